What follows belongs to an exercise in optimizing a design on an open flow for small area and a short achievable clock period; a production flow would make more cautious choices. Where RTL was checked, it was by simulation tests only, not by an equivalence proof against the original. Order is by start time. A run may have started before the one above it ended, and the first run may already hold edits. The series may have gaps, and a smaller design here may also do less where the tests do not look. The RTL of runs 2 to 14, 17, 21, 28 to 32, 35 and 36 was laid out without a check of its function. The flow treats the clock pin as an ideal source, which a real chip does not have.

==> flow/design.v <==
module multi_node #(
    parameter IDX   = 0,
    parameter WIDTH = 32
) (
    input clk,
    input reset,
    input [WIDTH - 1: 0] md_val,
    input [WIDTH - 1: 0] pd_val,
    input [WIDTH - 1: 0] mr_val,
    input mx_val,
    output reg [WIDTH - 1: 0] md_next,
    output reg [WIDTH - 1: 0] pd_next,
    output reg [WIDTH - 1: 0] mr_next,
    output reg mx_next
);
	wire [WIDTH: 0] pd_ext = { pd_val[WIDTH - 1], pd_val };
	wire [WIDTH: 0] md_ext = { md_val[WIDTH - 1], md_val };
	wire [WIDTH: 0] pd_res =
		mr_val[0] == 1 && mx_val == 0 ?
			pd_ext - md_ext:
		mr_val[0] == 0 && mx_val == 1 ?
			pd_ext + md_ext:
			pd_ext;
	always @(posedge clk) begin
		if (reset) begin
			md_next <= 0;
			pd_next <= 0;
			mr_next <= 0;
			mx_next <= 0;
		end else begin
			md_next <= md_val;
			pd_next[WIDTH - 1: 0] <= pd_res[WIDTH: 1];
			mr_next[WIDTH - 1] <= pd_res[0];
			mr_next[WIDTH - 2: 0] <= mr_val >> 1;
			mx_next <= mr_val[0];
		end
	end
endmodule
module pipelined_boothe_multiplier #(
    parameter WIDTH = 32
) (
    input clk,
    input reset,
    input en,
    input [WIDTH - 1: 0] md,
    input [WIDTH - 1: 0] mr,
    output [(2 * WIDTH) - 1: 0] s_result
);
	wire [WIDTH - 1: 0] _md[WIDTH: 0];
	wire [WIDTH - 1: 0] _pd[WIDTH: 0];
	wire [WIDTH - 1: 0] _mr[WIDTH: 0];
	wire _mx[WIDTH: 0];
	genvar i;
	assign _md[0] = md;
	assign _pd[0] = 0;
	assign _mr[0] = mr;
	assign _mx[0] = 0;
	assign s_result[(2 * WIDTH) - 1: 0] = { _pd[WIDTH], _mr[WIDTH] };
	for (i = 0; i < WIDTH; i = i + 1) begin
		multi_node #(
			.IDX        (i),
			.WIDTH      (WIDTH)
		) u_multi_node (
			.clk        (clk),
			.reset      (reset),
			.md_val     (_md[i]),
			.pd_val     (_pd[i]),
			.mr_val     (_mr[i]),
			.mx_val     (_mx[i]),
			.md_next    (_md[i + 1]),
			.pd_next    (_pd[i + 1]),
			.mr_next    (_mr[i + 1]),
			.mx_next    (_mx[i + 1])
		);
	end
endmodule
==> flow/run.sh <==
#!/bin/bash
# synth_recipe.tcl (not shown) runs the flow's synth.tcl, then flattens the netlist and writes it again
# the make line also repeats each setting of config.mk as NAME=value (left out here)
make -C /OpenROAD-flow-scripts/flow DESIGN_CONFIG=/design/flow/config.mk WORK_HOME=/design/flow/orfs CLKGATE_MAP_FILE= SYNTH_SCRIPT=/design/flow/synth_recipe.tcl finish
==> flow/config.mk <==
export PLATFORM = sky130hd
export DESIGN_NAME = pipelined_boothe_multiplier
export DESIGN_NICKNAME = pipelined_boothe_multiplier
export VERILOG_FILES = /design/flow/design.v
export SDC_FILE = /design/flow/constraint.sdc
export NUM_CORES = 4
export LEC_CHECK = 0
export CAP_MARGIN = 20
export CORE_MARGIN = 2
export CORE_UTILIZATION = 30
export PLACE_DENSITY = 0.4
export SLEW_MARGIN = 20
==> flow/constraint.sdc <==
create_clock -name core_clock -period 5.0 [get_ports {clk}]
set_input_delay 1.0000 -clock core_clock [delete_from_list [all_inputs] [get_ports {clk}]]
set_output_delay 1.0000 -clock core_clock [all_outputs]
set_load 0.01 [all_outputs]
==> results of run 1 <==
-- worst max-delay path, cell delays in order (launching register included) --
cell       delay [ns]
dfxtp_1          0.33
inv_1            0.06
ha_1             0.39
nor2_1           0.16
o21ai_0          0.20
a2111oi_0        0.81
o21ai_1          0.24
a2111oi_0        0.64
buf_4            0.22
o31a_1           0.25
a221o_1          0.39
a31oi_1          0.16
a2111oi_0        0.61
a32oi_1          0.10
nor2_1           0.12
-- registers in the layout (all words and copies together) (netlist names) --
register	count
genblk1.u_multi_node.mr_next	1024
genblk1.u_multi_node.pd_next	1024
genblk1.u_multi_node.mx_next	31
genblk1.u_multi_node.md_next	992
-- cells by family (layout without fill, tap and decap cells) --
group,after synthesis,after routing,synth area share (%)
other,0,25,0
DFF,3071,3071,32.0
and+or+nand+nor,7701,7701,18.9
buffers and inverters,3393,3152,6.63
muxes,86,86,0.462
xor gates and xnor gates,317,317,1.44
AOI/OAI and AO/OA,7519,7519,27.0
adders and majority gates,2048,2048,13.6
-- worst paths after layout --
check                                               to  cells after the start  slack, ns
hold reg to reg   genblk1[31].u_multi_node.mr_next[26]                      1       0.38
setup / recovery  genblk1[27].u_multi_node.pd_next[25]                     14       0.28
hold / removal    genblk1[31].u_multi_node.mr_next[26]                      1       0.38
setup reg to reg  genblk1[27].u_multi_node.pd_next[25]                     14       0.28
-- per-stage QoR --
stage	cells	setup slack (ns)	util (%)	area (µm²)	hold slack [ns]
global route	32300	0.0394	33.7	215000	0.373
floorplan	24100	1.37	-	192000	0.414
CTS	32300	0.489	33.7	215000	0.353
finish	32300	0.277	33.7	215000	0.382
global placement	31600	0.399	31.7	202000	0.415
detailed placement	31600	0.502	31.7	202000	0.420
-- cells in the final DEF, fill, tap and decap left out, drive strengths merged, types with 92 or more instances in the layout --
master,instances
nor3,542
clkbuf,546
a221o,406
and3,99
clkinv,98
a22oi,96
a21oi,2069
nand3,279
nor2,3616
xnor2,263
clkdlybuf4s50,128
a21o,380
a2111oi,163
ha,1985
o221ai,436
dfxtp,3071
o21a,142
or3,136
nand2b,324
o21bai,553
o211ai,136
a211oi,692
o21ai,910
nor4,136
o31ai,177
inv,1986
nand2,820
buf,342
o22ai,198
a31oi,220
a221oi,153
nor2b,1339
nand4,92
-- per-layer routing --
layer | part of all wire [%] | global-route usage (%) | routed length [µm]
met1 | 51 | 28.5 | 323000
met2 | 41 | 27.6 | 261000
met3 | 5.5 | 2.33 | 34800
met4 | 1.8 | 3.44 | 11400
met5 | 0.0021 | 0 | 13
-- layout make-up --
class | count | area [µm²] | area share (%)
flip-flops and latches | 3071 | 61500 | 28.6
multi-input cells | 17700 | 118000 | 55.0
clock inverters | 154 | 1960 | 0.912
diodes | 25 | 62.6 | 0.0291
repair buffers | 470 | 4150 | 1.93
clock buffers | 546 | 11200 | 5.23
inverters | 1982 | 7450 | 3.46
well taps | 8407 | 10500 | 4.89
==> impl_metrics.json, run 1 <==
{
  "status": "finished clean",
  "drt_first_iter_violations": 13300,
  "wl_um": 631000,
  "core_um2": 638000,
  "grt_max_degree": 158,
  "finClkSkew_ns": 0.0694,
  "yosysWarnings": 33,
  "worstSetupStartpoint": "genblk1[26].u_multi_node.md_next[4]",
  "via_per_inst": 5.29,
  "floorplan.rows": 293,
  "synth-main-ff-cell": "dfxtp_1",
  "wire_per_inst_um": 19.5,
  "ctsResizeCount": 0,
  "route.detailed.drc": 0,
  "vias": 171000,
  "critPathKind": "flip-flop to flip-flop",
  "htree_levels": 5,
  "initial_core_util_pct": 30.1,
  "tightest_slew_ns": 1.14,
  "r2r-start": "genblk1[26].u_multi_node.md_next[4]",
  "clockBufferDepth": 4,
  "yosysSeqAreaShare_pct": 32.0,
  "syn_area_um2": 192000,
  "cts_buffers": 386,
  "synth_edf_count": 0,
  "dr.pass1.iters": 6,
  "synth.area.top_cells": "dfxtp_1, ha_1, nor2_1",
  "tritoncts": "built",
  "ant_nets": 0,
  "ioPinCount": 131,
  "period_needed_ns": 4.72,
  "cts_hold_buf": 0,
  "dpl.hpwl_um": 476000,
  "holdCritStartpoint": "genblk1[30].u_multi_node.mr_next[27]",
  "hold_violations": 0,
  "worstSetupStartpointType": "flip-flop",
  "dieArea_um2": 647000,
  "slew_violations": 0,
  "grt.overflow.total": 0,
  "synth_area_per_cell_um2": 7.96,
  "drv_cap": 0,
  "postCtsSetupBuffers": 0,
  "drive_above_1_share_pct": 5.29,
  "die_y_um": 804,
  "cp.required_ns": 5.94,
  "yosysTopAreaCellShare_pct": 32.0,
  "worst_ep_arrival_time_ns": 5.66,
  "fillers": 67500,
  "syn_inst": 24100,
  "die_x_um": 804,
  "cp_max_fo": 8,
  "cts_root_buffer": "clkbuf_16",
  "clkLatencyLatePin_ns": 1.04,
  "grt_usage_pct": 18.6,
  "critPathCaptureType": "flip-flop",
  "period_share_pct": 94.5,
  "port_buffers": 129,
  "areaGrowthSynthToFinish_pct": 11.9,
  "clkTransAtPathRegs_ns": 0.06,
  "yosys.area.top_type": "dfxtp_1",
  "tns_ns": 0,
  "synth.distinct_cells": 95,
  "clock-sinks": 3071,
  "hp-class": "flip-flop to flip-flop",
  "ys_async_sr_fraction_pct": 0,
  "setup_viol": 0,
  "synth.most_common_cell": "nor2_1",
  "grt_pass1_wl_um": 981000,
  "gp_congestion": 0.856,
  "synthTopCellsByCount": "nor2_1, dfxtp_1, a21oi_1",
  "synth_seq_cells": 3071,
  "fin_nets": 25700,
  "antenna_found_initial": 28,
  "fmax_mhz": 212,
  "relSlewSlack_pct": 23.7,
  "grt_pass1_vias": 165000,
  "rsz0062_at_grt": "false"
}
Power of run 1 is not shown: the default activity estimate is doubtful for this run.
==> run 2: too many edits to list; what changed since run 1 <==
flow/design.v: 76 -> 1792 lines; modules unchanged: 0
  pipelined_boothe_multiplier: edited, 38 -> 1792 lines, shown in part
  removed: multi_node
==> module pipelined_boothe_multiplier, changes in run 2, first 70 of 1811 lines <==
@@ -10,29 +10,1783 @@
 );
-	wire [WIDTH - 1: 0] _md[WIDTH: 0];
-	wire [WIDTH - 1: 0] _pd[WIDTH: 0];
-	wire [WIDTH - 1: 0] _mr[WIDTH: 0];
-	wire _mx[WIDTH: 0];
-	genvar i;
-	assign _md[0] = md;
-	assign _pd[0] = 0;
-	assign _mr[0] = mr;
-	assign _mx[0] = 0;
-	assign s_result[(2 * WIDTH) - 1: 0] = { _pd[WIDTH], _mr[WIDTH] };
-	for (i = 0; i < WIDTH; i = i + 1) begin
-		multi_node #(
-			.IDX        (i),
-			.WIDTH      (WIDTH)
-		) u_multi_node (
-			.clk        (clk),
-			.reset      (reset),
-			.md_val     (_md[i]),
-			.pd_val     (_pd[i]),
-			.mr_val     (_mr[i]),
-			.mx_val     (_mx[i]),
-			.md_next    (_md[i + 1]),
-			.pd_next    (_pd[i + 1]),
-			.mr_next    (_mr[i + 1]),
-			.mx_next    (_mx[i + 1])
-		);
-	end
+  reg [63:0] s1;
+  reg [133:0] s2;
+  reg [135:0] s3;
+  reg [135:0] s4;
+  reg [103:0] s5;
+  reg [63:0] s6;
+  reg [63:0] s7;
+  reg [63:0] s8;
+  reg [63:0] s9;
+  reg [63:0] s10;
+  reg [63:0] s11;
+  reg [63:0] s12;
+  reg [63:0] s13;
+  reg [63:0] s14;
+  reg [63:0] s15;
+  reg [63:0] s16;
+  reg [63:0] s17;
+  reg [63:0] s18;
+  reg [63:0] s19;
+  reg [63:0] s20;
+  reg [63:0] s21;
+  reg [63:0] s22;
+  reg [63:0] s23;
+  reg [63:0] s24;
+  reg [63:0] s25;
+  reg [63:0] s26;
+  reg [63:0] s27;
+  reg [63:0] s28;
+  reg [63:0] s29;
+  reg [63:0] s30;
+  reg [63:0] s31;
+  reg [63:0] s32;
+  reg [4:0] rcnt;
+  wire bone1 = s1[32];
+  wire btwo2 = s1[33] & ~s1[32];
+  wire pp3 = (bone1 & s1[0]) ^ s1[33];
+  wire pp4 = ((bone1 & s1[1]) | (btwo2 & s1[0])) ^ s1[33];
+  wire pp5 = ((bone1 & s1[2]) | (btwo2 & s1[1])) ^ s1[33];
+  wire pp6 = ((bone1 & s1[3]) | (btwo2 & s1[2])) ^ s1[33];
+  wire pp7 = ((bone1 & s1[4]) | (btwo2 & s1[3])) ^ s1[33];
+  wire pp8 = ((bone1 & s1[5]) | (btwo2 & s1[4])) ^ s1[33];
==> run 2 against run 1 <==
Net effect: critical path depth fell by 4; global-route usage fell by 5.7 points; routed wire length decreased by 71%; critical endpoint is now s3[44]; die area is 57% lower; via count is 70% lower; setup slack improved by 0.89 ns; maximum frequency grew 23%; cell area decreased by 56%.
==> impl_metrics.json, run 2 <==
{
  "tns_ns": 0,
  "htree_levels": 5,
  "synth.most_common_cell": "dfxtp_1",
  "wl_um": 180000,
  "cts_hold_buf": 0,
  "clockBufferDepth": 4,
  "dpl.hpwl_um": 118000,
  "floorplan.rows": 191,
  "dieArea_um2": 277000,
  "grt_pass1_vias": 51200,
  "drv_cap": 0,
  "worstSetupStartpointType": "flip-flop",
  "postCtsSetupBuffers": 0,
  "clock-sinks": 2306,
  "cp.required_ns": 5.72,
  "period_needed_ns": 3.84,
  "port_buffers": 129,
  "crit_cells": 10,
  "worst_ep_arrival_time_ns": 4.56,
  "status": "finished clean",
  "seq_area_um2": 46200,
  "slowest_delay_ns": 0.80,
  "drive_above_1_share_pct": 7.38,
  "r2r_cells": 10,
  "mostFrequentLayoutCells": "dfxtp_1, nand2_1, a21oi_1",
  "syn_inst": 7730,
  "relSlewSlack_pct": 21.1,
  "route.detailed.drc": 0,
  "rsz0062_at_grt": "false",
  "period_share_pct": 76.7,
  "critical_path_buf_inv_count": 3,
  "hold_depth": 0,
  "finClkSkew_ns": 0.0614,
  "synth_area_per_cell_um2": 10.6,
  "gp_congestion": 0.794,
  "grt_usage_pct": 12.8,
  "synth-main-ff-cell": "dfxtp_1",
  "clkTransAtPathRegs_ns": 0.06,
  "multi_input_area_um2": 31200,
  "slowest_stage": "dfxtp_4",
  "cts_buffers": 264,
  "areaGrowthSynthToFinish_pct": 15.9,
  "dr.pass1.iters": 7,
  "antenna_found_initial": 10,
  "yosysWarnings": 1,
  "syn_area_um2": 81900,
  "path_cells": "and2_1 > buf_4 > a21oi_1 > o22ai_1 > a21oi_1 > fa_1 > inv_1 > fa_1 > inv_1 > fa_1",
  "crit_path_frequent_cell": "fa_1",
  "wire_per_inst_um": 15.9,
  "setup_viol": 0,
  "synth_edf_count": 0,
  "die_x_um": 527,
  "final_common_cell": "dfxtp_1",
  "fillers": 26800,
  "slew_violations": 0,
  "via_per_inst": 4.57,
  "synthTopCellsByCount": "dfxtp_1, nand2_1, a21oi_1",
  "core_um2": 271000,
  "hp-class": "flip-flop to flip-flop",
  "yosysTopAreaCellShare_pct": 56.4,
  "tightest_slew_ns": 1.18,
  "fmax_mhz": 261,
  "critPathCaptureType": "flip-flop",
  "cp_max_fo": 60,
  "synth.area.top_cells": "dfxtp_1, fa_1, a21oi_1",
  "initial_core_util_pct": 30.2,
  "fin_nets": 8212,
  "vias": 51700,
  "synth_seq_cells": 2306,
  "grt_max_degree": 127,
  "ant_nets": 0,
  "grt.overflow.total": 0,
  "cts_root_buffer": "clkbuf_16",
  "yosysSeqAreaShare_pct": 56.4,
  "tritoncts": "built",
  "ioPinCount": 131,
  "yosys.area.top_type": "dfxtp_1",
  "ys_async_sr_fraction_pct": 0,
  "clkLatencyLatePin_ns": 0.87,
  "die_y_um": 527,
  "critPathKind": "flip-flop to flip-flop",
  "critical-path-top-delay-family": "adder cells",
  "drt_first_iter_violations": 3146,
  "grt_pass1_wl_um": 288000,
  "reg_top3": "s3: 136 flops, s4: 136 flops, s2: 134 flops",
  "synth.distinct_cells": 67,
  "hold_violations": 0,
  "ctsResizeCount": 0
}
## run 2: cell types whose count changed in the layout (fill, tap and decap cells not counted), sizes merged, moves of 375 or more
cell    previous run  this run
o21bai           553        10
o21ai            910       381
a221o            406         0
inv             1986       564
nor3             542         5
nor2            3616       475
dfxtp           3071      2306
o221ai           436         3
fa                62       437
ha              1985       192
a211oi           692        17
nor2b           1339       123
a21oi           2069       615
## run 2: layout make-up
class	count	area share (%)
Clock buffer	361	7.89
Timing Repair Buffer	211	2.16
Multi-Input combinational cell	4185	32.8
Tap cell	3570	4.71
Clock inverter	111	1.52
Sequential cell	2306	48.7
Antenna cell	8	0.0211
Inverter	548	2.17
## run 2: logic make-up (layout without fill, tap and decap cells)
| kind of cell | Yosys count | after routing | share of synthesized area [%] |
|---|---|---|---|
| AO/OA/AOI/OAI | 1724 | 1724 | 12.7 |
| XOR/XNOR | 86 | 86 | 0.920 |
| adder cells (fa/ha/maj) | 824 | 824 | 16.0 |
| buffers and inverters | 1239 | 1231 | 5.69 |
| flip-flops | 2306 | 2306 | 56.4 |
| multiplexers | 10 | 10 | 0.125 |
| other | 0 | 8 | 0 |
| AND/OR/NAND/NOR | 1541 | 1541 | 8.22 |
## run 2: metal layers
metal / up-vias / wire length (µm) / global-route usage, %
li1: 25100 / - / -
met1: 25000 / 81700 / 16.8
met2: 1273 / 82600 / 20.7
met3: 365 / 8600 / 2.20
met4: 0 / 6930 / 5.60
met5: - / 0 / 0
## run 2: through the flow
step / cells / hold slack (ns) / instance area (µm²) / utilization, % / setup WS [ns]
floorplan: 7730 / 0.310 / 81900 / - / 1.87
global placement: 10800 / 0.310 / 85900 / 31.7 / 1.14
detailed placement: 10800 / 0.312 / 85900 / 31.7 / 1.14
CTS: 11300 / 0.267 / 94900 / 35.0 / 1.14
global route: 11300 / 0.276 / 94900 / 35.0 / 0.924
finish: 11300 / 0.277 / 94900 / 35.0 / 1.16
## run 2: worst paths after layout
path              startpoint  endpoint  slack, ns
setup / recovery     s2[113]    s3[44]       1.16
hold / removal       s12[54]   s13[54]       0.28
setup reg to reg     s2[113]    s3[44]       1.16
hold reg to reg      s12[54]   s13[54]       0.28
Power of run 2 is not shown: the default activity estimate is doubtful for this run.
==> inputs of run 3 (changes only) <==
--- a/flow/config.mk
+++ b/flow/config.mk
@@ -9,4 +9,4 @@
 export CORE_MARGIN = 2
-export CORE_UTILIZATION = 30
-export PLACE_DENSITY = 0.4
+export CORE_UTILIZATION = 60
+export PLACE_DENSITY = 0.7
 export SLEW_MARGIN = 20
==> run 3 against run 2 <==
Net effect: worst hold slack got worse by 0.012 ns; synthesized cell count is the same; critical path depth is 2 lower; sequential share of layout area up 1.9 points; highest routed layer unchanged; critical endpoint is now s4[72]; cell area down 3.7%; global-route usage increased by 9.3 points; clock skew increased by 0.0092 ns; cell count fell by 17%; core utilization grew 32 points; critical path type unchanged; area after synthesis did not move.
==> impl_metrics.json, run 3 <==
{
  "status": "finished clean",
  "cp.required_ns": 5.67,
  "fmax_mhz": 272,
  "worstSetupStartpointType": "flip-flop",
  "floorplan.rows": 135,
  "vias": 51600,
  "cts_hold_buf": 0,
  "finalNonFillerCells": 9430,
  "grt_pass1_vias": 49500,
  "wl_um": 156000,
  "gp_congestion": 0.845,
  "relSlewSlack_pct": 27.3,
  "holdCritStartpoint": "s27[9]",
  "period_needed_ns": 3.68,
  "syn_area_um2": 81900,
  "period_share_pct": 73.6,
  "tritoncts": "built",
  "dr_wl_met3_um": 9400,
  "drive_above_1_share_pct": 6.68,
  "crit_path_frequent_cell": "fa_1",
  "hp-class": "flip-flop to flip-flop",
  "fillers": 10000,
  "via_per_inst": 5.47,
  "min_to": "s28[9]",
  "cts_root_buffer": "clkbuf_16",
  "ioPinCount": 131,
  "syn_inst": 7730,
  "clock-sinks": 2306,
  "yosys.area.top_type": "dfxtp_1",
  "setup_viol": 0,
  "wl_met1_um": 68300,
  "slew_violations": 0,
  "reg_top3": "s3: 136 flops, s4: 136 flops, s2: 134 flops",
  "yosysSeqAreaShare_pct": 56.4,
  "hold_violations": 0,
  "grt_max_degree": 112,
  "postCtsSetupBuffers": 0,
  "ant_nets": 0,
  "die_y_um": 373,
  "wl_met2_um": 72800,
  "slowest_delay_ns": 0.85,
  "path_cells": "xor2_1 > and2_1 > a221oi_1 > fa_1 > inv_1 > fa_1 > inv_1 > fa_1",
  "antenna_found_initial": 4,
  "grt.overflow.total": 0,
  "dieArea_um2": 139000,
  "tightest_slew_ns": 1.09,
  "dr.pass1.iters": 7,
  "clkLatencyLatePin_ns": 0.84,
  "r2r_setup_slack_ns": 1.32,
  "synthTopCellsByCount": "dfxtp_1, nand2_1, a21oi_1",
  "dpl.hpwl_um": 102000,
  "clkTransAtPathRegs_ns": 0.06,
  "slowest_stage": "and2_1",
  "cts_buffers": 206,
  "rsz0062_at_grt": "false",
  "critPathCaptureType": "flip-flop",
  "htree_levels": 4,
  "synth.area.top_cells": "dfxtp_1, fa_1, a21oi_1",
  "grt_pass1_wl_um": 255000,
  "synth.distinct_cells": 67,
  "placed_cells": 9040,
  "synth_area_per_cell_um2": 10.6,
  "synth_edf_count": 0,
  "timing.rr.end": "s4[72]",
  "critPathKind": "flip-flop to flip-flop",
  "finClkSkew_ns": 0.0706,
  "drv_cap": 0,
  "worst_ep_arrival_time_ns": 4.35,
  "clockBufferDepth": 3,
  "synth-main-ff-cell": "dfxtp_1",
  "grt_usage_pct": 22.2,
  "port_buffers": 129,
  "core_um2": 135000,
  "final_common_cell": "dfxtp_1",
  "route.detailed.drc": 0,
  "initial_core_util_pct": 60.5,
  "hold_depth": 0,
  "drt_first_iter_violations": 4153,
  "wire_per_inst_um": 16.5,
  "yosysWarnings": 1,
  "ys_async_sr_fraction_pct": 0,
  "dp_slack_ns": 1.34,
  "r2r-start": "s3[120]",
  "mostFrequentLayoutCells": "dfxtp_1, nand2_1, a21oi_1",
  "fin_area_um2": 91400,
  "ctsResizeCount": 0,
  "layout_setup_ws_ns": 1.32,
  "synth.most_common_cell": "dfxtp_1",
  "cp_max_fo": 26,
  "synth_seq_cells": 2306,
  "r2r_cells": 8,
  "fin_nets": 8164,
  "yosysTopAreaCellShare_pct": 56.4,
  "tns_ns": 0,
  "die_x_um": 373,
  "areaGrowthSynthToFinish_pct": 11.6,
  "highest_layer": "met4",
  "placed_cell_area_um2": 83800
}
==> run 3: cell counts after synthesis <==
No cell type changed its count.
==> run 3: through the flow <==
step,util (%),hold slack (ns)
6_report,67.5,0.265
5_1_grt,67.5,0.253
4_1_cts,67.4,0.254
3_5_place_dp,61.8,0.312
3_3_place_gp,61.8,0.310
2_1_floorplan,-,0.310
==> run 3: worst max-delay path by stage <==
stage | start | end | slack [ns] | depth (start not counted)
after floorplan | s2[110] | s3[26] | 1.87 | 11
after detailed placement | s3[120] | s4[72] | 1.34 | 8
after global placement | s3[123] | s4[58] | 1.37 | 10
final | s3[120] | s4[72] | 1.32 | 8
after global routing | s3[120] | s4[54] | 1.11 | 8
after CTS | s3[120] | s4[72] | 1.36 | 8
==> run 3: cell families (layout without fill, tap and decap cells) <==
group                    count (synthesis)  in the layout  synth area share (%)
flip-flops                            2306           2306                  56.4
AO/OA/AOI/OAI                         1724           1724                  12.7
AND/OR/NAND/NOR                       1541           1541                  8.22
buffers and inverters                 1239           1156                  5.69
adder cells (fa/ha/maj)                824            824                  16.0
XOR/XNOR                                86             86                 0.920
multiplexers                            10             10                 0.125
other                                    0              2                     0
==> run 3: area by class of cell <==
cell class	instances	area, µm²	area share [%]
multi-input cells	4185	31200	34.1
diodes	2	5.00	0.00548
well taps	1781	2230	2.44
clock buffers	285	6050	6.62
repair buffers	221	2130	2.33
clock inverters	102	1540	1.69
flip-flops and latches	2306	46200	50.6
inverters	548	2060	2.25
==> run 3: metal layers <==
metal	vias up	GRT usage, %
met4	0	8.78
met1	24500	29.7
met2	1812	36.0
li1	24900	-
met5	-	0
met3	352	3.67
==> run 3: worst max-delay path: cells and delay by family (launching register included) <==
kind,cells,cell delay (ns)
buf+inv,2,0.13
simple gates,1,0.85
xor+xnor,1,0.20
fa+ha+maj,3,1.63
compound gates,1,0.27
flops,1,0.47
Power of run 3 is not shown: the default activity estimate is doubtful for this run.
## Run 4: large edit since run 3, in outline
flow/design.v: 1792 -> 1808 lines; modules unchanged: 0
  pipelined_boothe_multiplier: edited, 1792 -> 1808 lines, shown in part
==> module pipelined_boothe_multiplier, changes in run 4, first 39 of 3373 lines <==
@@ -10,6 +10,6 @@
 );
-  reg [63:0] s1;
-  reg [133:0] s2;
-  reg [135:0] s3;
-  reg [135:0] s4;
+  reg [68:0] s1;
+  reg [137:0] s2;
+  reg [139:0] s3;
+  reg [139:0] s4;
   reg [103:0] s5;
@@ -43,276 +43,276 @@
   reg [4:0] rcnt;
-  wire bone1 = s1[32];
-  wire btwo2 = s1[33] & ~s1[32];
-  wire pp3 = (bone1 & s1[0]) ^ s1[33];
-  wire pp4 = ((bone1 & s1[1]) | (btwo2 & s1[0])) ^ s1[33];
-  wire pp5 = ((bone1 & s1[2]) | (btwo2 & s1[1])) ^ s1[33];
-  wire pp6 = ((bone1 & s1[3]) | (btwo2 & s1[2])) ^ s1[33];
-  wire pp7 = ((bone1 & s1[4]) | (btwo2 & s1[3])) ^ s1[33];
-  wire pp8 = ((bone1 & s1[5]) | (btwo2 & s1[4])) ^ s1[33];
-  wire pp9 = ((bone1 & s1[6]) | (btwo2 & s1[5])) ^ s1[33];
-  wire pp10 = ((bone1 & s1[7]) | (btwo2 & s1[6])) ^ s1[33];
-  wire pp11 = ((bone1 & s1[8]) | (btwo2 & s1[7])) ^ s1[33];
-  wire pp12 = ((bone1 & s1[9]) | (btwo2 & s1[8])) ^ s1[33];
-  wire pp13 = ((bone1 & s1[10]) | (btwo2 & s1[9])) ^ s1[33];
-  wire pp14 = ((bone1 & s1[11]) | (btwo2 & s1[10])) ^ s1[33];
-  wire pp15 = ((bone1 & s1[12]) | (btwo2 & s1[11])) ^ s1[33];
-  wire pp16 = ((bone1 & s1[13]) | (btwo2 & s1[12])) ^ s1[33];
-  wire pp17 = ((bone1 & s1[14]) | (btwo2 & s1[13])) ^ s1[33];
-  wire pp18 = ((bone1 & s1[15]) | (btwo2 & s1[14])) ^ s1[33];
-  wire pp19 = ((bone1 & s1[16]) | (btwo2 & s1[15])) ^ s1[33];
-  wire pp20 = ((bone1 & s1[17]) | (btwo2 & s1[16])) ^ s1[33];
-  wire pp21 = ((bone1 & s1[18]) | (btwo2 & s1[17])) ^ s1[33];
-  wire pp22 = ((bone1 & s1[19]) | (btwo2 & s1[18])) ^ s1[33];
-  wire pp23 = ((bone1 & s1[20]) | (btwo2 & s1[19])) ^ s1[33];
-  wire pp24 = ((bone1 & s1[21]) | (btwo2 & s1[20])) ^ s1[33];
-  wire pp25 = ((bone1 & s1[22]) | (btwo2 & s1[21])) ^ s1[33];
-  wire pp26 = ((bone1 & s1[23]) | (btwo2 & s1[22])) ^ s1[33];
--- a/flow/config.mk
+++ b/flow/config.mk
@@ -11,2 +11,3 @@
 export PLACE_DENSITY = 0.7
+export SETUP_SLACK_MARGIN = 2.7
 export SLEW_MARGIN = 20
==> run 4 against run 3 <==
Net effect: still clean; critical endpoint is now s6[62]; setup slack improved by 0.93 ns; cell count shrank 22%; critical path type unchanged; maximum frequency increased by 34%.
==> impl_metrics.json, run 4 <==
{
  "cp_max_fo": 3,
  "grt_max_degree": 65,
  "yosysTopAreaCellShare_pct": 64.2,
  "ant_nets": 0,
  "synth_area_per_cell_um2": 13.6,
  "setup_viol": 0,
  "dieArea_um2": 123000,
  "multi_input_area_um2": 24600,
  "hold_violations": 0,
  "synth_edf_count": 0,
  "clkTransAtPathRegs_ns": 0.06,
  "final_common_cell": "dfxtp_1",
  "clockBufferDepth": 3,
  "slowest_stage": "fa_2",
  "critical-path-top-delay-family": "compound AO/OA/AOI/OAI gates",
  "grt_pass1_wl_um": 209000,
  "port_buffers": 129,
  "slowest_delay_ns": 0.40,
  "die_x_um": 351,
  "route.detailed.drc": 0,
  "htree_levels": 4,
  "tns_ns": 0,
  "r2r-start": "s5[24]",
  "worstSetupStartpoint": "s5[24]",
  "ioPinCount": 131,
  "cts_root_buffer": "clkbuf_16",
  "status": "finished clean",
  "grt.overflow.total": 0,
  "dr.pass1.iters": 5,
  "relSlewSlack_pct": 53.6,
  "drive_above_1_share_pct": 25.1,
  "reg_top3": "s3: 139 flops, s4: 139 flops, s2: 137 flops",
  "slew_violations": 0,
  "syn_inst": 5313,
  "yosys.area.top_type": "dfxtp_1",
  "seq_area_um2": 46700,
  "clkLatencyLatePin_ns": 0.83,
  "placed_cell_area_um2": 75400,
  "grt_pass1_vias": 39300,
  "holdCritStartpoint": "s4[0]",
  "fmax_mhz": 364,
  "drt_first_iter_violations": 2284,
  "initial_core_util_pct": 60.4,
  "rsz0062_at_grt": "true",
  "ys_async_sr_fraction_pct": 0,
  "synth.area.top_cells": "dfxtp_1, fa_1, a22oi_1",
  "gp_congestion": 0.810,
  "yosysWarnings": 1,
  "synth.most_common_cell": "dfxtp_1",
  "floorplan.rows": 127,
  "period_needed_ns": 2.75,
  "tritoncts": "built",
  "yosysSeqAreaShare_pct": 64.2,
  "fin_nets": 6280,
  "drv_cap": 0,
  "synth-main-ff-cell": "dfxtp_1",
  "areaGrowthSynthToFinish_pct": 20.9,
  "worstSetupStartpointType": "flip-flop",
  "worst_ep_arrival_time_ns": 3.47,
  "critPathCaptureType": "flip-flop",
  "die_y_um": 351,
  "syn_area_um2": 72300,
  "wl_um": 133000,
  "via_per_inst": 5.04,
  "fin_area_um2": 87400,
  "clock-sinks": 2319,
  "antenna_found_initial": 0,
  "crit_path_frequent_cell": "fa_2",
  "synth.distinct_cells": 54,
  "fillers": 7581,
  "critical_path_buf_inv_count": 1,
  "finClkSkew_ns": 0.0791,
  "r2r_setup_slack_ns": 2.25,
  "grt_usage_pct": 21.7,
  "cts_buffers": 203,
  "path_cells": "fa_2 > fa_2 > a211oi_2 > o21bai_2 > o211ai_1 > buf_4 > a211oi_4 > o41ai_4 > o21bai_1 > a21oi_2 > xnor2_1",
  "vias": 37100,
  "cp.required_ns": 5.72,
  "hp-class": "flip-flop to flip-flop",
  "tightest_slew_ns": 0.678,
  "num_antenna_cells": 0,
  "synthTopCellsByCount": "dfxtp_1, inv_1, a22oi_1",
  "period_share_pct": 55.0,
  "core_um2": 120000,
  "critPathKind": "flip-flop to flip-flop",
  "wire_per_inst_um": 18.1,
  "dpl.hpwl_um": 70600,
  "synth_seq_cells": 2319,
  "mostFrequentLayoutCells": "dfxtp_1, inv_1, xor2_1"
}
## run 4: changes by cell type after synthesis, sizes merged, moves of 196 or more
cell,before,now
xor2,40,355
nor2,475,25
a22oi,74,497
o21ai,381,57
clkbuf,589,271
o22ai,330,0
xnor2,46,242
a21oi,615,49
nand2,672,46
## run 4: through the flow
stage	util, %	cells	worst slack, ns	hold WS (ns)
after floorplan	-	5313	2.54	0.310
after global placement	63.0	6773	1.64	0.310
after detailed placement	63.0	6773	1.63	0.312
after CTS	71.8	7307	2.24	0.246
after global routing	73.1	7364	2.07	0.266
final	73.1	7364	2.25	0.264
## run 4: timing repair
| action | in CTS | in global routing |
|---|---|---|
| setup buffers | 140 | 50 |
| gates cloned | 21 | 6 |
| gates resized for setup | 680 | 308 |
| hold buffers | 0 | 0 |
| pin swaps | 164 | 242 |
| endpoints found under the setup margin | 365 | 314 |
## run 4: layout make-up
cell class | instances | area share, %
clock inverters | 90 | 1.55
multi-input cells | 2120 | 28.1
flip-flops and latches | 2319 | 53.4
repair buffers | 381 | 5.51
well taps | 1612 | 2.31
clock buffers | 283 | 6.64
inverters | 559 | 2.40
## run 4: kinds of logic after synthesis
| kind of cell | Yosys count | synth area share, % |
|---|---|---|
| DFF | 2319 | 64.2 |
| xor gates and xnor gates | 597 | 7.23 |
| adders and majority gates | 629 | 15.4 |
| AOI/OAI and AO/OA | 669 | 6.71 |
| and+or+nand+nor | 222 | 1.68 |
| muxes | 3 | 0.0415 |
| buffers and inverters | 874 | 4.69 |
## run 4: final timing paths
path / to / cells after the start
hold / removal: s5[0] / 0
hold reg to reg: s5[0] / 0
setup / recovery: s6[62] / 11
setup reg to reg: s6[62] / 11
## run 4: routing by layer
| layer | global-route usage [%] | routed length (µm) | vias to the layer above | part of all wire (%) |
|---|---|---|---|---|
| li1 | - | - | 17300 | - |
| met1 | 26.3 | 53500 | 18300 | 40 |
| met2 | 37.6 | 66500 | 1111 | 50 |
| met3 | 4.61 | 8510 | 345 | 6.4 |
| met4 | 8.98 | 4790 | 0 | 3.6 |
| met5 | 0 | 0 | - | 0 |
Power of run 4 is not shown: the default activity estimate is doubtful for this run.
--- run 5: outline of the changes from run 4 ---
flow/design.v: 1808 -> 1856 lines; modules unchanged: 0
  pipelined_boothe_multiplier: edited, 1808 -> 1856 lines, shown in part
==> module pipelined_boothe_multiplier, changes in run 5, first 40 of 3447 lines <==
@@ -10,6 +10,6 @@
 );
-  reg [68:0] s1;
-  reg [137:0] s2;
-  reg [139:0] s3;
-  reg [139:0] s4;
+  reg [80:0] s1;
+  reg [149:0] s2;
+  reg [151:0] s3;
+  reg [151:0] s4;
   reg [103:0] s5;
@@ -46,285 +46,285 @@
   wire bneg3 = mr[1];
-  wire bone4 = mr[2] ^ mr[1];
-  wire btwo5 = (mr[3] & ~mr[2] & ~mr[1]) | (~mr[3] & mr[2] & mr[1]);
-  wire bneg6 = mr[3];
-  wire bone7 = mr[4] ^ mr[3];
-  wire btwo8 = (mr[5] & ~mr[4] & ~mr[3]) | (~mr[5] & mr[4] & mr[3]);
-  wire bneg9 = mr[5];
-  wire bone10 = mr[6] ^ mr[5];
-  wire btwo11 = (mr[7] & ~mr[6] & ~mr[5]) | (~mr[7] & mr[6] & mr[5]);
-  wire bneg12 = mr[7];
-  wire pp13 = (s1[32] & s1[0]) ^ s1[34];
-  wire pp14 = ((s1[32] & s1[1]) | (s1[33] & s1[0])) ^ s1[34];
-  wire pp15 = ((s1[32] & s1[2]) | (s1[33] & s1[1])) ^ s1[34];
-  wire pp16 = ((s1[32] & s1[3]) | (s1[33] & s1[2])) ^ s1[34];
-  wire pp17 = ((s1[32] & s1[4]) | (s1[33] & s1[3])) ^ s1[34];
-  wire pp18 = ((s1[32] & s1[5]) | (s1[33] & s1[4])) ^ s1[34];
-  wire pp19 = ((s1[32] & s1[6]) | (s1[33] & s1[5])) ^ s1[34];
-  wire pp20 = ((s1[32] & s1[7]) | (s1[33] & s1[6])) ^ s1[34];
-  wire pp21 = ((s1[32] & s1[8]) | (s1[33] & s1[7])) ^ s1[34];
-  wire pp22 = ((s1[32] & s1[9]) | (s1[33] & s1[8])) ^ s1[34];
-  wire pp23 = ((s1[32] & s1[10]) | (s1[33] & s1[9])) ^ s1[34];
-  wire pp24 = ((s1[32] & s1[11]) | (s1[33] & s1[10])) ^ s1[34];
-  wire pp25 = ((s1[32] & s1[12]) | (s1[33] & s1[11])) ^ s1[34];
-  wire pp26 = ((s1[32] & s1[13]) | (s1[33] & s1[12])) ^ s1[34];
-  wire pp27 = ((s1[32] & s1[14]) | (s1[33] & s1[13])) ^ s1[34];
-  wire pp28 = ((s1[32] & s1[15]) | (s1[33] & s1[14])) ^ s1[34];
-  wire pp29 = ((s1[32] & s1[16]) | (s1[33] & s1[15])) ^ s1[34];
-  wire pp30 = ((s1[32] & s1[17]) | (s1[33] & s1[16])) ^ s1[34];
--- a/flow/config.mk
+++ b/flow/config.mk
@@ -11,3 +11,3 @@
 export PLACE_DENSITY = 0.7
-export SETUP_SLACK_MARGIN = 2.7
+export SETUP_SLACK_MARGIN = 2.9
 export SLEW_MARGIN = 20
==> run 5 against run 4 <==
Net effect: cell area increased by 1.2%; die area increased by 1.5%; core utilization decreased by 0.32 points; cell count increased by 2.2%; critical endpoint is now s4[56]; largest cell class unchanged; highest routed layer unchanged.
==> impl_metrics.json, run 5 <==
{
  "hold_slack_ns": 0.277,
  "core_um2": 122000,
  "dieArea_um2": 125000,
  "tightest_slew_ns": 0.715,
  "drive_above_1_share_pct": 26.3,
  "final_common_cell": "dfxtp_1",
  "clkLatencyLatePin_ns": 0.82,
  "via_per_inst": 4.86,
  "slowest_stage": "fa_1",
  "cp_max_fo": 7,
  "synth.most_common_cell": "dfxtp_1",
  "period_needed_ns": 2.53,
  "placed_cells": 6947,
  "cts_root_buffer": "clkbuf_16",
  "status": "finished clean",
  "hold_depth": 0,
  "wl_um": 122000,
  "tritoncts": "built",
  "dr.pass1.iters": 5,
  "period_share_pct": 50.5,
  "die_x_um": 354,
  "path_cells": "buf_12 > o22ai_4 > xnor2_2 > fa_1 > inv_2 > fa_1 > inv_2 > fa_2",
  "gp_congestion": 0.838,
  "areaGrowthSynthToFinish_pct": 20.5,
  "clock-sinks": 2367,
  "mostFrequentLayoutCells": "dfxtp_1, inv_1, xnor2_1",
  "dpl.hpwl_um": 74800,
  "relSlewSlack_pct": 52.2,
  "vias": 36600,
  "rsz0062_at_grt": "true",
  "reg_top3": "s3: 151 flops, s4: 151 flops, s2: 149 flops",
  "antenna_found_initial": 0,
  "yosysWarnings": 1,
  "hold_violations": 0,
  "cts_hold_buf": 0,
  "setup_viol": 0,
  "finalNonFillerCells": 7528,
  "hp-class": "flip-flop to flip-flop",
  "dp_slack_ns": 1.85,
  "ant_nets": 0,
  "route.detailed.drc": 0,
  "yosysSeqAreaShare_pct": 64.6,
  "floorplan.rows": 128,
  "critPathKind": "flip-flop to flip-flop",
  "fin_nets": 6418,
  "synth_area_per_cell_um2": 13.4,
  "port_buffers": 129,
  "ioPinCount": 131,
  "syn_area_um2": 73400,
  "grt.overflow.total": 0,
  "die_y_um": 354,
  "critPathCaptureType": "flip-flop",
  "grt_usage_pct": 19.5,
  "synth.area.top_cells": "dfxtp_1, fa_1, xnor2_1",
  "clockBufferDepth": 3,
  "finClkSkew_ns": 0.0548,
  "cts_buffers": 206,
  "cp.required_ns": 5.71,
  "grt_pass1_vias": 39000,
  "worst_ep_arrival_time_ns": 3.24,
  "grt_pass1_wl_um": 198000,
  "synth_seq_cells": 2367,
  "wire_per_inst_um": 16.2,
  "drv_cap": 0,
  "yosys.area.top_type": "dfxtp_1",
  "initial_core_util_pct": 60.4,
  "layout_setup_ws_ns": 2.47,
  "fillers": 7819,
  "drt_first_iter_violations": 1624,
  "synth-main-ff-cell": "dfxtp_1",
  "synth.distinct_cells": 62,
  "tns_ns": 0,
  "synth_edf_count": 0,
  "yosysTopAreaCellShare_pct": 64.6,
  "fmax_mhz": 396,
  "r2r_cells": 8,
  "htree_levels": 4,
  "slowest_delay_ns": 0.53,
  "num_antenna_cells": 0,
  "clkTransAtPathRegs_ns": 0.06,
  "grt_max_degree": 33,
  "worstSetupStartpointType": "flip-flop",
  "synthTopCellsByCount": "dfxtp_1, inv_1, xnor2_1",
  "slew_violations": 0,
  "syn_inst": 5472,
  "ys_async_sr_fraction_pct": 0
}
==> run 5: cell types whose count changed in the layout (fill, tap and decap cells not counted), sizes merged, moves of 16 or more <==
cell / previous run / this run
a22oi: 497 / 259
buf: 308 / 248
dfxtp: 2319 / 2367
inv: 563 / 660
nand2: 46 / 94
nand2b: 22 / 6
nand3b: 16 / 0
o21a: 2 / 20
o21ai: 57 / 31
o22ai: 0 / 240
xnor2: 242 / 493
xor2: 355 / 111
==> run 5: final timing paths <==
| path | startpoint | to | slack, ns |
|---|---|---|---|
| max | s3[122] | s4[56] | 2.47 |
| min | s6[12] | s7[12] | 0.28 |
| max reg2reg | s3[122] | s4[56] | 2.47 |
| min reg2reg | s6[12] | s7[12] | 0.28 |
==> run 5: worst max-delay path, delay by kind of cell (launching register included) <==
| kind | cells | cell delay (ns) |
|---|---|---|
| adders and majority gates | 3 | 1.56 |
| AOI/OAI and AO/OA | 1 | 0.18 |
| buffers and inverters | 3 | 0.26 |
| DFF | 1 | 0.38 |
| xor gates and xnor gates | 1 | 0.08 |
==> run 5: cells by family after synthesis <==
group / after synthesis / synth area share, %
AO/OA/AOI/OAI: 674 / 6.25
multiplexers: 2 / 0.0273
adder cells (fa/ha/maj): 629 / 15.2
flip-flops: 2367 / 64.6
AND/OR/NAND/NOR: 263 / 1.82
buffers and inverters: 933 / 4.96
XOR/XNOR: 604 / 7.21
==> run 5: layout make-up <==
type                    count  area (µm²)  area share [%]
clock buffers             294        5970            6.75
well taps                1625        2030            2.30
clock inverters            95        1320            1.49
flip-flops and latches   2367       48000            54.2
repair buffers            318        3210            3.63
multi-input cells        2175       25400            28.7
inverters                 654        2570            2.91
==> run 5: stage by stage <==
stage               util, %  instance area [µm²]
floorplan                 -                76000
global placement       63.1                76600
detailed placement     63.1                76600
CTS                    71.4                86800
global route           72.7                88400
finish                 72.7                88400
==> run 5: repair_timing <==
action                     in CTS  in global routing
gates resized for setup       935                306
gates cloned                    4                  3
setup buffers                 138                 47
setup endpoints to repair     416                366
pin swaps                     236                171
==> run 5: routing by layer <==
metal  vias up  share of wire (%)  track usage, %
met3       298                4.2            3.65
met1     17700                 42            23.5
met5         -                  0               0
met2       842                 51            34.4
met4         0                3.3            7.93
li1      17800                  -               -
Power of run 5 is not shown: the default activity estimate is doubtful for this run.
==> inputs of run 6 (changes only) <==
--- a/flow/config.mk
+++ b/flow/config.mk
@@ -10,2 +10,4 @@
 export CORE_UTILIZATION = 60
+export CTS_BUF_LIST = sky130_fd_sc_hd__clkbuf_8
+export CTS_CLUSTER_SIZE = 24
 export PLACE_DENSITY = 0.7
==> run 6 against run 5 <==
Net effect: non-clock buffer count rose by 52; synthesized cell count did not move; core utilization rose by 0.086 points; cell count rose by 3.4%; clock skew fell by 0.0030 ns; die area did not move; global-route usage fell by 0.27 points; worst hold slack improved by 0.0068 ns; routed wire length fell by 1.2%; sequential cell count did not move; maximum frequency fell by 2.0%; critical endpoint is now s5[80].
==> impl_metrics.json, run 6 <==
{
  "cp_max_fo": 9,
  "met3_usage_pct": 4.76,
  "drv_cap": 0,
  "setup_viol": 0,
  "yosysSeqAreaShare_pct": 64.6,
  "postLayoutCoreUtil_pct": 72.8,
  "cts_hold_buf": 0,
  "yosysWarnings": 1,
  "clkTransAtPathRegs_ns": 0.07,
  "syn_area_um2": 73400,
  "vias": 37700,
  "hold_violations": 0,
  "critPathKind": "flip-flop to flip-flop",
  "tritoncts": "built",
  "synth_area_per_cell_um2": 13.4,
  "wl_um": 121000,
  "clockBufferDepth": 4,
  "yosysTopAreaCellShare_pct": 64.6,
  "cp.required_ns": 5.89,
  "rsz0062_at_grt": "true",
  "synth-main-ff-cell": "dfxtp_1",
  "worstSetupStartpointType": "flip-flop",
  "dr.pass1.iters": 7,
  "tightest_slew_ns": 0.763,
  "grt_pass1_wl_um": 196000,
  "period_share_pct": 51.6,
  "ioPinCount": 131,
  "synth_seq_cells": 2367,
  "core_um2": 122000,
  "worst_ep_arrival_time_ns": 3.47,
  "gp_congestion": 0.838,
  "relSlewSlack_pct": 49.0,
  "dieArea_um2": 125000,
  "slew_violations": 0,
  "grt_max_degree": 33,
  "floorplan.rows": 128,
  "reg_top3": "s3: 151 flops, s4: 151 flops, s2: 149 flops",
  "synth_edf_count": 0,
  "fmax_mhz": 388,
  "dpl.hpwl_um": 74800,
  "via_per_inst": 4.84,
  "finalNonFillerCells": 7781,
  "synth.most_common_cell": "dfxtp_1",
  "period_needed_ns": 2.58,
  "cts_root_buffer": "clkbuf_8",
  "die_y_um": 354,
  "grt.overflow.total": 0,
  "route.detailed.drc": 0,
  "hold_slack_ns": 0.284,
  "wire_per_inst_um": 15.5,
  "fin_nets": 6612,
  "clkLatencyLatePin_ns": 0.98,
  "ant_nets": 0,
  "met2_usage_pct": 32.9,
  "die_x_um": 354,
  "clock-sinks": 2367,
  "grt_usage_pct": 19.2,
  "tns_ns": 0,
  "syn_inst": 5472,
  "port_buffers": 129,
  "synthTopCellsByCount": "dfxtp_1, inv_1, xnor2_1",
  "antenna_found_initial": 1,
  "final_common_cell": "dfxtp_1",
  "synth.area.top_cells": "dfxtp_1, fa_1, xnor2_1",
  "grt_use_met1_pct": 22.7,
  "htree_levels": 5,
  "drive_above_1_share_pct": 28.5,
  "status": "finished clean",
  "initial_core_util_pct": 60.4,
  "placed_cells": 6947,
  "hp-class": "flip-flop to flip-flop",
  "mostFrequentLayoutCells": "dfxtp_1, inv_1, xnor2_1",
  "drt_first_iter_violations": 1624,
  "ys_async_sr_fraction_pct": 0,
  "top_usage_layer": "met2",
  "finClkSkew_ns": 0.0518,
  "grt_pass1_vias": 40000,
  "synth.distinct_cells": 62,
  "cts_buffers": 348,
  "critPathCaptureType": "flip-flop",
  "areaGrowthSynthToFinish_pct": 20.6,
  "yosys.area.top_type": "dfxtp_1"
}
run 6: kinds of logic after synthesis:
group,Yosys count,share of synthesized area (%)
AND/OR/NAND/NOR,263,1.82
multiplexers,2,0.0273
buffers and inverters,933,4.96
XOR/XNOR,604,7.21
flip-flops,2367,64.6
AO/OA/AOI/OAI,674,6.25
adder cells (fa/ha/maj),629,15.2
run 6: metrics by stage:
step | cell area (µm²) | worst slack (ns)
4_1_cts | 86900 | 2.45
5_1_grt | 88500 | 2.33
6_report | 88500 | 2.42
3_3_place_gp | 76600 | 1.88
2_1_floorplan | 76000 | 2.55
3_5_place_dp | 76600 | 1.85
run 6: metal layers:
layer,up-vias,share of wire [%]
met5,-,0
met4,0,3.7
met3,339,5.3
met2,1032,50
met1,18100,41
li1,18200,-
run 6: path summary, 6_finish.rpt:
path	startpoint	endpoint	slack (ns)	cells past startpoint
worst max-delay path	s4[131]	s5[80]	2.42	8
worst min-delay path	s8[24]	s9[24]	0.28	0
worst max register to register	s4[131]	s5[80]	2.42	8
worst min register to register	s8[24]	s9[24]	0.28	0
run 6: timing repair:
action | CTS | global route
gates resized for setup | 991 | 293
gates cloned | 5 | 4
buffers inserted | 179 | 56
pin swaps | 256 | 142
endpoints found under the setup margin | 416 | 395
run 6: area by class of cell:
cell class                      instances  area (µm²)
Clock buffer                          428        5890
Sequential cell                      2367       47900
Antenna cell                            2        5.00
Inverter                              654        2560
Multi-Input combinational cell       2175       25500
Fill cell                            7947       33000
Tap cell                             1625        2030
Clock inverter                        160         855
Timing Repair Buffer                  370        3710
run 6: worst max-delay path, cell delays in order (launching register included):
cell     delay [ns]
dfxtp_4        0.39
buf_4          0.15
o22ai_4        0.20
xnor2_2        0.11
fa_1           0.51
inv_2          0.04
fa_1           0.49
inv_2          0.04
fa_2           0.57
Power of run 6 is not shown: the default activity estimate is doubtful for this run.
--- run 7: outline of the changes from run 6 ---
flow/design.v: 1856 -> 3302 lines; modules unchanged: 0
  bxor: new, 3 lines
  pipelined_boothe_multiplier: edited, 1856 -> 3299 lines, shown in part
==> module bxor as of run 7 <==
module bxor (input a, input b, output y);
  assign y = a ^ b;
endmodule
==> module pipelined_boothe_multiplier, changes in run 7, first 60 of 4667 lines <==
@@ -199,1626 +199,3069 @@
   wire pp156 = ~(((~s1[53] & s1[31]) | (~s1[54] & s1[31])) ^ ~s1[55]);
-  wire hs157 = s1[52] ^ pp31;
+  wire x157;
+  bxor ux157 (.a(s1[52]), .b(pp31), .y(x157));
   wire hc158 = s1[52] & pp31;
-  wire hs159 = pp32 ^ pp63;
+  wire x159;
+  bxor ux159 (.a(pp32), .b(pp63), .y(x159));
   wire hc160 = pp32 & pp63;
-  wire hs161 = pp33 ^ pp64;
+  wire x161;
+  bxor ux161 (.a(pp33), .b(pp64), .y(x161));
   wire hc162 = pp33 & pp64;
-  wire hs163 = pp34 ^ pp65;
+  wire x163;
+  bxor ux163 (.a(pp34), .b(pp65), .y(x163));
   wire hc164 = pp34 & pp65;
-  wire hs165 = pp35 ^ pp66;
+  wire x165;
+  bxor ux165 (.a(pp35), .b(pp66), .y(x165));
   wire hc166 = pp35 & pp66;
-  wire hs167 = pp36 ^ pp67;
+  wire x167;
+  bxor ux167 (.a(pp36), .b(pp67), .y(x167));
   wire hc168 = pp36 & pp67;
-  wire hs169 = pp37 ^ pp68;
+  wire x169;
+  bxor ux169 (.a(pp37), .b(pp68), .y(x169));
   wire hc170 = pp37 & pp68;
-  wire hs171 = pp38 ^ pp69;
+  wire x171;
+  bxor ux171 (.a(pp38), .b(pp69), .y(x171));
   wire hc172 = pp38 & pp69;
-  wire hs173 = pp39 ^ pp70;
+  wire x173;
+  bxor ux173 (.a(pp39), .b(pp70), .y(x173));
   wire hc174 = pp39 & pp70;
-  wire hs175 = pp40 ^ pp71;
+  wire x175;
+  bxor ux175 (.a(pp40), .b(pp71), .y(x175));
   wire hc176 = pp40 & pp71;
-  wire hs177 = pp41 ^ pp72;
+  wire x177;
+  bxor ux177 (.a(pp41), .b(pp72), .y(x177));
   wire hc178 = pp41 & pp72;
-  wire hs179 = pp42 ^ pp73;
+  wire x179;
+  bxor ux179 (.a(pp42), .b(pp73), .y(x179));
   wire hc180 = pp42 & pp73;
-  wire hs181 = pp43 ^ pp74;
+  wire x181;
+  bxor ux181 (.a(pp43), .b(pp74), .y(x181));
   wire hc182 = pp43 & pp74;
-  wire hs183 = pp44 ^ pp75;
+  wire x183;
+  bxor ux183 (.a(pp44), .b(pp75), .y(x183));
   wire hc184 = pp44 & pp75;
-  wire hs185 = pp45 ^ pp76;
+  wire x185;
--- a/flow/config.mk
+++ b/flow/config.mk
@@ -10,4 +10,2 @@
 export CORE_UTILIZATION = 60
-export CTS_BUF_LIST = sky130_fd_sc_hd__clkbuf_8
-export CTS_CLUSTER_SIZE = 24
 export PLACE_DENSITY = 0.7
@@ -15 +13,3 @@
 export SLEW_MARGIN = 20
+export SYNTH_HIERARCHICAL = 1
+export SYNTH_MINIMUM_KEEP_SIZE = 0
==> run 7 against run 6 <==
Net effect: still clean; synthesized cell count grew 9.4%; largest cell class unchanged; cell area down 0.90%; sequential cell count unchanged; register-to-register slack improved by 0.08 ns; clock-buffer cell count is 130 lower; critical path type unchanged; global-route usage is 1.3 points lower; highest routed layer unchanged; area after synthesis grew 4.6%.
==> impl_metrics.json, run 7 <==
{
  "r2r_cells": 9,
  "status": "finished clean",
  "final_common_cell": "dfxtp_1",
  "fin_nets": 6277,
  "cts_root_buffer": "clkbuf_16",
  "tritoncts": "built",
  "critPathKind": "flip-flop to flip-flop",
  "slowest_stage": "fa_2",
  "hp-class": "flip-flop to flip-flop",
  "worstSetupStartpoint": "s5[25]",
  "clkLatencyLatePin_ns": 0.83,
  "crit_end": "s6[61]",
  "drive_above_1_share_pct": 20.1,
  "crit_cells": 9,
  "cp_max_fo": 3,
  "floorplan.rows": 131,
  "grt_max_degree": 33,
  "synth_edf_count": 0,
  "tightest_slew_ns": 0.711,
  "antenna_found_initial": 1,
  "critical_path_buf_inv_count": 0,
  "synth.area.top_cells": "dfxtp_1, xor2_1, xnor2_1",
  "grt_usage_pct": 17.9,
  "setup_viol": 0,
  "route.detailed.drc": 0,
  "rsz0062_at_grt": "true",
  "worst_ep_arrival_time_ns": 3.20,
  "slowest_delay_ns": 0.42,
  "ioPinCount": 131,
  "dr.pass1.iters": 7,
  "wire_per_inst_um": 15.0,
  "r2r-start": "s5[25]",
  "grt_pass1_wl_um": 194000,
  "gp_congestion": 0.863,
  "slew_violations": 0,
  "cp.required_ns": 5.70,
  "drt_first_iter_violations": 1654,
  "finClkSkew_ns": 0.0738,
  "synth.most_common_cell": "dfxtp_1",
  "relSlewSlack_pct": 52.5,
  "wl_um": 120000,
  "path_cells": "fa_2 > a211oi_2 > o21bai_2 > o21ai_4 > o31ai_4 > a22o_4 > a311oi_4 > o21ai_2 > xor2_1",
  "tns_ns": 0,
  "yosysSeqAreaShare_pct": 61.7,
  "ant_nets": 0,
  "dieArea_um2": 131000,
  "dpl.hpwl_um": 78000,
  "syn_area_um2": 76800,
  "worstSetupStartpointType": "flip-flop",
  "reg_top3": "s3: 151 flops, s4: 151 flops, s2: 149 flops",
  "critical-path-top-delay-family": "compound AO/OA/AOI/OAI gates",
  "grt_pass1_vias": 39300,
  "cts_hold_buf": 0,
  "initial_core_util_pct": 60.3,
  "yosys.area.top_type": "dfxtp_1",
  "die_y_um": 362,
  "synth_area_per_cell_um2": 12.8,
  "ys_async_sr_fraction_pct": 0,
  "fillers": 8974,
  "synth_seq_cells": 2367,
  "timing.rr.end": "s6[61]",
  "die_x_um": 362,
  "syn_inst": 5984,
  "yosysTopAreaCellShare_pct": 61.7,
  "areaGrowthSynthToFinish_pct": 14.3,
  "core_um2": 127000,
  "mostFrequentLayoutCells": "dfxtp_1, xor2_1, xnor2_1",
  "clock-sinks": 2367,
  "htree_levels": 4,
  "grt.overflow.total": 0,
  "period_share_pct": 49.9,
  "synthTopCellsByCount": "dfxtp_1, xor2_1, xnor2_1",
  "port_buffers": 129,
  "r2r_setup_slack_ns": 2.50,
  "via_per_inst": 4.93,
  "critPathCaptureType": "flip-flop",
  "clkTransAtPathRegs_ns": 0.06,
  "clockBufferDepth": 3,
  "yosysWarnings": 7,
  "period_needed_ns": 2.50,
  "drv_cap": 0,
  "cts_buffers": 206,
  "fmax_mhz": 401,
  "synth-main-ff-cell": "dfxtp_1",
  "vias": 39300,
  "synth.distinct_cells": 71,
  "hold_violations": 0
}
[run 7: changes by cell type after synthesis, sizes merged, moves of 178 or more]
cell	previous run	this run
xor2	111	1040
clkbuf	262	84
maj3	0	430
buf	10	199
inv	653	136
fa	434	3
[run 7: worst min-delay path by stage]
| stage | startpoint | end | slack (ns) | cells past startpoint |
|---|---|---|---|---|
| 3_5_place_dp | s9[13] | s10[13] | 0.31 | 0 |
| 2_1_floorplan | s9[0] | s10[0] | 0.31 | 0 |
| 6_report | s7[11] | s8[11] | 0.26 | 0 |
| 4_1_cts | s7[11] | s8[11] | 0.25 | 0 |
| 3_3_place_gp | s6[27] | s7[27] | 0.31 | 0 |
| 5_1_grt | s7[11] | s8[11] | 0.25 | 0 |
[run 7: repair_timing]
item                       CTS  global route
pin swaps                   34            88
setup endpoints to repair  404           313
resized for setup          504           290
buffers inserted            17            68
cloned                       1             1
[run 7: logic make-up (layout without fill, tap and decap cells)]
family                     after synthesis  count (layout)  synth area share [%]
muxes                                    5               5                0.0652
DFF                                   2367            2367                  61.7
AOI/OAI and AO/OA                      695             695                  6.81
other                                    1              17               0.00488
adders and majority gates              498             498                  7.22
and+or+nand+nor                        393             395                  2.83
buffers and inverters                  419             725                  3.04
xor gates and xnor gates              1606            1606                  18.3
[run 7: layout make-up]
cell class	instances	area [µm²]	share of cell area, %
clock buffer	298	5960	6.79
multi-input combinational	3215	28300	32.3
tap	1662	2080	2.37
sequential	2367	47800	54.5
clock inverter	75	1150	1.31
inverter	136	513	0.585
antenna	1	2.50	0.00285
timing repair buffer	216	1870	2.13
[run 7: per-module statistics from Yosys (local to each module, per instance)]
module | cells inside | cell area, µm² | flip-flops and latches | times used
bxor | 1 | 8.76 | 0 | 1008
pipelined_boothe_multiplier | 4976 | 68000 | 2367 | 1
[run 7: metal layers]
| metal | routed length [µm] | GRT usage [%] | vias up |
|---|---|---|---|
| met4 | 3400 | 7.57 | 0 |
| li1 | - | - | 19900 |
| met5 | 0 | 0 | - |
| met2 | 59100 | 30.5 | 752 |
| met1 | 52700 | 22.3 | 18400 |
| met3 | 4370 | 3.28 | 270 |
[run 7: per-stage QoR]
step	std cells	worst slack (ns)	util [%]	cell area, µm²	hold WS (ns)
after floorplan	5999	2.79	-	76900	0.310
after global placement	7509	2.28	61.6	78500	0.310
after detailed placement	7509	2.23	61.6	78500	0.312
after CTS	7900	2.48	67.6	86100	0.254
after global routing	7969	2.45	68.9	87700	0.254
final	7970	2.50	68.9	87700	0.265
Power of run 7 is not shown: the default activity estimate is doubtful for this run.
==> run 8: too many edits to list; what changed since run 7 <==
flow/design.v: 3302 -> 3208 lines; modules unchanged: 1
  pipelined_boothe_multiplier: edited, 3299 -> 3205 lines, shown in part
==> module pipelined_boothe_multiplier, changes in run 8, first 38 of 5898 lines <==
@@ -10,7 +10,7 @@
 );
-  reg [80:0] s1;
-  reg [149:0] s2;
-  reg [151:0] s3;
-  reg [151:0] s4;
-  reg [103:0] s5;
+  reg [88:0] s1;
+  reg [157:0] s2;
+  reg [157:0] s3;
+  reg [105:0] s4;
+  reg [63:0] s5;
   reg [63:0] s6;
@@ -67,3201 +67,3107 @@
   wire bnegn24 = ~bneg21;
-  wire pp25 = (s1[32] & s1[0]) ^ s1[34];
-  wire pp26 = ((s1[32] & s1[1]) | (s1[33] & s1[0])) ^ s1[34];
-  wire pp27 = ((s1[32] & s1[2]) | (s1[33] & s1[1])) ^ s1[34];
-  wire pp28 = ((s1[32] & s1[3]) | (s1[33] & s1[2])) ^ s1[34];
-  wire pp29 = ((s1[32] & s1[4]) | (s1[33] & s1[3])) ^ s1[34];
-  wire pp30 = ((s1[32] & s1[5]) | (s1[33] & s1[4])) ^ s1[34];
-  wire pp31 = ((s1[32] & s1[6]) | (s1[33] & s1[5])) ^ s1[34];
-  wire pp32 = ((s1[32] & s1[7]) | (s1[33] & s1[6])) ^ s1[34];
-  wire pp33 = ((s1[32] & s1[8]) | (s1[33] & s1[7])) ^ s1[34];
-  wire pp34 = ((s1[32] & s1[9]) | (s1[33] & s1[8])) ^ s1[34];
-  wire pp35 = ((s1[32] & s1[10]) | (s1[33] & s1[9])) ^ s1[34];
-  wire pp36 = ((s1[32] & s1[11]) | (s1[33] & s1[10])) ^ s1[34];
-  wire pp37 = ((s1[32] & s1[12]) | (s1[33] & s1[11])) ^ s1[34];
-  wire pp38 = ((s1[32] & s1[13]) | (s1[33] & s1[12])) ^ s1[34];
-  wire pp39 = ((s1[32] & s1[14]) | (s1[33] & s1[13])) ^ s1[34];
-  wire pp40 = ((s1[32] & s1[15]) | (s1[33] & s1[14])) ^ s1[34];
-  wire pp41 = ((s1[32] & s1[16]) | (s1[33] & s1[15])) ^ s1[34];
-  wire pp42 = ((~s1[35] & s1[17]) | (~s1[36] & s1[16])) ^ ~s1[37];
-  wire pp43 = ((~s1[35] & s1[18]) | (~s1[36] & s1[17])) ^ ~s1[37];
-  wire pp44 = ((~s1[35] & s1[19]) | (~s1[36] & s1[18])) ^ ~s1[37];
-  wire pp45 = ((~s1[35] & s1[20]) | (~s1[36] & s1[19])) ^ ~s1[37];
-  wire pp46 = ((~s1[35] & s1[21]) | (~s1[36] & s1[20])) ^ ~s1[37];
-  wire pp47 = ((~s1[35] & s1[22]) | (~s1[36] & s1[21])) ^ ~s1[37];
==> run 8 against run 7 <==
Net effect: still clean on timing, DRC and antenna; setup slack lost 0.045 ns; routed wire length rose by 23%; critical path depth rose by 6; worst hold slack improved by 0.013 ns.
==> impl_metrics.json, run 8 <==
{
  "status": "finished clean",
  "grt.overflow.total": 0,
  "r2r-start": "s4[28]",
  "tns_ns": 0,
  "finClkSkew_ns": 0.0741,
  "synth_seq_cells": 2304,
  "synth.area.top_cells": "dfxtp_1, xor2_1, xnor2_1",
  "grt_pass1_vias": 42800,
  "path_cells": "ha_4 > buf_4 > buf_6 > buf_6 > buf_6 > a21oi_4 > o22ai_4 > o21ai_4 > buf_6 > o21ai_4 > a21oi_4 > buf_6 > o22ai_4 > a31oi_2 > xnor2_1",
  "ys_async_sr_fraction_pct": 0,
  "critical-path-top-delay-family": "compound AO/OA/AOI/OAI gates",
  "cts_buffers": 200,
  "floorplan.rows": 128,
  "hp-class": "flip-flop to flip-flop",
  "dpl.hpwl_um": 82800,
  "slew_violations": 0,
  "worstSetupStartpoint": "s4[28]",
  "yosysSeqAreaShare_pct": 62.3,
  "slowest_delay_ns": 0.33,
  "dr.pass1.iters": 5,
  "htree_levels": 4,
  "cp.required_ns": 5.73,
  "antenna_found_initial": 0,
  "yosysWarnings": 7,
  "crit_path_frequent_cell": "buf_6",
  "fillers": 7355,
  "synthTopCellsByCount": "dfxtp_1, xor2_1, xnor2_1",
  "timing.rr.end": "s5[56]",
  "grt_pass1_wl_um": 230000,
  "synth-main-ff-cell": "dfxtp_1",
  "dp_slack_ns": 1.92,
  "syn_inst": 5854,
  "setup_viol": 0,
  "areaGrowthSynthToFinish_pct": 24.8,
  "grt_usage_pct": 22.9,
  "fin_nets": 6495,
  "drv_cap": 0,
  "synthAdderAreaFrac_pct": 7.29,
  "synthXorXnorAreaFrac_pct": 18.7,
  "mostFrequentLayoutCells": "dfxtp_1, xor2_1, xnor2_1",
  "drive_above_1_share_pct": 30.3,
  "synth_area_per_cell_um2": 12.6,
  "r2r_cells": 15,
  "gp_congestion": 0.812,
  "met2_usage_pct": 41.9,
  "cts_root_buffer": "clkbuf_16",
  "syn_area_um2": 74000,
  "rsz0062_at_grt": "true",
  "crit_cells": 15,
  "layout_setup_ws_ns": 2.46,
  "critPathKind": "flip-flop to flip-flop",
  "crit_end": "s5[56]",
  "period_share_pct": 50.8,
  "final_common_cell": "dfxtp_1",
  "route.detailed.drc": 0,
  "met3_usage_pct": 3.36,
  "wl_um": 147000,
  "clkLatencyLatePin_ns": 0.82,
  "grt_max_degree": 22,
  "synth_top_family_by_area": "XOR/XNOR gates",
  "relSlewSlack_pct": 46.1,
  "grt_use_met1_pct": 27.1,
  "synth_edf_count": 0,
  "ioPinCount": 131,
  "worstSetupStartpointType": "flip-flop",
  "dieArea_um2": 126000,
  "clkTransAtPathRegs_ns": 0.07,
  "synth.most_common_cell": "dfxtp_1",
  "reg_top3": "s2: 157 flops, s3: 157 flops, s4: 105 flops",
  "core_um2": 122000,
  "slowest_stage": "dfxtp_2",
  "synth_compound_area_share_pct": 6.36,
  "top_usage_layer": "met2",
  "synth.mux.area_fraction_pct": 0.0406,
  "wire_per_inst_um": 18.1,
  "critPathCaptureType": "flip-flop",
  "drt_first_iter_violations": 2097,
  "yosysTopAreaCellShare_pct": 62.3,
  "synth.distinct_cells": 63,
  "hold_violations": 0,
  "worst_ep_arrival_time_ns": 3.28,
  "holdCritStartpoint": "s9[35]",
  "tightest_slew_ns": 0.805,
  "die_x_um": 355,
  "initial_core_util_pct": 60.6,
  "critical_path_buf_inv_count": 6,
  "vias": 41200,
  "tritoncts": "built",
  "fmax_mhz": 393,
  "port_buffers": 129,
  "cp_max_fo": 3,
  "ant_nets": 0,
  "synth-simple-area-share_pct": 2.82,
  "clockBufferDepth": 3,
  "clock-sinks": 2304,
  "yosys.area.top_type": "dfxtp_1",
  "die_y_um": 355,
  "period_needed_ns": 2.54,
  "via_per_inst": 5.06,
  "cts_hold_buf": 0,
  "r2r_setup_slack_ns": 2.46
}
## run 8: cell count changes in the layout (fill, tap and decap cells not counted), sizes merged, moves of 8 or more
cell,previous run,this run
o21bai,13,4
xor2,1040,1022
nand2,81,92
clkinvlp,9,29
clkinv,38,60
clkbuf,299,282
dfxtp,2367,2304
xnor2,566,558
inv,147,107
nor2,29,61
a21o,35,13
and2,194,163
buf,150,489
o21a,17,25
## run 8: how the worst min path moves through the flow
stage / end / depth (start not counted)
6_report: s10[35] / 0
5_1_grt: s10[35] / 0
4_1_cts: s9[38] / 0
3_5_place_dp: s10[14] / 0
3_3_place_gp: s28[22] / 0
2_1_floorplan: s10[0] / 0
## run 8: worst reg2reg max path, delay by kind of cell (launching register included)
kind	cells	cell delay [ns]
compound gates	7	1.02
flops	1	0.33
buf+inv	6	0.73
fa+ha+maj	1	0.24
xor+xnor	1	0.15
## run 8: through the flow
step | hold WS [ns] | utilization [%] | instances | cell area, µm²
after floorplan | 0.310 | - | 5869 | 75300
after global placement | 0.309 | 63.0 | 7360 | 76900
after detailed placement | 0.312 | 63.0 | 7360 | 76900
after CTS | 0.287 | 73.2 | 8035 | 89400
after global routing | 0.287 | 75.6 | 8147 | 92300
final | 0.278 | 75.6 | 8148 | 92300
## run 8: metal layers
metal,part of all wire [%],wire (µm)
met1,41,59900
met2,52,77200
met3,3.9,5670
met4,2.9,4310
met5,0,0
## run 8: cells by family (layout without fill, tap and decap cells)
family,count (synthesis),count (layout)
AO/OA/AOI/OAI,678,678
flip-flops,2304,2304
XOR/XNOR,1580,1580
adder cells (fa/ha/maj),495,495
multiplexers,3,3
other,1,17
buffers and inverters,396,1046
AND/OR/NAND/NOR,397,400
## run 8: area by class of cell
type / count / area, µm² / area share (%)
Antenna cell: 1 / 2.50 / 0.00271
Clock buffer: 282 / 5740 / 6.21
Clock inverter: 81 / 1130 / 1.22
Inverter: 125 / 669 / 0.725
Multi-Input combinational cell: 3172 / 30500 / 33.1
Sequential cell: 2304 / 46800 / 50.7
Tap cell: 1625 / 2030 / 2.20
Timing Repair Buffer: 554 / 5390 / 5.84
Timing Repair inverter: 4 / 21.3 / 0.0230
## run 8: what timing repair did
action	4_1_cts	5_1_grt
setup buffers	306	108
gates resized for setup	1101	368
pin swaps	489	467
setup endpoints to repair	367	319
cloned	6	4
## run 8: per-module statistics from Yosys (local to each module, per instance)
module                       cells  area (µm²)  flops+latches  times used
pipelined_boothe_multiplier   4877       65400           2304           1
bxor                             1        8.76              0         977
Power of run 8 is not shown: the default activity estimate is doubtful for this run.
==> run 9: too many edits to list; what changed since run 8 <==
flow/design.v: 3208 -> 3832 lines; modules unchanged: 1
  bao: new, 3 lines
  band: new, 3 lines
  pipelined_boothe_multiplier: edited, 3205 -> 3823 lines, shown in part
==> module bao as of run 9 <==
module bao (input a, input b, input c, output y);
  assign y = a | (b & c);
endmodule
==> module band as of run 9 <==
module band (input a, input b, output y);
  assign y = a & b;
endmodule
==> module pipelined_boothe_multiplier, changes in run 9, first 44 of 6422 lines <==
@@ -10,7 +10,7 @@
 );
-  reg [88:0] s1;
-  reg [157:0] s2;
-  reg [157:0] s3;
-  reg [105:0] s4;
-  reg [63:0] s5;
+  reg [80:0] s1;
+  reg [149:0] s2;
+  reg [151:0] s3;
+  reg [151:0] s4;
+  reg [103:0] s5;
   reg [63:0] s6;
@@ -67,3107 +67,3725 @@
   wire bnegn24 = ~bneg21;
-  wire bone25 = mr[8] ^ mr[7];
-  wire btwo26 = (mr[9] & ~mr[8] & ~mr[7]) | (~mr[9] & mr[8] & mr[7]);
-  wire bneg27 = mr[9];
-  wire bonen28 = ~bone25;
-  wire btwon29 = ~btwo26;
-  wire bnegn30 = ~bneg27;
-  wire bone31 = mr[10] ^ mr[9];
-  wire btwo32 = (mr[11] & ~mr[10] & ~mr[9]) | (~mr[11] & mr[10] & mr[9]);
-  wire bneg33 = mr[11];
-  wire bonen34 = ~bone31;
-  wire btwon35 = ~btwo32;
-  wire bnegn36 = ~bneg33;
-  wire pp37 = (s1[32] & s1[0]) ^ s1[34];
-  wire pp38 = ((s1[32] & s1[1]) | (s1[33] & s1[0])) ^ s1[34];
-  wire pp39 = ((s1[32] & s1[2]) | (s1[33] & s1[1])) ^ s1[34];
-  wire pp40 = ((s1[32] & s1[3]) | (s1[33] & s1[2])) ^ s1[34];
-  wire pp41 = ((s1[32] & s1[4]) | (s1[33] & s1[3])) ^ s1[34];
-  wire pp42 = ((s1[32] & s1[5]) | (s1[33] & s1[4])) ^ s1[34];
-  wire pp43 = ((s1[32] & s1[6]) | (s1[33] & s1[5])) ^ s1[34];
-  wire pp44 = ((s1[32] & s1[7]) | (s1[33] & s1[6])) ^ s1[34];
-  wire pp45 = ((s1[32] & s1[8]) | (s1[33] & s1[7])) ^ s1[34];
-  wire pp46 = ((s1[32] & s1[9]) | (s1[33] & s1[8])) ^ s1[34];
-  wire pp47 = ((s1[32] & s1[10]) | (s1[33] & s1[9])) ^ s1[34];
-  wire pp48 = ((s1[32] & s1[11]) | (s1[33] & s1[10])) ^ s1[34];
-  wire pp49 = ((s1[32] & s1[12]) | (s1[33] & s1[11])) ^ s1[34];
-  wire pp50 = ((s1[32] & s1[13]) | (s1[33] & s1[12])) ^ s1[34];
-  wire pp51 = ((s1[32] & s1[14]) | (s1[33] & s1[13])) ^ s1[34];
-  wire pp52 = ((s1[32] & s1[15]) | (s1[33] & s1[14])) ^ s1[34];
-  wire pp53 = ((s1[32] & s1[16]) | (s1[33] & s1[15])) ^ s1[34];
==> run 9 against run 8 <==
Net effect: cell count grew 14%; maximum frequency grew 0.35%; clock-buffer cell count shrank 2; setup slack gained 0.0088 ns; critical path depth shrank 3; first-iteration DRC count grew 1.4%; core utilization shrank 0.83 points; global-route usage shrank 2.7 points; critical endpoint is now s4[79].
==> impl_metrics.json, run 9 <==
{
  "synth_seq_cells": 2367,
  "fin_nets": 7440,
  "r2r_cells": 12,
  "critical-path-top-delay-family": "compound AO/OA/AOI/OAI gates",
  "grt.overflow.total": 0,
  "antenna_found_initial": 1,
  "syn_area_um2": 79900,
  "via_per_inst": 5.17,
  "synth.area.top_cells": "dfxtp_1, xor2_1, xnor2_1",
  "placed_cell_area_um2": 82400,
  "drt_first_iter_violations": 2127,
  "synth_edf_count": 0,
  "floorplan.rows": 133,
  "yosysWarnings": 7,
  "yosys.area.top_type": "dfxtp_1",
  "finClkSkew_ns": 0.0432,
  "timing.rr.end": "s4[79]",
  "htree_levels": 4,
  "ant_nets": 0,
  "wire_per_inst_um": 16.3,
  "dieArea_um2": 136000,
  "core_um2": 132000,
  "rsz0062_at_grt": "true",
  "vias": 47900,
  "clkLatencyLatePin_ns": 0.82,
  "tritoncts": "built",
  "wl_um": 151000,
  "ys_async_sr_fraction_pct": 0,
  "relSlewSlack_pct": 51.7,
  "tightest_slew_ns": 0.722,
  "holdCritStartpoint": "s13[36]",
  "clockBufferDepth": 3,
  "min_to": "s14[36]",
  "gp_congestion": 0.802,
  "synth_compound_area_share_pct": 8.88,
  "synth-main-ff-cell": "dfxtp_1",
  "slew_violations": 0,
  "ioPinCount": 131,
  "die_y_um": 369,
  "cts_root_buffer": "clkbuf_16",
  "synth.mux.area_fraction_pct": 0.0501,
  "worst_ep_arrival_time_ns": 3.23,
  "critPathKind": "flip-flop to flip-flop",
  "yosysSeqAreaShare_pct": 59.3,
  "critPathCaptureType": "flip-flop",
  "grt_max_degree": 33,
  "die_x_um": 369,
  "synthXorXnorAreaFrac_pct": 16.5,
  "slowest_stage": "dfxtp_4",
  "r2r_setup_slack_ns": 2.47,
  "fmax_mhz": 395,
  "synth.distinct_cells": 55,
  "final_common_cell": "dfxtp_1",
  "setup_viol": 0,
  "initial_core_util_pct": 60.6,
  "yosysTopAreaCellShare_pct": 59.3,
  "critical_path_buf_inv_count": 4,
  "dpl.hpwl_um": 85600,
  "cts_buffers": 206,
  "clock-sinks": 2367,
  "status": "finished clean",
  "reg_top3": "s3: 151 flops, s4: 151 flops, s2: 149 flops",
  "hold_violations": 0,
  "hp-class": "flip-flop to flip-flop",
  "slowest_delay_ns": 0.39,
  "synth_top_family_by_area": "XOR/XNOR gates",
  "crit_cells": 12,
  "fin_area_um2": 98600,
  "dr.pass1.iters": 8,
  "synth-simple-area-share_pct": 8.14,
  "synthAdderAreaFrac_pct": 4.47,
  "cp_max_fo": 4,
  "syn_inst": 6753,
  "drive_above_1_share_pct": 27.9,
  "period_needed_ns": 2.53,
  "period_share_pct": 50.7,
  "port_buffers": 129,
  "grt_usage_pct": 20.2,
  "route.detailed.drc": 0,
  "synth.most_common_cell": "dfxtp_1",
  "synthTopCellsByCount": "dfxtp_1, xor2_1, xnor2_1",
  "grt_pass1_wl_um": 227000,
  "cp.required_ns": 5.70,
  "clkTransAtPathRegs_ns": 0.07,
  "grt_pass1_vias": 46700,
  "worstSetupStartpointType": "flip-flop",
  "areaGrowthSynthToFinish_pct": 23.5,
  "synth_area_per_cell_um2": 11.8,
  "drv_cap": 0,
  "r2r-start": "s3[134]",
  "tns_ns": 0,
  "path_cells": "buf_12 > buf_12 > nor2b_4 > or3_4 > a22oi_2 > a21oi_2 > inv_2 > xor2_1 > xor2_1 > buf_4 > o21ai_0 > o211ai_1",
  "hold_depth": 0,
  "mostFrequentLayoutCells": "dfxtp_1, xor2_1, buf_4"
}
[run 9: cell types whose count changed in the layout (fill, tap and decap cells not counted), sizes merged, moves of 123 or more]
| cell | previous run | this run |
|---|---|---|
| xor2 | 1022 | 1145 |
| nor2b | 10 | 276 |
| o21ai | 30 | 166 |
| and2 | 163 | 300 |
| xnor2 | 558 | 363 |
| nand2 | 92 | 224 |
| or3 | 4 | 133 |
| maj3 | 428 | 301 |
| o22ai | 243 | 105 |
[run 9: Yosys stat by module (local to each module, per instance)]
module	cells	area, µm²	copies in the design
bao	1	7.51	100
pipelined_boothe_multiplier	5505	69200	1
bxor	1	8.76	1087
band	1	6.26	61
[run 9: per-layer routing]
metal  vias to the layer above  wire [µm]  track usage, %
met5                         -          0               0
met4                         0       7520            8.81
met3                       555       6450            3.54
met2                      1256      75200            35.6
met1                     22700      61900            24.2
li1                      23400          -               -
[run 9: how the worst max path moves through the flow]
stage,start,to,slack (ns)
after floorplan,s3[138],s4[63],2.79
after global placement,s3[142],s4[71],2.20
after detailed placement,s3[142],s4[71],2.12
after CTS,s32[48],s_result[48],2.66
after global routing,s3[134],s4[73],2.43
final,s3[134],s4[79],2.47
[run 9: kinds of logic after synthesis]
group | count (synthesis)
DFF | 2367
xor gates and xnor gates | 1508
and+or+nand+nor | 1170
AOI/OAI and AO/OA | 959
buffers and inverters | 415
adders and majority gates | 329
muxes | 4
other | 1
[run 9: final cells by class]
cell class / count / area [µm²]
Timing Repair Buffer: 610 / 5570
Clock inverter: 103 / 1360
Clock buffer: 280 / 5810
Antenna cell: 1 / 2.50
Fill cell: 8519 / 33200
Tap cell: 1755 / 2200
Multi-Input combinational cell: 3991 / 35100
Inverter: 169 / 641
Sequential cell: 2367 / 47900
[run 9: repair_timing]
item	4_1_cts	5_1_grt
buffers inserted	313	159
endpoints found under the hold margin	0	0
pin swaps	238	273
hold buffers	0	0
gates resized for setup	1177	455
gates cloned	4	2
endpoints found under the setup margin	398	333
[run 9: metrics by stage]
stage	utilization (%)	worst slack, ns	std cells	hold slack [ns]
global placement	62.5	2.20	8414	0.310
global route	74.8	2.43	9275	0.298
floorplan	-	2.79	6769	0.310
finish	74.8	2.47	9276	0.292
detailed placement	62.5	2.12	8414	0.312
CTS	72.3	2.66	9114	0.293
Power of run 9 is not shown: the default activity estimate is doubtful for this run.
==> inputs of run 10 (changes only) <==
--- a/flow/design.v
+++ b/flow/design.v
@@ -3464,331 +3464,215 @@
   wire q2326;
-  bao uq2326 (.a(g2211), .b(x2212), .c(q2287), .y(q2326));
+  bao uq2326 (.a(q2288), .b(q2289), .c(q2287), .y(q2326));
   wire q2327;
-  bao uq2327 (.a(q2288), .b(q2289), .c(q2287), .y(q2327));
+  bao uq2327 (.a(q2292), .b(q2293), .c(q2290), .y(q2327));
   wire q2328;
-  bao uq2328 (.a(g2219), .b(x2220), .c(q2290), .y(q2328));
+  band uq2328 (.a(q2293), .b(q2291), .y(q2328));
   wire q2329;
-  band uq2329 (.a(x2220), .b(q2291), .y(q2329));
+  bao uq2329 (.a(q2296), .b(q2297), .c(q2294), .y(q2329));
   wire q2330;
-  bao uq2330 (.a(q2292), .b(q2293), .c(q2290), .y(q2330));
+  band uq2330 (.a(q2297), .b(q2295), .y(q2330));
   wire q2331;
-  band uq2331 (.a(q2293), .b(q2291), .y(q2331));
+  bao uq2331 (.a(q2300), .b(q2301), .c(q2298), .y(q2331));
   wire q2332;
-  bao uq2332 (.a(g2227), .b(x2228), .c(q2294), .y(q2332));
+  band uq2332 (.a(q2301), .b(q2299), .y(q2332));
   wire q2333;
-  band uq2333 (.a(x2228), .b(q2295), .y(q2333));
+  bao uq2333 (.a(q2304), .b(q2305), .c(q2302), .y(q2333));
   wire q2334;
-  bao uq2334 (.a(q2296), .b(q2297), .c(q2294), .y(q2334));
+  band uq2334 (.a(q2305), .b(q2303), .y(q2334));
   wire q2335;
-  band uq2335 (.a(q2297), .b(q2295), .y(q2335));
+  bao uq2335 (.a(q2308), .b(q2309), .c(q2306), .y(q2335));
   wire q2336;
-  bao uq2336 (.a(g2235), .b(x2236), .c(q2298), .y(q2336));
+  band uq2336 (.a(q2309), .b(q2307), .y(q2336));
   wire q2337;
-  band uq2337 (.a(x2236), .b(q2299), .y(q2337));
+  bao uq2337 (.a(q2312), .b(q2313), .c(q2310), .y(q2337));
   wire q2338;
-  bao uq2338 (.a(q2300), .b(q2301), .c(q2298), .y(q2338));
+  band uq2338 (.a(q2313), .b(q2311), .y(q2338));
   wire q2339;
-  band uq2339 (.a(q2301), .b(q2299), .y(q2339));
+  bao uq2339 (.a(q2316), .b(q2317), .c(q2314), .y(q2339));
   wire q2340;
-  bao uq2340 (.a(g2243), .b(x2244), .c(q2302), .y(q2340));
+  band uq2340 (.a(q2317), .b(q2315), .y(q2340));
   wire q2341;
-  band uq2341 (.a(x2244), .b(q2303), .y(q2341));
+  bao uq2341 (.a(q2320), .b(q2321), .c(q2318), .y(q2341));
   wire q2342;
-  bao uq2342 (.a(q2304), .b(q2305), .c(q2302), .y(q2342));
+  band uq2342 (.a(q2321), .b(q2319), .y(q2342));
   wire q2343;
-  band uq2343 (.a(q2305), .b(q2303), .y(q2343));
+  bao uq2343 (.a(q2324), .b(q2325), .c(q2322), .y(q2343));
   wire q2344;
-  bao uq2344 (.a(g2251), .b(x2252), .c(q2306), .y(q2344));
+  band uq2344 (.a(q2325), .b(q2323), .y(q2344));
   wire q2345;
-  band uq2345 (.a(x2252), .b(q2307), .y(q2345));
+  bao uq2345 (.a(q2327), .b(q2328), .c(q2326), .y(q2345));
   wire q2346;
-  bao uq2346 (.a(q2308), .b(q2309), .c(q2306), .y(q2346));
+  bao uq2346 (.a(q2331), .b(q2332), .c(q2329), .y(q2346));
   wire q2347;
-  band uq2347 (.a(q2309), .b(q2307), .y(q2347));
+  band uq2347 (.a(q2332), .b(q2330), .y(q2347));
   wire q2348;
-  bao uq2348 (.a(g2259), .b(x2260), .c(q2310), .y(q2348));
+  bao uq2348 (.a(q2335), .b(q2336), .c(q2333), .y(q2348));
   wire q2349;
-  band uq2349 (.a(x2260), .b(q2311), .y(q2349));
+  band uq2349 (.a(q2336), .b(q2334), .y(q2349));
   wire q2350;
-  bao uq2350 (.a(q2312), .b(q2313), .c(q2310), .y(q2350));
+  bao uq2350 (.a(q2339), .b(q2340), .c(q2337), .y(q2350));
   wire q2351;
-  band uq2351 (.a(q2313), .b(q2311), .y(q2351));
+  band uq2351 (.a(q2340), .b(q2338), .y(q2351));
   wire q2352;
-  bao uq2352 (.a(g2267), .b(x2268), .c(q2314), .y(q2352));
+  bao uq2352 (.a(q2343), .b(q2344), .c(q2341), .y(q2352));
   wire q2353;
-  band uq2353 (.a(x2268), .b(q2315), .y(q2353));
+  band uq2353 (.a(q2344), .b(q2342), .y(q2353));
   wire q2354;
-  bao uq2354 (.a(q2316), .b(q2317), .c(q2314), .y(q2354));
+  bao uq2354 (.a(q2346), .b(q2347), .c(q2345), .y(q2354));
   wire q2355;
-  band uq2355 (.a(q2317), .b(q2315), .y(q2355));
+  bao uq2355 (.a(q2350), .b(q2351), .c(q2348), .y(q2355));
   wire q2356;
-  bao uq2356 (.a(g2275), .b(x2276), .c(q2318), .y(q2356));
+  band uq2356 (.a(q2351), .b(q2349), .y(q2356));
   wire q2357;
-  band uq2357 (.a(x2276), .b(q2319), .y(q2357));
+  bao uq2357 (.a(q2355), .b(q2356), .c(q2354), .y(q2357));
   wire q2358;
-  bao uq2358 (.a(q2320), .b(q2321), .c(q2318), .y(q2358));
+  bao uq2358 (.a(q2348), .b(q2349), .c(q2354), .y(q2358));
   wire q2359;
-  band uq2359 (.a(q2321), .b(q2319), .y(q2359));
+  bao uq2359 (.a(q2352), .b(q2353), .c(q2357), .y(q2359));
   wire q2360;
-  bao uq2360 (.a(g2283), .b(x2284), .c(q2322), .y(q2360));
+  bao uq2360 (.a(q2329), .b(q2330), .c(q2345), .y(q2360));
   wire q2361;
-  band uq2361 (.a(x2284), .b(q2323), .y(q2361));
+  bao uq2361 (.a(q2333), .b(q2334), .c(q2354), .y(q2361));
   wire q2362;
-  bao uq2362 (.a(q2324), .b(q2325), .c(q2322), .y(q2362));
+  bao uq2362 (.a(q2337), .b(q2338), .c(q2358), .y(q2362));
   wire q2363;
-  band uq2363 (.a(q2325), .b(q2323), .y(q2363));
+  bao uq2363 (.a(q2341), .b(q2342), .c(q2357), .y(q2363));
   wire q2364;
-  bao uq2364 (.a(g2215), .b(x2216), .c(q2327), .y(q2364));
+  bao uq2364 (.a(q2290), .b(q2291), .c(q2326), .y(q2364));
   wire q2365;
-  bao uq2365 (.a(q2290), .b(q2291), .c(q2327), .y(q2365));
+  bao uq2365 (.a(q2294), .b(q2295), .c(q2345), .y(q2365));
   wire q2366;
-  bao uq2366 (.a(q2328), .b(q2329), .c(q2327), .y(q2366));
+  bao uq2366 (.a(q2298), .b(q2299), .c(q2360), .y(q2366));
   wire q2367;
-  bao uq2367 (.a(q2330), .b(q2331), .c(q2327), .y(q2367));
+  bao uq2367 (.a(q2302), .b(q2303), .c(q2354), .y(q2367));
   wire q2368;
-  bao uq2368 (.a(g2231), .b(x2232), .c(q2334), .y(q2368));
+  bao uq2368 (.a(q2306), .b(q2307), .c(q2361), .y(q2368));
   wire q2369;
-  band uq2369 (.a(x2232), .b(q2335), .y(q2369));
+  bao uq2369 (.a(q2310), .b(q2311), .c(q2358), .y(q2369));
   wire q2370;
-  bao uq2370 (.a(q2298), .b(q2299), .c(q2334), .y(q2370));
+  bao uq2370 (.a(q2314), .b(q2315), .c(q2362), .y(q2370));
   wire q2371;
-  band uq2371 (.a(q2299), .b(q2335), .y(q2371));
+  bao uq2371 (.a(q2318), .b(q2319), .c(q2357), .y(q2371));
   wire q2372;
-  bao uq2372 (.a(q2336), .b(q2337), .c(q2334), .y(q2372));
+  bao uq2372 (.a(q2322), .b(q2323), .c(q2363), .y(q2372));
   wire q2373;
-  band uq2373 (.a(q2337), .b(q2335), .y(q2373));
+  bao uq2373 (.a(g2211), .b(x2212), .c(q2287), .y(q2373));
   wire q2374;
-  bao uq2374 (.a(q2338), .b(q2339), .c(q2334), .y(q2374));
+  bao uq2374 (.a(g2215), .b(x2216), .c(q2326), .y(q2374));
   wire q2375;
-  band uq2375 (.a(q2339), .b(q2335), .y(q2375));
+  bao uq2375 (.a(g2219), .b(x2220), .c(q2364), .y(q2375));
   wire q2376;
-  bao uq2376 (.a(g2247), .b(x2248), .c(q2342), .y(q2376));
+  bao uq2376 (.a(g2223), .b(x2224), .c(q2345), .y(q2376));
   wire q2377;
-  band uq2377 (.a(x2248), .b(q2343), .y(q2377));
+  bao uq2377 (.a(g2227), .b(x2228), .c(q2365), .y(q2377));
   wire q2378;
-  bao uq2378 (.a(q2306), .b(q2307), .c(q2342), .y(q2378));
+  bao uq2378 (.a(g2231), .b(x2232), .c(q2360), .y(q2378));
   wire q2379;
-  band uq2379 (.a(q2307), .b(q2343), .y(q2379));
+  bao uq2379 (.a(g2235), .b(x2236), .c(q2366), .y(q2379));
   wire q2380;
-  bao uq2380 (.a(q2344), .b(q2345), .c(q2342), .y(q2380));
+  bao uq2380 (.a(g2239), .b(x2240), .c(q2354), .y(q2380));
   wire q2381;
-  band uq2381 (.a(q2345), .b(q2343), .y(q2381));
+  bao uq2381 (.a(g2243), .b(x2244), .c(q2367), .y(q2381));
   wire q2382;
-  bao uq2382 (.a(q2346), .b(q2347), .c(q2342), .y(q2382));
+  bao uq2382 (.a(g2247), .b(x2248), .c(q2361), .y(q2382));
   wire q2383;
-  band uq2383 (.a(q2347), .b(q2343), .y(q2383));
+  bao uq2383 (.a(g2251), .b(x2252), .c(q2368), .y(q2383));
   wire q2384;
-  bao uq2384 (.a(g2263), .b(x2264), .c(q2350), .y(q2384));
+  bao uq2384 (.a(g2255), .b(x2256), .c(q2358), .y(q2384));
   wire q2385;
-  band uq2385 (.a(x2264), .b(q2351), .y(q2385));
+  bao uq2385 (.a(g2259), .b(x2260), .c(q2369), .y(q2385));
   wire q2386;
-  bao uq2386 (.a(q2314), .b(q2315), .c(q2350), .y(q2386));
+  bao uq2386 (.a(g2263), .b(x2264), .c(q2362), .y(q2386));
   wire q2387;
-  band uq2387 (.a(q2315), .b(q2351), .y(q2387));
+  bao uq2387 (.a(g2267), .b(x2268), .c(q2370), .y(q2387));
   wire q2388;
-  bao uq2388 (.a(q2352), .b(q2353), .c(q2350), .y(q2388));
+  bao uq2388 (.a(g2271), .b(x2272), .c(q2357), .y(q2388));
   wire q2389;
-  band uq2389 (.a(q2353), .b(q2351), .y(q2389));
+  bao uq2389 (.a(g2275), .b(x2276), .c(q2371), .y(q2389));
   wire q2390;
-  bao uq2390 (.a(q2354), .b(q2355), .c(q2350), .y(q2390));
+  bao uq2390 (.a(g2279), .b(x2280), .c(q2363), .y(q2390));
   wire q2391;
-  band uq2391 (.a(q2355), .b(q2351), .y(q2391));
+  bao uq2391 (.a(g2283), .b(x2284), .c(q2372), .y(q2391));
   wire q2392;
-  bao uq2392 (.a(g2279), .b(x2280), .c(q2358), .y(q2392));
-  wire q2393;
-  band uq2393 (.a(x2280), .b(q2359), .y(q2393));
-  wire q2394;
-  bao uq2394 (.a(q2322), .b(q2323), .c(q2358), .y(q2394));
-  wire q2395;
-  band uq2395 (.a(q2323), .b(q2359), .y(q2395));
-  wire q2396;
-  bao uq2396 (.a(q2360), .b(q2361), .c(q2358), .y(q2396));
-  wire q2397;
-  band uq2397 (.a(q2361), .b(q2359), .y(q2397));
-  wire q2398;
-  bao uq2398 (.a(q2362), .b(q2363), .c(q2358), .y(q2398));
-  wire q2399;
-  band uq2399 (.a(q2363), .b(q2359), .y(q2399));
-  wire q2400;
-  bao uq2400 (.a(g2223), .b(x2224), .c(q2367), .y(q2400));
-  wire q2401;
-  bao uq2401 (.a(q2294), .b(q2295), .c(q2367), .y(q2401));
-  wire q2402;
-  bao uq2402 (.a(q2332), .b(q2333), .c(q2367), .y(q2402));
-  wire q2403;
-  bao uq2403 (.a(q2334), .b(q2335), .c(q2367), .y(q2403));
-  wire q2404;
-  bao uq2404 (.a(q2368), .b(q2369), .c(q2367), .y(q2404));
-  wire q2405;
-  bao uq2405 (.a(q2370), .b(q2371), .c(q2367), .y(q2405));
-  wire q2406;
-  bao uq2406 (.a(q2372), .b(q2373), .c(q2367), .y(q2406));
-  wire q2407;
-  bao uq2407 (.a(q2374), .b(q2375), .c(q2367), .y(q2407));
-  wire q2408;
-  bao uq2408 (.a(g2255), .b(x2256), .c(q2382), .y(q2408));
-  wire q2409;
-  band uq2409 (.a(x2256), .b(q2383), .y(q2409));
-  wire q2410;
-  bao uq2410 (.a(q2310), .b(q2311), .c(q2382), .y(q2410));
-  wire q2411;
-  band uq2411 (.a(q2311), .b(q2383), .y(q2411));
-  wire q2412;
-  bao uq2412 (.a(q2348), .b(q2349), .c(q2382), .y(q2412));
-  wire q2413;
-  band uq2413 (.a(q2349), .b(q2383), .y(q2413));
-  wire q2414;
-  bao uq2414 (.a(q2350), .b(q2351), .c(q2382), .y(q2414));
-  wire q2415;
-  band uq2415 (.a(q2351), .b(q2383), .y(q2415));
-  wire q2416;
-  bao uq2416 (.a(q2384), .b(q2385), .c(q2382), .y(q2416));
-  wire q2417;
-  band uq2417 (.a(q2385), .b(q2383), .y(q2417));
-  wire q2418;
-  bao uq2418 (.a(q2386), .b(q2387), .c(q2382), .y(q2418));
-  wire q2419;
-  band uq2419 (.a(q2387), .b(q2383), .y(q2419));
-  wire q2420;
-  bao uq2420 (.a(q2388), .b(q2389), .c(q2382), .y(q2420));
-  wire q2421;
-  band uq2421 (.a(q2389), .b(q2383), .y(q2421));
-  wire q2422;
-  bao uq2422 (.a(q2390), .b(q2391), .c(q2382), .y(q2422));
-  wire q2423;
-  band uq2423 (.a(q2391), .b(q2383), .y(q2423));
-  wire q2424;
-  band uq2424 (.a(s5[103]), .b(q2398), .y(q2424));
-  wire q2425;
-  band uq2425 (.a(s5[103]), .b(q2399), .y(q2425));
-  wire q2426;
-  bao uq2426 (.a(g2239), .b(x2240), .c(q2407), .y(q2426));
-  wire q2427;
-  bao uq2427 (.a(q2302), .b(q2303), .c(q2407), .y(q2427));
-  wire q2428;
-  bao uq2428 (.a(q2340), .b(q2341), .c(q2407), .y(q2428));
-  wire q2429;
-  bao uq2429 (.a(q2342), .b(q2343), .c(q2407), .y(q2429));
-  wire q2430;
-  bao uq2430 (.a(q2376), .b(q2377), .c(q2407), .y(q2430));
-  wire q2431;
-  bao uq2431 (.a(q2378), .b(q2379), .c(q2407), .y(q2431));
-  wire q2432;
-  bao uq2432 (.a(q2380), .b(q2381), .c(q2407), .y(q2432));
-  wire q2433;
-  bao uq2433 (.a(q2382), .b(q2383), .c(q2407), .y(q2433));
-  wire q2434;
-  bao uq2434 (.a(q2408), .b(q2409), .c(q2407), .y(q2434));
-  wire q2435;
-  bao uq2435 (.a(q2410), .b(q2411), .c(q2407), .y(q2435));
-  wire q2436;
-  bao uq2436 (.a(q2412), .b(q2413), .c(q2407), .y(q2436));
-  wire q2437;
-  bao uq2437 (.a(q2414), .b(q2415), .c(q2407), .y(q2437));
-  wire q2438;
-  bao uq2438 (.a(q2416), .b(q2417), .c(q2407), .y(q2438));
-  wire q2439;
-  bao uq2439 (.a(q2418), .b(q2419), .c(q2407), .y(q2439));
-  wire q2440;
-  bao uq2440 (.a(q2420), .b(q2421), .c(q2407), .y(q2440));
-  wire q2441;
-  bao uq2441 (.a(q2422), .b(q2423), .c(q2407), .y(q2441));
-  wire q2442;
-  bao uq2442 (.a(g2271), .b(x2272), .c(q2441), .y(q2442));
-  wire q2443;
-  bao uq2443 (.a(q2318), .b(q2319), .c(q2441), .y(q2443));
-  wire q2444;
-  bao uq2444 (.a(q2356), .b(q2357), .c(q2441), .y(q2444));
-  wire q2445;
-  bao uq2445 (.a(q2358), .b(q2359), .c(q2441), .y(q2445));
-  wire q2446;
-  bao uq2446 (.a(q2392), .b(q2393), .c(q2441), .y(q2446));
-  wire q2447;
-  bao uq2447 (.a(q2394), .b(q2395), .c(q2441), .y(q2447));
-  wire q2448;
-  bao uq2448 (.a(q2396), .b(q2397), .c(q2441), .y(q2448));
-  wire q2449;
-  bao uq2449 (.a(q2398), .b(q2399), .c(q2441), .y(q2449));
-  wire q2450;
-  bao uq2450 (.a(q2424), .b(q2425), .c(q2441), .y(q2450));
-  wire x2451;
-  bxor ux2451 (.a(x2210), .b(s5[24]), .y(x2451));
-  wire x2452;
-  bxor ux2452 (.a(x2212), .b(q2287), .y(x2452));
-  wire x2453;
-  bxor ux2453 (.a(x2214), .b(q2326), .y(x2453));
-  wire x2454;
-  bxor ux2454 (.a(x2216), .b(q2327), .y(x2454));
-  wire x2455;
-  bxor ux2455 (.a(x2218), .b(q2364), .y(x2455));
-  wire x2456;
-  bxor ux2456 (.a(x2220), .b(q2365), .y(x2456));
-  wire x2457;
-  bxor ux2457 (.a(x2222), .b(q2366), .y(x2457));
-  wire x2458;
-  bxor ux2458 (.a(x2224), .b(q2367), .y(x2458));
-  wire x2459;
-  bxor ux2459 (.a(x2226), .b(q2400), .y(x2459));
-  wire x2460;
-  bxor ux2460 (.a(x2228), .b(q2401), .y(x2460));
-  wire x2461;
-  bxor ux2461 (.a(x2230), .b(q2402), .y(x2461));
-  wire x2462;
-  bxor ux2462 (.a(x2232), .b(q2403), .y(x2462));
-  wire x2463;
-  bxor ux2463 (.a(x2234), .b(q2404), .y(x2463));
-  wire x2464;
-  bxor ux2464 (.a(x2236), .b(q2405), .y(x2464));
-  wire x2465;
-  bxor ux2465 (.a(x2238), .b(q2406), .y(x2465));
-  wire x2466;
-  bxor ux2466 (.a(x2240), .b(q2407), .y(x2466));
-  wire x2467;
-  bxor ux2467 (.a(x2242), .b(q2426), .y(x2467));
-  wire x2468;
-  bxor ux2468 (.a(x2244), .b(q2427), .y(x2468));
-  wire x2469;
-  bxor ux2469 (.a(x2246), .b(q2428), .y(x2469));
-  wire x2470;
-  bxor ux2470 (.a(x2248), .b(q2429), .y(x2470));
-  wire x2471;
-  bxor ux2471 (.a(x2250), .b(q2430), .y(x2471));
-  wire x2472;
-  bxor ux2472 (.a(x2252), .b(q2431), .y(x2472));
-  wire x2473;
-  bxor ux2473 (.a(x2254), .b(q2432), .y(x2473));
-  wire x2474;
-  bxor ux2474 (.a(x2256), .b(q2433), .y(x2474));
-  wire x2475;
-  bxor ux2475 (.a(x2258), .b(q2434), .y(x2475));
-  wire x2476;
-  bxor ux2476 (.a(x2260), .b(q2435), .y(x2476));
-  wire x2477;
-  bxor ux2477 (.a(x2262), .b(q2436), .y(x2477));
-  wire x2478;
-  bxor ux2478 (.a(x2264), .b(q2437), .y(x2478));
-  wire x2479;
-  bxor ux2479 (.a(x2266), .b(q2438), .y(x2479));
-  wire x2480;
-  bxor ux2480 (.a(x2268), .b(q2439), .y(x2480));
-  wire x2481;
-  bxor ux2481 (.a(x2270), .b(q2440), .y(x2481));
-  wire x2482;
-  bxor ux2482 (.a(x2272), .b(q2441), .y(x2482));
-  wire x2483;
-  bxor ux2483 (.a(x2274), .b(q2442), .y(x2483));
-  wire x2484;
-  bxor ux2484 (.a(x2276), .b(q2443), .y(x2484));
-  wire x2485;
-  bxor ux2485 (.a(x2278), .b(q2444), .y(x2485));
-  wire x2486;
-  bxor ux2486 (.a(x2280), .b(q2445), .y(x2486));
-  wire x2487;
-  bxor ux2487 (.a(x2282), .b(q2446), .y(x2487));
-  wire x2488;
-  bxor ux2488 (.a(x2284), .b(q2447), .y(x2488));
-  wire x2489;
-  bxor ux2489 (.a(x2286), .b(q2448), .y(x2489));
-  wire x2490;
-  bxor ux2490 (.a(s5[103]), .b(q2449), .y(x2490));
+  band uq2392 (.a(s5[103]), .b(q2359), .y(q2392));
+  wire x2393;
+  bxor ux2393 (.a(x2210), .b(s5[24]), .y(x2393));
+  wire x2394;
+  bxor ux2394 (.a(x2212), .b(q2287), .y(x2394));
+  wire x2395;
+  bxor ux2395 (.a(x2214), .b(q2373), .y(x2395));
+  wire x2396;
+  bxor ux2396 (.a(x2216), .b(q2326), .y(x2396));
+  wire x2397;
+  bxor ux2397 (.a(x2218), .b(q2374), .y(x2397));
+  wire x2398;
+  bxor ux2398 (.a(x2220), .b(q2364), .y(x2398));
+  wire x2399;
+  bxor ux2399 (.a(x2222), .b(q2375), .y(x2399));
+  wire x2400;
+  bxor ux2400 (.a(x2224), .b(q2345), .y(x2400));
+  wire x2401;
+  bxor ux2401 (.a(x2226), .b(q2376), .y(x2401));
+  wire x2402;
+  bxor ux2402 (.a(x2228), .b(q2365), .y(x2402));
+  wire x2403;
+  bxor ux2403 (.a(x2230), .b(q2377), .y(x2403));
+  wire x2404;
+  bxor ux2404 (.a(x2232), .b(q2360), .y(x2404));
+  wire x2405;
+  bxor ux2405 (.a(x2234), .b(q2378), .y(x2405));
+  wire x2406;
+  bxor ux2406 (.a(x2236), .b(q2366), .y(x2406));
+  wire x2407;
+  bxor ux2407 (.a(x2238), .b(q2379), .y(x2407));
+  wire x2408;
+  bxor ux2408 (.a(x2240), .b(q2354), .y(x2408));
+  wire x2409;
+  bxor ux2409 (.a(x2242), .b(q2380), .y(x2409));
+  wire x2410;
+  bxor ux2410 (.a(x2244), .b(q2367), .y(x2410));
+  wire x2411;
+  bxor ux2411 (.a(x2246), .b(q2381), .y(x2411));
+  wire x2412;
+  bxor ux2412 (.a(x2248), .b(q2361), .y(x2412));
+  wire x2413;
+  bxor ux2413 (.a(x2250), .b(q2382), .y(x2413));
+  wire x2414;
+  bxor ux2414 (.a(x2252), .b(q2368), .y(x2414));
+  wire x2415;
+  bxor ux2415 (.a(x2254), .b(q2383), .y(x2415));
+  wire x2416;
+  bxor ux2416 (.a(x2256), .b(q2358), .y(x2416));
+  wire x2417;
+  bxor ux2417 (.a(x2258), .b(q2384), .y(x2417));
+  wire x2418;
+  bxor ux2418 (.a(x2260), .b(q2369), .y(x2418));
+  wire x2419;
+  bxor ux2419 (.a(x2262), .b(q2385), .y(x2419));
+  wire x2420;
+  bxor ux2420 (.a(x2264), .b(q2362), .y(x2420));
+  wire x2421;
+  bxor ux2421 (.a(x2266), .b(q2386), .y(x2421));
+  wire x2422;
+  bxor ux2422 (.a(x2268), .b(q2370), .y(x2422));
+  wire x2423;
+  bxor ux2423 (.a(x2270), .b(q2387), .y(x2423));
+  wire x2424;
+  bxor ux2424 (.a(x2272), .b(q2357), .y(x2424));
+  wire x2425;
+  bxor ux2425 (.a(x2274), .b(q2388), .y(x2425));
+  wire x2426;
+  bxor ux2426 (.a(x2276), .b(q2371), .y(x2426));
+  wire x2427;
+  bxor ux2427 (.a(x2278), .b(q2389), .y(x2427));
+  wire x2428;
+  bxor ux2428 (.a(x2280), .b(q2363), .y(x2428));
+  wire x2429;
+  bxor ux2429 (.a(x2282), .b(q2390), .y(x2429));
+  wire x2430;
+  bxor ux2430 (.a(x2284), .b(q2372), .y(x2430));
+  wire x2431;
+  bxor ux2431 (.a(x2286), .b(q2391), .y(x2431));
+  wire x2432;
+  bxor ux2432 (.a(s5[103]), .b(q2359), .y(x2432));
   always @(posedge clk) s1 <= {mr[31], mr[30], mr[29], mr[28], mr[27], mr[26], mr[25], mr[24], mr[23], mr[22], mr[21], mr[20], mr[19], mr[18], mr[17], mr[16], mr[15], mr[14], mr[13], mr[12], mr[11], mr[10], mr[9], mr[8], mr[7], bnegn24, btwon23, bonen22, bneg21, btwo20, bone19, bnegn18, btwon17, bonen16, bneg15, btwo14, bone13, bnegn12, btwon11, bonen10, bneg9, btwo8, bone7, bnegn6, btwon5, bonen4, bneg3, btwo2, bone1, md[31], md[30], md[29], md[28], md[27], md[26], md[25], md[24], md[23], md[22], md[21], md[20], md[19], md[18], md[17], md[16], md[15], md[14], md[13], md[12], md[11], md[10], md[9], md[8], md[7], md[6], md[5], md[4], md[3], md[2], md[1], md[0]};
@@ -3798,3 +3682,3 @@
   always @(posedge clk) s5 <= {1'b1, hc2208, pp1765, fc2206, x2207, fc2203, x2205, fc2200, x2202, x2199, fc2197, x2196, fc2194, x2193, fc2191, x2190, fc2188, x2187, fc2185, x2184, fc2182, x2181, fc2179, x2178, fc2176, x2175, fc2173, x2172, fc2170, x2169, fc2167, x2166, fc2164, x2163, fc2161, x2160, fc2158, x2157, fc2155, x2154, fc2152, x2151, fc2149, x2148, fc2146, x2145, fc2143, x2142, fc2140, x2139, fc2137, x2136, fc2134, x2133, fc2131, x2130, fc2128, x2127, fc2125, x2124, fc2122, x2121, fc2119, x2118, fc2116, x2115, fc2113, x2112, fc2110, x2109, fc2107, x2106, fc2104, x2103, fc2101, x2100, hc2098, x2097, pp1634, ra1766[9], ra1766[8], ra1766[7], ra1766[6], ra1766[5], ra1766[4], ra1766[3], ra1766[2], ra1766[1], s4[15], s4[14], s4[13], s4[12], s4[11], s4[10], s4[9], s4[8], s4[7], s4[6], s4[5], s4[4], s4[3], s4[2], s4[1], s4[0]};
-  always @(posedge clk) s6 <= {x2490, x2489, x2488, x2487, x2486, x2485, x2484, x2483, x2482, x2481, x2480, x2479, x2478, x2477, x2476, x2475, x2474, x2473, x2472, x2471, x2470, x2469, x2468, x2467, x2466, x2465, x2464, x2463, x2462, x2461, x2460, x2459, x2458, x2457, x2456, x2455, x2454, x2453, x2452, x2451, s5[23], s5[22], s5[21], s5[20], s5[19], s5[18], s5[17], s5[16], s5[15], s5[14], s5[13], s5[12], s5[11], s5[10], s5[9], s5[8], s5[7], s5[6], s5[5], s5[4], s5[3], s5[2], s5[1], s5[0]};
+  always @(posedge clk) s6 <= {x2432, x2431, x2430, x2429, x2428, x2427, x2426, x2425, x2424, x2423, x2422, x2421, x2420, x2419, x2418, x2417, x2416, x2415, x2414, x2413, x2412, x2411, x2410, x2409, x2408, x2407, x2406, x2405, x2404, x2403, x2402, x2401, x2400, x2399, x2398, x2397, x2396, x2395, x2394, x2393, s5[23], s5[22], s5[21], s5[20], s5[19], s5[18], s5[17], s5[16], s5[15], s5[14], s5[13], s5[12], s5[11], s5[10], s5[9], s5[8], s5[7], s5[6], s5[5], s5[4], s5[3], s5[2], s5[1], s5[0]};
   always @(posedge clk) s7 <= {s6[63], s6[62], s6[61], s6[60], s6[59], s6[58], s6[57], s6[56], s6[55], s6[54], s6[53], s6[52], s6[51], s6[50], s6[49], s6[48], s6[47], s6[46], s6[45], s6[44], s6[43], s6[42], s6[41], s6[40], s6[39], s6[38], s6[37], s6[36], s6[35], s6[34], s6[33], s6[32], s6[31], s6[30], s6[29], s6[28], s6[27], s6[26], s6[25], s6[24], s6[23], s6[22], s6[21], s6[20], s6[19], s6[18], s6[17], s6[16], s6[15], s6[14], s6[13], s6[12], s6[11], s6[10], s6[9], s6[8], s6[7], s6[6], s6[5], s6[4], s6[3], s6[2], s6[1], s6[0]};
==> run 10 against run 9 <==
Net effect: clock skew up 0.031 ns; sequential share of layout area up 0.29 points; global-route usage is essentially flat; critical endpoint is now s4[71].
==> impl_metrics.json, run 10 <==
{
  "status": "finished clean",
  "cp_max_fo": 5,
  "synth.area.top_cells": "dfxtp_1, xor2_1, xnor2_1",
  "finClkSkew_ns": 0.0740,
  "synth-main-ff-cell": "dfxtp_1",
  "reg_top3": "s3: 151 flops, s4: 151 flops, s2: 149 flops",
  "fin_nets": 7350,
  "fillers": 8356,
  "route.detailed.drc": 0,
  "grt_usage_pct": 20.2,
  "initial_core_util_pct": 60.4,
  "fin_area_um2": 98000,
  "grt_max_degree": 33,
  "critPathCaptureType": "flip-flop",
  "clkTransAtPathRegs_ns": 0.06,
  "areaGrowthSynthToFinish_pct": 23.3,
  "ant_nets": 0,
  "via_per_inst": 5.11,
  "synthTopCellsByCount": "dfxtp_1, xor2_1, xnor2_1",
  "drv_cap": 0,
  "seq_area_um2": 47900,
  "port_buffers": 129,
  "tightest_slew_ns": 0.733,
  "synth.most_common_cell": "dfxtp_1",
  "synth_area_per_cell_um2": 11.9,
  "worstSetupStartpointType": "flip-flop",
  "drt_first_iter_violations": 2318,
  "yosysWarnings": 7,
  "period_needed_ns": 2.46,
  "relSlewSlack_pct": 51.0,
  "htree_levels": 4,
  "worst_ep_arrival_time_ns": 3.08,
  "grt.overflow.total": 0,
  "ys_async_sr_fraction_pct": 0,
  "yosysSeqAreaShare_pct": 59.6,
  "wire_per_inst_um": 15.9,
  "hold_violations": 0,
  "slew_violations": 0,
  "clkLatencyLatePin_ns": 0.83,
  "cts_buffers": 209,
  "postLayoutCoreUtil_pct": 74.6,
  "vias": 46900,
  "dr.pass1.iters": 6,
  "synth_edf_count": 0,
  "tritoncts": "built",
  "gp_congestion": 0.804,
  "clock-sinks": 2367,
  "die_y_um": 368,
  "synth.distinct_cells": 55,
  "syn_inst": 6697,
  "synth_seq_cells": 2367,
  "final_common_cell": "dfxtp_1",
  "die_x_um": 368,
  "hp-class": "flip-flop to flip-flop",
  "grt_pass1_vias": 46300,
  "floorplan.rows": 133,
  "drive_above_1_share_pct": 27.5,
  "tns_ns": 0,
  "period_share_pct": 49.2,
  "dieArea_um2": 135000,
  "setup_viol": 0,
  "clockBufferDepth": 3,
  "fmax_mhz": 407,
  "cp.required_ns": 5.62,
  "critPathKind": "flip-flop to flip-flop",
  "yosysTopAreaCellShare_pct": 59.6,
  "wl_um": 146000,
  "antenna_found_initial": 1,
  "core_um2": 131000,
  "rsz0062_at_grt": "true",
  "syn_area_um2": 79500,
  "mostFrequentLayoutCells": "dfxtp_1, xor2_1, xnor2_1",
  "dpl.hpwl_um": 85700,
  "yosys.area.top_type": "dfxtp_1",
  "grt_pass1_wl_um": 226000,
  "multi_input_area_um2": 34500,
  "cts_root_buffer": "clkbuf_16",
  "placed_cell_area_um2": 82100,
  "num_antenna_cells": 0,
  "ioPinCount": 131
}
-- run 10: cell types whose count changed in the layout (fill, tap and decap cells not counted), moves of 7 or more --
cell / change
clkbuf_8: +7
clkinv_2: -9
buf_8: -7
buf_4: -36
nor2b_1: +10
clkinv_16: +8
and2_1: -28
dfxtp_2: +10
clkinv_4: -8
nor2b_2: +8
nor2b_4: -18
a21o_1: -26
-- run 10: timing repair --
item,CTS,global route
gates cloned,4,3
resized for setup,1030,551
hold buffers,0,0
pin swaps,190,307
endpoints found under the setup margin,402,301
buffers inserted,288,145
-- run 10: path summary, 6_finish.rpt --
check                             start     end  slack, ns  cells after the start
worst max-delay path            s3[108]  s4[71]       2.54                     11
worst min-delay path             s27[7]  s28[7]       0.27                      0
worst max register to register  s3[108]  s4[71]       2.54                     11
worst min register to register   s27[7]  s28[7]       0.27                      0
-- run 10: layout make-up --
type                       count  share of cell area (%)
clock buffer                 293                    6.13
clock inverter                92                    1.43
inverter                     169                   0.657
multi-input combinational   3934                    35.2
sequential                  2367                    48.9
tap                         1755                    2.24
timing repair buffer         574                    5.44
-- run 10: metrics by stage --
step                      hold WS (ns)  std cells  setup WS [ns]
final                            0.266       9184           2.54
after CTS                        0.251       9036           2.61
after global routing             0.256       9184           2.44
after global placement           0.310       8359           2.18
after floorplan                  0.310       6713           2.71
after detailed placement         0.312       8359           2.10
-- run 10: per-module statistics from Yosys (local to each module, per instance) --
module	times used	area [µm²]
band	33	6.26
bxor	1087	8.76
pipelined_boothe_multiplier	1	69200
bao	72	7.51
-- run 10: routing by layer --
layer	vias up	part of all wire, %	track usage, %
met5	-	0	0
met4	0	3.7	8.25
met3	395	4.3	3.37
met2	1118	50	35.9
met1	22300	42	24.3
li1	23100	-	-
-- run 10: cells by family after synthesis --
family | share of synthesized area (%)
and+or+nand+nor | 7.96
muxes | 0.0504
AOI/OAI and AO/OA | 8.66
xor gates and xnor gates | 16.6
other | 0.00472
DFF | 59.6
adders and majority gates | 4.49
buffers and inverters | 2.58
-- run 10: critical path, cell delays in order (launching register included) --
cell and delay, ns:
dfxtp_4 0.38, buf_6 0.12, nor2b_4 0.12, or3_4 0.36
a22oi_2 0.28, a21oi_2 0.07, inv_2 0.10, xor2_2 0.19
xor2_2 0.12, o21a_1 0.23, a22oi_2 0.14, o211ai_1 0.15
Power of run 10 is not shown: the default activity estimate is doubtful for this run.
## Run 11: large edit since run 10, in outline
flow/design.v: 3716 -> 4672 lines; modules unchanged: 3
  bmaj: new, 3 lines
  bpp: new, 3 lines
  bppn: new, 3 lines
  pipelined_boothe_multiplier: edited, 3707 -> 4654 lines, shown in part
==> module bmaj as of run 11 <==
module bmaj (input a, input b, input c, output y);
  assign y = (a & b) | (c & (a | b));
endmodule
==> module bpp as of run 11 <==
module bpp (input o, input t, input n, input x, input z, output y);
  assign y = ((o & x) | (t & z)) ^ n;
endmodule
==> module bppn as of run 11 <==
module bppn (input o, input t, input n, input x, input z, output y);
  assign y = ~((o | x) & (t | z)) ^ ~n;
endmodule
==> module pipelined_boothe_multiplier, changes in run 11, first 49 of 7459 lines <==
@@ -10,6 +10,6 @@
 );
-  reg [80:0] s1;
-  reg [149:0] s2;
-  reg [151:0] s3;
-  reg [151:0] s4;
+  reg [81:0] s1;
+  reg [150:0] s2;
+  reg [152:0] s3;
+  reg [152:0] s4;
   reg [103:0] s5;
@@ -43,1475 +43,1908 @@
   reg [4:0] rcnt;
-  wire bone1 = mr[0];
-  wire btwo2 = mr[1] & ~mr[0];
-  wire bneg3 = mr[1];
-  wire bonen4 = ~bone1;
-  wire btwon5 = ~btwo2;
-  wire bnegn6 = ~bneg3;
-  wire bone7 = mr[2] ^ mr[1];
-  wire btwo8 = (mr[3] & ~mr[2] & ~mr[1]) | (~mr[3] & mr[2] & mr[1]);
-  wire bneg9 = mr[3];
-  wire bonen10 = ~bone7;
-  wire btwon11 = ~btwo8;
-  wire bnegn12 = ~bneg9;
-  wire bone13 = mr[4] ^ mr[3];
-  wire btwo14 = (mr[5] & ~mr[4] & ~mr[3]) | (~mr[5] & mr[4] & mr[3]);
-  wire bneg15 = mr[5];
-  wire bonen16 = ~bone13;
-  wire btwon17 = ~btwo14;
-  wire bnegn18 = ~bneg15;
-  wire bone19 = mr[6] ^ mr[5];
-  wire btwo20 = (mr[7] & ~mr[6] & ~mr[5]) | (~mr[7] & mr[6] & mr[5]);
-  wire bneg21 = mr[7];
-  wire bonen22 = ~bone19;
-  wire btwon23 = ~btwo20;
-  wire bnegn24 = ~bneg21;
-  wire pp25 = (s1[32] & s1[0]) ^ s1[34];
-  wire pp26 = ((s1[32] & s1[1]) | (s1[33] & s1[0])) ^ s1[34];
-  wire pp27 = ((s1[32] & s1[2]) | (s1[33] & s1[1])) ^ s1[34];
-  wire pp28 = ((s1[32] & s1[3]) | (s1[33] & s1[2])) ^ s1[34];
-  wire pp29 = ((s1[32] & s1[4]) | (s1[33] & s1[3])) ^ s1[34];
-  wire pp30 = ((s1[32] & s1[5]) | (s1[33] & s1[4])) ^ s1[34];
-  wire pp31 = ((s1[32] & s1[6]) | (s1[33] & s1[5])) ^ s1[34];
-  wire pp32 = ((s1[32] & s1[7]) | (s1[33] & s1[6])) ^ s1[34];
-  wire pp33 = ((s1[32] & s1[8]) | (s1[33] & s1[7])) ^ s1[34];
-  wire pp34 = ((s1[32] & s1[9]) | (s1[33] & s1[8])) ^ s1[34];
-  wire pp35 = ((s1[32] & s1[10]) | (s1[33] & s1[9])) ^ s1[34];
-  wire pp36 = ((s1[32] & s1[11]) | (s1[33] & s1[10])) ^ s1[34];
==> run 11 against run 10 <==
Net effect: critical path depth shrank 1; largest cell class unchanged; routed wire length shrank 17%; clock-buffer cell count is the same; highest routed layer unchanged.
==> impl_metrics.json, run 11 <==
{
  "synth.most_common_cell": "dfxtp_1",
  "cp_max_fo": 3,
  "tightest_slew_ns": 0.743,
  "reg_top3": "s3: 152 flops, s4: 152 flops, s2: 150 flops",
  "areaGrowthSynthToFinish_pct": 16.7,
  "die_y_um": 362,
  "floorplan.rows": 131,
  "placed_cells": 7345,
  "rsz0062_at_grt": "true",
  "period_share_pct": 47.3,
  "grt_max_degree": 33,
  "num_antenna_cells": 0,
  "hold_violations": 0,
  "crit_end": "s6[62]",
  "synth_seq_cells": 2371,
  "layout_setup_ws_ns": 2.63,
  "mostFrequentLayoutCells": "dfxtp_1, xor2_1, xnor2_1",
  "r2r-start": "s5[29]",
  "cp.required_ns": 5.66,
  "drv_cap": 0,
  "setup_viol": 0,
  "period_needed_ns": 2.37,
  "synth-main-ff-cell": "dfxtp_1",
  "status": "finished clean",
  "antenna_found_initial": 0,
  "worst_ep_arrival_time_ns": 3.02,
  "slew_violations": 0,
  "initial_core_util_pct": 60.3,
  "grt_usage_pct": 18.6,
  "tritoncts": "built",
  "htree_levels": 4,
  "vias": 38400,
  "dr.pass1.iters": 5,
  "wl_um": 122000,
  "port_buffers": 129,
  "worstSetupStartpointType": "flip-flop",
  "synth_edf_count": 0,
  "critPathCaptureType": "flip-flop",
  "ant_nets": 0,
  "synth.distinct_cells": 43,
  "dpl.hpwl_um": 76600,
  "fin_nets": 6115,
  "ioPinCount": 131,
  "yosys.area.top_type": "dfxtp_1",
  "worstSetupStartpoint": "s5[29]",
  "clkTransAtPathRegs_ns": 0.06,
  "synth_area_per_cell_um2": 13.8,
  "drive_above_1_share_pct": 29.0,
  "dp_slack_ns": 2.20,
  "via_per_inst": 4.89,
  "yosysTopAreaCellShare_pct": 61.8,
  "yosysSeqAreaShare_pct": 61.8,
  "grt_pass1_vias": 39100,
  "drt_first_iter_violations": 1270,
  "die_x_um": 362,
  "cts_root_buffer": "clkbuf_16",
  "ys_async_sr_fraction_pct": 0,
  "syn_area_um2": 76900,
  "final_common_cell": "dfxtp_1",
  "yosysWarnings": 7,
  "grt.overflow.total": 0,
  "route.detailed.drc": 0,
  "relSlewSlack_pct": 50.3,
  "clock-sinks": 2371,
  "postLayoutCoreUtil_pct": 70.4,
  "r2r_setup_slack_ns": 2.63,
  "synthTopCellsByCount": "dfxtp_1, xor2_1, xnor2_1",
  "synth.area.top_cells": "dfxtp_1, xor2_1, maj3_2",
  "tns_ns": 0,
  "clkLatencyLatePin_ns": 0.81,
  "clockBufferDepth": 3,
  "finalNonFillerCells": 7851,
  "syn_inst": 5561,
  "cts_buffers": 211,
  "hp-class": "flip-flop to flip-flop",
  "fmax_mhz": 423,
  "timing.rr.end": "s6[62]",
  "gp_congestion": 0.802,
  "cts_hold_buf": 0,
  "core_um2": 127000,
  "critPathKind": "flip-flop to flip-flop",
  "dieArea_um2": 131000,
  "wire_per_inst_um": 15.5,
  "r2r_cells": 10,
  "finClkSkew_ns": 0.0479,
  "grt_pass1_wl_um": 200000
}
[run 11: changes by cell type in the layout (fill, tap and decap cells not counted), moves of 85 or more]
cell	previous run	this run
maj3_2	178	431
buf_4	315	92
nor2b_1	181	1
maj3_1	123	0
xnor2_1	345	494
a22oi_1	159	0
a22oi_2	162	256
o22ai_2	29	256
xor2_2	129	31
nand2_1	204	28
or3_4	85	0
[run 11: Yosys stat by module, one instance, submodules excluded]
module / cell area [µm²] / cells inside / times used
bpp: 21.3 / 2 / 256
bao: 7.51 / 1 / 72
pipelined_boothe_multiplier: 51000 / 2930 / 1
bmaj: 11.3 / 1 / 431
bxor: 8.76 / 1 / 1071
band: 6.26 / 1 / 33
bppn: 21.3 / 2 / 256
[run 11: how the worst min path moves through the flow]
stage	from	end	slack, ns	depth (start not counted)
finish	s1[80]	s2[149]	0.29	0
global route	s1[80]	s2[149]	0.29	0
CTS	s1[80]	s2[149]	0.29	0
detailed placement	s13[58]	s14[58]	0.31	0
global placement	s6[25]	s7[25]	0.31	0
floorplan	s9[0]	s10[0]	0.31	0
[run 11: per-stage QoR]
stage | hold slack [ns] | area, µm²
floorplan | 0.310 | 76900
global placement | 0.310 | 80300
detailed placement | 0.312 | 80300
CTS | 0.292 | 87900
global route | 0.295 | 89700
finish | 0.294 | 89700
[run 11: final cells by class]
class	instances	area, µm²
clock buffer	293	6030
clock inverter	89	1350
fill	8677	37700
inverter	102	383
multi-input combinational	3083	29600
sequential	2371	48000
tap	1662	2080
timing repair buffer	251	2210
[run 11: cells by family (layout without fill, tap and decap cells)]
logic type | after synthesis | in the layout | synth area share [%]
XOR/XNOR | 1636 | 1636 | 18.6
AND/OR/NAND/NOR | 345 | 348 | 2.65
flip-flops | 2371 | 2371 | 61.8
buffers and inverters | 110 | 735 | 0.554
multiplexers | 2 | 2 | 0.0260
adder cells (fa/ha/maj) | 459 | 459 | 6.79
AO/OA/AOI/OAI | 637 | 637 | 9.57
other | 1 | 1 | 0.00488
[run 11: critical path, cell delays in order, from the launching register on]
cell	delay, ns
dfxtp_2	0.33
xor2_2	0.19
and2_1	0.17
a21o_1	0.21
a21o_4	0.23
a21o_4	0.22
a21o_4	0.22
a21o_1	0.17
a21o_1	0.18
a21o_1	0.17
xor2_1	0.16
[run 11: what timing repair did]
item | 4_1_cts | 5_1_grt
setup endpoints to repair | 380 | 309
buffers inserted | 18 | 103
pin swaps | 16 | 40
endpoints found under the hold margin | 0 | 0
cloned | 2 | 1
gates resized for setup | 462 | 175
[run 11: routing by layer]
metal	vias to the layer above	global-route usage [%]	routed length, µm
met2	482	33.0	62000
met1	18200	23.0	53600
li1	19500	-	-
met4	0	5.69	2560
met5	-	0	0
met3	207	3.23	3740
Power of run 11 is not shown: the default activity estimate is doubtful for this run.
==> inputs of run 12 (changes only) <==
--- a/flow/design.v
+++ b/flow/design.v
@@ -4420,215 +4420,331 @@
   wire q2346;
-  bao uq2346 (.a(q2308), .b(q2309), .c(q2307), .y(q2346));
+  bao uq2346 (.a(g2231), .b(x2232), .c(q2307), .y(q2346));
   wire q2347;
-  bao uq2347 (.a(q2312), .b(q2313), .c(q2310), .y(q2347));
+  bao uq2347 (.a(q2308), .b(q2309), .c(q2307), .y(q2347));
   wire q2348;
-  band uq2348 (.a(q2313), .b(q2311), .y(q2348));
+  bao uq2348 (.a(g2239), .b(x2240), .c(q2310), .y(q2348));
   wire q2349;
-  bao uq2349 (.a(q2316), .b(q2317), .c(q2314), .y(q2349));
+  band uq2349 (.a(x2240), .b(q2311), .y(q2349));
   wire q2350;
-  band uq2350 (.a(q2317), .b(q2315), .y(q2350));
+  bao uq2350 (.a(q2312), .b(q2313), .c(q2310), .y(q2350));
   wire q2351;
-  bao uq2351 (.a(q2320), .b(q2321), .c(q2318), .y(q2351));
+  band uq2351 (.a(q2313), .b(q2311), .y(q2351));
   wire q2352;
-  band uq2352 (.a(q2321), .b(q2319), .y(q2352));
+  bao uq2352 (.a(g2247), .b(x2248), .c(q2314), .y(q2352));
   wire q2353;
-  bao uq2353 (.a(q2324), .b(q2325), .c(q2322), .y(q2353));
+  band uq2353 (.a(x2248), .b(q2315), .y(q2353));
   wire q2354;
-  band uq2354 (.a(q2325), .b(q2323), .y(q2354));
+  bao uq2354 (.a(q2316), .b(q2317), .c(q2314), .y(q2354));
   wire q2355;
-  bao uq2355 (.a(q2328), .b(q2329), .c(q2326), .y(q2355));
+  band uq2355 (.a(q2317), .b(q2315), .y(q2355));
   wire q2356;
-  band uq2356 (.a(q2329), .b(q2327), .y(q2356));
+  bao uq2356 (.a(g2255), .b(x2256), .c(q2318), .y(q2356));
   wire q2357;
-  bao uq2357 (.a(q2332), .b(q2333), .c(q2330), .y(q2357));
+  band uq2357 (.a(x2256), .b(q2319), .y(q2357));
   wire q2358;
-  band uq2358 (.a(q2333), .b(q2331), .y(q2358));
+  bao uq2358 (.a(q2320), .b(q2321), .c(q2318), .y(q2358));
   wire q2359;
-  bao uq2359 (.a(q2336), .b(q2337), .c(q2334), .y(q2359));
+  band uq2359 (.a(q2321), .b(q2319), .y(q2359));
   wire q2360;
-  band uq2360 (.a(q2337), .b(q2335), .y(q2360));
+  bao uq2360 (.a(g2263), .b(x2264), .c(q2322), .y(q2360));
   wire q2361;
-  bao uq2361 (.a(q2340), .b(q2341), .c(q2338), .y(q2361));
+  band uq2361 (.a(x2264), .b(q2323), .y(q2361));
   wire q2362;
-  band uq2362 (.a(q2341), .b(q2339), .y(q2362));
+  bao uq2362 (.a(q2324), .b(q2325), .c(q2322), .y(q2362));
   wire q2363;
-  bao uq2363 (.a(q2344), .b(q2345), .c(q2342), .y(q2363));
+  band uq2363 (.a(q2325), .b(q2323), .y(q2363));
   wire q2364;
-  band uq2364 (.a(q2345), .b(q2343), .y(q2364));
+  bao uq2364 (.a(g2271), .b(x2272), .c(q2326), .y(q2364));
   wire q2365;
-  bao uq2365 (.a(q2347), .b(q2348), .c(q2346), .y(q2365));
+  band uq2365 (.a(x2272), .b(q2327), .y(q2365));
   wire q2366;
-  bao uq2366 (.a(q2351), .b(q2352), .c(q2349), .y(q2366));
+  bao uq2366 (.a(q2328), .b(q2329), .c(q2326), .y(q2366));
   wire q2367;
-  band uq2367 (.a(q2352), .b(q2350), .y(q2367));
+  band uq2367 (.a(q2329), .b(q2327), .y(q2367));
   wire q2368;
-  bao uq2368 (.a(q2355), .b(q2356), .c(q2353), .y(q2368));
+  bao uq2368 (.a(g2279), .b(x2280), .c(q2330), .y(q2368));
   wire q2369;
-  band uq2369 (.a(q2356), .b(q2354), .y(q2369));
+  band uq2369 (.a(x2280), .b(q2331), .y(q2369));
   wire q2370;
-  bao uq2370 (.a(q2359), .b(q2360), .c(q2357), .y(q2370));
+  bao uq2370 (.a(q2332), .b(q2333), .c(q2330), .y(q2370));
   wire q2371;
-  band uq2371 (.a(q2360), .b(q2358), .y(q2371));
+  band uq2371 (.a(q2333), .b(q2331), .y(q2371));
   wire q2372;
-  bao uq2372 (.a(q2363), .b(q2364), .c(q2361), .y(q2372));
+  bao uq2372 (.a(g2287), .b(x2288), .c(q2334), .y(q2372));
   wire q2373;
-  band uq2373 (.a(q2364), .b(q2362), .y(q2373));
+  band uq2373 (.a(x2288), .b(q2335), .y(q2373));
   wire q2374;
-  bao uq2374 (.a(q2366), .b(q2367), .c(q2365), .y(q2374));
+  bao uq2374 (.a(q2336), .b(q2337), .c(q2334), .y(q2374));
   wire q2375;
-  bao uq2375 (.a(q2370), .b(q2371), .c(q2368), .y(q2375));
+  band uq2375 (.a(q2337), .b(q2335), .y(q2375));
   wire q2376;
-  band uq2376 (.a(q2371), .b(q2369), .y(q2376));
+  bao uq2376 (.a(g2295), .b(x2296), .c(q2338), .y(q2376));
   wire q2377;
-  bao uq2377 (.a(q2375), .b(q2376), .c(q2374), .y(q2377));
+  band uq2377 (.a(x2296), .b(q2339), .y(q2377));
   wire q2378;
-  bao uq2378 (.a(q2368), .b(q2369), .c(q2374), .y(q2378));
+  bao uq2378 (.a(q2340), .b(q2341), .c(q2338), .y(q2378));
   wire q2379;
-  bao uq2379 (.a(q2372), .b(q2373), .c(q2377), .y(q2379));
+  band uq2379 (.a(q2341), .b(q2339), .y(q2379));
   wire q2380;
-  bao uq2380 (.a(q2349), .b(q2350), .c(q2365), .y(q2380));
+  bao uq2380 (.a(g2303), .b(x2304), .c(q2342), .y(q2380));
   wire q2381;
-  bao uq2381 (.a(q2353), .b(q2354), .c(q2374), .y(q2381));
+  band uq2381 (.a(x2304), .b(q2343), .y(q2381));
   wire q2382;
-  bao uq2382 (.a(q2357), .b(q2358), .c(q2378), .y(q2382));
+  bao uq2382 (.a(q2344), .b(q2345), .c(q2342), .y(q2382));
   wire q2383;
-  bao uq2383 (.a(q2361), .b(q2362), .c(q2377), .y(q2383));
+  band uq2383 (.a(q2345), .b(q2343), .y(q2383));
   wire q2384;
-  bao uq2384 (.a(q2310), .b(q2311), .c(q2346), .y(q2384));
+  bao uq2384 (.a(g2235), .b(x2236), .c(q2347), .y(q2384));
   wire q2385;
-  bao uq2385 (.a(q2314), .b(q2315), .c(q2365), .y(q2385));
+  bao uq2385 (.a(q2310), .b(q2311), .c(q2347), .y(q2385));
   wire q2386;
-  bao uq2386 (.a(q2318), .b(q2319), .c(q2380), .y(q2386));
+  bao uq2386 (.a(q2348), .b(q2349), .c(q2347), .y(q2386));
   wire q2387;
-  bao uq2387 (.a(q2322), .b(q2323), .c(q2374), .y(q2387));
+  bao uq2387 (.a(q2350), .b(q2351), .c(q2347), .y(q2387));
   wire q2388;
-  bao uq2388 (.a(q2326), .b(q2327), .c(q2381), .y(q2388));
+  bao uq2388 (.a(g2251), .b(x2252), .c(q2354), .y(q2388));
   wire q2389;
-  bao uq2389 (.a(q2330), .b(q2331), .c(q2378), .y(q2389));
+  band uq2389 (.a(x2252), .b(q2355), .y(q2389));
   wire q2390;
-  bao uq2390 (.a(q2334), .b(q2335), .c(q2382), .y(q2390));
+  bao uq2390 (.a(q2318), .b(q2319), .c(q2354), .y(q2390));
   wire q2391;
-  bao uq2391 (.a(q2338), .b(q2339), .c(q2377), .y(q2391));
+  band uq2391 (.a(q2319), .b(q2355), .y(q2391));
   wire q2392;
-  bao uq2392 (.a(q2342), .b(q2343), .c(q2383), .y(q2392));
+  bao uq2392 (.a(q2356), .b(q2357), .c(q2354), .y(q2392));
   wire q2393;
-  bao uq2393 (.a(g2231), .b(x2232), .c(q2307), .y(q2393));
+  band uq2393 (.a(q2357), .b(q2355), .y(q2393));
   wire q2394;
-  bao uq2394 (.a(g2235), .b(x2236), .c(q2346), .y(q2394));
+  bao uq2394 (.a(q2358), .b(q2359), .c(q2354), .y(q2394));
   wire q2395;
-  bao uq2395 (.a(g2239), .b(x2240), .c(q2384), .y(q2395));
+  band uq2395 (.a(q2359), .b(q2355), .y(q2395));
   wire q2396;
-  bao uq2396 (.a(g2243), .b(x2244), .c(q2365), .y(q2396));
+  bao uq2396 (.a(g2267), .b(x2268), .c(q2362), .y(q2396));
   wire q2397;
-  bao uq2397 (.a(g2247), .b(x2248), .c(q2385), .y(q2397));
+  band uq2397 (.a(x2268), .b(q2363), .y(q2397));
   wire q2398;
-  bao uq2398 (.a(g2251), .b(x2252), .c(q2380), .y(q2398));
+  bao uq2398 (.a(q2326), .b(q2327), .c(q2362), .y(q2398));
   wire q2399;
-  bao uq2399 (.a(g2255), .b(x2256), .c(q2386), .y(q2399));
+  band uq2399 (.a(q2327), .b(q2363), .y(q2399));
   wire q2400;
-  bao uq2400 (.a(g2259), .b(x2260), .c(q2374), .y(q2400));
+  bao uq2400 (.a(q2364), .b(q2365), .c(q2362), .y(q2400));
   wire q2401;
-  bao uq2401 (.a(g2263), .b(x2264), .c(q2387), .y(q2401));
+  band uq2401 (.a(q2365), .b(q2363), .y(q2401));
   wire q2402;
-  bao uq2402 (.a(g2267), .b(x2268), .c(q2381), .y(q2402));
+  bao uq2402 (.a(q2366), .b(q2367), .c(q2362), .y(q2402));
   wire q2403;
-  bao uq2403 (.a(g2271), .b(x2272), .c(q2388), .y(q2403));
+  band uq2403 (.a(q2367), .b(q2363), .y(q2403));
   wire q2404;
-  bao uq2404 (.a(g2275), .b(x2276), .c(q2378), .y(q2404));
+  bao uq2404 (.a(g2283), .b(x2284), .c(q2370), .y(q2404));
   wire q2405;
-  bao uq2405 (.a(g2279), .b(x2280), .c(q2389), .y(q2405));
+  band uq2405 (.a(x2284), .b(q2371), .y(q2405));
   wire q2406;
-  bao uq2406 (.a(g2283), .b(x2284), .c(q2382), .y(q2406));
+  bao uq2406 (.a(q2334), .b(q2335), .c(q2370), .y(q2406));
   wire q2407;
-  bao uq2407 (.a(g2287), .b(x2288), .c(q2390), .y(q2407));
+  band uq2407 (.a(q2335), .b(q2371), .y(q2407));
   wire q2408;
-  bao uq2408 (.a(g2291), .b(x2292), .c(q2377), .y(q2408));
+  bao uq2408 (.a(q2372), .b(q2373), .c(q2370), .y(q2408));
   wire q2409;
-  bao uq2409 (.a(g2295), .b(x2296), .c(q2391), .y(q2409));
+  band uq2409 (.a(q2373), .b(q2371), .y(q2409));
   wire q2410;
-  bao uq2410 (.a(g2299), .b(x2300), .c(q2383), .y(q2410));
+  bao uq2410 (.a(q2374), .b(q2375), .c(q2370), .y(q2410));
   wire q2411;
-  bao uq2411 (.a(g2303), .b(x2304), .c(q2392), .y(q2411));
+  band uq2411 (.a(q2375), .b(q2371), .y(q2411));
   wire q2412;
-  band uq2412 (.a(s5[103]), .b(q2379), .y(q2412));
-  wire x2413;
-  bxor ux2413 (.a(x2230), .b(s5[24]), .y(x2413));
-  wire x2414;
-  bxor ux2414 (.a(x2232), .b(q2307), .y(x2414));
-  wire x2415;
-  bxor ux2415 (.a(x2234), .b(q2393), .y(x2415));
-  wire x2416;
-  bxor ux2416 (.a(x2236), .b(q2346), .y(x2416));
-  wire x2417;
-  bxor ux2417 (.a(x2238), .b(q2394), .y(x2417));
-  wire x2418;
-  bxor ux2418 (.a(x2240), .b(q2384), .y(x2418));
-  wire x2419;
-  bxor ux2419 (.a(x2242), .b(q2395), .y(x2419));
-  wire x2420;
-  bxor ux2420 (.a(x2244), .b(q2365), .y(x2420));
-  wire x2421;
-  bxor ux2421 (.a(x2246), .b(q2396), .y(x2421));
-  wire x2422;
-  bxor ux2422 (.a(x2248), .b(q2385), .y(x2422));
-  wire x2423;
-  bxor ux2423 (.a(x2250), .b(q2397), .y(x2423));
-  wire x2424;
-  bxor ux2424 (.a(x2252), .b(q2380), .y(x2424));
-  wire x2425;
-  bxor ux2425 (.a(x2254), .b(q2398), .y(x2425));
-  wire x2426;
-  bxor ux2426 (.a(x2256), .b(q2386), .y(x2426));
-  wire x2427;
-  bxor ux2427 (.a(x2258), .b(q2399), .y(x2427));
-  wire x2428;
-  bxor ux2428 (.a(x2260), .b(q2374), .y(x2428));
-  wire x2429;
-  bxor ux2429 (.a(x2262), .b(q2400), .y(x2429));
-  wire x2430;
-  bxor ux2430 (.a(x2264), .b(q2387), .y(x2430));
-  wire x2431;
-  bxor ux2431 (.a(x2266), .b(q2401), .y(x2431));
-  wire x2432;
-  bxor ux2432 (.a(x2268), .b(q2381), .y(x2432));
-  wire x2433;
-  bxor ux2433 (.a(x2270), .b(q2402), .y(x2433));
-  wire x2434;
-  bxor ux2434 (.a(x2272), .b(q2388), .y(x2434));
-  wire x2435;
-  bxor ux2435 (.a(x2274), .b(q2403), .y(x2435));
-  wire x2436;
-  bxor ux2436 (.a(x2276), .b(q2378), .y(x2436));
-  wire x2437;
-  bxor ux2437 (.a(x2278), .b(q2404), .y(x2437));
-  wire x2438;
-  bxor ux2438 (.a(x2280), .b(q2389), .y(x2438));
-  wire x2439;
-  bxor ux2439 (.a(x2282), .b(q2405), .y(x2439));
-  wire x2440;
-  bxor ux2440 (.a(x2284), .b(q2382), .y(x2440));
-  wire x2441;
-  bxor ux2441 (.a(x2286), .b(q2406), .y(x2441));
-  wire x2442;
-  bxor ux2442 (.a(x2288), .b(q2390), .y(x2442));
-  wire x2443;
-  bxor ux2443 (.a(x2290), .b(q2407), .y(x2443));
-  wire x2444;
-  bxor ux2444 (.a(x2292), .b(q2377), .y(x2444));
-  wire x2445;
-  bxor ux2445 (.a(x2294), .b(q2408), .y(x2445));
-  wire x2446;
-  bxor ux2446 (.a(x2296), .b(q2391), .y(x2446));
-  wire x2447;
-  bxor ux2447 (.a(x2298), .b(q2409), .y(x2447));
-  wire x2448;
-  bxor ux2448 (.a(x2300), .b(q2383), .y(x2448));
-  wire x2449;
-  bxor ux2449 (.a(x2302), .b(q2410), .y(x2449));
-  wire x2450;
-  bxor ux2450 (.a(x2304), .b(q2392), .y(x2450));
-  wire x2451;
-  bxor ux2451 (.a(x2306), .b(q2411), .y(x2451));
-  wire x2452;
-  bxor ux2452 (.a(s5[103]), .b(q2379), .y(x2452));
+  bao uq2412 (.a(g2299), .b(x2300), .c(q2378), .y(q2412));
+  wire q2413;
+  band uq2413 (.a(x2300), .b(q2379), .y(q2413));
+  wire q2414;
+  bao uq2414 (.a(q2342), .b(q2343), .c(q2378), .y(q2414));
+  wire q2415;
+  band uq2415 (.a(q2343), .b(q2379), .y(q2415));
+  wire q2416;
+  bao uq2416 (.a(q2380), .b(q2381), .c(q2378), .y(q2416));
+  wire q2417;
+  band uq2417 (.a(q2381), .b(q2379), .y(q2417));
+  wire q2418;
+  bao uq2418 (.a(q2382), .b(q2383), .c(q2378), .y(q2418));
+  wire q2419;
+  band uq2419 (.a(q2383), .b(q2379), .y(q2419));
+  wire q2420;
+  bao uq2420 (.a(g2243), .b(x2244), .c(q2387), .y(q2420));
+  wire q2421;
+  bao uq2421 (.a(q2314), .b(q2315), .c(q2387), .y(q2421));
+  wire q2422;
+  bao uq2422 (.a(q2352), .b(q2353), .c(q2387), .y(q2422));
+  wire q2423;
+  bao uq2423 (.a(q2354), .b(q2355), .c(q2387), .y(q2423));
+  wire q2424;
+  bao uq2424 (.a(q2388), .b(q2389), .c(q2387), .y(q2424));
+  wire q2425;
+  bao uq2425 (.a(q2390), .b(q2391), .c(q2387), .y(q2425));
+  wire q2426;
+  bao uq2426 (.a(q2392), .b(q2393), .c(q2387), .y(q2426));
+  wire q2427;
+  bao uq2427 (.a(q2394), .b(q2395), .c(q2387), .y(q2427));
+  wire q2428;
+  bao uq2428 (.a(g2275), .b(x2276), .c(q2402), .y(q2428));
+  wire q2429;
+  band uq2429 (.a(x2276), .b(q2403), .y(q2429));
+  wire q2430;
+  bao uq2430 (.a(q2330), .b(q2331), .c(q2402), .y(q2430));
+  wire q2431;
+  band uq2431 (.a(q2331), .b(q2403), .y(q2431));
+  wire q2432;
+  bao uq2432 (.a(q2368), .b(q2369), .c(q2402), .y(q2432));
+  wire q2433;
+  band uq2433 (.a(q2369), .b(q2403), .y(q2433));
+  wire q2434;
+  bao uq2434 (.a(q2370), .b(q2371), .c(q2402), .y(q2434));
+  wire q2435;
+  band uq2435 (.a(q2371), .b(q2403), .y(q2435));
+  wire q2436;
+  bao uq2436 (.a(q2404), .b(q2405), .c(q2402), .y(q2436));
+  wire q2437;
+  band uq2437 (.a(q2405), .b(q2403), .y(q2437));
+  wire q2438;
+  bao uq2438 (.a(q2406), .b(q2407), .c(q2402), .y(q2438));
+  wire q2439;
+  band uq2439 (.a(q2407), .b(q2403), .y(q2439));
+  wire q2440;
+  bao uq2440 (.a(q2408), .b(q2409), .c(q2402), .y(q2440));
+  wire q2441;
+  band uq2441 (.a(q2409), .b(q2403), .y(q2441));
+  wire q2442;
+  bao uq2442 (.a(q2410), .b(q2411), .c(q2402), .y(q2442));
+  wire q2443;
+  band uq2443 (.a(q2411), .b(q2403), .y(q2443));
+  wire q2444;
+  band uq2444 (.a(s5[103]), .b(q2418), .y(q2444));
+  wire q2445;
+  band uq2445 (.a(s5[103]), .b(q2419), .y(q2445));
+  wire q2446;
+  bao uq2446 (.a(g2259), .b(x2260), .c(q2427), .y(q2446));
+  wire q2447;
+  bao uq2447 (.a(q2322), .b(q2323), .c(q2427), .y(q2447));
+  wire q2448;
+  bao uq2448 (.a(q2360), .b(q2361), .c(q2427), .y(q2448));
+  wire q2449;
+  bao uq2449 (.a(q2362), .b(q2363), .c(q2427), .y(q2449));
+  wire q2450;
+  bao uq2450 (.a(q2396), .b(q2397), .c(q2427), .y(q2450));
+  wire q2451;
+  bao uq2451 (.a(q2398), .b(q2399), .c(q2427), .y(q2451));
+  wire q2452;
+  bao uq2452 (.a(q2400), .b(q2401), .c(q2427), .y(q2452));
+  wire q2453;
+  bao uq2453 (.a(q2402), .b(q2403), .c(q2427), .y(q2453));
+  wire q2454;
+  bao uq2454 (.a(q2428), .b(q2429), .c(q2427), .y(q2454));
+  wire q2455;
+  bao uq2455 (.a(q2430), .b(q2431), .c(q2427), .y(q2455));
+  wire q2456;
+  bao uq2456 (.a(q2432), .b(q2433), .c(q2427), .y(q2456));
+  wire q2457;
+  bao uq2457 (.a(q2434), .b(q2435), .c(q2427), .y(q2457));
+  wire q2458;
+  bao uq2458 (.a(q2436), .b(q2437), .c(q2427), .y(q2458));
+  wire q2459;
+  bao uq2459 (.a(q2438), .b(q2439), .c(q2427), .y(q2459));
+  wire q2460;
+  bao uq2460 (.a(q2440), .b(q2441), .c(q2427), .y(q2460));
+  wire q2461;
+  bao uq2461 (.a(q2442), .b(q2443), .c(q2427), .y(q2461));
+  wire q2462;
+  bao uq2462 (.a(g2291), .b(x2292), .c(q2461), .y(q2462));
+  wire q2463;
+  bao uq2463 (.a(q2338), .b(q2339), .c(q2461), .y(q2463));
+  wire q2464;
+  bao uq2464 (.a(q2376), .b(q2377), .c(q2461), .y(q2464));
+  wire q2465;
+  bao uq2465 (.a(q2378), .b(q2379), .c(q2461), .y(q2465));
+  wire q2466;
+  bao uq2466 (.a(q2412), .b(q2413), .c(q2461), .y(q2466));
+  wire q2467;
+  bao uq2467 (.a(q2414), .b(q2415), .c(q2461), .y(q2467));
+  wire q2468;
+  bao uq2468 (.a(q2416), .b(q2417), .c(q2461), .y(q2468));
+  wire q2469;
+  bao uq2469 (.a(q2418), .b(q2419), .c(q2461), .y(q2469));
+  wire q2470;
+  bao uq2470 (.a(q2444), .b(q2445), .c(q2461), .y(q2470));
+  wire x2471;
+  bxor ux2471 (.a(x2230), .b(s5[24]), .y(x2471));
+  wire x2472;
+  bxor ux2472 (.a(x2232), .b(q2307), .y(x2472));
+  wire x2473;
+  bxor ux2473 (.a(x2234), .b(q2346), .y(x2473));
+  wire x2474;
+  bxor ux2474 (.a(x2236), .b(q2347), .y(x2474));
+  wire x2475;
+  bxor ux2475 (.a(x2238), .b(q2384), .y(x2475));
+  wire x2476;
+  bxor ux2476 (.a(x2240), .b(q2385), .y(x2476));
+  wire x2477;
+  bxor ux2477 (.a(x2242), .b(q2386), .y(x2477));
+  wire x2478;
+  bxor ux2478 (.a(x2244), .b(q2387), .y(x2478));
+  wire x2479;
+  bxor ux2479 (.a(x2246), .b(q2420), .y(x2479));
+  wire x2480;
+  bxor ux2480 (.a(x2248), .b(q2421), .y(x2480));
+  wire x2481;
+  bxor ux2481 (.a(x2250), .b(q2422), .y(x2481));
+  wire x2482;
+  bxor ux2482 (.a(x2252), .b(q2423), .y(x2482));
+  wire x2483;
+  bxor ux2483 (.a(x2254), .b(q2424), .y(x2483));
+  wire x2484;
+  bxor ux2484 (.a(x2256), .b(q2425), .y(x2484));
+  wire x2485;
+  bxor ux2485 (.a(x2258), .b(q2426), .y(x2485));
+  wire x2486;
+  bxor ux2486 (.a(x2260), .b(q2427), .y(x2486));
+  wire x2487;
+  bxor ux2487 (.a(x2262), .b(q2446), .y(x2487));
+  wire x2488;
+  bxor ux2488 (.a(x2264), .b(q2447), .y(x2488));
+  wire x2489;
+  bxor ux2489 (.a(x2266), .b(q2448), .y(x2489));
+  wire x2490;
+  bxor ux2490 (.a(x2268), .b(q2449), .y(x2490));
+  wire x2491;
+  bxor ux2491 (.a(x2270), .b(q2450), .y(x2491));
+  wire x2492;
+  bxor ux2492 (.a(x2272), .b(q2451), .y(x2492));
+  wire x2493;
+  bxor ux2493 (.a(x2274), .b(q2452), .y(x2493));
+  wire x2494;
+  bxor ux2494 (.a(x2276), .b(q2453), .y(x2494));
+  wire x2495;
+  bxor ux2495 (.a(x2278), .b(q2454), .y(x2495));
+  wire x2496;
+  bxor ux2496 (.a(x2280), .b(q2455), .y(x2496));
+  wire x2497;
+  bxor ux2497 (.a(x2282), .b(q2456), .y(x2497));
+  wire x2498;
+  bxor ux2498 (.a(x2284), .b(q2457), .y(x2498));
+  wire x2499;
+  bxor ux2499 (.a(x2286), .b(q2458), .y(x2499));
+  wire x2500;
+  bxor ux2500 (.a(x2288), .b(q2459), .y(x2500));
+  wire x2501;
+  bxor ux2501 (.a(x2290), .b(q2460), .y(x2501));
+  wire x2502;
+  bxor ux2502 (.a(x2292), .b(q2461), .y(x2502));
+  wire x2503;
+  bxor ux2503 (.a(x2294), .b(q2462), .y(x2503));
+  wire x2504;
+  bxor ux2504 (.a(x2296), .b(q2463), .y(x2504));
+  wire x2505;
+  bxor ux2505 (.a(x2298), .b(q2464), .y(x2505));
+  wire x2506;
+  bxor ux2506 (.a(x2300), .b(q2465), .y(x2506));
+  wire x2507;
+  bxor ux2507 (.a(x2302), .b(q2466), .y(x2507));
+  wire x2508;
+  bxor ux2508 (.a(x2304), .b(q2467), .y(x2508));
+  wire x2509;
+  bxor ux2509 (.a(x2306), .b(q2468), .y(x2509));
+  wire x2510;
+  bxor ux2510 (.a(s5[103]), .b(q2469), .y(x2510));
   always @(posedge clk) s1 <= {mr[31], mr[30], mr[29], mr[28], mr[27], mr[26], mr[25], mr[24], mr[23], mr[22], mr[21], mr[20], mr[19], mr[18], mr[17], mr[16], mr[15], mr[14], mr[13], mr[12], mr[11], mr[10], mr[9], mr[8], mr[7], bnegn40, btwon39, bonen38, bneg37, btwo36, bone35, bnegn34, btwon33, bonen32, bneg31, btwo30, bone29, bnegn28, btwon27, bonen26, bneg25, btwo24, bone23, bnegn22, btwon21, bonen20, bneg19, btwo18, bone17, md[16], md[15], md[14], md[13], md[12], md[11], md[10], md[9], md[8], md[7], md[6], md[5], md[4], md[3], md[2], md[1], md[0], mdn16, mdn15, mdn14, mdn13, mdn12, mdn11, mdn10, mdn9, mdn8, mdn7, mdn6, mdn5, mdn4, mdn3, mdn2, mdn1};
@@ -4638,3 +4754,3 @@
   always @(posedge clk) s5 <= {1'b1, pi1788, q1786, q2227, hn2228, x2226, q2224, q2221, x2223, x2220, q2218, x2217, q2215, x2214, q2212, x2211, q2209, x2208, q2206, x2205, q2203, x2202, q2200, x2199, q2197, x2196, q2194, x2193, q2191, x2190, q2188, x2187, q2185, x2184, q2182, x2181, q2179, x2178, q2176, x2175, q2173, x2172, q2170, x2169, q2167, x2166, q2164, x2163, q2161, x2160, q2158, x2157, q2155, x2154, q2152, x2151, q2149, x2148, q2146, x2145, q2143, x2142, q2140, x2139, q2137, x2136, q2134, x2133, q2131, x2130, q2128, x2127, q2125, x2124, q2122, x2121, hc2119, x2118, pp1653, ra1789[9], ra1789[8], ra1789[7], ra1789[6], ra1789[5], ra1789[4], ra1789[3], ra1789[2], ra1789[1], s4[15], s4[14], s4[13], s4[12], s4[11], s4[10], s4[9], s4[8], s4[7], s4[6], s4[5], s4[4], s4[3], s4[2], s4[1], s4[0]};
-  always @(posedge clk) s6 <= {x2452, x2451, x2450, x2449, x2448, x2447, x2446, x2445, x2444, x2443, x2442, x2441, x2440, x2439, x2438, x2437, x2436, x2435, x2434, x2433, x2432, x2431, x2430, x2429, x2428, x2427, x2426, x2425, x2424, x2423, x2422, x2421, x2420, x2419, x2418, x2417, x2416, x2415, x2414, x2413, s5[23], s5[22], s5[21], s5[20], s5[19], s5[18], s5[17], s5[16], s5[15], s5[14], s5[13], s5[12], s5[11], s5[10], s5[9], s5[8], s5[7], s5[6], s5[5], s5[4], s5[3], s5[2], s5[1], s5[0]};
+  always @(posedge clk) s6 <= {x2510, x2509, x2508, x2507, x2506, x2505, x2504, x2503, x2502, x2501, x2500, x2499, x2498, x2497, x2496, x2495, x2494, x2493, x2492, x2491, x2490, x2489, x2488, x2487, x2486, x2485, x2484, x2483, x2482, x2481, x2480, x2479, x2478, x2477, x2476, x2475, x2474, x2473, x2472, x2471, s5[23], s5[22], s5[21], s5[20], s5[19], s5[18], s5[17], s5[16], s5[15], s5[14], s5[13], s5[12], s5[11], s5[10], s5[9], s5[8], s5[7], s5[6], s5[5], s5[4], s5[3], s5[2], s5[1], s5[0]};
   always @(posedge clk) s7 <= {s6[63], s6[62], s6[61], s6[60], s6[59], s6[58], s6[57], s6[56], s6[55], s6[54], s6[53], s6[52], s6[51], s6[50], s6[49], s6[48], s6[47], s6[46], s6[45], s6[44], s6[43], s6[42], s6[41], s6[40], s6[39], s6[38], s6[37], s6[36], s6[35], s6[34], s6[33], s6[32], s6[31], s6[30], s6[29], s6[28], s6[27], s6[26], s6[25], s6[24], s6[23], s6[22], s6[21], s6[20], s6[19], s6[18], s6[17], s6[16], s6[15], s6[14], s6[13], s6[12], s6[11], s6[10], s6[9], s6[8], s6[7], s6[6], s6[5], s6[4], s6[3], s6[2], s6[1], s6[0]};
==> run 12 against run 11 <==
Net effect: sequential cell count unchanged; via count up 1.8%; cell area up 0.79%; first-iteration DRC count up 4.4%; clock-buffer cell count up 4; maximum frequency up 2.9%; setup slack better by 0.066 ns; cell count up 1.1%; register-to-register slack better by 0.21 ns; worst hold slack worse by 0.010 ns; critical path depth down 9; core utilization up 0.38 points; critical path type is now flip-flop to output pin; largest cell class unchanged.
==> impl_metrics.json, run 12 <==
{
  "status": "finished clean",
  "drive_above_1_share_pct": 29.0,
  "layout_setup_ws_ns": 2.70,
  "grt_pass1_vias": 39800,
  "rsz0062_at_grt": "true",
  "tritoncts": "built",
  "hp-class": "flip-flop to flip-flop",
  "clkLatencyLatePin_ns": 0.82,
  "dpl.hpwl_um": 81700,
  "placed_cell_area_um2": 80700,
  "hold_slack_ns": 0.283,
  "r2r-start": "s5[26]",
  "synthTopCellsByCount": "dfxtp_1, xor2_1, xnor2_1",
  "cp.required_ns": 4.00,
  "slew_violations": 0,
  "mostFrequentLayoutCells": "dfxtp_1, xor2_1, xnor2_1",
  "core_um2": 128000,
  "wl_um": 131000,
  "fin_area_um2": 90400,
  "gp_congestion": 0.779,
  "vias": 39100,
  "syn_area_um2": 77200,
  "period_needed_ns": 2.30,
  "num_antenna_cells": 0,
  "synth_seq_cells": 2371,
  "clockBufferDepth": 3,
  "ioPinCount": 131,
  "final_common_cell": "dfxtp_1",
  "fillers": 8653,
  "via_per_inst": 4.92,
  "drv_cap": 0,
  "yosys.area.top_type": "dfxtp_1",
  "relSlewSlack_pct": 57.6,
  "crit_cells": 1,
  "seq_area_um2": 48000,
  "port_buffers": 129,
  "critPathKind": "flip-flop to output pin",
  "yosysSeqAreaShare_pct": 61.5,
  "holdCritStartpoint": "s12[57]",
  "setup_viol": 0,
  "die_y_um": 363,
  "dr.pass1.iters": 5,
  "path_cells": "buf_6",
  "hold_depth": 0,
  "tns_ns": 0,
  "worst_ep_arrival_time_ns": 1.30,
  "synth.distinct_cells": 43,
  "critical-path-top-delay-family": "flip-flops",
  "grt_usage_pct": 19.7,
  "dieArea_um2": 132000,
  "multi_input_area_um2": 29800,
  "die_x_um": 363,
  "yosysWarnings": 7,
  "yosysTopAreaCellShare_pct": 61.5,
  "cp_max_fo": 1,
  "htree_levels": 4,
  "r2r_cells": 8,
  "period_share_pct": 46.0,
  "reg_top3": "s3: 152 flops, s4: 152 flops, s2: 150 flops",
  "grt.overflow.total": 0,
  "clkTransAtPathRegs_ns": 0.07,
  "r2r_setup_slack_ns": 2.84,
  "crit_end": "s_result[36]",
  "cts_buffers": 206,
  "grt_pass1_wl_um": 210000,
  "synth.most_common_cell": "dfxtp_1",
  "worstSetupStartpoint": "s32[36]",
  "ant_nets": 0,
  "hold_violations": 0,
  "wl_met2_um": 66800,
  "wire_per_inst_um": 16.4,
  "route.detailed.drc": 0,
  "synth-main-ff-cell": "dfxtp_1",
  "timing.rr.end": "s6[62]",
  "cts_root_buffer": "clkbuf_16",
  "antenna_found_initial": 3,
  "slowest_delay_ns": 0.36,
  "slowest_stage": "dfxtp_4",
  "grt_max_degree": 42,
  "clock-sinks": 2371,
  "synth_area_per_cell_um2": 13.8,
  "dp_slack_ns": 2.40,
  "highest_layer": "met4",
  "areaGrowthSynthToFinish_pct": 17.0,
  "synth.area.top_cells": "dfxtp_1, xor2_1, maj3_2",
  "syn_inst": 5617,
  "critPathCaptureType": "output pin",
  "tightest_slew_ns": 0.637,
  "floorplan.rows": 131,
  "fin_nets": 6205,
  "cts_hold_buf": 0,
  "initial_core_util_pct": 60.5,
  "drt_first_iter_violations": 1326,
  "worstSetupStartpointType": "flip-flop",
  "critical_path_buf_inv_count": 1,
  "ys_async_sr_fraction_pct": 0,
  "dr_wl_met3_um": 3440,
  "finClkSkew_ns": 0.0689,
  "synth_edf_count": 0,
  "wl_met1_um": 57400,
  "fmax_mhz": 435
}
run 12: changes by cell type after synthesis, sizes merged:
cell	previous run	this run
and2	262	290
a21o	76	104
run 12: per-layer routing:
layer	track usage [%]	vias up
li1	-	19800
met1	24.3	18600
met2	35.0	474
met3	2.98	197
met4	6.26	0
met5	0	-
run 12: layout make-up:
class	instances	area share [%]
clock buffer	297	6.64
clock inverter	80	1.41
inverter	102	0.424
multi-input combinational	3138	33.0
sequential	2371	53.2
tap	1662	2.30
timing repair buffer	291	3.09
run 12: metrics by stage:
stage | std cells | util, %
after CTS | 7790 | 69.1
after floorplan | 5617 | -
after global routing | 7941 | 70.8
final | 7941 | 70.8
after detailed placement | 7403 | 63.2
after global placement | 7402 | 63.2
run 12: Yosys stat by module (local to each module, per instance):
module / copies in the design / flip-flops and latches / cell area [µm²]
band: 61 / 0 / 6.26
bao: 100 / 0 / 7.51
bmaj: 431 / 0 / 11.3
bpp: 256 / 0 / 21.3
bppn: 256 / 0 / 21.3
bxor: 1071 / 0 / 8.76
pipelined_boothe_multiplier: 1 / 2371 / 51000
run 12: logic make-up after synthesis:
| logic type | count (synthesis) | share of synthesized area, % |
|---|---|---|
| flops | 2371 | 61.5 |
| xor+xnor | 1636 | 18.6 |
| compound gates | 665 | 9.79 |
| fa+ha+maj | 459 | 6.76 |
| simple gates | 373 | 2.86 |
| buf+inv | 110 | 0.551 |
| mux | 2 | 0.0259 |
| other cells | 1 | 0.00486 |
run 12: worst min-delay path by stage:
stage / endpoint / slack, ns
after floorplan: s10[0] / 0.31
after global placement: s13[49] / 0.31
after detailed placement: s10[13] / 0.31
after CTS: s13[57] / 0.28
after global routing: s13[57] / 0.28
final: s13[57] / 0.28
run 12: timing repair:
action	CTS	global route
endpoints found under the hold margin	0	0
setup endpoints to repair	313	323
gates resized for setup	486	153
setup buffers	9	150
cloned	1	1
pin swaps	8	26
Power of run 12 is not shown: the default activity estimate is doubtful for this run.
==> inputs of run 13 (changes only) <==
--- a/flow/config.mk
+++ b/flow/config.mk
@@ -10,4 +10,6 @@
 export CORE_UTILIZATION = 60
+export CTS_CLUSTER_DIAMETER = 100
+export CTS_CLUSTER_SIZE = 30
 export PLACE_DENSITY = 0.7
-export SETUP_SLACK_MARGIN = 2.9
+export SETUP_SLACK_MARGIN = 2.8
 export SLEW_MARGIN = 20
==> run 13 against run 12 <==
Net effect: still clean; register-to-register slack got worse by 0.17 ns; sequential share of layout area rose by 4.1 points; clock skew fell by 0.021 ns; setup slack got worse by 0.034 ns; global-route usage fell by 1.9 points; routed wire length fell by 11%; die area did not move; cell count fell by 5.2%; critical path depth rose by 8; sequential cell count did not move; synthesized cell count did not move; via count fell by 4.8%; critical endpoint is now s6[60].
==> impl_metrics.json, run 13 <==
{
  "status": "finished clean",
  "vias": 37200,
  "syn_area_um2": 77200,
  "grt_use_met1_pct": 23.1,
  "hold_violations": 0,
  "cp_max_fo": 7,
  "cts_root_buffer": "clkbuf_16",
  "clockBufferDepth": 3,
  "setup_viol": 0,
  "initial_core_util_pct": 60.5,
  "synth_edf_count": 0,
  "yosysTopAreaCellShare_pct": 61.5,
  "synthXorXnorAreaFrac_pct": 18.6,
  "synthAdderAreaFrac_pct": 6.76,
  "period_share_pct": 46.7,
  "critical_path_buf_inv_count": 1,
  "drv_cap": 0,
  "worstSetupStartpointType": "flip-flop",
  "rsz0062_at_grt": "true",
  "synth-main-ff-cell": "dfxtp_1",
  "finClkSkew_ns": 0.0475,
  "gp_congestion": 0.794,
  "grt_pass1_vias": 36900,
  "synth_area_per_cell_um2": 13.8,
  "die_x_um": 363,
  "path_cells": "xor2_2 > a21o_1 > a21o_4 > a21o_4 > a21o_1 > buf_12 > a21o_4 > a21o_1 > xor2_2",
  "floorplan.rows": 131,
  "grt_usage_pct": 17.7,
  "synth.most_common_cell": "dfxtp_1",
  "synth_top_family_by_area": "XOR/XNOR gates",
  "fin_nets": 5942,
  "synth.mux.area_fraction_pct": 0.0259,
  "synth.distinct_cells": 43,
  "num_antenna_cells": 0,
  "clkLatencyLatePin_ns": 0.74,
  "worst_ep_arrival_time_ns": 2.94,
  "synth-simple-area-share_pct": 2.86,
  "synth_compound_area_share_pct": 9.79,
  "dr.pass1.iters": 4,
  "core_um2": 128000,
  "synthTopCellsByCount": "dfxtp_1, xor2_1, xnor2_1",
  "cts_buffers": 91,
  "critical-path-top-delay-family": "compound AO/OA/AOI/OAI gates",
  "synth.area.top_cells": "dfxtp_1, xor2_1, maj3_2",
  "top_usage_layer": "met2",
  "relSlewSlack_pct": 31.2,
  "mostFrequentLayoutCells": "dfxtp_1, xor2_1, xnor2_1",
  "cp.required_ns": 5.61,
  "clock-sinks": 2371,
  "route.detailed.drc": 0,
  "met2_usage_pct": 31.2,
  "yosysSeqAreaShare_pct": 61.5,
  "via_per_inst": 4.94,
  "ys_async_sr_fraction_pct": 0,
  "final_common_cell": "dfxtp_1",
  "syn_inst": 5617,
  "fmax_mhz": 428,
  "port_buffers": 129,
  "wl_um": 116000,
  "tns_ns": 0,
  "critPathKind": "flip-flop to flip-flop",
  "dpl.hpwl_um": 81400,
  "drive_above_1_share_pct": 23.4,
  "slew_violations": 0,
  "period_needed_ns": 2.33,
  "hp-class": "flip-flop to flip-flop",
  "tritoncts": "built",
  "met3_usage_pct": 2.39,
  "grt.overflow.total": 0,
  "grt_max_degree": 47,
  "slowest_delay_ns": 0.35,
  "ant_nets": 0,
  "tightest_slew_ns": 1.03,
  "dieArea_um2": 132000,
  "yosysWarnings": 7,
  "drt_first_iter_violations": 1566,
  "antenna_found_initial": 0,
  "synth_seq_cells": 2371,
  "critPathCaptureType": "flip-flop",
  "wire_per_inst_um": 15.5,
  "ioPinCount": 131,
  "areaGrowthSynthToFinish_pct": 8.38,
  "die_y_um": 363,
  "yosys.area.top_type": "dfxtp_1",
  "grt_pass1_wl_um": 191000,
  "slowest_stage": "dfxtp_2",
  "reg_top3": "s3: 152 flops, s4: 152 flops, s2: 150 flops",
  "htree_levels": 3,
  "clkTransAtPathRegs_ns": 0.10,
  "r2r_setup_slack_ns": 2.67,
  "fillers": 9475
}
run 13: per-module statistics from Yosys (local to each module, per instance):
module,flops+latches,times used,area (µm²)
bmaj,0,431,11.3
bxor,0,1071,8.76
bpp,0,256,21.3
band,0,61,6.26
pipelined_boothe_multiplier,2371,1,51000
bao,0,100,7.51
bppn,0,256,21.3
run 13: layout make-up:
| type | instances | area [µm²] | share of cell area, % |
|---|---|---|---|
| sequential | 2371 | 47900 | 57.2 |
| multi-input combinational | 3136 | 29500 | 35.2 |
| clock buffer | 91 | 2280 | 2.72 |
| tap | 1662 | 2080 | 2.48 |
| timing repair buffer | 145 | 1320 | 1.58 |
| inverter | 102 | 383 | 0.457 |
| clock inverter | 19 | 289 | 0.345 |
run 13: per-layer routing:
metal | wire length (µm) | vias to the layer above
li1 | - | 19100
met1 | 54900 | 17700
met2 | 56700 | 325
met3 | 2650 | 130
met4 | 2240 | 0
met5 | 0 | -
run 13: final timing paths:
path / cells past startpoint / start / endpoint
max: 9 / s5[26] / s6[60]
min: 0 / s10[31] / s11[31]
max reg2reg: 9 / s5[26] / s6[60]
min reg2reg: 0 / s10[31] / s11[31]
run 13: stage by stage:
step           cell area (µm²)  hold slack (ns)  setup slack (ns)  util, %  cells
2_1_floorplan            77300            0.310              2.82        -   5617
3_3_place_gp             80600            0.309              2.20     63.1   7403
3_5_place_dp             80600            0.312              2.15     63.1   7403
4_1_cts                  83400            0.311              2.61     65.3   7519
5_1_grt                  83700            0.310              2.58     65.6   7526
6_report                 83700            0.309              2.67     65.6   7526
run 13: what timing repair did:
item	4_1_cts	5_1_grt
setup buffers	6	7
setup endpoints to repair	316	358
gates resized for setup	456	119
gates cloned	0	0
hold buffers	0	0
pin swaps	6	4
run 13: cells by family (layout without fill, tap and decap cells):
kind of cell	after synthesis	after routing
buffers and inverters	110	357
AO/OA/AOI/OAI	665	665
XOR/XNOR	1636	1636
flip-flops	2371	2371
AND/OR/NAND/NOR	373	373
adder cells (fa/ha/maj)	459	459
multiplexers	2	2
other	1	1
Power of run 13 is not shown: the default activity estimate is doubtful for this run.
==> inputs of run 14 (changes only) <==
--- a/flow/config.mk
+++ b/flow/config.mk
@@ -10,4 +10,4 @@
 export CORE_UTILIZATION = 60
-export CTS_CLUSTER_DIAMETER = 100
-export CTS_CLUSTER_SIZE = 30
+export CTS_CLUSTER_DIAMETER = 50
+export CTS_CLUSTER_SIZE = 40
 export PLACE_DENSITY = 0.7
==> run 14 against run 13 <==
Net effect: global-route usage grew 0.65 points; clock skew up 0.0079 ns; via count rose by 1.4%; maximum frequency rose by 0.99%; worst hold slack worse by 0.038 ns; cell count rose by 2.0%; first-iteration DRC count stayed put; sequential cell count stayed put; setup slack gained 0.023 ns; critical endpoint is now s_result[36].
==> impl_metrics.json, run 14 <==
{
  "tightest_slew_ns": 1.07,
  "htree_levels": 4,
  "tritoncts": "built",
  "crit_end": "s_result[36]",
  "slew_violations": 0,
  "grt_pass1_vias": 37500,
  "drt_first_iter_violations": 1566,
  "setup_viol": 0,
  "port_buffers": 129,
  "synth.area.top_cells": "dfxtp_1, xor2_1, maj3_2",
  "critPathCaptureType": "output pin",
  "mostFrequentLayoutCells": "dfxtp_1, xor2_1, xnor2_1",
  "grt.overflow.total": 0,
  "grt_usage_pct": 18.4,
  "period_share_pct": 46.2,
  "wire_per_inst_um": 15.6,
  "die_x_um": 363,
  "critPathKind": "flip-flop to output pin",
  "synth_area_per_cell_um2": 13.8,
  "yosys.area.top_type": "dfxtp_1",
  "fmax_mhz": 433,
  "synth.distinct_cells": 43,
  "cts_root_buffer": "clkbuf_16",
  "hp-class": "flip-flop to flip-flop",
  "cp.required_ns": 4.00,
  "wl_um": 120000,
  "worstSetupStartpointType": "flip-flop",
  "yosysWarnings": 7,
  "clock-sinks": 2371,
  "syn_inst": 5617,
  "multi_input_area_um2": 29500,
  "synth_seq_cells": 2371,
  "worstSetupStartpoint": "s32[36]",
  "die_y_um": 363,
  "ioPinCount": 131,
  "drv_cap": 0,
  "hold_violations": 0,
  "grt_max_degree": 47,
  "ys_async_sr_fraction_pct": 0,
  "fillers": 9134,
  "clkTransAtPathRegs_ns": 0.12,
  "r2r_cells": 10,
  "postLayoutCoreUtil_pct": 67.8,
  "via_per_inst": 4.91,
  "cts_buffers": 142,
  "slowest_delay_ns": 0.38,
  "reg_top3": "s3: 152 flops, s4: 152 flops, s2: 150 flops",
  "clockBufferDepth": 3,
  "final_common_cell": "dfxtp_1",
  "period_needed_ns": 2.31,
  "dr.pass1.iters": 4,
  "synth.most_common_cell": "dfxtp_1",
  "status": "finished clean",
  "finClkSkew_ns": 0.0554,
  "gp_congestion": 0.794,
  "cp_max_fo": 1,
  "cts_hold_buf": 0,
  "areaGrowthSynthToFinish_pct": 12.1,
  "seq_area_um2": 47900,
  "path_cells": "buf_6",
  "r2r_setup_slack_ns": 2.73,
  "ant_nets": 0,
  "slowest_stage": "dfxtp_4",
  "synth-main-ff-cell": "dfxtp_1",
  "yosysSeqAreaShare_pct": 61.5,
  "dieArea_um2": 132000,
  "timing.rr.end": "s6[57]",
  "route.detailed.drc": 0,
  "relSlewSlack_pct": 28.8,
  "core_um2": 128000,
  "dpl.hpwl_um": 81400,
  "crit_cells": 1,
  "num_antenna_cells": 0,
  "worst_ep_arrival_time_ns": 1.31,
  "clkLatencyLatePin_ns": 0.79,
  "rsz0062_at_grt": "true",
  "holdCritStartpoint": "s7[51]",
  "yosysTopAreaCellShare_pct": 61.5,
  "critical-path-top-delay-family": "flip-flops",
  "synth_edf_count": 0,
  "tns_ns": 0,
  "syn_area_um2": 77200,
  "antenna_found_initial": 0,
  "synthTopCellsByCount": "dfxtp_1, xor2_1, xnor2_1",
  "fin_nets": 5990,
  "grt_pass1_wl_um": 196000,
  "critical_path_buf_inv_count": 1,
  "vias": 37700,
  "floorplan.rows": 131,
  "initial_core_util_pct": 60.5,
  "drive_above_1_share_pct": 25.4,
  "r2r-start": "s5[25]"
}
[run 14: cell counts after synthesis]
Identical to the previous run, type by type.
[run 14: layout make-up]
type                       count  share of cell area (%)
sequential                  2371                    55.3
inverter                     102                   0.442
clock buffer                 156                    4.30
tap                         1662                    2.40
clock inverter               109                    1.96
timing repair buffer         141                    1.47
multi-input combinational   3137                    34.1
[run 14: timing repair]
action                                  4_1_cts  5_1_grt
setup buffers                                 8        1
endpoints found under the setup margin      326      353
resized for setup                           452      131
cloned                                        1        0
pin swaps                                     9       10
[run 14: worst min path at each step]
| stage | end | slack (ns) | depth (start not counted) |
|---|---|---|---|
| floorplan | s10[0] | 0.31 | 0 |
| global placement | s8[21] | 0.31 | 0 |
| detailed placement | s10[26] | 0.31 | 0 |
| CTS | s8[51] | 0.27 | 0 |
| global route | s24[35] | 0.28 | 0 |
| finish | s8[51] | 0.27 | 0 |
[run 14: Yosys stat by module, one instance, submodules excluded]
module                       cell area [µm²]  flip-flops and latches
pipelined_boothe_multiplier            51000                    2371
bpp                                     21.3                       0
bppn                                    21.3                       0
bmaj                                    11.3                       0
bxor                                    8.76                       0
bao                                     7.51                       0
band                                    6.26                       0
[run 14: cell families after synthesis]
family                   count (synthesis)  share of synthesized area [%]
flip-flops                            2371                           61.5
AO/OA/AOI/OAI                          665                           9.79
buffers and inverters                  110                          0.551
other                                    1                        0.00486
AND/OR/NAND/NOR                        373                           2.86
XOR/XNOR                              1636                           18.6
multiplexers                             2                         0.0259
adder cells (fa/ha/maj)                459                           6.76
[run 14: metrics by stage]
step | std cells | hold slack, ns | setup slack, ns | area [µm²]
floorplan | 5617 | 0.310 | 2.82 | 77300
global placement | 7403 | 0.309 | 2.20 | 80600
detailed placement | 7403 | 0.312 | 2.15 | 80600
CTS | 7677 | 0.270 | 2.62 | 86200
global route | 7678 | 0.282 | 2.63 | 86600
finish | 7678 | 0.271 | 2.69 | 86600
[run 14: per-layer routing]
layer	track usage, %	vias to the layer above	share of wire (%)
met5	0	-	0
met4	5.38	0	2.1
met3	2.84	177	2.7
met2	32.2	398	49
met1	23.4	17800	46
li1	-	19300	-
Power of run 14 is not shown: the default activity estimate is doubtful for this run.
## Run 15: large edit since run 14, in outline
flow/design.v: 4788 -> 5135 lines; modules unchanged: 4
  baoi: new, 3 lines
  boai: new, 3 lines
  bnand: new, 3 lines
  bnor: new, 3 lines
  bxnor: new, 3 lines
  pipelined_boothe_multiplier: edited, 4770 -> 5108 lines, shown in part
  removed: bao, band
==> module baoi as of run 15 <==
module baoi (input a, input b, input c, output y);
  assign y = ~(a | (b & c));
endmodule
==> module boai as of run 15 <==
module boai (input a, input b, input c, output y);
  assign y = ~(a & (b | c));
endmodule
==> module bnand as of run 15 <==
module bnand (input a, input b, output y);
  assign y = ~(a & b);
endmodule
==> module bnor as of run 15 <==
module bnor (input a, input b, output y);
  assign y = ~(a | b);
endmodule
==> module bxnor as of run 15 <==
module bxnor (input a, input b, output y);
  assign y = ~(a ^ b);
endmodule
==> module pipelined_boothe_multiplier, changes in run 15, first 42 of 999 lines <==
@@ -4324,409 +4324,747 @@
   wire q2307;
-  bao uq2307 (.a(g2229), .b(x2230), .c(s5[24]), .y(q2307));
+  baoi uq2307 (.a(g2229), .b(x2230), .c(s5[24]), .y(q2307));
   wire q2308;
-  bao uq2308 (.a(g2233), .b(x2234), .c(g2231), .y(q2308));
+  baoi uq2308 (.a(g2231), .b(x2232), .c(g2229), .y(q2308));
   wire q2309;
-  band uq2309 (.a(x2234), .b(x2232), .y(q2309));
+  bnand uq2309 (.a(x2232), .b(x2230), .y(q2309));
   wire q2310;
-  bao uq2310 (.a(g2237), .b(x2238), .c(g2235), .y(q2310));
+  baoi uq2310 (.a(g2233), .b(x2234), .c(g2231), .y(q2310));
   wire q2311;
-  band uq2311 (.a(x2238), .b(x2236), .y(q2311));
+  bnand uq2311 (.a(x2234), .b(x2232), .y(q2311));
   wire q2312;
-  bao uq2312 (.a(g2241), .b(x2242), .c(g2239), .y(q2312));
+  baoi uq2312 (.a(g2235), .b(x2236), .c(g2233), .y(q2312));
   wire q2313;
-  band uq2313 (.a(x2242), .b(x2240), .y(q2313));
+  bnand uq2313 (.a(x2236), .b(x2234), .y(q2313));
   wire q2314;
-  bao uq2314 (.a(g2245), .b(x2246), .c(g2243), .y(q2314));
+  baoi uq2314 (.a(g2237), .b(x2238), .c(g2235), .y(q2314));
   wire q2315;
-  band uq2315 (.a(x2246), .b(x2244), .y(q2315));
+  bnand uq2315 (.a(x2238), .b(x2236), .y(q2315));
   wire q2316;
-  bao uq2316 (.a(g2249), .b(x2250), .c(g2247), .y(q2316));
+  baoi uq2316 (.a(g2239), .b(x2240), .c(g2237), .y(q2316));
   wire q2317;
-  band uq2317 (.a(x2250), .b(x2248), .y(q2317));
+  bnand uq2317 (.a(x2240), .b(x2238), .y(q2317));
   wire q2318;
-  bao uq2318 (.a(g2253), .b(x2254), .c(g2251), .y(q2318));
+  baoi uq2318 (.a(g2241), .b(x2242), .c(g2239), .y(q2318));
   wire q2319;
-  band uq2319 (.a(x2254), .b(x2252), .y(q2319));
+  bnand uq2319 (.a(x2242), .b(x2240), .y(q2319));
   wire q2320;
-  bao uq2320 (.a(g2257), .b(x2258), .c(g2255), .y(q2320));
--- a/flow/config.mk
+++ b/flow/config.mk
@@ -10,4 +10,4 @@
 export CORE_UTILIZATION = 60
-export CTS_CLUSTER_DIAMETER = 50
-export CTS_CLUSTER_SIZE = 40
+export CTS_CLUSTER_DIAMETER = 100
+export CTS_CLUSTER_SIZE = 30
 export PLACE_DENSITY = 0.7
==> run 15 against run 14 <==
Net effect: first-iteration DRC count shrank 0.57%; maximum frequency grew 6.6%; still clean; largest cell class unchanged; die area grew 0.86%; sequential cell count is the same; register-to-register slack gained 0.13 ns.
==> impl_metrics.json, run 15 <==
{
  "mostFrequentLayoutCells": "dfxtp_1, xor2_1, xnor2_1",
  "port_buffers": 129,
  "fmax_mhz": 461,
  "areaGrowthSynthToFinish_pct": 9.04,
  "wl_um": 122000,
  "tightest_slew_ns": 0.701,
  "fillers": 9603,
  "finClkSkew_ns": 0.0558,
  "cp_max_fo": 1,
  "dpl.hpwl_um": 86700,
  "syn_inst": 5784,
  "relSlewSlack_pct": 53.1,
  "r2r_cells": 8,
  "drive_above_1_share_pct": 25.0,
  "dieArea_um2": 133000,
  "hold_depth": 0,
  "rsz0062_at_grt": "true",
  "setup_viol": 0,
  "yosysSeqAreaShare_pct": 60.9,
  "drv_cap": 0,
  "cp.required_ns": 4.00,
  "tns_ns": 0,
  "slew_violations": 0,
  "clock-sinks": 2371,
  "r2r-start": "s5[82]",
  "clkLatencyLatePin_ns": 0.73,
  "num_antenna_cells": 0,
  "placed_cells": 7649,
  "clockBufferDepth": 3,
  "reg_top3": "s3: 152 flops, s4: 152 flops, s2: 150 flops",
  "worstSetupStartpoint": "s32[36]",
  "grt_usage_pct": 18.5,
  "seq_area_um2": 47900,
  "synthTopCellsByCount": "dfxtp_1, xor2_1, xnor2_1",
  "worst_ep_arrival_time_ns": 1.17,
  "grt_pass1_wl_um": 201000,
  "yosysWarnings": 7,
  "grt_pass1_vias": 38800,
  "synth.area.top_cells": "dfxtp_1, xor2_1, xnor2_1",
  "synth.distinct_cells": 39,
  "synth_area_per_cell_um2": 13.5,
  "wire_per_inst_um": 15.7,
  "grt_max_degree": 33,
  "path_cells": "buf_2",
  "slowest_delay_ns": 0.32,
  "synth-main-ff-cell": "dfxtp_1",
  "yosys.area.top_type": "dfxtp_1",
  "period_needed_ns": 2.17,
  "die_x_um": 364,
  "r2r_setup_slack_ns": 2.86,
  "die_y_um": 364,
  "critPathCaptureType": "output pin",
  "hold_violations": 0,
  "final_common_cell": "dfxtp_1",
  "clkTransAtPathRegs_ns": 0.11,
  "yosysTopAreaCellShare_pct": 60.9,
  "drt_first_iter_violations": 1557,
  "syn_area_um2": 77900,
  "fin_nets": 6108,
  "ant_nets": 0,
  "cts_root_buffer": "clkbuf_16",
  "core_um2": 129000,
  "tritoncts": "built",
  "synth_edf_count": 0,
  "ioPinCount": 131,
  "floorplan.rows": 132,
  "vias": 38600,
  "holdCritStartpoint": "s10[14]",
  "route.detailed.drc": 0,
  "critical-path-top-delay-family": "flip-flops",
  "cts_hold_buf": 0,
  "cts_buffers": 93,
  "synth.most_common_cell": "dfxtp_1",
  "period_share_pct": 43.4,
  "synth_seq_cells": 2371,
  "via_per_inst": 4.96,
  "gp_congestion": 0.828,
  "htree_levels": 3,
  "grt.overflow.total": 0,
  "slowest_stage": "dfxtp_1",
  "status": "finished clean",
  "ys_async_sr_fraction_pct": 0,
  "initial_core_util_pct": 60.3,
  "worstSetupStartpointType": "flip-flop",
  "crit_cells": 1,
  "dr.pass1.iters": 5,
  "critical_path_buf_inv_count": 1,
  "antenna_found_initial": 1,
  "finalNonFillerCells": 7775,
  "hp-class": "flip-flop to flip-flop",
  "critPathKind": "flip-flop to output pin",
  "multi_input_area_um2": 30600
}
==> run 15: final cells by class <==
cell class | instances | area share [%]
inverters | 105 | 0.464
flip-flops and latches | 2371 | 56.4
clock inverters | 18 | 0.393
well taps | 1742 | 2.57
multi-input cells | 3302 | 36.0
repair buffers | 140 | 1.40
clock buffers | 97 | 2.81
==> run 15: layer usage <==
layer	share of wire, %	up-vias	global-route usage, %
li1	-	19700	-
met1	45	18400	23.3
met2	50	386	33.4
met3	2.4	173	2.33
met4	2.2	0	5.06
met5	0	-	0
==> run 15: cells by family after synthesis <==
kind of cell               Yosys count  synth area share [%]
DFF                               2371                  60.9
xor gates and xnor gates          1635                  18.4
AOI/OAI and AO/OA                  751                  10.4
adders and majority gates          459                  6.70
and+or+nand+nor                    452                  3.04
buffers and inverters              113                 0.548
muxes                                2                0.0257
other                                1               0.00481
==> run 15: what timing repair did <==
action                                  4_1_cts  5_1_grt
hold endpoints to repair                      0        0
pin swaps                                     0        2
resized for setup                           481      132
setup buffers                                 0        9
endpoints found under the setup margin      388      258
gates cloned                                  1        1
==> run 15: stage by stage <==
stage	hold WS [ns]	utilization, %	instance area, µm²	setup WS (ns)
final	0.308	65.8	85000	2.83
after global routing	0.312	65.8	85000	2.71
after CTS	0.318	65.4	84400	2.63
after detailed placement	0.312	63.0	81400	2.17
after global placement	0.309	63.0	81400	2.22
after floorplan	0.310	-	77900	2.82
==> run 15: worst paths after layout <==
path | to
worst max-delay path | s_result[36]
worst min register to register | s11[14]
worst max register to register | s6[60]
worst min-delay path | s11[14]
==> run 15: worst register-to-register path, stage by stage (launching register included) <==
cell     delay (ns)
dfxtp_1        0.43
xor2_4         0.28
nand2_1        0.16
nor2_2         0.25
nand2_1        0.17
nor2_1         0.19
nand2_1        0.09
o21ai_2        0.26
xor2_2         0.22
==> run 15: Yosys stat by module (local to each module, per instance) <==
module | flops+latches | cells | copies in the design | area (µm²)
baoi | 0 | 1 | 99 | 8.76
bppn | 0 | 2 | 256 | 21.3
pipelined_boothe_multiplier | 2371 | 2943 | 1 | 51000
bnand | 0 | 1 | 78 | 3.75
boai | 0 | 1 | 78 | 5.00
bmaj | 0 | 1 | 431 | 11.3
bpp | 0 | 2 | 256 | 21.3
bnor | 0 | 1 | 60 | 3.75
bxor | 0 | 1 | 1050 | 8.76
bxnor | 0 | 1 | 21 | 8.76
Power of run 15 is not shown: the default activity estimate is doubtful for this run.
==> inputs of run 16 (changes only) <==
--- a/flow/config.mk
+++ b/flow/config.mk
@@ -10,6 +10,6 @@
 export CORE_UTILIZATION = 60
-export CTS_CLUSTER_DIAMETER = 100
-export CTS_CLUSTER_SIZE = 30
+export CTS_CLUSTER_DIAMETER = 160
+export CTS_CLUSTER_SIZE = 32
 export PLACE_DENSITY = 0.7
-export SETUP_SLACK_MARGIN = 2.8
+export SETUP_SLACK_MARGIN = 2.85
 export SLEW_MARGIN = 20
==> run 16 against run 15 <==
Net effect: largest cell class unchanged; non-clock buffer count is 65 higher; sequential cell count stayed put; highest routed layer unchanged; worst hold slack better by 0.0053 ns; via count is 0.18% higher.
==> impl_metrics.json, run 16 <==
{
  "synth-main-ff-cell": "dfxtp_1",
  "hold_slack_ns": 0.314,
  "slowest_delay_ns": 0.33,
  "route.detailed.drc": 0,
  "cp_max_fo": 1,
  "tns_ns": 0,
  "grt_usage_pct": 18.4,
  "critical_path_buf_inv_count": 1,
  "setup_viol": 0,
  "clkTransAtPathRegs_ns": 0.11,
  "gp_congestion": 0.827,
  "yosysSeqAreaShare_pct": 60.9,
  "synth_seq_cells": 2371,
  "r2r_setup_slack_ns": 2.90,
  "clockBufferDepth": 3,
  "critPathCaptureType": "output pin",
  "path_cells": "buf_6",
  "period_needed_ns": 2.16,
  "synth.most_common_cell": "dfxtp_1",
  "synth_area_per_cell_um2": 13.5,
  "wl_um": 122000,
  "cts_hold_buf": 0,
  "drv_cap": 0,
  "yosysTopAreaCellShare_pct": 60.9,
  "drive_above_1_share_pct": 26.3,
  "num_antenna_cells": 0,
  "syn_inst": 5784,
  "final_common_cell": "dfxtp_1",
  "postLayoutCoreUtil_pct": 66.1,
  "synth_edf_count": 0,
  "synth.distinct_cells": 39,
  "worstSetupStartpointType": "flip-flop",
  "die_y_um": 364,
  "vias": 38700,
  "ant_nets": 0,
  "relSlewSlack_pct": 53.5,
  "antenna_found_initial": 0,
  "grt.overflow.total": 0,
  "initial_core_util_pct": 60.3,
  "finClkSkew_ns": 0.0542,
  "yosys.area.top_type": "dfxtp_1",
  "yosysWarnings": 7,
  "reg_top3": "s3: 152 flops, s4: 152 flops, s2: 150 flops",
  "ioPinCount": 131,
  "wire_per_inst_um": 15.6,
  "synthTopCellsByCount": "dfxtp_1, xor2_1, xnor2_1",
  "areaGrowthSynthToFinish_pct": 9.61,
  "fin_nets": 6163,
  "slew_violations": 0,
  "core_um2": 129000,
  "worst_ep_arrival_time_ns": 1.16,
  "grt_max_degree": 33,
  "critical-path-top-delay-family": "flip-flops",
  "critPathKind": "flip-flop to output pin",
  "grt_pass1_wl_um": 200000,
  "fmax_mhz": 463,
  "clock-sinks": 2371,
  "status": "finished clean",
  "tightest_slew_ns": 0.696,
  "slowest_stage": "dfxtp_2",
  "htree_levels": 3,
  "cts_root_buffer": "clkbuf_16",
  "ys_async_sr_fraction_pct": 0,
  "cp.required_ns": 4.00,
  "rsz0062_at_grt": "true",
  "tritoncts": "built",
  "dpl.hpwl_um": 85900,
  "hold_violations": 0,
  "drt_first_iter_violations": 1355,
  "port_buffers": 129,
  "die_x_um": 364,
  "dr.pass1.iters": 4,
  "cts_buffers": 84,
  "period_share_pct": 43.2,
  "floorplan.rows": 132,
  "clkLatencyLatePin_ns": 0.75,
  "synth.area.top_cells": "dfxtp_1, xor2_1, xnor2_1",
  "mostFrequentLayoutCells": "dfxtp_1, xor2_1, xnor2_1",
  "hp-class": "flip-flop to flip-flop",
  "dieArea_um2": 133000,
  "via_per_inst": 4.95,
  "syn_area_um2": 77900,
  "grt_pass1_vias": 38600
}
==> run 16: stage by stage <==
stage	std cells	setup slack (ns)	cell area, µm²
finish	7816	2.84	85400
global route	7816	2.76	85400
CTS	7743	2.74	84200
detailed placement	7648	2.15	81400
global placement	7648	2.22	81400
floorplan	5784	2.85	78000
==> run 16: logic make-up after synthesis <==
| group | synth area share, % |
|---|---|
| xor gates and xnor gates | 18.4 |
| other | 0.00481 |
| buffers and inverters | 0.548 |
| AOI/OAI and AO/OA | 10.4 |
| adders and majority gates | 6.70 |
| muxes | 0.0257 |
| and+or+nand+nor | 3.04 |
| DFF | 60.9 |
==> run 16: final cells by class <==
type | instances | area, µm²
Timing Repair Buffer | 205 | 1720
Inverter | 105 | 394
Sequential cell | 2371 | 48000
Clock buffer | 84 | 2100
Multi-Input combinational cell | 3301 | 30800
Clock inverter | 8 | 191
Fill cell | 9632 | 43800
Tap cell | 1742 | 2180
==> run 16: metal layers <==
metal / part of all wire, % / vias to the layer above / GRT usage (%)
li1: - / 19800 / -
met1: 45 / 18300 / 23.2
met2: 50 / 402 / 33.0
met3: 2.5 / 174 / 2.19
met4: 2.1 / 0 / 5.32
met5: 0 / - / 0
==> run 16: path summary, 6_finish.rpt <==
kind / cells past startpoint / to / startpoint
setup / recovery: 1 / s_result[14] / s32[14]
hold / removal: 0 / s6[22] / s5[22]
setup reg to reg: 7 / s6[50] / s5[25]
hold reg to reg: 0 / s6[22] / s5[22]
==> run 16: per-module statistics from Yosys, one instance, submodules excluded, excerpt <==
| module | cells inside | times used |
|---|---|---|
| pipelined_boothe_multiplier | 2943 | 1 |
| bpp | 2 | 256 |
| bmaj | 1 | 431 |
| bxor | 1 | 1050 |
| baoi | 1 | 99 |
| boai | 1 | 78 |
| bnand | 1 | 78 |
| bnor | 1 | 60 |
==> run 16: timing repair <==
action / CTS / global route
resized for setup: 527 / 150
cloned: 1 / 0
setup endpoints to repair: 397 / 275
setup buffers: 2 / 73
pin swaps: 1 / 17
endpoints found under the hold margin: 0 / 0
Power of run 16 is not shown: the default activity estimate is doubtful for this run.
==> run 17: too many edits to list; what changed since run 16 <==
flow/design.v: 5135 -> 6165 lines; modules unchanged: 9
  bsel: new, 3 lines
  bseln: new, 3 lines
  pipelined_boothe_multiplier: edited, 5108 -> 6132 lines, shown in part
==> module bsel as of run 17 <==
module bsel (input o, input t, input x, input z, output y);
  assign y = (o & x) | (t & z);
endmodule
==> module bseln as of run 17 <==
module bseln (input o, input t, input x, input z, output y);
  assign y = ~((o | x) & (t | z));
endmodule
==> module pipelined_boothe_multiplier, changes in run 17, first 35 of 10142 lines <==
@@ -85,4992 +85,6016 @@
   wire q42;
-  bpp uq42 (.o(s1[33]), .t(s1[34]), .n(s1[35]), .x(s1[17]), .z(s1[16]), .y(q42));
+  bsel uq42 (.o(s1[33]), .t(s1[34]), .x(s1[17]), .z(s1[16]), .y(q42));
   wire q43;
-  bpp uq43 (.o(s1[33]), .t(s1[34]), .n(s1[35]), .x(s1[18]), .z(s1[17]), .y(q43));
+  bxor uq43 (.a(q42), .b(s1[35]), .y(q43));
   wire q44;
-  bpp uq44 (.o(s1[33]), .t(s1[34]), .n(s1[35]), .x(s1[19]), .z(s1[18]), .y(q44));
+  bsel uq44 (.o(s1[33]), .t(s1[34]), .x(s1[18]), .z(s1[17]), .y(q44));
   wire q45;
-  bpp uq45 (.o(s1[33]), .t(s1[34]), .n(s1[35]), .x(s1[20]), .z(s1[19]), .y(q45));
+  bxor uq45 (.a(q44), .b(s1[35]), .y(q45));
   wire q46;
-  bpp uq46 (.o(s1[33]), .t(s1[34]), .n(s1[35]), .x(s1[21]), .z(s1[20]), .y(q46));
+  bsel uq46 (.o(s1[33]), .t(s1[34]), .x(s1[19]), .z(s1[18]), .y(q46));
   wire q47;
-  bpp uq47 (.o(s1[33]), .t(s1[34]), .n(s1[35]), .x(s1[22]), .z(s1[21]), .y(q47));
+  bxor uq47 (.a(q46), .b(s1[35]), .y(q47));
   wire q48;
-  bpp uq48 (.o(s1[33]), .t(s1[34]), .n(s1[35]), .x(s1[23]), .z(s1[22]), .y(q48));
+  bsel uq48 (.o(s1[33]), .t(s1[34]), .x(s1[20]), .z(s1[19]), .y(q48));
   wire q49;
-  bpp uq49 (.o(s1[33]), .t(s1[34]), .n(s1[35]), .x(s1[24]), .z(s1[23]), .y(q49));
+  bxor uq49 (.a(q48), .b(s1[35]), .y(q49));
   wire q50;
-  bpp uq50 (.o(s1[33]), .t(s1[34]), .n(s1[35]), .x(s1[25]), .z(s1[24]), .y(q50));
+  bsel uq50 (.o(s1[33]), .t(s1[34]), .x(s1[21]), .z(s1[20]), .y(q50));
   wire q51;
-  bpp uq51 (.o(s1[33]), .t(s1[34]), .n(s1[35]), .x(s1[26]), .z(s1[25]), .y(q51));
+  bxor uq51 (.a(q50), .b(s1[35]), .y(q51));
   wire q52;
-  bpp uq52 (.o(s1[33]), .t(s1[34]), .n(s1[35]), .x(s1[27]), .z(s1[26]), .y(q52));
+  bsel uq52 (.o(s1[33]), .t(s1[34]), .x(s1[22]), .z(s1[21]), .y(q52));
   wire q53;
--- a/flow/config.mk
+++ b/flow/config.mk
@@ -10,6 +10,6 @@
 export CORE_UTILIZATION = 60
-export CTS_CLUSTER_DIAMETER = 160
-export CTS_CLUSTER_SIZE = 32
+export CTS_CLUSTER_DIAMETER = 100
+export CTS_CLUSTER_SIZE = 30
 export PLACE_DENSITY = 0.7
-export SETUP_SLACK_MARGIN = 2.85
+export SETUP_SLACK_MARGIN = 2.8
 export SLEW_MARGIN = 20
==> run 17 against run 16 <==
Net effect: core utilization down 0.48 points; register-to-register slack worse by 0.04 ns; highest routed layer unchanged; largest cell class unchanged; routed wire length down 3.4%; setup slack worse by 0.0011 ns; maximum frequency about the same; critical path depth unchanged; die area down 3.3%; clock-buffer cell count up 11.
==> impl_metrics.json, run 17 <==
{
  "critical_path_buf_inv_count": 1,
  "timing.rr.end": "s6[56]",
  "cp.required_ns": 4.00,
  "path_cells": "buf_6",
  "grt_pass1_wl_um": 192000,
  "setup_viol": 0,
  "wl_um": 118000,
  "critPathCaptureType": "output pin",
  "synth_area_per_cell_um2": 13.0,
  "relSlewSlack_pct": 47.7,
  "synth.area.top_cells": "dfxtp_1, xor2_1, maj3_2",
  "antenna_found_initial": 0,
  "tritoncts": "built",
  "dr.pass1.iters": 5,
  "wire_per_inst_um": 15.4,
  "finClkSkew_ns": 0.0516,
  "cts_buffers": 91,
  "worstSetupStartpointType": "flip-flop",
  "gp_congestion": 0.838,
  "ioPinCount": 131,
  "grt.overflow.total": 0,
  "synthTopCellsByCount": "dfxtp_1, xor2_1, maj3_2",
  "hp-class": "flip-flop to flip-flop",
  "critPathKind": "flip-flop to output pin",
  "synth_seq_cells": 2371,
  "port_buffers": 129,
  "yosysSeqAreaShare_pct": 63.0,
  "fmax_mhz": 463,
  "synth_edf_count": 0,
  "initial_core_util_pct": 60.2,
  "r2r-start": "s5[64]",
  "clockBufferDepth": 3,
  "mostFrequentLayoutCells": "dfxtp_1, xor2_1, maj3_2",
  "grt_usage_pct": 18.2,
  "holdCritStartpoint": "s11[34]",
  "period_needed_ns": 2.16,
  "dieArea_um2": 128000,
  "tns_ns": 0,
  "critical-path-top-delay-family": "flip-flops",
  "synth.distinct_cells": 38,
  "hold_violations": 0,
  "die_y_um": 358,
  "cp_max_fo": 1,
  "cts_hold_buf": 0,
  "r2r_setup_slack_ns": 2.86,
  "htree_levels": 3,
  "vias": 38200,
  "floorplan.rows": 130,
  "rsz0062_at_grt": "true",
  "grt_max_degree": 33,
  "synth-main-ff-cell": "dfxtp_1",
  "clkLatencyLatePin_ns": 0.73,
  "yosysTopAreaCellShare_pct": 63.0,
  "synth.most_common_cell": "dfxtp_1",
  "slew_violations": 0,
  "status": "finished clean",
  "cts_root_buffer": "clkbuf_16",
  "r2r_cells": 8,
  "worst_ep_arrival_time_ns": 1.16,
  "tightest_slew_ns": 0.783,
  "hold_depth": 0,
  "route.detailed.drc": 0,
  "drt_first_iter_violations": 1491,
  "die_x_um": 358,
  "core_um2": 125000,
  "min_to": "s12[34]",
  "areaGrowthSynthToFinish_pct": 8.97,
  "drive_above_1_share_pct": 16.2,
  "clock-sinks": 2371,
  "syn_inst": 5784,
  "drv_cap": 0,
  "ys_async_sr_fraction_pct": 0,
  "clkTransAtPathRegs_ns": 0.11,
  "fin_nets": 6098,
  "ant_nets": 0,
  "dpl.hpwl_um": 84300,
  "slowest_stage": "dfxtp_2",
  "yosysWarnings": 7,
  "slowest_delay_ns": 0.34,
  "syn_area_um2": 75400,
  "grt_pass1_vias": 37800,
  "final_common_cell": "dfxtp_1",
  "period_share_pct": 43.2,
  "via_per_inst": 4.98,
  "yosys.area.top_type": "dfxtp_1",
  "reg_top3": "s3: 152 flops, s4: 152 flops, s2: 150 flops"
}
[run 17: cell count changes after synthesis]
cell,delta
o22ai_1,+256
a22o_1,+256
xnor2_1,-256
o22ai_2,-256
a22oi_2,-256
xor2_1,+256
[run 17: worst max path at each step]
stage	end	start	cells after the start	slack, ns
after global placement	s32[61]	reset	3	2.22
after CTS	s_result[12]	s32[12]	1	2.75
after global routing	s6[56]	s5[74]	8	2.73
after floorplan	s5[42]	s4[148]	5	2.85
after detailed placement	s32[56]	reset	3	2.19
final	s_result[12]	s32[12]	1	2.84
[run 17: timing repair]
action,CTS,global route
pin swaps,1,5
resized for setup,408,201
buffers inserted,0,4
setup endpoints to repair,354,251
cloned,1,0
[run 17: kinds of logic after synthesis]
family | after synthesis | synth area share [%]
mux | 2 | 0.0266
fa+ha+maj | 459 | 6.93
simple gates | 452 | 3.14
other cells | 1 | 0.00498
flops | 2371 | 63.0
compound gates | 751 | 7.33
xor+xnor | 1635 | 19.0
buf+inv | 113 | 0.566
[run 17: routing by layer]
metal	share of wire [%]	global-route usage (%)	up-vias	wire, µm
met3	3.0	2.34	170	3560
met4	2.3	5.88	0	2690
met5	0	0	-	0
li1	-	-	19700	-
met1	45	22.8	17900	53300
met2	50	32.6	500	58400
[run 17: stage by stage]
stage / hold WS [ns] / setup WS, ns / std cells / util (%) / area [µm²]
floorplan: 0.310 / 2.85 / 5784 / - / 75400
global placement: 0.309 / 2.22 / 7555 / 62.9 / 78700
detailed placement: 0.312 / 2.19 / 7555 / 62.9 / 78700
CTS: 0.320 / 2.75 / 7667 / 65.1 / 81500
global route: 0.324 / 2.73 / 7671 / 65.6 / 82100
finish: 0.319 / 2.84 / 7672 / 65.6 / 82100
[run 17: modules after synthesis (local to each module, per instance), excerpt]
module | cell area [µm²] | flops+latches | times used
bseln | 6.26 | 0 | 256
bxnor | 8.76 | 0 | 277
bnor | 3.75 | 0 | 60
bxor | 8.76 | 0 | 1306
bsel | 8.76 | 0 | 256
bnand | 3.75 | 0 | 78
baoi | 8.76 | 0 | 99
bmaj | 11.3 | 0 | 431
boai | 5.00 | 0 | 78
[run 17: cell type report]
class | count | area (µm²)
multi-input combinational | 3301 | 28100
tap | 1650 | 2060
sequential | 2371 | 47800
clock inverter | 16 | 250
fill | 9420 | 43000
antenna | 1 | 2.50
clock buffer | 95 | 2320
timing repair buffer | 133 | 1210
inverter | 105 | 394
Power of run 17 is not shown: the default activity estimate is doubtful for this run.
==> inputs of run 18 (changes only) <==
--- a/flow/design.v
+++ b/flow/design.v
@@ -48,28 +48,28 @@
   reg [103:0] s5;
-  reg [63:0] s6;
-  reg [63:0] s7;
-  reg [63:0] s8;
-  reg [63:0] s9;
-  reg [63:0] s10;
-  reg [63:0] s11;
-  reg [63:0] s12;
-  reg [63:0] s13;
-  reg [63:0] s14;
-  reg [63:0] s15;
-  reg [63:0] s16;
-  reg [63:0] s17;
-  reg [63:0] s18;
-  reg [63:0] s19;
-  reg [63:0] s20;
-  reg [63:0] s21;
-  reg [63:0] s22;
-  reg [63:0] s23;
-  reg [63:0] s24;
-  reg [63:0] s25;
-  reg [63:0] s26;
-  reg [63:0] s27;
-  reg [63:0] s28;
-  reg [63:0] s29;
-  reg [63:0] s30;
-  reg [63:0] s31;
+  reg [62:0] s6;
+  reg [62:0] s7;
+  reg [62:0] s8;
+  reg [62:0] s9;
+  reg [62:0] s10;
+  reg [62:0] s11;
+  reg [62:0] s12;
+  reg [62:0] s13;
+  reg [62:0] s14;
+  reg [62:0] s15;
+  reg [62:0] s16;
+  reg [62:0] s17;
+  reg [62:0] s18;
+  reg [62:0] s19;
+  reg [62:0] s20;
+  reg [62:0] s21;
+  reg [62:0] s22;
+  reg [62:0] s23;
+  reg [62:0] s24;
+  reg [62:0] s25;
+  reg [62:0] s26;
+  reg [62:0] s27;
+  reg [62:0] s28;
+  reg [62:0] s29;
+  reg [62:0] s30;
+  reg [62:0] s31;
   reg [63:0] s32;
@@ -6131,28 +6131,28 @@
   always @(posedge clk) s5 <= {1'b1, pi2300, q2297, q2739, hn2740, x2738, q2736, q2733, x2735, x2732, q2730, x2729, q2727, x2726, q2724, x2723, q2721, x2720, q2718, x2717, q2715, x2714, q2712, x2711, q2709, x2708, q2706, x2705, q2703, x2702, q2700, x2699, q2697, x2696, q2694, x2693, q2691, x2690, q2688, x2687, q2685, x2684, q2682, x2681, q2679, x2678, q2676, x2675, q2673, x2672, q2670, x2669, q2667, x2666, q2664, x2663, q2661, x2660, q2658, x2657, q2655, x2654, q2652, x2651, q2649, x2648, q2646, x2645, q2643, x2642, q2640, x2639, q2637, x2636, q2634, x2633, hc2631, x2630, pp2037, ra2301[9], ra2301[8], ra2301[7], ra2301[6], ra2301[5], ra2301[4], ra2301[3], ra2301[2], ra2301[1], s4[15], s4[14], s4[13], s4[12], s4[11], s4[10], s4[9], s4[8], s4[7], s4[6], s4[5], s4[4], s4[3], s4[2], s4[1], s4[0]};
-  always @(posedge clk) s6 <= {x3198, x3197, x3196, x3195, x3194, x3193, x3192, x3191, q3190, q3189, q3188, q3187, q3186, q3185, q3184, q3183, q3182, q3181, q3180, q3179, q3178, q3177, q3176, q3175, x3174, x3173, x3172, x3171, x3170, x3169, x3168, x3167, q3166, q3165, q3164, q3163, x3162, x3161, q3160, x3159, s5[23], s5[22], s5[21], s5[20], s5[19], s5[18], s5[17], s5[16], s5[15], s5[14], s5[13], s5[12], s5[11], s5[10], s5[9], s5[8], s5[7], s5[6], s5[5], s5[4], s5[3], s5[2], s5[1], s5[0]};
-  always @(posedge clk) s7 <= {s6[63], s6[62], s6[61], s6[60], s6[59], s6[58], s6[57], s6[56], s6[55], s6[54], s6[53], s6[52], s6[51], s6[50], s6[49], s6[48], s6[47], s6[46], s6[45], s6[44], s6[43], s6[42], s6[41], s6[40], s6[39], s6[38], s6[37], s6[36], s6[35], s6[34], s6[33], s6[32], s6[31], s6[30], s6[29], s6[28], s6[27], s6[26], s6[25], s6[24], s6[23], s6[22], s6[21], s6[20], s6[19], s6[18], s6[17], s6[16], s6[15], s6[14], s6[13], s6[12], s6[11], s6[10], s6[9], s6[8], s6[7], s6[6], s6[5], s6[4], s6[3], s6[2], s6[1], s6[0]};
-  always @(posedge clk) s8 <= {s7[63], s7[62], s7[61], s7[60], s7[59], s7[58], s7[57], s7[56], s7[55], s7[54], s7[53], s7[52], s7[51], s7[50], s7[49], s7[48], s7[47], s7[46], s7[45], s7[44], s7[43], s7[42], s7[41], s7[40], s7[39], s7[38], s7[37], s7[36], s7[35], s7[34], s7[33], s7[32], s7[31], s7[30], s7[29], s7[28], s7[27], s7[26], s7[25], s7[24], s7[23], s7[22], s7[21], s7[20], s7[19], s7[18], s7[17], s7[16], s7[15], s7[14], s7[13], s7[12], s7[11], s7[10], s7[9], s7[8], s7[7], s7[6], s7[5], s7[4], s7[3], s7[2], s7[1], s7[0]};
-  always @(posedge clk) s9 <= {s8[63], s8[62], s8[61], s8[60], s8[59], s8[58], s8[57], s8[56], s8[55], s8[54], s8[53], s8[52], s8[51], s8[50], s8[49], s8[48], s8[47], s8[46], s8[45], s8[44], s8[43], s8[42], s8[41], s8[40], s8[39], s8[38], s8[37], s8[36], s8[35], s8[34], s8[33], s8[32], s8[31], s8[30], s8[29], s8[28], s8[27], s8[26], s8[25], s8[24], s8[23], s8[22], s8[21], s8[20], s8[19], s8[18], s8[17], s8[16], s8[15], s8[14], s8[13], s8[12], s8[11], s8[10], s8[9], s8[8], s8[7], s8[6], s8[5], s8[4], s8[3], s8[2], s8[1], s8[0]};
-  always @(posedge clk) s10 <= {s9[63], s9[62], s9[61], s9[60], s9[59], s9[58], s9[57], s9[56], s9[55], s9[54], s9[53], s9[52], s9[51], s9[50], s9[49], s9[48], s9[47], s9[46], s9[45], s9[44], s9[43], s9[42], s9[41], s9[40], s9[39], s9[38], s9[37], s9[36], s9[35], s9[34], s9[33], s9[32], s9[31], s9[30], s9[29], s9[28], s9[27], s9[26], s9[25], s9[24], s9[23], s9[22], s9[21], s9[20], s9[19], s9[18], s9[17], s9[16], s9[15], s9[14], s9[13], s9[12], s9[11], s9[10], s9[9], s9[8], s9[7], s9[6], s9[5], s9[4], s9[3], s9[2], s9[1], s9[0]};
-  always @(posedge clk) s11 <= {s10[63], s10[62], s10[61], s10[60], s10[59], s10[58], s10[57], s10[56], s10[55], s10[54], s10[53], s10[52], s10[51], s10[50], s10[49], s10[48], s10[47], s10[46], s10[45], s10[44], s10[43], s10[42], s10[41], s10[40], s10[39], s10[38], s10[37], s10[36], s10[35], s10[34], s10[33], s10[32], s10[31], s10[30], s10[29], s10[28], s10[27], s10[26], s10[25], s10[24], s10[23], s10[22], s10[21], s10[20], s10[19], s10[18], s10[17], s10[16], s10[15], s10[14], s10[13], s10[12], s10[11], s10[10], s10[9], s10[8], s10[7], s10[6], s10[5], s10[4], s10[3], s10[2], s10[1], s10[0]};
-  always @(posedge clk) s12 <= {s11[63], s11[62], s11[61], s11[60], s11[59], s11[58], s11[57], s11[56], s11[55], s11[54], s11[53], s11[52], s11[51], s11[50], s11[49], s11[48], s11[47], s11[46], s11[45], s11[44], s11[43], s11[42], s11[41], s11[40], s11[39], s11[38], s11[37], s11[36], s11[35], s11[34], s11[33], s11[32], s11[31], s11[30], s11[29], s11[28], s11[27], s11[26], s11[25], s11[24], s11[23], s11[22], s11[21], s11[20], s11[19], s11[18], s11[17], s11[16], s11[15], s11[14], s11[13], s11[12], s11[11], s11[10], s11[9], s11[8], s11[7], s11[6], s11[5], s11[4], s11[3], s11[2], s11[1], s11[0]};
-  always @(posedge clk) s13 <= {s12[63], s12[62], s12[61], s12[60], s12[59], s12[58], s12[57], s12[56], s12[55], s12[54], s12[53], s12[52], s12[51], s12[50], s12[49], s12[48], s12[47], s12[46], s12[45], s12[44], s12[43], s12[42], s12[41], s12[40], s12[39], s12[38], s12[37], s12[36], s12[35], s12[34], s12[33], s12[32], s12[31], s12[30], s12[29], s12[28], s12[27], s12[26], s12[25], s12[24], s12[23], s12[22], s12[21], s12[20], s12[19], s12[18], s12[17], s12[16], s12[15], s12[14], s12[13], s12[12], s12[11], s12[10], s12[9], s12[8], s12[7], s12[6], s12[5], s12[4], s12[3], s12[2], s12[1], s12[0]};
-  always @(posedge clk) s14 <= {s13[63], s13[62], s13[61], s13[60], s13[59], s13[58], s13[57], s13[56], s13[55], s13[54], s13[53], s13[52], s13[51], s13[50], s13[49], s13[48], s13[47], s13[46], s13[45], s13[44], s13[43], s13[42], s13[41], s13[40], s13[39], s13[38], s13[37], s13[36], s13[35], s13[34], s13[33], s13[32], s13[31], s13[30], s13[29], s13[28], s13[27], s13[26], s13[25], s13[24], s13[23], s13[22], s13[21], s13[20], s13[19], s13[18], s13[17], s13[16], s13[15], s13[14], s13[13], s13[12], s13[11], s13[10], s13[9], s13[8], s13[7], s13[6], s13[5], s13[4], s13[3], s13[2], s13[1], s13[0]};
-  always @(posedge clk) s15 <= {s14[63], s14[62], s14[61], s14[60], s14[59], s14[58], s14[57], s14[56], s14[55], s14[54], s14[53], s14[52], s14[51], s14[50], s14[49], s14[48], s14[47], s14[46], s14[45], s14[44], s14[43], s14[42], s14[41], s14[40], s14[39], s14[38], s14[37], s14[36], s14[35], s14[34], s14[33], s14[32], s14[31], s14[30], s14[29], s14[28], s14[27], s14[26], s14[25], s14[24], s14[23], s14[22], s14[21], s14[20], s14[19], s14[18], s14[17], s14[16], s14[15], s14[14], s14[13], s14[12], s14[11], s14[10], s14[9], s14[8], s14[7], s14[6], s14[5], s14[4], s14[3], s14[2], s14[1], s14[0]};
-  always @(posedge clk) s16 <= {s15[63], s15[62], s15[61], s15[60], s15[59], s15[58], s15[57], s15[56], s15[55], s15[54], s15[53], s15[52], s15[51], s15[50], s15[49], s15[48], s15[47], s15[46], s15[45], s15[44], s15[43], s15[42], s15[41], s15[40], s15[39], s15[38], s15[37], s15[36], s15[35], s15[34], s15[33], s15[32], s15[31], s15[30], s15[29], s15[28], s15[27], s15[26], s15[25], s15[24], s15[23], s15[22], s15[21], s15[20], s15[19], s15[18], s15[17], s15[16], s15[15], s15[14], s15[13], s15[12], s15[11], s15[10], s15[9], s15[8], s15[7], s15[6], s15[5], s15[4], s15[3], s15[2], s15[1], s15[0]};
-  always @(posedge clk) s17 <= {s16[63], s16[62], s16[61], s16[60], s16[59], s16[58], s16[57], s16[56], s16[55], s16[54], s16[53], s16[52], s16[51], s16[50], s16[49], s16[48], s16[47], s16[46], s16[45], s16[44], s16[43], s16[42], s16[41], s16[40], s16[39], s16[38], s16[37], s16[36], s16[35], s16[34], s16[33], s16[32], s16[31], s16[30], s16[29], s16[28], s16[27], s16[26], s16[25], s16[24], s16[23], s16[22], s16[21], s16[20], s16[19], s16[18], s16[17], s16[16], s16[15], s16[14], s16[13], s16[12], s16[11], s16[10], s16[9], s16[8], s16[7], s16[6], s16[5], s16[4], s16[3], s16[2], s16[1], s16[0]};
-  always @(posedge clk) s18 <= {s17[63], s17[62], s17[61], s17[60], s17[59], s17[58], s17[57], s17[56], s17[55], s17[54], s17[53], s17[52], s17[51], s17[50], s17[49], s17[48], s17[47], s17[46], s17[45], s17[44], s17[43], s17[42], s17[41], s17[40], s17[39], s17[38], s17[37], s17[36], s17[35], s17[34], s17[33], s17[32], s17[31], s17[30], s17[29], s17[28], s17[27], s17[26], s17[25], s17[24], s17[23], s17[22], s17[21], s17[20], s17[19], s17[18], s17[17], s17[16], s17[15], s17[14], s17[13], s17[12], s17[11], s17[10], s17[9], s17[8], s17[7], s17[6], s17[5], s17[4], s17[3], s17[2], s17[1], s17[0]};
-  always @(posedge clk) s19 <= {s18[63], s18[62], s18[61], s18[60], s18[59], s18[58], s18[57], s18[56], s18[55], s18[54], s18[53], s18[52], s18[51], s18[50], s18[49], s18[48], s18[47], s18[46], s18[45], s18[44], s18[43], s18[42], s18[41], s18[40], s18[39], s18[38], s18[37], s18[36], s18[35], s18[34], s18[33], s18[32], s18[31], s18[30], s18[29], s18[28], s18[27], s18[26], s18[25], s18[24], s18[23], s18[22], s18[21], s18[20], s18[19], s18[18], s18[17], s18[16], s18[15], s18[14], s18[13], s18[12], s18[11], s18[10], s18[9], s18[8], s18[7], s18[6], s18[5], s18[4], s18[3], s18[2], s18[1], s18[0]};
-  always @(posedge clk) s20 <= {s19[63], s19[62], s19[61], s19[60], s19[59], s19[58], s19[57], s19[56], s19[55], s19[54], s19[53], s19[52], s19[51], s19[50], s19[49], s19[48], s19[47], s19[46], s19[45], s19[44], s19[43], s19[42], s19[41], s19[40], s19[39], s19[38], s19[37], s19[36], s19[35], s19[34], s19[33], s19[32], s19[31], s19[30], s19[29], s19[28], s19[27], s19[26], s19[25], s19[24], s19[23], s19[22], s19[21], s19[20], s19[19], s19[18], s19[17], s19[16], s19[15], s19[14], s19[13], s19[12], s19[11], s19[10], s19[9], s19[8], s19[7], s19[6], s19[5], s19[4], s19[3], s19[2], s19[1], s19[0]};
-  always @(posedge clk) s21 <= {s20[63], s20[62], s20[61], s20[60], s20[59], s20[58], s20[57], s20[56], s20[55], s20[54], s20[53], s20[52], s20[51], s20[50], s20[49], s20[48], s20[47], s20[46], s20[45], s20[44], s20[43], s20[42], s20[41], s20[40], s20[39], s20[38], s20[37], s20[36], s20[35], s20[34], s20[33], s20[32], s20[31], s20[30], s20[29], s20[28], s20[27], s20[26], s20[25], s20[24], s20[23], s20[22], s20[21], s20[20], s20[19], s20[18], s20[17], s20[16], s20[15], s20[14], s20[13], s20[12], s20[11], s20[10], s20[9], s20[8], s20[7], s20[6], s20[5], s20[4], s20[3], s20[2], s20[1], s20[0]};
-  always @(posedge clk) s22 <= {s21[63], s21[62], s21[61], s21[60], s21[59], s21[58], s21[57], s21[56], s21[55], s21[54], s21[53], s21[52], s21[51], s21[50], s21[49], s21[48], s21[47], s21[46], s21[45], s21[44], s21[43], s21[42], s21[41], s21[40], s21[39], s21[38], s21[37], s21[36], s21[35], s21[34], s21[33], s21[32], s21[31], s21[30], s21[29], s21[28], s21[27], s21[26], s21[25], s21[24], s21[23], s21[22], s21[21], s21[20], s21[19], s21[18], s21[17], s21[16], s21[15], s21[14], s21[13], s21[12], s21[11], s21[10], s21[9], s21[8], s21[7], s21[6], s21[5], s21[4], s21[3], s21[2], s21[1], s21[0]};
-  always @(posedge clk) s23 <= {s22[63], s22[62], s22[61], s22[60], s22[59], s22[58], s22[57], s22[56], s22[55], s22[54], s22[53], s22[52], s22[51], s22[50], s22[49], s22[48], s22[47], s22[46], s22[45], s22[44], s22[43], s22[42], s22[41], s22[40], s22[39], s22[38], s22[37], s22[36], s22[35], s22[34], s22[33], s22[32], s22[31], s22[30], s22[29], s22[28], s22[27], s22[26], s22[25], s22[24], s22[23], s22[22], s22[21], s22[20], s22[19], s22[18], s22[17], s22[16], s22[15], s22[14], s22[13], s22[12], s22[11], s22[10], s22[9], s22[8], s22[7], s22[6], s22[5], s22[4], s22[3], s22[2], s22[1], s22[0]};
-  always @(posedge clk) s24 <= {s23[63], s23[62], s23[61], s23[60], s23[59], s23[58], s23[57], s23[56], s23[55], s23[54], s23[53], s23[52], s23[51], s23[50], s23[49], s23[48], s23[47], s23[46], s23[45], s23[44], s23[43], s23[42], s23[41], s23[40], s23[39], s23[38], s23[37], s23[36], s23[35], s23[34], s23[33], s23[32], s23[31], s23[30], s23[29], s23[28], s23[27], s23[26], s23[25], s23[24], s23[23], s23[22], s23[21], s23[20], s23[19], s23[18], s23[17], s23[16], s23[15], s23[14], s23[13], s23[12], s23[11], s23[10], s23[9], s23[8], s23[7], s23[6], s23[5], s23[4], s23[3], s23[2], s23[1], s23[0]};
-  always @(posedge clk) s25 <= {s24[63], s24[62], s24[61], s24[60], s24[59], s24[58], s24[57], s24[56], s24[55], s24[54], s24[53], s24[52], s24[51], s24[50], s24[49], s24[48], s24[47], s24[46], s24[45], s24[44], s24[43], s24[42], s24[41], s24[40], s24[39], s24[38], s24[37], s24[36], s24[35], s24[34], s24[33], s24[32], s24[31], s24[30], s24[29], s24[28], s24[27], s24[26], s24[25], s24[24], s24[23], s24[22], s24[21], s24[20], s24[19], s24[18], s24[17], s24[16], s24[15], s24[14], s24[13], s24[12], s24[11], s24[10], s24[9], s24[8], s24[7], s24[6], s24[5], s24[4], s24[3], s24[2], s24[1], s24[0]};
-  always @(posedge clk) s26 <= {s25[63], s25[62], s25[61], s25[60], s25[59], s25[58], s25[57], s25[56], s25[55], s25[54], s25[53], s25[52], s25[51], s25[50], s25[49], s25[48], s25[47], s25[46], s25[45], s25[44], s25[43], s25[42], s25[41], s25[40], s25[39], s25[38], s25[37], s25[36], s25[35], s25[34], s25[33], s25[32], s25[31], s25[30], s25[29], s25[28], s25[27], s25[26], s25[25], s25[24], s25[23], s25[22], s25[21], s25[20], s25[19], s25[18], s25[17], s25[16], s25[15], s25[14], s25[13], s25[12], s25[11], s25[10], s25[9], s25[8], s25[7], s25[6], s25[5], s25[4], s25[3], s25[2], s25[1], s25[0]};
-  always @(posedge clk) s27 <= {s26[63], s26[62], s26[61], s26[60], s26[59], s26[58], s26[57], s26[56], s26[55], s26[54], s26[53], s26[52], s26[51], s26[50], s26[49], s26[48], s26[47], s26[46], s26[45], s26[44], s26[43], s26[42], s26[41], s26[40], s26[39], s26[38], s26[37], s26[36], s26[35], s26[34], s26[33], s26[32], s26[31], s26[30], s26[29], s26[28], s26[27], s26[26], s26[25], s26[24], s26[23], s26[22], s26[21], s26[20], s26[19], s26[18], s26[17], s26[16], s26[15], s26[14], s26[13], s26[12], s26[11], s26[10], s26[9], s26[8], s26[7], s26[6], s26[5], s26[4], s26[3], s26[2], s26[1], s26[0]};
-  always @(posedge clk) s28 <= {s27[63], s27[62], s27[61], s27[60], s27[59], s27[58], s27[57], s27[56], s27[55], s27[54], s27[53], s27[52], s27[51], s27[50], s27[49], s27[48], s27[47], s27[46], s27[45], s27[44], s27[43], s27[42], s27[41], s27[40], s27[39], s27[38], s27[37], s27[36], s27[35], s27[34], s27[33], s27[32], s27[31], s27[30], s27[29], s27[28], s27[27], s27[26], s27[25], s27[24], s27[23], s27[22], s27[21], s27[20], s27[19], s27[18], s27[17], s27[16], s27[15], s27[14], s27[13], s27[12], s27[11], s27[10], s27[9], s27[8], s27[7], s27[6], s27[5], s27[4], s27[3], s27[2], s27[1], s27[0]};
-  always @(posedge clk) s29 <= {s28[63], s28[62], s28[61], s28[60], s28[59], s28[58], s28[57], s28[56], s28[55], s28[54], s28[53], s28[52], s28[51], s28[50], s28[49], s28[48], s28[47], s28[46], s28[45], s28[44], s28[43], s28[42], s28[41], s28[40], s28[39], s28[38], s28[37], s28[36], s28[35], s28[34], s28[33], s28[32], s28[31], s28[30], s28[29], s28[28], s28[27], s28[26], s28[25], s28[24], s28[23], s28[22], s28[21], s28[20], s28[19], s28[18], s28[17], s28[16], s28[15], s28[14], s28[13], s28[12], s28[11], s28[10], s28[9], s28[8], s28[7], s28[6], s28[5], s28[4], s28[3], s28[2], s28[1], s28[0]};
-  always @(posedge clk) s30 <= {s29[63], s29[62], s29[61], s29[60], s29[59], s29[58], s29[57], s29[56], s29[55], s29[54], s29[53], s29[52], s29[51], s29[50], s29[49], s29[48], s29[47], s29[46], s29[45], s29[44], s29[43], s29[42], s29[41], s29[40], s29[39], s29[38], s29[37], s29[36], s29[35], s29[34], s29[33], s29[32], s29[31], s29[30], s29[29], s29[28], s29[27], s29[26], s29[25], s29[24], s29[23], s29[22], s29[21], s29[20], s29[19], s29[18], s29[17], s29[16], s29[15], s29[14], s29[13], s29[12], s29[11], s29[10], s29[9], s29[8], s29[7], s29[6], s29[5], s29[4], s29[3], s29[2], s29[1], s29[0]};
-  always @(posedge clk) s31 <= {s30[63], s30[62], s30[61], s30[60], s30[59], s30[58], s30[57], s30[56], s30[55], s30[54], s30[53], s30[52], s30[51], s30[50], s30[49], s30[48], s30[47], s30[46], s30[45], s30[44], s30[43], s30[42], s30[41], s30[40], s30[39], s30[38], s30[37], s30[36], s30[35], s30[34], s30[33], s30[32], s30[31], s30[30], s30[29], s30[28], s30[27], s30[26], s30[25], s30[24], s30[23], s30[22], s30[21], s30[20], s30[19], s30[18], s30[17], s30[16], s30[15], s30[14], s30[13], s30[12], s30[11], s30[10], s30[9], s30[8], s30[7], s30[6], s30[5], s30[4], s30[3], s30[2], s30[1], s30[0]};
+  always @(posedge clk) s6 <= {x3197, x3196, x3195, x3194, x3193, x3192, x3191, q3190, q3189, q3188, q3187, q3186, q3185, q3184, q3183, q3182, q3181, q3180, q3179, q3178, q3177, q3176, q3175, x3174, x3173, x3172, x3171, x3170, x3169, x3168, x3167, q3166, q3165, q3164, q3163, x3162, x3161, q3160, x3159, s5[23], s5[22], s5[21], s5[20], s5[19], s5[18], s5[17], s5[16], s5[15], s5[14], s5[13], s5[12], s5[11], s5[10], s5[9], s5[8], s5[7], s5[6], s5[5], s5[4], s5[3], s5[2], s5[1], s5[0]};
+  always @(posedge clk) s7 <= {s6[62], s6[61], s6[60], s6[59], s6[58], s6[57], s6[56], s6[55], s6[54], s6[53], s6[52], s6[51], s6[50], s6[49], s6[48], s6[47], s6[46], s6[45], s6[44], s6[43], s6[42], s6[41], s6[40], s6[39], s6[38], s6[37], s6[36], s6[35], s6[34], s6[33], s6[32], s6[31], s6[30], s6[29], s6[28], s6[27], s6[26], s6[25], s6[24], s6[23], s6[22], s6[21], s6[20], s6[19], s6[18], s6[17], s6[16], s6[15], s6[14], s6[13], s6[12], s6[11], s6[10], s6[9], s6[8], s6[7], s6[6], s6[5], s6[4], s6[3], s6[2], s6[1], s6[0]};
+  always @(posedge clk) s8 <= {s7[62], s7[61], s7[60], s7[59], s7[58], s7[57], s7[56], s7[55], s7[54], s7[53], s7[52], s7[51], s7[50], s7[49], s7[48], s7[47], s7[46], s7[45], s7[44], s7[43], s7[42], s7[41], s7[40], s7[39], s7[38], s7[37], s7[36], s7[35], s7[34], s7[33], s7[32], s7[31], s7[30], s7[29], s7[28], s7[27], s7[26], s7[25], s7[24], s7[23], s7[22], s7[21], s7[20], s7[19], s7[18], s7[17], s7[16], s7[15], s7[14], s7[13], s7[12], s7[11], s7[10], s7[9], s7[8], s7[7], s7[6], s7[5], s7[4], s7[3], s7[2], s7[1], s7[0]};
+  always @(posedge clk) s9 <= {s8[62], s8[61], s8[60], s8[59], s8[58], s8[57], s8[56], s8[55], s8[54], s8[53], s8[52], s8[51], s8[50], s8[49], s8[48], s8[47], s8[46], s8[45], s8[44], s8[43], s8[42], s8[41], s8[40], s8[39], s8[38], s8[37], s8[36], s8[35], s8[34], s8[33], s8[32], s8[31], s8[30], s8[29], s8[28], s8[27], s8[26], s8[25], s8[24], s8[23], s8[22], s8[21], s8[20], s8[19], s8[18], s8[17], s8[16], s8[15], s8[14], s8[13], s8[12], s8[11], s8[10], s8[9], s8[8], s8[7], s8[6], s8[5], s8[4], s8[3], s8[2], s8[1], s8[0]};
+  always @(posedge clk) s10 <= {s9[62], s9[61], s9[60], s9[59], s9[58], s9[57], s9[56], s9[55], s9[54], s9[53], s9[52], s9[51], s9[50], s9[49], s9[48], s9[47], s9[46], s9[45], s9[44], s9[43], s9[42], s9[41], s9[40], s9[39], s9[38], s9[37], s9[36], s9[35], s9[34], s9[33], s9[32], s9[31], s9[30], s9[29], s9[28], s9[27], s9[26], s9[25], s9[24], s9[23], s9[22], s9[21], s9[20], s9[19], s9[18], s9[17], s9[16], s9[15], s9[14], s9[13], s9[12], s9[11], s9[10], s9[9], s9[8], s9[7], s9[6], s9[5], s9[4], s9[3], s9[2], s9[1], s9[0]};
+  always @(posedge clk) s11 <= {s10[62], s10[61], s10[60], s10[59], s10[58], s10[57], s10[56], s10[55], s10[54], s10[53], s10[52], s10[51], s10[50], s10[49], s10[48], s10[47], s10[46], s10[45], s10[44], s10[43], s10[42], s10[41], s10[40], s10[39], s10[38], s10[37], s10[36], s10[35], s10[34], s10[33], s10[32], s10[31], s10[30], s10[29], s10[28], s10[27], s10[26], s10[25], s10[24], s10[23], s10[22], s10[21], s10[20], s10[19], s10[18], s10[17], s10[16], s10[15], s10[14], s10[13], s10[12], s10[11], s10[10], s10[9], s10[8], s10[7], s10[6], s10[5], s10[4], s10[3], s10[2], s10[1], s10[0]};
+  always @(posedge clk) s12 <= {s11[62], s11[61], s11[60], s11[59], s11[58], s11[57], s11[56], s11[55], s11[54], s11[53], s11[52], s11[51], s11[50], s11[49], s11[48], s11[47], s11[46], s11[45], s11[44], s11[43], s11[42], s11[41], s11[40], s11[39], s11[38], s11[37], s11[36], s11[35], s11[34], s11[33], s11[32], s11[31], s11[30], s11[29], s11[28], s11[27], s11[26], s11[25], s11[24], s11[23], s11[22], s11[21], s11[20], s11[19], s11[18], s11[17], s11[16], s11[15], s11[14], s11[13], s11[12], s11[11], s11[10], s11[9], s11[8], s11[7], s11[6], s11[5], s11[4], s11[3], s11[2], s11[1], s11[0]};
+  always @(posedge clk) s13 <= {s12[62], s12[61], s12[60], s12[59], s12[58], s12[57], s12[56], s12[55], s12[54], s12[53], s12[52], s12[51], s12[50], s12[49], s12[48], s12[47], s12[46], s12[45], s12[44], s12[43], s12[42], s12[41], s12[40], s12[39], s12[38], s12[37], s12[36], s12[35], s12[34], s12[33], s12[32], s12[31], s12[30], s12[29], s12[28], s12[27], s12[26], s12[25], s12[24], s12[23], s12[22], s12[21], s12[20], s12[19], s12[18], s12[17], s12[16], s12[15], s12[14], s12[13], s12[12], s12[11], s12[10], s12[9], s12[8], s12[7], s12[6], s12[5], s12[4], s12[3], s12[2], s12[1], s12[0]};
+  always @(posedge clk) s14 <= {s13[62], s13[61], s13[60], s13[59], s13[58], s13[57], s13[56], s13[55], s13[54], s13[53], s13[52], s13[51], s13[50], s13[49], s13[48], s13[47], s13[46], s13[45], s13[44], s13[43], s13[42], s13[41], s13[40], s13[39], s13[38], s13[37], s13[36], s13[35], s13[34], s13[33], s13[32], s13[31], s13[30], s13[29], s13[28], s13[27], s13[26], s13[25], s13[24], s13[23], s13[22], s13[21], s13[20], s13[19], s13[18], s13[17], s13[16], s13[15], s13[14], s13[13], s13[12], s13[11], s13[10], s13[9], s13[8], s13[7], s13[6], s13[5], s13[4], s13[3], s13[2], s13[1], s13[0]};
+  always @(posedge clk) s15 <= {s14[62], s14[61], s14[60], s14[59], s14[58], s14[57], s14[56], s14[55], s14[54], s14[53], s14[52], s14[51], s14[50], s14[49], s14[48], s14[47], s14[46], s14[45], s14[44], s14[43], s14[42], s14[41], s14[40], s14[39], s14[38], s14[37], s14[36], s14[35], s14[34], s14[33], s14[32], s14[31], s14[30], s14[29], s14[28], s14[27], s14[26], s14[25], s14[24], s14[23], s14[22], s14[21], s14[20], s14[19], s14[18], s14[17], s14[16], s14[15], s14[14], s14[13], s14[12], s14[11], s14[10], s14[9], s14[8], s14[7], s14[6], s14[5], s14[4], s14[3], s14[2], s14[1], s14[0]};
+  always @(posedge clk) s16 <= {s15[62], s15[61], s15[60], s15[59], s15[58], s15[57], s15[56], s15[55], s15[54], s15[53], s15[52], s15[51], s15[50], s15[49], s15[48], s15[47], s15[46], s15[45], s15[44], s15[43], s15[42], s15[41], s15[40], s15[39], s15[38], s15[37], s15[36], s15[35], s15[34], s15[33], s15[32], s15[31], s15[30], s15[29], s15[28], s15[27], s15[26], s15[25], s15[24], s15[23], s15[22], s15[21], s15[20], s15[19], s15[18], s15[17], s15[16], s15[15], s15[14], s15[13], s15[12], s15[11], s15[10], s15[9], s15[8], s15[7], s15[6], s15[5], s15[4], s15[3], s15[2], s15[1], s15[0]};
+  always @(posedge clk) s17 <= {s16[62], s16[61], s16[60], s16[59], s16[58], s16[57], s16[56], s16[55], s16[54], s16[53], s16[52], s16[51], s16[50], s16[49], s16[48], s16[47], s16[46], s16[45], s16[44], s16[43], s16[42], s16[41], s16[40], s16[39], s16[38], s16[37], s16[36], s16[35], s16[34], s16[33], s16[32], s16[31], s16[30], s16[29], s16[28], s16[27], s16[26], s16[25], s16[24], s16[23], s16[22], s16[21], s16[20], s16[19], s16[18], s16[17], s16[16], s16[15], s16[14], s16[13], s16[12], s16[11], s16[10], s16[9], s16[8], s16[7], s16[6], s16[5], s16[4], s16[3], s16[2], s16[1], s16[0]};
+  always @(posedge clk) s18 <= {s17[62], s17[61], s17[60], s17[59], s17[58], s17[57], s17[56], s17[55], s17[54], s17[53], s17[52], s17[51], s17[50], s17[49], s17[48], s17[47], s17[46], s17[45], s17[44], s17[43], s17[42], s17[41], s17[40], s17[39], s17[38], s17[37], s17[36], s17[35], s17[34], s17[33], s17[32], s17[31], s17[30], s17[29], s17[28], s17[27], s17[26], s17[25], s17[24], s17[23], s17[22], s17[21], s17[20], s17[19], s17[18], s17[17], s17[16], s17[15], s17[14], s17[13], s17[12], s17[11], s17[10], s17[9], s17[8], s17[7], s17[6], s17[5], s17[4], s17[3], s17[2], s17[1], s17[0]};
+  always @(posedge clk) s19 <= {s18[62], s18[61], s18[60], s18[59], s18[58], s18[57], s18[56], s18[55], s18[54], s18[53], s18[52], s18[51], s18[50], s18[49], s18[48], s18[47], s18[46], s18[45], s18[44], s18[43], s18[42], s18[41], s18[40], s18[39], s18[38], s18[37], s18[36], s18[35], s18[34], s18[33], s18[32], s18[31], s18[30], s18[29], s18[28], s18[27], s18[26], s18[25], s18[24], s18[23], s18[22], s18[21], s18[20], s18[19], s18[18], s18[17], s18[16], s18[15], s18[14], s18[13], s18[12], s18[11], s18[10], s18[9], s18[8], s18[7], s18[6], s18[5], s18[4], s18[3], s18[2], s18[1], s18[0]};
+  always @(posedge clk) s20 <= {s19[62], s19[61], s19[60], s19[59], s19[58], s19[57], s19[56], s19[55], s19[54], s19[53], s19[52], s19[51], s19[50], s19[49], s19[48], s19[47], s19[46], s19[45], s19[44], s19[43], s19[42], s19[41], s19[40], s19[39], s19[38], s19[37], s19[36], s19[35], s19[34], s19[33], s19[32], s19[31], s19[30], s19[29], s19[28], s19[27], s19[26], s19[25], s19[24], s19[23], s19[22], s19[21], s19[20], s19[19], s19[18], s19[17], s19[16], s19[15], s19[14], s19[13], s19[12], s19[11], s19[10], s19[9], s19[8], s19[7], s19[6], s19[5], s19[4], s19[3], s19[2], s19[1], s19[0]};
+  always @(posedge clk) s21 <= {s20[62], s20[61], s20[60], s20[59], s20[58], s20[57], s20[56], s20[55], s20[54], s20[53], s20[52], s20[51], s20[50], s20[49], s20[48], s20[47], s20[46], s20[45], s20[44], s20[43], s20[42], s20[41], s20[40], s20[39], s20[38], s20[37], s20[36], s20[35], s20[34], s20[33], s20[32], s20[31], s20[30], s20[29], s20[28], s20[27], s20[26], s20[25], s20[24], s20[23], s20[22], s20[21], s20[20], s20[19], s20[18], s20[17], s20[16], s20[15], s20[14], s20[13], s20[12], s20[11], s20[10], s20[9], s20[8], s20[7], s20[6], s20[5], s20[4], s20[3], s20[2], s20[1], s20[0]};
+  always @(posedge clk) s22 <= {s21[62], s21[61], s21[60], s21[59], s21[58], s21[57], s21[56], s21[55], s21[54], s21[53], s21[52], s21[51], s21[50], s21[49], s21[48], s21[47], s21[46], s21[45], s21[44], s21[43], s21[42], s21[41], s21[40], s21[39], s21[38], s21[37], s21[36], s21[35], s21[34], s21[33], s21[32], s21[31], s21[30], s21[29], s21[28], s21[27], s21[26], s21[25], s21[24], s21[23], s21[22], s21[21], s21[20], s21[19], s21[18], s21[17], s21[16], s21[15], s21[14], s21[13], s21[12], s21[11], s21[10], s21[9], s21[8], s21[7], s21[6], s21[5], s21[4], s21[3], s21[2], s21[1], s21[0]};
+  always @(posedge clk) s23 <= {s22[62], s22[61], s22[60], s22[59], s22[58], s22[57], s22[56], s22[55], s22[54], s22[53], s22[52], s22[51], s22[50], s22[49], s22[48], s22[47], s22[46], s22[45], s22[44], s22[43], s22[42], s22[41], s22[40], s22[39], s22[38], s22[37], s22[36], s22[35], s22[34], s22[33], s22[32], s22[31], s22[30], s22[29], s22[28], s22[27], s22[26], s22[25], s22[24], s22[23], s22[22], s22[21], s22[20], s22[19], s22[18], s22[17], s22[16], s22[15], s22[14], s22[13], s22[12], s22[11], s22[10], s22[9], s22[8], s22[7], s22[6], s22[5], s22[4], s22[3], s22[2], s22[1], s22[0]};
+  always @(posedge clk) s24 <= {s23[62], s23[61], s23[60], s23[59], s23[58], s23[57], s23[56], s23[55], s23[54], s23[53], s23[52], s23[51], s23[50], s23[49], s23[48], s23[47], s23[46], s23[45], s23[44], s23[43], s23[42], s23[41], s23[40], s23[39], s23[38], s23[37], s23[36], s23[35], s23[34], s23[33], s23[32], s23[31], s23[30], s23[29], s23[28], s23[27], s23[26], s23[25], s23[24], s23[23], s23[22], s23[21], s23[20], s23[19], s23[18], s23[17], s23[16], s23[15], s23[14], s23[13], s23[12], s23[11], s23[10], s23[9], s23[8], s23[7], s23[6], s23[5], s23[4], s23[3], s23[2], s23[1], s23[0]};
+  always @(posedge clk) s25 <= {s24[62], s24[61], s24[60], s24[59], s24[58], s24[57], s24[56], s24[55], s24[54], s24[53], s24[52], s24[51], s24[50], s24[49], s24[48], s24[47], s24[46], s24[45], s24[44], s24[43], s24[42], s24[41], s24[40], s24[39], s24[38], s24[37], s24[36], s24[35], s24[34], s24[33], s24[32], s24[31], s24[30], s24[29], s24[28], s24[27], s24[26], s24[25], s24[24], s24[23], s24[22], s24[21], s24[20], s24[19], s24[18], s24[17], s24[16], s24[15], s24[14], s24[13], s24[12], s24[11], s24[10], s24[9], s24[8], s24[7], s24[6], s24[5], s24[4], s24[3], s24[2], s24[1], s24[0]};
+  always @(posedge clk) s26 <= {s25[62], s25[61], s25[60], s25[59], s25[58], s25[57], s25[56], s25[55], s25[54], s25[53], s25[52], s25[51], s25[50], s25[49], s25[48], s25[47], s25[46], s25[45], s25[44], s25[43], s25[42], s25[41], s25[40], s25[39], s25[38], s25[37], s25[36], s25[35], s25[34], s25[33], s25[32], s25[31], s25[30], s25[29], s25[28], s25[27], s25[26], s25[25], s25[24], s25[23], s25[22], s25[21], s25[20], s25[19], s25[18], s25[17], s25[16], s25[15], s25[14], s25[13], s25[12], s25[11], s25[10], s25[9], s25[8], s25[7], s25[6], s25[5], s25[4], s25[3], s25[2], s25[1], s25[0]};
+  always @(posedge clk) s27 <= {s26[62], s26[61], s26[60], s26[59], s26[58], s26[57], s26[56], s26[55], s26[54], s26[53], s26[52], s26[51], s26[50], s26[49], s26[48], s26[47], s26[46], s26[45], s26[44], s26[43], s26[42], s26[41], s26[40], s26[39], s26[38], s26[37], s26[36], s26[35], s26[34], s26[33], s26[32], s26[31], s26[30], s26[29], s26[28], s26[27], s26[26], s26[25], s26[24], s26[23], s26[22], s26[21], s26[20], s26[19], s26[18], s26[17], s26[16], s26[15], s26[14], s26[13], s26[12], s26[11], s26[10], s26[9], s26[8], s26[7], s26[6], s26[5], s26[4], s26[3], s26[2], s26[1], s26[0]};
+  always @(posedge clk) s28 <= {s27[62], s27[61], s27[60], s27[59], s27[58], s27[57], s27[56], s27[55], s27[54], s27[53], s27[52], s27[51], s27[50], s27[49], s27[48], s27[47], s27[46], s27[45], s27[44], s27[43], s27[42], s27[41], s27[40], s27[39], s27[38], s27[37], s27[36], s27[35], s27[34], s27[33], s27[32], s27[31], s27[30], s27[29], s27[28], s27[27], s27[26], s27[25], s27[24], s27[23], s27[22], s27[21], s27[20], s27[19], s27[18], s27[17], s27[16], s27[15], s27[14], s27[13], s27[12], s27[11], s27[10], s27[9], s27[8], s27[7], s27[6], s27[5], s27[4], s27[3], s27[2], s27[1], s27[0]};
+  always @(posedge clk) s29 <= {s28[62], s28[61], s28[60], s28[59], s28[58], s28[57], s28[56], s28[55], s28[54], s28[53], s28[52], s28[51], s28[50], s28[49], s28[48], s28[47], s28[46], s28[45], s28[44], s28[43], s28[42], s28[41], s28[40], s28[39], s28[38], s28[37], s28[36], s28[35], s28[34], s28[33], s28[32], s28[31], s28[30], s28[29], s28[28], s28[27], s28[26], s28[25], s28[24], s28[23], s28[22], s28[21], s28[20], s28[19], s28[18], s28[17], s28[16], s28[15], s28[14], s28[13], s28[12], s28[11], s28[10], s28[9], s28[8], s28[7], s28[6], s28[5], s28[4], s28[3], s28[2], s28[1], s28[0]};
+  always @(posedge clk) s30 <= {s29[62], s29[61], s29[60], s29[59], s29[58], s29[57], s29[56], s29[55], s29[54], s29[53], s29[52], s29[51], s29[50], s29[49], s29[48], s29[47], s29[46], s29[45], s29[44], s29[43], s29[42], s29[41], s29[40], s29[39], s29[38], s29[37], s29[36], s29[35], s29[34], s29[33], s29[32], s29[31], s29[30], s29[29], s29[28], s29[27], s29[26], s29[25], s29[24], s29[23], s29[22], s29[21], s29[20], s29[19], s29[18], s29[17], s29[16], s29[15], s29[14], s29[13], s29[12], s29[11], s29[10], s29[9], s29[8], s29[7], s29[6], s29[5], s29[4], s29[3], s29[2], s29[1], s29[0]};
+  always @(posedge clk) s31 <= {s30[62], s30[61], s30[60], s30[59], s30[58], s30[57], s30[56], s30[55], s30[54], s30[53], s30[52], s30[51], s30[50], s30[49], s30[48], s30[47], s30[46], s30[45], s30[44], s30[43], s30[42], s30[41], s30[40], s30[39], s30[38], s30[37], s30[36], s30[35], s30[34], s30[33], s30[32], s30[31], s30[30], s30[29], s30[28], s30[27], s30[26], s30[25], s30[24], s30[23], s30[22], s30[21], s30[20], s30[19], s30[18], s30[17], s30[16], s30[15], s30[14], s30[13], s30[12], s30[11], s30[10], s30[9], s30[8], s30[7], s30[6], s30[5], s30[4], s30[3], s30[2], s30[1], s30[0]};
   always @(posedge clk) begin
@@ -6162,3 +6162,4 @@
   wire valid = ~reset & (&rcnt);
-  always @(posedge clk) s32 <= valid ? {s31[63], s31[62], s31[61], s31[60], s31[59], s31[58], s31[57], s31[56], s31[55], s31[54], s31[53], s31[52], s31[51], s31[50], s31[49], s31[48], s31[47], s31[46], s31[45], s31[44], s31[43], s31[42], s31[41], s31[40], s31[39], s31[38], s31[37], s31[36], s31[35], s31[34], s31[33], s31[32], s31[31], s31[30], s31[29], s31[28], s31[27], s31[26], s31[25], s31[24], s31[23], s31[22], s31[21], s31[20], s31[19], s31[18], s31[17], s31[16], s31[15], s31[14], s31[13], s31[12], s31[11], s31[10], s31[9], s31[8], s31[7], s31[6], s31[5], s31[4], s31[3], s31[2], s31[1], s31[0]} : 64'd0;
+  wire p63 = s31[62] & (|{s31[61], s31[60], s31[59], s31[58], s31[57], s31[56], s31[55], s31[54], s31[53], s31[52], s31[51], s31[50], s31[49], s31[48], s31[47], s31[46], s31[45], s31[44], s31[43], s31[42], s31[41], s31[40], s31[39], s31[38], s31[37], s31[36], s31[35], s31[34], s31[33], s31[32], s31[31], s31[30], s31[29], s31[28], s31[27], s31[26], s31[25], s31[24], s31[23], s31[22], s31[21], s31[20], s31[19], s31[18], s31[17], s31[16], s31[15], s31[14], s31[13], s31[12], s31[11], s31[10], s31[9], s31[8], s31[7], s31[6], s31[5], s31[4], s31[3], s31[2], s31[1], s31[0]});
+  always @(posedge clk) s32 <= valid ? {p63, s31[62], s31[61], s31[60], s31[59], s31[58], s31[57], s31[56], s31[55], s31[54], s31[53], s31[52], s31[51], s31[50], s31[49], s31[48], s31[47], s31[46], s31[45], s31[44], s31[43], s31[42], s31[41], s31[40], s31[39], s31[38], s31[37], s31[36], s31[35], s31[34], s31[33], s31[32], s31[31], s31[30], s31[29], s31[28], s31[27], s31[26], s31[25], s31[24], s31[23], s31[22], s31[21], s31[20], s31[19], s31[18], s31[17], s31[16], s31[15], s31[14], s31[13], s31[12], s31[11], s31[10], s31[9], s31[8], s31[7], s31[6], s31[5], s31[4], s31[3], s31[2], s31[1], s31[0]} : 64'd0;
   assign s_result = s32;
--- a/flow/config.mk
+++ b/flow/config.mk
@@ -13,3 +13,3 @@
 export PLACE_DENSITY = 0.7
-export SETUP_SLACK_MARGIN = 2.8
+export SETUP_SLACK_MARGIN = 2.88
 export SLEW_MARGIN = 20
==> run 18 against run 17 <==
Net effect: still clean; die area fell by 0.49%; sequential cell count down 26; area after synthesis decreased by 0.49%; critical path depth rose by 6.
==> impl_metrics.json, run 18 <==
{
  "status": "finished clean",
  "ioPinCount": 131,
  "clockBufferDepth": 3,
  "postLayoutCoreUtil_pct": 67.4,
  "worstSetupStartpointType": "flip-flop",
  "tns_ns": 0,
  "synthTopCellsByCount": "dfxtp_1, xor2_1, maj3_2",
  "finClkSkew_ns": 0.0532,
  "dieArea_um2": 128000,
  "r2r_cells": 7,
  "drv_cap": 0,
  "wire_per_inst_um": 16.1,
  "grt_usage_pct": 18.8,
  "dr.pass1.iters": 7,
  "floorplan.rows": 129,
  "synth_seq_cells": 2345,
  "worst_ep_arrival_time_ns": 2.76,
  "timing.rr.end": "s4[40]",
  "period_share_pct": 43.5,
  "htree_levels": 3,
  "synth_edf_count": 0,
  "gp_congestion": 0.844,
  "placed_cell_area_um2": 78300,
  "yosysWarnings": 7,
  "clock-sinks": 2345,
  "hp-class": "flip-flop to flip-flop",
  "yosys.area.top_type": "dfxtp_1",
  "syn_area_um2": 75000,
  "r2r-start": "s3[132]",
  "cp_max_fo": 8,
  "route.detailed.drc": 0,
  "final_common_cell": "dfxtp_1",
  "rsz0062_at_grt": "true",
  "dpl.hpwl_um": 88500,
  "tritoncts": "built",
  "holdCritStartpoint": "s1[80]",
  "cts_hold_buf": 0,
  "critPathKind": "flip-flop to flip-flop",
  "cts_root_buffer": "clkbuf_16",
  "vias": 39200,
  "cp.required_ns": 5.58,
  "synth_area_per_cell_um2": 13.0,
  "wl_um": 124000,
  "fin_nets": 6164,
  "port_buffers": 129,
  "slowest_stage": "dfxtp_4",
  "die_y_um": 358,
  "relSlewSlack_pct": 51.3,
  "die_x_um": 358,
  "reg_top3": "s3: 152 flops, s4: 152 flops, s2: 150 flops",
  "fin_area_um2": 83400,
  "cts_buffers": 91,
  "drt_first_iter_violations": 1809,
  "drive_above_1_share_pct": 19.3,
  "fmax_mhz": 460,
  "critPathCaptureType": "flip-flop",
  "grt_pass1_vias": 38300,
  "min_to": "s2[149]",
  "via_per_inst": 5.08,
  "synth.most_common_cell": "dfxtp_1",
  "slowest_delay_ns": 0.42,
  "setup_viol": 0,
  "ant_nets": 0,
  "antenna_found_initial": 1,
  "initial_core_util_pct": 60.6,
  "synth-main-ff-cell": "dfxtp_1",
  "clkLatencyLatePin_ns": 0.75,
  "hold_violations": 0,
  "clkTransAtPathRegs_ns": 0.10,
  "path_cells": "buf_6 > a22o_1 > xor2_2 > maj3_2 > maj3_2 > xor2_1 > xor2_1",
  "tightest_slew_ns": 0.724,
  "r2r_setup_slack_ns": 2.82,
  "period_needed_ns": 2.18,
  "critical-path-top-delay-family": "adder cells",
  "yosysTopAreaCellShare_pct": 62.6,
  "yosysSeqAreaShare_pct": 62.6,
  "grt_pass1_wl_um": 196000,
  "synth.area.top_cells": "dfxtp_1, xor2_1, maj3_2",
  "finalNonFillerCells": 7727,
  "areaGrowthSynthToFinish_pct": 11.2,
  "critical_path_buf_inv_count": 1,
  "synth.distinct_cells": 42,
  "slew_violations": 0,
  "hold_depth": 0,
  "core_um2": 124000,
  "placed_cells": 7535,
  "grt.overflow.total": 0,
  "syn_inst": 5776,
  "ys_async_sr_fraction_pct": 0,
  "grt_max_degree": 33,
  "mostFrequentLayoutCells": "dfxtp_1, xor2_1, maj3_2"
}
-- run 18: changes by cell type in the layout (fill, tap and decap cells not counted), sizes merged, moves of 3 or more --
cell	delta
buf	+70
dfxtp	-26
nor4	+17
o211ai	+8
inv	+5
a21oi	-4
nand4	+4
o21a	-3
-- run 18: worst reg2reg max path, cell delays in order (launching register included) --
cell and delay [ns]:
dfxtp_4 0.42, buf_6 0.15, a22o_1 0.26, xor2_2 0.16, maj3_2 0.35, maj3_2 0.34, xor2_1 0.18, xor2_1 0.15
-- run 18: worst max path at each step --
stage / slack [ns] / cells past startpoint / start / end
finish: 2.82 / 7 / s3[132] / s4[40]
global route: 2.75 / 7 / s3[132] / s4[40]
CTS: 2.76 / 1 / s32[4] / s_result[4]
detailed placement: 2.17 / 4 / reset / s32[63]
global placement: 2.23 / 4 / reset / s32[63]
floorplan: 2.88 / 5 / s2[118] / s3[26]
-- run 18: through the flow --
stage | setup slack [ns] | hold slack (ns)
floorplan | 2.88 | 0.310
global placement | 2.23 | 0.309
detailed placement | 2.17 | 0.312
CTS | 2.76 | 0.300
global route | 2.75 | 0.289
finish | 2.82 | 0.294
-- run 18: cells by family (layout without fill, tap and decap cells) --
group | Yosys count | after routing | share of synthesized area (%)
DFF | 2345 | 2345 | 62.6
xor gates and xnor gates | 1633 | 1633 | 19.1
AOI/OAI and AO/OA | 751 | 751 | 7.41
and+or+nand+nor | 472 | 474 | 3.32
adders and majority gates | 459 | 459 | 6.96
buffers and inverters | 113 | 424 | 0.582
muxes | 3 | 3 | 0.0400
other | 0 | 1 | 0
-- run 18: per-module statistics from Yosys (local to each module, per instance) --
module,copies in the design,cells,flip-flops and latches
boai,75,1,0
bxor,1305,1,0
bnand,75,1,0
bseln,256,1,0
pipelined_boothe_multiplier,1,2947,2345
bsel,256,1,0
bnor,58,1,0
bmaj,431,1,0
bxnor,277,1,0
baoi,96,1,0
-- run 18: what timing repair did --
| action | CTS | global route |
|---|---|---|
| buffers inserted | 2 | 74 |
| resized for setup | 441 | 319 |
| pin swaps | 2 | 163 |
| cloned | 1 | 1 |
| setup endpoints to repair | 400 | 369 |
-- run 18: area by class of cell --
cell class / count / area (µm²)
diodes: 1 / 2.50
clock inverters: 19 / 327
clock buffers: 94 / 2320
repair buffers: 206 / 1930
inverters: 105 / 394
flip-flops and latches: 2345 / 47400
multi-input cells: 3320 / 29000
well taps: 1637 / 2050
fillers: 9110 / 40400
-- run 18: layer usage --
metal | part of all wire, % | track usage, % | up-vias
li1 | - | - | 19800
met3 | 3.8 | 2.74 | 227
met2 | 49 | 32.7 | 685
met5 | 0.010 | 0 | -
met1 | 44 | 23.5 | 18500
met4 | 3.3 | 7.58 | 2
Power of run 18 is not shown: the default activity estimate is doubtful for this run.
==> inputs of run 19 (changes only) <==
--- a/flow/config.mk
+++ b/flow/config.mk
@@ -9,6 +9,6 @@
 export CORE_MARGIN = 2
-export CORE_UTILIZATION = 60
+export CORE_UTILIZATION = 65
 export CTS_CLUSTER_DIAMETER = 100
 export CTS_CLUSTER_SIZE = 30
-export PLACE_DENSITY = 0.7
+export PLACE_DENSITY = 0.75
 export SETUP_SLACK_MARGIN = 2.88
==> run 19 against run 18 <==
Net effect: still clean on timing, DRC and antenna; sequential cell count unchanged; setup slack improved by 0.0097 ns; die area decreased by 7.6%; register-to-register slack improved by 0.04 ns; sequential share of layout area increased by 0.93 points; cell count decreased by 2.4%; worst hold slack improved by 0.018 ns; first-iteration DRC count decreased by 5.0%; synthesized cell count unchanged; cell area decreased by 1.6%.
==> impl_metrics.json, run 19 <==
{
  "synth.area.top_cells": "dfxtp_1, xor2_1, maj3_2",
  "syn_inst": 5776,
  "slowest_stage": "dfxtp_2",
  "antenna_found_initial": 3,
  "reg_top3": "s3: 152 flops, s4: 152 flops, s2: 150 flops",
  "clkTransAtPathRegs_ns": 0.12,
  "dpl.hpwl_um": 90100,
  "slowest_delay_ns": 0.34,
  "cts_buffers": 89,
  "critPathCaptureType": "output pin",
  "yosysTopAreaCellShare_pct": 62.6,
  "dp_slack_ns": 2.15,
  "hp-class": "flip-flop to flip-flop",
  "period_needed_ns": 2.17,
  "worstSetupStartpointType": "flip-flop",
  "finClkSkew_ns": 0.0341,
  "setup_viol": 0,
  "synthTopCellsByCount": "dfxtp_1, xor2_1, maj3_2",
  "syn_area_um2": 75000,
  "clockBufferDepth": 3,
  "ant_nets": 0,
  "cts_root_buffer": "clkbuf_16",
  "grt_pass1_vias": 39500,
  "drt_first_iter_violations": 1718,
  "critical_path_buf_inv_count": 1,
  "synth_compound_area_share_pct": 7.41,
  "dr.pass1.iters": 5,
  "tightest_slew_ns": 0.800,
  "grt.overflow.total": 0,
  "via_per_inst": 5.21,
  "wl_um": 132000,
  "port_buffers": 129,
  "yosysWarnings": 7,
  "synth.mux.area_fraction_pct": 0.0400,
  "htree_levels": 3,
  "vias": 39300,
  "fillers": 7678,
  "die_x_um": 344,
  "synth_edf_count": 0,
  "die_y_um": 344,
  "areaGrowthSynthToFinish_pct": 9.40,
  "drive_above_1_share_pct": 17.5,
  "relSlewSlack_pct": 46.2,
  "final_common_cell": "dfxtp_1",
  "dieArea_um2": 118000,
  "tritoncts": "built",
  "cts_hold_buf": 0,
  "postLayoutCoreUtil_pct": 71.7,
  "tns_ns": 0,
  "synth-main-ff-cell": "dfxtp_1",
  "critPathKind": "flip-flop to output pin",
  "cp.required_ns": 4.00,
  "clock-sinks": 2345,
  "grt_max_degree": 33,
  "fmax_mhz": 462,
  "route.detailed.drc": 0,
  "status": "finished clean",
  "synth.most_common_cell": "dfxtp_1",
  "cp_max_fo": 1,
  "synthAdderAreaFrac_pct": 6.96,
  "yosys.area.top_type": "dfxtp_1",
  "synth.distinct_cells": 42,
  "rsz0062_at_grt": "true",
  "worst_ep_arrival_time_ns": 1.17,
  "fin_nets": 6111,
  "gp_congestion": 0.846,
  "synth_seq_cells": 2345,
  "grt_pass1_wl_um": 209000,
  "floorplan.rows": 124,
  "core_um2": 114000,
  "synthXorXnorAreaFrac_pct": 19.1,
  "ys_async_sr_fraction_pct": 0,
  "layout_setup_ws_ns": 2.83,
  "wire_per_inst_um": 17.5,
  "mostFrequentLayoutCells": "dfxtp_1, xor2_1, maj3_2",
  "synth-simple-area-share_pct": 3.32,
  "initial_core_util_pct": 65.6,
  "critical-path-top-delay-family": "flip-flops",
  "drv_cap": 0,
  "yosysSeqAreaShare_pct": 62.6,
  "synth_top_family_by_area": "XOR/XNOR gates",
  "clkLatencyLatePin_ns": 0.71,
  "synth_area_per_cell_um2": 13.0,
  "path_cells": "buf_6",
  "grt_usage_pct": 21.9,
  "period_share_pct": 43.3,
  "hold_violations": 0,
  "ioPinCount": 131,
  "slew_violations": 0
}
run 19: cell counts after synthesis:
Identical to the previous run, type by type.
run 19: final timing paths:
check	start	cells past startpoint	end	slack [ns]
setup / recovery	s32[13]	1	s_result[13]	2.83
hold / removal	s27[9]	0	s28[9]	0.31
setup reg to reg	s5[35]	7	s6[42]	2.86
hold reg to reg	s27[9]	0	s28[9]	0.31
run 19: worst reg2reg max path, stage by stage (launching register included):
cell and delay [ns]:
dfxtp_1 0.38, xor2_2 0.30, nand2_1 0.17, o21ai_1 0.30, a21oi_2 0.12, o21ai_1 0.28
a21oi_2 0.07, xnor2_1 0.39
run 19: kinds of logic after synthesis:
logic type / Yosys count
AO/OA/AOI/OAI: 751
XOR/XNOR: 1633
adder cells (fa/ha/maj): 459
buffers and inverters: 113
flip-flops: 2345
multiplexers: 3
AND/OR/NAND/NOR: 472
run 19: per-module statistics from Yosys (local to each module, per instance):
module / cells / times used
bxor: 1 / 1305
bnor: 1 / 58
bnand: 1 / 75
bsel: 1 / 256
bmaj: 1 / 431
baoi: 1 / 96
bxnor: 1 / 277
pipelined_boothe_multiplier: 2947 / 1
boai: 1 / 75
bseln: 1 / 256
run 19: timing repair:
item	4_1_cts	5_1_grt
buffers inserted	0	25
setup endpoints to repair	386	346
pin swaps	0	61
gates cloned	1	1
resized for setup	415	279
run 19: cell type report:
class | instances | area [µm²] | share of cell area [%]
sequential | 2345 | 47400 | 57.8
timing repair buffer | 155 | 1370 | 1.66
antenna | 2 | 5.00 | 0.00610
tap | 1512 | 1890 | 2.31
inverter | 105 | 394 | 0.480
multi-input combinational | 3320 | 28500 | 34.8
clock inverter | 12 | 221 | 0.270
clock buffer | 90 | 2240 | 2.73
run 19: metal layers:
| layer | GRT usage, % | part of all wire [%] | vias to the layer above |
|---|---|---|---|
| met1 | 27.2 | 43 | 18700 |
| met5 | 0 | 0 | - |
| met4 | 8.02 | 3.2 | 0 |
| met3 | 2.34 | 3.2 | 226 |
| li1 | - | - | 19700 |
| met2 | 39.3 | 50 | 672 |
run 19: metrics by stage:
step / instances / hold WS [ns] / cell area, µm²
after floorplan: 5776 / 0.310 / 75000
after global placement: 7410 / 0.309 / 78100
after detailed placement: 7410 / 0.312 / 78100
after CTS: 7513 / 0.320 / 80800
after global routing: 7539 / 0.318 / 82000
final: 7541 / 0.312 / 82000
Power of run 19 is not shown: the default activity estimate is doubtful for this run.
==> inputs of run 20 (changes only) <==
--- a/flow/config.mk
+++ b/flow/config.mk
@@ -9,7 +9,7 @@
 export CORE_MARGIN = 2
-export CORE_UTILIZATION = 65
+export CORE_UTILIZATION = 60
 export CTS_CLUSTER_DIAMETER = 100
 export CTS_CLUSTER_SIZE = 30
-export PLACE_DENSITY = 0.75
-export SETUP_SLACK_MARGIN = 2.88
+export PLACE_DENSITY = 0.7
+export SETUP_SLACK_MARGIN = 2.8
 export SLEW_MARGIN = 20
==> run 20 against run 19 <==
Net effect: non-clock buffer count fell by 21; global-route usage fell by 3.1 points; first-iteration DRC count rose by 1.8%; cell area fell by 0.80%; synthesized cell count did not move; maximum frequency rose by 0.79%; critical endpoint is now s_result[45].
==> impl_metrics.json, run 20 <==
{
  "status": "finished clean",
  "critPathKind": "flip-flop to output pin",
  "worst_ep_arrival_time_ns": 1.15,
  "min_to": "s16[40]",
  "r2r-start": "s1[9]",
  "path_cells": "buf_2",
  "synth.most_common_cell": "dfxtp_1",
  "core_um2": 124000,
  "port_buffers": 129,
  "period_share_pct": 43.0,
  "synth_seq_cells": 2345,
  "clock-sinks": 2345,
  "period_needed_ns": 2.15,
  "fillers": 9287,
  "yosysSeqAreaShare_pct": 62.6,
  "syn_inst": 5776,
  "dpl.hpwl_um": 88400,
  "cts_root_buffer": "clkbuf_16",
  "worstSetupStartpointType": "flip-flop",
  "grt_pass1_wl_um": 196000,
  "yosysTopAreaCellShare_pct": 62.6,
  "initial_core_util_pct": 60.6,
  "cp_max_fo": 1,
  "critical-path-top-delay-family": "flip-flops",
  "floorplan.rows": 129,
  "synthTopCellsByCount": "dfxtp_1, xor2_1, maj3_2",
  "finClkSkew_ns": 0.0390,
  "hold_violations": 0,
  "r2r_setup_slack_ns": 2.86,
  "ys_async_sr_fraction_pct": 0,
  "slew_violations": 0,
  "areaGrowthSynthToFinish_pct": 8.53,
  "hp-class": "flip-flop to flip-flop",
  "ioPinCount": 131,
  "fin_nets": 6091,
  "cts_buffers": 91,
  "via_per_inst": 5.05,
  "synth_area_per_cell_um2": 13.0,
  "fmax_mhz": 465,
  "mostFrequentLayoutCells": "dfxtp_1, xor2_1, maj3_2",
  "cts_hold_buf": 0,
  "clkLatencyLatePin_ns": 0.71,
  "tns_ns": 0,
  "tightest_slew_ns": 0.723,
  "wl_um": 120000,
  "htree_levels": 3,
  "hold_depth": 0,
  "drv_cap": 0,
  "vias": 38700,
  "r2r_cells": 6,
  "grt_max_degree": 38,
  "timing.rr.end": "s2[56]",
  "grt_pass1_vias": 38100,
  "dr.pass1.iters": 5,
  "synth_edf_count": 0,
  "synth.area.top_cells": "dfxtp_1, xor2_1, maj3_2",
  "grt.overflow.total": 0,
  "route.detailed.drc": 0,
  "drive_above_1_share_pct": 15.5,
  "die_x_um": 358,
  "rsz0062_at_grt": "true",
  "critical_path_buf_inv_count": 1,
  "relSlewSlack_pct": 51.8,
  "gp_congestion": 0.846,
  "slowest_stage": "dfxtp_1",
  "clockBufferDepth": 3,
  "holdCritStartpoint": "s15[40]",
  "ant_nets": 0,
  "cp.required_ns": 4.00,
  "synth-main-ff-cell": "dfxtp_1",
  "antenna_found_initial": 2,
  "clkTransAtPathRegs_ns": 0.10,
  "grt_usage_pct": 18.8,
  "wire_per_inst_um": 15.7,
  "synth.distinct_cells": 42,
  "critPathCaptureType": "output pin",
  "dieArea_um2": 128000,
  "tritoncts": "built",
  "syn_area_um2": 75000,
  "slowest_delay_ns": 0.32,
  "yosysWarnings": 7,
  "reg_top3": "s3: 152 flops, s4: 152 flops, s2: 150 flops",
  "setup_viol": 0,
  "yosys.area.top_type": "dfxtp_1",
  "die_y_um": 358,
  "drt_first_iter_violations": 1749,
  "crit_cells": 1,
  "final_common_cell": "dfxtp_1"
}
run 20: changes by cell type in the layout (fill, tap and decap cells not counted), moves of 9 or more:
cell     change
dfxtp_1     +50
xor2_1      +39
dfxtp_2     -29
xor2_2      -29
dfxtp_4     -21
buf_4       -15
buf_6       -14
buf_2       +12
nor2_1      +12
xor2_4      -10
nor2_2       -9
run 20: final cells by class:
type                       instances  area (µm²)  area share (%)
antenna                            2        5.00         0.00615
clock buffer                      94        2330            2.86
clock inverter                    17         250           0.308
inverter                         105         394           0.484
multi-input combinational       3319       28000            34.4
sequential                      2345       47300            58.1
tap                             1637        2050            2.52
timing repair buffer             134        1080            1.33
run 20: cells by family (layout without fill, tap and decap cells):
| group | count (synthesis) | in the layout | synth area share, % |
|---|---|---|---|
| flip-flops | 2345 | 2345 | 62.6 |
| XOR/XNOR | 1633 | 1633 | 19.1 |
| AO/OA/AOI/OAI | 751 | 751 | 7.41 |
| AND/OR/NAND/NOR | 472 | 473 | 3.32 |
| adder cells (fa/ha/maj) | 459 | 459 | 6.96 |
| buffers and inverters | 113 | 350 | 0.582 |
| multiplexers | 3 | 3 | 0.0400 |
| other | 0 | 2 | 0 |
run 20: worst max-delay path by stage:
stage / slack, ns / start / endpoint
3_3_place_gp: 2.13 / reset / s32[63]
5_1_grt: 2.78 / s32[39] / s_result[39]
2_1_floorplan: 2.85 / s4[148] / s5[42]
4_1_cts: 2.68 / s32[52] / s_result[52]
3_5_place_dp: 2.05 / reset / s32[63]
6_report: 2.85 / s32[45] / s_result[45]
run 20: modules after synthesis (local to each module, per instance):
| module | cell area (µm²) | cells | flip-flops and latches |
|---|---|---|---|
| baoi | 8.76 | 1 | 0 |
| pipelined_boothe_multiplier | 50700 | 2947 | 2345 |
| bsel | 8.76 | 1 | 0 |
| bmaj | 11.3 | 1 | 0 |
| bxnor | 8.76 | 1 | 0 |
| bnor | 3.75 | 1 | 0 |
| boai | 5.00 | 1 | 0 |
| bxor | 8.76 | 1 | 0 |
| bseln | 6.26 | 1 | 0 |
| bnand | 3.75 | 1 | 0 |
run 20: timing repair:
| item | 4_1_cts | 5_1_grt |
|---|---|---|
| setup endpoints to repair | 346 | 230 |
| gates resized for setup | 368 | 169 |
| pin swaps | 0 | 1 |
| cloned | 1 | 0 |
| setup buffers | 1 | 2 |
run 20: per-stage QoR:
stage                     instance area (µm²)  setup WS [ns]  instances  utilization (%)  hold WS (ns)
after floorplan                         75000           2.85       5776                -         0.310
after global placement                  78300           2.13       7536             63.2         0.309
after detailed placement                78300           2.05       7536             63.2         0.312
after CTS                               80800           2.68       7649             65.3         0.315
after global routing                    81400           2.78       7651             65.7         0.322
final                                   81400           2.85       7653             65.7         0.316
run 20: metal layers:
| metal | vias to the layer above | part of all wire [%] | track usage [%] |
|---|---|---|---|
| li1 | 19700 | - | - |
| met1 | 18200 | 45 | 23.7 |
| met2 | 612 | 49 | 33.2 |
| met3 | 188 | 3.6 | 2.40 |
| met4 | 2 | 2.7 | 6.42 |
| met5 | - | 0.0058 | 0 |
Power of run 20 is not shown: the default activity estimate is doubtful for this run.
==> inputs of run 21 (changes only) <==
--- a/flow/design.v
+++ b/flow/design.v
@@ -5383,745 +5383,304 @@
   wire q2820;
-  baoi uq2820 (.a(g2743), .b(x2744), .c(g2741), .y(q2820));
+  baoi uq2820 (.a(g2745), .b(x2746), .c(g2743), .y(q2820));
   wire q2821;
-  bnand uq2821 (.a(x2744), .b(x2742), .y(q2821));
+  bnand uq2821 (.a(x2746), .b(x2744), .y(q2821));
   wire q2822;
-  baoi uq2822 (.a(g2745), .b(x2746), .c(g2743), .y(q2822));
+  baoi uq2822 (.a(g2749), .b(x2750), .c(g2747), .y(q2822));
   wire q2823;
-  bnand uq2823 (.a(x2746), .b(x2744), .y(q2823));
+  bnand uq2823 (.a(x2750), .b(x2748), .y(q2823));
   wire q2824;
-  baoi uq2824 (.a(g2747), .b(x2748), .c(g2745), .y(q2824));
+  baoi uq2824 (.a(g2753), .b(x2754), .c(g2751), .y(q2824));
   wire q2825;
-  bnand uq2825 (.a(x2748), .b(x2746), .y(q2825));
+  bnand uq2825 (.a(x2754), .b(x2752), .y(q2825));
   wire q2826;
-  baoi uq2826 (.a(g2749), .b(x2750), .c(g2747), .y(q2826));
+  baoi uq2826 (.a(g2757), .b(x2758), .c(g2755), .y(q2826));
   wire q2827;
-  bnand uq2827 (.a(x2750), .b(x2748), .y(q2827));
+  bnand uq2827 (.a(x2758), .b(x2756), .y(q2827));
   wire q2828;
-  baoi uq2828 (.a(g2751), .b(x2752), .c(g2749), .y(q2828));
+  baoi uq2828 (.a(g2761), .b(x2762), .c(g2759), .y(q2828));
   wire q2829;
-  bnand uq2829 (.a(x2752), .b(x2750), .y(q2829));
+  bnand uq2829 (.a(x2762), .b(x2760), .y(q2829));
   wire q2830;
-  baoi uq2830 (.a(g2753), .b(x2754), .c(g2751), .y(q2830));
+  baoi uq2830 (.a(g2765), .b(x2766), .c(g2763), .y(q2830));
   wire q2831;
-  bnand uq2831 (.a(x2754), .b(x2752), .y(q2831));
+  bnand uq2831 (.a(x2766), .b(x2764), .y(q2831));
   wire q2832;
-  baoi uq2832 (.a(g2755), .b(x2756), .c(g2753), .y(q2832));
+  baoi uq2832 (.a(g2769), .b(x2770), .c(g2767), .y(q2832));
   wire q2833;
-  bnand uq2833 (.a(x2756), .b(x2754), .y(q2833));
+  bnand uq2833 (.a(x2770), .b(x2768), .y(q2833));
   wire q2834;
-  baoi uq2834 (.a(g2757), .b(x2758), .c(g2755), .y(q2834));
+  baoi uq2834 (.a(g2773), .b(x2774), .c(g2771), .y(q2834));
   wire q2835;
-  bnand uq2835 (.a(x2758), .b(x2756), .y(q2835));
+  bnand uq2835 (.a(x2774), .b(x2772), .y(q2835));
   wire q2836;
-  baoi uq2836 (.a(g2759), .b(x2760), .c(g2757), .y(q2836));
+  baoi uq2836 (.a(g2777), .b(x2778), .c(g2775), .y(q2836));
   wire q2837;
-  bnand uq2837 (.a(x2760), .b(x2758), .y(q2837));
+  bnand uq2837 (.a(x2778), .b(x2776), .y(q2837));
   wire q2838;
-  baoi uq2838 (.a(g2761), .b(x2762), .c(g2759), .y(q2838));
+  baoi uq2838 (.a(g2781), .b(x2782), .c(g2779), .y(q2838));
   wire q2839;
-  bnand uq2839 (.a(x2762), .b(x2760), .y(q2839));
+  bnand uq2839 (.a(x2782), .b(x2780), .y(q2839));
   wire q2840;
-  baoi uq2840 (.a(g2763), .b(x2764), .c(g2761), .y(q2840));
+  baoi uq2840 (.a(g2785), .b(x2786), .c(g2783), .y(q2840));
   wire q2841;
-  bnand uq2841 (.a(x2764), .b(x2762), .y(q2841));
+  bnand uq2841 (.a(x2786), .b(x2784), .y(q2841));
   wire q2842;
-  baoi uq2842 (.a(g2765), .b(x2766), .c(g2763), .y(q2842));
+  baoi uq2842 (.a(g2789), .b(x2790), .c(g2787), .y(q2842));
   wire q2843;
-  bnand uq2843 (.a(x2766), .b(x2764), .y(q2843));
+  bnand uq2843 (.a(x2790), .b(x2788), .y(q2843));
   wire q2844;
-  baoi uq2844 (.a(g2767), .b(x2768), .c(g2765), .y(q2844));
+  baoi uq2844 (.a(g2793), .b(x2794), .c(g2791), .y(q2844));
   wire q2845;
-  bnand uq2845 (.a(x2768), .b(x2766), .y(q2845));
+  bnand uq2845 (.a(x2794), .b(x2792), .y(q2845));
   wire q2846;
-  baoi uq2846 (.a(g2769), .b(x2770), .c(g2767), .y(q2846));
+  baoi uq2846 (.a(g2797), .b(x2798), .c(g2795), .y(q2846));
   wire q2847;
-  bnand uq2847 (.a(x2770), .b(x2768), .y(q2847));
+  bnand uq2847 (.a(x2798), .b(x2796), .y(q2847));
   wire q2848;
-  baoi uq2848 (.a(g2771), .b(x2772), .c(g2769), .y(q2848));
+  baoi uq2848 (.a(g2801), .b(x2802), .c(g2799), .y(q2848));
   wire q2849;
-  bnand uq2849 (.a(x2772), .b(x2770), .y(q2849));
+  bnand uq2849 (.a(x2802), .b(x2800), .y(q2849));
   wire q2850;
-  baoi uq2850 (.a(g2773), .b(x2774), .c(g2771), .y(q2850));
+  baoi uq2850 (.a(g2805), .b(x2806), .c(g2803), .y(q2850));
   wire q2851;
-  bnand uq2851 (.a(x2774), .b(x2772), .y(q2851));
+  bnand uq2851 (.a(x2806), .b(x2804), .y(q2851));
   wire q2852;
-  baoi uq2852 (.a(g2775), .b(x2776), .c(g2773), .y(q2852));
+  baoi uq2852 (.a(g2809), .b(x2810), .c(g2807), .y(q2852));
   wire q2853;
-  bnand uq2853 (.a(x2776), .b(x2774), .y(q2853));
+  bnand uq2853 (.a(x2810), .b(x2808), .y(q2853));
   wire q2854;
-  baoi uq2854 (.a(g2777), .b(x2778), .c(g2775), .y(q2854));
+  baoi uq2854 (.a(g2813), .b(x2814), .c(g2811), .y(q2854));
   wire q2855;
-  bnand uq2855 (.a(x2778), .b(x2776), .y(q2855));
+  bnand uq2855 (.a(x2814), .b(x2812), .y(q2855));
   wire q2856;
-  baoi uq2856 (.a(g2779), .b(x2780), .c(g2777), .y(q2856));
+  baoi uq2856 (.a(g2817), .b(x2818), .c(g2815), .y(q2856));
   wire q2857;
-  bnand uq2857 (.a(x2780), .b(x2778), .y(q2857));
+  bnand uq2857 (.a(x2818), .b(x2816), .y(q2857));
   wire q2858;
-  baoi uq2858 (.a(g2781), .b(x2782), .c(g2779), .y(q2858));
+  boai uq2858 (.a(q2820), .b(q2821), .c(q2819), .y(q2858));
   wire q2859;
-  bnand uq2859 (.a(x2782), .b(x2780), .y(q2859));
+  boai uq2859 (.a(q2824), .b(q2825), .c(q2822), .y(q2859));
   wire q2860;
-  baoi uq2860 (.a(g2783), .b(x2784), .c(g2781), .y(q2860));
+  bnor uq2860 (.a(q2825), .b(q2823), .y(q2860));
   wire q2861;
-  bnand uq2861 (.a(x2784), .b(x2782), .y(q2861));
+  boai uq2861 (.a(q2828), .b(q2829), .c(q2826), .y(q2861));
   wire q2862;
-  baoi uq2862 (.a(g2785), .b(x2786), .c(g2783), .y(q2862));
+  bnor uq2862 (.a(q2829), .b(q2827), .y(q2862));
   wire q2863;
-  bnand uq2863 (.a(x2786), .b(x2784), .y(q2863));
+  boai uq2863 (.a(q2832), .b(q2833), .c(q2830), .y(q2863));
   wire q2864;
-  baoi uq2864 (.a(g2787), .b(x2788), .c(g2785), .y(q2864));
+  bnor uq2864 (.a(q2833), .b(q2831), .y(q2864));
   wire q2865;
-  bnand uq2865 (.a(x2788), .b(x2786), .y(q2865));
+  boai uq2865 (.a(q2836), .b(q2837), .c(q2834), .y(q2865));
   wire q2866;
-  baoi uq2866 (.a(g2789), .b(x2790), .c(g2787), .y(q2866));
+  bnor uq2866 (.a(q2837), .b(q2835), .y(q2866));
   wire q2867;
-  bnand uq2867 (.a(x2790), .b(x2788), .y(q2867));
+  boai uq2867 (.a(q2840), .b(q2841), .c(q2838), .y(q2867));
   wire q2868;
-  baoi uq2868 (.a(g2791), .b(x2792), .c(g2789), .y(q2868));
+  bnor uq2868 (.a(q2841), .b(q2839), .y(q2868));
   wire q2869;
-  bnand uq2869 (.a(x2792), .b(x2790), .y(q2869));
+  boai uq2869 (.a(q2844), .b(q2845), .c(q2842), .y(q2869));
   wire q2870;
-  baoi uq2870 (.a(g2793), .b(x2794), .c(g2791), .y(q2870));
+  bnor uq2870 (.a(q2845), .b(q2843), .y(q2870));
   wire q2871;
-  bnand uq2871 (.a(x2794), .b(x2792), .y(q2871));
+  boai uq2871 (.a(q2848), .b(q2849), .c(q2846), .y(q2871));
   wire q2872;
-  baoi uq2872 (.a(g2795), .b(x2796), .c(g2793), .y(q2872));
+  bnor uq2872 (.a(q2849), .b(q2847), .y(q2872));
   wire q2873;
-  bnand uq2873 (.a(x2796), .b(x2794), .y(q2873));
+  boai uq2873 (.a(q2852), .b(q2853), .c(q2850), .y(q2873));
   wire q2874;
-  baoi uq2874 (.a(g2797), .b(x2798), .c(g2795), .y(q2874));
+  bnor uq2874 (.a(q2853), .b(q2851), .y(q2874));
   wire q2875;
-  bnand uq2875 (.a(x2798), .b(x2796), .y(q2875));
+  boai uq2875 (.a(q2856), .b(q2857), .c(q2854), .y(q2875));
   wire q2876;
-  baoi uq2876 (.a(g2799), .b(x2800), .c(g2797), .y(q2876));
+  bnor uq2876 (.a(q2857), .b(q2855), .y(q2876));
   wire q2877;
-  bnand uq2877 (.a(x2800), .b(x2798), .y(q2877));
+  baoi uq2877 (.a(q2859), .b(q2860), .c(q2858), .y(q2877));
   wire q2878;
-  baoi uq2878 (.a(g2801), .b(x2802), .c(g2799), .y(q2878));
+  baoi uq2878 (.a(q2863), .b(q2864), .c(q2861), .y(q2878));
   wire q2879;
-  bnand uq2879 (.a(x2802), .b(x2800), .y(q2879));
+  bnand uq2879 (.a(q2864), .b(q2862), .y(q2879));
   wire q2880;
-  baoi uq2880 (.a(g2803), .b(x2804), .c(g2801), .y(q2880));
+  baoi uq2880 (.a(q2867), .b(q2868), .c(q2865), .y(q2880));
   wire q2881;
-  bnand uq2881 (.a(x2804), .b(x2802), .y(q2881));
+  bnand uq2881 (.a(q2868), .b(q2866), .y(q2881));
   wire q2882;
-  baoi uq2882 (.a(g2805), .b(x2806), .c(g2803), .y(q2882));
+  baoi uq2882 (.a(q2871), .b(q2872), .c(q2869), .y(q2882));
   wire q2883;
-  bnand uq2883 (.a(x2806), .b(x2804), .y(q2883));
+  bnand uq2883 (.a(q2872), .b(q2870), .y(q2883));
   wire q2884;
-  baoi uq2884 (.a(g2807), .b(x2808), .c(g2805), .y(q2884));
+  baoi uq2884 (.a(q2875), .b(q2876), .c(q2873), .y(q2884));
   wire q2885;
-  bnand uq2885 (.a(x2808), .b(x2806), .y(q2885));
+  bnand uq2885 (.a(q2876), .b(q2874), .y(q2885));
   wire q2886;
-  baoi uq2886 (.a(g2809), .b(x2810), .c(g2807), .y(q2886));
+  boai uq2886 (.a(q2878), .b(q2879), .c(q2877), .y(q2886));
   wire q2887;
-  bnand uq2887 (.a(x2810), .b(x2808), .y(q2887));
+  boai uq2887 (.a(q2882), .b(q2883), .c(q2880), .y(q2887));
   wire q2888;
-  baoi uq2888 (.a(g2811), .b(x2812), .c(g2809), .y(q2888));
+  bnor uq2888 (.a(q2883), .b(q2881), .y(q2888));
   wire q2889;
-  bnand uq2889 (.a(x2812), .b(x2810), .y(q2889));
-  wire q2890;
-  baoi uq2890 (.a(g2813), .b(x2814), .c(g2811), .y(q2890));
+  baoi uq2889 (.a(q2887), .b(q2888), .c(q2886), .y(q2889));
+  wire pv2890 = ~q2886;
   wire q2891;
-  bnand uq2891 (.a(x2814), .b(x2812), .y(q2891));
+  boai uq2891 (.a(q2880), .b(q2881), .c(pv2890), .y(q2891));
   wire q2892;
-  baoi uq2892 (.a(g2815), .b(x2816), .c(g2813), .y(q2892));
-  wire q2893;
-  bnand uq2893 (.a(x2816), .b(x2814), .y(q2893));
+  boai uq2892 (.a(q2884), .b(q2885), .c(q2889), .y(q2892));
+  wire pv2893 = ~q2877;
   wire q2894;
-  baoi uq2894 (.a(g2817), .b(x2818), .c(g2815), .y(q2894));
+  baoi uq2894 (.a(q2861), .b(q2862), .c(pv2893), .y(q2894));
   wire q2895;
-  bnand uq2895 (.a(x2818), .b(x2816), .y(q2895));
+  baoi uq2895 (.a(q2865), .b(q2866), .c(q2886), .y(q2895));
   wire q2896;
-  bnand uq2896 (.a(s5[103]), .b(g2817), .y(q2896));
-  wire q2897;
-  bnand uq2897 (.a(s5[103]), .b(x2818), .y(q2897));
-  wire pv2898 = ~s5[24];
-  wire q2899;
-  boai uq2899 (.a(q2820), .b(q2821), .c(pv2898), .y(q2899));
+  baoi uq2896 (.a(q2869), .b(q2870), .c(q2891), .y(q2896));
+  wire pv2897 = ~q2889;
+  wire q2898;
+  baoi uq2898 (.a(q2873), .b(q2874), .c(pv2897), .y(q2898));
+  wire pv2899 = ~q2858;
   wire q2900;
-  boai uq2900 (.a(q2822), .b(q2823), .c(q2819), .y(q2900));
+  boai uq2900 (.a(q2822), .b(q2823), .c(pv2899), .y(q2900));
   wire q2901;
-  boai uq2901 (.a(q2824), .b(q2825), .c(q2820), .y(q2901));
+  boai uq2901 (.a(q2826), .b(q2827), .c(q2877), .y(q2901));
   wire q2902;
-  bnor uq2902 (.a(q2825), .b(q2821), .y(q2902));
-  wire q2903;
-  boai uq2903 (.a(q2826), .b(q2827), .c(q2822), .y(q2903));
+  boai uq2902 (.a(q2830), .b(q2831), .c(q2894), .y(q2902));
+  wire pv2903 = ~q2886;
   wire q2904;
-  bnor uq2904 (.a(q2827), .b(q2823), .y(q2904));
+  boai uq2904 (.a(q2834), .b(q2835), .c(pv2903), .y(q2904));
   wire q2905;
-  boai uq2905 (.a(q2828), .b(q2829), .c(q2824), .y(q2905));
-  wire q2906;
-  bnor uq2906 (.a(q2829), .b(q2825), .y(q2906));
+  boai uq2905 (.a(q2838), .b(q2839), .c(q2895), .y(q2905));
+  wire pv2906 = ~q2891;
   wire q2907;
-  boai uq2907 (.a(q2830), .b(q2831), .c(q2826), .y(q2907));
+  boai uq2907 (.a(q2842), .b(q2843), .c(pv2906), .y(q2907));
   wire q2908;
-  bnor uq2908 (.a(q2831), .b(q2827), .y(q2908));
+  boai uq2908 (.a(q2846), .b(q2847), .c(q2896), .y(q2908));
   wire q2909;
-  boai uq2909 (.a(q2832), .b(q2833), .c(q2828), .y(q2909));
+  boai uq2909 (.a(q2850), .b(q2851), .c(q2889), .y(q2909));
   wire q2910;
-  bnor uq2910 (.a(q2833), .b(q2829), .y(q2910));
-  wire q2911;
-  boai uq2911 (.a(q2834), .b(q2835), .c(q2830), .y(q2911));
+  boai uq2910 (.a(q2854), .b(q2855), .c(q2898), .y(q2910));
+  wire pv2911 = ~q2819;
   wire q2912;
-  bnor uq2912 (.a(q2835), .b(q2831), .y(q2912));
+  baoi uq2912 (.a(g2743), .b(x2744), .c(pv2911), .y(q2912));
   wire q2913;
-  boai uq2913 (.a(q2836), .b(q2837), .c(q2832), .y(q2913));
+  baoi uq2913 (.a(g2747), .b(x2748), .c(q2858), .y(q2913));
   wire q2914;
-  bnor uq2914 (.a(q2837), .b(q2833), .y(q2914));
-  wire q2915;
-  boai uq2915 (.a(q2838), .b(q2839), .c(q2834), .y(q2915));
+  baoi uq2914 (.a(g2751), .b(x2752), .c(q2900), .y(q2914));
+  wire pv2915 = ~q2877;
   wire q2916;
-  bnor uq2916 (.a(q2839), .b(q2835), .y(q2916));
+  baoi uq2916 (.a(g2755), .b(x2756), .c(pv2915), .y(q2916));
   wire q2917;
-  boai uq2917 (.a(q2840), .b(q2841), .c(q2836), .y(q2917));
-  wire q2918;
-  bnor uq2918 (.a(q2841), .b(q2837), .y(q2918));
+  baoi uq2917 (.a(g2759), .b(x2760), .c(q2901), .y(q2917));
+  wire pv2918 = ~q2894;
   wire q2919;
-  boai uq2919 (.a(q2842), .b(q2843), .c(q2838), .y(q2919));
+  baoi uq2919 (.a(g2763), .b(x2764), .c(pv2918), .y(q2919));
   wire q2920;
-  bnor uq2920 (.a(q2843), .b(q2839), .y(q2920));
+  baoi uq2920 (.a(g2767), .b(x2768), .c(q2902), .y(q2920));
   wire q2921;
-  boai uq2921 (.a(q2844), .b(q2845), .c(q2840), .y(q2921));
+  baoi uq2921 (.a(g2771), .b(x2772), .c(q2886), .y(q2921));
   wire q2922;
-  bnor uq2922 (.a(q2845), .b(q2841), .y(q2922));
-  wire q2923;
-  boai uq2923 (.a(q2846), .b(q2847), .c(q2842), .y(q2923));
+  baoi uq2922 (.a(g2775), .b(x2776), .c(q2904), .y(q2922));
+  wire pv2923 = ~q2895;
   wire q2924;
-  bnor uq2924 (.a(q2847), .b(q2843), .y(q2924));
+  baoi uq2924 (.a(g2779), .b(x2780), .c(pv2923), .y(q2924));
   wire q2925;
-  boai uq2925 (.a(q2848), .b(q2849), .c(q2844), .y(q2925));
+  baoi uq2925 (.a(g2783), .b(x2784), .c(q2905), .y(q2925));
   wire q2926;
-  bnor uq2926 (.a(q2849), .b(q2845), .y(q2926));
+  baoi uq2926 (.a(g2787), .b(x2788), .c(q2891), .y(q2926));
   wire q2927;
-  boai uq2927 (.a(q2850), .b(q2851), .c(q2846), .y(q2927));
-  wire q2928;
-  bnor uq2928 (.a(q2851), .b(q2847), .y(q2928));
+  baoi uq2927 (.a(g2791), .b(x2792), .c(q2907), .y(q2927));
+  wire pv2928 = ~q2896;
   wire q2929;
-  boai uq2929 (.a(q2852), .b(q2853), .c(q2848), .y(q2929));
+  baoi uq2929 (.a(g2795), .b(x2796), .c(pv2928), .y(q2929));
   wire q2930;
-  bnor uq2930 (.a(q2853), .b(q2849), .y(q2930));
-  wire q2931;
-  boai uq2931 (.a(q2854), .b(q2855), .c(q2850), .y(q2931));
+  baoi uq2930 (.a(g2799), .b(x2800), .c(q2908), .y(q2930));
+  wire pv2931 = ~q2889;
   wire q2932;
-  bnor uq2932 (.a(q2855), .b(q2851), .y(q2932));
+  baoi uq2932 (.a(g2803), .b(x2804), .c(pv2931), .y(q2932));
   wire q2933;
-  boai uq2933 (.a(q2856), .b(q2857), .c(q2852), .y(q2933));
-  wire q2934;
-  bnor uq2934 (.a(q2857), .b(q2853), .y(q2934));
+  baoi uq2933 (.a(g2807), .b(x2808), .c(q2909), .y(q2933));
+  wire pv2934 = ~q2898;
   wire q2935;
-  boai uq2935 (.a(q2858), .b(q2859), .c(q2854), .y(q2935));
+  baoi uq2935 (.a(g2811), .b(x2812), .c(pv2934), .y(q2935));
   wire q2936;
-  bnor uq2936 (.a(q2859), .b(q2855), .y(q2936));
+  baoi uq2936 (.a(g2815), .b(x2816), .c(q2910), .y(q2936));
   wire q2937;
-  boai uq2937 (.a(q2860), .b(q2861), .c(q2856), .y(q2937));
-  wire q2938;
-  bnor uq2938 (.a(q2861), .b(q2857), .y(q2938));
+  bnand uq2937 (.a(s5[103]), .b(q2892), .y(q2937));
+  wire x2938;
+  bxor ux2938 (.a(x2742), .b(s5[24]), .y(x2938));
   wire q2939;
-  boai uq2939 (.a(q2862), .b(q2863), .c(q2858), .y(q2939));
+  bxnor uq2939 (.a(x2744), .b(q2819), .y(q2939));
   wire q2940;
-  bnor uq2940 (.a(q2863), .b(q2859), .y(q2940));
-  wire q2941;
-  boai uq2941 (.a(q2864), .b(q2865), .c(q2860), .y(q2941));
+  bxnor uq2940 (.a(x2746), .b(q2912), .y(q2940));
+  wire x2941;
+  bxor ux2941 (.a(x2748), .b(q2858), .y(x2941));
   wire q2942;
-  bnor uq2942 (.a(q2865), .b(q2861), .y(q2942));
-  wire q2943;
-  boai uq2943 (.a(q2866), .b(q2867), .c(q2862), .y(q2943));
+  bxnor uq2942 (.a(x2750), .b(q2913), .y(q2942));
+  wire x2943;
+  bxor ux2943 (.a(x2752), .b(q2900), .y(x2943));
   wire q2944;
-  bnor uq2944 (.a(q2867), .b(q2863), .y(q2944));
+  bxnor uq2944 (.a(x2754), .b(q2914), .y(q2944));
   wire q2945;
-  boai uq2945 (.a(q2868), .b(q2869), .c(q2864), .y(q2945));
+  bxnor uq2945 (.a(x2756), .b(q2877), .y(q2945));
   wire q2946;
-  bnor uq2946 (.a(q2869), .b(q2865), .y(q2946));
-  wire q2947;
-  boai uq2947 (.a(q2870), .b(q2871), .c(q2866), .y(q2947));
+  bxnor uq2946 (.a(x2758), .b(q2916), .y(q2946));
+  wire x2947;
+  bxor ux2947 (.a(x2760), .b(q2901), .y(x2947));
   wire q2948;
-  bnor uq2948 (.a(q2871), .b(q2867), .y(q2948));
+  bxnor uq2948 (.a(x2762), .b(q2917), .y(q2948));
   wire q2949;
-  boai uq2949 (.a(q2872), .b(q2873), .c(q2868), .y(q2949));
+  bxnor uq2949 (.a(x2764), .b(q2894), .y(q2949));
   wire q2950;
-  bnor uq2950 (.a(q2873), .b(q2869), .y(q2950));
-  wire q2951;
-  boai uq2951 (.a(q2874), .b(q2875), .c(q2870), .y(q2951));
+  bxnor uq2950 (.a(x2766), .b(q2919), .y(q2950));
+  wire x2951;
+  bxor ux2951 (.a(x2768), .b(q2902), .y(x2951));
   wire q2952;
-  bnor uq2952 (.a(q2875), .b(q2871), .y(q2952));
-  wire q2953;
-  boai uq2953 (.a(q2876), .b(q2877), .c(q2872), .y(q2953));
+  bxnor uq2952 (.a(x2770), .b(q2920), .y(q2952));
+  wire x2953;
+  bxor ux2953 (.a(x2772), .b(q2886), .y(x2953));
   wire q2954;
-  bnor uq2954 (.a(q2877), .b(q2873), .y(q2954));
-  wire q2955;
-  boai uq2955 (.a(q2878), .b(q2879), .c(q2874), .y(q2955));
+  bxnor uq2954 (.a(x2774), .b(q2921), .y(q2954));
+  wire x2955;
+  bxor ux2955 (.a(x2776), .b(q2904), .y(x2955));
   wire q2956;
-  bnor uq2956 (.a(q2879), .b(q2875), .y(q2956));
+  bxnor uq2956 (.a(x2778), .b(q2922), .y(q2956));
   wire q2957;
-  boai uq2957 (.a(q2880), .b(q2881), .c(q2876), .y(q2957));
+  bxnor uq2957 (.a(x2780), .b(q2895), .y(q2957));
   wire q2958;
-  bnor uq2958 (.a(q2881), .b(q2877), .y(q2958));
-  wire q2959;
-  boai uq2959 (.a(q2882), .b(q2883), .c(q2878), .y(q2959));
+  bxnor uq2958 (.a(x2782), .b(q2924), .y(q2958));
+  wire x2959;
+  bxor ux2959 (.a(x2784), .b(q2905), .y(x2959));
   wire q2960;
-  bnor uq2960 (.a(q2883), .b(q2879), .y(q2960));
-  wire q2961;
-  boai uq2961 (.a(q2884), .b(q2885), .c(q2880), .y(q2961));
+  bxnor uq2960 (.a(x2786), .b(q2925), .y(q2960));
+  wire x2961;
+  bxor ux2961 (.a(x2788), .b(q2891), .y(x2961));
   wire q2962;
-  bnor uq2962 (.a(q2885), .b(q2881), .y(q2962));
-  wire q2963;
-  boai uq2963 (.a(q2886), .b(q2887), .c(q2882), .y(q2963));
+  bxnor uq2962 (.a(x2790), .b(q2926), .y(q2962));
+  wire x2963;
+  bxor ux2963 (.a(x2792), .b(q2907), .y(x2963));
   wire q2964;
-  bnor uq2964 (.a(q2887), .b(q2883), .y(q2964));
+  bxnor uq2964 (.a(x2794), .b(q2927), .y(q2964));
   wire q2965;
-  boai uq2965 (.a(q2888), .b(q2889), .c(q2884), .y(q2965));
+  bxnor uq2965 (.a(x2796), .b(q2896), .y(q2965));
   wire q2966;
-  bnor uq2966 (.a(q2889), .b(q2885), .y(q2966));
-  wire q2967;
-  boai uq2967 (.a(q2890), .b(q2891), .c(q2886), .y(q2967));
+  bxnor uq2966 (.a(x2798), .b(q2929), .y(q2966));
+  wire x2967;
+  bxor ux2967 (.a(x2800), .b(q2908), .y(x2967));
   wire q2968;
-  bnor uq2968 (.a(q2891), .b(q2887), .y(q2968));
+  bxnor uq2968 (.a(x2802), .b(q2930), .y(q2968));
   wire q2969;
-  boai uq2969 (.a(q2892), .b(q2893), .c(q2888), .y(q2969));
+  bxnor uq2969 (.a(x2804), .b(q2889), .y(q2969));
   wire q2970;
-  bnor uq2970 (.a(q2893), .b(q2889), .y(q2970));
-  wire q2971;
-  boai uq2971 (.a(q2894), .b(q2895), .c(q2890), .y(q2971));
+  bxnor uq2970 (.a(x2806), .b(q2932), .y(q2970));
+  wire x2971;
+  bxor ux2971 (.a(x2808), .b(q2909), .y(x2971));
   wire q2972;
-  bnor uq2972 (.a(q2895), .b(q2891), .y(q2972));
+  bxnor uq2972 (.a(x2810), .b(q2933), .y(q2972));
   wire q2973;
-  boai uq2973 (.a(q2896), .b(q2897), .c(q2892), .y(q2973));
+  bxnor uq2973 (.a(x2812), .b(q2898), .y(q2973));
   wire q2974;
-  bnor uq2974 (.a(q2897), .b(q2893), .y(q2974));
-  wire q2975;
-  baoi uq2975 (.a(q2901), .b(q2902), .c(s5[24]), .y(q2975));
-  wire pv2976 = ~q2819;
-  wire q2977;
-  baoi uq2977 (.a(q2903), .b(q2904), .c(pv2976), .y(q2977));
-  wire q2978;
-  baoi uq2978 (.a(q2905), .b(q2906), .c(q2899), .y(q2978));
-  wire q2979;
-  baoi uq2979 (.a(q2907), .b(q2908), .c(q2900), .y(q2979));
-  wire q2980;
-  baoi uq2980 (.a(q2909), .b(q2910), .c(q2901), .y(q2980));
-  wire q2981;
-  bnand uq2981 (.a(q2910), .b(q2902), .y(q2981));
-  wire q2982;
-  baoi uq2982 (.a(q2911), .b(q2912), .c(q2903), .y(q2982));
-  wire q2983;
-  bnand uq2983 (.a(q2912), .b(q2904), .y(q2983));
-  wire q2984;
-  baoi uq2984 (.a(q2913), .b(q2914), .c(q2905), .y(q2984));
-  wire q2985;
-  bnand uq2985 (.a(q2914), .b(q2906), .y(q2985));
-  wire q2986;
-  baoi uq2986 (.a(q2915), .b(q2916), .c(q2907), .y(q2986));
-  wire q2987;
-  bnand uq2987 (.a(q2916), .b(q2908), .y(q2987));
-  wire q2988;
-  baoi uq2988 (.a(q2917), .b(q2918), .c(q2909), .y(q2988));
-  wire q2989;
-  bnand uq2989 (.a(q2918), .b(q2910), .y(q2989));
-  wire q2990;
-  baoi uq2990 (.a(q2919), .b(q2920), .c(q2911), .y(q2990));
-  wire q2991;
-  bnand uq2991 (.a(q2920), .b(q2912), .y(q2991));
-  wire q2992;
-  baoi uq2992 (.a(q2921), .b(q2922), .c(q2913), .y(q2992));
-  wire q2993;
-  bnand uq2993 (.a(q2922), .b(q2914), .y(q2993));
-  wire q2994;
-  baoi uq2994 (.a(q2923), .b(q2924), .c(q2915), .y(q2994));
-  wire q2995;
-  bnand uq2995 (.a(q2924), .b(q2916), .y(q2995));
-  wire q2996;
-  baoi uq2996 (.a(q2925), .b(q2926), .c(q2917), .y(q2996));
-  wire q2997;
-  bnand uq2997 (.a(q2926), .b(q2918), .y(q2997));
-  wire q2998;
-  baoi uq2998 (.a(q2927), .b(q2928), .c(q2919), .y(q2998));
-  wire q2999;
-  bnand uq2999 (.a(q2928), .b(q2920), .y(q2999));
-  wire q3000;
-  baoi uq3000 (.a(q2929), .b(q2930), .c(q2921), .y(q3000));
-  wire q3001;
-  bnand uq3001 (.a(q2930), .b(q2922), .y(q3001));
-  wire q3002;
-  baoi uq3002 (.a(q2931), .b(q2932), .c(q2923), .y(q3002));
-  wire q3003;
-  bnand uq3003 (.a(q2932), .b(q2924), .y(q3003));
-  wire q3004;
-  baoi uq3004 (.a(q2933), .b(q2934), .c(q2925), .y(q3004));
-  wire q3005;
-  bnand uq3005 (.a(q2934), .b(q2926), .y(q3005));
-  wire q3006;
-  baoi uq3006 (.a(q2935), .b(q2936), .c(q2927), .y(q3006));
-  wire q3007;
-  bnand uq3007 (.a(q2936), .b(q2928), .y(q3007));
-  wire q3008;
-  baoi uq3008 (.a(q2937), .b(q2938), .c(q2929), .y(q3008));
-  wire q3009;
-  bnand uq3009 (.a(q2938), .b(q2930), .y(q3009));
-  wire q3010;
-  baoi uq3010 (.a(q2939), .b(q2940), .c(q2931), .y(q3010));
-  wire q3011;
-  bnand uq3011 (.a(q2940), .b(q2932), .y(q3011));
-  wire q3012;
-  baoi uq3012 (.a(q2941), .b(q2942), .c(q2933), .y(q3012));
-  wire q3013;
-  bnand uq3013 (.a(q2942), .b(q2934), .y(q3013));
-  wire q3014;
-  baoi uq3014 (.a(q2943), .b(q2944), .c(q2935), .y(q3014));
-  wire q3015;
-  bnand uq3015 (.a(q2944), .b(q2936), .y(q3015));
-  wire q3016;
-  baoi uq3016 (.a(q2945), .b(q2946), .c(q2937), .y(q3016));
-  wire q3017;
-  bnand uq3017 (.a(q2946), .b(q2938), .y(q3017));
-  wire q3018;
-  baoi uq3018 (.a(q2947), .b(q2948), .c(q2939), .y(q3018));
-  wire q3019;
-  bnand uq3019 (.a(q2948), .b(q2940), .y(q3019));
-  wire q3020;
-  baoi uq3020 (.a(q2949), .b(q2950), .c(q2941), .y(q3020));
-  wire q3021;
-  bnand uq3021 (.a(q2950), .b(q2942), .y(q3021));
-  wire q3022;
-  baoi uq3022 (.a(q2951), .b(q2952), .c(q2943), .y(q3022));
-  wire q3023;
-  bnand uq3023 (.a(q2952), .b(q2944), .y(q3023));
-  wire q3024;
-  baoi uq3024 (.a(q2953), .b(q2954), .c(q2945), .y(q3024));
-  wire q3025;
-  bnand uq3025 (.a(q2954), .b(q2946), .y(q3025));
-  wire q3026;
-  baoi uq3026 (.a(q2955), .b(q2956), .c(q2947), .y(q3026));
-  wire q3027;
-  bnand uq3027 (.a(q2956), .b(q2948), .y(q3027));
-  wire q3028;
-  baoi uq3028 (.a(q2957), .b(q2958), .c(q2949), .y(q3028));
-  wire q3029;
-  bnand uq3029 (.a(q2958), .b(q2950), .y(q3029));
-  wire q3030;
-  baoi uq3030 (.a(q2959), .b(q2960), .c(q2951), .y(q3030));
-  wire q3031;
-  bnand uq3031 (.a(q2960), .b(q2952), .y(q3031));
-  wire q3032;
-  baoi uq3032 (.a(q2961), .b(q2962), .c(q2953), .y(q3032));
-  wire q3033;
-  bnand uq3033 (.a(q2962), .b(q2954), .y(q3033));
-  wire q3034;
-  baoi uq3034 (.a(q2963), .b(q2964), .c(q2955), .y(q3034));
-  wire q3035;
-  bnand uq3035 (.a(q2964), .b(q2956), .y(q3035));
-  wire q3036;
-  baoi uq3036 (.a(q2965), .b(q2966), .c(q2957), .y(q3036));
-  wire q3037;
-  bnand uq3037 (.a(q2966), .b(q2958), .y(q3037));
-  wire q3038;
-  baoi uq3038 (.a(q2967), .b(q2968), .c(q2959), .y(q3038));
-  wire q3039;
-  bnand uq3039 (.a(q2968), .b(q2960), .y(q3039));
-  wire q3040;
-  baoi uq3040 (.a(q2969), .b(q2970), .c(q2961), .y(q3040));
-  wire q3041;
-  bnand uq3041 (.a(q2970), .b(q2962), .y(q3041));
-  wire q3042;
-  baoi uq3042 (.a(q2971), .b(q2972), .c(q2963), .y(q3042));
-  wire q3043;
-  bnand uq3043 (.a(q2972), .b(q2964), .y(q3043));
-  wire q3044;
-  baoi uq3044 (.a(q2973), .b(q2974), .c(q2965), .y(q3044));
-  wire q3045;
-  bnand uq3045 (.a(q2974), .b(q2966), .y(q3045));
-  wire pv3046 = ~s5[24];
-  wire q3047;
-  boai uq3047 (.a(q2980), .b(q2981), .c(pv3046), .y(q3047));
-  wire q3048;
-  boai uq3048 (.a(q2982), .b(q2983), .c(q2819), .y(q3048));
-  wire pv3049 = ~q2899;
-  wire q3050;
-  boai uq3050 (.a(q2984), .b(q2985), .c(pv3049), .y(q3050));
-  wire pv3051 = ~q2900;
-  wire q3052;
-  boai uq3052 (.a(q2986), .b(q2987), .c(pv3051), .y(q3052));
-  wire q3053;
-  boai uq3053 (.a(q2988), .b(q2989), .c(q2975), .y(q3053));
-  wire q3054;
-  boai uq3054 (.a(q2990), .b(q2991), .c(q2977), .y(q3054));
-  wire q3055;
-  boai uq3055 (.a(q2992), .b(q2993), .c(q2978), .y(q3055));
-  wire q3056;
-  boai uq3056 (.a(q2994), .b(q2995), .c(q2979), .y(q3056));
-  wire q3057;
-  boai uq3057 (.a(q2996), .b(q2997), .c(q2980), .y(q3057));
-  wire q3058;
-  bnor uq3058 (.a(q2997), .b(q2981), .y(q3058));
-  wire q3059;
-  boai uq3059 (.a(q2998), .b(q2999), .c(q2982), .y(q3059));
-  wire q3060;
-  bnor uq3060 (.a(q2999), .b(q2983), .y(q3060));
-  wire q3061;
-  boai uq3061 (.a(q3000), .b(q3001), .c(q2984), .y(q3061));
-  wire q3062;
-  bnor uq3062 (.a(q3001), .b(q2985), .y(q3062));
-  wire q3063;
-  boai uq3063 (.a(q3002), .b(q3003), .c(q2986), .y(q3063));
-  wire q3064;
-  bnor uq3064 (.a(q3003), .b(q2987), .y(q3064));
-  wire q3065;
-  boai uq3065 (.a(q3004), .b(q3005), .c(q2988), .y(q3065));
-  wire q3066;
-  bnor uq3066 (.a(q3005), .b(q2989), .y(q3066));
-  wire q3067;
-  boai uq3067 (.a(q3006), .b(q3007), .c(q2990), .y(q3067));
-  wire q3068;
-  bnor uq3068 (.a(q3007), .b(q2991), .y(q3068));
-  wire q3069;
-  boai uq3069 (.a(q3008), .b(q3009), .c(q2992), .y(q3069));
-  wire q3070;
-  bnor uq3070 (.a(q3009), .b(q2993), .y(q3070));
-  wire q3071;
-  boai uq3071 (.a(q3010), .b(q3011), .c(q2994), .y(q3071));
-  wire q3072;
-  bnor uq3072 (.a(q3011), .b(q2995), .y(q3072));
-  wire q3073;
-  boai uq3073 (.a(q3012), .b(q3013), .c(q2996), .y(q3073));
-  wire q3074;
-  bnor uq3074 (.a(q3013), .b(q2997), .y(q3074));
-  wire q3075;
-  boai uq3075 (.a(q3014), .b(q3015), .c(q2998), .y(q3075));
-  wire q3076;
-  bnor uq3076 (.a(q3015), .b(q2999), .y(q3076));
-  wire q3077;
-  boai uq3077 (.a(q3016), .b(q3017), .c(q3000), .y(q3077));
-  wire q3078;
-  bnor uq3078 (.a(q3017), .b(q3001), .y(q3078));
-  wire q3079;
-  boai uq3079 (.a(q3018), .b(q3019), .c(q3002), .y(q3079));
-  wire q3080;
-  bnor uq3080 (.a(q3019), .b(q3003), .y(q3080));
-  wire q3081;
-  boai uq3081 (.a(q3020), .b(q3021), .c(q3004), .y(q3081));
-  wire q3082;
-  bnor uq3082 (.a(q3021), .b(q3005), .y(q3082));
-  wire q3083;
-  boai uq3083 (.a(q3022), .b(q3023), .c(q3006), .y(q3083));
-  wire q3084;
-  bnor uq3084 (.a(q3023), .b(q3007), .y(q3084));
-  wire q3085;
-  boai uq3085 (.a(q3024), .b(q3025), .c(q3008), .y(q3085));
-  wire q3086;
-  bnor uq3086 (.a(q3025), .b(q3009), .y(q3086));
-  wire q3087;
-  boai uq3087 (.a(q3026), .b(q3027), .c(q3010), .y(q3087));
-  wire q3088;
-  bnor uq3088 (.a(q3027), .b(q3011), .y(q3088));
-  wire q3089;
-  boai uq3089 (.a(q3028), .b(q3029), .c(q3012), .y(q3089));
-  wire q3090;
-  bnor uq3090 (.a(q3029), .b(q3013), .y(q3090));
-  wire q3091;
-  boai uq3091 (.a(q3030), .b(q3031), .c(q3014), .y(q3091));
-  wire q3092;
-  bnor uq3092 (.a(q3031), .b(q3015), .y(q3092));
-  wire q3093;
-  boai uq3093 (.a(q3032), .b(q3033), .c(q3016), .y(q3093));
-  wire q3094;
-  bnor uq3094 (.a(q3033), .b(q3017), .y(q3094));
-  wire q3095;
-  boai uq3095 (.a(q3034), .b(q3035), .c(q3018), .y(q3095));
-  wire q3096;
-  bnor uq3096 (.a(q3035), .b(q3019), .y(q3096));
-  wire q3097;
-  boai uq3097 (.a(q3036), .b(q3037), .c(q3020), .y(q3097));
-  wire q3098;
-  bnor uq3098 (.a(q3037), .b(q3021), .y(q3098));
-  wire q3099;
-  boai uq3099 (.a(q3038), .b(q3039), .c(q3022), .y(q3099));
-  wire q3100;
-  bnor uq3100 (.a(q3039), .b(q3023), .y(q3100));
-  wire q3101;
-  boai uq3101 (.a(q3040), .b(q3041), .c(q3024), .y(q3101));
-  wire q3102;
-  bnor uq3102 (.a(q3041), .b(q3025), .y(q3102));
-  wire q3103;
-  boai uq3103 (.a(q3042), .b(q3043), .c(q3026), .y(q3103));
-  wire q3104;
-  bnor uq3104 (.a(q3043), .b(q3027), .y(q3104));
-  wire q3105;
-  boai uq3105 (.a(q3044), .b(q3045), .c(q3028), .y(q3105));
-  wire q3106;
-  bnor uq3106 (.a(q3045), .b(q3029), .y(q3106));
-  wire q3107;
-  baoi uq3107 (.a(q3057), .b(q3058), .c(s5[24]), .y(q3107));
-  wire pv3108 = ~q2819;
-  wire q3109;
-  baoi uq3109 (.a(q3059), .b(q3060), .c(pv3108), .y(q3109));
-  wire q3110;
-  baoi uq3110 (.a(q3061), .b(q3062), .c(q2899), .y(q3110));
-  wire q3111;
-  baoi uq3111 (.a(q3063), .b(q3064), .c(q2900), .y(q3111));
-  wire pv3112 = ~q2975;
-  wire q3113;
-  baoi uq3113 (.a(q3065), .b(q3066), .c(pv3112), .y(q3113));
-  wire pv3114 = ~q2977;
-  wire q3115;
-  baoi uq3115 (.a(q3067), .b(q3068), .c(pv3114), .y(q3115));
-  wire pv3116 = ~q2978;
-  wire q3117;
-  baoi uq3117 (.a(q3069), .b(q3070), .c(pv3116), .y(q3117));
-  wire pv3118 = ~q2979;
-  wire q3119;
-  baoi uq3119 (.a(q3071), .b(q3072), .c(pv3118), .y(q3119));
-  wire q3120;
-  baoi uq3120 (.a(q3073), .b(q3074), .c(q3047), .y(q3120));
-  wire q3121;
-  baoi uq3121 (.a(q3075), .b(q3076), .c(q3048), .y(q3121));
-  wire q3122;
-  baoi uq3122 (.a(q3077), .b(q3078), .c(q3050), .y(q3122));
-  wire q3123;
-  baoi uq3123 (.a(q3079), .b(q3080), .c(q3052), .y(q3123));
-  wire q3124;
-  baoi uq3124 (.a(q3081), .b(q3082), .c(q3053), .y(q3124));
-  wire q3125;
-  baoi uq3125 (.a(q3083), .b(q3084), .c(q3054), .y(q3125));
-  wire q3126;
-  baoi uq3126 (.a(q3085), .b(q3086), .c(q3055), .y(q3126));
-  wire q3127;
-  baoi uq3127 (.a(q3087), .b(q3088), .c(q3056), .y(q3127));
-  wire q3128;
-  baoi uq3128 (.a(q3089), .b(q3090), .c(q3057), .y(q3128));
-  wire q3129;
-  bnand uq3129 (.a(q3090), .b(q3058), .y(q3129));
-  wire q3130;
-  baoi uq3130 (.a(q3091), .b(q3092), .c(q3059), .y(q3130));
-  wire q3131;
-  bnand uq3131 (.a(q3092), .b(q3060), .y(q3131));
-  wire q3132;
-  baoi uq3132 (.a(q3093), .b(q3094), .c(q3061), .y(q3132));
-  wire q3133;
-  bnand uq3133 (.a(q3094), .b(q3062), .y(q3133));
-  wire q3134;
-  baoi uq3134 (.a(q3095), .b(q3096), .c(q3063), .y(q3134));
-  wire q3135;
-  bnand uq3135 (.a(q3096), .b(q3064), .y(q3135));
-  wire q3136;
-  baoi uq3136 (.a(q3097), .b(q3098), .c(q3065), .y(q3136));
-  wire q3137;
-  bnand uq3137 (.a(q3098), .b(q3066), .y(q3137));
-  wire q3138;
-  baoi uq3138 (.a(q3099), .b(q3100), .c(q3067), .y(q3138));
-  wire q3139;
-  bnand uq3139 (.a(q3100), .b(q3068), .y(q3139));
-  wire q3140;
-  baoi uq3140 (.a(q3101), .b(q3102), .c(q3069), .y(q3140));
-  wire q3141;
-  bnand uq3141 (.a(q3102), .b(q3070), .y(q3141));
-  wire q3142;
-  baoi uq3142 (.a(q3103), .b(q3104), .c(q3071), .y(q3142));
-  wire q3143;
-  bnand uq3143 (.a(q3104), .b(q3072), .y(q3143));
-  wire q3144;
-  baoi uq3144 (.a(q3105), .b(q3106), .c(q3073), .y(q3144));
-  wire q3145;
-  bnand uq3145 (.a(q3106), .b(q3074), .y(q3145));
-  wire pv3146 = ~s5[24];
-  wire q3147;
-  boai uq3147 (.a(q3128), .b(q3129), .c(pv3146), .y(q3147));
-  wire q3148;
-  boai uq3148 (.a(q3130), .b(q3131), .c(q2819), .y(q3148));
-  wire pv3149 = ~q2899;
-  wire q3150;
-  boai uq3150 (.a(q3132), .b(q3133), .c(pv3149), .y(q3150));
-  wire pv3151 = ~q2900;
-  wire q3152;
-  boai uq3152 (.a(q3134), .b(q3135), .c(pv3151), .y(q3152));
-  wire q3153;
-  boai uq3153 (.a(q3136), .b(q3137), .c(q2975), .y(q3153));
-  wire q3154;
-  boai uq3154 (.a(q3138), .b(q3139), .c(q2977), .y(q3154));
-  wire q3155;
-  boai uq3155 (.a(q3140), .b(q3141), .c(q2978), .y(q3155));
-  wire q3156;
-  boai uq3156 (.a(q3142), .b(q3143), .c(q2979), .y(q3156));
-  wire pv3157 = ~q3047;
-  wire q3158;
-  boai uq3158 (.a(q3144), .b(q3145), .c(pv3157), .y(q3158));
-  wire x3159;
-  bxor ux3159 (.a(x2742), .b(s5[24]), .y(x3159));
-  wire q3160;
-  bxnor uq3160 (.a(x2744), .b(q2819), .y(q3160));
-  wire x3161;
-  bxor ux3161 (.a(x2746), .b(q2899), .y(x3161));
-  wire x3162;
-  bxor ux3162 (.a(x2748), .b(q2900), .y(x3162));
-  wire q3163;
-  bxnor uq3163 (.a(x2750), .b(q2975), .y(q3163));
-  wire q3164;
-  bxnor uq3164 (.a(x2752), .b(q2977), .y(q3164));
-  wire q3165;
-  bxnor uq3165 (.a(x2754), .b(q2978), .y(q3165));
-  wire q3166;
-  bxnor uq3166 (.a(x2756), .b(q2979), .y(q3166));
-  wire x3167;
-  bxor ux3167 (.a(x2758), .b(q3047), .y(x3167));
-  wire x3168;
-  bxor ux3168 (.a(x2760), .b(q3048), .y(x3168));
-  wire x3169;
-  bxor ux3169 (.a(x2762), .b(q3050), .y(x3169));
-  wire x3170;
-  bxor ux3170 (.a(x2764), .b(q3052), .y(x3170));
-  wire x3171;
-  bxor ux3171 (.a(x2766), .b(q3053), .y(x3171));
-  wire x3172;
-  bxor ux3172 (.a(x2768), .b(q3054), .y(x3172));
-  wire x3173;
-  bxor ux3173 (.a(x2770), .b(q3055), .y(x3173));
-  wire x3174;
-  bxor ux3174 (.a(x2772), .b(q3056), .y(x3174));
-  wire q3175;
-  bxnor uq3175 (.a(x2774), .b(q3107), .y(q3175));
-  wire q3176;
-  bxnor uq3176 (.a(x2776), .b(q3109), .y(q3176));
-  wire q3177;
-  bxnor uq3177 (.a(x2778), .b(q3110), .y(q3177));
-  wire q3178;
-  bxnor uq3178 (.a(x2780), .b(q3111), .y(q3178));
-  wire q3179;
-  bxnor uq3179 (.a(x2782), .b(q3113), .y(q3179));
-  wire q3180;
-  bxnor uq3180 (.a(x2784), .b(q3115), .y(q3180));
-  wire q3181;
-  bxnor uq3181 (.a(x2786), .b(q3117), .y(q3181));
-  wire q3182;
-  bxnor uq3182 (.a(x2788), .b(q3119), .y(q3182));
-  wire q3183;
-  bxnor uq3183 (.a(x2790), .b(q3120), .y(q3183));
-  wire q3184;
-  bxnor uq3184 (.a(x2792), .b(q3121), .y(q3184));
-  wire q3185;
-  bxnor uq3185 (.a(x2794), .b(q3122), .y(q3185));
-  wire q3186;
-  bxnor uq3186 (.a(x2796), .b(q3123), .y(q3186));
-  wire q3187;
-  bxnor uq3187 (.a(x2798), .b(q3124), .y(q3187));
-  wire q3188;
-  bxnor uq3188 (.a(x2800), .b(q3125), .y(q3188));
-  wire q3189;
-  bxnor uq3189 (.a(x2802), .b(q3126), .y(q3189));
-  wire q3190;
-  bxnor uq3190 (.a(x2804), .b(q3127), .y(q3190));
-  wire x3191;
-  bxor ux3191 (.a(x2806), .b(q3147), .y(x3191));
-  wire x3192;
-  bxor ux3192 (.a(x2808), .b(q3148), .y(x3192));
-  wire x3193;
-  bxor ux3193 (.a(x2810), .b(q3150), .y(x3193));
-  wire x3194;
-  bxor ux3194 (.a(x2812), .b(q3152), .y(x3194));
-  wire x3195;
-  bxor ux3195 (.a(x2814), .b(q3153), .y(x3195));
-  wire x3196;
-  bxor ux3196 (.a(x2816), .b(q3154), .y(x3196));
-  wire x3197;
-  bxor ux3197 (.a(x2818), .b(q3155), .y(x3197));
-  wire x3198;
-  bxor ux3198 (.a(s5[103]), .b(q3156), .y(x3198));
+  bxnor uq2974 (.a(x2814), .b(q2935), .y(q2974));
+  wire x2975;
+  bxor ux2975 (.a(x2816), .b(q2910), .y(x2975));
+  wire q2976;
+  bxnor uq2976 (.a(x2818), .b(q2936), .y(q2976));
+  wire x2977;
+  bxor ux2977 (.a(s5[103]), .b(q2892), .y(x2977));
   always @(posedge clk) s1 <= {mr[31], mr[30], mr[29], mr[28], mr[27], mr[26], mr[25], mr[24], mr[23], mr[22], mr[21], mr[20], mr[19], mr[18], mr[17], mr[16], mr[15], mr[14], mr[13], mr[12], mr[11], mr[10], mr[9], mr[8], mr[7], bnegn40, btwon39, bonen38, bneg37, btwo36, bone35, bnegn34, btwon33, bonen32, bneg31, btwo30, bone29, bnegn28, btwon27, bonen26, bneg25, btwo24, bone23, bnegn22, btwon21, bonen20, bneg19, btwo18, bone17, md[16], md[15], md[14], md[13], md[12], md[11], md[10], md[9], md[8], md[7], md[6], md[5], md[4], md[3], md[2], md[1], md[0], mdn16, mdn15, mdn14, mdn13, mdn12, mdn11, mdn10, mdn9, mdn8, mdn7, mdn6, mdn5, mdn4, mdn3, mdn2, mdn1};
@@ -6131,3 +5690,3 @@
   always @(posedge clk) s5 <= {1'b1, pi2300, q2297, q2739, hn2740, x2738, q2736, q2733, x2735, x2732, q2730, x2729, q2727, x2726, q2724, x2723, q2721, x2720, q2718, x2717, q2715, x2714, q2712, x2711, q2709, x2708, q2706, x2705, q2703, x2702, q2700, x2699, q2697, x2696, q2694, x2693, q2691, x2690, q2688, x2687, q2685, x2684, q2682, x2681, q2679, x2678, q2676, x2675, q2673, x2672, q2670, x2669, q2667, x2666, q2664, x2663, q2661, x2660, q2658, x2657, q2655, x2654, q2652, x2651, q2649, x2648, q2646, x2645, q2643, x2642, q2640, x2639, q2637, x2636, q2634, x2633, hc2631, x2630, pp2037, ra2301[9], ra2301[8], ra2301[7], ra2301[6], ra2301[5], ra2301[4], ra2301[3], ra2301[2], ra2301[1], s4[15], s4[14], s4[13], s4[12], s4[11], s4[10], s4[9], s4[8], s4[7], s4[6], s4[5], s4[4], s4[3], s4[2], s4[1], s4[0]};
-  always @(posedge clk) s6 <= {x3197, x3196, x3195, x3194, x3193, x3192, x3191, q3190, q3189, q3188, q3187, q3186, q3185, q3184, q3183, q3182, q3181, q3180, q3179, q3178, q3177, q3176, q3175, x3174, x3173, x3172, x3171, x3170, x3169, x3168, x3167, q3166, q3165, q3164, q3163, x3162, x3161, q3160, x3159, s5[23], s5[22], s5[21], s5[20], s5[19], s5[18], s5[17], s5[16], s5[15], s5[14], s5[13], s5[12], s5[11], s5[10], s5[9], s5[8], s5[7], s5[6], s5[5], s5[4], s5[3], s5[2], s5[1], s5[0]};
+  always @(posedge clk) s6 <= {q2976, x2975, q2974, q2973, q2972, x2971, q2970, q2969, q2968, x2967, q2966, q2965, q2964, x2963, q2962, x2961, q2960, x2959, q2958, q2957, q2956, x2955, q2954, x2953, q2952, x2951, q2950, q2949, q2948, x2947, q2946, q2945, q2944, x2943, q2942, x2941, q2940, q2939, x2938, s5[23], s5[22], s5[21], s5[20], s5[19], s5[18], s5[17], s5[16], s5[15], s5[14], s5[13], s5[12], s5[11], s5[10], s5[9], s5[8], s5[7], s5[6], s5[5], s5[4], s5[3], s5[2], s5[1], s5[0]};
   always @(posedge clk) s7 <= {s6[62], s6[61], s6[60], s6[59], s6[58], s6[57], s6[56], s6[55], s6[54], s6[53], s6[52], s6[51], s6[50], s6[49], s6[48], s6[47], s6[46], s6[45], s6[44], s6[43], s6[42], s6[41], s6[40], s6[39], s6[38], s6[37], s6[36], s6[35], s6[34], s6[33], s6[32], s6[31], s6[30], s6[29], s6[28], s6[27], s6[26], s6[25], s6[24], s6[23], s6[22], s6[21], s6[20], s6[19], s6[18], s6[17], s6[16], s6[15], s6[14], s6[13], s6[12], s6[11], s6[10], s6[9], s6[8], s6[7], s6[6], s6[5], s6[4], s6[3], s6[2], s6[1], s6[0]};
==> run 21 against run 20 <==
Net effect: critical endpoint is now s6[62]; core utilization up 0.47 points; via count shrank 2.6%; sequential cell count is the same; sequential share of layout area increased by 0.47 points; die area fell by 1.5%; global-route usage is 0.17 points lower; synthesized cell count shrank 3.4%; highest routed layer unchanged; maximum frequency down 1.1%; routed wire length down 1.7%; non-clock buffer count rose by 33; cell count decreased by 2.3%.
==> impl_metrics.json, run 21 <==
{
  "status": "finished clean",
  "clkTransAtPathRegs_ns": 0.10,
  "met3_usage_pct": 2.17,
  "clock-sinks": 2345,
  "grt.overflow.total": 0,
  "placed_cells": 7334,
  "cts_buffers": 91,
  "timing.rr.end": "s6[62]",
  "areaGrowthSynthToFinish_pct": 9.36,
  "finalNonFillerCells": 7477,
  "synth_seq_cells": 2345,
  "grt_use_met1_pct": 22.8,
  "grt_max_degree": 64,
  "synth.most_common_cell": "dfxtp_1",
  "tns_ns": 0,
  "slowest_delay_ns": 0.35,
  "drv_cap": 0,
  "worstSetupStartpointType": "flip-flop",
  "reg_top3": "s3: 152 flops, s4: 152 flops, s2: 150 flops",
  "dp_slack_ns": 2.19,
  "mostFrequentLayoutCells": "dfxtp_1, xor2_1, maj3_2",
  "r2r-start": "s5[37]",
  "hold_violations": 0,
  "yosysSeqAreaShare_pct": 63.5,
  "floorplan.rows": 128,
  "cp.required_ns": 5.63,
  "clockBufferDepth": 3,
  "worstSetupStartpoint": "s5[37]",
  "fmax_mhz": 460,
  "syn_inst": 5579,
  "ioPinCount": 131,
  "rsz0062_at_grt": "true",
  "min_to": "s31[29]",
  "yosysWarnings": 7,
  "path_cells": "xor2_2 > a21oi_2 > o21ai_4 > a21oi_4 > o21ai_4 > buf_6 > a21oi_4 > inv_2 > a21oi_4 > o21ai_2 > a21oi_2 > xnor2_1",
  "cp_max_fo": 3,
  "cts_root_buffer": "clkbuf_16",
  "synth.distinct_cells": 44,
  "top_usage_layer": "met2",
  "setup_viol": 0,
  "gp_congestion": 0.858,
  "grt_usage_pct": 18.6,
  "dpl.hpwl_um": 83400,
  "synth_edf_count": 0,
  "grt_pass1_wl_um": 191000,
  "wl_um": 118000,
  "final_common_cell": "dfxtp_1",
  "yosysTopAreaCellShare_pct": 63.5,
  "core_um2": 122000,
  "via_per_inst": 5.04,
  "tritoncts": "built",
  "synthTopCellsByCount": "dfxtp_1, xor2_1, maj3_2",
  "synth-main-ff-cell": "dfxtp_1",
  "finClkSkew_ns": 0.0423,
  "ant_nets": 0,
  "holdCritStartpoint": "s30[29]",
  "synth_area_per_cell_um2": 13.2,
  "htree_levels": 3,
  "drt_first_iter_violations": 1782,
  "route.detailed.drc": 0,
  "fin_nets": 5926,
  "initial_core_util_pct": 60.5,
  "slowest_stage": "dfxtp_2",
  "critPathCaptureType": "flip-flop",
  "tightest_slew_ns": 0.710,
  "die_y_um": 355,
  "drive_above_1_share_pct": 16.4,
  "worst_ep_arrival_time_ns": 2.80,
  "yosys.area.top_type": "dfxtp_1",
  "crit_path_frequent_cell": "a21oi_4",
  "dieArea_um2": 126000,
  "clkLatencyLatePin_ns": 0.73,
  "vias": 37700,
  "critPathKind": "flip-flop to flip-flop",
  "syn_area_um2": 73900,
  "wire_per_inst_um": 15.8,
  "synth.area.top_cells": "dfxtp_1, xor2_1, maj3_2",
  "ys_async_sr_fraction_pct": 0,
  "hold_slack_ns": 0.323,
  "slew_violations": 0,
  "die_x_um": 355,
  "r2r_setup_slack_ns": 2.83,
  "dr.pass1.iters": 5,
  "r2r_cells": 12,
  "period_share_pct": 43.5,
  "layout_setup_ws_ns": 2.83,
  "cts_hold_buf": 0,
  "period_needed_ns": 2.17,
  "relSlewSlack_pct": 52.2,
  "hold_depth": 0,
  "port_buffers": 129,
  "antenna_found_initial": 3,
  "hp-class": "flip-flop to flip-flop",
  "grt_pass1_vias": 37200,
  "met2_usage_pct": 33.8
}
[run 21: cell types whose count changed after synthesis, moves of 6 or more]
cell	before	now
inv_1	105	116
o21ai_1	77	21
a211oi_2	6	0
clkbuf_1	0	6
nor2_1	78	29
a21oi_2	96	49
nand2_1	101	47
[run 21: layer usage]
layer / part of all wire [%] / vias to the layer above
li1: - / 19000
met1: 44 / 18000
met2: 50 / 514
met3: 3.1 / 180
met4: 2.7 / 2
met5: 0.0059 / -
[run 21: worst max path at each step]
stage | cells past startpoint | to
2_1_floorplan | 11 | s6[54]
3_3_place_gp | 11 | s6[54]
3_5_place_dp | 11 | s6[54]
4_1_cts | 12 | s6[62]
5_1_grt | 12 | s6[62]
6_report | 12 | s6[62]
[run 21: what timing repair did]
item	4_1_cts	5_1_grt
pin swaps	12	30
setup buffers	11	18
setup endpoints to repair	300	168
resized for setup	404	200
[run 21: modules after synthesis (local to each module, per instance), a selection]
module | cells inside | flops+latches | times used | cell area (µm²)
bxnor | 1 | 0 | 282 | 8.76
boai | 1 | 0 | 21 | 5.00
bmaj | 1 | 0 | 431 | 11.3
pipelined_boothe_multiplier | 2956 | 2345 | 1 | 50700
bnor | 1 | 0 | 9 | 3.75
bsel | 1 | 0 | 256 | 8.76
bnand | 1 | 0 | 21 | 3.75
[run 21: layout make-up]
class	count	area [µm²]
Sequential cell	2345	47300
Fill cell	9082	41200
Multi-Input combinational cell	3110	27000
Clock buffer	92	2300
Tap cell	1625	2030
Timing Repair Buffer	167	1370
Inverter	116	435
Clock inverter	20	308
Antenna cell	2	5.00
[run 21: worst max-delay path: cells and delay by family (launching register included)]
family,cells,cell delay (ns)
DFF,1,0.35
buffers and inverters,2,0.21
AOI/OAI and AO/OA,8,1.20
xor gates and xnor gates,2,0.32
[run 21: logic make-up after synthesis]
logic type	after synthesis	share of synthesized area, %
muxes	2	0.0271
and+or+nand+nor	375	2.89
buffers and inverters	124	0.633
adders and majority gates	459	7.06
xor gates and xnor gates	1633	19.4
AOI/OAI and AO/OA	641	6.48
DFF	2345	63.5
[run 21: metrics by stage]
step | utilization, % | cell area, µm²
global route | 66.2 | 80800
finish | 66.2 | 80800
detailed placement | 63.3 | 77300
floorplan | - | 73900
CTS | 65.6 | 80100
global placement | 63.3 | 77300
Power of run 21 is not shown: the default activity estimate is doubtful for this run.
==> inputs of run 22 (changes only) <==
==> flow/design.v: back to that of run 18 <==
--- a/flow/config.mk
+++ b/flow/config.mk
@@ -11,5 +11,5 @@
 export CTS_CLUSTER_DIAMETER = 100
-export CTS_CLUSTER_SIZE = 30
+export CTS_CLUSTER_SIZE = 34
 export PLACE_DENSITY = 0.7
-export SETUP_SLACK_MARGIN = 2.8
+export SETUP_SLACK_MARGIN = 2.82
 export SLEW_MARGIN = 20
==> run 22 against run 21 <==
Net effect: largest cell class unchanged; critical path depth shrank 11; setup slack gained 0.035 ns; die area grew 1.5%; register-to-register slack gained 0.04 ns; cell count grew 2.2%.
==> impl_metrics.json, run 22 <==
{
  "status": "finished clean",
  "clockBufferDepth": 3,
  "worst_ep_arrival_time_ns": 1.14,
  "cts_hold_buf": 0,
  "syn_area_um2": 75000,
  "grt.overflow.total": 0,
  "htree_levels": 3,
  "synth-main-ff-cell": "dfxtp_1",
  "dieArea_um2": 128000,
  "critPathKind": "flip-flop to output pin",
  "dr.pass1.iters": 7,
  "yosys.area.top_type": "dfxtp_1",
  "setup_viol": 0,
  "drt_first_iter_violations": 1633,
  "synth_seq_cells": 2345,
  "clkTransAtPathRegs_ns": 0.12,
  "grt_max_degree": 38,
  "wire_per_inst_um": 15.7,
  "rsz0062_at_grt": "true",
  "antenna_found_initial": 1,
  "tns_ns": 0,
  "critPathCaptureType": "output pin",
  "relSlewSlack_pct": 51.5,
  "port_buffers": 129,
  "final_common_cell": "dfxtp_1",
  "die_y_um": 358,
  "ioPinCount": 131,
  "drive_above_1_share_pct": 15.6,
  "via_per_inst": 5.06,
  "critical-path-top-delay-family": "flip-flops",
  "grt_pass1_vias": 37900,
  "r2r_setup_slack_ns": 2.87,
  "fin_nets": 6081,
  "ant_nets": 0,
  "hold_slack_ns": 0.299,
  "yosysTopAreaCellShare_pct": 62.6,
  "fillers": 9339,
  "dp_slack_ns": 2.05,
  "floorplan.rows": 129,
  "vias": 38700,
  "period_share_pct": 42.8,
  "fmax_mhz": 468,
  "mostFrequentLayoutCells": "dfxtp_1, xor2_1, maj3_2",
  "slowest_delay_ns": 0.35,
  "cts_buffers": 81,
  "ys_async_sr_fraction_pct": 0,
  "drv_cap": 0,
  "areaGrowthSynthToFinish_pct": 8.22,
  "tritoncts": "built",
  "slowest_stage": "dfxtp_2",
  "core_um2": 124000,
  "die_x_um": 358,
  "tightest_slew_ns": 0.727,
  "synthTopCellsByCount": "dfxtp_1, xor2_1, maj3_2",
  "yosysSeqAreaShare_pct": 62.6,
  "cp.required_ns": 4.00,
  "synth_edf_count": 0,
  "grt_pass1_wl_um": 195000,
  "postLayoutCoreUtil_pct": 65.5,
  "clkLatencyLatePin_ns": 0.71,
  "synth.area.top_cells": "dfxtp_1, xor2_1, maj3_2",
  "critical_path_buf_inv_count": 1,
  "yosysWarnings": 7,
  "timing.rr.end": "s3[35]",
  "min_to": "s10[42]",
  "route.detailed.drc": 0,
  "period_needed_ns": 2.14,
  "hp-class": "flip-flop to flip-flop",
  "layout_setup_ws_ns": 2.86,
  "path_cells": "buf_6",
  "worstSetupStartpointType": "flip-flop",
  "clock-sinks": 2345,
  "gp_congestion": 0.846,
  "wl_um": 120000,
  "synth_area_per_cell_um2": 13.0,
  "hold_violations": 0,
  "hold_depth": 0,
  "reg_top3": "s3: 152 flops, s4: 152 flops, s2: 150 flops",
  "synth.distinct_cells": 42,
  "syn_inst": 5776,
  "dpl.hpwl_um": 88400,
  "holdCritStartpoint": "s9[42]",
  "finClkSkew_ns": 0.0459,
  "grt_usage_pct": 18.7,
  "cts_root_buffer": "clkbuf_16",
  "initial_core_util_pct": 60.6,
  "r2r_cells": 6,
  "r2r-start": "s2[88]",
  "slew_violations": 0,
  "synth.most_common_cell": "dfxtp_1",
  "cp_max_fo": 1
}
## run 22: changes by cell type in the layout (fill, tap and decap cells not counted), sizes merged, moves of 12 or more
cell	change
buf	-33
a21oi	+51
inv	-12
o21ai	+52
nand2	+54
nor2	+49
## run 22: worst max-delay path by stage
stage,start,to,slack [ns],depth (start not counted)
final,s32[44],s_result[44],2.86,1
after global routing,s2[88],s3[35],2.78,6
after CTS,s32[52],s_result[52],2.71,1
after detailed placement,reset,s32[63],2.05,5
after global placement,reset,s32[63],2.13,5
after floorplan,s4[148],s5[42],2.85,5
## run 22: final cells by class
type	count	area, µm²	area share [%]
repair buffers	134	1090	1.35
flip-flops and latches	2345	47300	58.3
clock buffers	86	2060	2.53
clock inverters	14	204	0.251
multi-input cells	3319	28000	34.6
inverters	105	394	0.486
diodes	1	2.50	0.00308
well taps	1637	2050	2.52
## run 22: what timing repair did
action / in CTS / in global routing
cloned: 1 / 0
gates resized for setup: 374 / 190
pin swaps: 0 / 3
endpoints found under the setup margin: 352 / 252
buffers inserted: 0 / 3
## run 22: metrics by stage
stage,std cells,area [µm²]
global route,7640,81100
CTS,7637,80600
global placement,7536,78300
finish,7641,81100
floorplan,5776,75000
detailed placement,7536,78300
## run 22: per-layer routing
metal,GRT usage (%),share of wire (%)
met5,0,0.0058
met4,6.32,2.6
met3,2.41,3.6
met2,33.0,49
met1,23.6,45
## run 22: modules after synthesis (local to each module, per instance)
module	copies in the design	cell area [µm²]	flops+latches	cells inside
bmaj	431	11.3	0	1
bseln	256	6.26	0	1
pipelined_boothe_multiplier	1	50700	2345	2947
bxor	1305	8.76	0	1
bnand	75	3.75	0	1
bsel	256	8.76	0	1
baoi	96	8.76	0	1
bnor	58	3.75	0	1
bxnor	277	8.76	0	1
boai	75	5.00	0	1
## run 22: cells by family after synthesis
group	count (synthesis)	share of synthesized area (%)
flops	2345	62.6
xor+xnor	1633	19.1
compound gates	751	7.41
simple gates	472	3.32
fa+ha+maj	459	6.96
buf+inv	113	0.582
mux	3	0.0400
Power of run 22 is not shown: the default activity estimate is doubtful for this run.
==> inputs of run 23 (changes only) <==
--- a/flow/config.mk
+++ b/flow/config.mk
@@ -11,5 +11,5 @@
 export CTS_CLUSTER_DIAMETER = 100
-export CTS_CLUSTER_SIZE = 34
+export CTS_CLUSTER_SIZE = 30
 export PLACE_DENSITY = 0.7
-export SETUP_SLACK_MARGIN = 2.82
+export SETUP_SLACK_MARGIN = 2.85
 export SLEW_MARGIN = 20
@@ -17 +17,2 @@
 export SYNTH_MINIMUM_KEEP_SIZE = 0
+export TNS_END_PERCENT = 30
==> run 23 against run 22 <==
Net effect: synthesized cell count did not move; core utilization is 0.22 points higher; sequential share of layout area fell by 0.21 points; still clean; die area stayed put; routed wire length rose by 0.25%; via count up 0.11%; sequential cell count stayed put; first-iteration DRC count grew 4.5%; area after synthesis is the same; highest routed layer unchanged.
==> impl_metrics.json, run 23 <==
{
  "dr.pass1.iters": 5,
  "reg_top3": "s3: 152 flops, s4: 152 flops, s2: 150 flops",
  "yosysTopAreaCellShare_pct": 62.6,
  "relSlewSlack_pct": 50.3,
  "floorplan.rows": 129,
  "yosys.area.top_type": "dfxtp_1",
  "tns_ns": 0,
  "grt_max_degree": 38,
  "finClkSkew_ns": 0.0416,
  "clock-sinks": 2345,
  "core_um2": 124000,
  "antenna_found_initial": 2,
  "wire_per_inst_um": 15.7,
  "dieArea_um2": 128000,
  "crit_path_frequent_cell": "xor2_1",
  "rsz0062_at_grt": "true",
  "cts_hold_buf": 0,
  "clkTransAtPathRegs_ns": 0.10,
  "port_buffers": 129,
  "via_per_inst": 5.06,
  "period_needed_ns": 2.16,
  "synth_edf_count": 0,
  "worst_ep_arrival_time_ns": 2.80,
  "grt.overflow.total": 0,
  "r2r_setup_slack_ns": 2.84,
  "clockBufferDepth": 3,
  "grt_usage_pct": 18.7,
  "areaGrowthSynthToFinish_pct": 8.58,
  "synth.most_common_cell": "dfxtp_1",
  "synth_seq_cells": 2345,
  "slowest_stage": "dfxtp_2",
  "grt_pass1_vias": 38100,
  "ys_async_sr_fraction_pct": 0,
  "drt_first_iter_violations": 1707,
  "tritoncts": "built",
  "cp_max_fo": 19,
  "critPathKind": "flip-flop to flip-flop",
  "worstSetupStartpointType": "flip-flop",
  "hold_violations": 0,
  "tightest_slew_ns": 0.745,
  "die_x_um": 358,
  "critical_path_buf_inv_count": 0,
  "route.detailed.drc": 0,
  "fmax_mhz": 462,
  "grt_pass1_wl_um": 195000,
  "placed_cell_area_um2": 78300,
  "fin_area_um2": 81400,
  "synthTopCellsByCount": "dfxtp_1, xor2_1, maj3_2",
  "critical-path-top-delay-family": "flip-flops",
  "synth.area.top_cells": "dfxtp_1, xor2_1, maj3_2",
  "die_y_um": 358,
  "drive_above_1_share_pct": 15.6,
  "htree_levels": 3,
  "status": "finished clean",
  "final_common_cell": "dfxtp_1",
  "slew_violations": 0,
  "synth-main-ff-cell": "dfxtp_1",
  "holdCritStartpoint": "s15[40]",
  "hp-class": "flip-flop to flip-flop",
  "yosysSeqAreaShare_pct": 62.6,
  "mostFrequentLayoutCells": "dfxtp_1, xor2_1, maj3_2",
  "gp_congestion": 0.846,
  "synth_area_per_cell_um2": 13.0,
  "yosysWarnings": 7,
  "critPathCaptureType": "flip-flop",
  "drv_cap": 0,
  "wl_um": 120000,
  "layout_setup_ws_ns": 2.84,
  "ant_nets": 0,
  "dp_slack_ns": 2.05,
  "worstSetupStartpoint": "s3[128]",
  "initial_core_util_pct": 60.6,
  "ioPinCount": 131,
  "clkLatencyLatePin_ns": 0.72,
  "vias": 38700,
  "fin_nets": 6092,
  "synth.distinct_cells": 42,
  "r2r-start": "s3[128]",
  "path_cells": "xor2_1 > maj3_2 > xor2_1 > xor2_1 > maj3_2",
  "dpl.hpwl_um": 88400,
  "cp.required_ns": 5.64,
  "slowest_delay_ns": 0.73,
  "setup_viol": 0,
  "syn_area_um2": 75000,
  "period_share_pct": 43.3,
  "hold_slack_ns": 0.316,
  "syn_inst": 5776,
  "cts_root_buffer": "clkbuf_16",
  "cts_buffers": 91
}
[run 23: changes by cell type in the layout (fill, tap and decap cells not counted), sizes merged]
| cell | previous run | this run |
|---|---|---|
| buf | 69 | 70 |
| clkinv | 5 | 6 |
| clkbuf | 86 | 94 |
| inv | 113 | 115 |
[run 23: cell families (layout without fill, tap and decap cells)]
family                     Yosys count  in the layout  synth area share (%)
AOI/OAI and AO/OA                  751            751                  7.41
muxes                                3              3                0.0400
adders and majority gates          459            459                  6.96
other                                0              1                     0
xor gates and xnor gates          1633           1633                  19.1
and+or+nand+nor                    472            473                  3.32
DFF                               2345           2345                  62.6
buffers and inverters              113            351                 0.582
[run 23: what timing repair did]
action                     4_1_cts  5_1_grt
setup buffers                    0        4
cloned                           0        1
setup endpoints to repair      360      361
resized for setup              347      194
pin swaps                        0        4
[run 23: final cells by class]
cell class	count	area, µm²
clock inverter	17	250
multi-input combinational	3319	28100
fill	9301	42400
antenna	1	2.50
tap	1637	2050
inverter	105	394
clock buffer	94	2330
timing repair buffer	135	1050
sequential	2345	47300
[run 23: metrics by stage]
step           instances  utilization, %
3_5_place_dp        7536            63.2
5_1_grt             7652            65.8
4_1_cts             7647            65.2
3_3_place_gp        7536            63.2
2_1_floorplan       5776               -
6_report            7653            65.8
[run 23: worst reg2reg max path: cells and delay by family (launching register included)]
family	cells	cell delay, ns
XOR/XNOR	3	0.73
flip-flops	1	0.73
adder cells (fa/ha/maj)	2	0.63
[run 23: Yosys stat by module (local to each module, per instance)]
| module | copies in the design | cells inside | area, µm² | flops+latches |
|---|---|---|---|---|
| pipelined_boothe_multiplier | 1 | 2947 | 50700 | 2345 |
| bmaj | 431 | 1 | 11.3 | 0 |
| baoi | 96 | 1 | 8.76 | 0 |
| bsel | 256 | 1 | 8.76 | 0 |
| bxnor | 277 | 1 | 8.76 | 0 |
| bxor | 1305 | 1 | 8.76 | 0 |
| bseln | 256 | 1 | 6.26 | 0 |
| boai | 75 | 1 | 5.00 | 0 |
| bnand | 75 | 1 | 3.75 | 0 |
| bnor | 58 | 1 | 3.75 | 0 |
[run 23: worst paths after layout]
check / endpoint / cells past startpoint
worst min register to register: s16[40] / 0
worst min-delay path: s16[40] / 0
worst max register to register: s4[37] / 5
worst max-delay path: s4[37] / 5
[run 23: metal layers]
metal,share of wire [%],up-vias,wire length [µm],global-route usage [%]
li1,-,19700,-,-
met1,45,18200,53700,23.7
met2,49,600,58800,33.1
met3,3.6,185,4310,2.41
met4,2.7,2,3210,6.35
met5,0.0058,-,7,0
Power of run 23 is not shown: the default activity estimate is doubtful for this run.
==> inputs of run 24 (changes only) <==
--- a/flow/config.mk
+++ b/flow/config.mk
@@ -17,2 +17 @@
 export SYNTH_MINIMUM_KEEP_SIZE = 0
-export TNS_END_PERCENT = 30
==> run 24 against run 23 <==
Net effect: cell count grew 0.13%; first-iteration DRC count grew 8.1%; setup slack gained 0.017 ns; die area is the same; via count grew 0.31%; clock skew shrank 0.0081 ns; cell area grew 0.67%; highest routed layer unchanged; global-route usage shrank 0.094 points; clock-buffer cell count shrank 3; maximum frequency grew 0.78%.
==> impl_metrics.json, run 24 <==
{
  "status": "finished clean",
  "port_buffers": 129,
  "ant_nets": 0,
  "mostFrequentLayoutCells": "dfxtp_1, xor2_1, maj3_2",
  "htree_levels": 3,
  "cts_buffers": 91,
  "critPathCaptureType": "output pin",
  "areaGrowthSynthToFinish_pct": 9.31,
  "yosysSeqAreaShare_pct": 62.6,
  "tightest_slew_ns": 0.740,
  "syn_inst": 5776,
  "r2r_cells": 7,
  "path_cells": "buf_6",
  "hold_slack_ns": 0.321,
  "synth.area.top_cells": "dfxtp_1, xor2_1, maj3_2",
  "fillers": 9359,
  "holdCritStartpoint": "s1[80]",
  "dr.pass1.iters": 5,
  "r2r_setup_slack_ns": 2.87,
  "fin_nets": 6104,
  "gp_congestion": 0.842,
  "critical_path_buf_inv_count": 1,
  "grt.overflow.total": 0,
  "syn_area_um2": 75000,
  "synthTopCellsByCount": "dfxtp_1, xor2_1, maj3_2",
  "hold_depth": 0,
  "fmax_mhz": 466,
  "drv_cap": 0,
  "cts_root_buffer": "clkbuf_16",
  "synth_area_per_cell_um2": 13.0,
  "synth_edf_count": 0,
  "slowest_delay_ns": 0.33,
  "cts_hold_buf": 0,
  "worstSetupStartpointType": "flip-flop",
  "postLayoutCoreUtil_pct": 66.2,
  "synth.most_common_cell": "dfxtp_1",
  "hold_violations": 0,
  "timing.rr.end": "s3[40]",
  "finClkSkew_ns": 0.0336,
  "dieArea_um2": 128000,
  "ioPinCount": 131,
  "cp_max_fo": 1,
  "final_common_cell": "dfxtp_1",
  "clkTransAtPathRegs_ns": 0.11,
  "clock-sinks": 2345,
  "vias": 38800,
  "tns_ns": 0,
  "grt_pass1_wl_um": 194000,
  "min_to": "s2[149]",
  "wl_um": 121000,
  "grt_pass1_vias": 37800,
  "relSlewSlack_pct": 50.6,
  "yosysTopAreaCellShare_pct": 62.6,
  "hp-class": "flip-flop to flip-flop",
  "drt_first_iter_violations": 1846,
  "yosys.area.top_type": "dfxtp_1",
  "worst_ep_arrival_time_ns": 1.15,
  "critical-path-top-delay-family": "flip-flops",
  "via_per_inst": 5.07,
  "tritoncts": "built",
  "period_needed_ns": 2.15,
  "dpl.hpwl_um": 88300,
  "grt_usage_pct": 18.6,
  "ys_async_sr_fraction_pct": 0,
  "clockBufferDepth": 3,
  "setup_viol": 0,
  "synth-main-ff-cell": "dfxtp_1",
  "core_um2": 124000,
  "clkLatencyLatePin_ns": 0.73,
  "rsz0062_at_grt": "true",
  "wire_per_inst_um": 15.8,
  "route.detailed.drc": 0,
  "slew_violations": 0,
  "critPathKind": "flip-flop to output pin",
  "reg_top3": "s3: 152 flops, s4: 152 flops, s2: 150 flops",
  "drive_above_1_share_pct": 16.8,
  "antenna_found_initial": 4,
  "period_share_pct": 42.9,
  "r2r-start": "s2[110]",
  "yosysWarnings": 7,
  "die_x_um": 358,
  "num_antenna_cells": 0,
  "slowest_stage": "dfxtp_2",
  "cp.required_ns": 4.00,
  "floorplan.rows": 129,
  "worstSetupStartpoint": "s32[6]",
  "initial_core_util_pct": 60.6,
  "die_y_um": 358,
  "synth_seq_cells": 2345,
  "synth.distinct_cells": 42,
  "grt_max_degree": 33
}
==> run 24: cell counts after synthesis <==
No cell type changed its count.
==> run 24: cell type report <==
class / instances / area (µm²) / area share [%]
sequential: 2345 / 47400 / 57.8
multi-input combinational: 3319 / 28300 / 34.6
clock buffer: 91 / 2280 / 2.78
tap: 1637 / 2050 / 2.50
timing repair buffer: 147 / 1250 / 1.52
inverter: 105 / 394 / 0.481
clock inverter: 19 / 295 / 0.360
==> run 24: cells by family (layout without fill, tap and decap cells) <==
kind of cell | count (synthesis) | after routing | share of synthesized area, %
multiplexers | 3 | 3 | 0.0400
buffers and inverters | 113 | 362 | 0.582
XOR/XNOR | 1633 | 1633 | 19.1
adder cells (fa/ha/maj) | 459 | 459 | 6.96
AO/OA/AOI/OAI | 751 | 751 | 7.41
AND/OR/NAND/NOR | 472 | 473 | 3.32
flip-flops | 2345 | 2345 | 62.6
==> run 24: metal layers <==
layer	share of wire (%)	GRT usage [%]	routed length [µm]
met5	0.019	0	23
met4	3.4	7.03	4130
met3	3.7	2.48	4520
met2	48	32.6	58400
met1	44	23.5	53700
==> run 24: worst max-delay path by stage <==
stage	endpoint	slack, ns	cells after the start
finish	s_result[6]	2.85	1
global route	s32[63]	2.71	6
CTS	s_result[52]	2.68	1
detailed placement	s32[63]	2.18	4
global placement	s32[63]	2.22	4
floorplan	s3[52]	2.86	5
==> run 24: timing repair <==
item,in CTS,in global routing
endpoints found under the setup margin,387,345
pin swaps,0,61
gates resized for setup,394,247
cloned,1,0
endpoints found under the hold margin,0,0
setup buffers,0,17
==> run 24: through the flow <==
step	cell area, µm²	worst slack, ns	std cells
6_report	82000	2.85	7663
5_1_grt	82000	2.71	7663
4_1_cts	81000	2.68	7646
3_5_place_dp	78300	2.18	7535
3_3_place_gp	78300	2.22	7535
2_1_floorplan	75000	2.86	5776
==> run 24: Yosys stat by module (local to each module, per instance), excerpt <==
module  cell area, µm²  cells  flip-flops and latches
bnor              3.75      1                       0
bnand             3.75      1                       0
bsel              8.76      1                       0
bseln             6.26      1                       0
bxnor             8.76      1                       0
bmaj              11.3      1                       0
Power of run 24 is not shown: the default activity estimate is doubtful for this run.
==> inputs of run 25 (changes only) <==
--- a/flow/config.mk
+++ b/flow/config.mk
@@ -13,3 +13,3 @@
 export PLACE_DENSITY = 0.7
-export SETUP_SLACK_MARGIN = 2.85
+export SETUP_SLACK_MARGIN = 2.87
 export SLEW_MARGIN = 20
@@ -17 +17,2 @@
 export SYNTH_MINIMUM_KEEP_SIZE = 0
+export TNS_END_PERCENT = 60
==> run 25 against run 24 <==
Net effect: core utilization barely moved; setup slack got worse by 0.017 ns; non-clock buffer count rose by 3; critical path type unchanged.
==> impl_metrics.json, run 25 <==
{
  "status": "finished clean",
  "hold_violations": 0,
  "syn_inst": 5776,
  "finClkSkew_ns": 0.0418,
  "critPathKind": "flip-flop to output pin",
  "cp_max_fo": 1,
  "grt.overflow.total": 0,
  "relSlewSlack_pct": 48.1,
  "final_common_cell": "dfxtp_1",
  "htree_levels": 3,
  "synth.area.top_cells": "dfxtp_1, xor2_1, maj3_2",
  "period_share_pct": 43.3,
  "tns_ns": 0,
  "synthTopCellsByCount": "dfxtp_1, xor2_1, maj3_2",
  "synth-main-ff-cell": "dfxtp_1",
  "grt_max_degree": 33,
  "crit_cells": 1,
  "worstSetupStartpointType": "flip-flop",
  "floorplan.rows": 129,
  "core_um2": 124000,
  "tritoncts": "built",
  "cp.required_ns": 4.00,
  "antenna_found_initial": 4,
  "ys_async_sr_fraction_pct": 0,
  "mostFrequentLayoutCells": "dfxtp_1, xor2_1, maj3_2",
  "synth_seq_cells": 2345,
  "critical-path-top-delay-family": "flip-flops",
  "period_needed_ns": 2.16,
  "tightest_slew_ns": 0.772,
  "hold_depth": 0,
  "ant_nets": 0,
  "wire_per_inst_um": 15.8,
  "die_y_um": 358,
  "fmax_mhz": 462,
  "yosys.area.top_type": "dfxtp_1",
  "r2r_setup_slack_ns": 2.87,
  "worst_ep_arrival_time_ns": 1.16,
  "synth_edf_count": 0,
  "synth_area_per_cell_um2": 13.0,
  "cts_buffers": 90,
  "reg_top3": "s3: 152 flops, s4: 152 flops, s2: 150 flops",
  "yosysSeqAreaShare_pct": 62.6,
  "slowest_delay_ns": 0.33,
  "dr.pass1.iters": 7,
  "ioPinCount": 131,
  "grt_usage_pct": 18.7,
  "path_cells": "buf_2",
  "route.detailed.drc": 0,
  "r2r_cells": 7,
  "critical_path_buf_inv_count": 1,
  "num_antenna_cells": 0,
  "areaGrowthSynthToFinish_pct": 9.38,
  "grt_pass1_wl_um": 195000,
  "critPathCaptureType": "output pin",
  "cts_root_buffer": "clkbuf_16",
  "drv_cap": 0,
  "dieArea_um2": 128000,
  "drive_above_1_share_pct": 16.8,
  "hp-class": "flip-flop to flip-flop",
  "synth.most_common_cell": "dfxtp_1",
  "drt_first_iter_violations": 1768,
  "fin_nets": 6107,
  "via_per_inst": 5.08,
  "slew_violations": 0,
  "clock-sinks": 2345,
  "port_buffers": 129,
  "dpl.hpwl_um": 88600,
  "gp_congestion": 0.817,
  "die_x_um": 358,
  "syn_area_um2": 75000,
  "synth.distinct_cells": 42,
  "slowest_stage": "dfxtp_1",
  "vias": 38900,
  "yosysWarnings": 7,
  "wl_um": 121000,
  "yosysTopAreaCellShare_pct": 62.6,
  "rsz0062_at_grt": "true",
  "cts_hold_buf": 0,
  "setup_viol": 0,
  "clkTransAtPathRegs_ns": 0.10,
  "initial_core_util_pct": 60.6,
  "clkLatencyLatePin_ns": 0.73,
  "grt_pass1_vias": 38400,
  "clockBufferDepth": 3
}
-- run 25: routing by layer --
layer / global-route usage [%] / vias to the layer above / share of wire (%)
met5: 0 / - / 0.026
met4: 6.24 / 6 / 2.7
met3: 3.10 / 210 / 3.9
met2: 33.2 / 647 / 49
met1: 23.1 / 18300 / 44
li1: - / 19700 / -
-- run 25: timing repair --
item,4_1_cts,5_1_grt
resized for setup,423,207
buffers inserted,0,20
setup endpoints to repair,385,369
cloned,1,1
pin swaps,0,44
-- run 25: per-stage QoR --
step	cell area [µm²]	cells	setup WS (ns)	hold slack, ns	utilization [%]
5_1_grt	82000	7666	2.75	0.325	66.2
2_1_floorplan	75000	5776	2.86	0.310	-
3_3_place_gp	78300	7535	2.23	0.309	63.2
6_report	82000	7666	2.84	0.319	66.2
3_5_place_dp	78300	7535	2.18	0.312	63.2
4_1_cts	81100	7645	2.73	0.321	65.5
-- run 25: final timing paths --
kind | start | endpoint
setup / recovery | s32[21] | s_result[21]
hold / removal | s22[20] | s23[20]
setup reg to reg | s2[122] | s3[38]
hold reg to reg | s22[20] | s23[20]
-- run 25: per-module statistics from Yosys (local to each module, per instance) --
module	times used	cells
bnor	58	1
bmaj	431	1
bsel	256	1
bseln	256	1
baoi	96	1
pipelined_boothe_multiplier	1	2947
boai	75	1
bxnor	277	1
bxor	1305	1
bnand	75	1
-- run 25: final cells by class --
type                       count  area, µm²
timing repair buffer         150       1300
multi-input combinational   3320      28300
tap                         1637       2050
clock inverter                17        308
clock buffer                  92       2300
fill                        9307      41800
inverter                     105        394
sequential                  2345      47400
-- run 25: cell families (layout without fill, tap and decap cells) --
| logic type | count (synthesis) | count (layout) | synth area share, % |
|---|---|---|---|
| compound gates | 751 | 751 | 7.41 |
| buf+inv | 113 | 364 | 0.582 |
| mux | 3 | 3 | 0.0400 |
| xor+xnor | 1633 | 1633 | 19.1 |
| flops | 2345 | 2345 | 62.6 |
| fa+ha+maj | 459 | 459 | 6.96 |
| simple gates | 472 | 474 | 3.32 |
Power of run 25 is not shown: the default activity estimate is doubtful for this run.
==> inputs of run 26 (changes only) <==
--- a/flow/config.mk
+++ b/flow/config.mk
@@ -11,5 +11,5 @@
 export CTS_CLUSTER_DIAMETER = 100
-export CTS_CLUSTER_SIZE = 30
+export CTS_CLUSTER_SIZE = 34
 export PLACE_DENSITY = 0.7
-export SETUP_SLACK_MARGIN = 2.87
+export SETUP_SLACK_MARGIN = 2.85
 export SLEW_MARGIN = 20
==> run 26 against run 25 <==
Net effect: sequential cell count stayed put; die area did not move; maximum frequency is 1.3% higher; setup slack improved by 0.027 ns; cell count fell by 0.26%; critical path depth stayed put; non-clock buffer count is 10 lower; critical path type unchanged; critical endpoint is now s_result[13]; largest cell class unchanged.
==> impl_metrics.json, run 26 <==
{
  "status": "finished clean",
  "drt_first_iter_violations": 1678,
  "grt_usage_pct": 18.7,
  "wire_per_inst_um": 15.7,
  "period_share_pct": 42.7,
  "gp_congestion": 0.846,
  "rsz0062_at_grt": "true",
  "crit_cells": 1,
  "vias": 38700,
  "yosysTopAreaCellShare_pct": 62.6,
  "grt.overflow.total": 0,
  "cp.required_ns": 4.00,
  "postLayoutCoreUtil_pct": 65.7,
  "grt_max_degree": 38,
  "worst_ep_arrival_time_ns": 1.14,
  "hold_slack_ns": 0.299,
  "placed_cell_area_um2": 78300,
  "synth_area_per_cell_um2": 13.0,
  "critPathKind": "flip-flop to output pin",
  "cp_max_fo": 1,
  "synthXorXnorAreaFrac_pct": 19.1,
  "grt_pass1_vias": 37900,
  "tns_ns": 0,
  "hold_violations": 0,
  "route.detailed.drc": 0,
  "synth_seq_cells": 2345,
  "worstSetupStartpointType": "flip-flop",
  "period_needed_ns": 2.14,
  "floorplan.rows": 129,
  "synth-simple-area-share_pct": 3.32,
  "timing.rr.end": "s3[38]",
  "ioPinCount": 131,
  "slew_violations": 0,
  "holdCritStartpoint": "s9[42]",
  "synth.area.top_cells": "dfxtp_1, xor2_1, maj3_2",
  "htree_levels": 3,
  "wl_um": 120000,
  "clockBufferDepth": 3,
  "dpl.hpwl_um": 88400,
  "final_common_cell": "dfxtp_1",
  "synth-main-ff-cell": "dfxtp_1",
  "dieArea_um2": 128000,
  "tritoncts": "built",
  "die_y_um": 358,
  "drive_above_1_share_pct": 16.3,
  "crit_end": "s_result[13]",
  "yosysWarnings": 7,
  "areaGrowthSynthToFinish_pct": 8.53,
  "die_x_um": 358,
  "clkTransAtPathRegs_ns": 0.11,
  "mostFrequentLayoutCells": "dfxtp_1, xor2_1, maj3_2",
  "cts_buffers": 81,
  "drv_cap": 0,
  "yosysSeqAreaShare_pct": 62.6,
  "fmax_mhz": 468,
  "fin_area_um2": 81400,
  "reg_top3": "s3: 152 flops, s4: 152 flops, s2: 150 flops",
  "hp-class": "flip-flop to flip-flop",
  "slowest_stage": "dfxtp_1",
  "cts_hold_buf": 0,
  "worstSetupStartpoint": "s32[13]",
  "fillers": 9323,
  "r2r_cells": 7,
  "synth_compound_area_share_pct": 7.41,
  "clock-sinks": 2345,
  "relSlewSlack_pct": 54.7,
  "synth_top_family_by_area": "XOR/XNOR gates",
  "syn_area_um2": 75000,
  "critPathCaptureType": "output pin",
  "synthTopCellsByCount": "dfxtp_1, xor2_1, maj3_2",
  "path_cells": "buf_2",
  "cts_root_buffer": "clkbuf_16",
  "antenna_found_initial": 1,
  "syn_inst": 5776,
  "setup_viol": 0,
  "port_buffers": 129,
  "via_per_inst": 5.06,
  "slowest_delay_ns": 0.33,
  "r2r-start": "s2[128]",
  "synth.distinct_cells": 42,
  "num_antenna_cells": 0,
  "clkLatencyLatePin_ns": 0.71,
  "ys_async_sr_fraction_pct": 0,
  "ant_nets": 0,
  "initial_core_util_pct": 60.6,
  "dr.pass1.iters": 5,
  "tightest_slew_ns": 0.674,
  "finClkSkew_ns": 0.0429,
  "synthAdderAreaFrac_pct": 6.96,
  "synth.mux.area_fraction_pct": 0.0400,
  "synth_edf_count": 0,
  "core_um2": 124000,
  "yosys.area.top_type": "dfxtp_1",
  "critical_path_buf_inv_count": 1,
  "synth.most_common_cell": "dfxtp_1",
  "critical-path-top-delay-family": "flip-flops",
  "r2r_setup_slack_ns": 2.87,
  "grt_pass1_wl_um": 194000,
  "fin_nets": 6087
}
-- run 26: cell types whose count changed in the layout (fill, tap and decap cells not counted), moves of 3 or more --
cell | before | now
buf_4 | 14 | 7
clkbuf_16 | 93 | 81
buf_2 | 49 | 54
nor2_1 | 67 | 61
dfxtp_1 | 2146 | 2152
xor2_1 | 1274 | 1278
nor2_2 | 11 | 17
dfxtp_4 | 73 | 68
clkbuf_1 | 0 | 4
xor2_4 | 15 | 9
bufinv_16 | 3 | 0
buf_6 | 17 | 12
-- run 26: worst min-delay path by stage --
| stage | to | slack [ns] | depth (start not counted) |
|---|---|---|---|
| detailed placement | s10[11] | 0.31 | 0 |
| global route | s9[50] | 0.32 | 0 |
| global placement | s28[12] | 0.31 | 0 |
| CTS | s10[42] | 0.30 | 0 |
| floorplan | s10[0] | 0.31 | 0 |
| finish | s10[42] | 0.30 | 0 |
-- run 26: area by class of cell --
type | count | area, µm² | area share (%)
repair buffers | 140 | 1150 | 1.41
well taps | 1637 | 2050 | 2.52
clock inverters | 14 | 204 | 0.251
clock buffers | 86 | 2060 | 2.53
multi-input cells | 3319 | 28200 | 34.6
flip-flops and latches | 2345 | 47400 | 58.2
inverters | 105 | 394 | 0.484
-- run 26: through the flow --
step | cells | worst slack (ns)
floorplan | 5776 | 2.85
global placement | 7536 | 2.13
detailed placement | 7536 | 2.05
CTS | 7637 | 2.69
global route | 7646 | 2.79
finish | 7646 | 2.86
-- run 26: kinds of logic after synthesis --
| logic type | after synthesis |
|---|---|
| AOI/OAI and AO/OA | 751 |
| adders and majority gates | 459 |
| xor gates and xnor gates | 1633 |
| muxes | 3 |
| buffers and inverters | 113 |
| and+or+nand+nor | 472 |
| DFF | 2345 |
-- run 26: Yosys stat by module, one instance, submodules excluded --
module | cells | area, µm² | copies in the design
pipelined_boothe_multiplier | 2947 | 50700 | 1
bxnor | 1 | 8.76 | 277
bnand | 1 | 3.75 | 75
boai | 1 | 5.00 | 75
bseln | 1 | 6.26 | 256
bmaj | 1 | 11.3 | 431
bxor | 1 | 8.76 | 1305
bnor | 1 | 3.75 | 58
bsel | 1 | 8.76 | 256
baoi | 1 | 8.76 | 96
-- run 26: per-layer routing --
layer / track usage [%] / part of all wire, % / vias to the layer above
met2: 33.0 / 49 / 579
met5: 0 / 0.0058 / -
met4: 6.23 / 2.6 / 2
li1: - / - / 19700
met1: 23.6 / 45 / 18200
met3: 2.34 / 3.5 / 190
-- run 26: timing repair --
action | 4_1_cts | 5_1_grt
gates cloned | 1 | 0
setup endpoints to repair | 359 | 303
setup buffers | 0 | 9
resized for setup | 384 | 229
pin swaps | 0 | 18
Power of run 26 is not shown: the default activity estimate is doubtful for this run.
==> inputs of run 27 (changes only) <==
--- a/flow/config.mk
+++ b/flow/config.mk
@@ -11,3 +11,3 @@
 export CTS_CLUSTER_DIAMETER = 100
-export CTS_CLUSTER_SIZE = 34
+export CTS_CLUSTER_SIZE = 30
 export PLACE_DENSITY = 0.7
==> run 27 against run 26 <==
Net effect: routed wire length is essentially flat; die area is the same; global-route usage grew 0.14 points; critical path depth is the same; cell area grew 0.28%; via count is essentially flat; still clean; synthesized cell count is the same; worst hold slack gained 0.020 ns; non-clock buffer count shrank 5.
==> impl_metrics.json, run 27 <==
{
  "syn_inst": 5776,
  "gp_congestion": 0.846,
  "clock-sinks": 2345,
  "synth_edf_count": 0,
  "finClkSkew_ns": 0.0394,
  "grt_pass1_wl_um": 196000,
  "period_share_pct": 43.0,
  "tritoncts": "built",
  "mostFrequentLayoutCells": "dfxtp_1, xor2_1, maj3_2",
  "vias": 38700,
  "dieArea_um2": 128000,
  "synth_seq_cells": 2345,
  "initial_core_util_pct": 60.6,
  "tightest_slew_ns": 0.693,
  "slowest_delay_ns": 0.32,
  "grt.overflow.total": 0,
  "synth-main-ff-cell": "dfxtp_1",
  "fillers": 9279,
  "yosys.area.top_type": "dfxtp_1",
  "hp-class": "flip-flop to flip-flop",
  "status": "finished clean",
  "synth.most_common_cell": "dfxtp_1",
  "dpl.hpwl_um": 88400,
  "cp.required_ns": 4.00,
  "reg_top3": "s3: 152 flops, s4: 152 flops, s2: 150 flops",
  "port_buffers": 129,
  "areaGrowthSynthToFinish_pct": 8.84,
  "yosysWarnings": 7,
  "drive_above_1_share_pct": 16.3,
  "ant_nets": 0,
  "slew_violations": 0,
  "final_common_cell": "dfxtp_1",
  "postLayoutCoreUtil_pct": 65.9,
  "rsz0062_at_grt": "true",
  "dr.pass1.iters": 8,
  "clkLatencyLatePin_ns": 0.71,
  "wl_um": 120000,
  "clockBufferDepth": 3,
  "setup_viol": 0,
  "drt_first_iter_violations": 1713,
  "critical_path_buf_inv_count": 1,
  "hold_violations": 0,
  "htree_levels": 3,
  "route.detailed.drc": 0,
  "ys_async_sr_fraction_pct": 0,
  "drv_cap": 0,
  "path_cells": "buf_2",
  "syn_area_um2": 75000,
  "clkTransAtPathRegs_ns": 0.10,
  "period_needed_ns": 2.15,
  "grt_pass1_vias": 38100,
  "wire_per_inst_um": 15.7,
  "floorplan.rows": 129,
  "synthTopCellsByCount": "dfxtp_1, xor2_1, maj3_2",
  "grt_max_degree": 38,
  "yosysTopAreaCellShare_pct": 62.6,
  "tns_ns": 0,
  "cp_max_fo": 1,
  "synth.area.top_cells": "dfxtp_1, xor2_1, maj3_2",
  "relSlewSlack_pct": 53.4,
  "grt_usage_pct": 18.8,
  "yosysSeqAreaShare_pct": 62.6,
  "slowest_stage": "dfxtp_1",
  "critical-path-top-delay-family": "flip-flops",
  "ioPinCount": 131,
  "die_y_um": 358,
  "fmax_mhz": 465,
  "synth_area_per_cell_um2": 13.0,
  "core_um2": 124000,
  "critPathKind": "flip-flop to output pin",
  "via_per_inst": 5.06,
  "hold_slack_ns": 0.319,
  "cts_buffers": 91,
  "critPathCaptureType": "output pin",
  "worst_ep_arrival_time_ns": 1.15,
  "fin_nets": 6092,
  "antenna_found_initial": 2,
  "synth.distinct_cells": 42,
  "cts_root_buffer": "clkbuf_16",
  "worstSetupStartpointType": "flip-flop",
  "cts_hold_buf": 0,
  "die_x_um": 358
}
[run 27: cell counts after synthesis]
No cell type changed its count.
[run 27: modules after synthesis (local to each module, per instance), a selection]
module                       cells inside  cell area, µm²  flops+latches
bmaj                                    1            11.3              0
pipelined_boothe_multiplier          2947           50700           2345
bseln                                   1            6.26              0
bxor                                    1            8.76              0
bnor                                    1            3.75              0
bnand                                   1            3.75              0
boai                                    1            5.00              0
baoi                                    1            8.76              0
bsel                                    1            8.76              0
[run 27: routing by layer]
metal | up-vias | wire length [µm] | track usage, %
met1 | 18200 | 53800 | 23.7
met3 | 173 | 4280 | 2.40
met5 | - | 7 | 0
li1 | 19700 | - | -
met4 | 2 | 3090 | 6.34
met2 | 585 | 59100 | 33.2
[run 27: final cells by class]
| cell class | count | area (µm²) | area share [%] |
|---|---|---|---|
| Inverter | 105 | 394 | 0.483 |
| Timing Repair Buffer | 135 | 1090 | 1.34 |
| Clock buffer | 94 | 2330 | 2.86 |
| Clock inverter | 17 | 250 | 0.307 |
| Tap cell | 1637 | 2050 | 2.51 |
| Sequential cell | 2345 | 47400 | 58.0 |
| Multi-Input combinational cell | 3319 | 28100 | 34.5 |
| Antenna cell | 1 | 2.50 | 0.00307 |
[run 27: logic make-up after synthesis]
| kind of cell | after synthesis | synth area share (%) |
|---|---|---|
| xor+xnor | 1633 | 19.1 |
| flops | 2345 | 62.6 |
| mux | 3 | 0.0400 |
| simple gates | 472 | 3.32 |
| fa+ha+maj | 459 | 6.96 |
| buf+inv | 113 | 0.582 |
| compound gates | 751 | 7.41 |
[run 27: final timing paths]
| kind | startpoint | end | slack, ns | cells past startpoint |
|---|---|---|---|---|
| worst max-delay path | s32[45] | s_result[45] | 2.85 | 1 |
| worst min-delay path | s15[40] | s16[40] | 0.32 | 0 |
| worst min register to register | s15[40] | s16[40] | 0.32 | 0 |
| worst max register to register | s2[93] | s3[45] | 2.91 | 6 |
[run 27: stage by stage]
step	instances	worst slack, ns	area, µm²
4_1_cts	7649	2.68	80900
6_report	7653	2.85	81600
2_1_floorplan	5776	2.85	75000
3_3_place_gp	7536	2.13	78300
5_1_grt	7652	2.78	81600
3_5_place_dp	7536	2.05	78300
[run 27: repair_timing]
action	4_1_cts	5_1_grt
buffers inserted	1	3
cloned	1	0
endpoints found under the setup margin	360	303
gates resized for setup	380	227
pin swaps	0	3
Power of run 27 is not shown: the default activity estimate is doubtful for this run.
--- run 28: outline of the changes from run 27 ---
flow/design.v: 6166 -> 5901 lines; modules unchanged: 11
  pipelined_boothe_multiplier: edited, 6133 -> 5868 lines, shown in part
==> module pipelined_boothe_multiplier, changes in run 28, first 60 of 9114 lines <==
@@ -11,6 +11,6 @@
   reg [81:0] s1;
-  reg [150:0] s2;
-  reg [152:0] s3;
-  reg [152:0] s4;
-  reg [103:0] s5;
+  reg [148:0] s2;
+  reg [151:0] s3;
+  reg [151:0] s4;
+  reg [102:0] s5;
   reg [62:0] s6;
@@ -604,5497 +604,5232 @@
   wire x305;
-  bxor ux305 (.a(s1[53]), .b(q53), .y(x305));
-  wire hc306 = s1[53] & q53;
-  wire x307;
-  bxor ux307 (.a(q55), .b(q117), .y(x307));
-  wire hc308 = q55 & q117;
+  bxor ux305 (.a(s1[41]), .b(q45), .y(x305));
+  wire x306;
+  bxor ux306 (.a(x305), .b(pp107), .y(x306));
+  wire q307;
+  bmaj uq307 (.a(s1[41]), .b(q45), .c(pp107), .y(q307));
+  wire x308;
+  bxor ux308 (.a(s1[47]), .b(q49), .y(x308));
   wire x309;
-  bxor ux309 (.a(q57), .b(q119), .y(x309));
-  wire hc310 = q57 & q119;
+  bxor ux309 (.a(x308), .b(q111), .y(x309));
+  wire q310;
+  bmaj uq310 (.a(s1[47]), .b(q49), .c(q111), .y(q310));
   wire x311;
-  bxor ux311 (.a(q59), .b(q121), .y(x311));
-  wire hc312 = q59 & q121;
-  wire x313;
-  bxor ux313 (.a(q61), .b(q123), .y(x313));
-  wire hc314 = q61 & q123;
+  bxor ux311 (.a(q51), .b(q113), .y(x311));
+  wire x312;
+  bxor ux312 (.a(x311), .b(q175), .y(x312));
+  wire q313;
+  bmaj uq313 (.a(q51), .b(q113), .c(q175), .y(q313));
+  wire x314;
+  bxor ux314 (.a(s1[53]), .b(q53), .y(x314));
   wire x315;
-  bxor ux315 (.a(q63), .b(q125), .y(x315));
-  wire hc316 = q63 & q125;
+  bxor ux315 (.a(x314), .b(q115), .y(x315));
+  wire q316;
+  bmaj uq316 (.a(s1[53]), .b(q53), .c(q115), .y(q316));
   wire x317;
-  bxor ux317 (.a(q65), .b(q127), .y(x317));
-  wire hc318 = q65 & q127;
-  wire x319;
-  bxor ux319 (.a(q67), .b(q129), .y(x319));
-  wire hc320 = q67 & q129;
+  bxor ux317 (.a(q55), .b(q117), .y(x317));
+  wire x318;
+  bxor ux318 (.a(x317), .b(q179), .y(x318));
+  wire q319;
==> run 28 against run 27 <==
Net effect: non-clock buffer count increased by 71; core utilization increased by 0.71 points; die area decreased by 2.1%; first-iteration DRC count increased by 3.4%; register-to-register slack got worse by 0.06 ns; sequential cell count decreased by 5; critical path type unchanged; maximum frequency decreased by 5.7%; worst hold slack improved by 0.0020 ns; clock-buffer cell count unchanged; synthesized cell count decreased by 3.4%; routed wire length increased by 1.2%.
==> impl_metrics.json, run 28 <==
{
  "route.detailed.drc": 0,
  "dr_wl_met3_um": 3550,
  "floorplan.rows": 128,
  "wl_met1_um": 55400,
  "htree_levels": 3,
  "holdCritStartpoint": "s9[27]",
  "fin_nets": 5962,
  "tritoncts": "built",
  "yosysTopAreaCellShare_pct": 63.8,
  "synthTopCellsByCount": "dfxtp_1, xor2_1, maj3_2",
  "die_y_um": 354,
  "critical-path-top-delay-family": "flip-flops",
  "slowest_stage": "dfxtp_2",
  "synth-main-ff-cell": "dfxtp_1",
  "synth.distinct_cells": 43,
  "r2r_cells": 8,
  "slew_violations": 0,
  "initial_core_util_pct": 60.4,
  "dpl.hpwl_um": 86000,
  "fmax_mhz": 439,
  "period_needed_ns": 2.28,
  "r2r-start": "s4[130]",
  "hold_violations": 0,
  "synth_area_per_cell_um2": 13.2,
  "critical_path_buf_inv_count": 1,
  "cts_buffers": 90,
  "dieArea_um2": 125000,
  "critPathCaptureType": "output pin",
  "timing.rr.end": "s5[63]",
  "via_per_inst": 4.99,
  "min_to": "s10[27]",
  "yosysWarnings": 7,
  "clockBufferDepth": 3,
  "syn_inst": 5580,
  "ys_async_sr_fraction_pct": 0,
  "hp-class": "flip-flop to flip-flop",
  "synth.most_common_cell": "dfxtp_1",
  "fin_area_um2": 81000,
  "clock-sinks": 2340,
  "relSlewSlack_pct": 51.2,
  "grt_pass1_wl_um": 194000,
  "highest_layer": "met4",
  "num_antenna_cells": 0,
  "gp_congestion": 0.806,
  "port_buffers": 129,
  "rsz0062_at_grt": "true",
  "r2r_setup_slack_ns": 2.85,
  "period_share_pct": 45.6,
  "syn_area_um2": 73400,
  "yosysSeqAreaShare_pct": 63.8,
  "wl_met2_um": 60200,
  "tns_ns": 0,
  "cts_root_buffer": "clkbuf_16",
  "critPathKind": "flip-flop to output pin",
  "tightest_slew_ns": 0.726,
  "worstSetupStartpointType": "flip-flop",
  "drt_first_iter_violations": 1772,
  "antenna_found_initial": 2,
  "die_x_um": 354,
  "grt_max_degree": 33,
  "cp_max_fo": 1,
  "slowest_delay_ns": 0.34,
  "grt.overflow.total": 0,
  "cp.required_ns": 4.00,
  "mostFrequentLayoutCells": "dfxtp_1, xor2_1, maj3_2",
  "status": "finished clean",
  "grt_usage_pct": 19.1,
  "hold_depth": 0,
  "final_common_cell": "dfxtp_1",
  "clkLatencyLatePin_ns": 0.73,
  "drv_cap": 0,
  "wl_um": 122000,
  "grt_pass1_vias": 36800,
  "hold_slack_ns": 0.321,
  "synth_edf_count": 0,
  "synth_seq_cells": 2340,
  "yosys.area.top_type": "dfxtp_1",
  "synth.area.top_cells": "dfxtp_1, xor2_1, maj3_2",
  "dr.pass1.iters": 5,
  "areaGrowthSynthToFinish_pct": 10.3,
  "ant_nets": 0,
  "cts_hold_buf": 0,
  "vias": 37500,
  "wire_per_inst_um": 16.2,
  "setup_viol": 0,
  "ioPinCount": 131,
  "placed_cell_area_um2": 76700,
  "clkTransAtPathRegs_ns": 0.10,
  "path_cells": "clkdlybuf4s15_2",
  "core_um2": 122000,
  "worst_ep_arrival_time_ns": 1.28,
  "drive_above_1_share_pct": 18.7,
  "finClkSkew_ns": 0.0363,
  "reg_top3": "s3: 151 flops, s4: 151 flops, s2: 148 flops"
}
-- run 28: changes by cell type after synthesis, moves of 5 or more --
| cell | before | now |
|---|---|---|
| o21ai_0 | 6 | 1 |
| dfxtp_1 | 2345 | 2340 |
| xor2_1 | 1328 | 1240 |
| maj3_2 | 431 | 423 |
| a21oi_1 | 12 | 6 |
| o211ai_1 | 8 | 2 |
| a211oi_2 | 6 | 0 |
| nand3_1 | 13 | 19 |
| and2_1 | 227 | 137 |
| or2_2 | 4 | 15 |
-- run 28: worst register-to-register path, cell delays in order (launching register included) --
cell and delay [ns]:
dfxtp_4 0.41, buf_8 0.15, buf_4 0.13, o22ai_2 0.19
xnor2_2 0.13, maj3_2 0.35, xor2_1 0.16, xor2_1 0.21
maj3_2 0.31
-- run 28: stage by stage --
step           std cells  setup WS [ns]  utilization, %
2_1_floorplan       5580           2.86               -
3_3_place_gp        7327           2.19            63.1
3_5_place_dp        7327           2.14            63.1
4_1_cts             7438           2.62            65.4
5_1_grt             7510           2.65            66.6
6_report            7510           2.72            66.6
-- run 28: layer usage --
layer,GRT usage (%),vias to the layer above
met5,0,-
met4,5.77,0
met3,2.32,165
met2,33.3,473
met1,24.7,17700
li1,-,19100
-- run 28: cell families (layout without fill, tap and decap cells) --
group	after synthesis	after routing	share of synthesized area (%)
buf+inv	118	422	0.632
compound gates	728	728	7.39
flops	2340	2340	63.8
xor+xnor	1545	1545	18.4
mux	2	2	0.0273
fa+ha+maj	449	449	6.95
simple gates	398	399	2.75
-- run 28: worst max-delay path by stage --
stage	startpoint	slack, ns	cells after the start	end
global placement	reset	2.19	4	s32[63]
global route	s32[8]	2.65	1	s_result[8]
finish	s32[8]	2.72	1	s_result[8]
floorplan	s4[141]	2.86	5	s5[42]
CTS	s32[8]	2.62	1	s_result[8]
detailed placement	reset	2.14	4	s32[63]
-- run 28: cell type report --
type                            instances  area, µm²
Timing Repair Buffer                  206       1770
Tap cell                             1625       2030
Fill cell                            9006      40600
Clock buffer                           94       2300
Inverter                              108        405
Sequential cell                      2340      47300
Clock inverter                         14        249
Multi-Input combinational cell       3123      26900
-- run 28: modules after synthesis, one instance, submodules excluded, excerpt --
| module | copies in the design | flip-flops and latches |
|---|---|---|
| bxor | 1214 | 0 |
| bseln | 256 | 0 |
| bnor | 58 | 0 |
| boai | 75 | 0 |
| bxnor | 277 | 0 |
| baoi | 95 | 0 |
| bmaj | 423 | 0 |
-- run 28: timing repair --
item / in CTS / in global routing
pin swaps: 1 / 65
resized for setup: 427 / 235
cloned: 1 / 0
endpoints found under the setup margin: 395 / 298
buffers inserted: 2 / 72
endpoints found under the hold margin: 0 / 0
Power of run 28 is not shown: the default activity estimate is doubtful for this run.
==> inputs of run 29 (changes only) <==
--- a/flow/config.mk
+++ b/flow/config.mk
@@ -17,2 +17 @@
 export SYNTH_MINIMUM_KEEP_SIZE = 0
-export TNS_END_PERCENT = 60
==> run 29 against run 28 <==
Net effect: still clean on timing, DRC and antenna; cell count is essentially flat; area after synthesis is the same; highest routed layer unchanged; die area unchanged; core utilization increased by 0.098 points; first-iteration DRC count decreased by 1.6%.
==> impl_metrics.json, run 29 <==
{
  "vias": 37500,
  "synth_seq_cells": 2340,
  "die_x_um": 354,
  "areaGrowthSynthToFinish_pct": 10.5,
  "synth-main-ff-cell": "dfxtp_1",
  "slowest_stage": "dfxtp_2",
  "reg_top3": "s3: 151 flops, s4: 151 flops, s2: 148 flops",
  "synthTopCellsByCount": "dfxtp_1, xor2_1, maj3_2",
  "cp.required_ns": 4.00,
  "period_share_pct": 45.6,
  "finClkSkew_ns": 0.0386,
  "worstSetupStartpointType": "flip-flop",
  "hold_violations": 0,
  "floorplan.rows": 128,
  "yosysWarnings": 7,
  "dr.pass1.iters": 5,
  "grt_max_degree": 33,
  "ant_nets": 0,
  "synth.most_common_cell": "dfxtp_1",
  "tightest_slew_ns": 0.716,
  "die_y_um": 354,
  "final_common_cell": "dfxtp_1",
  "antenna_found_initial": 2,
  "drive_above_1_share_pct": 19.0,
  "fin_nets": 5964,
  "cts_hold_buf": 0,
  "via_per_inst": 5.00,
  "mostFrequentLayoutCells": "dfxtp_1, xor2_1, maj3_2",
  "clkTransAtPathRegs_ns": 0.10,
  "route.detailed.drc": 0,
  "port_buffers": 129,
  "period_needed_ns": 2.28,
  "synth_area_per_cell_um2": 13.2,
  "tritoncts": "built",
  "slowest_delay_ns": 0.34,
  "cts_root_buffer": "clkbuf_16",
  "critical-path-top-delay-family": "flip-flops",
  "setup_viol": 0,
  "gp_congestion": 0.806,
  "core_um2": 122000,
  "htree_levels": 3,
  "hp-class": "flip-flop to flip-flop",
  "critical_path_buf_inv_count": 1,
  "syn_inst": 5580,
  "drt_first_iter_violations": 1743,
  "fmax_mhz": 439,
  "tns_ns": 0,
  "clkLatencyLatePin_ns": 0.74,
  "worst_ep_arrival_time_ns": 1.28,
  "synth.area.top_cells": "dfxtp_1, xor2_1, maj3_2",
  "dpl.hpwl_um": 86000,
  "clock-sinks": 2340,
  "wire_per_inst_um": 16.2,
  "rsz0062_at_grt": "true",
  "critPathKind": "flip-flop to output pin",
  "initial_core_util_pct": 60.4,
  "critPathCaptureType": "output pin",
  "relSlewSlack_pct": 51.8,
  "wl_um": 122000,
  "grt_usage_pct": 19.1,
  "cts_buffers": 90,
  "ys_async_sr_fraction_pct": 0,
  "slew_violations": 0,
  "yosysTopAreaCellShare_pct": 63.8,
  "path_cells": "clkdlybuf4s15_2",
  "dieArea_um2": 125000,
  "grt.overflow.total": 0,
  "drv_cap": 0,
  "status": "finished clean",
  "synth_edf_count": 0,
  "ioPinCount": 131,
  "cp_max_fo": 1,
  "synth.distinct_cells": 43,
  "clockBufferDepth": 3,
  "yosys.area.top_type": "dfxtp_1",
  "grt_pass1_wl_um": 194000,
  "num_antenna_cells": 0,
  "grt_pass1_vias": 36800,
  "syn_area_um2": 73400,
  "yosysSeqAreaShare_pct": 63.8
}
## run 29: cell families (layout without fill, tap and decap cells)
family | after synthesis | in the layout | share of synthesized area, %
muxes | 2 | 2 | 0.0273
and+or+nand+nor | 398 | 399 | 2.75
buffers and inverters | 118 | 424 | 0.632
DFF | 2340 | 2340 | 63.8
adders and majority gates | 449 | 449 | 6.95
xor gates and xnor gates | 1545 | 1545 | 18.4
AOI/OAI and AO/OA | 728 | 728 | 7.39
## run 29: final cells by class
type / count / area, µm²
sequential: 2340 / 47300
clock buffer: 94 / 2300
multi-input combinational: 3123 / 27000
clock inverter: 14 / 249
fill: 8990 / 40400
inverter: 108 / 405
timing repair buffer: 208 / 1790
tap: 1625 / 2030
## run 29: worst paths after layout
check | start | slack, ns | cells past startpoint | end
worst max-delay path | s32[8] | 2.72 | 1 | s_result[8]
worst min-delay path | s9[27] | 0.32 | 0 | s10[27]
worst max register to register | s4[130] | 2.84 | 8 | s5[63]
worst min register to register | s9[27] | 0.32 | 0 | s10[27]
## run 29: Yosys stat by module, one instance, submodules excluded, excerpt
| module | flip-flops and latches | copies in the design | cell area (µm²) |
|---|---|---|---|
| bmaj | 0 | 423 | 11.3 |
| bsel | 0 | 256 | 8.76 |
| baoi | 0 | 95 | 8.76 |
| bnand | 0 | 76 | 3.75 |
| bxor | 0 | 1214 | 8.76 |
| bxnor | 0 | 277 | 8.76 |
## run 29: worst reg2reg max path: stages, from the launching register on
cell and delay (ns):
dfxtp_4 0.41, buf_8 0.16, buf_4 0.14, o22ai_2 0.19
xnor2_2 0.13, maj3_2 0.35, xor2_1 0.16, xor2_1 0.20
maj3_2 0.31
## run 29: per-layer routing
metal | GRT usage (%) | part of all wire (%) | wire length (µm) | vias up
met5 | 0 | 0 | 0 | -
met4 | 5.77 | 2.2 | 2630 | 0
met3 | 2.32 | 3.0 | 3670 | 168
met2 | 33.3 | 49 | 60200 | 476
met1 | 24.7 | 45 | 55200 | 17700
li1 | - | - | - | 19200
## run 29: repair_timing
item,CTS,global route
buffers inserted,2,74
pin swaps,1,80
gates cloned,1,0
resized for setup,428,257
setup endpoints to repair,395,297
## run 29: through the flow
stage          utilization, %  hold WS (ns)  worst slack (ns)  cell area [µm²]  instances
6_report                 66.7         0.322              2.72            81100       7512
4_1_cts                  65.4         0.322              2.62            79500       7438
5_1_grt                  66.7         0.328              2.65            81100       7512
2_1_floorplan               -         0.310              2.86            73400       5580
3_5_place_dp             63.1         0.312              2.14            76700       7327
3_3_place_gp             63.1         0.309              2.19            76700       7327
Power of run 29 is not shown: the default activity estimate is doubtful for this run.
==> inputs of run 30 (changes only) <==
--- a/flow/config.mk
+++ b/flow/config.mk
@@ -17 +17,2 @@
 export SYNTH_MINIMUM_KEEP_SIZE = 0
+export TNS_END_PERCENT = 80
==> run 30 against run 29 <==
Net effect: still clean on timing, DRC and antenna; clock skew decreased by 0.0015 ns; global-route usage unchanged; routed wire length about the same; clock-buffer cell count unchanged; area after synthesis unchanged; cell count about the same; critical endpoint unchanged.
==> impl_metrics.json, run 30 <==
{
  "synthTopCellsByCount": "dfxtp_1, xor2_1, maj3_2",
  "fmax_mhz": 439,
  "r2r_cells": 8,
  "hp-class": "flip-flop to flip-flop",
  "core_um2": 122000,
  "reg_top3": "s3: 151 flops, s4: 151 flops, s2: 148 flops",
  "worstSetupStartpointType": "flip-flop",
  "finClkSkew_ns": 0.0371,
  "clockBufferDepth": 3,
  "ant_nets": 0,
  "port_buffers": 129,
  "synth_area_per_cell_um2": 13.2,
  "grt_pass1_vias": 36800,
  "synth-main-ff-cell": "dfxtp_1",
  "dieArea_um2": 125000,
  "vias": 37600,
  "worstSetupStartpoint": "s32[8]",
  "synth.distinct_cells": 43,
  "worst_ep_arrival_time_ns": 1.28,
  "clkLatencyLatePin_ns": 0.74,
  "tightest_slew_ns": 0.728,
  "holdCritStartpoint": "s9[27]",
  "dr.pass1.iters": 5,
  "slowest_stage": "dfxtp_2",
  "ioPinCount": 131,
  "initial_core_util_pct": 60.4,
  "cp_max_fo": 1,
  "r2r-start": "s4[130]",
  "cts_root_buffer": "clkbuf_16",
  "drt_first_iter_violations": 1777,
  "clock-sinks": 2340,
  "final_common_cell": "dfxtp_1",
  "syn_area_um2": 73400,
  "areaGrowthSynthToFinish_pct": 10.4,
  "via_per_inst": 5.00,
  "hold_violations": 0,
  "yosysTopAreaCellShare_pct": 63.8,
  "critical-path-top-delay-family": "flip-flops",
  "grt_usage_pct": 19.1,
  "synth_seq_cells": 2340,
  "slowest_delay_ns": 0.34,
  "yosysWarnings": 7,
  "num_antenna_cells": 0,
  "slew_violations": 0,
  "floorplan.rows": 128,
  "dpl.hpwl_um": 86000,
  "critical_path_buf_inv_count": 1,
  "cp.required_ns": 4.00,
  "critPathKind": "flip-flop to output pin",
  "setup_viol": 0,
  "drv_cap": 0,
  "postLayoutCoreUtil_pct": 66.7,
  "placed_cells": 7327,
  "critPathCaptureType": "output pin",
  "cts_buffers": 90,
  "yosys.area.top_type": "dfxtp_1",
  "wl_um": 122000,
  "grt_max_degree": 33,
  "path_cells": "clkdlybuf4s15_2",
  "status": "finished clean",
  "cts_hold_buf": 0,
  "period_share_pct": 45.6,
  "route.detailed.drc": 0,
  "die_y_um": 354,
  "fin_nets": 5963,
  "synth.most_common_cell": "dfxtp_1",
  "antenna_found_initial": 2,
  "yosysSeqAreaShare_pct": 63.8,
  "crit_cells": 1,
  "drive_above_1_share_pct": 18.9,
  "grt.overflow.total": 0,
  "tritoncts": "built",
  "mostFrequentLayoutCells": "dfxtp_1, xor2_1, maj3_2",
  "clkTransAtPathRegs_ns": 0.10,
  "ys_async_sr_fraction_pct": 0,
  "tns_ns": 0,
  "hold_depth": 0,
  "synth.area.top_cells": "dfxtp_1, xor2_1, maj3_2",
  "synth_edf_count": 0,
  "htree_levels": 3,
  "finalNonFillerCells": 7511,
  "period_needed_ns": 2.28,
  "syn_inst": 5580,
  "dp_slack_ns": 2.14,
  "grt_pass1_wl_um": 194000,
  "die_x_um": 354,
  "rsz0062_at_grt": "true",
  "relSlewSlack_pct": 51.0,
  "gp_congestion": 0.806,
  "wire_per_inst_um": 16.2,
  "layout_setup_ws_ns": 2.72
}
==> run 30: modules after synthesis, one instance, submodules excluded <==
module                       cells inside  copies in the design  area (µm²)  flip-flops and latches
baoi                                    1                    95        8.76                       0
bmaj                                    1                   423        11.3                       0
bnand                                   1                    76        3.75                       0
bnor                                    1                    58        3.75                       0
boai                                    1                    75        5.00                       0
bsel                                    1                   256        8.76                       0
bseln                                   1                   256        6.26                       0
bxnor                                   1                   277        8.76                       0
bxor                                    1                  1214        8.76                       0
pipelined_boothe_multiplier          2850                     1       50000                    2340
==> run 30: metal layers <==
metal	wire length, µm	global-route usage (%)	up-vias
met5	0	0	-
met4	2620	5.77	0
met3	3610	2.32	164
met2	60200	33.3	501
met1	55200	24.7	17700
li1	-	-	19100
==> run 30: final cells by class <==
class | instances | area, µm²
Clock inverter | 14 | 249
Clock buffer | 94 | 2300
Fill cell | 9002 | 40500
Sequential cell | 2340 | 47300
Tap cell | 1625 | 2030
Timing Repair Buffer | 207 | 1780
Inverter | 108 | 405
Multi-Input combinational cell | 3123 | 27000
==> run 30: metrics by stage <==
| stage | hold slack [ns] | cell area [µm²] |
|---|---|---|
| floorplan | 0.310 | 73400 |
| global placement | 0.309 | 76700 |
| detailed placement | 0.312 | 76700 |
| CTS | 0.322 | 79500 |
| global route | 0.328 | 81100 |
| finish | 0.323 | 81100 |
==> run 30: repair_timing <==
action                                  in CTS  in global routing
gates cloned                                 1                  0
endpoints found under the setup margin     395                297
buffers inserted                             2                 73
resized for setup                          428                248
pin swaps                                    1                 76
endpoints found under the hold margin        0                  0
==> run 30: final timing paths <==
kind,endpoint,slack [ns]
worst max-delay path,s_result[8],2.72
worst min-delay path,s10[27],0.32
worst max register to register,s5[63],2.83
worst min register to register,s10[27],0.32
==> run 30: logic make-up after synthesis <==
group | Yosys count | synth area share [%]
AOI/OAI and AO/OA | 728 | 7.39
xor gates and xnor gates | 1545 | 18.4
adders and majority gates | 449 | 6.95
buffers and inverters | 118 | 0.632
DFF | 2340 | 63.8
muxes | 2 | 0.0273
and+or+nand+nor | 398 | 2.75
Power of run 30 is not shown: the default activity estimate is doubtful for this run.
==> inputs of run 31 (changes only) <==
--- a/flow/config.mk
+++ b/flow/config.mk
@@ -12,3 +12,3 @@
 export CTS_CLUSTER_SIZE = 30
-export PLACE_DENSITY = 0.7
+export PLACE_DENSITY = 0.65
 export SETUP_SLACK_MARGIN = 2.85
@@ -17,2 +17 @@
 export SYNTH_MINIMUM_KEEP_SIZE = 0
-export TNS_END_PERCENT = 80
==> run 31 against run 30 <==
Net effect: worst hold slack worse by 0.034 ns; routed wire length fell by 0.21%; cell count about the same; setup slack gained 0.11 ns; register-to-register slack is essentially flat; clock skew increased by 0.020 ns; critical path depth is 7 higher; die area did not move; maximum frequency grew 4.9%; area after synthesis stayed put; sequential share of layout area barely moved; critical endpoint is now s4[82].
==> impl_metrics.json, run 31 <==
{
  "status": "finished clean",
  "final_common_cell": "dfxtp_1",
  "synth.most_common_cell": "dfxtp_1",
  "period_needed_ns": 2.17,
  "grt_pass1_vias": 37100,
  "antenna_found_initial": 0,
  "reg_top3": "s3: 151 flops, s4: 151 flops, s2: 148 flops",
  "yosys.area.top_type": "dfxtp_1",
  "finClkSkew_ns": 0.0573,
  "clock-sinks": 2340,
  "relSlewSlack_pct": 48.2,
  "die_x_um": 354,
  "grt_usage_pct": 19.0,
  "route.detailed.drc": 0,
  "worst_ep_arrival_time_ns": 2.81,
  "worstSetupStartpoint": "s3[122]",
  "tightest_slew_ns": 0.775,
  "fmax_mhz": 460,
  "crit_end": "s4[82]",
  "setup_viol": 0,
  "cp_max_fo": 7,
  "clkLatencyLatePin_ns": 0.76,
  "ioPinCount": 131,
  "r2r_cells": 8,
  "slew_violations": 0,
  "syn_inst": 5580,
  "wire_per_inst_um": 16.2,
  "worstSetupStartpointType": "flip-flop",
  "cts_buffers": 91,
  "synthTopCellsByCount": "dfxtp_1, xor2_1, maj3_2",
  "clockBufferDepth": 3,
  "syn_area_um2": 73400,
  "timing.rr.end": "s4[82]",
  "placed_cells": 7325,
  "cts_root_buffer": "clkbuf_16",
  "slowest_stage": "dfxtp_4",
  "yosysTopAreaCellShare_pct": 63.8,
  "die_y_um": 354,
  "synth.distinct_cells": 43,
  "synth.area.top_cells": "dfxtp_1, xor2_1, maj3_2",
  "cts_hold_buf": 0,
  "fillers": 8928,
  "period_share_pct": 43.4,
  "cp.required_ns": 5.64,
  "hold_slack_ns": 0.289,
  "floorplan.rows": 128,
  "synth_seq_cells": 2340,
  "num_antenna_cells": 0,
  "critPathKind": "flip-flop to flip-flop",
  "drt_first_iter_violations": 1728,
  "path_cells": "buf_4 > o22ai_2 > xnor2_1 > maj3_2 > xor2_1 > maj3_2 > xor2_2 > xor2_2",
  "rsz0062_at_grt": "true",
  "drv_cap": 0,
  "initial_core_util_pct": 60.4,
  "ant_nets": 0,
  "clkTransAtPathRegs_ns": 0.10,
  "ys_async_sr_fraction_pct": 0,
  "areaGrowthSynthToFinish_pct": 10.6,
  "yosysWarnings": 7,
  "gp_congestion": 0.820,
  "yosysSeqAreaShare_pct": 63.8,
  "dieArea_um2": 125000,
  "critPathCaptureType": "flip-flop",
  "vias": 37800,
  "htree_levels": 3,
  "grt_max_degree": 31,
  "via_per_inst": 5.03,
  "grt_pass1_wl_um": 194000,
  "synth-main-ff-cell": "dfxtp_1",
  "tritoncts": "built",
  "mostFrequentLayoutCells": "dfxtp_1, xor2_1, maj3_2",
  "dpl.hpwl_um": 85700,
  "hp-class": "flip-flop to flip-flop",
  "slowest_delay_ns": 0.41,
  "r2r_setup_slack_ns": 2.83,
  "wl_um": 121000,
  "fin_nets": 5965,
  "tns_ns": 0,
  "dr.pass1.iters": 5,
  "r2r-start": "s3[122]",
  "synth_area_per_cell_um2": 13.2,
  "core_um2": 122000,
  "synth_edf_count": 0,
  "port_buffers": 129,
  "finalNonFillerCells": 7515,
  "drive_above_1_share_pct": 19.1,
  "hold_depth": 0,
  "grt.overflow.total": 0,
  "hold_violations": 0
}
==> run 31: routing by layer <==
| metal | GRT usage (%) | routed length, µm | vias to the layer above |
|---|---|---|---|
| li1 | - | - | 19200 |
| met1 | 24.2 | 54400 | 17900 |
| met2 | 33.3 | 59500 | 546 |
| met3 | 2.30 | 4040 | 186 |
| met4 | 6.43 | 3480 | 0 |
| met5 | 0 | 0 | - |
==> run 31: repair_timing <==
action / CTS / global route
gates resized for setup: 457 / 256
buffers inserted: 2 / 75
endpoints found under the setup margin: 344 / 295
cloned: 1 / 1
pin swaps: 0 / 89
==> run 31: area by class of cell <==
class | count | area, µm² | share of cell area (%)
sequential | 2340 | 47300 | 58.3
multi-input combinational | 3124 | 27000 | 33.3
clock buffer | 94 | 2320 | 2.86
tap | 1625 | 2030 | 2.51
timing repair buffer | 207 | 1760 | 2.16
inverter | 108 | 405 | 0.499
clock inverter | 17 | 282 | 0.347
==> run 31: critical path, delay by kind of cell, from the launching register on <==
kind | cells | cell delay [ns]
adder cells (fa/ha/maj) | 2 | 0.74
XOR/XNOR | 4 | 0.65
flip-flops | 1 | 0.41
buffers and inverters | 1 | 0.15
AO/OA/AOI/OAI | 1 | 0.15
==> run 31: cells by family after synthesis <==
kind of cell    synth area share (%)
compound gates                  7.39
xor+xnor                        18.4
fa+ha+maj                       6.95
buf+inv                        0.632
flops                           63.8
mux                           0.0273
simple gates                    2.75
==> run 31: modules after synthesis, one instance, submodules excluded, excerpt <==
| module | flip-flops and latches | cells inside |
|---|---|---|
| bmaj | 0 | 1 |
| bxnor | 0 | 1 |
| bnor | 0 | 1 |
| bsel | 0 | 1 |
| bseln | 0 | 1 |
| bnand | 0 | 1 |
==> run 31: worst min-delay path by stage <==
stage                       start      end  slack (ns)
final                     s10[41]  s11[41]        0.29
after global routing       s1[81]  s2[148]        0.29
after CTS                 s10[41]  s11[41]        0.30
after detailed placement    s9[0]   s10[0]        0.31
after global placement     s16[4]   s17[4]        0.31
after floorplan             s9[0]   s10[0]        0.31
==> run 31: metrics by stage <==
| stage | util, % | instance area [µm²] | setup WS (ns) |
|---|---|---|---|
| global route | 66.8 | 81200 | 2.78 |
| floorplan | - | 73400 | 2.86 |
| CTS | 65.5 | 79600 | 2.73 |
| global placement | 63.1 | 76700 | 2.24 |
| finish | 66.8 | 81200 | 2.83 |
| detailed placement | 63.1 | 76700 | 2.20 |
Power of run 31 is not shown: the default activity estimate is doubtful for this run.
==> inputs of run 32 (changes only) <==
--- a/flow/config.mk
+++ b/flow/config.mk
@@ -9,6 +9,6 @@
 export CORE_MARGIN = 2
-export CORE_UTILIZATION = 60
+export CORE_UTILIZATION = 58
 export CTS_CLUSTER_DIAMETER = 100
 export CTS_CLUSTER_SIZE = 30
-export PLACE_DENSITY = 0.65
+export PLACE_DENSITY = 0.7
 export SETUP_SLACK_MARGIN = 2.85
==> run 32 against run 31 <==
Net effect: still clean on timing, DRC and antenna; area after synthesis did not move; first-iteration DRC count fell by 8.9%; global-route usage fell by 1.1 points; core utilization fell by 2.3 points.
==> impl_metrics.json, run 32 <==
{
  "yosysWarnings": 7,
  "grt.overflow.total": 0,
  "critPathKind": "flip-flop to output pin",
  "syn_inst": 5580,
  "grt_max_degree": 33,
  "critPathCaptureType": "output pin",
  "areaGrowthSynthToFinish_pct": 10.3,
  "cts_hold_buf": 0,
  "clkTransAtPathRegs_ns": 0.11,
  "antenna_found_initial": 3,
  "slowest_stage": "dfxtp_2",
  "drt_first_iter_violations": 1575,
  "num_antenna_cells": 0,
  "drv_cap": 0,
  "cts_root_buffer": "clkbuf_16",
  "clock-sinks": 2340,
  "route.detailed.drc": 0,
  "yosysSeqAreaShare_pct": 63.8,
  "synth_edf_count": 0,
  "tns_ns": 0,
  "hp-class": "flip-flop to flip-flop",
  "gp_congestion": 0.858,
  "wl_um": 119000,
  "fmax_mhz": 457,
  "grt_pass1_vias": 36500,
  "clkLatencyLatePin_ns": 0.73,
  "placed_cells": 7351,
  "final_common_cell": "dfxtp_1",
  "ys_async_sr_fraction_pct": 0,
  "drive_above_1_share_pct": 18.7,
  "tightest_slew_ns": 0.661,
  "period_share_pct": 43.7,
  "cp_max_fo": 1,
  "wire_per_inst_um": 15.8,
  "hold_violations": 0,
  "worstSetupStartpointType": "flip-flop",
  "ant_nets": 0,
  "critical_path_buf_inv_count": 1,
  "clockBufferDepth": 3,
  "dieArea_um2": 129000,
  "initial_core_util_pct": 58.5,
  "reg_top3": "s3: 151 flops, s4: 151 flops, s2: 148 flops",
  "slowest_delay_ns": 0.35,
  "setup_viol": 0,
  "status": "finished clean",
  "floorplan.rows": 130,
  "synthTopCellsByCount": "dfxtp_1, xor2_1, maj3_2",
  "fin_nets": 5947,
  "cp.required_ns": 4.00,
  "die_y_um": 360,
  "grt_usage_pct": 17.9,
  "dr.pass1.iters": 7,
  "htree_levels": 3,
  "yosysTopAreaCellShare_pct": 63.8,
  "die_x_um": 360,
  "slew_violations": 0,
  "yosys.area.top_type": "dfxtp_1",
  "grt_pass1_wl_um": 189000,
  "placed_cell_area_um2": 76700,
  "finClkSkew_ns": 0.0393,
  "synth.distinct_cells": 43,
  "synth_area_per_cell_um2": 13.2,
  "period_needed_ns": 2.19,
  "via_per_inst": 4.97,
  "mostFrequentLayoutCells": "dfxtp_1, xor2_1, maj3_2",
  "dpl.hpwl_um": 85200,
  "core_um2": 126000,
  "synth.most_common_cell": "dfxtp_1",
  "tritoncts": "built",
  "syn_area_um2": 73400,
  "cts_buffers": 91,
  "fin_area_um2": 81000,
  "finalNonFillerCells": 7521,
  "synth-main-ff-cell": "dfxtp_1",
  "worst_ep_arrival_time_ns": 1.19,
  "port_buffers": 129,
  "relSlewSlack_pct": 55.5,
  "synth_seq_cells": 2340,
  "critical-path-top-delay-family": "flip-flops",
  "synth.area.top_cells": "dfxtp_1, xor2_1, maj3_2",
  "rsz0062_at_grt": "true",
  "vias": 37400,
  "path_cells": "buf_2",
  "ioPinCount": 131
}
## run 32: area by class of cell
| type | count | area, µm² |
|---|---|---|
| Inverter | 108 | 405 |
| Clock inverter | 17 | 280 |
| Sequential cell | 2340 | 47300 |
| Clock buffer | 93 | 2310 |
| Tap cell | 1650 | 2060 |
| Multi-Input combinational cell | 3124 | 27000 |
| Timing Repair Buffer | 189 | 1620 |
| Fill cell | 9464 | 44600 |
## run 32: through the flow
stage	hold WS, ns	setup WS [ns]	util, %
after floorplan	0.310	2.86	-
after global placement	0.310	2.23	61.1
after detailed placement	0.312	2.14	61.1
after CTS	0.324	2.63	63.4
after global routing	0.333	2.74	64.5
final	0.323	2.81	64.5
## run 32: logic make-up after synthesis
| family | Yosys count | share of synthesized area [%] |
|---|---|---|
| flip-flops | 2340 | 63.8 |
| AO/OA/AOI/OAI | 728 | 7.39 |
| multiplexers | 2 | 0.0273 |
| buffers and inverters | 118 | 0.632 |
| AND/OR/NAND/NOR | 398 | 2.75 |
| adder cells (fa/ha/maj) | 449 | 6.95 |
| XOR/XNOR | 1545 | 18.4 |
## run 32: routing by layer
metal  global-route usage, %  part of all wire (%)
met4                    6.62                   2.7
met2                    31.6                    49
met5                       0                     0
met3                    2.21                   3.1
met1                    22.3                    45
## run 32: worst paths after layout
path	from	endpoint	slack (ns)	cells after the start
worst max-delay path	s32[12]	s_result[12]	2.81	1
worst min-delay path	s2[148]	s3[151]	0.32	0
worst max register to register	s4[131]	s5[84]	2.84	7
worst min register to register	s2[148]	s3[151]	0.32	0
## run 32: Yosys stat by module, one instance, submodules excluded
module / area (µm²) / flip-flops and latches
pipelined_boothe_multiplier: 50000 / 2340
boai: 5.00 / 0
bxnor: 8.76 / 0
bsel: 8.76 / 0
bmaj: 11.3 / 0
bseln: 6.26 / 0
bnand: 3.75 / 0
bnor: 3.75 / 0
bxor: 8.76 / 0
baoi: 8.76 / 0
## run 32: repair_timing
item,4_1_cts,5_1_grt
setup endpoints to repair,393,269
setup buffers,8,50
pin swaps,1,66
gates resized for setup,452,234
gates cloned,1,1
Power of run 32 is not shown: the default activity estimate is doubtful for this run.
==> inputs of run 33 (changes only) <==
==> flow/design.v: back to that of run 18 <==
--- a/flow/config.mk
+++ b/flow/config.mk
@@ -9,5 +9,6 @@
 export CORE_MARGIN = 2
-export CORE_UTILIZATION = 58
+export CORE_UTILIZATION = 60
+export CTS_BUF_LIST = sky130_fd_sc_hd__clkbuf_16 sky130_fd_sc_hd__clkbuf_8
 export CTS_CLUSTER_DIAMETER = 100
-export CTS_CLUSTER_SIZE = 30
+export CTS_CLUSTER_SIZE = 24
 export PLACE_DENSITY = 0.7
@@ -17 +18,2 @@
 export SYNTH_MINIMUM_KEEP_SIZE = 0
+export TNS_END_PERCENT = 60
==> run 33 against run 32 <==
Net effect: sequential share of layout area decreased by 0.68 points; clock skew increased by 0.0076 ns; cell count increased by 1.9%; setup slack improved by 0.0096 ns; still clean on timing, DRC and antenna; worst hold slack got worse by 0.031 ns; die area decreased by 1.3%; routed wire length increased by 3.1%; critical endpoint is now s_result[44].
==> impl_metrics.json, run 33 <==
{
  "critical_path_buf_inv_count": 1,
  "clkTransAtPathRegs_ns": 0.09,
  "cts_root_buffer": "clkbuf_16",
  "period_share_pct": 43.5,
  "drive_above_1_share_pct": 16.3,
  "cp_max_fo": 1,
  "yosysWarnings": 7,
  "fillers": 9213,
  "grt_usage_pct": 19.2,
  "slew_violations": 0,
  "synth-main-ff-cell": "dfxtp_1",
  "yosysTopAreaCellShare_pct": 62.6,
  "multi_input_area_um2": 28100,
  "synth.distinct_cells": 42,
  "gp_congestion": 0.846,
  "finClkSkew_ns": 0.0469,
  "slowest_delay_ns": 0.33,
  "ys_async_sr_fraction_pct": 0,
  "clock-sinks": 2345,
  "drt_first_iter_violations": 1546,
  "hold_violations": 0,
  "wl_um": 122000,
  "initial_core_util_pct": 60.6,
  "clkLatencyLatePin_ns": 0.73,
  "cts_hold_buf": 0,
  "wire_per_inst_um": 16.0,
  "floorplan.rows": 129,
  "syn_inst": 5776,
  "htree_levels": 3,
  "synth_seq_cells": 2345,
  "cp.required_ns": 4.00,
  "grt_max_degree": 38,
  "synth_area_per_cell_um2": 13.0,
  "port_buffers": 129,
  "setup_viol": 0,
  "status": "finished clean",
  "synth.most_common_cell": "dfxtp_1",
  "dpl.hpwl_um": 88400,
  "worstSetupStartpointType": "flip-flop",
  "seq_area_um2": 47400,
  "synth_edf_count": 0,
  "grt.overflow.total": 0,
  "yosys.area.top_type": "dfxtp_1",
  "syn_area_um2": 75000,
  "dieArea_um2": 128000,
  "clockBufferDepth": 3,
  "reg_top3": "s3: 152 flops, s4: 152 flops, s2: 150 flops",
  "dr.pass1.iters": 5,
  "die_x_um": 358,
  "tns_ns": 0,
  "antenna_found_initial": 2,
  "fmax_mhz": 459,
  "die_y_um": 358,
  "cts_buffers": 108,
  "critPathCaptureType": "output pin",
  "yosysSeqAreaShare_pct": 62.6,
  "mostFrequentLayoutCells": "dfxtp_1, xor2_1, maj3_2",
  "relSlewSlack_pct": 49.5,
  "ioPinCount": 131,
  "synthTopCellsByCount": "dfxtp_1, xor2_1, maj3_2",
  "areaGrowthSynthToFinish_pct": 9.34,
  "drv_cap": 0,
  "synth.area.top_cells": "dfxtp_1, xor2_1, maj3_2",
  "slowest_stage": "dfxtp_2",
  "core_um2": 124000,
  "fin_nets": 6108,
  "rsz0062_at_grt": "true",
  "route.detailed.drc": 0,
  "worst_ep_arrival_time_ns": 1.18,
  "period_needed_ns": 2.18,
  "path_cells": "buf_6",
  "ant_nets": 0,
  "vias": 38900,
  "tritoncts": "built",
  "critPathKind": "flip-flop to output pin",
  "hp-class": "flip-flop to flip-flop",
  "tightest_slew_ns": 0.757,
  "critical-path-top-delay-family": "flip-flops",
  "grt_pass1_vias": 38800,
  "via_per_inst": 5.07,
  "final_common_cell": "dfxtp_1",
  "grt_pass1_wl_um": 199000
}
run 33: cell types whose count changed after synthesis, sizes merged, moves of 4 or more:
cell    previous run  this run
nor2              74        78
dfxtp           2340      2345
or2               15         4
o21ai             77        83
nand3             19        14
maj3             423       431
nor2b              7         3
a211oi             1         7
a21o               4         9
xor2            1240      1328
and2             137       227
run 33: Yosys stat by module, one instance, submodules excluded:
module	cell area, µm²	cells	flip-flops and latches
pipelined_boothe_multiplier	50700	2947	2345
bseln	6.26	1	0
bxnor	8.76	1	0
bxor	8.76	1	0
bsel	8.76	1	0
baoi	8.76	1	0
bnor	3.75	1	0
boai	5.00	1	0
bmaj	11.3	1	0
bnand	3.75	1	0
run 33: kinds of logic after synthesis:
logic type / Yosys count / synth area share [%]
DFF: 2345 / 62.6
xor gates and xnor gates: 1633 / 19.1
AOI/OAI and AO/OA: 751 / 7.41
and+or+nand+nor: 472 / 3.32
adders and majority gates: 459 / 6.96
buffers and inverters: 113 / 0.582
muxes: 3 / 0.0400
run 33: path summary, 6_finish.rpt:
kind / slack [ns] / start / to / cells after the start
setup / recovery: 2.82 / s32[44] / s_result[44] / 1
hold reg to reg: 0.29 / s10[42] / s11[42] / 0
setup reg to reg: 2.89 / s4[125] / s5[86] / 6
hold / removal: 0.29 / s10[42] / s11[42] / 0
run 33: stage by stage:
step	hold WS (ns)	area, µm²	cells	setup WS (ns)	util (%)
detailed placement	0.312	78300	7536	2.05	63.2
global route	0.289	82000	7664	2.74	66.2
floorplan	0.310	75000	5776	2.85	-
finish	0.292	82000	7665	2.82	66.2
CTS	0.292	81300	7662	2.68	65.7
global placement	0.309	78300	7536	2.13	63.2
run 33: metal layers:
layer	share of wire, %	GRT usage (%)	wire [µm]
met1	44	24.0	54400
met2	49	34.1	60400
met3	3.5	2.41	4240
met4	2.8	6.67	3420
met5	0.0057	0	7
run 33: repair_timing:
action,4_1_cts,5_1_grt
pin swaps,0,2
setup endpoints to repair,357,304
buffers inserted,1,2
cloned,1,0
resized for setup,381,221
run 33: final cells by class:
class | count | area share [%]
Antenna cell | 1 | 0.00305
Clock buffer | 112 | 3.36
Clock inverter | 12 | 0.278
Inverter | 105 | 0.481
Multi-Input combinational cell | 3319 | 34.3
Sequential cell | 2345 | 57.8
Tap cell | 1637 | 2.50
Timing Repair Buffer | 134 | 1.33
Power of run 33 is not shown: the default activity estimate is doubtful for this run.
==> inputs of run 34 (changes only) <==
--- a/flow/config.mk
+++ b/flow/config.mk
@@ -10,5 +10,5 @@
 export CORE_UTILIZATION = 60
-export CTS_BUF_LIST = sky130_fd_sc_hd__clkbuf_16 sky130_fd_sc_hd__clkbuf_8
+export CTS_BUF_LIST = sky130_fd_sc_hd__clkbuf_16 sky130_fd_sc_hd__clkbuf_4
 export CTS_CLUSTER_DIAMETER = 100
-export CTS_CLUSTER_SIZE = 24
+export CTS_CLUSTER_SIZE = 30
 export PLACE_DENSITY = 0.7
==> run 34 against run 33 <==
Net effect: still clean; cell area decreased by 0.45%; via count decreased by 0.48%; clock skew decreased by 0.0077 ns.
==> impl_metrics.json, run 34 <==
{
  "status": "finished clean",
  "met2_usage_pct": 33.2,
  "relSlewSlack_pct": 53.4,
  "cp_max_fo": 1,
  "grt.overflow.total": 0,
  "antenna_found_initial": 2,
  "ioPinCount": 131,
  "met3_usage_pct": 2.40,
  "synth_seq_cells": 2345,
  "yosysTopAreaCellShare_pct": 62.6,
  "finClkSkew_ns": 0.0392,
  "mostFrequentLayoutCells": "dfxtp_1, xor2_1, maj3_2",
  "slowest_stage": "dfxtp_1",
  "die_x_um": 358,
  "synth-main-ff-cell": "dfxtp_1",
  "grt_pass1_wl_um": 196000,
  "dp_slack_ns": 2.05,
  "synth.most_common_cell": "dfxtp_1",
  "grt_usage_pct": 18.8,
  "clockBufferDepth": 3,
  "grt_use_met1_pct": 23.7,
  "via_per_inst": 5.05,
  "drt_first_iter_violations": 1713,
  "dr.pass1.iters": 8,
  "worst_ep_arrival_time_ns": 1.15,
  "floorplan.rows": 129,
  "hp-class": "flip-flop to flip-flop",
  "final_common_cell": "dfxtp_1",
  "worstSetupStartpointType": "flip-flop",
  "clock-sinks": 2345,
  "critical-path-top-delay-family": "flip-flops",
  "syn_inst": 5776,
  "r2r-start": "s3[132]",
  "yosys.area.top_type": "dfxtp_1",
  "top_usage_layer": "met2",
  "holdCritStartpoint": "s15[40]",
  "syn_area_um2": 75000,
  "tns_ns": 0,
  "critPathKind": "flip-flop to output pin",
  "yosysWarnings": 7,
  "fmax_mhz": 465,
  "cts_buffers": 91,
  "tightest_slew_ns": 0.693,
  "cts_root_buffer": "clkbuf_16",
  "drv_cap": 0,
  "yosysSeqAreaShare_pct": 62.6,
  "wl_um": 120000,
  "synth_area_per_cell_um2": 13.0,
  "vias": 38700,
  "period_needed_ns": 2.15,
  "drive_above_1_share_pct": 16.3,
  "cts_hold_buf": 0,
  "htree_levels": 3,
  "critPathCaptureType": "output pin",
  "rsz0062_at_grt": "true",
  "tritoncts": "built",
  "initial_core_util_pct": 60.6,
  "reg_top3": "s3: 152 flops, s4: 152 flops, s2: 150 flops",
  "synth_edf_count": 0,
  "dieArea_um2": 128000,
  "die_y_um": 358,
  "grt_pass1_vias": 38100,
  "wire_per_inst_um": 15.7,
  "dpl.hpwl_um": 88400,
  "clkTransAtPathRegs_ns": 0.10,
  "ys_async_sr_fraction_pct": 0,
  "synth.area.top_cells": "dfxtp_1, xor2_1, maj3_2",
  "gp_congestion": 0.846,
  "core_um2": 124000,
  "grt_max_degree": 38,
  "synthTopCellsByCount": "dfxtp_1, xor2_1, maj3_2",
  "route.detailed.drc": 0,
  "period_share_pct": 43.0,
  "setup_viol": 0,
  "worstSetupStartpoint": "s32[45]",
  "fin_nets": 6092,
  "slew_violations": 0,
  "areaGrowthSynthToFinish_pct": 8.84,
  "port_buffers": 129,
  "hold_violations": 0,
  "cp.required_ns": 4.00,
  "ant_nets": 0,
  "clkLatencyLatePin_ns": 0.71,
  "layout_setup_ws_ns": 2.85,
  "path_cells": "buf_2",
  "critical_path_buf_inv_count": 1,
  "slowest_delay_ns": 0.32,
  "synth.distinct_cells": 42
}
[run 34: cell counts after synthesis]
No cell type changed its count.
[run 34: final timing paths]
| kind | to | slack [ns] | depth (start not counted) |
|---|---|---|---|
| worst max register to register | s4[37] | 2.91 | 6 |
| worst max-delay path | s_result[45] | 2.85 | 1 |
| worst min register to register | s16[40] | 0.32 | 0 |
| worst min-delay path | s16[40] | 0.32 | 0 |
[run 34: modules after synthesis (local to each module, per instance)]
module                       copies in the design  cell area [µm²]
bnand                                          75             3.75
bmaj                                          431             11.3
boai                                           75             5.00
bsel                                          256             8.76
bseln                                         256             6.26
bnor                                           58             3.75
bxnor                                         277             8.76
bxor                                         1305             8.76
baoi                                           96             8.76
pipelined_boothe_multiplier                     1            50700
[run 34: what timing repair did]
action	CTS	global route
setup buffers	1	3
gates cloned	1	0
endpoints found under the setup margin	360	303
pin swaps	0	3
gates resized for setup	380	227
[run 34: cell type report]
cell class / instances / area (µm²)
Timing Repair Buffer: 135 / 1090
Clock buffer: 94 / 2330
Sequential cell: 2345 / 47400
Inverter: 105 / 394
Fill cell: 9280 / 42200
Tap cell: 1637 / 2050
Multi-Input combinational cell: 3319 / 28100
Antenna cell: 1 / 2.50
Clock inverter: 17 / 250
[run 34: kinds of logic after synthesis]
| family | synth area share (%) |
|---|---|
| flip-flops | 62.6 |
| XOR/XNOR | 19.1 |
| AO/OA/AOI/OAI | 7.41 |
| AND/OR/NAND/NOR | 3.32 |
| adder cells (fa/ha/maj) | 6.96 |
| buffers and inverters | 0.582 |
| multiplexers | 0.0400 |
[run 34: per-stage QoR]
step                hold slack (ns)  instance area [µm²]  instances  utilization (%)
finish                        0.319                81600       7653             65.9
global route                  0.322                81600       7652             65.9
CTS                           0.315                80900       7649             65.4
detailed placement            0.312                78300       7536             63.2
global placement              0.309                78300       7536             63.2
floorplan                     0.310                75000       5776                -
[run 34: routing by layer]
metal / up-vias / share of wire (%)
met2: 577 / 49
li1: 19700 / -
met3: 177 / 3.5
met1: 18200 / 45
met4: 2 / 2.6
met5: - / 0.0058
[run 34: worst reg2reg max path: cells and delay by family (launching register included)]
kind / cells / cell delay (ns)
flip-flops: 1 / 0.44
adder cells (fa/ha/maj): 2 / 0.63
AO/OA/AOI/OAI: 1 / 0.27
XOR/XNOR: 3 / 0.67
Power of run 34 is not shown: the default activity estimate is doubtful for this run.
==> inputs of run 35 (changes only) <==
==> flow/design.v: back to that of run 28 <==
--- a/flow/config.mk
+++ b/flow/config.mk
@@ -9,7 +9,6 @@
 export CORE_MARGIN = 2
-export CORE_UTILIZATION = 60
-export CTS_BUF_LIST = sky130_fd_sc_hd__clkbuf_16 sky130_fd_sc_hd__clkbuf_4
+export CORE_UTILIZATION = 62
 export CTS_CLUSTER_DIAMETER = 100
 export CTS_CLUSTER_SIZE = 30
-export PLACE_DENSITY = 0.7
+export PLACE_DENSITY = 0.72
 export SETUP_SLACK_MARGIN = 2.85
==> run 35 against run 34 <==
Net effect: setup slack worse by 0.0081 ns; worst hold slack got worse by 0.036 ns; routed wire length increased by 3.2%; cell area shrank 1.2%; non-clock buffer count rose by 43; clock-buffer cell count up 3; still clean; via count fell by 2.5%; global-route usage increased by 1.5 points; maximum frequency is 0.38% lower; sequential cell count decreased by 5; die area down 5.2%.
==> impl_metrics.json, run 35 <==
{
  "ys_async_sr_fraction_pct": 0,
  "vias": 37700,
  "dpl.hpwl_um": 86100,
  "htree_levels": 3,
  "clkLatencyLatePin_ns": 0.73,
  "tightest_slew_ns": 0.696,
  "period_needed_ns": 2.16,
  "ant_nets": 0,
  "critPathKind": "flip-flop to flip-flop",
  "synth.most_common_cell": "dfxtp_1",
  "clockBufferDepth": 3,
  "num_antenna_cells": 0,
  "dieArea_um2": 121000,
  "fin_nets": 5935,
  "cts_hold_buf": 0,
  "route.detailed.drc": 0,
  "slew_violations": 0,
  "tritoncts": "built",
  "synth.area.top_cells": "dfxtp_1, xor2_1, maj3_2",
  "period_share_pct": 43.1,
  "wire_per_inst_um": 16.8,
  "floorplan.rows": 126,
  "drt_first_iter_violations": 1630,
  "grt_pass1_wl_um": 200000,
  "seq_area_um2": 47300,
  "multi_input_area_um2": 26900,
  "status": "finished clean",
  "cp.required_ns": 5.65,
  "ioPinCount": 131,
  "core_um2": 118000,
  "synth_edf_count": 0,
  "die_y_um": 348,
  "synth-main-ff-cell": "dfxtp_1",
  "clock-sinks": 2340,
  "fmax_mhz": 464,
  "antenna_found_initial": 0,
  "cts_root_buffer": "clkbuf_16",
  "dr.pass1.iters": 5,
  "relSlewSlack_pct": 53.6,
  "yosysTopAreaCellShare_pct": 63.8,
  "highest_layer": "met4",
  "wl_met1_um": 55200,
  "hold_violations": 0,
  "dr_wl_met3_um": 4120,
  "reg_top3": "s3: 151 flops, s4: 151 flops, s2: 148 flops",
  "gp_congestion": 0.825,
  "yosysSeqAreaShare_pct": 63.8,
  "wl_met2_um": 62100,
  "synth.distinct_cells": 43,
  "via_per_inst": 5.10,
  "finClkSkew_ns": 0.0556,
  "wl_um": 124000,
  "cp_max_fo": 32,
  "mostFrequentLayoutCells": "dfxtp_1, xor2_1, maj3_2",
  "port_buffers": 129,
  "clkTransAtPathRegs_ns": 0.11,
  "areaGrowthSynthToFinish_pct": 9.87,
  "syn_inst": 5580,
  "final_common_cell": "dfxtp_1",
  "synth_seq_cells": 2340,
  "yosys.area.top_type": "dfxtp_1",
  "initial_core_util_pct": 62.3,
  "setup_viol": 0,
  "yosysWarnings": 7,
  "grt_pass1_vias": 37500,
  "drv_cap": 0,
  "rsz0062_at_grt": "true",
  "tns_ns": 0,
  "cts_buffers": 91,
  "synthTopCellsByCount": "dfxtp_1, xor2_1, maj3_2",
  "drive_above_1_share_pct": 18.1,
  "worstSetupStartpointType": "flip-flop",
  "die_x_um": 348,
  "grt_max_degree": 33,
  "grt.overflow.total": 0,
  "hp-class": "flip-flop to flip-flop",
  "grt_usage_pct": 20.3,
  "critPathCaptureType": "flip-flop",
  "worst_ep_arrival_time_ns": 2.80,
  "syn_area_um2": 73400,
  "fillers": 8482,
  "synth_area_per_cell_um2": 13.2
}
## run 35: changes by cell type after synthesis, sizes merged, moves of 4 or more
| cell | delta |
|---|---|
| a21o | -5 |
| maj3 | -8 |
| nand3 | +5 |
| xor2 | -88 |
| nor2 | -4 |
| dfxtp | -5 |
| o21ai | -6 |
| a211oi | -6 |
| nor2b | +4 |
| and2 | -90 |
| or2 | +11 |
## run 35: worst paths after layout
path | from | endpoint | slack [ns] | depth (start not counted)
hold / removal | s12[22] | s13[22] | 0.28 | 0
setup reg to reg | rcnt[0] | s32[63] | 2.84 | 6
setup / recovery | rcnt[0] | s32[63] | 2.84 | 6
hold reg to reg | s12[22] | s13[22] | 0.28 | 0
## run 35: metal layers
metal	global-route usage [%]	up-vias
li1	-	19100
met1	25.9	17900
met2	36.3	585
met3	2.37	169
met4	5.92	0
met5	0	-
## run 35: logic make-up (layout without fill, tap and decap cells)
family                     Yosys count  in the layout  share of synthesized area [%]
and+or+nand+nor                    398            399                           2.75
xor gates and xnor gates          1545           1545                           18.4
adders and majority gates          449            449                           6.95
buffers and inverters              118            400                          0.632
muxes                                2              2                         0.0273
AOI/OAI and AO/OA                  728            728                           7.39
DFF                               2340           2340                           63.8
## run 35: critical path, cell delays in order, from the launching register on
cell and delay [ns]:
dfxtp_1 0.40, ha_1 0.18, and3_1 0.18, ha_1 0.36, nor2b_4 0.63, and2_1 0.23
nor2b_1 0.12
## run 35: area by class of cell
type                    count  share of cell area [%]
multi-input cells        3123                    33.4
flip-flops and latches   2340                    58.7
inverters                 108                   0.503
well taps                1536                    2.38
clock buffers              97                    2.91
clock inverters            17                   0.369
repair buffers            178                    1.79
## run 35: metrics by stage
stage	setup slack [ns]	utilization [%]	instance area (µm²)	hold WS, ns	std cells
floorplan	2.86	-	73400	0.310	5580
global placement	2.20	65.1	76600	0.309	7238
detailed placement	2.19	65.1	76600	0.312	7238
CTS	2.69	67.5	79500	0.275	7355
global route	2.66	68.5	80700	0.296	7399
finish	2.84	68.5	80700	0.284	7399
## run 35: timing repair
action | in CTS | in global routing
buffers inserted | 2 | 44
setup endpoints to repair | 394 | 321
cloned | 1 | 0
pin swaps | 2 | 46
gates resized for setup | 442 | 216
## run 35: per-module statistics from Yosys (local to each module, per instance)
module,area [µm²],flip-flops and latches,cells inside,times used
bnor,3.75,0,1,58
bmaj,11.3,0,1,423
bseln,6.26,0,1,256
bnand,3.75,0,1,76
baoi,8.76,0,1,95
bxor,8.76,0,1,1214
bxnor,8.76,0,1,277
pipelined_boothe_multiplier,50000,2340,2850,1
boai,5.00,0,1,75
bsel,8.76,0,1,256
Power of run 35 is not shown: the default activity estimate is doubtful for this run.
==> inputs of run 36 (changes only) <==
--- a/flow/config.mk
+++ b/flow/config.mk
@@ -9,7 +9,7 @@
 export CORE_MARGIN = 2
-export CORE_UTILIZATION = 62
+export CORE_UTILIZATION = 58
 export CTS_CLUSTER_DIAMETER = 100
 export CTS_CLUSTER_SIZE = 30
-export PLACE_DENSITY = 0.72
-export SETUP_SLACK_MARGIN = 2.85
+export PLACE_DENSITY = 0.7
+export SETUP_SLACK_MARGIN = 2.87
 export SLEW_MARGIN = 20
==> run 36 against run 35 <==
Net effect: maximum frequency decreased by 0.11%; first-iteration DRC count is 3.6% lower; critical endpoint is now s_result[12]; area after synthesis did not move; global-route usage down 2.5 points; sequential cell count unchanged; clock skew is 0.016 ns lower; still clean on timing, DRC and antenna; setup slack got worse by 0.0025 ns; non-clock buffer count up 8.
==> impl_metrics.json, run 36 <==
{
  "ys_async_sr_fraction_pct": 0,
  "synth_edf_count": 0,
  "period_share_pct": 43.2,
  "grt.overflow.total": 0,
  "hp-class": "flip-flop to flip-flop",
  "ant_nets": 0,
  "dpl.hpwl_um": 84500,
  "yosysTopAreaCellShare_pct": 63.8,
  "clkLatencyLatePin_ns": 0.74,
  "dieArea_um2": 129000,
  "cts_root_buffer": "clkbuf_16",
  "hold_depth": 0,
  "hold_violations": 0,
  "synth_seq_cells": 2340,
  "grt_usage_pct": 17.8,
  "finClkSkew_ns": 0.0399,
  "critPathCaptureType": "output pin",
  "vias": 37400,
  "synth-main-ff-cell": "dfxtp_1",
  "htree_levels": 3,
  "antenna_found_initial": 1,
  "critical-path-top-delay-family": "flip-flops",
  "slowest_stage": "dfxtp_2",
  "via_per_inst": 4.98,
  "fmax_mhz": 463,
  "cp_max_fo": 1,
  "cts_buffers": 90,
  "yosys.area.top_type": "dfxtp_1",
  "route.detailed.drc": 0,
  "wl_um": 118000,
  "synth.area.top_cells": "dfxtp_1, xor2_1, maj3_2",
  "holdCritStartpoint": "s7[42]",
  "clkTransAtPathRegs_ns": 0.11,
  "synth.distinct_cells": 43,
  "worstSetupStartpointType": "flip-flop",
  "period_needed_ns": 2.16,
  "tns_ns": 0,
  "yosysWarnings": 7,
  "cts_hold_buf": 0,
  "r2r_cells": 8,
  "status": "finished clean",
  "relSlewSlack_pct": 49.5,
  "syn_inst": 5580,
  "final_common_cell": "dfxtp_1",
  "drv_cap": 0,
  "synthTopCellsByCount": "dfxtp_1, xor2_1, maj3_2",
  "path_cells": "buf_6",
  "yosysSeqAreaShare_pct": 63.8,
  "critical_path_buf_inv_count": 1,
  "timing.rr.end": "s5[84]",
  "die_x_um": 360,
  "synth.most_common_cell": "dfxtp_1",
  "floorplan.rows": 130,
  "multi_input_area_um2": 26900,
  "rsz0062_at_grt": "true",
  "worst_ep_arrival_time_ns": 1.16,
  "clockBufferDepth": 3,
  "num_antenna_cells": 0,
  "fin_nets": 5942,
  "slowest_delay_ns": 0.34,
  "core_um2": 126000,
  "postLayoutCoreUtil_pct": 64.4,
  "seq_area_um2": 47300,
  "drive_above_1_share_pct": 18.5,
  "crit_cells": 1,
  "ioPinCount": 131,
  "wire_per_inst_um": 15.7,
  "slew_violations": 0,
  "tritoncts": "built",
  "synth_area_per_cell_um2": 13.2,
  "reg_top3": "s3: 151 flops, s4: 151 flops, s2: 148 flops",
  "grt_pass1_wl_um": 190000,
  "fillers": 9543,
  "hold_slack_ns": 0.312,
  "layout_setup_ws_ns": 2.84,
  "mostFrequentLayoutCells": "dfxtp_1, xor2_1, maj3_2",
  "min_to": "s8[42]",
  "r2r-start": "s4[130]",
  "clock-sinks": 2340,
  "die_y_um": 360,
  "drt_first_iter_violations": 1571,
  "grt_pass1_vias": 36600,
  "critPathKind": "flip-flop to output pin",
  "r2r_setup_slack_ns": 2.85,
  "dr.pass1.iters": 5,
  "areaGrowthSynthToFinish_pct": 10.1,
  "grt_max_degree": 33,
  "setup_viol": 0,
  "port_buffers": 129,
  "dp_slack_ns": 2.15,
  "cp.required_ns": 4.00,
  "syn_area_um2": 73400,
  "initial_core_util_pct": 58.5,
  "tightest_slew_ns": 0.751,
  "gp_congestion": 0.834
}
[run 36: kinds of logic (layout without fill, tap and decap cells)]
kind of cell             after synthesis  in the layout  share of synthesized area (%)
flip-flops                          2340           2340                           63.8
multiplexers                           2              2                         0.0273
AND/OR/NAND/NOR                      398            399                           2.75
buffers and inverters                118            401                          0.632
AO/OA/AOI/OAI                        728            728                           7.39
XOR/XNOR                            1545           1545                           18.4
adder cells (fa/ha/maj)              449            449                           6.95
[run 36: cell type report]
type | instances | share of cell area [%]
Timing Repair Buffer | 186 | 1.90
Multi-Input combinational cell | 3123 | 33.3
Inverter | 108 | 0.502
Tap cell | 1650 | 2.55
Clock buffer | 93 | 2.84
Sequential cell | 2340 | 58.6
Clock inverter | 14 | 0.345
[run 36: worst reg2reg max path, cell delays in order, from the launching register on]
cell	delay, ns
dfxtp_4	0.38
buf_4	0.15
o22ai_4	0.17
xnor2_2	0.16
xor2_1	0.31
xor2_2	0.14
xor2_2	0.21
maj3_2	0.36
xor2_1	0.17
[run 36: repair_timing]
action	4_1_cts	5_1_grt
gates cloned	1	0
resized for setup	481	212
pin swaps	3	51
setup endpoints to repair	392	319
setup buffers	1	54
[run 36: worst max path at each step]
stage,startpoint,slack (ns),endpoint
after global routing,rcnt[0],2.68,s32[63]
final,s32[12],2.84,s_result[12]
after CTS,s32[24],2.76,s_result[24]
after global placement,reset,2.22,s32[63]
after floorplan,s4[141],2.86,s5[42]
after detailed placement,reset,2.15,s32[63]
[run 36: Yosys stat by module (local to each module, per instance)]
| module | copies in the design | cells |
|---|---|---|
| bnand | 76 | 1 |
| baoi | 95 | 1 |
| boai | 75 | 1 |
| bnor | 58 | 1 |
| bseln | 256 | 1 |
| bsel | 256 | 1 |
| bxnor | 277 | 1 |
| bxor | 1214 | 1 |
| bmaj | 423 | 1 |
| pipelined_boothe_multiplier | 1 | 2850 |
[run 36: stage by stage]
step | std cells | instance area, µm²
2_1_floorplan | 5580 | 73400
3_3_place_gp | 7351 | 76700
3_5_place_dp | 7351 | 76700
4_1_cts | 7460 | 79700
5_1_grt | 7514 | 80800
6_report | 7514 | 80800
[run 36: routing by layer]
layer | vias to the layer above | wire, µm | track usage, %
met1 | 17600 | 53400 | 22.3
met4 | 0 | 3350 | 6.70
met3 | 184 | 3760 | 2.34
met2 | 529 | 57300 | 31.4
li1 | 19100 | - | -
met5 | - | 0 | 0
Power of run 36 is not shown: the default activity estimate is doubtful for this run.

separate check: timing with driven ports:
The results above use ideal ports. As a check the final layouts listed here were re-extracted and re-timed, cells and wires unchanged.
Step 1, drivers: a clkbuf_16 drives clk and a buf_2 each remaining input, both assumed.
Step 2 adds t to the input delays and takes it off the output delays; t is the mean of the earliest and latest rising clock arrival at the registers after step 1. Input paths then give back, and output paths get back, about the clock's delay inside the block.
Three values: ideal ports, drivers, drivers and shift; two values: the first two.
run | t, ns | setup WS [ns] | worst setup path at the end | slew at the worst register clock pin (ns)
run 1 | 1.123 | 0.277 / 0.277 / 0.277 | register to register | 0.07 / 0.07
run 2 | 0.935 | 1.163 / 1.163 / 1.163 | register to register | 0.07 / 0.07
run 3 | 0.877 | 1.321 / 1.321 / 1.321 | register to register | 0.07 / 0.07
run 4 | 0.869 | 2.250 / 2.250 / 2.250 | register to register | 0.07 / 0.07
run 5 | 0.871 | 2.473 / 2.473 / 2.354 | input to register | 0.07 / 0.07
run 6 | 1.022 | 2.421 / 2.421 / 2.421 | register to register | 0.07 / 0.07
run 7 | 0.865 | 2.503 / 2.503 / 2.335 | input to register | 0.07 / 0.07
run 8 | 0.861 | 2.458 / 2.458 / 2.263 | input to register | 0.08 / 0.08
run 9 | 0.888 | 2.467 / 2.467 / 2.395 | input to register | 0.07 / 0.07
run 10 | 0.894 | 2.542 / 2.542 / 2.415 | input to register | 0.07 / 0.07
run 11 | 0.864 | 2.634 / 2.634 / 2.321 | input to register | 0.07 / 0.07
run 12 | 0.853 | 2.700 / 2.630 / 2.534 | input to register | 0.07 / 0.07
run 13 | 0.792 | 2.666 / 2.666 / 2.514 | input to register | 0.11 / 0.11
run 14 | 0.849 | 2.689 / 2.620 / 2.578 | input to register | 0.12 / 0.12
run 15 | 0.783 | 2.832 / 2.760 / 2.395 | input to register | 0.11 / 0.11
run 16 | 0.791 | 2.841 / 2.765 / 2.397 | input to register | 0.12 / 0.12
run 17 | 0.780 | 2.840 / 2.768 / 2.453 | input to register | 0.11 / 0.11
run 18 | 0.793 | 2.825 / 2.772 / 2.355 | input to register | 0.11 / 0.11
run 19 | 0.772 | 2.834 / 2.763 / 2.328 | input to register | 0.12 / 0.12
run 20 | 0.766 | 2.851 / 2.780 / 2.504 | input to register | 0.11 / 0.11
run 21 | 0.778 | 2.826 / 2.772 / 2.537 | input to register | 0.11 / 0.11
run 22 | 0.756 | 2.861 / 2.791 / 2.408 | input to register | 0.12 / 0.12
run 23 | 0.768 | 2.837 / 2.779 / 2.554 | input to register | 0.11 / 0.11
run 24 | 0.773 | 2.853 / 2.785 / 2.350 | input to register | 0.11 / 0.11
run 25 | 0.781 | 2.836 / 2.765 / 2.377 | input to register | 0.11 / 0.11
run 26 | 0.755 | 2.863 / 2.793 / 2.542 | input to register | 0.12 / 0.12
run 27 | 0.766 | 2.851 / 2.780 / 2.499 | input to register | 0.11 / 0.11
run 28 | 0.795 | 2.722 / 2.641 / 2.357 | input to register | 0.11 / 0.11
run 29 | 0.798 | 2.722 / 2.640 / 2.356 | input to register | 0.11 / 0.11
run 30 | 0.796 | 2.722 / 2.641 / 2.360 | input to register | 0.11 / 0.11
run 31 | 0.799 | 2.828 / 2.758 / 2.151 | input to register | 0.11 / 0.11
run 32 | 0.792 | 2.814 / 2.735 / 2.456 | input to register | 0.11 / 0.11
run 33 | 0.780 | 2.823 / 2.754 / 2.517 | input to register | 0.09 / 0.09
run 34 | 0.766 | 2.851 / 2.780 / 2.499 | input to register | 0.11 / 0.11
run 35 | 0.774 | 2.843 / 2.783 / 2.342 | input to register | 0.11 / 0.11
run 36 | 0.790 | 2.840 / 2.765 / 2.381 | input to register | 0.11 / 0.11
After both steps every run listed still meets setup and hold. For run 31, which loses most, drivers alone change the setup slack by -0.070 ns; drivers and shift together by -0.677 ns.
